Source: an optimization exercise on an open RTL-to-GDS flow (aim: small area, a short achievable clock period and few clock cycles). Production flows keep margins and buffers that such runs may drop. RTL that was checked went through simulation tests only; none was proved equivalent to the original. Runs are listed by start time; runs that overlapped did not see each other's results, and the first one shown may already differ from the original design. Some runs may be left out. An edit can pass the tests and still lose a function that they never use. No functional check of the RTL was part of runs 2 to 7, 11, 12, 15, 16, 22 to 24, 31, 32, 35 and 36. Power is estimated from default activity; no workload was simulated.

==> design/flow/design.v <==
`timescale 1ns / 1ps
module sign_extend(
	input [5:0] instr,
	input [15:0] imm,
	output reg [17:0] offset
);
parameter BGTZ = 6'b000111;
parameter J = 6'b000010;
always@(*)
begin
	case(instr)
		BGTZ:
			offset <= imm << 2;
		J:
			offset <= imm << 2;
		default:
			offset <= {2'b0, imm};
	endcase
end
endmodule
`timescale 1ns / 1ps
module reg_file(
	input clk,
	input rst_n,
	input [4:0]r1_addr,
	input [4:0]r2_addr,
	input [4:0]r3_addr,
	input [31:0]r3_din,
	input r3_wr,
	output [31:0]r1_dout,
	output [31:0]r2_dout
);
integer i;
reg [31:0]add[31:0];
assign r1_dout = add[r1_addr];  
assign r2_dout = add[r2_addr];
always @ (posedge clk or negedge rst_n)
begin 
	if(~rst_n)
	begin
		for(i = 0; i < 32; i = i + 1)
		begin
			add[i] = 0;
		end
	end
	else if(r3_wr)
	begin
		add[r3_addr] = r3_din;
	end
	else
	begin
		add[r3_addr] = add[r3_addr];
	end
end
endmodule
`timescale 1ns / 1ps
module alu(
	input signed [31:0] alu_a,
   input signed [31:0] alu_b,
   input [2:0]	alu_op,
	output reg zero,
   output reg [31:0] alu_out
);
parameter A_MOV = 0; 	
parameter A_ADD = 1;
parameter A_SUB = 2;
parameter A_AND = 3;
parameter A_OR  = 4;
parameter A_XOR = 5;
parameter A_NOR = 6;
parameter A_JMP = 7;
always @ (*)
	case(alu_op)
		A_MOV:
		begin
			alu_out = alu_b << 15;
			zero = 0;
		end
		A_ADD:
		begin
			alu_out = alu_a + alu_b;
			if(!alu_out[31] && alu_out != 0)
				zero = 1;
			else
				zero = 0;
		end
		A_SUB:
		begin
			alu_out = alu_a - alu_b;
			zero = 0;
		end
		A_AND:
		begin
			alu_out = alu_a & alu_b;
			zero = 0;
		end
		A_OR:
		begin
			alu_out = alu_a | alu_b;
			zero = 0;
		end
		A_XOR:
		begin
			alu_out = alu_a ^ alu_b;
			zero = 0;
		end
		A_NOR:
		begin
			alu_out = ~(alu_a | alu_b);
			zero = 0;
		end
		A_JMP:
		begin
			alu_out = 0;
			zero = 1;
		end
	endcase
endmodule
`timescale 1ns / 1ps
module pc(
	input clk,
	input rst_n,
	input j_en,
	input bgtz_en,
	input PCSrc,
	input [17:0] offset,
	output reg [31:0] pc
);
reg [2:0]curr_state;
reg [2:0]next_state;
parameter S0 = 0;
parameter S1 = 1;
parameter S2 = 2;
parameter S3 = 3;
always @ (posedge clk or negedge rst_n)
begin
	if(!rst_n)
	begin
		pc <= 0;
	end
	else if(PCSrc)
	begin
		if(j_en)
			begin
				if(!offset[17])
					pc <= (pc & 18'b0) + offset;
				else
					pc <= (pc & 18'b0) - (~{14'h3fff, offset} + 1);
			end
			else if(bgtz_en)
			begin
				if(!offset[17])
					pc <= pc + offset;
				else
					pc <= pc - (~{14'h3fff, offset} + 1);
			end
		end
	else if(!PCSrc && curr_state == S1)
		pc <= pc + 4;
end
always @ (posedge clk or negedge rst_n)
begin
if(!rst_n)
	curr_state <= S0;
else
	curr_state <= next_state;
end
always @ (*)
begin
	case(curr_state)
		S0: next_state = S1;
		S1: next_state = S2;
		S2: next_state = S3;
		S3: next_state = S0;
		default: next_state = S0;
	endcase
end
endmodule
`timescale 1ns / 1ps
module cu(
	input clk,
	input rst_n,
	input [5:0]instr,
	output reg [2:0]curr_state,
	output reg IorD,
	output reg Branch,
	output reg j_en,
	output reg bgtz_en,
	output reg RegDst,
	output reg ALUSrc,
	output reg [2:0]ALUControl,
	output reg MemtoReg,
	output reg RegWrite,
	output reg MemWrite
);
reg [2:0] next_state;
parameter S0 = 0;
parameter S1 = 1;
parameter S2 = 2;
parameter S3 = 3;
parameter ADD = 6'b000000;
parameter ADDI = 6'b001000;
parameter SW = 6'b101011;
parameter LW = 6'b100011;
parameter BGTZ = 6'b000111;
parameter J = 6'b000010;
always @ (posedge clk or negedge rst_n)
begin
	if(!rst_n)
	begin
		IorD <= 0;
		Branch <= 0;
		j_en <= 0;
		bgtz_en <= 0;
		RegDst <= 0;
		ALUSrc <= 0;
		ALUControl <= 0;
		MemtoReg <= 0;
		RegWrite <= 0;
		MemWrite <= 0;
	end
	else
	begin
		case(instr)
			ADD:
				if(curr_state == S1)
				begin
					IorD <= 0;
					RegDst <= 1;
					ALUSrc <= 0;
					ALUControl <= 1;
					Branch <= 0;
					MemWrite <= 0;
					MemtoReg <= 0;
					RegWrite <= 0;
					j_en <= 0;
					bgtz_en <= 0;
				end
				else if(curr_state == S2)
				begin
					RegWrite <= 1;
				end
				else if(curr_state == S3)
				begin
					RegWrite <= 0;
				end
			ADDI:
				if(curr_state == S1) 
				begin
					IorD <= 0;
					RegDst <= 0;
					ALUSrc <= 1;
					ALUControl <= 1;
					Branch <= 0;
					MemWrite <= 0;
					MemtoReg <= 0;
					RegWrite <= 0;
					j_en <= 0;
					bgtz_en <= 0;
				end
				else if(curr_state == S2)
				begin
					RegWrite <= 1;
				end
				else if(curr_state == S3)
				begin
					RegWrite <= 0;
				end
			SW:
				if(curr_state == S1)
				begin
					IorD <= 1;
					RegDst <= 1;
					ALUSrc <= 1;
					ALUControl <= 1;
					Branch <= 0;
					RegWrite <= 0;
					MemtoReg <= 0;
					MemWrite <= 1;
					j_en <= 0;
					bgtz_en <= 0;
				end
				else if(curr_state == S2)
				begin
					IorD <= 0;
					MemWrite <= 0;
				end
			LW:
				if(curr_state == S1)
				begin
					IorD <= 1;
					RegDst <= 0;
					ALUSrc <= 1;
					ALUControl <= 1;
					Branch <= 0;
					MemWrite <= 0;
					MemtoReg <= 1;
					RegWrite <= 0;		
					j_en <= 0;
					bgtz_en <= 0;
				end
				else if(curr_state == S2)
				begin
					IorD <= 0;
					RegWrite <= 1;
				end
				else if(curr_state == S3)
				begin
					RegWrite <= 0;
				end
			BGTZ:
				if(curr_state == S1)
				begin
					IorD <= 0;
					RegDst <= 1;
					ALUSrc <= 0;
					ALUControl <= 1;
					Branch <= 1;
					RegWrite <= 0;
					MemWrite <= 0;
					MemtoReg <= 0;
					bgtz_en <= 1;
					j_en <= 0;
				end
				else
				begin
					Branch <= 0;
				end
			J:
				if(curr_state == S1)
				begin
					IorD <= 0;
					RegDst <= 1;
					ALUSrc <= 0;
					ALUControl <= 7;
					Branch <= 1;
					RegWrite <= 0;
					MemWrite <= 0;
					MemtoReg <= 0;
					j_en <= 1;
					bgtz_en <= 0;
				end
				else
				begin
					Branch <= 0;
				end
		endcase
	end
end
always@(posedge clk or negedge rst_n)
begin
	if(!rst_n)
		curr_state <= S0;
	else
		curr_state <= next_state;
end
always@(*)
begin
	case(curr_state)
		S0:
			next_state = S1;
		S1:
			next_state = S2;
		S2:
			next_state = S3;
		S3:
			next_state = S0;
		default:
			next_state = S0;
	endcase
end
endmodule
`timescale 1ns / 1ps
module top(
	input clk, rst_n,
	output [5:0] mem_raddr,
	input [31:0] mem_rdata,
	output mem_we,
	output [5:0] mem_waddr,
	output [31:0] mem_wdata
);
wire IorD;
wire Branch;
wire j_en;
wire bgtz_en;
wire RegDst;
wire ALUSrc;
wire [2:0] ALUControl;
wire MemtoReg;
wire RegWrite;
wire MemWrite;
wire [31:0] pc;
wire [31:0] pc_word;
reg [31:0] ir;
wire [4:0] r3_addr;
wire [31:0] r3_din;
wire [31:0] Memout;
wire [31:0] alu_out;
wire [31:0] r1_dout;
wire [31:0] r2_dout;
wire [31:0] alu_b;
wire PCSrc;
wire Zero;
wire [17:0] offset;
wire [5:0] addrb;
wire [2:0] state;
parameter S0 = 0;
assign PCSrc = Branch & Zero;
assign r3_addr = RegDst ? ir[15:11] : ir[20:16];
assign r3_din = MemtoReg ? Memout : alu_out;
assign alu_b = ALUSrc ? {{16{ir[15]}}, ir[15:0]} : r2_dout;
assign addrb = IorD ? alu_out[5:0] : pc_word[5:0];
assign pc_word = pc >> 2;
always @ (posedge clk)
begin
	if(state == S0)
		ir <= Memout;
end
sign_extend se(
	.instr(ir[31:26]),
	.imm(ir[15:0]),
	.offset(offset)
	);
reg_file register(
	.clk(clk),
	.rst_n(rst_n),
	.r1_addr(ir[25:21]),
	.r2_addr(ir[20:16]),
	.r3_addr(r3_addr),
	.r3_din(r3_din),
	.r3_wr(RegWrite),
	.r1_dout(r1_dout),
	.r2_dout(r2_dout)
);
alu alu_1(
	.alu_a(r1_dout),   
	.alu_b(alu_b),      
	.alu_op(ALUControl), 
	.zero(Zero),       
	.alu_out(alu_out)     
);
assign mem_we = MemWrite;
assign mem_waddr = alu_out[5:0];
assign mem_wdata = r2_dout;
assign mem_raddr = addrb;
assign Memout = mem_rdata;
pc pc_1(
	.clk(clk),		
	.rst_n(rst_n),	
	.j_en(j_en),	
	.bgtz_en(bgtz_en),
	.PCSrc(PCSrc),
	.offset(offset),
	.pc(pc)
);
cu control_unit(
	.clk(clk),			
	.rst_n(rst_n),		
	.instr(ir[31:26]),	
	.curr_state(state),		
	.IorD(IorD),			
	.Branch(Branch),
	.j_en(j_en),
	.bgtz_en(bgtz_en),	
	.RegDst(RegDst),
	.ALUSrc(ALUSrc),
	.ALUControl(ALUControl),
	.MemtoReg(MemtoReg),
	.RegWrite(RegWrite),
	.MemWrite(MemWrite)	
);
endmodule
==> design/flow/run.sh <==
#!/bin/bash
# synth_recipe.tcl (not shown) runs the flow's synth.tcl, then flattens the netlist and writes it again
# the make line also repeats each setting of config.mk as NAME=value (left out here)
make -C /OpenROAD-flow-scripts/flow DESIGN_CONFIG=/design/flow/config.mk WORK_HOME=/design/flow/orfs CLKGATE_MAP_FILE= SYNTH_SCRIPT=/design/flow/synth_recipe.tcl finish
==> design/flow/config.mk <==
export PLATFORM = sky130hd
export DESIGN_NAME = top
export DESIGN_NICKNAME = top
export VERILOG_FILES = /design/flow/design.v
export SDC_FILE = /design/flow/constraint.sdc
export NUM_CORES = 8
export LEC_CHECK = 0
export CAP_MARGIN = 20
export CORE_MARGIN = 2
export CORE_UTILIZATION = 25
export PLACE_DENSITY = 0.45
export SLEW_MARGIN = 20
==> design/flow/constraint.sdc <==
create_clock -name core_clock -period 10.0 [get_ports {clk}]
set_input_delay 2.0000 -clock core_clock [delete_from_list [all_inputs] [get_ports {clk}]]
set_output_delay 2.0000 -clock core_clock [all_outputs]
set_load 0.01 [all_outputs]
==> notes.md, run 1 <==
- Outcome: complete, no violations
- Number of hold violations in the final report: 0
- Initial antenna violation count: 46
- Part of the Yosys area used for sequential elements: about 44%
- Max-Cap Viols: 0
- Clock tree from TritonCTS: yes
- Period utilization: slightly above 90%
- Count of routing violations after the opening detailed-route iteration: 16.2k
- DRC violations left: 0
- Crit path required time: 8000 ps
- Worst relative slew slack: about a tenth
- Site Rows: 182
- Post-synth EDFFs: 32
- Net count of the mapped netlist: roughly 7.5k
- Total wire length after detailed routing: 456 mm
- Master of the slowest instance on the critical path: edfxtp_1
- Largest net degree at the start of global routing: approximately 150
- Clock tree root buffer cell: clkbuf_16
- Minimum clock period: about 9300 ps
- Max Root-Sink Buffers: 3
- Vias in the first global route: 65.0k
- Number of iterations in the first detailed-routing pass: 13
- Average via count per standard cell: about 6.7
- Fraction of final layout cells sized beyond drive strength 1: 9.81%
- Leakage power: 31.2 nW
- # setup viols final: 0
- Most used flip-flop cell after synthesis: dfrtp_1
- Post-Route Setup TNS: 0 ps
- Element type at the critical path start: register
- Fill cell count: 26.2k
- Worst IR drop on VDD: 0.000223 V
- Die Ht: 502 µm
- Die ar.: 252000 µm²
- Worst hold path type: reg2reg
- Post-route non-filler standard cell count: 10.6k
- Synth Instances: between 7k and 8k
- Critical path fanouts, max: 20
- Post-CTS setup buffer count: 0
- Clock-pin transition on the worst setup and hold timing paths: ~60 ps
- Latest clock arrival within the worst-skew pair: around 870 ps
- Number of max-slew violations in the final report: 0
- Critical setup path kind: reg2out
- Post-layout power: 15.5 mW
- Yosys warns: 7
- Starting density of the core: 25.2%
- Width of the die: 502 µm
- Highest Clock Rate: roughly 110 MHz
- Quantity of gates resized following cts: 0
- Max incr delay on CP: 880 ps
- Post-route worst hold slack: roughly 510 ps
- Total clock buffers created by CTS: about 130
- CTS Sinks: ~1.1k
- Cts-stage hold buffer count: 0
- Growth of design area from synthesis to finish: 17.1%
- Number of vias after detailed routing: 71.6k
- Input/output buffers: 78
- Pwr dens: 213 nW/µm²
- Instance count after placement with tap cells included: 10.3k
- Endpoint class of the critical path: output pin
- Total core area: 246000 µm²
- Placer Congestion: 1.03
- HPWL after DPL: between 200 and 300 mm
- Number of H-tree levels: 4
- Actual slew at the worst max-slew pin: 1340 ps
- Avg Inst Size Synth: 8.45 µm²
- Remaining global-route overflow: 0
- Top-Level Pins: 79
- Area of the mapped netlist: 62000 µm²
- Critical path data arrival time: 7320 ps
- Flip-flop and latch count after synthesis: 1078
- Final routed wire length divided by cell count: about 43 µm
- Setup repair after global routing missed its margin: false
- Total routing usage reported by global routing: about a third
- Total number of nets in the final design: 7309
- FFs w/ async S/R, synth: a little over nine tenths
- Count of different cell masters after synthesis: 101
- Detail Route Antenna Nets: 0
- Worst path cell trace: or3b_1 > nor2_4 > buf_4 > a22oi_1 > nand2_1 > nor4_1 > nand4_1 > o22ai_1 > nor2_1 > a21oi_1 > inv_1 > ha_1 > nor2b_1 > a21oi_1 > nor2b_1 > xnor2_1 > o21ai_0 > mux2_2 > clkdlybuf4s50_1
- Clock Skew: around 53 ps
- Global-route wire length before repair: 606 mm
kinds of logic after synthesis:
kind of cell               count (synthesis)  share of synthesized area, %
AOI/OAI and AO/OA                       2921                          31.4
xor gates and xnor gates                  43                         0.607
DFF                                     1078                          43.8
adders and majority gates                107                          2.18
and+or+nand+nor                         2328                          16.3
buffers and inverters                    827                          5.21
muxes                                     35                         0.571
layout by cell type (no fill, tap or decap), types with 114 or more instances in the layout:
master and count:
a22oi_1 946, nor2_1 189, o21ai_0 1018, buf_4 264, a221oi_1 194, nand2_1 1483
nand4_1 114, a21oi_1 203, dfrtp_1 1043, inv_1 149, a22o_1 190, clkbuf_16 138
per-layer routing:
layer	vias up	part of all wire [%]	track usage, %
met2	7308	39	48.2
met4	36	8.9	24.3
li1	26800	-	-
met5	-	0.11	0.656
met3	2466	15	16.4
met1	34900	37	43.0
cell type report:
class / count / area [µm²] / area share (%)
flip-flops and latches: 1078 / 27100 / 37.4
well taps: 3312 / 4140 / 5.71
multi-input cells: 5434 / 32800 / 45.1
diodes: 54 / 135 / 0.186
repair buffers: 371 / 3340 / 4.60
clock inverters: 54 / 614 / 0.846
clock buffers: 184 / 3890 / 5.35
inverters: 150 / 563 / 0.776
critical path, delay by kind of cell (launching register included):
family	cells	cell delay (ps)
AO/OA/AOI/OAI	5	2320
buffers and inverters	3	930
flip-flops	1	880
AND/OR/NAND/NOR	8	1720
XOR/XNOR	1	110
adder cells (fa/ha/maj)	1	230
multiplexers	1	260
path summary, 6_finish.rpt:
check	from	to	slack, ps	cells after the start
min reg2reg	control_unit.Branch	control_unit.Branch	510	1
min	control_unit.Branch	control_unit.Branch	510	1
max reg2reg	ir[20]	pc_1.pc[4]	1440	26
max	ir[20]	mem_raddr[5]	680	19
max in group asynchronous	rst_n	register.add[16][20]	6500	3
min in group asynchronous	rst_n	register.add[14][11]	1220	1
Yosys cell counts, types with 14 or more instances:
library cell  number  area [µm²]
xnor2_1           30         263
and3_1            29         181
nand3b_1          23         173
nand3_1          103         515
o32ai_1           31         272
a22oi_1          946        7100
nor2_1           275        1030
nor4_1            82         513
o21ai_0         1028        5140
buf_1             80         300
o21ai_1           40         200
clkbuf_1         554        2080
nor2b_1           19         119
o21a_1            53         398
nand2_1         1516        5690
dfrtp_1         1046       26200
nor3_1            53         265
edfxtp_1          32         961
nand2b_1          25         156
inv_1            149         559
nand4_1          114         713
a221oi_1         194        1700
a222oi_1          38         380
a22o_1           190        1660
a211oi_1          14         105
ha_1             105        1310
mux2i_1           32         320
a21oi_1          222        1110
o22ai_1           33         206
buf_2             26         130
metrics by stage:
stage	worst slack, ps	util, %	area (µm²)
floorplan	4170	-	62000
global placement	1850	27.6	67800
detailed placement	1840	27.6	67900
CTS	1140	29.4	72400
global route	627	29.4	72500
finish	676	29.5	72600
flip-flops by register name, summed over array words and instances, names as in the netlist:
name and flops:
control_unit.MemtoReg 1, pc_1.curr_state 2, control_unit.ALUControl 2, control_unit.bgtz_en 1, control_unit.ALUSrc 1, control_unit.RegWrite 1
control_unit.curr_state 2, ir 32, control_unit.MemWrite 1, control_unit.Branch 1, register.add 1024, pc_1.pc 8
control_unit.IorD 1, control_unit.RegDst 1
where the power goes:
part | leakage (nW) | switching [mW] | total [mW] | internal [mW]
combinational | 15.9 | 2.67 | 3.84 | 1.17
clock | 2.23 | 2.17 | 5.15 | 2.98
sequential | 13.0 | 1.33 | 6.46 | 5.13
total | 31.2 | 6.17 | 15.5 | 9.28
Testbench counts, summed over its fixed seeds: cycles 62,368.
==> run 2: changes to the inputs <==
==> design/flow/design.v (replaced) <==
module sign_extend(
	input [15:0] imm,
	output [31:0] ext
);
assign ext = {{16{imm[15]}}, imm};
endmodule
module reg_file(
	input clk,
	input rst_n,
	input [4:0] r1_addr,
	input [4:0] r2_addr,
	input [4:0] r3_addr,
	input [31:0] r3_din,
	input r3_wr,
	output [31:0] r1_dout,
	output [31:0] r2_dout
);
reg [31:0] rf [0:31];
reg [31:0] rv;
always @(posedge clk)
	if (r3_wr)
		rf[r3_addr] <= r3_din;
always @(posedge clk or negedge rst_n)
	if (!rst_n)
		rv <= 32'd0;
	else if (r3_wr)
		rv[r3_addr] <= 1'b1;
assign r1_dout = rv[r1_addr] ? rf[r1_addr] : 32'd0;
assign r2_dout = rv[r2_addr] ? rf[r2_addr] : 32'd0;
endmodule
module alu(
	input [31:0] alu_a,
	input [31:0] alu_b,
	output [31:0] alu_out,
	output gtz
);
assign alu_out = alu_a + alu_b;
assign gtz = !alu_out[31] && (alu_out != 32'd0);
endmodule
module pc(
	input [31:0] word,
	input [5:0] pc1,
	output redir,
	output [5:0] tgt
);
wire is_j = word[31:26] == 6'b000010;
wire is_b = word[31:26] == 6'b000111;
assign redir = is_j | (is_b & word[15]);
assign tgt = is_j ? word[5:0] : pc1 + word[5:0];
endmodule
module cu(
	input [5:0] op,
	output is_add,    
	output is_addi,
	output is_lw,
	output is_sw,
	output is_bgtz
);
assign is_addi = op == 6'b001000;
assign is_add = (op == 6'b000000) | is_addi;
assign is_lw = op == 6'b100011;
assign is_sw = op == 6'b101011;
assign is_bgtz = op == 6'b000111;
endmodule
module top(
	input clk, rst_n,
	output [5:0] mem_raddr,
	input [31:0] mem_rdata,
	output mem_we,
	output [5:0] mem_waddr,
	output [31:0] mem_wdata
);
reg        fvalid;       
reg [5:0]  fpc;          
reg [5:0]  npc;          
reg        svalid;
reg [31:0] sw_word;
reg [5:0]  spc;
reg        sredir;
reg [5:0]  stgt;
reg        dvalid;
reg [31:0] ir;
reg [5:0]  dpc;
reg        dredir;       
reg [5:0]  dtgt;
reg        evalid;
reg        e_add, e_lw, e_sw, e_bgtz, e_pred;
reg [31:0] e_a, e_b;
reg [5:0]  e_imm;
reg [4:0]  e_dest;
reg [5:0]  e_alt;        
reg        lwb;          
reg        redir;
reg [5:0]  redir_addr;
wire kill = redir;
wire       f_redir;
wire [5:0] f_tgt;
pc pd(.word(mem_rdata), .pc1(npc), .redir(f_redir), .tgt(f_tgt));
wire [31:0] sum;
wire        gtz;
alu alu_1(.alu_a(e_a), .alu_b(e_b), .alu_out(sum), .gtz(gtz));
wire [5:0] maddr = e_a[5:0] + e_imm;
wire e_go  = evalid & ~kill;
wire e_lw0 = e_go & e_lw;           
wire        rf_we = (e_go & e_add) | lwb;
wire [31:0] rf_wd = lwb ? mem_rdata : sum;
wire d_add, d_addi, d_lw, d_sw, d_bgtz;
cu dec(.op(ir[31:26]), .is_add(d_add), .is_addi(d_addi), .is_lw(d_lw),
       .is_sw(d_sw), .is_bgtz(d_bgtz));
wire [4:0] rs = ir[25:21];
wire [4:0] rt = ir[20:16];
wire [31:0] r1, r2;
reg_file register(
	.clk(clk), .rst_n(rst_n),
	.r1_addr(rs), .r2_addr(rt),
	.r3_addr(e_dest), .r3_din(rf_wd), .r3_wr(rf_we),
	.r1_dout(r1), .r2_dout(r2)
);
wire [31:0] simm;
sign_extend se(.imm(ir[15:0]), .ext(simm));
wire [31:0] opa = (rf_we && e_dest == rs) ? rf_wd : r1;
wire [31:0] opb_r = (rf_we && e_dest == rt) ? rf_wd : r2;
wire [31:0] opb = d_addi ? simm : opb_r;
wire dfire = dvalid & ~kill & ~e_lw0;
wire dtake = dfire & dredir;
wire [5:0] raddr = kill ? redir_addr :
                   e_lw0 ? maddr :
                   dtake ? dtgt : npc;
wire fetching = ~(~kill & e_lw0);
assign mem_raddr = raddr;
assign mem_we = e_go & e_sw;
assign mem_waddr = maddr;
assign mem_wdata = e_b;
wire sw_hit = (dvalid & (dpc == maddr)) | (svalid & (spc == maddr)) |
              (fvalid & (fpc == maddr)) | (fetching & (raddr == maddr));
wire e_redir = e_go & ((e_bgtz & (gtz ^ e_pred)) | (e_sw & sw_hit));
wire d_accept = ~dvalid | dfire;
always @(posedge clk or negedge rst_n)
	if (!rst_n) begin
		fvalid <= 1'b0;
		fpc <= 6'd0;
		npc <= 6'd0;
		svalid <= 1'b0;
		dvalid <= 1'b0;
		evalid <= 1'b0;
		lwb <= 1'b0;
		redir <= 1'b0;
	end else begin
		fvalid <= fetching;
		fpc <= raddr;
		if (fetching)
			npc <= raddr + 6'd1;
		redir <= e_redir;
		lwb <= e_lw0;
		if (kill) begin
			dvalid <= 1'b0;
			svalid <= 1'b0;
			evalid <= 1'b0;
		end else begin
			evalid <= dfire;
			if (d_accept) begin
				if (dtake) begin
					dvalid <= 1'b0;
					svalid <= 1'b0;
				end else if (svalid) begin
					dvalid <= 1'b1;
					svalid <= fvalid;
				end else begin
					dvalid <= fvalid;
				end
			end else begin
				svalid <= fvalid;
			end
		end
	end
always @(posedge clk) begin
	redir_addr <= e_alt;
	if (~kill) begin
		if (d_accept & ~dtake) begin
			if (svalid) begin
				ir <= sw_word;
				dpc <= spc;
				dredir <= sredir;
				dtgt <= stgt;
			end else begin
				ir <= mem_rdata;
				dpc <= fpc;
				dredir <= f_redir;
				dtgt <= f_tgt;
			end
		end
		if (svalid ? (d_accept & ~dtake) : ~d_accept) begin
			sw_word <= mem_rdata;
			spc <= fpc;
			sredir <= f_redir;
			stgt <= f_tgt;
		end
		if (dfire) begin
			e_add <= d_add;
			e_lw <= d_lw;
			e_sw <= d_sw;
			e_bgtz <= d_bgtz;
			e_pred <= dredir;
			e_a <= opa;
			e_b <= opb;
			e_imm <= ir[5:0];
			e_dest <= (ir[31:26] == 6'b000000) ? ir[15:11] : rt;
			e_alt <= (dredir | d_sw) ? dpc + 6'd1 : dtgt;
		end
	end
end
endmodule
==> notes.md, run 2 <==
- Starting density of the core: 25.1%
- Dpl ws: 4890 ps
- Commonest non-fill, non-tap cell in the layout: edfxtp_1
- Fin worst setup slack: 4040 ps
- Outcome: complete, no violations
- Internal portion of total power: 17.0 mW
- Net count of the mapped netlist: 3204
- Clock tree from TritonCTS: yes
- Capture instance of the worst register-to-register path: register.rf[19][10]
- Beginning of the worst hold path: e_alt[5]
- Die ar.: 243000 µm²
- Pwr dens: 398 nW/µm²
- CP most frequent cell: a21oi_1
- Endpoint class of the critical path: output pin
- Post-layout power: 27.8 mW
- Clock Skew: 30.2 ps
- Setup repair after global routing missed its margin: false
- Top post-synthesis cells by area: edfxtp_1, mux4_2, dfrtp_1
- Vias in the first global route: roughly 34k
- Critical path fanouts, max: 19
- Global-route wire length before repair: about 280 mm
- Placer Congestion: 0.865
- Average via count per standard cell: roughly 5.1
- Detail Route Antenna Nets: 0
- Critical setup path kind: reg2out
- Input/output buffers: 78
- Count of routing violations after the opening detailed-route iteration: 3231
- Number of iterations in the first detailed-routing pass: 7
- Quantity of gates resized following cts: 0
- Avg Inst Size Synth: 19.2 µm²
- Minimum clock period: 5960 ps
- CP startpoint: redir
- Number of vias after detailed routing: 33.3k
- Actual slew at the worst max-slew pin: 1170 ps
- Width of the die: 493 µm
- CTS Sinks: 1266
- Total number of nets in the final design: 3332
- Net switching share of the total power: 39.0%
- Largest area contributor in the netlist: edfxtp_1
- Worst hold path type: reg2reg
- Worst path depth: 7
- Grt met2 use: 27.4%
- Total core area: ~240000 µm²
- Max incr delay on CP: a little over 700 ps
- Remaining global-route overflow: 0
- Crit path required time: ~8000 ps
- Cts-stage hold buffer count: 0
- Period utilization: 59.6%
- Most numerous cell types in the synthesized netlist: edfxtp_1, mux4_2, clkbuf_1, nor2_1, nand2_1
- Largest net degree at the start of global routing: 113
- Most used flip-flop cell after synthesis: edfxtp_1
- Top Usage Layer GRT: met2
- Worst IR drop on VDD: 0.000267 V
- Area share of the largest cell type after synthesis: around three fifths
- Relative contribution of sequential cells to total power: about 36%
- Clock tree root buffer cell: clkbuf_16
- Yosys warns: 2
- Highest Clock Rate: between 150 and 200 MHz
- Growth of design area from synthesis to finish: 16.6%
- Worst relative slew slack: 22.3%
- Buffers plus inverters on the worst setup path: 2
- DRC violations left: 0
- Post-route non-filler standard cell count: 6531
- Total clock buffers created by CTS: 145
- Post-Route Setup TNS: 0 ps
- Master of the slowest instance on the critical path: dfrtp_1
- Total routing usage reported by global routing: 16.5%
- Global routing met3 resource utilization: under 10%
- Fraction of final layout cells sized beyond drive strength 1: 33.6%
- Latest clock arrival within the worst-skew pair: just over 800 ps
- Worst-case register-to-register setup slack: 5690 ps
- Element type at the critical path start: register
- Routing usage on met1: between 20 and 25%
- HPWL after DPL: 116 mm
- Post-route worst hold slack: about 340 ps
- Family of cells with the greatest summed delay on the critical path: buffers and inverters
- Leakage power: about 22 nW
- Fill cell count: 23.2k
- Synth Instances: 3120
- Max-Cap Viols: 0
- Psw: 10.8 mW
- Total wire length after detailed routing: just over 200 mm
- Clock-pin transition on the worst setup and hold timing paths: 60 ps
- # setup viols final: 0
- Top-Level Pins: 79
- Number of max-slew violations in the final report: 0
- Highest-count cells in the layout ignoring fill and taps: edfxtp_1, mux4_2, clkbuf_16, nand2_1, a21oi_1
- Instance count after placement with tap cells included: between 6k and 7k
- Worst Setup EP: mem_raddr[2]
- Most numerous cell in the Yosys netlist: edfxtp_1
- Number of H-tree levels: 4
- Count of different cell masters after synthesis: 72
- Final routed wire length divided by cell count: slightly above 30 µm
- Flip-flop and latch count after synthesis: 1266
- Initial antenna violation count: 6
- Critical R2R Launch: lwb
- Worst path cell trace: and2b_1 > nand2_1 > inv_1 > a21oi_1 > a21oi_1 > o21ai_1 > clkdlybuf4s50_1
- Area of the mapped netlist: roughly 60000 µm²
- Number of flip-flops in the largest register: 1024
- Part of the Yosys area used for sequential elements: 62.8%
- Post-CTS setup buffer count: 0
- Relative contribution of the clock network to total power: 19.2%
- Site Rows: 179
- Post-synth EDFFs: 1200
- Max Root-Sink Buffers: 3
- Register-to-Register Path Depth: 6
- FFs w/ async S/R, synth: 3.95%
- Die Ht: 493 µm
- Share of total power in combinational logic: 45.1%
- Number of hold violations in the final report: 0
- Critical path data arrival time: 3960 ps
-- run 2: through the flow --
| step | instance area [µm²] | util (%) |
|---|---|---|
| floorplan | 59900 | - |
| global placement | 65000 | 27.3 |
| detailed placement | 65200 | 27.4 |
| CTS | 69800 | 29.3 |
| global route | 69800 | 29.3 |
| finish | 69800 | 29.3 |
-- run 2: cells by family (layout without fill, tap and decap cells) --
kind of cell	Yosys count	count (layout)	share of synthesized area (%)
adders and majority gates	50	50	1.08
AOI/OAI and AO/OA	311	311	3.26
muxes	804	804	27.4
other	0	1	0
buffers and inverters	265	508	1.73
and+or+nand+nor	347	347	2.62
DFF	1266	1266	62.8
xor gates and xnor gates	77	77	1.13
-- run 2: power groups by stage --
stage	Clock (mW)	Sequential (mW)	Combinational, mW
6_report	5.34	9.93	12.5
3_5_place_dp	0	10.0	12.7
3_3_place_gp	0	10.1	12.6
2_1_floorplan	0	9.43	8.16
5_1_grt	5.64	10.0	13.5
4_1_cts	5.46	9.94	12.7
-- run 2: layout make-up --
| class | count | area (µm²) | share of cell area (%) |
|---|---|---|---|
| diodes | 1 | 2.50 | 0.00358 |
| clock buffers | 179 | 3870 | 5.54 |
| clock inverters | 83 | 803 | 1.15 |
| inverters | 60 | 225 | 0.322 |
| multi-input cells | 1589 | 21600 | 30.9 |
| flip-flops and latches | 1266 | 37600 | 53.9 |
| well taps | 3167 | 3960 | 5.67 |
| repair buffers | 186 | 1730 | 2.48 |
-- run 2: worst min path at each step --
stage	end	slack, ps	cells after the start
4_1_cts	redir_addr[5]	340	0
5_1_grt	redir_addr[5]	350	0
3_5_place_dp	redir_addr[1]	330	0
2_1_floorplan	redir_addr[0]	320	0
6_report	redir_addr[5]	340	0
3_3_place_gp	redir_addr[3]	320	0
-- run 2: layer usage --
layer | part of all wire [%] | wire length, µm
met1 | 43 | 87400
met2 | 49 | 99400
met3 | 5.6 | 11300
met4 | 2.6 | 5390
met5 | 0.032 | 65
==> run 3: changes to the inputs <==
==> design/flow/design.v (replaced) <==
module sign_extend(
	input [15:0] imm,
	output [31:0] ext
);
assign ext = {{16{imm[15]}}, imm};
endmodule
module reg_file(
	input clk,
	input rst_n,
	input [4:0] r1_addr,
	input [4:0] r2_addr,
	input [4:0] r3_addr,
	input [31:0] r3_din,
	input r3_wr,
	output [31:0] r1_dout,
	output [31:0] r2_dout
);
reg [31:0] rf [0:31];
reg [31:0] rv;
always @(posedge clk)
	if (r3_wr)
		rf[r3_addr] <= r3_din;
always @(posedge clk or negedge rst_n)
	if (!rst_n)
		rv <= 32'd0;
	else if (r3_wr)
		rv[r3_addr] <= 1'b1;
assign r1_dout = rv[r1_addr] ? rf[r1_addr] : 32'd0;
assign r2_dout = rv[r2_addr] ? rf[r2_addr] : 32'd0;
endmodule
module alu(
	input [31:0] alu_a,
	input [31:0] alu_b,
	output [31:0] alu_out,
	output gtz
);
assign alu_out = alu_a + alu_b;
assign gtz = !alu_out[31] && (alu_out != 32'd0);
endmodule
module pc(
	input [31:0] word,
	input [5:0] wpc,
	output redir,
	output [5:0] tgt
);
wire is_j = word[31:26] == 6'b000010;
wire is_b = word[31:26] == 6'b000111;
assign redir = is_j | (is_b & word[15]);
assign tgt = is_j ? word[5:0] : wpc + word[5:0] + 6'd1;
endmodule
module cu(
	input [5:0] op,
	output is_add,    
	output is_addi,
	output is_lw,
	output is_sw,
	output is_bgtz
);
assign is_addi = op == 6'b001000;
assign is_add = (op == 6'b000000) | is_addi;
assign is_lw = op == 6'b100011;
assign is_sw = op == 6'b101011;
assign is_bgtz = op == 6'b000111;
endmodule
module top(
	input clk, rst_n,
	output [5:0] mem_raddr,
	input [31:0] mem_rdata,
	output mem_we,
	output [5:0] mem_waddr,
	output [31:0] mem_wdata
);
reg [5:0]  raddr_q;      
reg        ra_fetch;     
reg [5:0]  npc;          
reg        fvalid;       
reg [5:0]  fpc;          
reg        svalid;
reg [31:0] sk_word;
reg [5:0]  spc;
reg        sredir;
reg [5:0]  stgt;
reg        dvalid;
reg [31:0] ir;
reg [5:0]  dpc;
reg        dredir;       
reg        dpend;        
reg [5:0]  dtgt;
reg        evalid;
reg        e_add, e_lw, e_sw, e_bgtz, e_pred;
reg [31:0] e_a, e_b;
reg [5:0]  e_maddr;
reg [4:0]  e_dest;
reg [5:0]  e_alt;        
reg        we_q;         
reg        lwb;          
reg        kill;         
wire       f_redir;
wire [5:0] f_tgt;
pc pd(.word(mem_rdata), .wpc(fpc), .redir(f_redir), .tgt(f_tgt));
wire [31:0] sum;
wire        gtz;
alu alu_1(.alu_a(e_a), .alu_b(e_b), .alu_out(sum), .gtz(gtz));
wire e_go = evalid & ~kill;
wire e_lw0 = e_go & e_lw;           
wire        rf_we = (e_go & e_add) | lwb;
wire [31:0] rf_wd = lwb ? mem_rdata : sum;
wire d_add, d_addi, d_lw, d_sw, d_bgtz;
cu dec(.op(ir[31:26]), .is_add(d_add), .is_addi(d_addi), .is_lw(d_lw),
       .is_sw(d_sw), .is_bgtz(d_bgtz));
wire [4:0] rs = ir[25:21];
wire [4:0] rt = ir[20:16];
wire [31:0] r1, r2;
reg_file register(
	.clk(clk), .rst_n(rst_n),
	.r1_addr(rs), .r2_addr(rt),
	.r3_addr(e_dest), .r3_din(rf_wd), .r3_wr(rf_we),
	.r1_dout(r1), .r2_dout(r2)
);
wire [31:0] simm;
sign_extend se(.imm(ir[15:0]), .ext(simm));
wire [31:0] opa = (rf_we && e_dest == rs) ? rf_wd : r1;
wire [31:0] opb_r = (rf_we && e_dest == rt) ? rf_wd : r2;
wire [31:0] opb = d_addi ? simm : opb_r;
wire [5:0]  maddr = opa[5:0] + ir[5:0];
wire dlive = dvalid & ~kill;
wire dfire = dlive & ~e_lw0;
wire flive = fvalid & ~kill;
wire sw_hit = (dvalid & (dpc == e_maddr)) | (svalid & (spc == e_maddr)) |
              (fvalid & (fpc == e_maddr)) | (ra_fetch & (raddr_q == e_maddr));
wire e_mis = e_go & ((e_bgtz & (gtz ^ e_pred)) | (e_sw & sw_hit));
wire req_lw = dfire & d_lw;
wire req_d  = dlive & dpend;
wire req_f  = flive & f_redir;
wire take_d = ~req_lw & req_d;                  
wire take_f = ~req_lw & ~req_d & req_f;
wire [5:0] seq_addr = take_d ? dtgt : take_f ? f_tgt : npc;
wire d_accept = ~dvalid | dfire;
wire f_keep = flive & ~take_d;                  
always @(posedge clk or negedge rst_n)
	if (!rst_n) begin
		raddr_q <= 6'd0;
		ra_fetch <= 1'b1;
		npc <= 6'd1;
		fvalid <= 1'b0;
		svalid <= 1'b0;
		dvalid <= 1'b0;
		dpend <= 1'b0;
		evalid <= 1'b0;
		we_q <= 1'b0;
		lwb <= 1'b0;
		kill <= 1'b0;
	end else begin
		kill <= e_mis;
		lwb <= e_lw0;
		we_q <= dfire & d_sw & ~e_mis;
		evalid <= dfire;
		if (e_mis) begin
			raddr_q <= e_alt;
			npc <= e_alt + 6'd1;
			ra_fetch <= 1'b1;
		end else if (req_lw) begin
			raddr_q <= maddr;
			ra_fetch <= 1'b0;
		end else begin
			raddr_q <= seq_addr;
			npc <= seq_addr + 6'd1;
			ra_fetch <= 1'b1;
		end
		fvalid <= ra_fetch & ~take_d & ~take_f;
		if (kill) begin
			dvalid <= 1'b0;
			svalid <= 1'b0;
			dpend <= 1'b0;
		end else if (d_accept) begin
			if (svalid) begin
				dvalid <= ~take_d;
				dpend <= 1'b0;
				svalid <= f_keep;
			end else begin
				dvalid <= f_keep;
				dpend <= f_keep & req_f & req_lw;
			end
		end else begin
			if (take_d)
				dpend <= 1'b0;
			svalid <= f_keep;
		end
	end
always @(posedge clk) begin
	fpc <= raddr_q;
	e_alt <= (dredir | d_sw) ? dpc + 6'd1 : dtgt;
	e_a <= opa;
	e_b <= opb;
	e_maddr <= maddr;
	e_add <= d_add;
	e_lw <= d_lw;
	e_sw <= d_sw;
	e_bgtz <= d_bgtz;
	e_pred <= dredir;
	if (dfire)
		e_dest <= (ir[31:26] == 6'b000000) ? ir[15:11] : rt;
	if (d_accept) begin
		if (svalid) begin
			ir <= sk_word;
			dpc <= spc;
			dredir <= sredir;
			dtgt <= stgt;
		end else begin
			ir <= mem_rdata;
			dpc <= fpc;
			dredir <= f_redir;
			dtgt <= f_tgt;
		end
	end
	if (svalid ? d_accept : ~d_accept) begin
		sk_word <= mem_rdata;
		spc <= fpc;
		sredir <= f_redir;
		stgt <= f_tgt;
	end
end
assign mem_raddr = raddr_q;
assign mem_we = we_q;
assign mem_waddr = e_maddr;
assign mem_wdata = e_b;
endmodule
==> notes.md, run 3 <==
- Worst hold path type: reg2reg
- Clock tree root buffer cell: clkbuf_16
- Final routed wire length divided by cell count: 31.5 µm
- Top post-synthesis cells by area: edfxtp_1, mux4_2, dfxtp_1
- Max Root-Sink Buffers: 3
- Highest-count cells in the layout ignoring fill and taps: edfxtp_1, mux4_2, clkbuf_16, nand2_1, nor2_1
- Max-Cap Viols: 0
- Detail Route Antenna Nets: 0
- Synthesized-area fraction occupied by ao, oa, aoi and oai cells: 3.31%
- Part of the Yosys area used for sequential elements: a little over 60%
- Total wire length after detailed routing: between 200 and 250 mm
- Total area of sequential cells: 36900 µm²
- Input/output buffers: 78
- Buffers plus inverters on the worst setup path: 1
- Setup repair after global routing missed its margin: false
- Master of the slowest instance on the critical path: or4_1
- Combinational family with the most area after synthesis: multiplexers
- Crit path required time: 10660 ps
- Worst IR drop on VDD: ~0.00021 V
- Quantity of gates resized following cts: 0
- Family of cells with the greatest summed delay on the critical path: simple AND/OR/NAND/NOR gates
- CTS Sinks: 1269
- Count of different cell masters after synthesis: 73
- Growth of design area from synthesis to finish: 16.1%
- Width of the die: roughly 500 µm
- Number of flip-flops in the largest register: 1024
- Synth Instances: 3104
- Yosys warns: 2
- Placer Congestion: 0.833
- Number of hold violations in the final report: 0
- Fraction of final layout cells sized beyond drive strength 1: approximately 34%
- Number of H-tree levels: 4
- Critical setup path kind: reg2reg
- Endpoint class of the critical path: register
- Worst relative slew slack: about a fifth
- Worst path cell trace: ha_1 > nand2_1 > or4_1 > nor4_1 > o21ai_1 > a31oi_1 > xor2_1 > a21oi_1 > and4_1 > a31oi_1 > nand3_2 > o21ai_0 > ha_1 > inv_1 > nor2_1 > nand2_1 > xnor2_1 > nor2_1 > a211oi_1 > a21oi_1
- Critical path data arrival time: 5980 ps
- Area of the multi-input gates: ~22000 µm²
- Outcome: complete, no violations
- Total clock buffers created by CTS: 147
- Worst-case register-to-register setup slack: 4680 ps
- Mux cell area share after synthesis: around 28%
- Flip-flop and latch count after synthesis: 1269
- Number of vias after detailed routing: between 30k and 40k
- Global-route wire length before repair: between 200 and 300 mm
- Post-CTS setup buffer count: 0
- Post-Route Setup TNS: 0 ps
- Remaining global-route overflow: 0
- FFs w/ async S/R, synth: 4.18%
- Area share of the largest cell type after synthesis: 56.8%
- Commonest non-fill, non-tap cell in the layout: edfxtp_1
- Max incr delay on CP: 510 ps
- Dpl ws: 4580 ps
- Fin worst setup slack: 4680 ps
- Most numerous cell in the Yosys netlist: edfxtp_1
- Post-route worst hold slack: 447 ps
- Period utilization: 53.2%
- Fill cell count: between 20k and 25k
- Avg Inst Size Synth: 19.1 µm²
- Number of max-slew violations in the final report: 0
- Critical path fanouts, max: 28
- Xor/xnor cell area share of the yosys netlist: 1.23%
- Most used flip-flop cell after synthesis: edfxtp_1
- Most numerous cell types in the synthesized netlist: edfxtp_1, mux4_2, clkbuf_1
- Total number of nets in the final design: 3297
- # setup viols final: 0
- Average via count per standard cell: 5.12
- Highest Clock Rate: approximately 190 MHz
- Net count of the mapped netlist: 3188
- Post-synth EDFFs: 1119
- Site Rows: 178
- Largest net degree at the start of global routing: between 100 and 150
- Synth Area in Simple Gates: under 10%
- HPWL after DPL: 114 mm
- Largest area contributor in the netlist: edfxtp_1
- Actual slew at the worst max-slew pin: 1190 ps
- Die Ht: between 400 and 500 µm
- Clock-pin transition on the worst setup and hold timing paths: approximately 60 ps
- Leakage power: 22.0 nW
- Latest clock arrival within the worst-skew pair: 800 ps
- DRC violations left: 0
- Minimum clock period: 5320 ps
- Clock tree from TritonCTS: yes
- Count of routing violations after the opening detailed-route iteration: between 3k and 4k
- Clock Skew: ~32 ps
- Element type at the critical path start: register
- Core occupancy in the finished layout: 29.2%
- Vias in the first global route: 33.8k
- Die ar.: 241000 µm²
- Total routing usage reported by global routing: 16.6%
- Starting density of the core: 25.1%
- Cts-stage hold buffer count: 0
- Top-Level Pins: 79
- Total core area: between 200000 and 250000 µm²
- Number of iterations in the first detailed-routing pass: 5
- Pwr dens: 322 nW/µm²
- Area of the mapped netlist: 59200 µm²
- Initial antenna violation count: 4
- Post-Synth Adder-Cell Area: between 1 and 1.5%
-- run 3: cell families (layout without fill, tap and decap cells) --
logic type / Yosys count / after routing
other: 0 / 1
multiplexers: 797 / 797
AO/OA/AOI/OAI: 292 / 292
buffers and inverters: 264 / 480
flip-flops: 1269 / 1269
AND/OR/NAND/NOR: 349 / 349
XOR/XNOR: 83 / 83
adder cells (fa/ha/maj): 50 / 50
-- run 3: where the power goes --
group          total, mW  internal [mW]  switching, mW
Clock               5.11           2.91           2.20
Sequential          8.16           7.29          0.864
Combinational       8.87           3.93           4.94
-- run 3: area by class of cell --
cell class,instances,share of cell area (%)
Clock buffer,205,5.81
Tap cell,3150,5.74
Sequential cell,1269,53.7
Clock inverter,51,0.659
Timing Repair Buffer,167,2.21
Multi-Input combinational cell,1571,31.5
Antenna cell,1,0.00364
Inverter,57,0.311
-- run 3: through the flow --
stage / std cells / cell area, µm² / total power [mW]
3_5_place_dp: 6214 / 64200 / 17.3
5_1_grt: 6470 / 68700 / 23.1
6_report: 6471 / 68700 / 22.1
3_3_place_gp: 6214 / 64200 / 17.3
2_1_floorplan: 3104 / 59200 / 13.8
4_1_cts: 6470 / 68700 / 22.4
-- run 3: path summary, 6_finish.rpt --
path                                         to     from  cells past startpoint
worst max-delay path                     npc[4]  e_b[17]                     20
worst min-delay path                     e_pred   dredir                      0
worst max register to register           npc[4]  e_b[17]                     20
worst min register to register           e_pred   dredir                      0
max in group asynchronous                svalid    rst_n                      2
min in group asynchronous       register.rv[12]    rst_n                      2
-- run 3: per-layer routing --
layer | vias up | global-route usage (%) | part of all wire [%]
met5 | - | 0 | 0
met4 | 0 | 4.62 | 2.5
met3 | 250 | 2.44 | 6.0
met2 | 1237 | 26.3 | 47
met1 | 18300 | 23.8 | 45
li1 | 13300 | - | -
==> run 4: changes to the inputs <==
--- a/design/flow/config.mk
+++ b/design/flow/config.mk
@@ -5,8 +5,10 @@
 export SDC_FILE = /design/flow/constraint.sdc
 export NUM_CORES = 8
 export LEC_CHECK = 0
+export ABC_CLOCK_PERIOD_IN_PS = 3000
 export CAP_MARGIN = 20
 export CORE_MARGIN = 2
 export CORE_UTILIZATION = 25
 export PLACE_DENSITY = 0.45
+export SETUP_SLACK_MARGIN = 5
 export SLEW_MARGIN = 20
==> notes.md, run 4 <==
- Outcome: complete, no violations
- Clock tree root buffer cell: clkbuf_16
- Area share of the largest cell type after synthesis: 56.8%
- Initial antenna violation count: 4
- Total number of nets in the final design: approximately 3.3k
- Number of H-tree levels: 4
- Detail Route Antenna Nets: 0
- Flip-flop and latch count after synthesis: 1269
- Count of routing violations after the opening detailed-route iteration: between 3k and 4k
- Die Ht: 491 µm
- Synth Area in Simple Gates: 2.72%
- Die ar.: around 240000 µm²
- Actual slew at the worst max-slew pin: 1190 ps
- Total routing usage reported by global routing: 16.7%
- FFs w/ async S/R, synth: around 4.2%
- Minimum clock period: 4810 ps
- Yosys warns: 2
- Master of the slowest instance on the critical path: or4_1
- Post-Route Setup TNS: 0 ps
- Latest clock arrival within the worst-skew pair: 810 ps
- Endpoint class of the critical path: register
- Count of different cell masters after synthesis: 73
- Starting density of the core: roughly a quarter
- Beginning of the worst hold path: dredir
- Synth Instances: 3104
- Highest-count cells in the layout ignoring fill and taps: edfxtp_1, mux4_2, clkbuf_16, buf_4, nand2_1
- Critical setup path kind: reg2reg
- Worst Hold End: e_pred
- HPWL after DPL: 114 mm
- Pwr dens: 324 nW/µm²
- Worst path cell trace: ha_1 > nand2_1 > or4_1 > nor4_1 > o21ai_1 > a31oi_1 > xor2_2 > a21oi_1 > and4_1 > a31oi_4 > nand3_4 > o21ai_1 > ha_2 > inv_1 > nor2_1 > nand2_1 > xnor2_1 > nor2_1 > a211oi_1 > a21oi_1
- CTS Sinks: 1269
- Worst hold path cell count: 0
- Worst-case register-to-register setup slack: 5190 ps
- Critical R2R Launch: e_b[18]
- Net count of the mapped netlist: ~3.2k
- DRC violations left: 0
- Growth of design area from synthesis to finish: 16.7%
- Clock-pin transition on the worst setup and hold timing paths: 60 ps
- Mux cell area share after synthesis: 27.6%
- Number of iterations in the first detailed-routing pass: 5
- Post-synth EDFFs: 1119
- Avg Inst Size Synth: 19.1 µm²
- Post-layout power: 22.3 mW
- Cts-stage hold buffer count: 0
- Number of vias after detailed routing: about 33k
- Highest Clock Rate: ~210 MHz
- Fill cell count: approximately 23k
- Average via count per standard cell: 5.12
- Global-route wire length before repair: about 280 mm
- Clock tree from TritonCTS: yes
- Number of flip-flops in the largest register: 1024
- Most numerous cell in the Yosys netlist: edfxtp_1
- Fin worst setup slack: 5190 ps
- Total wire length after detailed routing: 205 mm
- Worst IR drop on VDD: 0.000218 V
- Total core area: 235000 µm²
- Width of the die: between 400 and 500 µm
- # setup viols final: 0
- Area of the mapped netlist: 59200 µm²
- Dpl ws: 4580 ps
- Most numerous cell types in the synthesized netlist: edfxtp_1, mux4_2, clkbuf_1
- Max-Cap Viols: 0
- Period utilization: between 40% and 50%
- Critical path fanouts, max: 11
- Input/output buffers: 78
- Site Rows: 178
- Top post-synthesis cells by area: edfxtp_1, mux4_2, dfxtp_1
- Synthesized-area fraction occupied by ao, oa, aoi and oai cells: approximately 3.3%
- Number of max-slew violations in the final report: 0
- Post-Synth Adder-Cell Area: between 1 and 1.5%
- Element type at the critical path start: register
- Capture instance of the worst register-to-register path: npc[4]
- Most used flip-flop cell after synthesis: edfxtp_1
- Top-Level Pins: 79
- Vias in the first global route: around 34k
- Crit path required time: 10670 ps
- Max Root-Sink Buffers: 3
- Fraction of final layout cells sized beyond drive strength 1: between 30% and 40%
- Critical path data arrival time: about 5500 ps
- Worst hold path type: reg2reg
- Total clock buffers created by CTS: 147
- Commonest non-fill, non-tap cell in the layout: edfxtp_1
- Combinational family with the most area after synthesis: multiplexers
- Max incr delay on CP: between 500 and 600 ps
- Placer Congestion: 0.833
- Worst relative slew slack: between 20% and 30%
- Largest area contributor in the netlist: edfxtp_1
- Final routed wire length divided by cell count: 31.5 µm
- Remaining global-route overflow: 0
- Largest net degree at the start of global routing: 127
- Clock Skew: 33.1 ps
- Number of hold violations in the final report: 0
- Register-to-Register Path Depth: 20
- Leakage power: 22.1 nW
- Part of the Yosys area used for sequential elements: 62.3%
- Setup repair after global routing missed its margin: true
- Xor/xnor cell area share of the yosys netlist: 1.23%
run 4: logic make-up after synthesis:
| group | after synthesis |
|---|---|
| buffers and inverters | 264 |
| adder cells (fa/ha/maj) | 50 |
| AND/OR/NAND/NOR | 349 |
| multiplexers | 797 |
| XOR/XNOR | 83 |
| AO/OA/AOI/OAI | 292 |
| flip-flops | 1269 |
run 4: final cells by class:
| type | count | area, µm² | area share [%] |
|---|---|---|---|
| multi-input cells | 1572 | 21800 | 31.5 |
| clock buffers | 205 | 3990 | 5.78 |
| diodes | 1 | 2.50 | 0.00362 |
| repair buffers | 188 | 1740 | 2.52 |
| inverters | 57 | 214 | 0.310 |
| clock inverters | 51 | 453 | 0.656 |
| flip-flops and latches | 1269 | 36900 | 53.5 |
| well taps | 3150 | 3940 | 5.71 |
run 4: worst max path at each step:
stage                        startpoint    endpoint  slack (ps)  cells after the start
after floorplan            mem_rdata[1]  raddr_q[5]        5050                     13
after global placement    mem_rdata[29]      npc[4]        4350                     15
after detailed placement  mem_rdata[29]      npc[4]        4580                     15
after CTS                       e_b[17]      npc[4]        5010                     20
after global routing             e_b[0]      npc[4]        4960                     22
final                           e_b[18]      npc[4]        5190                     20
run 4: metal layers:
metal	GRT usage, %	vias to the layer above	wire length, µm
li1	-	13400	-
met1	23.8	18400	92300
met2	26.4	1168	95700
met3	2.44	252	11400
met4	4.62	0	5120
met5	0	-	0
run 4: power breakdown:
group          switching, mW  internal [mW]  total [mW]
Combinational           5.06           4.04        9.10
Sequential             0.823           7.29        8.11
Clock                   2.20           2.91        5.11
run 4: critical path, delay by kind of cell (launching register included):
kind / cells / cell delay (ps)
and+or+nand+nor: 8 / 1690
AOI/OAI and AO/OA: 7 / 1420
adders and majority gates: 2 / 690
xor gates and xnor gates: 2 / 490
DFF: 1 / 330
buffers and inverters: 1 / 60
run 4: timing repair:
| action | CTS | global route |
|---|---|---|
| gates resized for setup | 4 | 18 |
| pin swaps | 0 | 3 |
| cloned | 1 | 1 |
| endpoints found under the setup margin | 3 | 3 |
| setup buffers | 1 | 19 |
run 4: through the flow:
step	area (µm²)	hold WS [ps]	utilization, %	cells
finish	69000	448	29.3	6493
global route	69000	461	29.3	6492
CTS	68800	443	29.2	6472
detailed placement	64200	409	27.3	6214
global placement	64200	439	27.3	6214
floorplan	59200	349	-	3104
==> run 5: changes to the inputs <==
--- a/design/flow/design.v
+++ b/design/flow/design.v
@@ -12,11 +12,12 @@
 	input [4:0] r3_addr,
 	input [31:0] r3_din,
 	input r3_wr,
-	output [31:0] r1_dout,
-	output [31:0] r2_dout
+	output reg [31:0] r1_dout,
+	output reg [31:0] r2_dout
 );
 reg [31:0] rf [0:31];
 reg [31:0] rv;
+integer i;
 always @(posedge clk)
 	if (r3_wr)
 		rf[r3_addr] <= r3_din;
@@ -25,8 +26,14 @@
 		rv <= 32'd0;
 	else if (r3_wr)
 		rv[r3_addr] <= 1'b1;
-assign r1_dout = rv[r1_addr] ? rf[r1_addr] : 32'd0;
-assign r2_dout = rv[r2_addr] ? rf[r2_addr] : 32'd0;
+always @(*) begin
+	r1_dout = 32'd0;
+	r2_dout = 32'd0;
+	for (i = 0; i < 32; i = i + 1) begin
+		r1_dout = r1_dout | ({32{rv[i] && r1_addr == i}} & rf[i]);
+		r2_dout = r2_dout | ({32{rv[i] && r2_addr == i}} & rf[i]);
+	end
+end
 endmodule
 module alu(
 	input [31:0] alu_a,
@@ -35,18 +42,21 @@
 	output gtz
 );
 assign alu_out = alu_a + alu_b;
-assign gtz = !alu_out[31] && (alu_out != 32'd0);
+wire zero = ((alu_a ^ alu_b) == {alu_a[30:0] | alu_b[30:0], 1'b0});
+assign gtz = ~alu_out[31] & ~zero;
 endmodule
 module pc(
 	input [31:0] word,
 	input [5:0] wpc,
 	output redir,
-	output [5:0] tgt
+	output [5:0] tgt,
+	output [5:0] tgt1
 );
 wire is_j = word[31:26] == 6'b000010;
 wire is_b = word[31:26] == 6'b000111;
 assign redir = is_j | (is_b & word[15]);
 assign tgt = is_j ? word[5:0] : wpc + word[5:0] + 6'd1;
+assign tgt1 = is_j ? word[5:0] + 6'd1 : wpc + word[5:0] + 6'd2;
 endmodule
 module cu(
 	input [5:0] op,
@@ -79,25 +89,26 @@
 reg [31:0] sk_word;
 reg [5:0]  spc;
 reg        sredir;
-reg [5:0]  stgt;
+reg [5:0]  stgt, stgt1;
 reg        dvalid;
 reg [31:0] ir;
 reg [5:0]  dpc;
 reg        dredir;       
 reg        dpend;        
-reg [5:0]  dtgt;
+reg [5:0]  dtgt, dtgt1;   
 reg        evalid;
 reg        e_add, e_lw, e_sw, e_bgtz, e_pred;
 reg [31:0] e_a, e_b;
 reg [5:0]  e_maddr;
 reg [4:0]  e_dest;
 reg [5:0]  e_alt;        
+reg [5:0]  e_alt1;       
 reg        we_q;         
 reg        lwb;          
 reg        kill;         
 wire       f_redir;
-wire [5:0] f_tgt;
-pc pd(.word(mem_rdata), .wpc(fpc), .redir(f_redir), .tgt(f_tgt));
+wire [5:0] f_tgt, f_tgt1;
+pc pd(.word(mem_rdata), .wpc(fpc), .redir(f_redir), .tgt(f_tgt), .tgt1(f_tgt1));
 wire [31:0] sum;
 wire        gtz;
 alu alu_1(.alu_a(e_a), .alu_b(e_b), .alu_out(sum), .gtz(gtz));
@@ -119,10 +130,13 @@
 );
 wire [31:0] simm;
 sign_extend se(.imm(ir[15:0]), .ext(simm));
-wire [31:0] opa = (rf_we && e_dest == rs) ? rf_wd : r1;
-wire [31:0] opb_r = (rf_we && e_dest == rt) ? rf_wd : r2;
-wire [31:0] opb = d_addi ? simm : opb_r;
-wire [5:0]  maddr = opa[5:0] + ir[5:0];
+wire fwd_a = rf_we && e_dest == rs;
+wire fwd_b = rf_we && e_dest == rt;
+wire [31:0] opa = fwd_a ? rf_wd : r1;
+wire [31:0] opb = d_addi ? simm : fwd_b ? rf_wd : r2;
+wire [5:0]  maddr_f = rf_wd[5:0] + ir[5:0];
+wire [5:0]  maddr_r = r1[5:0] + ir[5:0];
+wire [5:0]  maddr = fwd_a ? maddr_f : maddr_r;
 wire dlive = dvalid & ~kill;
 wire dfire = dlive & ~e_lw0;
 wire flive = fvalid & ~kill;
@@ -135,6 +149,9 @@
 wire take_d = ~req_lw & req_d;                  
 wire take_f = ~req_lw & ~req_d & req_f;
 wire [5:0] seq_addr = take_d ? dtgt : take_f ? f_tgt : npc;
+wire [5:0] seq_addr1 = take_d ? dtgt1 : take_f ? f_tgt1 : npc + 6'd1;
+wire [5:0] ra_next = req_lw ? maddr : seq_addr;
+wire [5:0] npc_next = req_lw ? npc : seq_addr1;
 wire d_accept = ~dvalid | dfire;
 wire f_keep = flive & ~take_d;                  
 always @(posedge clk or negedge rst_n)
@@ -155,18 +172,9 @@
 		lwb <= e_lw0;
 		we_q <= dfire & d_sw & ~e_mis;
 		evalid <= dfire;
-		if (e_mis) begin
-			raddr_q <= e_alt;
-			npc <= e_alt + 6'd1;
-			ra_fetch <= 1'b1;
-		end else if (req_lw) begin
-			raddr_q <= maddr;
-			ra_fetch <= 1'b0;
-		end else begin
-			raddr_q <= seq_addr;
-			npc <= seq_addr + 6'd1;
-			ra_fetch <= 1'b1;
-		end
+		raddr_q <= e_mis ? e_alt : ra_next;
+		npc <= e_mis ? e_alt1 : npc_next;
+		ra_fetch <= e_mis | ~req_lw;
 		fvalid <= ra_fetch & ~take_d & ~take_f;
 		if (kill) begin
 			dvalid <= 1'b0;
@@ -190,6 +198,7 @@
 always @(posedge clk) begin
 	fpc <= raddr_q;
 	e_alt <= (dredir | d_sw) ? dpc + 6'd1 : dtgt;
+	e_alt1 <= (dredir | d_sw) ? dpc + 6'd2 : dtgt1;
 	e_a <= opa;
 	e_b <= opb;
 	e_maddr <= maddr;
@@ -206,11 +215,13 @@
 			dpc <= spc;
 			dredir <= sredir;
 			dtgt <= stgt;
+			dtgt1 <= stgt1;
 		end else begin
 			ir <= mem_rdata;
 			dpc <= fpc;
 			dredir <= f_redir;
 			dtgt <= f_tgt;
+			dtgt1 <= f_tgt1;
 		end
 	end
 	if (svalid ? d_accept : ~d_accept) begin
@@ -218,6 +229,7 @@
 		spc <= fpc;
 		sredir <= f_redir;
 		stgt <= f_tgt;
+		stgt1 <= f_tgt1;
 	end
 end
 assign mem_raddr = raddr_q;
==> notes.md, run 5 <==
- Average via count per standard cell: 6.31
- Worst IR drop on VDD: 0.000146 V
- Global-route wire length before repair: about 390 mm
- Period utilization: between 40 and 50%
- Post-layout power: 17.5 mW
- Net count of the mapped netlist: 4160
- Fill cell count: 22.4k
- Post-CTS setup buffer count: 0
- FFs w/ async S/R, synth: under 10%
- Highest-count cells in the layout ignoring fill and taps: edfxtp_1, a22oi_1, a221oi_1, a22o_1, nand4_1
- Most used flip-flop cell after synthesis: edfxtp_1
- Max Root-Sink Buffers: 3
- Number of iterations in the first detailed-routing pass: 11
- Instance count after placement with tap cells included: 6929
- Remaining global-route overflow: 0
- Width of the die: 477 µm
- Total wire length after detailed routing: 295 mm
- Top-Level Pins: 79
- Number of max-slew violations in the final report: 0
- Latest clock arrival within the worst-skew pair: between 800 and 900 ps
- Register-to-Register Path Depth: 17
- Cts-stage hold buffer count: 0
- # setup viols final: 0
- Fraction of final layout cells sized beyond drive strength 1: 14.0%
- Area share of the largest cell type after synthesis: 60.8%
- Highest Clock Rate: 201 MHz
- Worst relative slew slack: 14.0%
- Clock tree from TritonCTS: yes
- Total routing usage reported by global routing: 24.9%
- Number of H-tree levels: 4
- Top Usage Layer GRT: met2
- Detail Route Antenna Nets: 0
- Crit path required time: 10670 ps
- Actual slew at the worst max-slew pin: 1290 ps
- Avg Inst Size Synth: 13.8 µm²
- Most numerous cell in the Yosys netlist: edfxtp_1
- Routing usage on met1: 31.7%
- Initial antenna violation count: 16
- HPWL after DPL: 165 mm
- Die ar.: roughly 230000 µm²
- Die Ht: 477 µm
- Post-route non-filler standard cell count: approximately 7k
- Number of vias after detailed routing: 45.4k
- Critical path data arrival time: 5640 ps
- Final Instance Area: 65700 µm²
- Clock tree root buffer cell: clkbuf_16
- Critical path fanouts, max: 21
- Number of hold violations in the final report: 0
- Max-Cap Viols: 0
- Worst hold path type: reg2reg
- Count of different cell masters after synthesis: just over 70
- Part of the Yosys area used for sequential elements: between 60% and 70%
- Setup repair after global routing missed its margin: true
- Post-synth EDFFs: ~1.1k
- Growth of design area from synthesis to finish: 17.6%
- Endpoint class of the critical path: register
- Post-Route Setup TNS: 0 ps
- Pwr dens: 266 nW/µm²
- Site Rows: between 150 and 200
- Outcome: complete, no violations
- Total core area: 222000 µm²
- Quantity of gates resized following cts: 0
- Largest net degree at the start of global routing: 60
- Leakage power: 21.9 nW
- Total clock buffers created by CTS: 147
- Commonest non-fill, non-tap cell in the layout: edfxtp_1
- Vias in the first global route: 42.5k
- Final routed wire length divided by cell count: 41.0 µm
- Critical setup path kind: reg2reg
- Global routing met3 resource utilization: under 10%
- Placed Instance Area: 60800 µm²
- Number of flip-flops in the largest register: 1024
- Area of the mapped netlist: 55900 µm²
- Core occupancy in the finished layout: 29.6%
- Top post-synthesis cells by area: edfxtp_1, a22oi_1, a221oi_1
- Synth Instances: 4041
- DRC violations left: 0
- Count of routing violations after the opening detailed-route iteration: 9810
- Placer Congestion: 0.912
- Clock Skew: 33.4 ps
- Grt met2 use: around 36%
- Yosys warns: 2
- Flip-flop and latch count after synthesis: 1277
- Total number of nets in the final design: 4223
- Clock-pin transition on the worst setup and hold timing paths: 60 ps
- Most numerous cell types in the synthesized netlist: edfxtp_1, a22oi_1, clkbuf_1
- Starting density of the core: 25.2%
- Largest area contributor in the netlist: edfxtp_1
- Element type at the critical path start: register
- Worst hold path cell count: 0
- Input/output buffers: roughly 80
- Minimum clock period: 4970 ps
- CTS Sinks: around 1.3k
## run 5: changes by cell type after synthesis, moves of 55 or more
cell / change
a22oi_1: +522
clkbuf_1: +122
nand3_1: +55
mux4_2: -660
and3_1: +70
nand4_1: +151
a22o_1: +244
o21ai_0: +55
a221oi_1: +227
## run 5: power breakdown
group          total (mW)  internal [mW]  switching, mW
clock                5.51           3.22           2.30
combinational        4.12           1.22           2.90
sequential           7.83           7.30          0.529
total                17.5           11.7           5.73
## run 5: layout make-up
cell class / instances / area, µm² / share of cell area, %
antenna: 3 / 7.51 / 0.0114
clock buffer: 194 / 4120 / 6.28
clock inverter: 76 / 729 / 1.11
inverter: 89 / 334 / 0.508
multi-input combinational: 2351 / 17600 / 26.8
sequential: 1277 / 37200 / 56.5
tap: 2975 / 3720 / 5.66
timing repair buffer: 238 / 1990 / 3.03
## run 5: kinds of logic (layout without fill, tap and decap cells)
family	count (synthesis)	after routing	share of synthesized area (%)
AOI/OAI and AO/OA	1341	1341	18.4
DFF	1277	1277	66.5
and+or+nand+nor	717	717	6.65
buffers and inverters	413	597	2.86
xor gates and xnor gates	128	128	2.01
adders and majority gates	85	85	1.94
muxes	80	80	1.61
other	0	3	0
## run 5: worst paths after layout
check                      startpoint          to  slack (ps)
max                            ir[24]  raddr_q[4]        5030
max reg2reg                    ir[24]  raddr_q[4]        5030
max in group asynchronous       rst_n         lwb        8020
min in group asynchronous       rst_n      svalid        1370
min                            dredir      e_pred         380
min reg2reg                    dredir      e_pred         380
## run 5: worst max-delay path: stages (launching register included)
cell,delay (ps)
edfxtp_1,460
nor2b_1,490
and3_2,820
buf_4,740
a22oi_1,160
nand4_1,190
nor3_1,100
a21oi_1,290
ha_1,240
inv_1,70
fa_1,430
inv_1,80
a21o_1,120
a21oi_1,70
xnor2_1,140
nor2_1,120
nor2_1,70
mux2_4,260
## run 5: routing by layer
metal  up-vias  wire, µm
li1      16700         -
met1     22900    108000
met2      4634    123000
met3      1168     43900
met4        14     19900
met5         -       149
## run 5: stage by stage
stage | hold slack (ps) | worst slack, ps
after floorplan | 349 | 5060
after global placement | 377 | 4440
after detailed placement | 369 | 4510
after CTS | 384 | 5100
after global routing | 395 | 5000
final | 384 | 5030
==> run 6: changes to the inputs <==
==> design/flow/flow/run.sh (new file) <==
#!/bin/bash
set -euo pipefail
bash standard.sh synth > synth.log 2>&1
bash standard.sh SETUP_SLACK_MARGIN=6.5 finish > layout.log 2>&1
==> design/flow/standard.sh (new file) <==
#!/bin/bash
# synth_recipe.tcl (not shown) runs the flow's synth.tcl, then flattens the netlist and writes it again
# the make line also repeats each setting of config.mk as NAME=value (left out here)
make -C /OpenROAD-flow-scripts/flow DESIGN_CONFIG=/design/flow/config.mk WORK_HOME=/design/flow/orfs CLKGATE_MAP_FILE= SYNTH_SCRIPT=/design/flow/synth_recipe.tcl "${@:-finish}"
removed: design/flow/run.sh
==> notes.md, run 6 <==
- Part of the Yosys area used for sequential elements: 66.5%
- Net count of the mapped netlist: 4160
- Total routing usage reported by global routing: 25.8%
- Worst Hold End: e_pred
- Period utilization: 41.8%
- Top post-synthesis cells by area: edfxtp_1, a22oi_1, a221oi_1
- Placer Congestion: approximately 0.93
- Master of the slowest instance on the critical path: edfxtp_1
- Setup repair after global routing missed its margin: true
- Flip-flop and latch count after synthesis: 1277
- Post-Route Setup TNS: 0 ps
- Critical path fanouts, max: 6
- Critical R2R Launch: ir[21]
- Growth of design area from synthesis to finish: 23.6%
- Worst relative slew slack: 15.7%
- Critical setup path kind: reg2reg
- # setup viols final: 0
- Capture instance of the worst register-to-register path: raddr_q[5]
- Beginning of the worst hold path: dredir
- Number of vias after detailed routing: 47.1k
- Leakage power: 23.3 nW
- Number of max-slew violations in the final report: 0
- Total number of nets in the final design: between 4k and 5k
- Most numerous cell in the Yosys netlist: edfxtp_1
- Die ar.: 227000 µm²
- Max-Cap Viols: 0
- Clock-pin transition on the worst setup and hold timing paths: roughly 60 ps
- Global-route wire length before repair: 402 mm
- Die Ht: 477 µm
- Most used flip-flop cell after synthesis: edfxtp_1
- Largest net degree at the start of global routing: 60
- Max incr delay on CP: about 500 ps
- Family of cells with the greatest summed delay on the critical path: compound AO/OA/AOI/OAI gates
- Final routed wire length divided by cell count: 41.8 µm
- Input/output buffers: 78
- Actual slew at the worst max-slew pin: 1250 ps
- Vias in the first global route: between 40k and 50k
- HPWL after DPL: 169 mm
- Register-to-Register Path Depth: 19
- Worst-case register-to-register setup slack: 5820 ps
- Worst hold path cell count: 0
- DRC violations left: 0
- Element type at the critical path start: register
- Clock tree root buffer cell: clkbuf_16
- Count of different cell masters after synthesis: 72
- Remaining global-route overflow: 0
- Clock Skew: 38.9 ps
- Synth Instances: 4041
- Commonest non-fill, non-tap cell in the layout: edfxtp_1
- Average via count per standard cell: 6.39
- FFs w/ async S/R, synth: 4.15%
- Worst hold path type: reg2reg
- Area share of the largest cell type after synthesis: 60.8%
- Number of hold violations in the final report: 0
- CTS Sinks: roughly 1.3k
- Max Root-Sink Buffers: 3
- Worst path cell trace: buf_6 > and3b_2 > and3_4 > buf_16 > a22o_1 > a221oi_2 > nand4_1 > nor3_4 > nand2_1 > o21a_1 > ha_1 > a21o_1 > a21oi_2 > o21bai_1 > a21oi_2 > xor2_1 > xnor2_1 > o221ai_1 > o2bb2ai_1
- Total core area: 222000 µm²
- Most numerous cell types in the synthesized netlist: edfxtp_1, a22oi_1, clkbuf_1
- Critical path data arrival time: 4890 ps
- Count of routing violations after the opening detailed-route iteration: between 10k and 15k
- Highest-count cells in the layout ignoring fill and taps: edfxtp_1, a22oi_1, a221oi_1, a22o_1, buf_4
- Largest area contributor in the netlist: edfxtp_1
- CP most frequent cell: a21oi_2
- Outcome: complete, no violations
- Site Rows: 173
- Endpoint class of the critical path: register
- Fraction of final layout cells sized beyond drive strength 1: ~22%
- Avg Inst Size Synth: approximately 14 µm²
- Detail Route Antenna Nets: 0
- Pwr dens: 263 nW/µm²
- Crit path required time: ~11000 ps
- Buffers plus inverters on the worst setup path: 2
- Post-route worst hold slack: 391 ps
- Number of H-tree levels: 4
- Clock tree from TritonCTS: yes
- Area of the mapped netlist: 55900 µm²
- Top-Level Pins: 79
- Minimum clock period: 4180 ps
- Width of the die: 477 µm
- Total wire length after detailed routing: 308 mm
- Post-synth EDFFs: around 1.1k
- Number of flip-flops in the largest register: 1024
- Total clock buffers created by CTS: 143
- Yosys warns: 2
- Number of iterations in the first detailed-routing pass: 11
- Latest clock arrival within the worst-skew pair: 820 ps
- Post-layout power: 18.1 mW
- Starting density of the core: 25.2%
- Highest Clock Rate: 239 MHz
- Initial antenna violation count: 22
- Worst IR drop on VDD: 0.000159 V
run 6: per-stage QoR:
step | instances | instance area, µm² | util (%) | worst slack (ps)
3_5_place_dp | 6926 | 60900 | 27.4 | 4840
2_1_floorplan | 4041 | 56000 | - | 6020
5_1_grt | 7360 | 69000 | 31.1 | 5670
6_report | 7371 | 69000 | 31.1 | 5820
3_3_place_gp | 6924 | 60900 | 27.4 | 4720
4_1_cts | 7331 | 68200 | 30.7 | 6000
run 6: report_power, final:
group          leakage [nW]  switching, mW  internal (mW)
Sequential             12.0          0.494           7.30
Clock                  2.32           2.33           3.06
Combinational          9.03           3.30           1.64
run 6: worst max path at each step:
stage,from,to,slack [ps],depth (start not counted)
after floorplan,mem_rdata[0],raddr_q[1],6020,9
after global placement,mem_rdata[0],raddr_q[4],4720,14
after detailed placement,mem_rdata[0],raddr_q[4],4840,14
after CTS,ir[21],raddr_q[5],6000,19
after global routing,ir[21],raddr_q[5],5670,19
final,ir[21],raddr_q[5],5820,19
run 6: final cells by class:
| class | count | area (µm²) |
|---|---|---|
| antenna | 11 | 27.5 |
| clock buffer | 182 | 3950 |
| clock inverter | 78 | 831 |
| fill | 22100 | 153000 |
| inverter | 89 | 344 |
| multi-input combinational | 2359 | 18800 |
| sequential | 1277 | 37200 |
| tap | 2975 | 3720 |
| timing repair buffer | 398 | 4130 |
| timing repair inverter | 2 | 15.0 |
run 6: layer usage:
| layer | global-route usage, % | vias up | wire, µm |
|---|---|---|---|
| met1 | 32.0 | 23400 | 109000 |
| met2 | 37.9 | 5043 | 127000 |
| met3 | 10.6 | 1492 | 48000 |
| li1 | - | 17100 | - |
| met5 | 0.189 | - | 359 |
| met4 | 14.7 | 24 | 23200 |
run 6: what timing repair did:
item | CTS | global route
endpoints found under the setup margin | 857 | 453
endpoints found under the hold margin | 0 | 0
pin swaps | 72 | 33
buffers inserted | 129 | 27
gates resized for setup | 458 | 119
gates cloned | 16 | 2
hold buffers | 0 | 0
run 6: kinds of logic (layout without fill, tap and decap cells):
group                      Yosys count  in the layout  share of synthesized area (%)
buffers and inverters              413            749                           2.86
AOI/OAI and AO/OA                 1341           1347                           18.4
adders and majority gates           85             85                           1.94
muxes                               80             82                           1.61
other                                0             11                              0
DFF                               1277           1277                           66.5
xor gates and xnor gates           128            128                           2.01
and+or+nand+nor                    717            717                           6.65
run 6: worst register-to-register path, cell delays in order, from the launching register on:
cell and delay [ps]:
edfxtp_1 500, buf_6 170, and3b_2 240, and3_4 230
buf_16 140, a22o_1 240, a221oi_2 190, nand4_1 200
nor3_4 410, nand2_1 120, o21a_1 170, ha_1 280
a21o_1 180, a21oi_2 150, o21bai_1 100, a21oi_2 170
xor2_1 190, xnor2_1 160, o221ai_1 120, o2bb2ai_1 160
==> run 7: changes to the inputs <==
--- a/design/flow/design.v
+++ b/design/flow/design.v
@@ -80,11 +80,17 @@
 	output [5:0] mem_waddr,
 	output [31:0] mem_wdata
 );
+localparam NB = 4;               
 reg [5:0]  raddr_q;      
 reg        ra_fetch;     
 reg [5:0]  npc;          
 reg        fvalid;       
 reg [5:0]  fpc;          
+reg        fhit;         
+reg [NB-1:0] bv;
+reg [5:0]  btag [0:NB-1];
+reg [5:0]  btgt [0:NB-1];
+reg [1:0]  brr;          
 reg        svalid;
 reg [31:0] sk_word;
 reg [5:0]  spc;
@@ -97,18 +103,21 @@
 reg        dpend;        
 reg [5:0]  dtgt, dtgt1;   
 reg        evalid;
-reg        e_add, e_lw, e_sw, e_bgtz, e_pred;
+reg        e_add, e_lw, e_sw, e_bgtz, e_j, e_pred;
 reg [31:0] e_a, e_b;
 reg [5:0]  e_maddr;
 reg [4:0]  e_dest;
+reg [5:0]  e_pc, e_tgt;
 reg [5:0]  e_alt;        
 reg [5:0]  e_alt1;       
 reg        we_q;         
 reg        lwb;          
 reg        kill;         
+integer i;
 wire       f_redir;
 wire [5:0] f_tgt, f_tgt1;
 pc pd(.word(mem_rdata), .wpc(fpc), .redir(f_redir), .tgt(f_tgt), .tgt1(f_tgt1));
+wire f_isb = mem_rdata[31:26] == 6'b000111;
 wire [31:0] sum;
 wire        gtz;
 alu alu_1(.alu_a(e_a), .alu_b(e_b), .alu_out(sum), .gtz(gtz));
@@ -119,6 +128,7 @@
 wire d_add, d_addi, d_lw, d_sw, d_bgtz;
 cu dec(.op(ir[31:26]), .is_add(d_add), .is_addi(d_addi), .is_lw(d_lw),
        .is_sw(d_sw), .is_bgtz(d_bgtz));
+wire d_j = ir[31:26] == 6'b000010;
 wire [4:0] rs = ir[25:21];
 wire [4:0] rt = ir[20:16];
 wire [31:0] r1, r2;
@@ -143,23 +153,46 @@
 wire sw_hit = (dvalid & (dpc == e_maddr)) | (svalid & (spc == e_maddr)) |
               (fvalid & (fpc == e_maddr)) | (ra_fetch & (raddr_q == e_maddr));
 wire e_mis = e_go & ((e_bgtz & (gtz ^ e_pred)) | (e_sw & sw_hit));
+reg [NB-1:0] bhit;
+reg [5:0]    bsel;
+always @(*) begin
+	bsel = 6'd0;
+	for (i = 0; i < NB; i = i + 1) begin
+		bhit[i] = bv[i] & (btag[i] == raddr_q);
+		bsel = bsel | ({6{bhit[i]}} & btgt[i]);
+	end
+end
+wire bpred = ra_fetch & (|bhit);
+wire [5:0] succ  = bpred ? bsel : npc;
+wire [5:0] succ1 = bpred ? bsel + 6'd1 : npc + 6'd1;
 wire req_lw = dfire & d_lw;
 wire req_d  = dlive & dpend;
-wire req_f  = flive & f_redir;
+wire req_f  = flive & f_redir & ~fhit;
 wire take_d = ~req_lw & req_d;                  
 wire take_f = ~req_lw & ~req_d & req_f;
-wire [5:0] seq_addr = take_d ? dtgt : take_f ? f_tgt : npc;
-wire [5:0] seq_addr1 = take_d ? dtgt1 : take_f ? f_tgt1 : npc + 6'd1;
+wire [5:0] seq_addr = take_d ? dtgt : take_f ? f_tgt : succ;
+wire [5:0] seq_addr1 = take_d ? dtgt1 : take_f ? f_tgt1 : succ1;
 wire [5:0] ra_next = req_lw ? maddr : seq_addr;
-wire [5:0] npc_next = req_lw ? npc : seq_addr1;
+wire [5:0] npc_next = req_lw ? succ : seq_addr1;
+reg [NB-1:0] bm_pc, bm_st;
+always @(*)
+	for (i = 0; i < NB; i = i + 1) begin
+		bm_pc[i] = bv[i] & (btag[i] == e_pc);
+		bm_st[i] = bv[i] & (btag[i] == e_maddr);
+	end
+wire b_ins = e_go & (e_j | (e_bgtz & gtz));
+wire b_del = e_go & e_bgtz & ~gtz;
+wire b_any = |bm_pc;
 wire d_accept = ~dvalid | dfire;
 wire f_keep = flive & ~take_d;                  
+wire f_pt = f_redir | (fhit & f_isb);           
 always @(posedge clk or negedge rst_n)
 	if (!rst_n) begin
 		raddr_q <= 6'd0;
 		ra_fetch <= 1'b1;
 		npc <= 6'd1;
 		fvalid <= 1'b0;
+		fhit <= 1'b0;
 		svalid <= 1'b0;
 		dvalid <= 1'b0;
 		dpend <= 1'b0;
@@ -167,6 +200,8 @@
 		we_q <= 1'b0;
 		lwb <= 1'b0;
 		kill <= 1'b0;
+		bv <= {NB{1'b0}};
+		brr <= 2'd0;
 	end else begin
 		kill <= e_mis;
 		lwb <= e_lw0;
@@ -176,6 +211,7 @@
 		npc <= e_mis ? e_alt1 : npc_next;
 		ra_fetch <= e_mis | ~req_lw;
 		fvalid <= ra_fetch & ~take_d & ~take_f;
+		fhit <= bpred;
 		if (kill) begin
 			dvalid <= 1'b0;
 			svalid <= 1'b0;
@@ -194,11 +230,28 @@
 				dpend <= 1'b0;
 			svalid <= f_keep;
 		end
+		if (we_q)
+			bv <= bv & ~bm_st;
+		else if (b_del)
+			bv <= bv & ~bm_pc;
+		else if (b_ins) begin
+			if (!b_any) begin
+				bv[brr] <= 1'b1;
+				brr <= brr + 2'd1;
+			end
+		end
+	end
+always @(posedge clk)
+	if (b_ins && !b_any) begin
+		btag[brr] <= e_pc;
+		btgt[brr] <= e_tgt;
 	end
 always @(posedge clk) begin
 	fpc <= raddr_q;
 	e_alt <= (dredir | d_sw) ? dpc + 6'd1 : dtgt;
 	e_alt1 <= (dredir | d_sw) ? dpc + 6'd2 : dtgt1;
+	e_pc <= dpc;
+	e_tgt <= dtgt;
 	e_a <= opa;
 	e_b <= opb;
 	e_maddr <= maddr;
@@ -206,6 +259,7 @@
 	e_lw <= d_lw;
 	e_sw <= d_sw;
 	e_bgtz <= d_bgtz;
+	e_j <= d_j;
 	e_pred <= dredir;
 	if (dfire)
 		e_dest <= (ir[31:26] == 6'b000000) ? ir[15:11] : rt;
@@ -219,7 +273,7 @@
 		end else begin
 			ir <= mem_rdata;
 			dpc <= fpc;
-			dredir <= f_redir;
+			dredir <= f_pt;
 			dtgt <= f_tgt;
 			dtgt1 <= f_tgt1;
 		end
@@ -227,7 +281,7 @@
 	if (svalid ? d_accept : ~d_accept) begin
 		sk_word <= mem_rdata;
 		spc <= fpc;
-		sredir <= f_redir;
+		sredir <= f_pt;
 		stgt <= f_tgt;
 		stgt1 <= f_tgt1;
 	end
==> notes.md, run 7 <==
- Die ar.: 241000 µm²
- Top-Level Pins: 79
- DRC violations left: 0
- Latest clock arrival within the worst-skew pair: 850 ps
- Number of iterations in the first detailed-routing pass: 10
- Largest area contributor in the netlist: edfxtp_1
- Worst relative slew slack: 14.3%
- Minimum clock period: 4140 ps
- Worst hold path type: reg2reg
- Clock Skew: 57.0 ps
- Worst IR drop on VDD: just over 0.0005 V
- Width of the die: 491 µm
- Pwr dens: 267 nW/µm²
- Highest Clock Rate: 241 MHz
- Top post-synthesis cells by area: edfxtp_1, a22oi_1, a221oi_1
- Post-Route Setup TNS: 0 ps
- FFs w/ async S/R, synth: 4.46%
- Total number of nets in the final design: 4755
- CTS Sinks: about 1.3k
- Total clock buffers created by CTS: 147
- Count of different cell masters after synthesis: 85
- Critical setup path kind: reg2reg
- Critical path fanouts, max: 10
- Highest-count cells in the layout ignoring fill and taps: edfxtp_1, a22oi_1, buf_4, a22o_1, a221oi_1
- Clock-pin transition on the worst setup and hold timing paths: 60 ps
- Most numerous cell in the Yosys netlist: edfxtp_1
- Leakage power: around 25 nW
- Final routed wire length divided by cell count: 40.6 µm
- Fraction of final layout cells sized beyond drive strength 1: 23.1%
- Critical path data arrival time: 4830 ps
- Number of hold violations in the final report: 0
- CP most frequent cell: a22oi_1
- Max-Cap Viols: 0
- Die Ht: 491 µm
- Area share of the largest cell type after synthesis: 59.7%
- Worst path cell trace: buf_6 > and3b_2 > and3_4 > buf_8 > a22oi_1 > nand4_1 > nor3_4 > mux2i_2 > ha_1 > inv_1 > o21bai_4 > a21oi_2 > xor2_1 > xnor2_2 > a22oi_1 > o21ai_1
- Flip-flop and latch count after synthesis: between 1k and 1.5k
- Initial antenna violation count: 15
- Number of H-tree levels: 4
- Placed Instance Area: 64700 µm²
- Placer Congestion: approximately 0.93
- Synth Instances: around 4.3k
- Max incr delay on CP: 550 ps
- HPWL after DPL: 179 mm
- Period utilization: 41.4%
- Count of routing violations after the opening detailed-route iteration: 9820
- Max Root-Sink Buffers: 3
- Final Instance Area: 73700 µm²
- Number of flip-flops in the largest register: 1024
- Global-route wire length before repair: between 400 and 500 mm
- Number of max-slew violations in the final report: 0
- Total wire length after detailed routing: 321 mm
- Net count of the mapped netlist: 4458
- Most numerous cell types in the synthesized netlist: edfxtp_1, a22oi_1, clkbuf_1
- Post-synth EDFFs: 1179
- Growth of design area from synthesis to finish: 24.4%
- Most used flip-flop cell after synthesis: edfxtp_1
- Avg Inst Size Synth: 13.7 µm²
- Element type at the critical path start: register
- Fill cell count: 23.5k
- Endpoint class of the critical path: register
- Starting density of the core: 25.2%
- Input/output buffers: slightly below 80
- Total core area: 236000 µm²
- Crit path required time: 10690 ps
- Total routing usage reported by global routing: 25.3%
- Clock tree root buffer cell: clkbuf_16
- Actual slew at the worst max-slew pin: 1280 ps
- Remaining global-route overflow: 0
- Average via count per standard cell: approximately 6.2
- Area of the mapped netlist: 59300 µm²
- Part of the Yosys area used for sequential elements: 65.8%
- Outcome: complete, no violations
- Site Rows: 178
- Yosys warns: 2
- # setup viols final: 0
- Number of vias after detailed routing: 49.4k
- Clock tree from TritonCTS: yes
- Largest net degree at the start of global routing: 62
- Master of the slowest instance on the critical path: edfxtp_1
- Commonest non-fill, non-tap cell in the layout: edfxtp_1
- Vias in the first global route: 46.2k
- Detail Route Antenna Nets: 0
- Setup repair after global routing missed its margin: true
[run 7: worst max-delay path: cells and delay by family, from the launching register on]
family	cells	cell delay, ps
AOI/OAI and AO/OA	5	820
xor gates and xnor gates	2	340
adders and majority gates	1	350
buffers and inverters	3	530
DFF	1	550
muxes	1	160
and+or+nand+nor	4	1220
[run 7: through the flow]
| step | util, % | hold WS [ps] | power, mW | setup WS [ps] | std cells |
|---|---|---|---|---|---|
| floorplan | - | 346 | 10.7 | 5850 | 4334 |
| global placement | 27.4 | 373 | 12.9 | 4740 | 7383 |
| detailed placement | 27.4 | 359 | 12.9 | 4760 | 7386 |
| CTS | 30.7 | 385 | 19.0 | 6180 | 7834 |
| global route | 31.3 | 392 | 20.2 | 5800 | 7902 |
| finish | 31.3 | 385 | 19.7 | 5860 | 7909 |
[run 7: what timing repair did]
item | CTS | global route
cloned | 19 | 7
hold buffers | 0 | 0
pin swaps | 78 | 81
gates resized for setup | 512 | 159
setup endpoints to repair | 1310 | 405
buffers inserted | 159 | 60
hold endpoints to repair | 0 | 0
[run 7: kinds of logic (layout without fill, tap and decap cells)]
group | Yosys count | in the layout | synth area share [%]
AO/OA/AOI/OAI | 1393 | 1399 | 18.0
XOR/XNOR | 191 | 191 | 2.82
adder cells (fa/ha/maj) | 90 | 90 | 1.94
buffers and inverters | 437 | 837 | 2.84
flip-flops | 1345 | 1345 | 65.8
multiplexers | 78 | 80 | 1.45
other | 0 | 7 | 0
AND/OR/NAND/NOR | 800 | 810 | 7.08
[run 7: cell type report]
| class | instances | area [µm²] | area share, % |
|---|---|---|---|
| Antenna cell | 7 | 17.5 | 0.0238 |
| Multi-Input combinational cell | 2570 | 20700 | 28.1 |
| Timing Repair Buffer | 469 | 4690 | 6.36 |
| Inverter | 96 | 373 | 0.506 |
| Clock inverter | 77 | 721 | 0.977 |
| Sequential cell | 1345 | 39100 | 53.1 |
| Tap cell | 3150 | 3940 | 5.34 |
| Clock buffer | 193 | 4090 | 5.55 |
| Timing Repair inverter | 2 | 15.0 | 0.0204 |
[run 7: power by group]
group          switching, mW  internal (mW)
registers              0.575           7.70
logic                   3.83           1.99
clock network           2.44           3.11
total                   6.85           12.8
[run 7: path summary, 6_finish.rpt]
| check | startpoint | slack (ps) | to | cells past startpoint |
|---|---|---|---|---|
| max | ir[22] | 5860 | raddr_q[5] | 16 |
| min | dredir | 380 | e_pred | 0 |
| max reg2reg | ir[22] | 5860 | raddr_q[5] | 16 |
| min reg2reg | dredir | 380 | e_pred | 0 |
| max in group asynchronous | rst_n | 7830 | raddr_q[1] | 2 |
| min in group asynchronous | rst_n | 1380 | bv[3] | 2 |
[run 7: routing by layer]
layer	share of wire (%)	global-route usage (%)	wire length (µm)
met3	15	10.6	48400
met2	41	36.9	133000
met4	7.1	13.6	22800
met5	0.093	0	298
met1	36	31.5	117000
==> run 8: changes to the inputs <==
--- a/design/flow/design.v
+++ b/design/flow/design.v
@@ -7,8 +7,8 @@
 module reg_file(
 	input clk,
 	input rst_n,
-	input [4:0] r1_addr,
-	input [4:0] r2_addr,
+	input [31:0] r1_sel,
+	input [31:0] r2_sel,
 	input [4:0] r3_addr,
 	input [31:0] r3_din,
 	input r3_wr,
@@ -30,8 +30,8 @@
 	r1_dout = 32'd0;
 	r2_dout = 32'd0;
 	for (i = 0; i < 32; i = i + 1) begin
-		r1_dout = r1_dout | ({32{rv[i] && r1_addr == i}} & rf[i]);
-		r2_dout = r2_dout | ({32{rv[i] && r2_addr == i}} & rf[i]);
+		r1_dout = r1_dout | ({32{rv[i] & r1_sel[i]}} & rf[i]);
+		r2_dout = r2_dout | ({32{rv[i] & r2_sel[i]}} & rf[i]);
 	end
 end
 endmodule
@@ -98,6 +98,7 @@
 reg [5:0]  stgt, stgt1;
 reg        dvalid;
 reg [31:0] ir;
+reg [31:0] dsel_a, dsel_b;   
 reg [5:0]  dpc;
 reg        dredir;       
 reg        dpend;        
@@ -134,7 +135,7 @@
 wire [31:0] r1, r2;
 reg_file register(
 	.clk(clk), .rst_n(rst_n),
-	.r1_addr(rs), .r2_addr(rt),
+	.r1_sel(dsel_a), .r2_sel(dsel_b),
 	.r3_addr(e_dest), .r3_din(rf_wd), .r3_wr(rf_we),
 	.r1_dout(r1), .r2_dout(r2)
 );
@@ -184,6 +185,7 @@
 wire b_del = e_go & e_bgtz & ~gtz;
 wire b_any = |bm_pc;
 wire d_accept = ~dvalid | dfire;
+wire [31:0] d_word = svalid ? sk_word : mem_rdata;    
 wire f_keep = flive & ~take_d;                  
 wire f_pt = f_redir | (fhit & f_isb);           
 always @(posedge clk or negedge rst_n)
@@ -264,6 +266,8 @@
 	if (dfire)
 		e_dest <= (ir[31:26] == 6'b000000) ? ir[15:11] : rt;
 	if (d_accept) begin
+		dsel_a <= 32'd1 << d_word[25:21];
+		dsel_b <= 32'd1 << d_word[20:16];
 		if (svalid) begin
 			ir <= sk_word;
 			dpc <= spc;
==> notes.md, run 8 <==
- Input/output buffers: a little under 80
- Total clock buffers created by CTS: 154
- Clock tree from TritonCTS: yes
- Final routed wire length divided by cell count: 41.1 µm
- Element type at the critical path start: register
- Number of flip-flops in the largest register: approximately 1.0k
- DRC violations left: 0
- Most numerous cell in the Yosys netlist: edfxtp_1
- Leakage power: ~25 nW
- Max-Cap Viols: 0
- Top post-synthesis cells by area: edfxtp_1, a22oi_1, dfxtp_1
- # setup viols final: 0
- Number of H-tree levels: 4
- Instance count after placement with tap cells included: 7593
- Beginning of the worst hold path: dredir
- Worst IR drop on VDD: 0.000142 V
- Number of iterations in the first detailed-routing pass: 9
- Net count of the mapped netlist: 4601
- Crit path required time: 10700 ps
- Clock Skew: 84.3 ps
- Outcome: complete, no violations
- Fill cell count: between 20k and 25k
- Post-synth EDFFs: 1243
- Period utilization: 37.0%
- Initial antenna violation count: 27
- Highest-count cells in the layout ignoring fill and taps: edfxtp_1, a22oi_1, buf_4, nand4_1, nor2_1
- Die ar.: 250000 µm²
- Largest area contributor in the netlist: edfxtp_1
- Most used flip-flop cell after synthesis: edfxtp_1
- Critical setup path kind: reg2reg
- Growth of design area from synthesis to finish: 21.8%
- HPWL after DPL: 183 mm
- Setup repair after global routing missed its margin: true
- Worst path cell trace: and2_2 > buf_4 > a221oi_2 > nand4_1 > nor3_4 > a21oi_4 > ha_4 > a21o_1 > a21oi_2 > o21bai_1 > a21oi_1 > xor2_1 > xnor2_1 > o2bb2ai_1 > mux2_2
- Cts-stage hold buffer count: 0
- Critical R2R Launch: register.rv[28]
- Die Ht: 500 µm
- Fraction of final layout cells sized beyond drive strength 1: 20.4%
- Pwr dens: 268 nW/µm²
- Number of hold violations in the final report: 0
- Count of different cell masters after synthesis: 87
- Register-to-Register Path Depth: 15
- Remaining global-route overflow: 0
- Total core area: 244000 µm²
- Total wire length after detailed routing: 330 mm
- Most numerous cell types in the synthesized netlist: edfxtp_1, a22oi_1, clkbuf_1
- Minimum clock period: about 3700 ps
- Max incr delay on CP: 390 ps
- Synth Instances: between 4k and 5k
- Worst hold path cell count: 0
- Worst hold path type: reg2reg
- Total routing usage reported by global routing: between 20 and 30%
- Count of routing violations after the opening detailed-route iteration: 11.0k
- Highest Clock Rate: 270 MHz
- Largest net degree at the start of global routing: 62
- Critical path data arrival time: 4390 ps
- Worst Hold End: e_pred
- Vias in the first global route: around 46k
- Yosys warns: 2
- Number of max-slew violations in the final report: 0
- Worst-case register-to-register setup slack: ~6300 ps
- Clock-pin transition on the worst setup and hold timing paths: ~60 ps
- Post-Route Setup TNS: 0 ps
- Top-Level Pins: just under 80
- Capture instance of the worst register-to-register path: raddr_q[5]
- Worst relative slew slack: ~16%
- Avg Inst Size Synth: about 14 µm²
- Area of the mapped netlist: 61400 µm²
- Area share of the largest cell type after synthesis: 60.8%
- Global-route wire length before repair: 428 mm
- Critical path fanouts, max: 15
- Starting density of the core: 25.2%
- Commonest non-fill, non-tap cell in the layout: edfxtp_1
- Master of the slowest instance on the critical path: dfrtp_1
- Placer Congestion: 0.902
- Endpoint class of the critical path: register
- Part of the Yosys area used for sequential elements: 66.7%
- Detail Route Antenna Nets: 0
- Site Rows: between 150 and 200
- Post-route non-filler standard cell count: about 8k
- Number of vias after detailed routing: 50.4k
- Flip-flop and latch count after synthesis: roughly 1.4k
- Latest clock arrival within the worst-skew pair: 850 ps
- Actual slew at the worst max-slew pin: 1250 ps
- Total number of nets in the final design: 4817
- Average via count per standard cell: around 6.3
- Max Root-Sink Buffers: 3
- Width of the die: 500 µm
- CTS Sinks: 1409
- FFs w/ async S/R, synth: 4.26%
- Clock tree root buffer cell: clkbuf_16
-- run 8: cell type report --
cell class	count	area (µm²)	area share [%]
Clock buffer	205	4180	5.58
Clock inverter	79	1070	1.43
Sequential cell	1409	41000	54.9
Multi-Input combinational cell	2635	20400	27.3
Timing Repair Buffer	387	3610	4.83
Antenna cell	11	27.5	0.0368
Inverter	105	405	0.542
Timing Repair inverter	2	15.0	0.0201
Tap cell	3202	4010	5.36
-- run 8: logic make-up after synthesis --
kind of cell	Yosys count	share of synthesized area, %
muxes	88	1.56
AOI/OAI and AO/OA	1380	17.1
adders and majority gates	89	1.85
buffers and inverters	449	2.79
and+or+nand+nor	878	7.41
DFF	1409	66.7
xor gates and xnor gates	185	2.64
-- run 8: per-layer routing --
layer / GRT usage (%) / wire, µm
met5: 0.193 / 235
met4: 12.5 / 21300
met3: 10.4 / 51600
met2: 36.0 / 136000
met1: 32.4 / 122000
-- run 8: worst max path at each step --
stage	from	to	slack, ps	cells after the start
2_1_floorplan	mem_rdata[0]	raddr_q[5]	5920	11
3_3_place_gp	mem_rdata[1]	raddr_q[5]	4700	13
4_1_cts	mem_rdata[2]	raddr_q[5]	6140	13
5_1_grt	register.rv[12]	raddr_q[5]	6170	17
3_5_place_dp	mem_rdata[1]	raddr_q[5]	4670	13
6_report	register.rv[28]	raddr_q[5]	6300	15
-- run 8: power by group --
| part | internal, mW | switching, mW | leakage (nW) |
|---|---|---|---|
| Sequential | 7.75 | 0.590 | 13.3 |
| Clock | 3.42 | 2.58 | 2.55 |
| Combinational | 1.87 | 3.87 | 9.22 |
-- run 8: stage by stage --
step | utilization, % | total power, mW | setup WS (ps) | hold WS (ps) | area (µm²)
6_report | 30.7 | 20.1 | 6300 | 415 | 74800
5_1_grt | 30.7 | 20.6 | 6170 | 429 | 74800
4_1_cts | 30.2 | 19.6 | 6140 | 416 | 73600
3_5_place_dp | 27.5 | 13.3 | 4670 | 391 | 67000
3_3_place_gp | 27.5 | 13.3 | 4700 | 403 | 67000
2_1_floorplan | - | 10.8 | 5920 | 346 | 61700
-- run 8: critical path: cells and delay by family, from the launching register on --
family	cells	cell delay, ps
xor+xnor	2	300
fa+ha+maj	1	220
flops	1	390
compound gates	7	1260
buf+inv	1	290
simple gates	3	740
mux	1	260
-- run 8: repair_timing --
action	CTS	global route
setup endpoints to repair	1560	520
pin swaps	32	45
resized for setup	396	145
setup buffers	71	56
cloned	11	8
Testbench counts for the RTL of run 8, summed over its fixed seeds: cycles 18,334.
==> run 9: changes to the inputs <==
--- a/design/flow/config.mk
+++ b/design/flow/config.mk
@@ -8,7 +8,7 @@
 export ABC_CLOCK_PERIOD_IN_PS = 3000
 export CAP_MARGIN = 20
 export CORE_MARGIN = 2
-export CORE_UTILIZATION = 25
-export PLACE_DENSITY = 0.45
+export CORE_UTILIZATION = 50
+export PLACE_DENSITY = 0.65
 export SETUP_SLACK_MARGIN = 5
 export SLEW_MARGIN = 20
==> notes.md, run 9 <==
- Outcome: complete, but fails checks
- Checks that blocked a clean result: capacitance limit, slew limit
- Endpoint class of the critical path: register
- Most numerous cell in the Yosys netlist: edfxtp_1
- Site Rows: around 130
- Relative contribution of sequential cells to total power: 43.7%
- Placer Congestion: 0.958
- Total routing usage reported by global routing: 42.8%
- Global-route wire length before repair: 370 mm
- Input/output buffers: between 70 and 80
- HPWL after DPL: 149 mm
- Routing usage on met1: 52.6%
- Commonest non-fill, non-tap cell in the layout: edfxtp_1
- Placed Instance Area: 64700 µm²
- Critical path data arrival time: 4390 ps
- Vias in the first global route: 45.7k
- Area of the mapped netlist: 61400 µm²
- Largest net degree at the start of global routing: 85
- Highest Clock Rate: 268 MHz
- Relative contribution of the clock network to total power: 29.3%
- Starting density of the core: roughly half
- Yosys warns: 2
- Average via count per standard cell: 7.93
- Max-Cap Viols: 1
- Post-synth EDFFs: 1243
- Buffers plus inverters on the worst setup path: 3
- Number of vias after detailed routing: roughly 51k
- Detail Route Antenna Nets: 0
- Share of total power in combinational logic: 27.0%
- FFs w/ async S/R, synth: between 4 and 5%
- Leakage power: 24.5 nW
- Width of the die: 354 µm
- Pwr dens: between 200 and 300 nW/µm²
- Fraction of final layout cells sized beyond drive strength 1: 18.5%
- Total clock buffers created by CTS: 147
- Initial antenna violation count: 17
- Minimum clock period: 3730 ps
- Final Instance Area: between 70000 and 80000 µm²
- Net count of the mapped netlist: 4601
- Total core area: 122000 µm²
- Fill cell count: ~9.4k
- Top-Level Pins: 79
- Number of max-slew violations in the final report: 4
- Crit path required time: 10660 ps
- Part of the Yosys area used for sequential elements: 66.7%
- Element type at the critical path start: register
- Number of hold violations in the final report: 0
- Clock tree root buffer cell: clkbuf_16
- Area share of the largest cell type after synthesis: 60.8%
- Synth Instances: 4478
- Top Usage Layer GRT: met2
- Count of different cell masters after synthesis: 87
- Actual slew at the worst max-slew pin: 2110 ps
- Max Root-Sink Buffers: 3
- Clock-pin transition on the worst setup and hold timing paths: 60 ps
- Count of routing violations after the opening detailed-route iteration: 12.5k
- Worst IR drop on VDD: 0.000297 V
- Final routed wire length divided by cell count: 43.9 µm
- Family of cells with the greatest summed delay on the critical path: buffers and inverters
- # setup viols final: 0
- DRC violations left: 0
- Number of flip-flops in the largest register: 1024
- Global routing met3 resource utilization: 22.1%
- Critical setup path kind: reg2reg
- Total wire length after detailed routing: 280 mm
- Remaining global-route overflow: 0
- Top post-synthesis cells by area: edfxtp_1, a22oi_1, dfxtp_1
- Worst hold path type: reg2reg
- Setup repair after global routing missed its margin: true
- Psw: approximately 6.4 mW
- Master of the slowest instance on the critical path: buf_4
- Period utilization: 37.3%
- Worst path cell trace: and2_2 > buf_4 > buf_4 > a22oi_1 > nand4_1 > o22a_1 > ha_1 > inv_1 > o21bai_1 > a21oi_1 > xor2_1 > xnor2_1 > o2bb2ai_1 > mux2_4
- Growth of design area from synthesis to finish: 16.6%
- Critical path fanouts, max: 20
- Largest area contributor in the netlist: edfxtp_1
- Total number of nets in the final design: 4749
- Die ar.: around 130000 µm²
- Number of iterations in the first detailed-routing pass: 12
- Most used flip-flop cell after synthesis: edfxtp_1
- Clock Skew: 42.1 ps
- Max incr delay on CP: 610 ps
- Highest-count cells in the layout ignoring fill and taps: edfxtp_1, a22oi_1, nand4_1, buf_4, nor2_1
- Number of H-tree levels: 4
- Post-Route Setup TNS: 0 ps
- Most numerous cell types in the synthesized netlist: edfxtp_1, a22oi_1, clkbuf_1
- Worst relative slew slack: -42.6%
- Internal portion of total power: 12.6 mW
- Net switching share of the total power: 33.6%
- Clock tree from TritonCTS: yes
- Flip-flop and latch count after synthesis: 1409
- CP most frequent cell: buf_4
- Avg Inst Size Synth: roughly 14 µm²
- Latest clock arrival within the worst-skew pair: 810 ps
- CTS Sinks: 1409
- Die Ht: 354 µm
- Grt met2 use: between 50% and 60%
run 9: cell type report:
class / count / area, µm² / area share [%]
antenna: 11 / 27.5 / 0.0384
clock buffer: 184 / 3930 / 5.49
clock inverter: 87 / 882 / 1.23
inverter: 105 / 405 / 0.566
multi-input combinational: 2631 / 20200 / 28.3
sequential: 1409 / 41000 / 57.3
tap: 1625 / 2030 / 2.84
timing repair buffer: 330 / 3010 / 4.20
timing repair inverter: 2 / 15.0 / 0.0210
run 9: per-stage QoR:
stage | util [%] | std cells | hold WS [ps] | setup WS, ps | power, mW
floorplan | - | 4478 | 346 | 5920 | 10.8
global placement | 53.1 | 5983 | 364 | 4920 | 12.7
detailed placement | 53.1 | 5984 | 358 | 4840 | 12.8
CTS | 57.7 | 6307 | 375 | 6150 | 18.5
global route | 58.7 | 6376 | 387 | 6310 | 19.4
finish | 58.7 | 6384 | 373 | 6270 | 19.1
run 9: worst reg2reg max path, delay by kind of cell (launching register included):
kind	cells	cell delay [ps]
flops	1	390
simple gates	2	410
buf+inv	3	1170
xor+xnor	2	300
fa+ha+maj	1	260
compound gates	5	790
mux	1	260
run 9: path summary, 6_finish.rpt:
check                                from         endpoint  slack, ps  cells after the start
min in group asynchronous           rst_n  register.rv[19]       1320                      1
max in group asynchronous           rst_n              lwb       7870                      1
min reg2reg                        dredir           e_pred        370                      0
max reg2reg                register.rv[0]       raddr_q[5]       6270                     14
max                        register.rv[0]       raddr_q[5]       6270                     14
min                                dredir           e_pred        370                      0
run 9: routing by layer:
metal  vias up  wire length (µm)  share of wire [%]
met5         -               400               0.14
met4        26             26400                9.4
met3      1860             54500                 19
met2      6093            110000                 39
met1     24300             89600                 32
li1      18400                 -                  -
run 9: what timing repair did:
| action | CTS | global route |
|---|---|---|
| hold buffers | 0 | 0 |
| pin swaps | 21 | 62 |
| gates resized for setup | 241 | 171 |
| cloned | 4 | 12 |
| endpoints found under the hold margin | 0 | 0 |
| buffers inserted | 48 | 53 |
| setup endpoints to repair | 666 | 696 |
run 9: cell families after synthesis:
logic type               Yosys count  share of synthesized area, %
XOR/XNOR                         185                          2.64
AND/OR/NAND/NOR                  878                          7.41
AO/OA/AOI/OAI                   1380                          17.1
flip-flops                      1409                          66.7
buffers and inverters            449                          2.79
adder cells (fa/ha/maj)           89                          1.85
multiplexers                      88                          1.56
run 9: power by group through the flow:
stage	Sequential [mW]	Combinational [mW]	Clock, mW
2_1_floorplan	8.12	2.73	0
3_3_place_gp	8.50	4.24	0
3_5_place_dp	8.49	4.30	0
4_1_cts	8.30	4.61	5.55
5_1_grt	8.37	5.30	5.78
6_report	8.33	5.15	5.58
==> run 10: changes to the inputs <==
==> design/flow/flow/run.sh (replaced) <==
#!/bin/bash
set -euo pipefail
bash standard.sh synth > synth.log 2>&1
bash standard.sh SETUP_SLACK_MARGIN=7.2 finish > layout.log 2>&1
--- a/design/flow/config.mk
+++ b/design/flow/config.mk
@@ -8,7 +8,7 @@
 export ABC_CLOCK_PERIOD_IN_PS = 3000
 export CAP_MARGIN = 20
 export CORE_MARGIN = 2
-export CORE_UTILIZATION = 50
-export PLACE_DENSITY = 0.65
+export CORE_UTILIZATION = 25
+export PLACE_DENSITY = 0.45
 export SETUP_SLACK_MARGIN = 5
 export SLEW_MARGIN = 20
==> notes.md, run 10 <==
- Number of flip-flops in the largest register: 1024
- Number of iterations in the first detailed-routing pass: 14
- HPWL after DPL: 184 mm
- Critical R2R Launch: dsel_a[27]
- Actual slew at the worst max-slew pin: 1210 ps
- Post-layout power: 21.8 mW
- Max-Cap Viols: 0
- Largest area contributor in the netlist: edfxtp_1
- Total clock buffers created by CTS: around 150
- Pwr dens: 269 nW/µm²
- Top routing layer used: met5
- CP startpoint: mem_rdata[0]
- Number of vias after detailed routing: 52.1k
- Cts-stage hold buffer count: 0
- Critical setup path kind: in2reg
- Part of the Yosys area used for sequential elements: 66.7%
- Wl on met1: approximately 130 mm
- Crit path required time: 10680 ps
- Endpoint class of the critical path: register
- Clock tree root buffer cell: clkbuf_16
- Average via count per standard cell: 6.28
- Total number of nets in the final design: 5066
- Placer Congestion: 0.910
- Relative contribution of sequential cells to total power: around 39%
- Share of total power in combinational logic: 34.1%
- Area of the mapped netlist: 61400 µm²
- Commonest non-fill, non-tap cell in the layout: edfxtp_1
- Highest-count cells in the layout ignoring fill and taps: edfxtp_1, a22oi_1, buf_4, nand4_1, buf_6
- Total length of routed met2 wires: 141 mm
- Starting density of the core: 25.2%
- DRC violations left: 0
- Latest clock arrival within the worst-skew pair: around 860 ps
- Relative contribution of the clock network to total power: 27.4%
- CP most frequent cell: mux2i_1
- Avg Inst Size Synth: 13.7 µm²
- Max Root-Sink Buffers: 3
- # setup viols final: 0
- Internal portion of total power: 14.1 mW
- Post-synth EDFFs: 1243
- Top-Level Pins: 79
- Critical path data arrival time: 4290 ps
- Growth of design area from synthesis to finish: 32.0%
- Worst IR drop on VDD: 0.000155 V
- Element type at the critical path start: input pin
- Area share of the largest cell type after synthesis: approximately three fifths
- Post-route worst hold slack: 447 ps
- Critical path fanouts, max: 4
- Buffers plus inverters on the worst setup path: 2
- Psw: between 7 and 8 mW
- Minimum clock period: 3610 ps
- Worst path cell trace: buf_12 > ha_4 > fa_2 > buf_6 > xor2_4 > ha_4 > nand2_4 > xnor2_2 > mux2i_1 > mux2i_1 > mux2i_1 > o21ai_1 > mux2_4
- Number of max-slew violations in the final report: 0
- Worst hold path type: reg2reg
- FFs w/ async S/R, synth: 4.26%
- Site Rows: around 180
- Dpl ws: 4730 ps
- Count of routing violations after the opening detailed-route iteration: 11.2k
- Die ar.: approximately 250000 µm²
- Fraction of final layout cells sized beyond drive strength 1: between 20% and 30%
- Total wire length after detailed routing: around 350 mm
- Yosys warns: 2
- Outcome: complete, no violations
- Period utilization: a little over a third
- Flip-flop and latch count after synthesis: between 1k and 1.5k
- Highest Clock Rate: approximately 280 MHz
- Synth Instances: around 4.5k
- Vias in the first global route: between 40k and 50k
- Core occupancy in the finished layout: 33.3%
- Net switching share of the total power: 35.3%
- Top post-synthesis cells by area: edfxtp_1, a22oi_1, dfxtp_1
- Family of cells with the greatest summed delay on the critical path: multiplexers
- Master of the slowest instance on the critical path: fa_2
- Largest net degree at the start of global routing: 75
- Max incr delay on CP: 360 ps
- Net count of the mapped netlist: 4601
- Setup repair after global routing missed its margin: true
- Global-route wire length before repair: 449 mm
- Clock tree from TritonCTS: yes
- Post-Route Setup TNS: 0 ps
- Worst relative slew slack: 19.1%
- Most used flip-flop cell after synthesis: edfxtp_1
- Leakage power: 27.6 nW
- Fin worst setup slack: about 6400 ps
- Beginning of the worst hold path: dtgt[0]
- Remaining global-route overflow: 0
- Number of H-tree levels: 4
- Initial antenna violation count: 16
- Total routing usage reported by global routing: around a quarter
- Final routed wire length divided by cell count: 41.8 µm
- Width of the die: 500 µm
- CTS Sinks: ~1.4k
- Most numerous cell types in the synthesized netlist: edfxtp_1, a22oi_1, clkbuf_1
- Die Ht: 500 µm
- Input/output buffers: 78
- Detail Route Antenna Nets: 0
- Met3 WL: about 55 mm
- Count of different cell masters after synthesis: between 80 and 90
- Number of hold violations in the final report: 0
- Most numerous cell in the Yosys netlist: edfxtp_1
- Total core area: 244000 µm²
- Worst-case register-to-register setup slack: about 6500 ps
- Clock Skew: 84.8 ps
- Clock-pin transition on the worst setup and hold timing paths: 60 ps
run 10: cell counts after synthesis:
Identical to the previous run, type by type.
run 10: logic make-up after synthesis:
group                      count (synthesis)  share of synthesized area, %
DFF                                     1409                          66.7
AOI/OAI and AO/OA                       1380                          17.1
and+or+nand+nor                          878                          7.41
buffers and inverters                    449                          2.79
xor gates and xnor gates                 185                          2.64
adders and majority gates                 89                          1.85
muxes                                     88                          1.56
run 10: layout make-up:
class | instances | area [µm²]
diodes | 11 | 27.5
repair buffers | 615 | 7660
clock buffers | 200 | 4220
flip-flops and latches | 1409 | 41100
multi-input cells | 2657 | 22600
fillers | 23700 | 163000
well taps | 3202 | 4010
clock inverters | 84 | 1020
repair inverters | 2 | 15.0
inverters | 105 | 425
run 10: path summary, 6_finish.rpt:
kind	to	cells after the start
worst max-delay path	raddr_q[3]	13
worst min-delay path	e_tgt[0]	0
worst max register to register	raddr_q[5]	16
worst min register to register	e_tgt[0]	0
max in group asynchronous	raddr_q[3]	2
min in group asynchronous	register.rv[24]	1
run 10: stage by stage:
stage               instances  instance area [µm²]
floorplan                4478                62300
global placement         7599                67400
detailed placement       7600                67400
CTS                      8182                79000
global route             8275                81000
finish                   8285                81100
run 10: timing repair:
| item | 4_1_cts | 5_1_grt |
|---|---|---|
| cloned | 60 | 20 |
| setup buffers | 238 | 72 |
| endpoints found under the setup margin | 2126 | 1106 |
| hold endpoints to repair | 0 | 0 |
| pin swaps | 174 | 114 |
| resized for setup | 1038 | 239 |
run 10: power by group through the flow:
| stage | Clock, mW | Sequential [mW] | Combinational (mW) |
|---|---|---|---|
| final | 5.98 | 8.41 | 7.44 |
| after global routing | 6.23 | 8.46 | 7.61 |
| after CTS | 6.00 | 8.38 | 6.49 |
| after detailed placement | 0 | 8.64 | 4.64 |
| after global placement | 0 | 8.66 | 4.63 |
| after floorplan | 0 | 8.11 | 2.84 |
run 10: metal layers:
metal  GRT usage (%)  vias up
met1            33.0    26300
met3            12.1     1420
met5           0.289        -
li1                -    19100
met4            13.9       26
met2            37.9     5204
==> run 11: changes to the inputs <==
--- a/design/flow/design.v
+++ b/design/flow/design.v
@@ -7,11 +7,13 @@
 module reg_file(
 	input clk,
 	input rst_n,
+	input [31:0] r0_sel,
 	input [31:0] r1_sel,
 	input [31:0] r2_sel,
 	input [4:0] r3_addr,
 	input [31:0] r3_din,
 	input r3_wr,
+	output reg [5:0] r0_dout,
 	output reg [31:0] r1_dout,
 	output reg [31:0] r2_dout
 );
@@ -27,9 +29,11 @@
 	else if (r3_wr)
 		rv[r3_addr] <= 1'b1;
 always @(*) begin
+	r0_dout = 6'd0;
 	r1_dout = 32'd0;
 	r2_dout = 32'd0;
 	for (i = 0; i < 32; i = i + 1) begin
+		r0_dout = r0_dout | ({6{rv[i] & r0_sel[i]}} & rf[i][5:0]);
 		r1_dout = r1_dout | ({32{rv[i] & r1_sel[i]}} & rf[i]);
 		r2_dout = r2_dout | ({32{rv[i] & r2_sel[i]}} & rf[i]);
 	end
@@ -99,6 +103,7 @@
 reg        dvalid;
 reg [31:0] ir;
 reg [31:0] dsel_a, dsel_b;   
+reg [5:0]  d_e6;         
 reg [5:0]  dpc;
 reg        dredir;       
 reg        dpend;        
@@ -133,9 +138,13 @@
 wire [4:0] rs = ir[25:21];
 wire [4:0] rt = ir[20:16];
 wire [31:0] r1, r2;
+wire [5:0]  r0;
+wire [31:0] d_word;      
+wire [31:0] nsel_a = 32'd1 << d_word[25:21];
 reg_file register(
 	.clk(clk), .rst_n(rst_n),
-	.r1_sel(dsel_a), .r2_sel(dsel_b),
+	.r0_sel(nsel_a), .r1_sel(dsel_a), .r2_sel(dsel_b),
+	.r0_dout(r0),
 	.r3_addr(e_dest), .r3_din(rf_wd), .r3_wr(rf_we),
 	.r1_dout(r1), .r2_dout(r2)
 );
@@ -146,8 +155,10 @@
 wire [31:0] opa = fwd_a ? rf_wd : r1;
 wire [31:0] opb = d_addi ? simm : fwd_b ? rf_wd : r2;
 wire [5:0]  maddr_f = rf_wd[5:0] + ir[5:0];
-wire [5:0]  maddr_r = r1[5:0] + ir[5:0];
+wire [5:0]  maddr_r = d_e6 + ir[5:0];
 wire [5:0]  maddr = fwd_a ? maddr_f : maddr_r;
+wire [5:0]  base_now = fwd_a ? rf_wd[5:0] : d_e6;
+wire [5:0]  base_next = (rf_we && e_dest == d_word[25:21]) ? rf_wd[5:0] : r0;
 wire dlive = dvalid & ~kill;
 wire dfire = dlive & ~e_lw0;
 wire flive = fvalid & ~kill;
@@ -185,7 +196,7 @@
 wire b_del = e_go & e_bgtz & ~gtz;
 wire b_any = |bm_pc;
 wire d_accept = ~dvalid | dfire;
-wire [31:0] d_word = svalid ? sk_word : mem_rdata;    
+assign d_word = svalid ? sk_word : mem_rdata;
 wire f_keep = flive & ~take_d;                  
 wire f_pt = f_redir | (fhit & f_isb);           
 always @(posedge clk or negedge rst_n)
@@ -265,8 +276,9 @@
 	e_pred <= dredir;
 	if (dfire)
 		e_dest <= (ir[31:26] == 6'b000000) ? ir[15:11] : rt;
+	d_e6 <= d_accept ? base_next : base_now;
 	if (d_accept) begin
-		dsel_a <= 32'd1 << d_word[25:21];
+		dsel_a <= nsel_a;
 		dsel_b <= 32'd1 << d_word[20:16];
 		if (svalid) begin
 			ir <= sk_word;
==> design/flow/flow/run.sh (replaced) <==
#!/bin/bash
set -euo pipefail
bash standard.sh synth > synth.log 2>&1
bash standard.sh SETUP_SLACK_MARGIN=6.5 finish > layout.log 2>&1
==> notes.md, run 11 <==
- Outcome: complete, no violations
- Number of iterations in the first detailed-routing pass: 9
- Period utilization: 36.7%
- Minimum clock period: 3670 ps
- Width of the die: 506 µm
- Net count of the mapped netlist: slightly below 5k
- Most numerous cell in the Yosys netlist: edfxtp_1
- Worst relative slew slack: 6.96%
- Count of routing violations after the opening detailed-route iteration: approximately 11k
- Top-Level Pins: slightly below 80
- Global-route wire length before repair: 473 mm
- Critical path data arrival time: 4300 ps
- Clock tree from TritonCTS: yes
- Number of hold violations in the final report: 0
- Site Rows: about 180
- Routing usage on met1: around a third
- Largest area contributor in the netlist: edfxtp_1
- Top Usage Layer GRT: met2
- Leakage power: 25.9 nW
- Total core area: 251000 µm²
- Worst IR drop on VDD: just over 0.0002 V
- Actual slew at the worst max-slew pin: 1380 ps
- Instance count after placement with tap cells included: 7948
- Number of vias after detailed routing: 53.6k
- Die ar.: 256000 µm²
- Number of flip-flops in the largest register: 1024
- Pwr dens: 256 nW/µm²
- Die Ht: roughly 510 µm
- Placer Congestion: 0.973
- # setup viols final: 0
- Number of H-tree levels: 4
- Yosys warns: 2
- Synth Instances: 4697
- Relative contribution of the clock network to total power: a little under a third
- Count of different cell masters after synthesis: 85
- Clock-pin transition on the worst setup and hold timing paths: 60 ps
- Most used flip-flop cell after synthesis: edfxtp_1
- Max-Cap Viols: 0
- Cts-stage hold buffer count: 0
- Fraction of final layout cells sized beyond drive strength 1: 21.4%
- Highest Clock Rate: 273 MHz
- Share of total power in combinational logic: 26.9%
- Endpoint class of the critical path: register
- CTS Sinks: 1415
- Growth of design area from synthesis to finish: 21.8%
- Total wire length after detailed routing: between 300 and 400 mm
- HPWL after DPL: between 200 and 250 mm
- Critical path fanouts, max: 19
- Grt met2 use: between 40 and 50%
- Relative contribution of sequential cells to total power: 42.5%
- Starting density of the core: about a quarter
- Area of the mapped netlist: 63100 µm²
- Internal portion of total power: about 13 mW
- Total clock buffers created by CTS: 151
- Psw: roughly 6.8 mW
- Highest-count cells in the layout ignoring fill and taps: edfxtp_1, a22oi_1, buf_4, nand4_1, a22o_1
- Clock tree root buffer cell: clkbuf_16
- Post-synth EDFFs: between 1k and 1.5k
- Part of the Yosys area used for sequential elements: between 60% and 70%
- Initial antenna violation count: 19
- Top post-synthesis cells by area: edfxtp_1, a22oi_1, dfxtp_1
- Global routing met3 resource utilization: between 10 and 15%
- Commonest non-fill, non-tap cell in the layout: edfxtp_1
- Remaining global-route overflow: 0
- Total routing usage reported by global routing: 27.3%
- Most numerous cell types in the synthesized netlist: edfxtp_1, a22oi_1, clkbuf_1
- Vias in the first global route: about 50k
- Post-Route Setup TNS: 0 ps
- Clock Skew: 60.6 ps
- Max Root-Sink Buffers: 3
- Setup repair after global routing missed its margin: true
- Area share of the largest cell type after synthesis: between 50% and 60%
- Worst hold path type: reg2reg
- Post-route non-filler standard cell count: 8410
- Net switching share of the total power: 34.6%
- Critical setup path kind: reg2reg
- Flip-flop and latch count after synthesis: 1415
- Input/output buffers: a little under 80
- Avg Inst Size Synth: 13.4 µm²
- DRC violations left: 0
- Average via count per standard cell: 6.37
- Worst-case register-to-register setup slack: 6330 ps
- Detail Route Antenna Nets: 0
- Crit path required time: 10640 ps
- Final routed wire length divided by cell count: 43.3 µm
- Largest net degree at the start of global routing: 65
- Element type at the critical path start: register
- Total number of nets in the final design: 5041
- Latest clock arrival within the worst-skew pair: around 860 ps
- Number of max-slew violations in the final report: 0
- FFs w/ async S/R, synth: 4.24%
-- run 11: power by group through the flow --
stage	Clock (mW)	Sequential, mW	Combinational (mW)
3_3_place_gp	0	8.56	4.37
5_1_grt	6.24	8.39	5.51
6_report	6.01	8.35	5.30
3_5_place_dp	0	8.55	4.39
4_1_cts	6.03	8.34	4.88
2_1_floorplan	0	8.10	2.62
-- run 11: worst max-delay path, stage by stage (launching register included) --
cell	delay, ps
dfrtp_1	440
and2_2	200
buf_4	300
buf_4	450
a22o_1	330
a221oi_1	250
nand4_1	160
nor3_1	970
a21oi_1	310
-- run 11: logic make-up (layout without fill, tap and decap cells) --
group	Yosys count	count (layout)	synth area share, %
buf+inv	474	804	2.90
simple gates	959	967	8.00
mux	83	85	1.46
compound gates	1489	1494	18.0
xor+xnor	188	188	2.61
flops	1415	1415	65.2
other cells	0	20	0
fa+ha+maj	89	89	1.80
-- run 11: repair_timing --
item,4_1_cts,5_1_grt
setup buffers,109,40
setup endpoints to repair,1320,198
gates cloned,10,6
resized for setup,415,110
pin swaps,54,38
hold endpoints to repair,0,0
-- run 11: routing by layer --
metal,routed length (µm),part of all wire [%]
met4,29500,8.1
met2,154000,42
met5,223,0.061
met1,129000,36
met3,50600,14
-- run 11: path summary, 6_finish.rpt --
kind	end	cells after the start	from
max	e_a[3]	8	register.rv[1]
min	e_pred	0	dredir
max reg2reg	e_a[3]	8	register.rv[1]
min reg2reg	e_pred	0	dredir
max in group asynchronous	raddr_q[5]	2	rst_n
min in group asynchronous	brr[1]	2	rst_n
-- run 11: area by class of cell --
type,instances,area (µm²)
diodes,20,50.0
clock buffers,192,4160
clock inverters,85,1020
fillers,25000,174000
inverters,110,425
multi-input cells,2823,22100
flip-flops and latches,1415,41300
well taps,3348,4190
repair buffers,417,3660
-- run 11: through the flow --
| step | power [mW] | util (%) | hold WS [ps] | cell area, µm² | setup WS, ps |
|---|---|---|---|---|---|
| after global routing | 20.1 | 30.6 | 406 | 76800 | 6220 |
| after detailed placement | 12.9 | 27.5 | 382 | 69000 | 4610 |
| after floorplan | 10.7 | - | 346 | 63600 | 4090 |
| after CTS | 19.2 | 30.3 | 409 | 76000 | 6230 |
| final | 19.7 | 30.6 | 409 | 76900 | 6330 |
| after global placement | 12.9 | 27.5 | 407 | 69000 | 4600 |
==> run 12: changes to the inputs <==
--- a/design/flow/config.mk
+++ b/design/flow/config.mk
@@ -6,9 +6,9 @@
 export NUM_CORES = 8
 export LEC_CHECK = 0
 export ABC_CLOCK_PERIOD_IN_PS = 3000
-export CAP_MARGIN = 20
+export CAP_MARGIN = 0
 export CORE_MARGIN = 2
 export CORE_UTILIZATION = 25
 export PLACE_DENSITY = 0.45
 export SETUP_SLACK_MARGIN = 5
-export SLEW_MARGIN = 20
+export SLEW_MARGIN = 0
==> notes.md, run 12 <==
- Outcome: complete, no violations
- Count of different cell masters after synthesis: between 80 and 90
- Number of iterations in the first detailed-routing pass: 10
- Max incr delay on CP: 380 ps
- HPWL after DPL: 207 mm
- Starting density of the core: 25.1%
- Master of the slowest instance on the critical path: fa_2
- Worst path cell trace: buf_6 > buf_6 > ha_4 > fa_2 > a21o_1 > a21oi_2 > xnor2_2 > nand3_2 > xor2_2 > a2111oi_2 > o21a_1 > a2111oi_2 > mux2_4
- Total number of nets in the final design: 5039
- Count of routing violations after the opening detailed-route iteration: 10.7k
- Part of the Yosys area used for sequential elements: 65.2%
- Worst hold path type: reg2reg
- Number of max-slew violations in the final report: 0
- Largest area contributor in the netlist: edfxtp_1
- Critical setup path kind: in2reg
- Leakage power: 25.8 nW
- Fill cell count: 25.1k
- Number of flip-flops in the largest register: around 1.0k
- Width of the die: between 500 and 600 µm
- Total routing usage reported by global routing: roughly 27%
- Capture instance of the worst register-to-register path: register.rf[2][30]
- # setup viols final: 0
- Total core area: 251000 µm²
- Die Ht: 506 µm
- Top-Level Pins: 79
- Growth of design area from synthesis to finish: 21.6%
- Clock-pin transition on the worst setup and hold timing paths: 60 ps
- Total wire length after detailed routing: 362 mm
- Most numerous cell in the Yosys netlist: edfxtp_1
- Input/output buffers: between 70 and 80
- Die ar.: 256000 µm²
- Critical R2R Launch: e_a[0]
- Max Root-Sink Buffers: 3
- Highest-count cells in the layout ignoring fill and taps: edfxtp_1, a22oi_1, buf_4, nand4_1, a22o_1
- Worst Setup EP: npc[5]
- Area of the mapped netlist: between 60000 and 70000 µm²
- Highest Clock Rate: 270 MHz
- Yosys warns: 2
- Fin worst setup slack: 6300 ps
- Avg Inst Size Synth: 13.4 µm²
- Clock tree root buffer cell: clkbuf_16
- Element type at the critical path start: input pin
- Total clock buffers created by CTS: around 150
- CP startpoint: mem_rdata[0]
- Post-synth EDFFs: 1249
- Cts-stage hold buffer count: 0
- Final routed wire length divided by cell count: around 43 µm
- Worst IR drop on VDD: between 0.0002 and 0.00025 V
- Global-route wire length before repair: approximately 470 mm
- Vias in the first global route: about 50k
- Dpl ws: between 4000 and 5000 ps
- Post-route worst hold slack: 418 ps
- Initial antenna violation count: 27
- Synth Instances: 4697
- Commonest non-fill, non-tap cell in the layout: edfxtp_1
- Worst relative slew slack: approximately 9%
- Clock Skew: 58.6 ps
- Average via count per standard cell: approximately 6.4
- Actual slew at the worst max-slew pin: 1370 ps
- Number of vias after detailed routing: ~54k
- Minimum clock period: around 3700 ps
- Site Rows: roughly 180
- Critical path data arrival time: 4420 ps
- Remaining global-route overflow: 0
- Period utilization: approximately 37%
- Detail Route Antenna Nets: 0
- Pwr dens: around 250 nW/µm²
- Most numerous cell types in the synthesized netlist: edfxtp_1, a22oi_1, clkbuf_1
- Max-Cap Viols: 0
- Post-Route Setup TNS: 0 ps
- Number of hold violations in the final report: 0
- Largest net degree at the start of global routing: 65
- Register-to-Register Path Depth: 12
- Endpoint class of the critical path: register
- Critical path fanouts, max: 3
- Placer Congestion: 0.973
- Most used flip-flop cell after synthesis: edfxtp_1
- Net count of the mapped netlist: 4820
- Fraction of final layout cells sized beyond drive strength 1: 21.7%
- Area share of the largest cell type after synthesis: 59.4%
- Top post-synthesis cells by area: edfxtp_1, a22oi_1, dfxtp_1
- Number of H-tree levels: 4
- Worst-case register-to-register setup slack: roughly 6300 ps
- DRC violations left: 0
- Flip-flop and latch count after synthesis: 1415
- Latest clock arrival within the worst-skew pair: 860 ps
- Core occupancy in the finished layout: 30.5%
- CTS Sinks: 1415
- FFs w/ async S/R, synth: 4.24%
- Crit path required time: 10720 ps
- Clock tree from TritonCTS: yes
- Setup repair after global routing missed its margin: true
run 12: changes by cell type in the layout (fill, tap and decap cells not counted), sizes merged, moves of 2 or more:
cell,previous run,this run
clkbuf,201,220
clkinv,48,40
clkinvlp,14,7
bufinv,17,11
buf,362,367
diode,20,24
dlygate4sd2,3,1
inv,116,114
run 12: how the worst min path moves through the flow:
stage | start | end | slack, ps | depth (start not counted)
floorplan | dpc[3] | e_pc[3] | 350 | 0
global placement | dredir | e_pred | 410 | 0
detailed placement | dredir | e_pred | 390 | 0
CTS | dredir | e_pred | 420 | 0
global route | dredir | e_pred | 420 | 0
finish | dredir | e_pred | 420 | 0
run 12: through the flow:
step	instance area, µm²	std cells	total power, mW
floorplan	63600	4697	10.7
global placement	69000	7946	12.9
detailed placement	69000	7946	12.9
CTS	75600	8329	19.0
global route	76700	8391	19.9
finish	76700	8412	19.4
run 12: report_power, final:
group	leakage [nW]	internal, mW	total (mW)	switching [mW]
combinational	10.0	1.72	5.27	3.54
sequential	13.4	7.72	8.34	0.620
clock	2.41	3.26	5.78	2.52
total	25.8	12.7	19.4	6.69
run 12: final cells by class:
type | count | area, µm² | area share [%]
timing repair buffer | 420 | 3640 | 4.75
clock inverter | 62 | 696 | 0.907
sequential | 1415 | 41300 | 53.8
clock buffer | 213 | 4240 | 5.53
multi-input combinational | 2820 | 22200 | 28.9
tap | 3348 | 4190 | 5.46
inverter | 110 | 428 | 0.558
antenna | 24 | 60.1 | 0.0783
run 12: worst max-delay path, delay by kind of cell:
family | cells | cell delay [ps]
XOR/XNOR | 2 | 350
AND/OR/NAND/NOR | 1 | 120
multiplexers | 1 | 280
AO/OA/AOI/OAI | 5 | 910
buffers and inverters | 2 | 210
adder cells (fa/ha/maj) | 2 | 540
run 12: kinds of logic after synthesis:
group | Yosys count | synth area share (%)
compound gates | 1489 | 18.0
fa+ha+maj | 89 | 1.80
flops | 1415 | 65.2
buf+inv | 474 | 2.90
simple gates | 959 | 8.00
mux | 83 | 1.46
xor+xnor | 188 | 2.61
run 12: what timing repair did:
item,4_1_cts,5_1_grt
gates cloned,9,3
gates resized for setup,410,152
endpoints found under the setup margin,1360,472
pin swaps,60,57
buffers inserted,99,56
endpoints found under the hold margin,0,0
run 12: metal layers:
layer	GRT usage [%]	vias to the layer above	wire length, µm
li1	-	19500	-
met1	32.7	26900	129000
met2	40.2	5449	153000
met3	10.7	1673	50600
met4	17.8	22	29000
met5	0.241	-	372
==> run 13: changes to the inputs <==
--- a/design/flow/design.v
+++ b/design/flow/design.v
@@ -7,13 +7,11 @@
 module reg_file(
 	input clk,
 	input rst_n,
-	input [31:0] r0_sel,
 	input [31:0] r1_sel,
 	input [31:0] r2_sel,
 	input [4:0] r3_addr,
 	input [31:0] r3_din,
 	input r3_wr,
-	output reg [5:0] r0_dout,
 	output reg [31:0] r1_dout,
 	output reg [31:0] r2_dout
 );
@@ -29,11 +27,9 @@
 	else if (r3_wr)
 		rv[r3_addr] <= 1'b1;
 always @(*) begin
-	r0_dout = 6'd0;
 	r1_dout = 32'd0;
 	r2_dout = 32'd0;
 	for (i = 0; i < 32; i = i + 1) begin
-		r0_dout = r0_dout | ({6{rv[i] & r0_sel[i]}} & rf[i][5:0]);
 		r1_dout = r1_dout | ({32{rv[i] & r1_sel[i]}} & rf[i]);
 		r2_dout = r2_dout | ({32{rv[i] & r2_sel[i]}} & rf[i]);
 	end
@@ -103,7 +99,6 @@
 reg        dvalid;
 reg [31:0] ir;
 reg [31:0] dsel_a, dsel_b;   
-reg [5:0]  d_e6;         
 reg [5:0]  dpc;
 reg        dredir;       
 reg        dpend;        
@@ -138,13 +133,9 @@
 wire [4:0] rs = ir[25:21];
 wire [4:0] rt = ir[20:16];
 wire [31:0] r1, r2;
-wire [5:0]  r0;
-wire [31:0] d_word;      
-wire [31:0] nsel_a = 32'd1 << d_word[25:21];
 reg_file register(
 	.clk(clk), .rst_n(rst_n),
-	.r0_sel(nsel_a), .r1_sel(dsel_a), .r2_sel(dsel_b),
-	.r0_dout(r0),
+	.r1_sel(dsel_a), .r2_sel(dsel_b),
 	.r3_addr(e_dest), .r3_din(rf_wd), .r3_wr(rf_we),
 	.r1_dout(r1), .r2_dout(r2)
 );
@@ -155,10 +146,8 @@
 wire [31:0] opa = fwd_a ? rf_wd : r1;
 wire [31:0] opb = d_addi ? simm : fwd_b ? rf_wd : r2;
 wire [5:0]  maddr_f = rf_wd[5:0] + ir[5:0];
-wire [5:0]  maddr_r = d_e6 + ir[5:0];
+wire [5:0]  maddr_r = r1[5:0] + ir[5:0];
 wire [5:0]  maddr = fwd_a ? maddr_f : maddr_r;
-wire [5:0]  base_now = fwd_a ? rf_wd[5:0] : d_e6;
-wire [5:0]  base_next = (rf_we && e_dest == d_word[25:21]) ? rf_wd[5:0] : r0;
 wire dlive = dvalid & ~kill;
 wire dfire = dlive & ~e_lw0;
 wire flive = fvalid & ~kill;
@@ -196,7 +185,7 @@
 wire b_del = e_go & e_bgtz & ~gtz;
 wire b_any = |bm_pc;
 wire d_accept = ~dvalid | dfire;
-assign d_word = svalid ? sk_word : mem_rdata;
+wire [31:0] d_word = svalid ? sk_word : mem_rdata;    
 wire f_keep = flive & ~take_d;                  
 wire f_pt = f_redir | (fhit & f_isb);           
 always @(posedge clk or negedge rst_n)
@@ -276,9 +265,8 @@
 	e_pred <= dredir;
 	if (dfire)
 		e_dest <= (ir[31:26] == 6'b000000) ? ir[15:11] : rt;
-	d_e6 <= d_accept ? base_next : base_now;
 	if (d_accept) begin
-		dsel_a <= nsel_a;
+		dsel_a <= 32'd1 << d_word[25:21];
 		dsel_b <= 32'd1 << d_word[20:16];
 		if (svalid) begin
 			ir <= sk_word;
--- a/design/flow/config.mk
+++ b/design/flow/config.mk
@@ -6,9 +6,11 @@
 export NUM_CORES = 8
 export LEC_CHECK = 0
 export ABC_CLOCK_PERIOD_IN_PS = 3000
-export CAP_MARGIN = 0
+export CAP_MARGIN = 20
 export CORE_MARGIN = 2
 export CORE_UTILIZATION = 25
+export CTS_BUF_LIST = sky130_fd_sc_hd__clkbuf_8
+export CTS_CLUSTER_SIZE = 30
 export PLACE_DENSITY = 0.45
 export SETUP_SLACK_MARGIN = 5
-export SLEW_MARGIN = 0
+export SLEW_MARGIN = 20
==> notes.md, run 13 <==
- Clock tree root buffer cell: clkbuf_8
- Global-route wire length before repair: between 400 and 500 mm
- Vias in the first global route: 47.1k
- Part of the Yosys area used for sequential elements: 66.7%
- Max incr delay on CP: 520 ps
- Highest Clock Rate: 270 MHz
- DRC violations left: 0
- Average via count per standard cell: 6.19
- Critical setup path kind: reg2out
- Die Ht: 500 µm
- Max-Cap Viols: 0
- Total routing usage reported by global routing: about 25%
- Number of hold violations in the final report: 0
- Number of H-tree levels: 4
- Number of vias after detailed routing: roughly 51k
- Area of the mapped netlist: 61400 µm²
- Post-synth EDFFs: 1243
- Post-route non-filler standard cell count: 8180
- Total clock buffers created by CTS: 227
- Leakage power: approximately 25 nW
- Element type at the critical path start: register
- Flip-flop and latch count after synthesis: 1409
- Pwr dens: 261 nW/µm²
- Clock-pin transition on the worst setup and hold timing paths: 70 ps
- Endpoint class of the critical path: output pin
- Latest clock arrival within the worst-skew pair: 1040 ps
- # setup viols final: 0
- Number of flip-flops in the largest register: approximately 1.0k
- Worst hold path type: reg2reg
- Count of different cell masters after synthesis: 87
- Growth of design area from synthesis to finish: 21.4%
- Starting density of the core: 25.2%
- Largest area contributor in the netlist: edfxtp_1
- Site Rows: 181
- Period utilization: between 30% and 40%
- Critical path fanouts, max: 2
- Clock Skew: between 100 and 150 ps
- Worst IR drop on VDD: 0.000131 V
- Highest-count cells in the layout ignoring fill and taps: edfxtp_1, a22oi_1, buf_4, clkbuf_8, nand4_1
- Cts-stage hold buffer count: 0
- Clock tree from TritonCTS: yes
- Master of the slowest instance on the critical path: dfrtp_4
- Number of iterations in the first detailed-routing pass: 8
- Final routed wire length divided by cell count: 40.7 µm
- HPWL after DPL: 183 mm
- Total number of nets in the final design: slightly below 5k
- Avg Inst Size Synth: around 14 µm²
- Commonest non-fill, non-tap cell in the layout: edfxtp_1
- Critical path data arrival time: 1700 ps
- Top post-synthesis cells by area: edfxtp_1, a22oi_1, dfxtp_1
- Post-route worst hold slack: about 420 ps
- Synth Instances: 4478
- Most numerous cell in the Yosys netlist: edfxtp_1
- Most numerous cell types in the synthesized netlist: edfxtp_1, a22oi_1, clkbuf_1
- Number of max-slew violations in the final report: 0
- Die ar.: 250000 µm²
- Net count of the mapped netlist: between 4k and 5k
- Top-Level Pins: 79
- Crit path required time: 8000 ps
- FFs w/ async S/R, synth: 4.26%
- Largest net degree at the start of global routing: 62
- Max Root-Sink Buffers: 3
- Fraction of final layout cells sized beyond drive strength 1: around 22%
- Total core area: 244000 µm²
- Width of the die: 500 µm
- Actual slew at the worst max-slew pin: approximately 1200 ps
- Most used flip-flop cell after synthesis: edfxtp_1
- Outcome: complete, no violations
- Buffers plus inverters on the worst setup path: 1
- Minimum clock period: around 3700 ps
- Count of routing violations after the opening detailed-route iteration: 11.0k
- Post-Route Setup TNS: 0 ps
- Detail Route Antenna Nets: 0
- Worst relative slew slack: 16.7%
- Setup repair after global routing missed its margin: true
- Total wire length after detailed routing: 333 mm
- Area share of the largest cell type after synthesis: 60.8%
- Input/output buffers: 78
- Family of cells with the greatest summed delay on the critical path: flip-flops
- Placer Congestion: 0.902
- Yosys warns: 2
- Instance count after placement with tap cells included: 7593
- Worst path cell trace: buf_6
- Initial antenna violation count: 23
- Remaining global-route overflow: 0
- CTS Sinks: 1409
-- run 13: final timing paths --
check | startpoint | endpoint | slack, ps | cells past startpoint
worst min-delay path | dredir | e_pred | 420 | 0
worst max-delay path | raddr_q[2] | mem_raddr[2] | 6300 | 1
worst max register to register | register.rv[19] | raddr_q[5] | 6330 | 14
worst min register to register | dredir | e_pred | 420 | 0
max in group asynchronous | rst_n | raddr_q[3] | 7990 | 1
min in group asynchronous | rst_n | register.rv[29] | 1130 | 1
-- run 13: layout make-up --
type                            instances  area (µm²)
Multi-Input combinational cell       2635       20500
Inverter                              105         405
Antenna cell                            8        20.0
Tap cell                             3202        4010
Clock inverter                        189        1470
Fill cell                           24400      169000
Clock buffer                          244        3360
Sequential cell                      1409       41100
Timing Repair inverter                  2        15.0
Timing Repair Buffer                  386        3740
-- run 13: where the power goes --
group | internal, mW | switching [mW]
registers | 7.76 | 0.589
logic | 1.84 | 3.87
clock network | 2.76 | 2.62
-- run 13: what timing repair did --
item / 4_1_cts / 5_1_grt
setup buffers: 97 / 30
pin swaps: 44 / 33
gates cloned: 13 / 6
endpoints found under the setup margin: 1548 / 417
gates resized for setup: 540 / 101
-- run 13: kinds of logic after synthesis --
kind of cell | count (synthesis) | share of synthesized area [%]
AO/OA/AOI/OAI | 1380 | 17.1
XOR/XNOR | 185 | 2.64
adder cells (fa/ha/maj) | 89 | 1.85
buffers and inverters | 449 | 2.79
flip-flops | 1409 | 66.7
multiplexers | 88 | 1.56
AND/OR/NAND/NOR | 878 | 7.41
-- run 13: stage by stage --
step	util [%]	instance area (µm²)	worst slack (ps)	power, mW
6_report	30.6	74600	6300	19.4
5_1_grt	30.6	74600	6180	20.0
4_1_cts	30.3	73800	6240	19.0
3_5_place_dp	27.5	67000	4670	13.3
3_3_place_gp	27.5	67000	4700	13.3
2_1_floorplan	-	61700	5920	10.8
-- run 13: metal layers --
metal  GRT usage (%)  part of all wire [%]
met1            32.7                    37
met2            36.5                    41
met3            10.5                    16
met4            12.8                   6.3
met5               0                 0.043
Testbench counts for the RTL of run 13, summed over its fixed seeds: cycles 18,334.
==> run 14: changes to the inputs <==
--- a/design/flow/config.mk
+++ b/design/flow/config.mk
@@ -9,8 +9,9 @@
 export CAP_MARGIN = 20
 export CORE_MARGIN = 2
 export CORE_UTILIZATION = 25
-export CTS_BUF_LIST = sky130_fd_sc_hd__clkbuf_8
-export CTS_CLUSTER_SIZE = 30
+export CTS_BUF_LIST = sky130_fd_sc_hd__clkbuf_8 sky130_fd_sc_hd__clkbuf_16
+export CTS_CLUSTER_DIAMETER = 50
+export CTS_CLUSTER_SIZE = 20
 export PLACE_DENSITY = 0.45
 export SETUP_SLACK_MARGIN = 5
 export SLEW_MARGIN = 20
==> notes.md, run 14 <==
- Most numerous cell types in the synthesized netlist: edfxtp_1, a22oi_1, clkbuf_1
- Yosys warns: 2
- DRC violations left: 0
- Max-Cap Viols: 0
- FFs w/ async S/R, synth: 4.26%
- Number of hold violations in the final report: 0
- Area of the mapped netlist: 61400 µm²
- Master of the slowest instance on the critical path: nor4_4
- Number of H-tree levels: 4
- Input/output buffers: 78
- Family of cells with the greatest summed delay on the critical path: compound AO/OA/AOI/OAI gates
- Die Ht: between 400 and 500 µm
- Post-Route Setup TNS: 0 ps
- Leakage power: 24.9 nW
- Final Instance Area: 74500 µm²
- Clock tree from TritonCTS: yes
- Initial antenna violation count: 24
- Total wire length after detailed routing: 330 mm
- # setup viols final: 0
- Critical path fanouts, max: 22
- Worst hold path cell count: 0
- Total core area: 244000 µm²
- Critical path data arrival time: 4430 ps
- Highest-count cells in the layout ignoring fill and taps: edfxtp_1, a22oi_1, nand4_1, buf_4, nor2_1
- Max Root-Sink Buffers: 3
- Starting density of the core: ~25%
- Clock-pin transition on the worst setup and hold timing paths: 70 ps
- Top post-synthesis cells by area: edfxtp_1, a22oi_1, dfxtp_1
- Net count of the mapped netlist: 4601
- Total clock buffers created by CTS: 137
- Average via count per standard cell: 6.28
- Crit path required time: 10710 ps
- Setup repair after global routing missed its margin: true
- Global-route wire length before repair: 426 mm
- Latest clock arrival within the worst-skew pair: approximately 860 ps
- Worst hold path type: reg2reg
- Minimum clock period: 3720 ps
- HPWL after DPL: 183 mm
- Endpoint class of the critical path: register
- Worst path cell trace: and2_2 > buf_4 > a22o_1 > a221oi_1 > nand3_1 > nor4_4 > a21oi_1 > ha_1 > a21oi_1 > xor2_1 > xnor2_1 > o2bb2ai_1 > mux2_2
- Period utilization: roughly 37%
- Synth Instances: 4478
- Number of flip-flops in the largest register: 1024
- Clock Skew: 77.0 ps
- Growth of design area from synthesis to finish: 21.4%
- CP startpoint: register.rv[21]
- Buffers plus inverters on the worst setup path: 1
- Clock tree root buffer cell: clkbuf_16
- Detail Route Antenna Nets: 0
- Worst path depth: 13
- Actual slew at the worst max-slew pin: between 1000 and 1500 ps
- Site Rows: 181
- Register-to-Register Path Depth: 13
- Area share of the largest cell type after synthesis: 60.8%
- Fraction of final layout cells sized beyond drive strength 1: 20.8%
- Most numerous cell in the Yosys netlist: edfxtp_1
- Vias in the first global route: about 46k
- Number of iterations in the first detailed-routing pass: 10
- Element type at the critical path start: register
- Pwr dens: 266 nW/µm²
- Post-route worst hold slack: around 420 ps
- Count of routing violations after the opening detailed-route iteration: 10.3k
- Placed Instance Area: 67000 µm²
- Number of max-slew violations in the final report: 0
- Beginning of the worst hold path: dredir
- Width of the die: 500 µm
- Commonest non-fill, non-tap cell in the layout: edfxtp_1
- Die ar.: 250000 µm²
- Final routed wire length divided by cell count: 41.2 µm
- Count of different cell masters after synthesis: just under 90
- Worst relative slew slack: a little under an eighth
- Dpl ws: 4670 ps
- Fin worst setup slack: around 6300 ps
- Avg Inst Size Synth: 13.7 µm²
- CP most frequent cell: a21oi_1
- Post-synth EDFFs: roughly 1.2k
- Top-Level Pins: 79
- Placer Congestion: 0.902
- Critical R2R Launch: register.rv[21]
- Number of vias after detailed routing: 50.2k
- Critical setup path kind: reg2reg
- Max incr delay on CP: 420 ps
- Total number of nets in the final design: 4795
- Largest area contributor in the netlist: edfxtp_1
- Highest Clock Rate: 269 MHz
- Largest net degree at the start of global routing: between 60 and 70
- Flip-flop and latch count after synthesis: about 1.4k
- Worst IR drop on VDD: 0.000134 V
- Part of the Yosys area used for sequential elements: 66.7%
- CTS Sinks: 1409
- Core occupancy in the finished layout: 30.6%
- Total routing usage reported by global routing: 25.1%
- Remaining global-route overflow: 0
- Most used flip-flop cell after synthesis: edfxtp_1
- Outcome: complete, no violations
[run 14: cell counts after synthesis]
No cell type changed its count.
[run 14: repair_timing]
action,CTS,global route
hold buffers,0,0
gates resized for setup,375,151
buffers inserted,66,55
pin swaps,30,54
setup endpoints to repair,1522,494
cloned,11,9
[run 14: worst paths after layout]
kind / to / slack, ps
worst max-delay path: raddr_q[5] / 6280
worst min-delay path: e_pred / 420
worst max register to register: raddr_q[5] / 6280
worst min register to register: e_pred / 420
max in group asynchronous: lwb / 7810
min in group asynchronous: register.rv[18] / 1310
[run 14: per-stage QoR]
step | std cells | total power [mW]
floorplan | 4478 | 10.8
global placement | 7590 | 13.3
detailed placement | 7593 | 13.3
CTS | 7924 | 19.3
global route | 7989 | 20.3
finish | 7997 | 19.8
[run 14: layout make-up]
class	count	area, µm²
antenna	8	20.0
clock buffer	140	3490
clock inverter	114	1490
fill	24200	169000
inverter	105	405
multi-input combinational	2635	20400
sequential	1409	41000
tap	3202	4010
timing repair buffer	382	3620
timing repair inverter	2	15.0
[run 14: kinds of logic after synthesis]
logic type	share of synthesized area (%)
AND/OR/NAND/NOR	7.41
XOR/XNOR	2.64
flip-flops	66.7
multiplexers	1.56
adder cells (fa/ha/maj)	1.85
AO/OA/AOI/OAI	17.1
buffers and inverters	2.79
[run 14: where the power goes]
group / switching (mW) / internal, mW / leakage, nW
sequential: 0.595 / 7.75 / 13.3
clock: 2.78 / 2.96 / 2.40
combinational: 3.87 / 1.85 / 9.19
[run 14: routing by layer]
layer | GRT usage (%) | share of wire [%]
met1 | 32.6 | 37
met2 | 36.1 | 41
met3 | 9.85 | 16
met4 | 12.1 | 6.5
met5 | 0.0772 | 0.045
==> run 15: changes to the inputs <==
--- a/design/flow/design.v
+++ b/design/flow/design.v
@@ -6,7 +6,6 @@
 endmodule
 module reg_file(
 	input clk,
-	input rst_n,
 	input [31:0] r1_sel,
 	input [31:0] r2_sel,
 	input [4:0] r3_addr,
@@ -16,22 +15,16 @@
 	output reg [31:0] r2_dout
 );
 reg [31:0] rf [0:31];
-reg [31:0] rv;
 integer i;
 always @(posedge clk)
 	if (r3_wr)
 		rf[r3_addr] <= r3_din;
-always @(posedge clk or negedge rst_n)
-	if (!rst_n)
-		rv <= 32'd0;
-	else if (r3_wr)
-		rv[r3_addr] <= 1'b1;
 always @(*) begin
 	r1_dout = 32'd0;
 	r2_dout = 32'd0;
 	for (i = 0; i < 32; i = i + 1) begin
-		r1_dout = r1_dout | ({32{rv[i] & r1_sel[i]}} & rf[i]);
-		r2_dout = r2_dout | ({32{rv[i] & r2_sel[i]}} & rf[i]);
+		r1_dout = r1_dout | ({32{r1_sel[i]}} & rf[i]);
+		r2_dout = r2_dout | ({32{r2_sel[i]}} & rf[i]);
 	end
 end
 endmodule
@@ -98,7 +91,9 @@
 reg [5:0]  stgt, stgt1;
 reg        dvalid;
 reg [31:0] ir;
-reg [31:0] dsel_a, dsel_b;   
+reg [31:0] dsel_a, dsel_b;
+reg        fa_q, fb_q;   
+reg [31:0] rv;           
 reg [5:0]  dpc;
 reg        dredir;       
 reg        dpend;        
@@ -134,15 +129,15 @@
 wire [4:0] rt = ir[20:16];
 wire [31:0] r1, r2;
 reg_file register(
-	.clk(clk), .rst_n(rst_n),
+	.clk(clk),
 	.r1_sel(dsel_a), .r2_sel(dsel_b),
 	.r3_addr(e_dest), .r3_din(rf_wd), .r3_wr(rf_we),
 	.r1_dout(r1), .r2_dout(r2)
 );
 wire [31:0] simm;
 sign_extend se(.imm(ir[15:0]), .ext(simm));
-wire fwd_a = rf_we && e_dest == rs;
-wire fwd_b = rf_we && e_dest == rt;
+wire fwd_a = fa_q;
+wire fwd_b = fb_q;
 wire [31:0] opa = fwd_a ? rf_wd : r1;
 wire [31:0] opb = d_addi ? simm : fwd_b ? rf_wd : r2;
 wire [5:0]  maddr_f = rf_wd[5:0] + ir[5:0];
@@ -186,11 +181,17 @@
 wire b_any = |bm_pc;
 wire d_accept = ~dvalid | dfire;
 wire [31:0] d_word = svalid ? sk_word : mem_rdata;    
+wire [4:0] d_dest = (ir[31:26] == 6'b000000) ? ir[15:11] : rt;
+wire [4:0] dest_next = dfire ? d_dest : e_dest;
+wire       we_next = (dfire & d_add) | e_lw0;     
+wire [4:0] rs_next = d_accept ? d_word[25:21] : rs;
+wire [4:0] rt_next = d_accept ? d_word[20:16] : rt;
+wire [31:0] rv_next = rv | ({31'd0, rf_we} << e_dest);
 wire f_keep = flive & ~take_d;                  
 wire f_pt = f_redir | (fhit & f_isb);           
 always @(posedge clk or negedge rst_n)
 	if (!rst_n) begin
-		raddr_q <= 6'd0;
+		rv <= 32'd0;
 		ra_fetch <= 1'b1;
 		npc <= 6'd1;
 		fvalid <= 1'b0;
@@ -209,7 +210,7 @@
 		lwb <= e_lw0;
 		we_q <= dfire & d_sw & ~e_mis;
 		evalid <= dfire;
-		raddr_q <= e_mis ? e_alt : ra_next;
+		rv <= rv_next;
 		npc <= e_mis ? e_alt1 : npc_next;
 		ra_fetch <= e_mis | ~req_lw;
 		fvalid <= ra_fetch & ~take_d & ~take_f;
@@ -248,6 +249,8 @@
 		btag[brr] <= e_pc;
 		btgt[brr] <= e_tgt;
 	end
+always @(posedge clk)
+	raddr_q <= !rst_n ? 6'd0 : e_mis ? e_alt : ra_next;
 always @(posedge clk) begin
 	fpc <= raddr_q;
 	e_alt <= (dredir | d_sw) ? dpc + 6'd1 : dtgt;
@@ -264,10 +267,12 @@
 	e_j <= d_j;
 	e_pred <= dredir;
 	if (dfire)
-		e_dest <= (ir[31:26] == 6'b000000) ? ir[15:11] : rt;
+		e_dest <= d_dest;
+	dsel_a <= (32'd1 << rs_next) & rv_next;
+	dsel_b <= (32'd1 << rt_next) & rv_next;
+	fa_q <= we_next & (dest_next == rs_next);
+	fb_q <= we_next & (dest_next == rt_next);
 	if (d_accept) begin
-		dsel_a <= 32'd1 << d_word[25:21];
-		dsel_b <= 32'd1 << d_word[20:16];
 		if (svalid) begin
 			ir <= sk_word;
 			dpc <= spc;
--- a/design/flow/config.mk
+++ b/design/flow/config.mk
@@ -9,9 +9,6 @@
 export CAP_MARGIN = 20
 export CORE_MARGIN = 2
 export CORE_UTILIZATION = 25
-export CTS_BUF_LIST = sky130_fd_sc_hd__clkbuf_8 sky130_fd_sc_hd__clkbuf_16
-export CTS_CLUSTER_DIAMETER = 50
-export CTS_CLUSTER_SIZE = 20
 export PLACE_DENSITY = 0.45
 export SETUP_SLACK_MARGIN = 5
 export SLEW_MARGIN = 20
==> notes.md, run 15 <==
- Outcome: complete, no violations
- Worst hold path type: reg2reg
- Synth Instances: 4359
- Minimum clock period: 3720 ps
- Starting density of the core: approximately 25%
- Critical path data arrival time: 4440 ps
- DRC violations left: 0
- Leakage power: ~25 nW
- Number of hold violations in the final report: 0
- Critical path fanouts, max: 3
- Total number of nets in the final design: 4779
- Commonest non-fill, non-tap cell in the layout: edfxtp_1
- Max-Cap Viols: 0
- Total core area: between 200000 and 250000 µm²
- Actual slew at the worst max-slew pin: 1290 ps
- Max Root-Sink Buffers: 3
- Clock tree root buffer cell: clkbuf_16
- Number of iterations in the first detailed-routing pass: 10
- Met3 WL: about 49 mm
- Top routing layer used: met5
- Post-synth EDFFs: about 1.2k
- Post-Route Setup TNS: 0 ps
- Detail Route Antenna Nets: 0
- Initial antenna violation count: 16
- Fraction of final layout cells sized beyond drive strength 1: around 22%
- Largest area contributor in the netlist: edfxtp_1
- Critical setup path kind: reg2reg
- Area share of the largest cell type after synthesis: 58.4%
- Worst Hold End: npc[0]
- Total length of routed met2 wires: 139 mm
- Highest Clock Rate: about 270 MHz
- Synth Area in Simple Gates: under 10%
- Total routing usage reported by global routing: 25.8%
- Critical R2R Launch: e_a[16]
- Pwr dens: about 300 nW/µm²
- Total clock buffers created by CTS: 151
- Crit path required time: 10710 ps
- Number of vias after detailed routing: 50.0k
- Core occupancy in the finished layout: between 30% and 40%
- Element type at the critical path start: register
- Top-Level Pins: 79
- Number of H-tree levels: 4
- Vias in the first global route: 46.7k
- Flip-flop and latch count after synthesis: around 1.4k
- Cts-stage hold buffer count: 0
- Net count of the mapped netlist: roughly 4.5k
- Wl on met1: 118 mm
- Clock-pin transition on the worst setup and hold timing paths: 60 ps
- Part of the Yosys area used for sequential elements: between 60 and 70%
- Setup repair after global routing missed its margin: true
- Worst relative slew slack: 13.7%
- Largest net degree at the start of global routing: 52
- Highest-count cells in the layout ignoring fill and taps: edfxtp_1, a22oi_1, a22o_1, a221oi_1, buf_4
- Most numerous cell types in the synthesized netlist: edfxtp_1, a22oi_1, a221oi_1
- Final routed wire length divided by cell count: 41.4 µm
- Post-Synth Adder-Cell Area: 1.80%
- Area of the mapped netlist: 60400 µm²
- Number of max-slew violations in the final report: 0
- Endpoint class of the critical path: register
- Number of flip-flops in the largest register: 1024
- Capture instance of the worst register-to-register path: npc[4]
- Latest clock arrival within the worst-skew pair: 850 ps
- Global-route wire length before repair: 430 mm
- Worst hold path cell count: 2
- Clock tree from TritonCTS: yes
- Yosys warns: 2
- Clock Skew: a little over 40 ps
- # setup viols final: 0
- Period utilization: 37.2%
- Most numerous cell in the Yosys netlist: edfxtp_1
- Top post-synthesis cells by area: edfxtp_1, dfxtp_1, a221oi_1
- Worst IR drop on VDD: 0.000157 V
- CTS Sinks: between 1k and 1.5k
- Combinational family with the most area after synthesis: compound AO/OA/AOI/OAI gates
- Growth of design area from synthesis to finish: 23.1%
- Total wire length after detailed routing: 330 mm
- Register-to-Register Path Depth: 14
- Xor/xnor cell area share of the yosys netlist: 2.73%
- Remaining global-route overflow: 0
- Average via count per standard cell: 6.26
- Die ar.: approximately 250000 µm²
- Beginning of the worst hold path: e_alt1[0]
- Site Rows: 180
- Avg Inst Size Synth: 13.9 µm²
- FFs w/ async S/R, synth: 3.83%
- HPWL after DPL: about 180 mm
- Count of routing violations after the opening detailed-route iteration: 10.4k
- Die Ht: around 500 µm
- Synthesized-area fraction occupied by ao, oa, aoi and oai cells: around 18%
- Worst-case register-to-register setup slack: 6280 ps
- Placer Congestion: 0.901
- Mux cell area share after synthesis: 1.56%
- Count of different cell masters after synthesis: 96
- Width of the die: 496 µm
- Most used flip-flop cell after synthesis: edfxtp_1
- Input/output buffers: 78
[run 15: changes by cell type after synthesis, sizes merged, moves of 90 or more]
cell	change
clkbuf	-90
a221oi	+139
a22oi	-397
a22o	+140
nor3	+98
nand4	-105
[run 15: worst max path at each step]
stage / start / endpoint / cells after the start
after global placement: mem_rdata[0] / raddr_q[5] / 12
after floorplan: mem_rdata[0] / raddr_q[3] / 11
after detailed placement: mem_rdata[0] / raddr_q[5] / 12
after CTS: e_b[4] / register.rf[26][17] / 11
final: e_a[16] / npc[4] / 14
after global routing: e_a[16] / npc[2] / 14
[run 15: what timing repair did]
action | in CTS | in global routing
gates cloned | 23 | 13
resized for setup | 510 | 141
endpoints found under the setup margin | 1463 | 694
buffers inserted | 121 | 33
pin swaps | 60 | 50
[run 15: cell families (layout without fill, tap and decap cells)]
group / Yosys count / count (layout)
fa+ha+maj: 85 / 85
mux: 85 / 85
other cells: 0 / 9
compound gates: 1369 / 1371
simple gates: 775 / 780
xor+xnor: 188 / 188
buf+inv: 446 / 869
flops: 1411 / 1411
[run 15: metal layers]
layer	vias up	global-route usage (%)
met5	-	0.174
met4	18	15.1
met3	1395	9.97
met2	5087	38.3
met1	25000	31.9
li1	18400	-
[run 15: final cells by class]
class / count / area, µm²
fillers: 23900 / 166000
repair inverters: 19 / 156
clock inverters: 85 / 892
clock buffers: 197 / 4140
inverters: 170 / 708
well taps: 3185 / 3990
repair buffers: 398 / 4020
flip-flops and latches: 1411 / 40500
diodes: 9 / 22.5
multi-input cells: 2509 / 19900
[run 15: critical path, stage by stage (launching register included)]
cell and delay (ps):
dfxtp_4 420, inv_4 50, ha_4 250, a211oi_4 220, o211ai_1 240, nand3b_1 150
o211ai_1 180, o41ai_4 460, mux2i_4 470, buf_6 160, buf_6 90, mux2_4 340
nor2_4 120, buf_6 130, mux2_4 300
[run 15: where the power goes]
part / total [mW] / leakage (nW) / internal (mW) / switching [mW]
Combinational: 7.53 / 9.51 / 2.54 / 4.99
Clock: 5.82 / 2.42 / 3.24 / 2.58
Sequential: 9.03 / 13.2 / 8.42 / 0.609
[run 15: through the flow]
step	instance area (µm²)	instances	total power, mW	hold slack, ps	worst slack [ps]
CTS	73300	7926	21.5	418	6040
global route	74400	7974	23.0	457	6210
detailed placement	65800	7500	14.9	406	4910
floorplan	60600	4359	12.1	346	5980
global placement	65800	7500	14.9	402	4920
finish	74400	7983	22.4	406	6280
==> run 16: changes to the inputs <==
--- a/design/flow/config.mk
+++ b/design/flow/config.mk
@@ -9,6 +9,9 @@
 export CAP_MARGIN = 20
 export CORE_MARGIN = 2
 export CORE_UTILIZATION = 25
+export CTS_BUF_LIST = sky130_fd_sc_hd__clkbuf_8 sky130_fd_sc_hd__clkbuf_16
+export CTS_CLUSTER_DIAMETER = 50
+export CTS_CLUSTER_SIZE = 20
 export PLACE_DENSITY = 0.45
 export SETUP_SLACK_MARGIN = 5
 export SLEW_MARGIN = 20
==> notes.md, run 16 <==
- Critical R2R Launch: dsel_a[22]
- FFs w/ async S/R, synth: 3.83%
- Synthesized-area fraction occupied by ao, oa, aoi and oai cells: 17.8%
- Minimum clock period: 3610 ps
- Site Rows: 180
- Post-synth EDFFs: about 1.2k
- Worst relative slew slack: 8.20%
- Final Instance Area: 75100 µm²
- Critical path data arrival time: 4360 ps
- Number of vias after detailed routing: between 50k and 60k
- Number of H-tree levels: 4
- Die Ht: 496 µm
- Max Root-Sink Buffers: 3
- Input/output buffers: 78
- Growth of design area from synthesis to finish: 24.2%
- Fin worst setup slack: 6390 ps
- Synth Instances: between 4k and 5k
- Synth Area in Simple Gates: 6.50%
- Fraction of final layout cells sized beyond drive strength 1: 23.4%
- Starting density of the core: 25.1%
- Pwr dens: 302 nW/µm²
- Most numerous cell in the Yosys netlist: edfxtp_1
- Area of the mapped netlist: roughly 60000 µm²
- Period utilization: 36.1%
- Most numerous cell types in the synthesized netlist: edfxtp_1, a22oi_1, a221oi_1
- HPWL after DPL: 180 mm
- Clock tree from TritonCTS: yes
- Area share of the largest cell type after synthesis: approximately three fifths
- Remaining global-route overflow: 0
- Most used flip-flop cell after synthesis: edfxtp_1
- Dpl ws: around 4900 ps
- Highest-count cells in the layout ignoring fill and taps: edfxtp_1, a22oi_1, a22o_1, a221oi_1, buf_4
- Total routing usage reported by global routing: 25.6%
- Buffers plus inverters on the worst setup path: 3
- Yosys warns: 2
- Avg Inst Size Synth: 13.9 µm²
- Latest clock arrival within the worst-skew pair: 840 ps
- Post-Route Setup TNS: 0 ps
- Number of iterations in the first detailed-routing pass: 21
- Post-Synth Adder-Cell Area: 1.80%
- Number of max-slew violations in the final report: 0
- Endpoint class of the critical path: register
- Flip-flop and latch count after synthesis: 1411
- Placer Congestion: between 0.9 and 1
- Max-Cap Viols: 0
- Count of different cell masters after synthesis: between 90 and 100
- # setup viols final: 0
- Max incr delay on CP: 430 ps
- Register-to-Register Path Depth: 14
- Final routed wire length divided by cell count: 41.3 µm
- Width of the die: between 400 and 500 µm
- Number of flip-flops in the largest register: between 1k and 1.5k
- Combinational family with the most area after synthesis: compound AO/OA/AOI/OAI gates
- Average via count per standard cell: 6.24
- Largest area contributor in the netlist: edfxtp_1
- Family of cells with the greatest summed delay on the critical path: compound AO/OA/AOI/OAI gates
- Clock-pin transition on the worst setup and hold timing paths: around 70 ps
- Worst hold path cell count: 2
- Detail Route Antenna Nets: 0
- Highest Clock Rate: 277 MHz
- Worst path cell trace: buf_8 > buf_16 > buf_4 > a22o_1 > a221oi_1 > nand4_1 > nor3_4 > a21oi_1 > ha_1 > a21oi_2 > xnor2_1 > xnor2_1 > nand2_1 > a211oi_2
- Count of routing violations after the opening detailed-route iteration: 10.1k
- Clock tree root buffer cell: clkbuf_16
- Number of hold violations in the final report: 0
- Setup repair after global routing missed its margin: true
- Placed Instance Area: 65800 µm²
- Outcome: complete, no violations
- Core occupancy in the finished layout: 31.2%
- Worst IR drop on VDD: 0.000269 V
- Part of the Yosys area used for sequential elements: 66.7%
- Largest net degree at the start of global routing: 52
- Net count of the mapped netlist: 4478
- Top post-synthesis cells by area: edfxtp_1, dfxtp_1, a221oi_1
- Die ar.: 246000 µm²
- DRC violations left: 0
- Critical setup path kind: reg2reg
- CTS Sinks: between 1k and 1.5k
- Top-Level Pins: 79
- Commonest non-fill, non-tap cell in the layout: edfxtp_1
- Master of the slowest instance on the critical path: nor3_4
- Crit path required time: 10750 ps
- Cts-stage hold buffer count: 0
- Vias in the first global route: 46.4k
- Actual slew at the worst max-slew pin: 1380 ps
- Worst path depth: 14
- CP most frequent cell: xnor2_1
- Element type at the critical path start: register
- CP startpoint: dsel_a[22]
- Global-route wire length before repair: ~430 mm
- Initial antenna violation count: 18
- Clock Skew: 33.6 ps
- Leakage power: 25.4 nW
- Xor/xnor cell area share of the yosys netlist: under 10%
- Total wire length after detailed routing: 331 mm
- Total core area: 241000 µm²
- Total clock buffers created by CTS: ~150
- Mux cell area share after synthesis: 1.56%
- Worst hold path type: reg2reg
- Critical path fanouts, max: 16
- Worst-case register-to-register setup slack: 6390 ps
- Beginning of the worst hold path: e_alt1[0]
- Total number of nets in the final design: 4815
## run 16: report_power, final
group	switching [mW]	internal [mW]	total (mW)
logic	5.06	2.69	7.74
clock network	2.77	3.12	5.89
registers	0.608	8.42	9.02
total	8.44	14.2	22.7
## run 16: cell type report
class | count | area [µm²]
clock inverter | 120 | 1370
timing repair inverter | 20 | 148
tap | 3185 | 3990
antenna | 17 | 42.5
fill | 23800 | 165000
timing repair buffer | 437 | 4520
multi-input combinational | 2510 | 20000
sequential | 1411 | 40500
inverter | 170 | 702
clock buffer | 153 | 3760
## run 16: cell families after synthesis
logic type / after synthesis
AO/OA/AOI/OAI: 1369
multiplexers: 85
XOR/XNOR: 188
buffers and inverters: 446
AND/OR/NAND/NOR: 775
adder cells (fa/ha/maj): 85
flip-flops: 1411
## run 16: per-stage QoR
step,instances,hold WS [ps],total power [mW]
floorplan,4359,346,12.1
global placement,7500,402,14.9
detailed placement,7500,406,14.9
CTS,7894,416,21.5
global route,8007,450,23.2
finish,8023,410,22.7
## run 16: worst paths after layout
check / endpoint
max reg2reg: raddr_q[5]
min: npc[0]
max: raddr_q[5]
max in group asynchronous: dvalid
min in group asynchronous: brr[0]
min reg2reg: npc[0]
## run 16: tightest hold or removal path, stage by stage (launching register included)
cell and delay, ps:
dfxtp_1 300, inv_1 50, mux2i_1 60
## run 16: timing repair
| item | in CTS | in global routing |
|---|---|---|
| endpoints found under the setup margin | 1462 | 620 |
| resized for setup | 501 | 189 |
| cloned | 23 | 20 |
| setup buffers | 98 | 89 |
| pin swaps | 61 | 80 |
## run 16: layer usage
layer	routed length (µm)	vias to the layer above	global-route usage (%)
met4	25400	20	14.7
met1	119000	25100	31.9
met3	48700	1354	9.58
met2	139000	5043	38.0
met5	296	-	0.174
li1	-	18500	-
==> run 17: changes to the inputs <==
--- a/design/flow/design.v
+++ b/design/flow/design.v
@@ -42,14 +42,12 @@
 	input [31:0] word,
 	input [5:0] wpc,
 	output redir,
-	output [5:0] tgt,
-	output [5:0] tgt1
+	output [5:0] tgt
 );
 wire is_j = word[31:26] == 6'b000010;
 wire is_b = word[31:26] == 6'b000111;
 assign redir = is_j | (is_b & word[15]);
 assign tgt = is_j ? word[5:0] : wpc + word[5:0] + 6'd1;
-assign tgt1 = is_j ? word[5:0] + 6'd1 : wpc + word[5:0] + 6'd2;
 endmodule
 module cu(
 	input [5:0] op,
@@ -88,7 +86,6 @@
 reg [31:0] sk_word;
 reg [5:0]  spc;
 reg        sredir;
-reg [5:0]  stgt, stgt1;
 reg        dvalid;
 reg [31:0] ir;
 reg [31:0] dsel_a, dsel_b;
@@ -97,22 +94,23 @@
 reg [5:0]  dpc;
 reg        dredir;       
 reg        dpend;        
-reg [5:0]  dtgt, dtgt1;   
+reg [5:0]  dtgt;         
 reg        evalid;
 reg        e_add, e_lw, e_sw, e_bgtz, e_j, e_pred;
 reg [31:0] e_a, e_b;
 reg [5:0]  e_maddr;
 reg [4:0]  e_dest;
 reg [5:0]  e_pc, e_tgt;
-reg [5:0]  e_alt;        
-reg [5:0]  e_alt1;       
 reg        we_q;         
 reg        lwb;          
 reg        kill;         
 integer i;
 wire       f_redir;
-wire [5:0] f_tgt, f_tgt1;
-pc pd(.word(mem_rdata), .wpc(fpc), .redir(f_redir), .tgt(f_tgt), .tgt1(f_tgt1));
+wire [5:0] f_tgt;
+pc pd(.word(mem_rdata), .wpc(fpc), .redir(f_redir), .tgt(f_tgt));
+wire       s_redir_unused;
+wire [5:0] s_tgt;
+pc pds(.word(sk_word), .wpc(spc), .redir(s_redir_unused), .tgt(s_tgt));
 wire f_isb = mem_rdata[31:26] == 6'b000111;
 wire [31:0] sum;
 wire        gtz;
@@ -149,6 +147,7 @@
 wire sw_hit = (dvalid & (dpc == e_maddr)) | (svalid & (spc == e_maddr)) |
               (fvalid & (fpc == e_maddr)) | (ra_fetch & (raddr_q == e_maddr));
 wire e_mis = e_go & ((e_bgtz & (gtz ^ e_pred)) | (e_sw & sw_hit));
+wire [5:0] e_alt = (e_pred | e_sw) ? e_pc + 6'd1 : e_tgt;
 reg [NB-1:0] bhit;
 reg [5:0]    bsel;
 always @(*) begin
@@ -159,17 +158,14 @@
 	end
 end
 wire bpred = ra_fetch & (|bhit);
-wire [5:0] succ  = bpred ? bsel : npc;
-wire [5:0] succ1 = bpred ? bsel + 6'd1 : npc + 6'd1;
+wire [5:0] succ = !ra_fetch ? npc : bpred ? bsel : raddr_q + 6'd1;
 wire req_lw = dfire & d_lw;
 wire req_d  = dlive & dpend;
 wire req_f  = flive & f_redir & ~fhit;
 wire take_d = ~req_lw & req_d;                  
 wire take_f = ~req_lw & ~req_d & req_f;
 wire [5:0] seq_addr = take_d ? dtgt : take_f ? f_tgt : succ;
-wire [5:0] seq_addr1 = take_d ? dtgt1 : take_f ? f_tgt1 : succ1;
 wire [5:0] ra_next = req_lw ? maddr : seq_addr;
-wire [5:0] npc_next = req_lw ? succ : seq_addr1;
 reg [NB-1:0] bm_pc, bm_st;
 always @(*)
 	for (i = 0; i < NB; i = i + 1) begin
@@ -193,7 +189,7 @@
 	if (!rst_n) begin
 		rv <= 32'd0;
 		ra_fetch <= 1'b1;
-		npc <= 6'd1;
+		npc <= 6'd0;
 		fvalid <= 1'b0;
 		fhit <= 1'b0;
 		svalid <= 1'b0;
@@ -211,7 +207,8 @@
 		we_q <= dfire & d_sw & ~e_mis;
 		evalid <= dfire;
 		rv <= rv_next;
-		npc <= e_mis ? e_alt1 : npc_next;
+		if (req_lw)
+			npc <= succ;
 		ra_fetch <= e_mis | ~req_lw;
 		fvalid <= ra_fetch & ~take_d & ~take_f;
 		fhit <= bpred;
@@ -253,8 +250,6 @@
 	raddr_q <= !rst_n ? 6'd0 : e_mis ? e_alt : ra_next;
 always @(posedge clk) begin
 	fpc <= raddr_q;
-	e_alt <= (dredir | d_sw) ? dpc + 6'd1 : dtgt;
-	e_alt1 <= (dredir | d_sw) ? dpc + 6'd2 : dtgt1;
 	e_pc <= dpc;
 	e_tgt <= dtgt;
 	e_a <= opa;
@@ -277,22 +272,18 @@
 			ir <= sk_word;
 			dpc <= spc;
 			dredir <= sredir;
-			dtgt <= stgt;
-			dtgt1 <= stgt1;
+			dtgt <= s_tgt;
 		end else begin
 			ir <= mem_rdata;
 			dpc <= fpc;
 			dredir <= f_pt;
 			dtgt <= f_tgt;
-			dtgt1 <= f_tgt1;
 		end
 	end
 	if (svalid ? d_accept : ~d_accept) begin
 		sk_word <= mem_rdata;
 		spc <= fpc;
 		sredir <= f_pt;
-		stgt <= f_tgt;
-		stgt1 <= f_tgt1;
 	end
 end
 assign mem_raddr = raddr_q;
--- a/design/flow/config.mk
+++ b/design/flow/config.mk
@@ -9,9 +9,6 @@
 export CAP_MARGIN = 20
 export CORE_MARGIN = 2
 export CORE_UTILIZATION = 25
-export CTS_BUF_LIST = sky130_fd_sc_hd__clkbuf_8 sky130_fd_sc_hd__clkbuf_16
-export CTS_CLUSTER_DIAMETER = 50
-export CTS_CLUSTER_SIZE = 20
 export PLACE_DENSITY = 0.45
 export SETUP_SLACK_MARGIN = 5
 export SLEW_MARGIN = 20
==> notes.md, run 17 <==
- Post-route non-filler standard cell count: 7790
- Site Rows: 178
- Total wire length after detailed routing: 313 mm
- Register-to-Register Path Depth: 15
- Clock tree from TritonCTS: yes
- Die ar.: between 200000 and 250000 µm²
- Clock-pin transition on the worst setup and hold timing paths: 60 ps
- Post-layout power: between 20 and 25 mW
- Element type at the critical path start: input pin
- Top-Level Pins: around 80
- Count of different cell masters after synthesis: 77
- Vias in the first global route: 45.6k
- Top post-synthesis cells by area: edfxtp_1, dfxtp_1, a221oi_1
- Leakage power: ~24 nW
- Number of hold violations in the final report: 0
- Detail Route Antenna Nets: 0
- Growth of design area from synthesis to finish: 20.5%
- Setup repair after global routing missed its margin: true
- Fill cell count: 23.5k
- Worst hold path type: reg2reg
- Critical setup path kind: in2reg
- Part of the Yosys area used for sequential elements: around two thirds
- CP most frequent cell: o21ai_0
- HPWL after DPL: 178 mm
- Crit path required time: 10690 ps
- FFs w/ async S/R, synth: 3.91%
- Highest-count cells in the layout ignoring fill and taps: edfxtp_1, a22oi_1, a22o_1, a221oi_1, buf_4
- Commonest non-fill, non-tap cell in the layout: edfxtp_1
- Input/output buffers: 78
- Worst IR drop on VDD: 0.000455 V
- Area of the multi-input gates: ~19000 µm²
- Width of the die: 490 µm
- Global-route wire length before repair: approximately 410 mm
- Largest net degree at the start of global routing: 61
- Placer Congestion: just over 0.9
- Average via count per standard cell: between 6 and 7
- Number of iterations in the first detailed-routing pass: 10
- Master of the slowest instance on the critical path: clkdlybuf4s50_1
- Number of H-tree levels: 4
- Post-Route Setup TNS: 0 ps
- Minimum clock period: 3670 ps
- Number of flip-flops in the largest register: 1024
- Total clock buffers created by CTS: 152
- Fraction of final layout cells sized beyond drive strength 1: 17.8%
- Critical R2R Launch: dsel_a[25]
- Yosys warns: 2
- Worst path cell trace: clkdlybuf4s50_1 > ha_1 > or2_2 > o22ai_1 > mux2i_1 > xnor2_1 > o21ai_0 > o21ai_0 > a21oi_1 > o21a_1
- Count of routing violations after the opening detailed-route iteration: 10.9k
- Final routed wire length divided by cell count: 40.2 µm
- Die Ht: a little under 500 µm
- Actual slew at the worst max-slew pin: 1280 ps
- Pwr dens: about 290 nW/µm²
- Synth Instances: ~4.3k
- Relative contribution of the clock network to total power: 28.1%
- CP startpoint: mem_rdata[4]
- Number of max-slew violations in the final report: 0
- Starting density of the core: 25.1%
- Relative contribution of sequential cells to total power: 41.4%
- Psw: about 7.6 mW
- DRC violations left: 0
- Worst relative slew slack: between 10% and 20%
- Initial antenna violation count: 21
- Worst path depth: 10
- Critical path data arrival time: 4360 ps
- Total routing usage reported by global routing: 25.0%
- Most numerous cell types in the synthesized netlist: edfxtp_1, a22oi_1, a221oi_1
- Outcome: complete, no violations
- Buffers plus inverters on the worst setup path: 1
- Clock tree root buffer cell: clkbuf_16
- Area share of the largest cell type after synthesis: between 50% and 60%
- Net switching share of the total power: 36.2%
- Internal portion of total power: 13.3 mW
- Critical path fanouts, max: 5
- Flip-flop and latch count after synthesis: 1381
- Post-synth EDFFs: 1156
- Total number of nets in the final design: 4618
- CTS Sinks: 1381
- Period utilization: 36.7%
- Most numerous cell in the Yosys netlist: edfxtp_1
- Max incr delay on CP: 540 ps
- Max-Cap Viols: 0
- Most used flip-flop cell after synthesis: edfxtp_1
- Cts-stage hold buffer count: 0
- Net count of the mapped netlist: ~4.4k
- Clock Skew: 40.2 ps
- Latest clock arrival within the worst-skew pair: 830 ps
- Largest area contributor in the netlist: edfxtp_1
- Family of cells with the greatest summed delay on the critical path: compound AO/OA/AOI/OAI gates
- Remaining global-route overflow: 0
- Endpoint class of the critical path: register
- Area of the mapped netlist: 59000 µm²
- Max Root-Sink Buffers: 3
- Highest Clock Rate: 272 MHz
- Share of total power in combinational logic: 30.6%
- Instance count after placement with tap cells included: 7394
- Total area of sequential cells: 39700 µm²
- # setup viols final: 0
- Number of vias after detailed routing: 48.3k
- Worst hold path cell count: 0
- Total core area: approximately 230000 µm²
- Beginning of the worst hold path: dredir
- Avg Inst Size Synth: between 10 and 15 µm²
==> run 17: layout make-up <==
cell class / instances / area share [%]
Antenna cell: 16 / 0.0563
Multi-Input combinational cell: 2455 / 26.2
Sequential cell: 1381 / 55.8
Clock buffer: 195 / 5.76
Timing Repair Buffer: 340 / 4.26
Timing Repair inverter: 13 / 0.137
Inverter: 154 / 0.897
Clock inverter: 86 / 1.40
Tap cell: 3150 / 5.54
==> run 17: per-layer routing <==
layer / share of wire (%) / GRT usage (%)
met3: 15 / 9.52
met1: 37 / 32.0
met2: 42 / 36.2
met4: 6.5 / 13.5
met5: 0.085 / 0.238
==> run 17: path summary, 6_finish.rpt <==
kind                              end  slack, ps
max in group asynchronous         lwb       7930
min in group asynchronous       bv[3]       1370
setup / recovery           raddr_q[5]       6330
hold / removal                 e_pred        350
hold reg to reg                e_pred        350
setup reg to reg           raddr_q[5]       6440
==> run 17: cells by family after synthesis <==
logic type	after synthesis	synth area share [%]
xor+xnor	188	2.79
mux	66	1.19
fa+ha+maj	87	1.89
compound gates	1367	18.0
simple gates	747	6.38
buf+inv	433	2.86
flops	1381	66.9
==> run 17: stage by stage <==
stage                     worst slack, ps  util (%)  hold WS, ps  cell area (µm²)
after global placement               5230      27.4          329            64400
final                                6330      30.3          351            71200
after floorplan                      6310         -          323            59100
after detailed placement             5350      27.4          334            64500
after global routing                 6280      30.3          365            71100
after CTS                            6030      30.1          349            70700
==> run 17: what timing repair did <==
item / 4_1_cts / 5_1_grt
setup buffers: 64 / 19
pin swaps: 22 / 9
setup endpoints to repair: 1043 / 669
resized for setup: 273 / 70
cloned: 11 / 2
==> run 17: power by group through the flow <==
stage | clock network (mW) | registers, mW | logic, mW
final | 5.86 | 8.64 | 6.38
after floorplan | 0 | 8.47 | 3.18
after global routing | 6.11 | 8.69 | 6.70
after global placement | 0 | 8.86 | 5.47
after CTS | 5.89 | 8.66 | 6.01
after detailed placement | 0 | 8.85 | 5.52
Testbench counts for the RTL of run 17, summed over its fixed seeds: cycles 18,334.
==> run 18: changes to the inputs <==
==> design/flow/flow/run.sh (replaced) <==
#!/bin/bash
set -euo pipefail
bash standard.sh synth > synth.log 2>&1
bash standard.sh SETUP_SLACK_MARGIN=6.8 finish > layout.log 2>&1
==> notes.md, run 18 <==
- Outcome: complete, no violations
- Minimum clock period: approximately 3400 ps
- Input/output buffers: 78
- Worst path depth: 1
- Clock tree root buffer cell: clkbuf_16
- Clock Skew: 46.0 ps
- HPWL after DPL: 172 mm
- Worst relative slew slack: 18.5%
- Critical path fanouts, max: 2
- Latest clock arrival within the worst-skew pair: just over 800 ps
- DRC violations left: 0
- Initial antenna violation count: 18
- Largest area contributor in the netlist: edfxtp_1
- Capture instance of the worst register-to-register path: raddr_q[5]
- Dpl ws: 5310 ps
- Max incr delay on CP: 450 ps
- Setup repair after global routing missed its margin: true
- Actual slew at the worst max-slew pin: 1210 ps
- Largest net degree at the start of global routing: 61
- Clock tree from TritonCTS: yes
- Total number of nets in the final design: between 4k and 5k
- Top routing layer used: met5
- Number of iterations in the first detailed-routing pass: 13
- Synth Instances: approximately 4.3k
- Critical setup path kind: reg2out
- Area of the mapped netlist: roughly 60000 µm²
- Total core area: 235000 µm²
- Commonest non-fill, non-tap cell in the layout: edfxtp_1
- Number of H-tree levels: 4
- Fin worst setup slack: around 6600 ps
- Total length of routed met2 wires: 134 mm
- Most numerous cell in the Yosys netlist: edfxtp_1
- Flip-flop and latch count after synthesis: 1381
- Placer Congestion: a little over 0.9
- Most used flip-flop cell after synthesis: edfxtp_1
- Growth of design area from synthesis to finish: 25.7%
- Max Root-Sink Buffers: 3
- Worst hold path cell count: 0
- Number of max-slew violations in the final report: 0
- Pwr dens: 298 nW/µm²
- Die ar.: 240000 µm²
- Top post-synthesis cells by area: edfxtp_1, dfxtp_1, a221oi_1
- Starting density of the core: 25.1%
- Number of hold violations in the final report: 0
- Total wire length after detailed routing: 324 mm
- Crit path required time: 8000 ps
- Remaining global-route overflow: 0
- Critical path data arrival time: 1380 ps
- Post-Route Setup TNS: 0 ps
- Max-Cap Viols: 0
- Worst hold path type: reg2reg
- Instance count after placement with tap cells included: 7370
- Post-synth EDFFs: about 1.2k
- Width of the die: 490 µm
- Clock-pin transition on the worst setup and hold timing paths: 60 ps
- Fraction of final layout cells sized beyond drive strength 1: 23.4%
- Site Rows: ~180
- Master of the slowest instance on the critical path: dfrtp_2
- Post-layout power: 22.1 mW
- Count of routing violations after the opening detailed-route iteration: 10.5k
- Period utilization: 33.8%
- Top-Level Pins: 79
- Total clock buffers created by CTS: 152
- Area share of the largest cell type after synthesis: approximately 59%
- FFs w/ async S/R, synth: under 10%
- Net count of the mapped netlist: 4390
- Family of cells with the greatest summed delay on the critical path: flip-flops
- Yosys warns: 2
- Endpoint class of the critical path: output pin
- Leakage power: 25.3 nW
- Most numerous cell types in the synthesized netlist: edfxtp_1, a22oi_1, a221oi_1
- Worst-case register-to-register setup slack: 6690 ps
- Worst Hold End: e_pred
- Part of the Yosys area used for sequential elements: 66.9%
- Die Ht: 490 µm
- Buffers plus inverters on the worst setup path: 1
- # setup viols final: 0
- Average via count per standard cell: 6.20
- Met3 WL: 52.0 mm
- Number of vias after detailed routing: 49.2k
- Number of flip-flops in the largest register: 1024
- Worst path cell trace: buf_6
- CTS Sinks: between 1k and 1.5k
- Avg Inst Size Synth: 13.8 µm²
- Vias in the first global route: around 46k
- Count of different cell masters after synthesis: between 70 and 80
- Total routing usage reported by global routing: 25.6%
- Detail Route Antenna Nets: 0
- Highest-count cells in the layout ignoring fill and taps: edfxtp_1, a22oi_1, a22o_1, a221oi_1, buf_4
- Global-route wire length before repair: approximately 420 mm
- Critical R2R Launch: dsel_a[24]
- Register-to-Register Path Depth: 17
- Final routed wire length divided by cell count: 40.9 µm
- Worst IR drop on VDD: 0.000321 V
- Wl on met1: 117 mm
- Element type at the critical path start: register
- Beginning of the worst hold path: dredir
- Post-route non-filler standard cell count: 7930
- Highest Clock Rate: approximately 300 MHz
[run 18: cell counts after synthesis]
No cell type changed its count.
[run 18: power breakdown]
group | internal (mW) | total, mW | switching (mW)
clock | 3.31 | 5.84 | 2.53
combinational | 2.55 | 7.58 | 5.03
sequential | 8.11 | 8.67 | 0.557
[run 18: stage by stage]
step | utilization [%] | instance area [µm²] | hold slack, ps
3_3_place_gp | 27.4 | 64300 | 336
3_5_place_dp | 27.4 | 64400 | 329
2_1_floorplan | - | 59200 | 323
4_1_cts | 31.0 | 72700 | 349
6_report | 31.6 | 74200 | 348
5_1_grt | 31.6 | 74200 | 363
[run 18: final cells by class]
| cell class | count | area [µm²] |
|---|---|---|
| clock inverter | 85 | 932 |
| clock buffer | 197 | 4130 |
| antenna | 4 | 10.0 |
| timing repair inverter | 19 | 143 |
| sequential | 1381 | 39800 |
| tap | 3150 | 3940 |
| multi-input combinational | 2463 | 19500 |
| timing repair buffer | 477 | 5100 |
| fill | 23200 | 161000 |
| inverter | 154 | 659 |
[run 18: repair_timing]
item	4_1_cts	5_1_grt
setup endpoints to repair	2032	1007
hold buffers	0	0
pin swaps	62	66
cloned	28	17
buffers inserted	170	57
gates resized for setup	652	165
[run 18: cell families (layout without fill, tap and decap cells)]
logic type,after synthesis,after routing,synth area share [%]
XOR/XNOR,188,188,2.79
AO/OA/AOI/OAI,1367,1368,18.0
AND/OR/NAND/NOR,747,753,6.38
buffers and inverters,433,932,2.86
flip-flops,1381,1381,66.9
multiplexers,66,67,1.19
other,0,4,0
adder cells (fa/ha/maj),87,87,1.89
[run 18: worst max-delay path by stage]
| stage | from | to | slack (ps) |
|---|---|---|---|
| after floorplan | mem_rdata[1] | raddr_q[5] | 6310 |
| after CTS | e_maddr[1] | mem_waddr[1] | 6500 |
| after global routing | dsel_a[24] | raddr_q[5] | 6550 |
| final | we_q | mem_we | 6620 |
| after global placement | mem_rdata[0] | raddr_q[4] | 5240 |
| after detailed placement | mem_rdata[0] | raddr_q[5] | 5310 |
[run 18: per-layer routing]
metal | up-vias | global-route usage (%)
met2 | 4984 | 37.0
met1 | 24700 | 32.4
li1 | 18200 | -
met3 | 1242 | 10.3
met4 | 14 | 13.6
met5 | - | 0
==> run 19: changes to the inputs <==
==> design/flow/flow/run.sh (replaced) <==
#!/bin/bash
set -euo pipefail
bash standard.sh synth > synth.log 2>&1
bash standard.sh SETUP_SLACK_MARGIN=7.2 finish > layout.log 2>&1
==> notes.md, run 19 <==
- HPWL after DPL: 175 mm
- Detail Route Antenna Nets: 0
- Max Root-Sink Buffers: 3
- Capture instance of the worst register-to-register path: e_b[31]
- Net count of the mapped netlist: 4390
- Element type at the critical path start: register
- Leakage power: 26.2 nW
- Number of iterations in the first detailed-routing pass: 8
- Clock tree root buffer cell: clkbuf_16
- Total routing usage reported by global routing: 26.1%
- CTS Sinks: 1381
- Number of hold violations in the final report: 0
- Fraction of final layout cells sized beyond drive strength 1: 28.2%
- Clock-pin transition on the worst setup and hold timing paths: around 70 ps
- Highest-count cells in the layout ignoring fill and taps: edfxtp_1, a22oi_1, a22o_1, a221oi_1, buf_4
- Remaining global-route overflow: 0
- Post-Route Setup TNS: 0 ps
- Worst path cell trace: buf_6
- Period utilization: 33.8%
- Beginning of the worst hold path: dredir
- Critical path data arrival time: 1380 ps
- Master of the slowest instance on the critical path: dfrtp_2
- Flip-flop and latch count after synthesis: 1381
- Avg Inst Size Synth: 13.8 µm²
- Actual slew at the worst max-slew pin: 1210 ps
- Commonest non-fill, non-tap cell in the layout: edfxtp_1
- Worst hold path cell count: 0
- Clock Skew: between 40 and 50 ps
- Placer Congestion: 0.903
- Largest net degree at the start of global routing: 61
- Part of the Yosys area used for sequential elements: about 67%
- Width of the die: 490 µm
- Setup repair after global routing missed its margin: true
- Number of H-tree levels: 4
- Family of cells with the greatest summed delay on the critical path: flip-flops
- Total clock buffers created by CTS: 151
- Most numerous cell in the Yosys netlist: edfxtp_1
- Synth Instances: 4269
- Area of the mapped netlist: 59000 µm²
- Total wire length after detailed routing: 328 mm
- Starting density of the core: 25.1%
- Max incr delay on CP: between 400 and 500 ps
- Post-synth EDFFs: 1156
- Post-layout power: between 20 and 25 mW
- Final routed wire length divided by cell count: 40.8 µm
- Initial antenna violation count: 14
- Top-Level Pins: 79
- Number of flip-flops in the largest register: 1024
- # setup viols final: 0
- Endpoint class of the critical path: output pin
- Vias in the first global route: around 47k
- Highest Clock Rate: 296 MHz
- Area share of the largest cell type after synthesis: ~59%
- Buffers plus inverters on the worst setup path: 1
- Worst Hold End: e_pred
- Global-route wire length before repair: 430 mm
- FFs w/ async S/R, synth: 3.91%
- Die Ht: 490 µm
- Site Rows: 178
- Minimum clock period: between 3000 and 4000 ps
- Cts-stage hold buffer count: 0
- Worst-case register-to-register setup slack: 6630 ps
- Worst relative slew slack: 19.6%
- DRC violations left: 0
- Input/output buffers: slightly below 80
- Pwr dens: 310 nW/µm²
- Largest area contributor in the netlist: edfxtp_1
- Yosys warns: 2
- Max-Cap Viols: 0
- Die ar.: approximately 240000 µm²
- Register-to-Register Path Depth: 17
- Number of max-slew violations in the final report: 0
- Worst hold path type: reg2reg
- Count of different cell masters after synthesis: 77
- Number of vias after detailed routing: 50.2k
- Crit path required time: 8000 ps
- Top post-synthesis cells by area: edfxtp_1, dfxtp_1, a221oi_1
- Outcome: complete, no violations
- Latest clock arrival within the worst-skew pair: 830 ps
- Average via count per standard cell: 6.25
- Count of routing violations after the opening detailed-route iteration: a little over 10k
- Total core area: 235000 µm²
- Clock tree from TritonCTS: yes
- Most numerous cell types in the synthesized netlist: edfxtp_1, a22oi_1, a221oi_1
- Critical path fanouts, max: 2
- Fill cell count: ~23k
- Total number of nets in the final design: a little under 5k
- Critical setup path kind: reg2out
- Growth of design area from synthesis to finish: 30.3%
- Critical R2R Launch: e_b[4]
- Most used flip-flop cell after synthesis: edfxtp_1
- Worst IR drop on VDD: 0.000354 V
==> run 19: cell type report <==
class                   instances  area (µm²)  share of cell area, %
inverters                     154         691                  0.898
clock buffers                 205        4210                   5.47
repair inverters               23         189                  0.246
well taps                    3150        3940                   5.12
flip-flops and latches       1381       39800                   51.7
repair buffers                569        6340                   8.24
diodes                         14        35.0                 0.0455
multi-input cells            2474       21100                   27.5
clock inverters                72         627                  0.815
==> run 19: report_power, final <==
part	switching [mW]	internal [mW]
combinational	5.71	3.83
sequential	0.590	8.11
clock	2.46	3.14
==> run 19: what timing repair did <==
item / CTS / global route
gates resized for setup: 965 / 193
endpoints found under the setup margin: 1948 / 1264
gates cloned: 51 / 13
pin swaps: 160 / 88
endpoints found under the hold margin: 0 / 0
setup buffers: 252 / 48
==> run 19: logic make-up after synthesis <==
logic type / Yosys count / share of synthesized area [%]
DFF: 1381 / 66.9
AOI/OAI and AO/OA: 1367 / 18.0
and+or+nand+nor: 747 / 6.38
buffers and inverters: 433 / 2.86
xor gates and xnor gates: 188 / 2.79
adders and majority gates: 87 / 1.89
muxes: 66 / 1.19
==> run 19: worst max path at each step <==
stage	from	end	slack (ps)	cells past startpoint
finish	we_q	mem_we	6620	1
detailed placement	mem_rdata[0]	raddr_q[4]	5240	12
global route	e_b[4]	e_b[31]	6540	17
CTS	we_q	mem_we	6590	1
global placement	mem_rdata[0]	raddr_q[4]	5100	12
floorplan	mem_rdata[1]	raddr_q[5]	6310	12
==> run 19: per-stage QoR <==
stage | hold WS [ps] | instance area [µm²] | std cells | worst slack (ps) | util (%)
floorplan | 323 | 59600 | 4269 | 6310 | -
global placement | 325 | 64700 | 7382 | 5100 | 27.5
detailed placement | 341 | 64800 | 7387 | 5240 | 27.6
CTS | 356 | 75600 | 7967 | 6590 | 32.2
global route | 360 | 76900 | 8028 | 6540 | 32.7
finish | 353 | 76900 | 8042 | 6620 | 32.7
==> run 19: layer usage <==
layer  track usage, %  part of all wire (%)  up-vias
met4             14.1                   7.2       14
met1             33.3                    36    25300
li1                 -                     -    18500
met3             10.2                    15     1369
met5                0                 0.038        -
met2             37.9                    41     5119
==> run 20: changes to the inputs <==
==> design/flow/flow/run.sh (replaced) <==
#!/bin/bash
set -euo pipefail
bash standard.sh synth > synth.log 2>&1
bash standard.sh SETUP_SLACK_MARGIN=6.8 finish > layout.log 2>&1
--- a/design/flow/config.mk
+++ b/design/flow/config.mk
@@ -9,6 +9,9 @@
 export CAP_MARGIN = 20
 export CORE_MARGIN = 2
 export CORE_UTILIZATION = 25
+export CTS_BUF_LIST = sky130_fd_sc_hd__clkbuf_4 sky130_fd_sc_hd__clkbuf_8 sky130_fd_sc_hd__clkbuf_16
+export CTS_CLUSTER_DIAMETER = 50
+export CTS_CLUSTER_SIZE = 20
 export PLACE_DENSITY = 0.45
 export SETUP_SLACK_MARGIN = 5
 export SLEW_MARGIN = 20
==> notes.md, run 20 <==
- Worst IR drop on VDD: 0.000317 V
- Most numerous cell types in the synthesized netlist: edfxtp_1, a22oi_1, a221oi_1
- Total number of nets in the final design: 4746
- Worst path cell trace: buf_6
- Leakage power: between 20 and 30 nW
- Clock Skew: about 53 ps
- Setup repair after global routing missed its margin: true
- Largest area contributor in the netlist: edfxtp_1
- Number of max-slew violations in the final report: 0
- Flip-flop and latch count after synthesis: about 1.4k
- Placer Congestion: 0.917
- Critical setup path kind: reg2out
- FFs w/ async S/R, synth: 3.91%
- Element type at the critical path start: register
- Input/output buffers: 78
- Top post-synthesis cells by area: edfxtp_1, dfxtp_1, a221oi_1
- Most used flip-flop cell after synthesis: edfxtp_1
- Most numerous cell in the Yosys netlist: edfxtp_1
- Outcome: complete, no violations
- Total core area: 235000 µm²
- Net count of the mapped netlist: 4390
- Fraction of final layout cells sized beyond drive strength 1: a little under a quarter
- Count of routing violations after the opening detailed-route iteration: 10.8k
- Number of flip-flops in the largest register: between 1k and 1.5k
- Clock-pin transition on the worst setup and hold timing paths: 60 ps
- Critical path data arrival time: 1370 ps
- Actual slew at the worst max-slew pin: 1190 ps
- Growth of design area from synthesis to finish: 25.5%
- Site Rows: approximately 180
- Beginning of the worst hold path: dredir
- Die Ht: 490 µm
- DRC violations left: 0
- Total routing usage reported by global routing: 25.6%
- Average via count per standard cell: 6.24
- Register-to-Register Path Depth: 15
- Highest-count cells in the layout ignoring fill and taps: edfxtp_1, a22oi_1, a22o_1, a221oi_1, buf_4
- Core occupancy in the finished layout: 31.5%
- Clock tree from TritonCTS: yes
- Worst hold path type: reg2reg
- Synth Instances: roughly 4.3k
- Commonest non-fill, non-tap cell in the layout: edfxtp_1
- Worst-case register-to-register setup slack: 6670 ps
- Area of the mapped netlist: 59000 µm²
- Area share of the largest cell type after synthesis: 58.8%
- Worst relative slew slack: 20.3%
- Critical path fanouts, max: 2
- Number of vias after detailed routing: 49.3k
- Final routed wire length divided by cell count: 40.6 µm
- Clock tree root buffer cell: clkbuf_16
- Fill cell count: 23.2k
- Initial antenna violation count: 26
- Global-route wire length before repair: 420 mm
- Area of the multi-input gates: 19400 µm²
- Post-synth EDFFs: 1156
- Critical R2R Launch: dsel_a[9]
- Largest net degree at the start of global routing: ~60
- Avg Inst Size Synth: 13.8 µm²
- Detail Route Antenna Nets: 0
- Total clock buffers created by CTS: between 100 and 150
- Worst hold path cell count: 0
- Family of cells with the greatest summed delay on the critical path: flip-flops
- Number of iterations in the first detailed-routing pass: 10
- Number of H-tree levels: 4
- Crit path required time: 8000 ps
- Post-route worst hold slack: 346 ps
- Total wire length after detailed routing: between 300 and 400 mm
- Capture instance of the worst register-to-register path: raddr_q[5]
- Max incr delay on CP: 440 ps
- # setup viols final: 0
- Post-Route Setup TNS: 0 ps
- Top-Level Pins: around 80
- Total area of sequential cells: approximately 40000 µm²
- Latest clock arrival within the worst-skew pair: 840 ps
- Fin worst setup slack: 6630 ps
- Minimum clock period: 3370 ps
- Remaining global-route overflow: 0
- Buffers plus inverters on the worst setup path: 1
- Master of the slowest instance on the critical path: dfrtp_2
- Max Root-Sink Buffers: 3
- HPWL after DPL: 172 mm
- Width of the die: about 490 µm
- Dpl ws: about 5300 ps
- Die ar.: ~240000 µm²
- Worst Hold End: e_pred
- Yosys warns: 2
- Part of the Yosys area used for sequential elements: 66.9%
- Count of different cell masters after synthesis: 77
- Period utilization: 33.7%
- Endpoint class of the critical path: output pin
- Number of hold violations in the final report: 0
- Starting density of the core: 25.1%
- Highest Clock Rate: around 300 MHz
- Pwr dens: 297 nW/µm²
- Max-Cap Viols: 0
- CTS Sinks: 1381
- Vias in the first global route: 45.9k
[run 20: power by group]
part | total, mW | leakage, nW | internal, mW | switching [mW]
clock | 6.00 | 2.56 | 3.31 | 2.70
sequential | 8.66 | 12.9 | 8.10 | 0.555
combinational | 7.35 | 9.79 | 2.48 | 4.87
[run 20: worst reg2reg max path: stages (launching register included)]
cell	delay [ps]
dfxtp_2	330
buf_8	260
a22o_1	360
a221oi_1	210
nand4_1	190
nor3_4	410
a21oi_1	130
ha_1	350
inv_1	60
o21bai_1	180
a21oi_2	90
xor2_1	170
xnor2_1	140
nand2_1	100
a21oi_2	50
o21a_1	160
[run 20: timing repair]
item                        CTS  global route
gates resized for setup     652           134
cloned                       28            10
buffers inserted            169            45
setup endpoints to repair  2020           900
pin swaps                    60            64
hold buffers                  0             0
[run 20: area by class of cell]
type	instances	share of cell area, %
clock buffers	162	5.32
clock inverters	110	1.80
multi-input cells	2462	26.1
repair buffers	462	6.68
well taps	3150	5.32
diodes	13	0.0439
inverters	154	0.880
repair inverters	17	0.172
flip-flops and latches	1381	53.7
[run 20: cell families (layout without fill, tap and decap cells)]
family,count (synthesis),count (layout),synth area share (%)
mux,66,66,1.19
buf+inv,433,905,2.86
flops,1381,1381,66.9
other cells,0,13,0
compound gates,1367,1368,18.0
fa+ha+maj,87,87,1.89
xor+xnor,188,188,2.79
simple gates,747,753,6.38
[run 20: layer usage]
metal	vias to the layer above	share of wire (%)	track usage, %
li1	18200	-	-
met1	25000	37	32.4
met2	4831	41	36.9
met3	1283	15	10.3
met4	18	6.9	13.8
met5	-	0.054	0.198
[run 20: how the worst max path moves through the flow]
stage | to | startpoint | cells after the start
2_1_floorplan | raddr_q[5] | mem_rdata[1] | 12
3_3_place_gp | raddr_q[4] | mem_rdata[0] | 12
3_5_place_dp | raddr_q[5] | mem_rdata[0] | 13
4_1_cts | mem_we | we_q | 1
5_1_grt | raddr_q[5] | dsel_a[21] | 18
6_report | mem_we | we_q | 1
[run 20: stage by stage]
stage / total power, mW / std cells / cell area, µm²
after global routing: 22.6 / 7901 / 74100
after CTS: 21.3 / 7839 / 73000
final: 22.0 / 7911 / 74100
after floorplan: 11.7 / 4269 / 59200
after detailed placement: 14.4 / 7370 / 64400
after global placement: 14.4 / 7369 / 64300
==> run 21: changes to the inputs <==
==> design/flow/flow/run.sh (replaced) <==
#!/bin/bash
set -euo pipefail
bash standard.sh synth > synth.log 2>&1
bash standard.sh SETUP_SLACK_MARGIN=6.65 finish > layout.log 2>&1
--- a/design/flow/config.mk
+++ b/design/flow/config.mk
@@ -9,9 +9,6 @@
 export CAP_MARGIN = 20
 export CORE_MARGIN = 2
 export CORE_UTILIZATION = 25
-export CTS_BUF_LIST = sky130_fd_sc_hd__clkbuf_4 sky130_fd_sc_hd__clkbuf_8 sky130_fd_sc_hd__clkbuf_16
-export CTS_CLUSTER_DIAMETER = 50
-export CTS_CLUSTER_SIZE = 20
 export PLACE_DENSITY = 0.45
 export SETUP_SLACK_MARGIN = 5
 export SLEW_MARGIN = 20
==> notes.md, run 21 <==
- Outcome: complete, no violations
- Most used flip-flop cell after synthesis: edfxtp_1
- Worst path cell trace: buf_4 > a22oi_1 > nand3_1 > nor3_2 > buf_6 > a21oi_2 > ha_1 > a21o_1 > a21oi_2 > o21bai_1 > a21oi_2 > xor2_1 > xnor2_1 > nand2_1 > a21oi_2 > o21a_1
- Worst hold path cell count: 0
- Total wire length after detailed routing: 316 mm
- FFs w/ async S/R, synth: 3.91%
- Max incr delay on CP: 630 ps
- Beginning of the worst hold path: dredir
- Period utilization: 33.9%
- Critical path fanouts, max: 18
- Post-route non-filler standard cell count: roughly 7.8k
- Width of the die: 490 µm
- Number of flip-flops in the largest register: 1024
- Largest net degree at the start of global routing: 61
- Register-to-Register Path Depth: 16
- Worst hold path type: reg2reg
- Most numerous cell in the Yosys netlist: edfxtp_1
- Post-synth EDFFs: roughly 1.2k
- Initial antenna violation count: 22
- Count of routing violations after the opening detailed-route iteration: about 11k
- Cts-stage hold buffer count: 0
- Average via count per standard cell: 6.22
- Part of the Yosys area used for sequential elements: 66.9%
- Number of iterations in the first detailed-routing pass: 8
- Capture instance of the worst register-to-register path: raddr_q[5]
- Die ar.: 240000 µm²
- Clock tree root buffer cell: clkbuf_16
- Synth Instances: 4269
- Count of different cell masters after synthesis: 77
- Largest area contributor in the netlist: edfxtp_1
- Global-route wire length before repair: 414 mm
- DRC violations left: 0
- Number of H-tree levels: 4
- Total routing usage reported by global routing: 25.1%
- Worst Hold End: e_pred
- Master of the slowest instance on the critical path: dfxtp_4
- Latest clock arrival within the worst-skew pair: 840 ps
- Clock-pin transition on the worst setup and hold timing paths: 60 ps
- CP most frequent cell: a21oi_2
- Minimum clock period: 3390 ps
- Crit path required time: 10770 ps
- Number of hold violations in the final report: 0
- Placer Congestion: 0.900
- Yosys warns: 2
- Element type at the critical path start: register
- Die Ht: 490 µm
- Total clock buffers created by CTS: 153
- Growth of design area from synthesis to finish: 22.0%
- Fill cell count: 23.4k
- Detail Route Antenna Nets: 0
- Buffers plus inverters on the worst setup path: 2
- Max Root-Sink Buffers: 3
- Worst relative slew slack: 17.2%
- Leakage power: 24.4 nW
- Final routed wire length divided by cell count: 40.5 µm
- Core occupancy in the finished layout: 30.7%
- Clock Skew: 38.4 ps
- Critical setup path kind: reg2reg
- Number of vias after detailed routing: 48.6k
- Worst IR drop on VDD: 0.000197 V
- Starting density of the core: 25.1%
- Pwr dens: 294 nW/µm²
- Critical path data arrival time: 4150 ps
- Commonest non-fill, non-tap cell in the layout: edfxtp_1
- Most numerous cell types in the synthesized netlist: edfxtp_1, a22oi_1, a221oi_1
- Worst-case register-to-register setup slack: ~6600 ps
- Top post-synthesis cells by area: edfxtp_1, dfxtp_1, a221oi_1
- Site Rows: 178
- Instance count after placement with tap cells included: 7386
- Area share of the largest cell type after synthesis: 58.8%
- Top-Level Pins: 79
- Post-Route Setup TNS: 0 ps
- Setup repair after global routing missed its margin: true
- Input/output buffers: between 70 and 80
- Fraction of final layout cells sized beyond drive strength 1: 20.2%
- Flip-flop and latch count after synthesis: 1381
- Placed Instance Area: 64400 µm²
- Total core area: ~230000 µm²
- Critical R2R Launch: dsel_a[31]
- Highest Clock Rate: approximately 300 MHz
- Vias in the first global route: 45.2k
- Family of cells with the greatest summed delay on the critical path: compound AO/OA/AOI/OAI gates
- Final Instance Area: 72000 µm²
- Endpoint class of the critical path: register
- Number of max-slew violations in the final report: 0
- # setup viols final: 0
- Highest-count cells in the layout ignoring fill and taps: edfxtp_1, a22oi_1, a22o_1, a221oi_1, buf_4
- HPWL after DPL: 177 mm
- Net count of the mapped netlist: between 4k and 5k
- Avg Inst Size Synth: 13.8 µm²
- Area of the mapped netlist: roughly 59000 µm²
- Remaining global-route overflow: 0
- Max-Cap Viols: 0
- Clock tree from TritonCTS: yes
- Actual slew at the worst max-slew pin: 1230 ps
- CTS Sinks: 1381
- Total number of nets in the final design: 4655
==> run 21: metal layers <==
layer	GRT usage (%)	wire (µm)	vias to the layer above
met5	0.179	160	-
met4	13.3	21400	16
met3	9.40	46200	1228
met2	36.9	132000	4936
met1	31.9	117000	24500
li1	-	-	18000
==> run 21: timing repair <==
item                       in CTS  in global routing
resized for setup             470                152
gates cloned                   17                  2
pin swaps                      36                 51
setup endpoints to repair    1181                862
hold endpoints to repair        0                  0
buffers inserted               92                 26
==> run 21: how the worst max path moves through the flow <==
stage,start,to,cells past startpoint
5_1_grt,mem_rdata[3],raddr_q[5],12
3_3_place_gp,mem_rdata[1],raddr_q[5],13
6_report,dsel_a[31],raddr_q[5],16
4_1_cts,e_maddr[4],mem_waddr[4],1
2_1_floorplan,mem_rdata[1],raddr_q[5],12
3_5_place_dp,mem_rdata[1],raddr_q[5],13
==> run 21: cell type report <==
class / count / area (µm²) / area share, %
tap: 3150 / 3940 / 5.47
sequential: 1381 / 39700 / 55.2
timing repair buffer: 373 / 3590 / 4.99
multi-input combinational: 2458 / 19100 / 26.5
clock buffer: 202 / 4260 / 5.92
clock inverter: 77 / 681 / 0.945
timing repair inverter: 13 / 97.6 / 0.135
inverter: 154 / 638 / 0.886
antenna: 8 / 20.0 / 0.0278
==> run 21: per-stage QoR <==
| step | worst slack [ps] | hold WS (ps) | total power, mW |
|---|---|---|---|
| 4_1_cts | 6240 | 344 | 20.6 |
| 3_3_place_gp | 5270 | 324 | 14.3 |
| 5_1_grt | 6500 | 352 | 21.8 |
| 2_1_floorplan | 6310 | 323 | 11.6 |
| 6_report | 6610 | 343 | 21.2 |
| 3_5_place_dp | 5350 | 330 | 14.3 |
==> run 21: report_power, final <==
| part | switching, mW | internal [mW] |
|---|---|---|
| logic | 4.64 | 2.15 |
| clock network | 2.51 | 3.20 |
| registers | 0.551 | 8.11 |
| total | 7.70 | 13.5 |
==> run 21: logic make-up (layout without fill, tap and decap cells) <==
kind of cell | after synthesis | in the layout | synth area share [%]
other | 0 | 8 | 0
flip-flops | 1381 | 1381 | 66.9
XOR/XNOR | 188 | 188 | 2.79
AND/OR/NAND/NOR | 747 | 749 | 6.38
buffers and inverters | 433 | 819 | 2.86
adder cells (fa/ha/maj) | 87 | 87 | 1.89
AO/OA/AOI/OAI | 1367 | 1367 | 18.0
multiplexers | 66 | 67 | 1.19
==> run 22: changes to the inputs <==
--- a/design/flow/design.v
+++ b/design/flow/design.v
@@ -79,6 +79,7 @@
 reg [5:0]  fpc;          
 reg        fhit;         
 reg [NB-1:0] bv;
+reg [NB-1:0] bj;         
 reg [5:0]  btag [0:NB-1];
 reg [5:0]  btgt [0:NB-1];
 reg [1:0]  brr;          
@@ -144,21 +145,29 @@
 wire dlive = dvalid & ~kill;
 wire dfire = dlive & ~e_lw0;
 wire flive = fvalid & ~kill;
-wire sw_hit = (dvalid & (dpc == e_maddr)) | (svalid & (spc == e_maddr)) |
-              (fvalid & (fpc == e_maddr)) | (ra_fetch & (raddr_q == e_maddr));
+wire [5:0] e_maddr_m1 = e_maddr - 6'd1;
+wire sw_hit = (dvalid & (dpc == e_maddr | dpc == e_maddr_m1)) |
+              (svalid & (spc == e_maddr | spc == e_maddr_m1)) |
+              (fvalid & (fpc == e_maddr | fpc == e_maddr_m1)) |
+              (ra_fetch & (raddr_q == e_maddr | raddr_q == e_maddr_m1)) |
+              (e_pc == e_maddr_m1);
 wire e_mis = e_go & ((e_bgtz & (gtz ^ e_pred)) | (e_sw & sw_hit));
 wire [5:0] e_alt = (e_pred | e_sw) ? e_pc + 6'd1 : e_tgt;
-reg [NB-1:0] bhit;
-reg [5:0]    bsel;
+wire [5:0] ra1 = raddr_q + 6'd1;
+reg [NB-1:0] bhit, jhit;
+reg [5:0]    bsel, jsel;
 always @(*) begin
 	bsel = 6'd0;
+	jsel = 6'd0;
 	for (i = 0; i < NB; i = i + 1) begin
 		bhit[i] = bv[i] & (btag[i] == raddr_q);
+		jhit[i] = bv[i] & bj[i] & (btag[i] == ra1);
 		bsel = bsel | ({6{bhit[i]}} & btgt[i]);
+		jsel = jsel | ({6{jhit[i]}} & btgt[i]);
 	end
 end
 wire bpred = ra_fetch & (|bhit);
-wire [5:0] succ = !ra_fetch ? npc : bpred ? bsel : raddr_q + 6'd1;
+wire [5:0] succ = !ra_fetch ? npc : bpred ? bsel : (|jhit) ? jsel : ra1;
 wire req_lw = dfire & d_lw;
 wire req_d  = dlive & dpend;
 wire req_f  = flive & f_redir & ~fhit;
@@ -245,6 +254,7 @@
 	if (b_ins && !b_any) begin
 		btag[brr] <= e_pc;
 		btgt[brr] <= e_tgt;
+		bj[brr] <= e_j;
 	end
 always @(posedge clk)
 	raddr_q <= !rst_n ? 6'd0 : e_mis ? e_alt : ra_next;
==> design/flow/flow/run.sh (replaced) <==
#!/bin/bash
set -euo pipefail
bash standard.sh synth > synth.log 2>&1
bash standard.sh SETUP_SLACK_MARGIN=6.8 finish > layout.log 2>&1
==> notes.md, run 22 <==
- Outcome: complete, no violations
- Net count of the mapped netlist: 4503
- Post-synth EDFFs: 1160
- Global-route wire length before repair: 429 mm
- Critical path data arrival time: about 4000 ps
- Vias in the first global route: 46.9k
- Width of the die: roughly 490 µm
- Number of max-slew violations in the final report: 0
- Top post-synthesis cells by area: edfxtp_1, dfxtp_1, a22o_1
- Total number of nets in the final design: 4811
- Area share of the largest cell type after synthesis: 57.8%
- Clock-pin transition on the worst setup and hold timing paths: ~60 ps
- Placed Instance Area: 65800 µm²
- Largest area contributor in the netlist: edfxtp_1
- Input/output buffers: 78
- Dpl ws: just over 5000 ps
- Relative contribution of the clock network to total power: 25.8%
- Critical R2R Launch: e_a[0]
- Critical path fanouts, max: 14
- Most numerous cell in the Yosys netlist: edfxtp_1
- Minimum clock period: 3480 ps
- Avg Inst Size Synth: 13.8 µm²
- Placer Congestion: 0.916
- Final Instance Area: between 70000 and 80000 µm²
- Pwr dens: 298 nW/µm²
- Crit path required time: 10570 ps
- Area of the mapped netlist: 60200 µm²
- Site Rows: 180
- Highest-count cells in the layout ignoring fill and taps: edfxtp_1, a22o_1, a221oi_1, a22oi_1, buf_4
- Highest Clock Rate: 287 MHz
- CTS Sinks: around 1.4k
- Number of vias after detailed routing: 49.9k
- Number of flip-flops in the largest register: 1024
- Detail Route Antenna Nets: 0
- Period utilization: 34.8%
- Latest clock arrival within the worst-skew pair: around 830 ps
- Die Ht: 495 µm
- Critical setup path kind: reg2reg
- Yosys warns: 2
- Relative contribution of sequential cells to total power: 39.0%
- Count of different cell masters after synthesis: 95
- CP startpoint: e_a[0]
- DRC violations left: 0
- Psw: 8.18 mW
- Post-layout power: 22.5 mW
- Final routed wire length divided by cell count: 40.8 µm
- Net switching share of the total power: 36.4%
- Endpoint class of the critical path: register
- Top-Level Pins: 79
- HPWL after DPL: about 180 mm
- Total core area: 240000 µm²
- Clock Skew: 43.8 ps
- Leakage power: roughly 25 nW
- Share of total power in combinational logic: 35.3%
- Number of H-tree levels: 4
- Worst relative slew slack: between 10 and 15%
- Total wire length after detailed routing: between 300 and 400 mm
- Clock tree from TritonCTS: yes
- Clock tree root buffer cell: clkbuf_16
- Remaining global-route overflow: 0
- Synth Instances: roughly 4.4k
- Number of hold violations in the final report: 0
- Largest net degree at the start of global routing: 67
- Actual slew at the worst max-slew pin: 1280 ps
- Fraction of final layout cells sized beyond drive strength 1: 23.0%
- Most used flip-flop cell after synthesis: edfxtp_1
- Count of routing violations after the opening detailed-route iteration: between 10k and 15k
- Element type at the critical path start: register
- Setup repair after global routing missed its margin: true
- # setup viols final: 0
- Beginning of the worst hold path: dpc[5]
- Die ar.: 245000 µm²
- Number of iterations in the first detailed-routing pass: 9
- FFs w/ async S/R, synth: around 4%
- Flip-flop and latch count after synthesis: 1385
- Part of the Yosys area used for sequential elements: 65.7%
- Internal portion of total power: approximately 14 mW
- Post-route worst hold slack: 392 ps
- Total routing usage reported by global routing: 25.7%
- Worst IR drop on VDD: 0.000180 V
- Initial antenna violation count: 19
- Average via count per standard cell: 6.23
- Commonest non-fill, non-tap cell in the layout: edfxtp_1
- Total clock buffers created by CTS: 148
- Max Root-Sink Buffers: 3
- Max-Cap Viols: 0
- Worst hold path type: reg2reg
- Most numerous cell types in the synthesized netlist: edfxtp_1, a22o_1, a221oi_1
- Fin worst setup slack: 6520 ps
- Starting density of the core: 25.1%
- Post-Route Setup TNS: 0 ps
- Growth of design area from synthesis to finish: 25.3%
run 22: changes by cell type after synthesis, sizes merged, moves of 14 or more:
| cell | previous run | this run |
|---|---|---|
| nor2 | 144 | 125 |
| xor2 | 80 | 94 |
| a22o | 300 | 325 |
| a22oi | 321 | 279 |
| a221oi | 303 | 318 |
| a21oi | 159 | 145 |
| nand2 | 118 | 137 |
| xnor2 | 108 | 130 |
run 22: layout make-up:
cell class / count / area, µm²
clock inverter: 71 / 820
sequential: 1385 / 39900
timing repair inverter: 14 / 105
clock buffer: 201 / 4180
inverter: 165 / 688
multi-input combinational: 2554 / 21000
fill: 23700 / 165000
timing repair buffer: 420 / 4740
tap: 3185 / 3990
antenna: 18 / 45.0
run 22: cell families (layout without fill, tap and decap cells):
| logic type | count (synthesis) | count (layout) | synth area share, % |
|---|---|---|---|
| AO/OA/AOI/OAI | 1379 | 1382 | 18.2 |
| XOR/XNOR | 224 | 224 | 3.28 |
| buffers and inverters | 449 | 871 | 2.89 |
| other | 0 | 18 | 0 |
| AND/OR/NAND/NOR | 781 | 786 | 6.68 |
| flip-flops | 1385 | 1385 | 65.7 |
| multiplexers | 73 | 73 | 1.29 |
| adder cells (fa/ha/maj) | 89 | 89 | 1.90 |
run 22: power by group through the flow:
| stage | Sequential (mW) | Clock (mW) | Combinational (mW) |
|---|---|---|---|
| after floorplan | 8.54 | 0 | 3.43 |
| after detailed placement | 8.95 | 0 | 5.78 |
| after global routing | 8.81 | 6.04 | 8.32 |
| final | 8.77 | 5.80 | 7.94 |
| after CTS | 8.77 | 5.83 | 7.06 |
| after global placement | 8.96 | 0 | 5.74 |
run 22: final timing paths:
check | cells past startpoint | to | slack (ps)
worst max-delay path | 14 | register.rf[31][21] | 6520
worst min-delay path | 0 | e_pc[5] | 390
worst max register to register | 14 | register.rf[31][21] | 6520
worst min register to register | 0 | e_pc[5] | 390
max in group asynchronous | 2 | svalid | 7800
min in group asynchronous | 2 | bv[3] | 1390
run 22: timing repair:
action / CTS / global route
hold buffers: 0 / 0
resized for setup: 726 / 197
cloned: 27 / 8
setup endpoints to repair: 1610 / 917
setup buffers: 109 / 43
pin swaps: 71 / 61
run 22: metal layers:
layer | global-route usage [%] | up-vias | part of all wire [%]
met5 | 0 | - | 0.076
met3 | 9.25 | 1358 | 14
li1 | - | 18500 | -
met2 | 38.1 | 4826 | 42
met1 | 32.0 | 25200 | 36
met4 | 15.3 | 10 | 7.7
run 22: through the flow:
| step | util, % | instances |
|---|---|---|
| after floorplan | - | 4380 |
| after global placement | 27.4 | 7532 |
| after detailed placement | 27.4 | 7533 |
| after CTS | 30.8 | 7941 |
| after global routing | 31.4 | 8003 |
| final | 31.4 | 8013 |
run 22: worst max-delay path, cell delays in order (launching register included):
cell	delay [ps]
dfxtp_4	360
ha_4	170
buf_6	110
buf_6	110
a211oi_4	320
o211ai_4	160
a31oi_4	290
o31ai_4	110
buf_6	150
buf_6	110
or2_4	260
xnor2_4	190
mux2i_4	430
clkinvlp_4	240
buf_6	190
==> run 23: changes to the inputs <==
==> design/flow/flow/run.sh (replaced) <==
#!/bin/bash
set -euo pipefail
bash standard.sh synth > synth.log 2>&1
bash standard.sh SETUP_SLACK_MARGIN=6.65 finish > layout.log 2>&1
==> notes.md, run 23 <==
- Outcome: complete, no violations
- Worst IR drop on VDD: 0.000178 V
- Largest net degree at the start of global routing: 48
- Number of H-tree levels: 4
- Top post-synthesis cells by area: edfxtp_1, dfxtp_1, a22o_1
- Initial antenna violation count: 30
- Master of the slowest instance on the critical path: ha_1
- Number of iterations in the first detailed-routing pass: 10
- Area share of the largest cell type after synthesis: 57.8%
- Worst-case register-to-register setup slack: 6510 ps
- Worst path cell trace: buf_6 > buf_12 > a22oi_1 > nand3_1 > nor3_2 > buf_4 > a21oi_1 > ha_1 > inv_1 > o21bai_1 > a21oi_2 > xor2_2 > xnor2_2 > o2bb2ai_2 > o211ai_1 > mux2i_1
- Minimum clock period: 3490 ps
- Max Root-Sink Buffers: 3
- Average via count per standard cell: between 6 and 7
- Post-Route Setup TNS: 0 ps
- Actual slew at the worst max-slew pin: 1240 ps
- Input/output buffers: 78
- Top-Level Pins: 79
- Leakage power: approximately 26 nW
- Number of hold violations in the final report: 0
- Net count of the mapped netlist: between 4k and 5k
- Site Rows: 180
- Post-synth EDFFs: 1160
- Remaining global-route overflow: 0
- Detail Route Antenna Nets: 0
- Growth of design area from synthesis to finish: 25.7%
- Register-to-Register Path Depth: 16
- HPWL after DPL: ~180 mm
- Highest Clock Rate: 286 MHz
- Setup repair after global routing missed its margin: true
- Vias in the first global route: 46.9k
- Pwr dens: 294 nW/µm²
- DRC violations left: 0
- Total core area: roughly 240000 µm²
- Die ar.: 245000 µm²
- Instance count after placement with tap cells included: 7525
- Largest area contributor in the netlist: edfxtp_1
- Most numerous cell in the Yosys netlist: edfxtp_1
- Worst relative slew slack: 16.5%
- Worst hold path cell count: 0
- Avg Inst Size Synth: roughly 14 µm²
- Number of flip-flops in the largest register: 1024
- Endpoint class of the critical path: register
- Placer Congestion: 0.892
- # setup viols final: 0
- Buffers plus inverters on the worst setup path: 4
- Critical path data arrival time: 4240 ps
- Flip-flop and latch count after synthesis: 1385
- Clock-pin transition on the worst setup and hold timing paths: 60 ps
- Max-Cap Viols: 0
- Max incr delay on CP: between 300 and 400 ps
- Crit path required time: roughly 11000 ps
- Highest-count cells in the layout ignoring fill and taps: edfxtp_1, a22o_1, a221oi_1, a22oi_1, buf_4
- Clock tree from TritonCTS: yes
- Placed Instance Area: 65700 µm²
- Count of different cell masters after synthesis: 95
- Clock Skew: around 54 ps
- Worst hold path type: reg2reg
- Period utilization: 34.9%
- Final Instance Area: between 70000 and 80000 µm²
- Total clock buffers created by CTS: 151
- Critical setup path kind: reg2reg
- Starting density of the core: 25.1%
- Width of the die: 495 µm
- Total number of nets in the final design: 4858
- FFs w/ async S/R, synth: 3.90%
- Critical path fanouts, max: 19
- Number of max-slew violations in the final report: 0
- Total routing usage reported by global routing: 26.0%
- Part of the Yosys area used for sequential elements: 65.7%
- Global-route wire length before repair: between 400 and 500 mm
- Area of the mapped netlist: 60200 µm²
- Post-route non-filler standard cell count: 8069
- Synth Instances: 4380
- Commonest non-fill, non-tap cell in the layout: edfxtp_1
- Total wire length after detailed routing: approximately 330 mm
- Family of cells with the greatest summed delay on the critical path: compound AO/OA/AOI/OAI gates
- Latest clock arrival within the worst-skew pair: 850 ps
- Final routed wire length divided by cell count: 41.4 µm
- Most used flip-flop cell after synthesis: edfxtp_1
- Fraction of final layout cells sized beyond drive strength 1: 22.4%
- Yosys warns: 2
- Element type at the critical path start: register
- Core occupancy in the finished layout: 31.5%
- Post-layout power: 22.3 mW
- Number of vias after detailed routing: 51.0k
- Die Ht: ~500 µm
- Most numerous cell types in the synthesized netlist: edfxtp_1, a22o_1, a221oi_1
- Worst path depth: 16
- Count of routing violations after the opening detailed-route iteration: around 11k
- CTS Sinks: 1385
- Clock tree root buffer cell: clkbuf_16
-- run 23: cell count changes in the layout (fill, tap and decap cells not counted), moves of 8 or more --
cell	previous run	this run
buf_6	112	88
ha_4	31	22
buf_8	20	9
buf_12	41	49
buf_4	192	251
-- run 23: cells by family after synthesis --
logic type | after synthesis | synth area share, %
flip-flops | 1385 | 65.7
AO/OA/AOI/OAI | 1379 | 18.2
AND/OR/NAND/NOR | 781 | 6.68
buffers and inverters | 449 | 2.89
XOR/XNOR | 224 | 3.28
adder cells (fa/ha/maj) | 89 | 1.90
multiplexers | 73 | 1.29
-- run 23: routing by layer --
layer	up-vias	track usage [%]	part of all wire, %
met5	-	0.685	0.12
met4	26	15.5	7.5
met3	1431	10.6	15
met2	5303	37.5	41
met1	25600	32.5	36
li1	18600	-	-
-- run 23: per-stage QoR --
step	hold slack (ps)	setup slack (ps)
floorplan	323	6200
global placement	377	5050
detailed placement	382	5120
CTS	393	6240
global route	395	6480
finish	393	6510
-- run 23: cell type report --
cell class / count / area [µm²]
Antenna cell: 21 / 52.6
Clock buffer: 203 / 4110
Clock inverter: 78 / 1050
Fill cell: 23900 / 164000
Inverter: 165 / 679
Multi-Input combinational cell: 2557 / 20600
Sequential cell: 1385 / 39900
Tap cell: 3185 / 3990
Timing Repair Buffer: 462 / 5230
Timing Repair inverter: 13 / 97.6
-- run 23: path summary, 6_finish.rpt --
path | from | to
worst max register to register | dsel_a[8] | raddr_q[5]
max in group asynchronous | rst_n | rv[16]
worst max-delay path | dsel_a[8] | raddr_q[5]
worst min register to register | dpc[4] | e_pc[4]
worst min-delay path | dpc[4] | e_pc[4]
min in group asynchronous | rst_n | npc[5]
-- run 23: worst reg2reg max path: cells and delay by family, from the launching register on --
kind	cells	cell delay, ps
AO/OA/AOI/OAI	6	910
XOR/XNOR	2	460
buffers and inverters	4	830
multiplexers	1	150
AND/OR/NAND/NOR	2	350
adder cells (fa/ha/maj)	1	380
flip-flops	1	320
-- run 23: timing repair --
item,4_1_cts,5_1_grt
hold buffers,0,0
setup buffers,153,48
cloned,26,13
resized for setup,660,153
pin swaps,64,55
setup endpoints to repair,1666,834
-- run 23: report_power, final --
part	switching, mW	internal (mW)
Combinational	5.05	2.53
Clock	2.55	3.37
Sequential	0.600	8.18
Total	8.20	14.1
==> run 24: changes to the inputs <==
--- a/design/flow/design.v
+++ b/design/flow/design.v
@@ -6,11 +6,13 @@
 endmodule
 module reg_file(
 	input clk,
+	input [31:0] r0_sel,
 	input [31:0] r1_sel,
 	input [31:0] r2_sel,
 	input [4:0] r3_addr,
 	input [31:0] r3_din,
 	input r3_wr,
+	output reg [5:0] r0_dout,
 	output reg [31:0] r1_dout,
 	output reg [31:0] r2_dout
 );
@@ -20,9 +22,11 @@
 	if (r3_wr)
 		rf[r3_addr] <= r3_din;
 always @(*) begin
+	r0_dout = 6'd0;
 	r1_dout = 32'd0;
 	r2_dout = 32'd0;
 	for (i = 0; i < 32; i = i + 1) begin
+		r0_dout = r0_dout | ({6{r0_sel[i]}} & rf[i][5:0]);
 		r1_dout = r1_dout | ({32{r1_sel[i]}} & rf[i]);
 		r2_dout = r2_dout | ({32{r2_sel[i]}} & rf[i]);
 	end
@@ -91,6 +95,7 @@
 reg [31:0] ir;
 reg [31:0] dsel_a, dsel_b;
 reg        fa_q, fb_q;   
+reg [5:0]  d_e6;         
 reg [31:0] rv;           
 reg [5:0]  dpc;
 reg        dredir;       
@@ -127,8 +132,11 @@
 wire [4:0] rs = ir[25:21];
 wire [4:0] rt = ir[20:16];
 wire [31:0] r1, r2;
+wire [5:0]  r0;
+wire [31:0] nsel_a, nsel_b;      
 reg_file register(
 	.clk(clk),
+	.r0_sel(nsel_a), .r0_dout(r0),
 	.r1_sel(dsel_a), .r2_sel(dsel_b),
 	.r3_addr(e_dest), .r3_din(rf_wd), .r3_wr(rf_we),
 	.r1_dout(r1), .r2_dout(r2)
@@ -139,11 +147,12 @@
 wire fwd_b = fb_q;
 wire [31:0] opa = fwd_a ? rf_wd : r1;
 wire [31:0] opb = d_addi ? simm : fwd_b ? rf_wd : r2;
-wire [5:0]  maddr_f = rf_wd[5:0] + ir[5:0];
-wire [5:0]  maddr_r = r1[5:0] + ir[5:0];
+wire [5:0]  maddr_f = sum[5:0] + ir[5:0];
+wire [5:0]  maddr_r = d_e6 + ir[5:0];
 wire [5:0]  maddr = fwd_a ? maddr_f : maddr_r;
 wire dlive = dvalid & ~kill;
-wire dfire = dlive & ~e_lw0;
+wire d_replay = dlive & (d_lw | d_sw) & fwd_a & lwb;
+wire dfire = dlive & ~e_lw0 & ~d_replay;
 wire flive = fvalid & ~kill;
 wire [5:0] e_maddr_m1 = e_maddr - 6'd1;
 wire sw_hit = (dvalid & (dpc == e_maddr | dpc == e_maddr_m1)) |
@@ -192,6 +201,9 @@
 wire [4:0] rs_next = d_accept ? d_word[25:21] : rs;
 wire [4:0] rt_next = d_accept ? d_word[20:16] : rt;
 wire [31:0] rv_next = rv | ({31'd0, rf_we} << e_dest);
+assign nsel_a = (32'd1 << rs_next) & rv_next;
+assign nsel_b = (32'd1 << rt_next) & rv_next;
+wire [5:0] base_next = (rf_we && e_dest == rs_next) ? rf_wd[5:0] : r0;
 wire f_keep = flive & ~take_d;                  
 wire f_pt = f_redir | (fhit & f_isb);           
 always @(posedge clk or negedge rst_n)
@@ -211,7 +223,7 @@
 		bv <= {NB{1'b0}};
 		brr <= 2'd0;
 	end else begin
-		kill <= e_mis;
+		kill <= e_mis | d_replay;
 		lwb <= e_lw0;
 		we_q <= dfire & d_sw & ~e_mis;
 		evalid <= dfire;
@@ -257,7 +269,7 @@
 		bj[brr] <= e_j;
 	end
 always @(posedge clk)
-	raddr_q <= !rst_n ? 6'd0 : e_mis ? e_alt : ra_next;
+	raddr_q <= !rst_n ? 6'd0 : e_mis ? e_alt : d_replay ? dpc : ra_next;
 always @(posedge clk) begin
 	fpc <= raddr_q;
 	e_pc <= dpc;
@@ -273,8 +285,9 @@
 	e_pred <= dredir;
 	if (dfire)
 		e_dest <= d_dest;
-	dsel_a <= (32'd1 << rs_next) & rv_next;
-	dsel_b <= (32'd1 << rt_next) & rv_next;
+	dsel_a <= nsel_a;
+	dsel_b <= nsel_b;
+	d_e6 <= base_next;
 	fa_q <= we_next & (dest_next == rs_next);
 	fb_q <= we_next & (dest_next == rt_next);
 	if (d_accept) begin
==> design/flow/flow/run.sh (replaced) <==
#!/bin/bash
set -euo pipefail
bash standard.sh synth > synth.log 2>&1
bash standard.sh SETUP_SLACK_MARGIN=6.8 finish > layout.log 2>&1
==> notes.md, run 24 <==
- Outcome: complete, no violations
- Fraction of final layout cells sized beyond drive strength 1: about a quarter
- Input/output buffers: slightly below 80
- Most numerous cell in the Yosys netlist: edfxtp_1
- Count of routing violations after the opening detailed-route iteration: 11.9k
- Period utilization: 36.6%
- CTS Sinks: 1391
- Number of hold violations in the final report: 0
- Yosys warns: 2
- Area share of the largest cell type after synthesis: 56.0%
- Max-Cap Viols: 0
- HPWL after DPL: between 200 and 250 mm
- Number of max-slew violations in the final report: 0
- Number of vias after detailed routing: 54.7k
- Number of H-tree levels: 4
- Vias in the first global route: 51.1k
- Critical path fanouts, max: 4
- Internal portion of total power: between 15 and 20 mW
- Max Root-Sink Buffers: 3
- Actual slew at the worst max-slew pin: 1370 ps
- Commonest non-fill, non-tap cell in the layout: edfxtp_1
- Worst IR drop on VDD: 0.000197 V
- Total routing usage reported by global routing: between 20% and 30%
- Global-route wire length before repair: 483 mm
- Largest net degree at the start of global routing: 62
- Register-to-Register Path Depth: 15
- Share of total power in combinational logic: about two fifths
- Top-Level Pins: 79
- Post-route worst hold slack: 351 ps
- Avg Inst Size Synth: 13.6 µm²
- Worst hold path type: reg2reg
- # setup viols final: 0
- Critical R2R Launch: e_b[0]
- Clock tree from TritonCTS: yes
- Minimum clock period: 3660 ps
- Pwr dens: about 300 nW/µm²
- Element type at the critical path start: register
- Worst hold path cell count: 0
- Worst relative slew slack: 7.87%
- Crit path required time: approximately 11000 ps
- Part of the Yosys area used for sequential elements: 63.9%
- Placed Instance Area: roughly 68000 µm²
- Area of the mapped netlist: ~62000 µm²
- Average via count per standard cell: 6.41
- Worst-case register-to-register setup slack: 6340 ps
- Total wire length after detailed routing: approximately 370 mm
- Clock Skew: 79.7 ps
- Relative contribution of sequential cells to total power: 36.5%
- Growth of design area from synthesis to finish: 28.9%
- Synth Instances: 4588
- CP startpoint: e_b[0]
- Highest-count cells in the layout ignoring fill and taps: edfxtp_1, a22oi_1, a22o_1, a221oi_1, buf_4
- Fin worst setup slack: 6340 ps
- Die ar.: approximately 250000 µm²
- Die Ht: 503 µm
- Highest Clock Rate: ~270 MHz
- FFs w/ async S/R, synth: 3.88%
- Post-Route Setup TNS: 0 ps
- Site Rows: 183
- Latest clock arrival within the worst-skew pair: 860 ps
- Beginning of the worst hold path: dredir
- Dpl ws: 4640 ps
- Most numerous cell types in the synthesized netlist: edfxtp_1, a22oi_1, a22o_1
- Net count of the mapped netlist: 4711
- Placer Congestion: 0.989
- Total core area: 248000 µm²
- Most used flip-flop cell after synthesis: edfxtp_1
- Post-synth EDFFs: 1160
- Setup repair after global routing missed its margin: true
- Count of different cell masters after synthesis: slightly below 100
- Total clock buffers created by CTS: 153
- Instance count after placement with tap cells included: approximately 7.9k
- Final routed wire length divided by cell count: 43.5 µm
- Critical setup path kind: reg2reg
- Leakage power: approximately 27 nW
- Relative contribution of the clock network to total power: 24.4%
- Net switching share of the total power: 37.2%
- Endpoint class of the critical path: register
- DRC violations left: 0
- Number of iterations in the first detailed-routing pass: 13
- Clock-pin transition on the worst setup and hold timing paths: 70 ps
- Post-route non-filler standard cell count: approximately 8.5k
- Critical path data arrival time: 4360 ps
- Remaining global-route overflow: 0
- Detail Route Antenna Nets: 0
- Flip-flop and latch count after synthesis: 1391
- Final Instance Area: ~80000 µm²
- Top post-synthesis cells by area: edfxtp_1, dfxtp_1, a22o_1
- Clock tree root buffer cell: clkbuf_16
- Psw: 8.97 mW
- Cts-stage hold buffer count: 0
- Total number of nets in the final design: 5184
- Number of flip-flops in the largest register: 1024
- Largest area contributor in the netlist: edfxtp_1
- Initial antenna violation count: 23
- Width of the die: around 500 µm
- Starting density of the core: 25.1%
## run 24: cell type report
| class | count | area, µm² |
|---|---|---|
| repair inverters | 22 | 194 |
| fillers | 24200 | 168000 |
| well taps | 3330 | 4170 |
| inverters | 159 | 682 |
| repair buffers | 585 | 6550 |
| flip-flops and latches | 1391 | 39900 |
| clock inverters | 78 | 968 |
| clock buffers | 205 | 4130 |
| diodes | 19 | 47.5 |
| multi-input cells | 2749 | 23400 |
## run 24: metal layers
layer  global-route usage, %  vias up  part of all wire (%)
met1                    34.2    27500                    35
met5                    1.29        -                  0.17
li1                        -    19800                     -
met4                    17.9       32                   8.3
met2                    40.8     5670                    41
met3                    12.6     1697                    15
## run 24: worst max-delay path, cell delays in order, from the launching register on
cell,delay (ps)
dfxtp_4,350
ha_4,160
fa_2,400
a211oi_2,240
o211ai_1,290
a41oi_2,310
a21oi_4,120
a221oi_4,290
a21oi_2,130
xnor2_2,170
nor2_4,210
a21oi_2,60
buf_6,160
buf_6,120
buf_6,100
a22oi_2,400
## run 24: path summary, 6_finish.rpt
check	end
worst min register to register	e_pred
min in group asynchronous	bv[0]
worst max register to register	e_b[22]
max in group asynchronous	svalid
worst max-delay path	e_b[22]
worst min-delay path	e_pred
## run 24: stage by stage
step	util, %	power [mW]
floorplan	-	12.2
global placement	27.4	14.9
detailed placement	27.5	14.9
CTS	31.7	23.1
global route	32.3	24.7
finish	32.3	24.1
## run 24: cells by family after synthesis
logic type               after synthesis  synth area share (%)
flip-flops                          1391                  63.9
buffers and inverters                462                  2.92
AND/OR/NAND/NOR                      819                  7.27
adder cells (fa/ha/maj)               90                  1.86
XOR/XNOR                             226                  3.39
AO/OA/AOI/OAI                       1506                  19.0
multiplexers                          94                  1.67
## run 24: power by group through the flow
stage | Sequential (mW) | Clock [mW] | Combinational (mW)
after detailed placement | 8.91 | 0 | 6.03
after floorplan | 8.47 | 0 | 3.70
after CTS | 8.77 | 5.88 | 8.41
final | 8.80 | 5.87 | 9.42
after global routing | 8.84 | 6.11 | 9.74
after global placement | 8.92 | 0 | 6.03
## run 24: timing repair
item | 4_1_cts | 5_1_grt
pin swaps | 152 | 90
gates cloned | 42 | 12
resized for setup | 766 | 197
setup buffers | 268 | 51
setup endpoints to repair | 1527 | 922
==> run 25: changes to the inputs <==
==> design/flow/design.v: back to that of run 17 <==
==> design/flow/flow/run.sh (replaced) <==
#!/bin/bash
set -euo pipefail
bash standard.sh synth > synth.log 2>&1
bash standard.sh SETUP_SLACK_MARGIN=6.8 \
  "CTS_ARGS=-sink_clustering_enable -repair_clock_nets -dont_use_dummy_load -sink_clustering_buffer sky130_fd_sc_hd__clkbuf_8" \
  finish > layout.log 2>&1
==> notes.md, run 25 <==
- Post-Route Setup TNS: 0 ps
- Crit path required time: 10680 ps
- Final routed wire length divided by cell count: 41.1 µm
- Total core area: 235000 µm²
- Core occupancy in the finished layout: a little under a third
- HPWL after DPL: 172 mm
- Endpoint class of the critical path: register
- Area share of the largest cell type after synthesis: 58.8%
- Critical path fanouts, max: 7
- Number of hold violations in the final report: 0
- Total routing usage reported by global routing: 25.7%
- Synthesized-area fraction occupied by ao, oa, aoi and oai cells: 18.0%
- Outcome: complete, no violations
- Combinational family with the most area after synthesis: compound AO/OA/AOI/OAI gates
- Site Rows: approximately 180
- Post-synth EDFFs: 1156
- Dpl ws: ~5300 ps
- Critical path data arrival time: 4030 ps
- Max-Cap Viols: 0
- Initial antenna violation count: 28
- Net count of the mapped netlist: approximately 4.4k
- Worst hold path type: reg2reg
- Latest clock arrival within the worst-skew pair: 830 ps
- Die ar.: around 240000 µm²
- Worst-case register-to-register setup slack: between 6000 and 7000 ps
- Number of flip-flops in the largest register: 1024
- Worst IR drop on VDD: 0.000319 V
- Worst hold path cell count: 0
- Setup repair after global routing missed its margin: true
- Remaining global-route overflow: 0
- Critical R2R Launch: dsel_a[1]
- Total number of nets in the final design: about 4.8k
- Period utilization: between 30% and 40%
- Most numerous cell in the Yosys netlist: edfxtp_1
- Clock Skew: 92.3 ps
- Minimum clock period: 3350 ps
- Commonest non-fill, non-tap cell in the layout: edfxtp_1
- Placer Congestion: 0.917
- Number of max-slew violations in the final report: 0
- Highest-count cells in the layout ignoring fill and taps: edfxtp_1, a22oi_1, a22o_1, a221oi_1, buf_4
- Clock-pin transition on the worst setup and hold timing paths: roughly 60 ps
- Top post-synthesis cells by area: edfxtp_1, dfxtp_1, a221oi_1
- CP startpoint: mem_rdata[30]
- Largest area contributor in the netlist: edfxtp_1
- Largest net degree at the start of global routing: 61
- Count of routing violations after the opening detailed-route iteration: 10.6k
- Fraction of final layout cells sized beyond drive strength 1: 23.8%
- Synth Instances: 4269
- Number of H-tree levels: 4
- Yosys warns: 2
- Most numerous cell types in the synthesized netlist: edfxtp_1, a22oi_1, a221oi_1
- Worst Setup EP: raddr_q[5]
- Worst path depth: 11
- Clock tree root buffer cell: clkbuf_16
- Number of vias after detailed routing: 49.4k
- Fin worst setup slack: between 6000 and 7000 ps
- Clock tree from TritonCTS: yes
- Vias in the first global route: around 46k
- CTS Sinks: 1381
- Master of the slowest instance on the critical path: dlygate4sd2_1
- Critical setup path kind: in2reg
- DRC violations left: 0
- Actual slew at the worst max-slew pin: 1270 ps
- Highest Clock Rate: 298 MHz
- Buffers plus inverters on the worst setup path: 3
- Worst path cell trace: dlygate4sd2_1 > nor4b_4 > o211ai_1 > buf_4 > buf_2 > nand3_1 > o21ai_0 > a31o_2 > o21ai_1 > a21oi_2 > o21a_1
- Input/output buffers: 78
- Post-layout power: 20.5 mW
- Worst relative slew slack: 14.5%
- Flip-flop and latch count after synthesis: 1381
- Growth of design area from synthesis to finish: 22.8%
- Part of the Yosys area used for sequential elements: 66.9%
- Placed Instance Area: 64400 µm²
- Detail Route Antenna Nets: 0
- Total wire length after detailed routing: 325 mm
- Total clock buffers created by CTS: between 200 and 250
- Number of iterations in the first detailed-routing pass: 14
- # setup viols final: 0
- Max incr delay on CP: 310 ps
- Element type at the critical path start: input pin
- Average via count per standard cell: 6.27
- Family of cells with the greatest summed delay on the critical path: compound AO/OA/AOI/OAI gates
- Pwr dens: 283 nW/µm²
- Global-route wire length before repair: 424 mm
- Count of different cell masters after synthesis: 77
- Post-Synth Adder-Cell Area: 1.89%
- Cts-stage hold buffer count: 0
- Mux cell area share after synthesis: 1.19%
- Capture instance of the worst register-to-register path: raddr_q[5]
- Final Instance Area: 72500 µm²
- Top-Level Pins: 79
- Register-to-Register Path Depth: 15
- Width of the die: 490 µm
- Most used flip-flop cell after synthesis: edfxtp_1
- FFs w/ async S/R, synth: around 3.9%
- Leakage power: 24.6 nW
- Area of the mapped netlist: 59000 µm²
- Avg Inst Size Synth: roughly 14 µm²
- Max Root-Sink Buffers: 3
- Starting density of the core: 25.1%
- Xor/xnor cell area share of the yosys netlist: 2.79%
- Die Ht: 490 µm
- Synth Area in Simple Gates: 6.38%
run 25: cell types whose count changed after synthesis, moves of 10 or more:
cell / previous run / this run
buf_1: 50 / 37
mux2i_1: 46 / 34
a22o_1: 326 / 300
xnor2_1: 144 / 108
a22oi_1: 374 / 321
nor4_1: 29 / 19
nor3_1: 122 / 141
a221oi_1: 322 / 303
a211oi_1: 24 / 12
and3_1: 20 / 10
o21ai_0: 66 / 76
nor4_2: 33 / 3
nand4_1: 158 / 135
run 25: area by class of cell:
class                      count  area (µm²)
fill                       23300      162000
antenna                       15        37.5
timing repair inverter        16         120
clock buffer                 234        3410
timing repair buffer         476        5100
sequential                  1381       39800
multi-input combinational   2462       19500
tap                         3150        3940
inverter                     154         652
run 25: cell families after synthesis:
kind of cell | after synthesis
buffers and inverters | 433
AOI/OAI and AO/OA | 1367
muxes | 66
adders and majority gates | 87
and+or+nand+nor | 747
xor gates and xnor gates | 188
DFF | 1381
run 25: power by group:
part           switching, mW  internal (mW)
sequential             0.558           8.12
combinational           4.89           2.51
clock                   2.24           2.20
run 25: stage by stage:
step                hold WS [ps]  cells
floorplan                    323   4269
global placement             336   7369
detailed placement           329   7370
CTS                          350   7803
global route                 365   7874
finish                       349   7888
run 25: worst min-delay path by stage:
stage                start      to
floorplan           dredir  e_pred
global placement    dredir  e_pred
detailed placement  dredir  e_pred
CTS                 dredir  e_pred
global route        dredir  e_pred
finish              dredir  e_pred
run 25: layer usage:
| layer | global-route usage (%) | part of all wire (%) | vias up |
|---|---|---|---|
| met5 | 0 | 0.035 | - |
| met4 | 14.0 | 6.7 | 16 |
| met3 | 10.9 | 15 | 1267 |
| met1 | 32.3 | 37 | 25000 |
| li1 | - | - | 18200 |
| met2 | 37.2 | 41 | 4930 |
run 25: timing repair:
action / CTS / global route
buffers inserted: 163 / 63
resized for setup: 677 / 148
setup endpoints to repair: 2080 / 935
gates cloned: 36 / 3
pin swaps: 66 / 72
Testbench counts for the RTL of run 25, summed over its fixed seeds: cycles 18,334.
==> run 26: changes to the inputs <==
==> design/flow/flow/run.sh (replaced) <==
#!/bin/bash
set -euo pipefail
bash standard.sh synth > synth.log 2>&1
bash standard.sh SETUP_SLACK_MARGIN=6.8 \
  "CTS_ARGS=-sink_clustering_enable -repair_clock_nets -dont_use_dummy_load" \
  finish > layout.log 2>&1
==> notes.md, run 26 <==
- Worst relative slew slack: around 15%
- Relative contribution of sequential cells to total power: 41.5%
- # setup viols final: 0
- Synth Instances: 4269
- Count of different cell masters after synthesis: 77
- Area of the mapped netlist: 59000 µm²
- Commonest non-fill, non-tap cell in the layout: edfxtp_1
- Worst-case register-to-register setup slack: between 6000 and 7000 ps
- HPWL after DPL: approximately 170 mm
- Core occupancy in the finished layout: 31.0%
- Total number of nets in the final design: 4767
- Area share of the largest cell type after synthesis: around 59%
- Number of iterations in the first detailed-routing pass: 10
- Top post-synthesis cells by area: edfxtp_1, dfxtp_1, a221oi_1
- Top-Level Pins: 79
- Max-Cap Viols: 0
- Net switching share of the total power: 36.6%
- Total core area: 235000 µm²
- Worst hold path type: reg2reg
- Family of cells with the greatest summed delay on the critical path: flip-flops
- Placed Instance Area: 64400 µm²
- Total routing usage reported by global routing: 25.6%
- Critical path fanouts, max: 2
- Clock tree root buffer cell: clkbuf_16
- Fraction of final layout cells sized beyond drive strength 1: 22.2%
- Share of total power in combinational logic: 35.2%
- Detail Route Antenna Nets: 0
- Number of max-slew violations in the final report: 0
- Setup repair after global routing missed its margin: true
- Flip-flop and latch count after synthesis: 1381
- Post-Route Setup TNS: 0 ps
- Die Ht: between 400 and 500 µm
- Clock-pin transition on the worst setup and hold timing paths: 60 ps
- Internal portion of total power: 13.2 mW
- Part of the Yosys area used for sequential elements: 66.9%
- Most numerous cell in the Yosys netlist: edfxtp_1
- Total clock buffers created by CTS: between 150 and 200
- Clock tree from TritonCTS: yes
- CTS Sinks: 1381
- Most numerous cell types in the synthesized netlist: edfxtp_1, a22oi_1, a221oi_1
- Max incr delay on CP: 440 ps
- Global-route wire length before repair: 421 mm
- Die ar.: ~240000 µm²
- Leakage power: ~25 nW
- DRC violations left: 0
- Worst path cell trace: buf_6
- Final routed wire length divided by cell count: 41.3 µm
- Input/output buffers: 78
- Largest area contributor in the netlist: edfxtp_1
- Total wire length after detailed routing: 322 mm
- Worst IR drop on VDD: 0.000318 V
- Site Rows: 178
- Yosys warns: 2
- Post-synth EDFFs: 1156
- Growth of design area from synthesis to finish: 23.3%
- Width of the die: 490 µm
- Master of the slowest instance on the critical path: dfrtp_2
- Placer Congestion: 0.917
- Relative contribution of the clock network to total power: 23.3%
- Avg Inst Size Synth: 13.8 µm²
- Number of hold violations in the final report: 0
- Element type at the critical path start: register
- Fin worst setup slack: 6670 ps
- Dpl ws: between 5000 and 6000 ps
- Starting density of the core: 25.1%
- Net count of the mapped netlist: 4390
- Minimum clock period: 3330 ps
- Critical setup path kind: reg2out
- Highest-count cells in the layout ignoring fill and taps: edfxtp_1, a22oi_1, a22o_1, a221oi_1, buf_4
- Number of H-tree levels: 4
- Critical path data arrival time: between 1000 and 1500 ps
- Buffers plus inverters on the worst setup path: 1
- Psw: 7.65 mW
- Crit path required time: around 8000 ps
- Actual slew at the worst max-slew pin: 1260 ps
- Most used flip-flop cell after synthesis: edfxtp_1
- FFs w/ async S/R, synth: 3.91%
- Vias in the first global route: 45.9k
- Max Root-Sink Buffers: 3
- Average via count per standard cell: about 6.3
- Count of routing violations after the opening detailed-route iteration: ~11k
- Latest clock arrival within the worst-skew pair: 830 ps
- Clock Skew: between 80 and 90 ps
- Largest net degree at the start of global routing: 61
- Remaining global-route overflow: 0
- Outcome: complete, no violations
- Highest Clock Rate: approximately 300 MHz
- Pwr dens: 287 nW/µm²
- Initial antenna violation count: 17
- Final Instance Area: 72800 µm²
- Number of vias after detailed routing: 49.2k
- Number of flip-flops in the largest register: 1024
- Period utilization: 33.3%
- Endpoint class of the critical path: output pin
## run 26: cell counts after synthesis
No cell type changed its count.
## run 26: kinds of logic after synthesis
logic type               synth area share (%)
XOR/XNOR                                 2.79
adder cells (fa/ha/maj)                  1.89
multiplexers                             1.19
buffers and inverters                    2.86
flip-flops                               66.9
AO/OA/AOI/OAI                            18.0
AND/OR/NAND/NOR                          6.38
## run 26: metal layers
metal	wire [µm]	up-vias	global-route usage, %
li1	-	18100	-
met2	133000	4902	37.0
met4	21500	12	13.9
met1	119000	25000	32.7
met5	88	-	0
met3	48900	1232	9.96
## run 26: timing repair
item | CTS | global route
hold buffers | 0 | 0
cloned | 31 | 6
setup buffers | 178 | 55
resized for setup | 661 | 146
setup endpoints to repair | 2092 | 855
pin swaps | 54 | 61
## run 26: final timing paths
path                         endpoint        from  cells after the start
setup / recovery               mem_we        we_q                      1
min in group asynchronous      brr[0]       rst_n                      2
hold reg to reg                e_pred      dredir                      0
max in group asynchronous         lwb       rst_n                      2
hold / removal                 e_pred      dredir                      0
setup reg to reg           raddr_q[5]  dsel_a[30]                     18
## run 26: metrics by stage
step                      cells  total power, mW  hold WS, ps
after floorplan            4269             11.7          323
after global placement     7369             14.4          336
after detailed placement   7370             14.4          329
after CTS                  7731             20.2          349
after global routing       7794             21.4          362
final                      7806             20.9          348
## run 26: power by group through the flow
stage	clock, mW	combinational, mW	sequential, mW
2_1_floorplan	0	3.20	8.46
3_3_place_gp	0	5.49	8.88
3_5_place_dp	0	5.50	8.87
4_1_cts	4.90	6.62	8.67
5_1_grt	5.09	7.64	8.71
6_report	4.87	7.35	8.67
## run 26: cell type report
class,count,area [µm²]
sequential,1381,39800
timing repair inverter,16,120
timing repair buffer,479,5080
clock buffer,152,3800
antenna,12,30.0
multi-input combinational,2462,19400
inverter,154,656
fill,23300,162000
tap,3150,3940
==> run 27: changes to the inputs <==
==> design/flow/flow/run.sh (replaced) <==
#!/bin/bash
set -euo pipefail
bash standard.sh synth > synth.log 2>&1
bash standard.sh SETUP_SLACK_MARGIN=6.95 \
  "CTS_ARGS=-sink_clustering_enable -repair_clock_nets -dont_use_dummy_load" \
  finish > layout.log 2>&1
==> notes.md, run 27 <==
- Width of the die: 490 µm
- Post-Route Setup TNS: 0 ps
- Period utilization: 33.9%
- Largest net degree at the start of global routing: 61
- Worst IR drop on VDD: 0.000214 V
- Buffers plus inverters on the worst setup path: 1
- Highest-count cells in the layout ignoring fill and taps: edfxtp_1, a22oi_1, a22o_1, a221oi_1, buf_4
- Critical setup path kind: reg2reg
- Detail Route Antenna Nets: 0
- Count of different cell masters after synthesis: 77
- Number of H-tree levels: 4
- CTS Sinks: 1381
- Die Ht: 490 µm
- FFs w/ async S/R, synth: 3.91%
- # setup viols final: 0
- Most numerous cell in the Yosys netlist: edfxtp_1
- Most numerous cell types in the synthesized netlist: edfxtp_1, a22oi_1, a221oi_1
- Worst hold path type: reg2reg
- Worst relative slew slack: 11.7%
- Minimum clock period: 3390 ps
- Vias in the first global route: 45.9k
- Family of cells with the greatest summed delay on the critical path: compound AO/OA/AOI/OAI gates
- Global-route wire length before repair: 426 mm
- Clock tree from TritonCTS: yes
- Max Root-Sink Buffers: 3
- Element type at the critical path start: register
- Critical path fanouts, max: 17
- CP most frequent cell: a21oi_2
- Starting density of the core: 25.1%
- Pwr dens: approximately 290 nW/µm²
- Avg Inst Size Synth: roughly 14 µm²
- Commonest non-fill, non-tap cell in the layout: edfxtp_1
- Part of the Yosys area used for sequential elements: between 60 and 70%
- Number of iterations in the first detailed-routing pass: 9
- Critical path data arrival time: 4130 ps
- Worst path cell trace: buf_6 > a22oi_1 > nand4_1 > nor3_4 > a21oi_2 > ha_2 > a21o_1 > a21oi_2 > o21bai_1 > a21oi_2 > xor2_1 > xnor2_1 > nand2_1 > a21oi_2 > o21a_1
- Endpoint class of the critical path: register
- Initial antenna violation count: 22
- Outcome: complete, no violations
- Number of vias after detailed routing: 49.4k
- Remaining global-route overflow: 0
- Cts-stage hold buffer count: 0
- Post-synth EDFFs: 1156
- Total core area: 235000 µm²
- Clock tree root buffer cell: clkbuf_16
- Top post-synthesis cells by area: edfxtp_1, dfxtp_1, a221oi_1
- Clock-pin transition on the worst setup and hold timing paths: 60 ps
- Most used flip-flop cell after synthesis: edfxtp_1
- Clock Skew: 77.4 ps
- Post-route worst hold slack: 348 ps
- Total clock buffers created by CTS: around 150
- Flip-flop and latch count after synthesis: about 1.4k
- Latest clock arrival within the worst-skew pair: between 800 and 900 ps
- Area of the mapped netlist: 59000 µm²
- Max-Cap Viols: 0
- Area share of the largest cell type after synthesis: 58.8%
- Fraction of final layout cells sized beyond drive strength 1: 25.3%
- Largest area contributor in the netlist: edfxtp_1
- Max incr delay on CP: about 510 ps
- Total routing usage reported by global routing: 25.9%
- Placer Congestion: 0.886
- Average via count per standard cell: 6.31
- Count of routing violations after the opening detailed-route iteration: 10.4k
- Site Rows: 178
- Input/output buffers: between 70 and 80
- Actual slew at the worst max-slew pin: 1290 ps
- Yosys warns: 2
- Crit path required time: 10740 ps
- Growth of design area from synthesis to finish: 25.1%
- DRC violations left: 0
- Top-Level Pins: 79
- Highest Clock Rate: around 300 MHz
- Total wire length after detailed routing: 327 mm
- Die ar.: 240000 µm²
- Number of hold violations in the final report: 0
- Final routed wire length divided by cell count: 41.8 µm
- Setup repair after global routing missed its margin: true
- Total number of nets in the final design: 4795
- Number of flip-flops in the largest register: 1024
- Net count of the mapped netlist: 4390
- Synth Instances: about 4.3k
- HPWL after DPL: 180 mm
- Master of the slowest instance on the critical path: dfxtp_4
- Leakage power: 24.9 nW
- Number of max-slew violations in the final report: 0
==> run 27: changes by cell type in the layout (fill, tap and decap cells not counted), moves of 10 or more <==
cell	previous run	this run
buf_6	82	107
nor2_1	107	93
buf_12	39	52
a21oi_1	127	115
buf_4	287	276
o21ai_0	55	45
==> run 27: path summary, 6_finish.rpt <==
kind	startpoint	end	slack (ps)	depth (start not counted)
min reg2reg	dredir	e_pred	350	0
max reg2reg	dsel_a[21]	raddr_q[5]	6610	15
max in group asynchronous	rst_n	lwb	7900	2
min	dredir	e_pred	350	0
min in group asynchronous	rst_n	brr[0]	1370	2
max	dsel_a[21]	raddr_q[5]	6610	15
==> run 27: kinds of logic (layout without fill, tap and decap cells) <==
family / count (synthesis) / in the layout / synth area share [%]
fa+ha+maj: 87 / 87 / 1.89
buf+inv: 433 / 826 / 2.86
other cells: 0 / 12 / 0
simple gates: 747 / 753 / 6.38
mux: 66 / 67 / 1.19
xor+xnor: 188 / 188 / 2.79
flops: 1381 / 1381 / 66.9
compound gates: 1367 / 1370 / 18.0
==> run 27: stage by stage <==
stage	total power, mW	cell area, µm²	std cells	utilization, %	worst slack [ps]
floorplan	11.7	59300	4269	-	6310
global placement	14.4	64500	7385	27.4	5300
detailed placement	14.5	64600	7390	27.5	5260
CTS	20.4	71700	7718	30.5	6540
global route	22.2	73800	7822	31.4	6570
finish	21.6	73800	7834	31.4	6610
==> run 27: what timing repair did <==
action | 4_1_cts | 5_1_grt
gates resized for setup | 728 | 291
setup endpoints to repair | 2111 | 904
buffers inserted | 151 | 88
pin swaps | 69 | 93
cloned | 28 | 13
==> run 27: area by class of cell <==
cell class	count	area (µm²)
Antenna cell	12	30.0
Clock buffer	149	3730
Fill cell	23300	161000
Inverter	154	658
Multi-Input combinational cell	2465	20300
Sequential cell	1381	39800
Tap cell	3150	3940
Timing Repair Buffer	499	5230
Timing Repair inverter	24	180
==> run 27: layer usage <==
| layer | GRT usage, % | routed length [µm] |
|---|---|---|
| met4 | 14.9 | 23900 |
| met1 | 32.6 | 118000 |
| met2 | 38.1 | 137000 |
| met3 | 9.40 | 47800 |
| met5 | 0 | 258 |
==> run 27: report_power, final <==
group          internal, mW  total [mW]  switching (mW)
sequential             8.11        8.67           0.566
clock                  2.60        4.79            2.19
combinational          2.93        8.16            5.23
total                  13.6        21.6            7.98
==> run 28: changes to the inputs <==
==> design/flow/flow/run.sh (replaced) <==
#!/bin/bash
set -euo pipefail
bash standard.sh synth > synth.log 2>&1
bash standard.sh SETUP_SLACK_MARGIN=6.8 \
  "CTS_ARGS=-sink_clustering_enable -repair_clock_nets -dont_use_dummy_load -sink_clustering_size 20 -sink_clustering_max_diameter 120" \
  finish > layout.log 2>&1
--- a/design/flow/config.mk
+++ b/design/flow/config.mk
@@ -9,6 +9,7 @@
 export CAP_MARGIN = 20
 export CORE_MARGIN = 2
 export CORE_UTILIZATION = 25
+export GPL_ROUTABILITY_DRIVEN = 0
 export PLACE_DENSITY = 0.45
 export SETUP_SLACK_MARGIN = 5
 export SLEW_MARGIN = 20
==> notes.md, run 28 <==
- Outcome: complete, no violations
- Critical path fanouts, max: 7
- Max incr delay on CP: 300 ps
- Family of cells with the greatest summed delay on the critical path: compound AO/OA/AOI/OAI gates
- Clock-pin transition on the worst setup and hold timing paths: 90 ps
- Fraction of final layout cells sized beyond drive strength 1: 20.7%
- Max Root-Sink Buffers: 3
- Master of the slowest instance on the critical path: dlygate4sd2_1
- CTS Sinks: 1381
- Area of the mapped netlist: 59000 µm²
- Number of max-slew violations in the final report: 0
- Final Instance Area: 70700 µm²
- Total wire length after detailed routing: 319 mm
- Avg Inst Size Synth: 13.8 µm²
- Highest Clock Rate: 295 MHz
- # setup viols final: 0
- CP startpoint: mem_rdata[29]
- Die Ht: between 400 and 500 µm
- Commonest non-fill, non-tap cell in the layout: edfxtp_1
- Clock tree root buffer cell: clkbuf_16
- Flip-flop and latch count after synthesis: 1381
- Capture instance of the worst register-to-register path: raddr_q[5]
- DRC violations left: 0
- Remaining global-route overflow: 0
- Post-synth EDFFs: 1156
- Net count of the mapped netlist: 4390
- Placed Instance Area: 64400 µm²
- Net switching share of the total power: 38.3%
- Register-to-Register Path Depth: 14
- Instance count after placement with tap cells included: 7370
- Largest area contributor in the netlist: edfxtp_1
- Number of iterations in the first detailed-routing pass: 11
- Max-Cap Viols: 0
- Count of routing violations after the opening detailed-route iteration: approximately 11k
- Number of H-tree levels: 3
- Worst-case register-to-register setup slack: 6650 ps
- Yosys warns: 2
- FFs w/ async S/R, synth: under 10%
- Setup repair after global routing missed its margin: true
- Worst IR drop on VDD: 0.000316 V
- Clock tree from TritonCTS: yes
- Endpoint class of the critical path: register
- Worst hold path type: reg2reg
- Number of flip-flops in the largest register: between 1k and 1.5k
- Synth Instances: 4269
- Most used flip-flop cell after synthesis: edfxtp_1
- Largest net degree at the start of global routing: 61
- Relative contribution of sequential cells to total power: 45.1%
- Element type at the critical path start: input pin
- Total clock buffers created by CTS: 79
- Number of hold violations in the final report: 0
- Highest-count cells in the layout ignoring fill and taps: edfxtp_1, a22oi_1, a22o_1, a221oi_1, buf_4
- Final routed wire length divided by cell count: roughly 41 µm
- Site Rows: 178
- Critical path data arrival time: 3990 ps
- Input/output buffers: 78
- Initial antenna violation count: 20
- Worst path cell trace: dlygate4sd2_1 > nor4b_4 > o211ai_1 > buf_4 > buf_2 > nand3_1 > o21ai_0 > a31o_2 > o21ai_1 > a21oi_2 > o21a_1
- Vias in the first global route: 44.9k
- Part of the Yosys area used for sequential elements: approximately two thirds
- Total core area: 235000 µm²
- Total length of routed met2 wires: 133 mm
- Buffers plus inverters on the worst setup path: 3
- Starting density of the core: 25.1%
- Share of total power in combinational logic: 37.3%
- Psw: 7.36 mW
- Top post-synthesis cells by area: edfxtp_1, dfxtp_1, a221oi_1
- Leakage power: between 20 and 25 nW
- Width of the die: 490 µm
- Number of vias after detailed routing: 48.6k
- Worst relative slew slack: 14.7%
- HPWL after DPL: roughly 170 mm
- Wl on met1: 118 mm
- Average via count per standard cell: 6.31
- Relative contribution of the clock network to total power: 17.6%
- Top-Level Pins: 79
- Worst path depth: 11
- Detail Route Antenna Nets: 0
- Critical setup path kind: in2reg
- Period utilization: 33.9%
- Area share of the largest cell type after synthesis: 58.8%
- Internal portion of total power: around 12 mW
- Die ar.: 240000 µm²
- Crit path required time: 10590 ps
- Growth of design area from synthesis to finish: 19.7%
- Top routing layer used: met5
- Global-route wire length before repair: 416 mm
- Total number of nets in the final design: 4663
- Worst Setup EP: raddr_q[5]
- Clock Skew: between 80 and 90 ps
- Post-route non-filler standard cell count: 7700
- Actual slew at the worst max-slew pin: 1270 ps
- Minimum clock period: between 3000 and 4000 ps
- Latest clock arrival within the worst-skew pair: 760 ps
- Post-route worst hold slack: 354 ps
- Most numerous cell in the Yosys netlist: edfxtp_1
- Count of different cell masters after synthesis: 77
- Most numerous cell types in the synthesized netlist: edfxtp_1, a22oi_1, a221oi_1
- Critical R2R Launch: dsel_a[15]
- Total routing usage reported by global routing: roughly a quarter
- Post-Route Setup TNS: 0 ps
- Met3 WL: around 48 mm
- Pwr dens: 272 nW/µm²
run 28: cell types whose count changed in the layout (fill, tap and decap cells not counted), moves of 8 or more:
cell,change
nor2_1,+11
o21ai_4,-8
xnor2_1,+8
clkbuf_16,-71
buf_12,-15
buf_4,-8
buf_6,-38
a21oi_4,-8
o21ai_0,+9
a21oi_1,+15
run 28: worst min path at each step:
stage	from	cells past startpoint	to	slack [ps]
after global placement	dredir	0	e_pred	340
after global routing	dredir	0	e_pred	370
after detailed placement	dredir	0	e_pred	330
after floorplan	dredir	0	e_pred	320
after CTS	dredir	0	e_pred	360
final	dredir	0	e_pred	350
run 28: area by class of cell:
type                            count  area [µm²]
Antenna cell                       10        25.0
Clock buffer                       79        1980
Fill cell                       23400      164000
Inverter                          154         653
Multi-Input combinational cell   2462       19400
Sequential cell                  1381       39800
Tap cell                         3150        3940
Timing Repair Buffer              445        4710
Timing Repair inverter             19         143
run 28: power groups by stage:
stage	combinational, mW	clock [mW]	sequential (mW)
detailed placement	5.50	0	8.87
floorplan	3.20	0	8.46
finish	7.17	3.38	8.67
global placement	5.49	0	8.88
global route	7.46	3.55	8.71
CTS	6.53	3.38	8.65
run 28: cells by family after synthesis:
kind of cell    synth area share, %
xor+xnor                       2.79
compound gates                 18.0
buf+inv                        2.86
fa+ha+maj                      1.89
mux                            1.19
simple gates                   6.38
flops                          66.9
run 28: layer usage:
layer	vias to the layer above	GRT usage (%)
li1	17900	-
met1	24700	32.6
met2	4897	37.1
met3	1175	9.13
met4	18	12.8
met5	-	0
run 28: what timing repair did:
| item | in CTS | in global routing |
|---|---|---|
| buffers inserted | 154 | 48 |
| hold buffers | 0 | 0 |
| gates resized for setup | 658 | 156 |
| pin swaps | 52 | 66 |
| gates cloned | 32 | 7 |
| setup endpoints to repair | 2131 | 883 |
run 28: metrics by stage:
stage / utilization [%] / setup WS [ps] / power (mW)
global route: 30.1 / 6550 / 19.7
finish: 30.1 / 6610 / 19.2
CTS: 29.6 / 6650 / 18.6
floorplan: - / 6310 / 11.7
detailed placement: 27.4 / 5310 / 14.4
global placement: 27.4 / 5240 / 14.4
==> run 29: changes to the inputs <==
--- a/design/flow/config.mk
+++ b/design/flow/config.mk
@@ -8,8 +8,7 @@
 export ABC_CLOCK_PERIOD_IN_PS = 3000
 export CAP_MARGIN = 20
 export CORE_MARGIN = 2
-export CORE_UTILIZATION = 25
-export GPL_ROUTABILITY_DRIVEN = 0
-export PLACE_DENSITY = 0.45
+export CORE_UTILIZATION = 35
+export PLACE_DENSITY = 0.55
 export SETUP_SLACK_MARGIN = 5
 export SLEW_MARGIN = 20
==> notes.md, run 29 <==
- Outcome: complete, no violations
- Remaining global-route overflow: 0
- Internal portion of total power: 11.9 mW
- Total routing usage reported by global routing: between 30% and 40%
- Endpoint class of the critical path: register
- Placer Congestion: roughly 0.95
- DRC violations left: 0
- FFs w/ async S/R, synth: 3.91%
- Final Instance Area: 69000 µm²
- Width of the die: ~410 µm
- CTS Sinks: about 1.4k
- Detail Route Antenna Nets: 0
- Total core area: 167000 µm²
- Total clock buffers created by CTS: 79
- Leakage power: about 23 nW
- Max incr delay on CP: ~470 ps
- Flip-flop and latch count after synthesis: 1381
- Post-synth EDFFs: ~1.2k
- Worst IR drop on VDD: 0.000166 V
- Number of iterations in the first detailed-routing pass: 13
- Largest net degree at the start of global routing: 61
- Worst hold path type: reg2reg
- Number of max-slew violations in the final report: 0
- Yosys warns: 2
- Die Ht: 415 µm
- Critical path data arrival time: around 4100 ps
- Relative contribution of sequential cells to total power: 45.8%
- Worst path cell trace: buf_8 > a221oi_2 > nand4_1 > nor3_4 > a21oi_4 > buf_4 > fa_2 > a21oi_2 > nor2_1 > nor2_1 > xnor2_1 > nor2_1 > nor4_2 > o21a_1
- Initial antenna violation count: 13
- Max Root-Sink Buffers: 3
- Post-Route Setup TNS: 0 ps
- # setup viols final: 0
- Count of routing violations after the opening detailed-route iteration: 11.5k
- Actual slew at the worst max-slew pin: between 1000 and 1500 ps
- Cts-stage hold buffer count: 0
- Area of the mapped netlist: approximately 60000 µm²
- Highest-count cells in the layout ignoring fill and taps: edfxtp_1, a22oi_1, a22o_1, a221oi_1, buf_4
- Starting density of the core: 35.3%
- Top post-synthesis cells by area: edfxtp_1, dfxtp_1, a221oi_1
- Die ar.: 172000 µm²
- Relative contribution of the clock network to total power: 17.4%
- Input/output buffers: between 70 and 80
- HPWL after DPL: 161 mm
- Worst relative slew slack: between 10% and 20%
- Vias in the first global route: 45.1k
- Psw: between 7 and 8 mW
- CP most frequent cell: nor2_1
- Global-route wire length before repair: 392 mm
- Average via count per standard cell: just over 7
- Total number of nets in the final design: 4637
- Commonest non-fill, non-tap cell in the layout: edfxtp_1
- Highest Clock Rate: between 200 and 300 MHz
- Pwr dens: 276 nW/µm²
- Element type at the critical path start: register
- Clock-pin transition on the worst setup and hold timing paths: 90 ps
- Most numerous cell in the Yosys netlist: edfxtp_1
- Buffers plus inverters on the worst setup path: 2
- Largest area contributor in the netlist: edfxtp_1
- Area share of the largest cell type after synthesis: 58.8%
- Total wire length after detailed routing: around 300 mm
- Net count of the mapped netlist: 4390
- Final routed wire length divided by cell count: 44.3 µm
- Clock tree root buffer cell: clkbuf_16
- Share of total power in combinational logic: 36.9%
- Crit path required time: 10640 ps
- Site Rows: 150
- Period utilization: 34.1%
- Most used flip-flop cell after synthesis: edfxtp_1
- Family of cells with the greatest summed delay on the critical path: simple AND/OR/NAND/NOR gates
- Fraction of final layout cells sized beyond drive strength 1: 20.4%
- Number of hold violations in the final report: 0
- Minimum clock period: 3410 ps
- Clock tree from TritonCTS: yes
- Net switching share of the total power: 37.7%
- Critical setup path kind: reg2reg
- Most numerous cell types in the synthesized netlist: edfxtp_1, a22oi_1, a221oi_1
- Critical path fanouts, max: 26
- Max-Cap Viols: 0
- Top-Level Pins: a little under 80
- Part of the Yosys area used for sequential elements: 66.9%
- Growth of design area from synthesis to finish: 16.8%
- Number of vias after detailed routing: 48.9k
- Number of H-tree levels: 3
- Clock Skew: 116 ps
- Setup repair after global routing missed its margin: true
- Avg Inst Size Synth: around 14 µm²
- Number of flip-flops in the largest register: approximately 1.0k
- Master of the slowest instance on the critical path: dfxtp_2
- Count of different cell masters after synthesis: 77
- Latest clock arrival within the worst-skew pair: 780 ps
- Synth Instances: about 4.3k
- Placed Instance Area: about 63000 µm²
==> run 29: cell types whose count changed in the layout (fill, tap and decap cells not counted), moves of 5 or more <==
cell       change
nor2_2         -5
buf_4          -9
diode_2        +8
buf_6         +13
bufbuf_16      -6
buf_8          -7
dfxtp_2        +5
buf_12        -15
==> run 29: final timing paths <==
| check | startpoint | end | slack (ps) | cells after the start |
|---|---|---|---|---|
| setup / recovery | dsel_a[26] | raddr_q[4] | 6590 | 14 |
| hold / removal | dredir | e_pred | 350 | 0 |
| setup reg to reg | dsel_a[26] | raddr_q[4] | 6590 | 14 |
| hold reg to reg | dredir | e_pred | 350 | 0 |
| max in group asynchronous | rst_n | lwb | 7790 | 2 |
| min in group asynchronous | rst_n | bv[3] | 1500 | 2 |
==> run 29: kinds of logic after synthesis <==
group	after synthesis	synth area share [%]
buffers and inverters	433	2.86
adders and majority gates	87	1.89
DFF	1381	66.9
xor gates and xnor gates	188	2.79
and+or+nand+nor	747	6.38
AOI/OAI and AO/OA	1367	18.0
muxes	66	1.19
==> run 29: area by class of cell <==
| class | count | area [µm²] |
|---|---|---|
| Timing Repair Buffer | 421 | 4170 |
| Fill cell | 15300 | 98400 |
| Clock buffer | 79 | 1980 |
| Timing Repair inverter | 19 | 143 |
| Multi-Input combinational cell | 2460 | 19500 |
| Antenna cell | 18 | 45.0 |
| Sequential cell | 1381 | 39800 |
| Inverter | 154 | 648 |
| Tap cell | 2204 | 2760 |
==> run 29: layer usage <==
metal  vias to the layer above  GRT usage (%)  routed length, µm
li1                      17800              -                  -
met1                     24000           39.8              98500
met2                      5420           46.4             119000
met3                      1654           15.8              52200
met4                        20           23.5              28800
met5                         -          0.167                246
==> run 29: through the flow <==
stage	total power [mW]	hold slack, ps	setup slack, ps	utilization [%]	cells
after floorplan	11.7	323	6310	-	4269
after global placement	14.1	331	5230	37.7	6411
after detailed placement	14.2	333	5310	37.7	6415
after CTS	18.2	354	6640	40.3	6629
after global routing	19.5	368	6560	41.2	6719
final	19.0	351	6590	41.2	6736
==> run 29: power groups by stage <==
| stage | Clock [mW] | Sequential [mW] | Combinational, mW |
|---|---|---|---|
| final | 3.31 | 8.72 | 7.02 |
| after CTS | 3.29 | 8.69 | 6.20 |
| after floorplan | 0 | 8.46 | 3.20 |
| after detailed placement | 0 | 8.90 | 5.31 |
| after global placement | 0 | 8.90 | 5.25 |
| after global routing | 3.48 | 8.75 | 7.26 |
==> run 29: worst reg2reg max path, cell delays in order (launching register included) <==
cell,delay (ps)
dfxtp_2,470
buf_8,340
a221oi_2,330
nand4_1,220
nor3_4,420
a21oi_4,90
buf_4,180
fa_2,370
a21oi_2,180
nor2_1,50
nor2_1,120
xnor2_1,150
nor2_1,80
nor4_2,210
o21a_1,150
==> run 29: what timing repair did <==
item,CTS,global route
resized for setup,645,170
gates cloned,23,8
endpoints found under the setup margin,1412,973
pin swaps,47,89
endpoints found under the hold margin,0,0
setup buffers,112,79
==> run 30: changes to the inputs <==
==> design/flow/flow/run.sh (replaced) <==
#!/bin/bash
set -euo pipefail
bash standard.sh synth > synth.log 2>&1
bash standard.sh SETUP_SLACK_MARGIN=6.8 \
  "BUFFER_PORTS_ARGS=-buffer_cell sky130_fd_sc_hd__buf_4" \
  "CTS_ARGS=-sink_clustering_enable -repair_clock_nets -dont_use_dummy_load -sink_clustering_size 20 -sink_clustering_max_diameter 120" \
  finish > layout.log 2>&1
--- a/design/flow/config.mk
+++ b/design/flow/config.mk
@@ -8,7 +8,7 @@
 export ABC_CLOCK_PERIOD_IN_PS = 3000
 export CAP_MARGIN = 20
 export CORE_MARGIN = 2
-export CORE_UTILIZATION = 35
-export PLACE_DENSITY = 0.55
+export CORE_UTILIZATION = 25
+export PLACE_DENSITY = 0.45
 export SETUP_SLACK_MARGIN = 5
 export SLEW_MARGIN = 20
==> notes.md, run 30 <==
- Total clock buffers created by CTS: 79
- Latest clock arrival within the worst-skew pair: around 770 ps
- Yosys warns: 2
- Fraction of final layout cells sized beyond drive strength 1: 21.2%
- Final routed wire length divided by cell count: 41.3 µm
- Number of hold violations in the final report: 0
- Worst hold path cell count: 0
- Area of the mapped netlist: 59000 µm²
- Fin worst setup slack: 6560 ps
- Setup repair after global routing missed its margin: true
- Remaining global-route overflow: 0
- Number of flip-flops in the largest register: 1024
- Leakage power: 23.4 nW
- Post-synth EDFFs: between 1k and 1.5k
- Die ar.: around 240000 µm²
- Number of vias after detailed routing: 48.0k
- Area of the multi-input gates: a little under 20000 µm²
- Average via count per standard cell: 6.25
- Max-Cap Viols: 0
- Synth Instances: 4269
- Period utilization: between 30% and 40%
- Critical path data arrival time: slightly above 4000 ps
- Post-Route Setup TNS: 0 ps
- Post-route non-filler standard cell count: 7675
- Capture instance of the worst register-to-register path: raddr_q[5]
- # setup viols final: 0
- Actual slew at the worst max-slew pin: 1290 ps
- Total area of sequential cells: 39700 µm²
- Worst IR drop on VDD: 0.000298 V
- Area share of the largest cell type after synthesis: 58.8%
- Beginning of the worst hold path: dredir
- Worst Hold End: e_pred
- Register-to-Register Path Depth: 14
- Instance count after placement with tap cells included: 7379
- Top post-synthesis cells by area: edfxtp_1, dfxtp_1, a221oi_1
- Growth of design area from synthesis to finish: 19.4%
- Die Ht: 490 µm
- Top-Level Pins: 79
- Most numerous cell in the Yosys netlist: edfxtp_1
- Net switching share of the total power: a little under two fifths
- Highest Clock Rate: 291 MHz
- Critical setup path kind: reg2reg
- Relative contribution of sequential cells to total power: 44.0%
- Placed Instance Area: 64200 µm²
- Most numerous cell types in the synthesized netlist: edfxtp_1, a22oi_1, a221oi_1
- Count of different cell masters after synthesis: between 70 and 80
- Worst hold path type: reg2reg
- Input/output buffers: 78
- Number of iterations in the first detailed-routing pass: 10
- Largest net degree at the start of global routing: 61
- Total routing usage reported by global routing: 25.0%
- Worst relative slew slack: 14.0%
- Pwr dens: 277 nW/µm²
- Placer Congestion: 0.893
- Flip-flop and latch count after synthesis: approximately 1.4k
- Total core area: 235000 µm²
- Share of total power in combinational logic: slightly below 40%
- Site Rows: 178
- Clock Skew: about 100 ps
- Minimum clock period: roughly 3400 ps
- HPWL after DPL: 176 mm
- Number of H-tree levels: 3
- Number of max-slew violations in the final report: 0
- Worst-case register-to-register setup slack: between 6000 and 7000 ps
- Cts-stage hold buffer count: 0
- Crit path required time: 10630 ps
- Element type at the critical path start: register
- Relative contribution of the clock network to total power: roughly 17%
- Initial antenna violation count: 20
- Total wire length after detailed routing: 317 mm
- Max Root-Sink Buffers: 3
- Net count of the mapped netlist: 4390
- Post-layout power: between 15 and 20 mW
- Internal portion of total power: roughly 12 mW
- Post-route worst hold slack: between 300 and 400 ps
- Width of the die: 490 µm
- Outcome: complete, no violations
- Final Instance Area: between 70000 and 80000 µm²
- Dpl ws: 5430 ps
- Most used flip-flop cell after synthesis: edfxtp_1
- Starting density of the core: 25.1%
- Critical path fanouts, max: 21
- Clock tree root buffer cell: clkbuf_16
- CTS Sinks: 1381
- Largest area contributor in the netlist: edfxtp_1
- Total number of nets in the final design: 4644
- Commonest non-fill, non-tap cell in the layout: edfxtp_1
- Global-route wire length before repair: 412 mm
- Detail Route Antenna Nets: 0
- Psw: between 7 and 8 mW
- Vias in the first global route: around 45k
- Avg Inst Size Synth: 13.8 µm²
- Fill cell count: 23.5k
- Highest-count cells in the layout ignoring fill and taps: edfxtp_1, a22oi_1, a22o_1, a221oi_1, buf_4
- Core occupancy in the finished layout: 30.0%
- Count of routing violations after the opening detailed-route iteration: 10.7k
- Critical R2R Launch: dsel_a[4]
- Clock tree from TritonCTS: yes
- Endpoint class of the critical path: register
- Part of the Yosys area used for sequential elements: between 60% and 70%
- DRC violations left: 0
- FFs w/ async S/R, synth: 3.91%
- Clock-pin transition on the worst setup and hold timing paths: roughly 90 ps
## run 30: power groups by stage
| stage | logic, mW | clock network, mW | registers (mW) |
|---|---|---|---|
| floorplan | 3.20 | 0 | 8.46 |
| detailed placement | 5.53 | 0 | 8.83 |
| CTS | 6.57 | 3.38 | 8.60 |
| global route | 7.89 | 3.56 | 8.65 |
| global placement | 5.52 | 0 | 8.82 |
| finish | 7.59 | 3.36 | 8.60 |
## run 30: layout make-up
class                      count  area share (%)
sequential                  1381            56.4
multi-input combinational   2460            27.8
timing repair buffer         430            6.26
tap                         3150            5.59
clock buffer                  79            2.80
inverter                     154           0.927
timing repair inverter        17           0.178
antenna                        4          0.0142
## run 30: repair_timing
item,4_1_cts,5_1_grt
gates resized for setup,428,150
setup endpoints to repair,1253,753
pin swaps,55,60
gates cloned,20,9
buffers inserted,142,40
## run 30: worst max-delay path, cell delays in order, from the launching register on
cell and delay [ps]:
dfxtp_4 480, buf_8 300, a222oi_1 270, nand4_1 230
nor3_4 460, a21oi_2 90, ha_1 360, a21oi_2 170
o21bai_1 90, a21oi_2 150, xor2_1 180, xnor2_1 180
nand2_1 110, a21oi_2 120, o21a_1 120
## run 30: kinds of logic after synthesis
| kind of cell | count (synthesis) | share of synthesized area (%) |
|---|---|---|
| compound gates | 1367 | 18.0 |
| xor+xnor | 188 | 2.79 |
| fa+ha+maj | 87 | 1.89 |
| buf+inv | 433 | 2.86 |
| flops | 1381 | 66.9 |
| mux | 66 | 1.19 |
| simple gates | 747 | 6.38 |
## run 30: worst max path at each step
stage	startpoint	end	cells after the start
after floorplan	mem_rdata[1]	raddr_q[5]	12
after global placement	e_b[0]	register.rf[24][16]	11
after detailed placement	e_b[0]	register.rf[18][16]	11
after CTS	dsel_a[18]	raddr_q[5]	16
after global routing	e_b[0]	raddr_q[5]	15
final	dsel_a[4]	raddr_q[5]	14
## run 30: metal layers
metal / vias up / wire, µm / GRT usage (%)
met2: 4741 / 131000 / 36.4
met1: 24300 / 117000 / 31.9
met3: 1132 / 49000 / 9.88
li1: 17800 / - / -
met4: 22 / 20100 / 12.8
met5: - / 238 / 0
==> run 31: changes to the inputs <==
--- a/design/flow/design.v
+++ b/design/flow/design.v
@@ -86,6 +86,7 @@
 reg [31:0] sk_word;
 reg [5:0]  spc;
 reg        sredir;
+reg        spend;
 reg        dvalid;
 reg [31:0] ir;
 reg [31:0] dsel_a, dsel_b;
@@ -161,10 +162,9 @@
 wire [5:0] succ = !ra_fetch ? npc : bpred ? bsel : raddr_q + 6'd1;
 wire req_lw = dfire & d_lw;
 wire req_d  = dlive & dpend;
-wire req_f  = flive & f_redir & ~fhit;
+wire f_pend = f_redir & ~fhit;                  
 wire take_d = ~req_lw & req_d;                  
-wire take_f = ~req_lw & ~req_d & req_f;
-wire [5:0] seq_addr = take_d ? dtgt : take_f ? f_tgt : succ;
+wire [5:0] seq_addr = take_d ? dtgt : succ;
 wire [5:0] ra_next = req_lw ? maddr : seq_addr;
 reg [NB-1:0] bm_pc, bm_st;
 always @(*)
@@ -210,7 +210,7 @@
 		if (req_lw)
 			npc <= succ;
 		ra_fetch <= e_mis | ~req_lw;
-		fvalid <= ra_fetch & ~take_d & ~take_f;
+		fvalid <= ra_fetch & ~take_d;
 		fhit <= bpred;
 		if (kill) begin
 			dvalid <= 1'b0;
@@ -219,11 +219,11 @@
 		end else if (d_accept) begin
 			if (svalid) begin
 				dvalid <= ~take_d;
-				dpend <= 1'b0;
+				dpend <= spend & ~take_d;
 				svalid <= f_keep;
 			end else begin
 				dvalid <= f_keep;
-				dpend <= f_keep & req_f & req_lw;
+				dpend <= f_keep & f_pend;
 			end
 		end else begin
 			if (take_d)
@@ -284,6 +284,7 @@
 		sk_word <= mem_rdata;
 		spc <= fpc;
 		sredir <= f_pt;
+		spend <= f_pend;
 	end
 end
 assign mem_raddr = raddr_q;
==> design/flow/flow/run.sh (replaced) <==
#!/bin/bash
set -euo pipefail
bash standard.sh synth > synth.log 2>&1
bash standard.sh SETUP_SLACK_MARGIN=6.8 \
  "CTS_ARGS=-sink_clustering_enable -repair_clock_nets -dont_use_dummy_load -sink_clustering_size 20 -sink_clustering_max_diameter 120" \
  finish > layout.log 2>&1
==> notes.md, run 31 <==
- Outcome: complete, no violations
- Most used flip-flop cell after synthesis: edfxtp_1
- Number of iterations in the first detailed-routing pass: 11
- Global-route wire length before repair: 415 mm
- Critical R2R Launch: dsel_a[6]
- Top-Level Pins: 79
- Starting density of the core: 25.1%
- Pwr dens: 279 nW/µm²
- Commonest non-fill, non-tap cell in the layout: edfxtp_1
- Area share of the largest cell type after synthesis: 59.0%
- Number of H-tree levels: 3
- Width of the die: 489 µm
- Top post-synthesis cells by area: edfxtp_1, dfxtp_1, a221oi_1
- Total clock buffers created by CTS: 79
- Input/output buffers: approximately 80
- Most numerous cell types in the synthesized netlist: edfxtp_1, a221oi_1, a22o_1
- Highest-count cells in the layout ignoring fill and taps: edfxtp_1, a22o_1, a221oi_1, a22oi_1, buf_4
- Flip-flop and latch count after synthesis: 1382
- DRC violations left: 0
- Period utilization: 36.4%
- Number of vias after detailed routing: about 48k
- Max Root-Sink Buffers: 3
- Highest Clock Rate: 275 MHz
- Worst hold path type: reg2reg
- CTS Sinks: 1382
- Post-route non-filler standard cell count: 7675
- Total routing usage reported by global routing: roughly 26%
- Post-layout power: 20.0 mW
- Site Rows: ~180
- Clock tree from TritonCTS: yes
- Total core area: 235000 µm²
- Critical path data arrival time: 4270 ps
- Count of different cell masters after synthesis: 82
- Fill cell count: around 23k
- Count of routing violations after the opening detailed-route iteration: 10.4k
- CP startpoint: dsel_a[6]
- Endpoint class of the critical path: register
- Worst Hold End: e_pred
- Post-synth EDFFs: 1157
- Net count of the mapped netlist: 4321
- Crit path required time: ~11000 ps
- Avg Inst Size Synth: around 14 µm²
- FFs w/ async S/R, synth: 3.91%
- Most numerous cell in the Yosys netlist: edfxtp_1
- Worst hold path cell count: 0
- Largest area contributor in the netlist: edfxtp_1
- Clock tree root buffer cell: clkbuf_16
- Number of hold violations in the final report: 0
- Die ar.: about 240000 µm²
- Area of the mapped netlist: between 50000 and 60000 µm²
- Worst-case register-to-register setup slack: 6360 ps
- CP most frequent cell: buf_4
- Vias in the first global route: 44.7k
- Setup repair after global routing missed its margin: true
- Clock Skew: 103 ps
- Largest net degree at the start of global routing: 67
- Yosys warns: 2
- Total number of nets in the final design: 4630
- Growth of design area from synthesis to finish: 21.7%
- Max incr delay on CP: 460 ps
- Synth Instances: 4200
- Die Ht: 489 µm
- Fraction of final layout cells sized beyond drive strength 1: 22.6%
- HPWL after DPL: 175 mm
- Number of max-slew violations in the final report: 0
- Minimum clock period: 3640 ps
- Critical setup path kind: reg2reg
- Element type at the critical path start: register
- Post-Route Setup TNS: 0 ps
- Detail Route Antenna Nets: 0
- Clock-pin transition on the worst setup and hold timing paths: 100 ps
- Worst IR drop on VDD: 0.000206 V
- Register-to-Register Path Depth: 15
- Capture instance of the worst register-to-register path: raddr_q[5]
- Actual slew at the worst max-slew pin: roughly 1400 ps
- Beginning of the worst hold path: dredir
- Initial antenna violation count: 29
- Part of the Yosys area used for sequential elements: between 60 and 70%
- Worst relative slew slack: 8.59%
- Leakage power: 24.0 nW
- Master of the slowest instance on the critical path: dfxtp_2
- Critical path fanouts, max: 18
- Average via count per standard cell: about 6.3
- Placer Congestion: 0.912
- Final routed wire length divided by cell count: 41.8 µm
- Total wire length after detailed routing: about 320 mm
- Worst path cell trace: buf_8 > buf_4 > a22o_1 > a221oi_1 > nand4_1 > nor3_2 > buf_4 > a21oi_1 > ha_1 > a21oi_2 > xor2_1 > xnor2_1 > and2_1 > o21ai_1 > mux2i_1
- Number of flip-flops in the largest register: 1024
- Max-Cap Viols: 0
- Remaining global-route overflow: 0
- Instance count after placement with tap cells included: 7318
- # setup viols final: 0
- Latest clock arrival within the worst-skew pair: 780 ps
-- run 31: logic make-up after synthesis --
family	count (synthesis)	share of synthesized area, %
fa+ha+maj	87	1.90
flops	1382	67.1
buf+inv	434	2.83
compound gates	1355	18.2
mux	69	1.24
simple gates	688	5.94
xor+xnor	185	2.75
-- run 31: what timing repair did --
item	4_1_cts	5_1_grt
buffers inserted	144	76
pin swaps	71	57
hold buffers	0	0
endpoints found under the hold margin	0	0
gates resized for setup	742	190
endpoints found under the setup margin	1939	951
cloned	29	10
-- run 31: report_power, final --
| group | switching (mW) | total, mW | internal (mW) |
|---|---|---|---|
| sequential | 0.596 | 8.68 | 8.09 |
| combinational | 4.98 | 7.94 | 2.96 |
| clock | 1.96 | 3.37 | 1.41 |
| total | 7.54 | 20.0 | 12.5 |
-- run 31: cell type report --
type                            count  area, µm²  area share (%)
Sequential cell                  1382      39800            55.6
Timing Repair Buffer              475       5040            7.04
Tap cell                         3150       3940            5.50
Antenna cell                       18       45.0          0.0629
Multi-Input combinational cell   2397      20000            28.0
Clock buffer                       79       1980            2.76
Timing Repair inverter             16        115           0.161
Inverter                          158        671           0.936
-- run 31: how the worst max path moves through the flow --
stage	endpoint	slack, ps	depth (start not counted)
floorplan	raddr_q[5]	6270	12
global placement	raddr_q[5]	4940	13
detailed placement	raddr_q[5]	5180	13
CTS	raddr_q[5]	6420	15
global route	raddr_q[5]	6340	17
finish	raddr_q[5]	6360	15
-- run 31: worst max-delay path: cells and delay by family, from the launching register on --
family / cells / cell delay [ps]
xor gates and xnor gates: 2 / 400
AOI/OAI and AO/OA: 5 / 750
muxes: 1 / 160
DFF: 1 / 460
and+or+nand+nor: 3 / 570
adders and majority gates: 1 / 370
buffers and inverters: 3 / 820
-- run 31: metrics by stage --
stage	util, %	hold slack (ps)	setup WS, ps	cell area [µm²]
2_1_floorplan	-	323	6270	59000
3_3_place_gp	27.4	336	4940	64300
3_5_place_dp	27.4	328	5180	64400
4_1_cts	29.7	353	6420	69800
5_1_grt	30.5	366	6340	71600
6_report	30.5	346	6360	71700
-- run 31: metal layers --
metal,track usage [%],vias up,wire length (µm)
met5,0,-,174
met4,14.1,18,22300
met3,9.85,1268,49300
met2,37.3,4928,132000
met1,32.4,24300,116000
li1,-,17700,-
==> run 32: changes to the inputs <==
--- a/design/flow/design.v
+++ b/design/flow/design.v
@@ -103,7 +103,9 @@
 reg [4:0]  e_dest;
 reg [5:0]  e_pc, e_tgt;
 reg        we_q;         
+reg        lwp;          
 reg        lwb;          
+reg [4:0]  lwp_dest, lwb_dest;
 reg        kill;         
 integer i;
 wire       f_redir;
@@ -117,8 +119,10 @@
 wire        gtz;
 alu alu_1(.alu_a(e_a), .alu_b(e_b), .alu_out(sum), .gtz(gtz));
 wire e_go = evalid & ~kill;
-wire e_lw0 = e_go & e_lw;           
+wire lw_issue = e_go & e_lw;        
+wire lw_cancel = lwp & e_go & e_add & (e_dest == lwp_dest);
 wire        rf_we = (e_go & e_add) | lwb;
+wire [4:0]  rf_wa = lwb ? lwb_dest : e_dest;
 wire [31:0] rf_wd = lwb ? mem_rdata : sum;
 wire d_add, d_addi, d_lw, d_sw, d_bgtz;
 cu dec(.op(ir[31:26]), .is_add(d_add), .is_addi(d_addi), .is_lw(d_lw),
@@ -130,7 +134,7 @@
 reg_file register(
 	.clk(clk),
 	.r1_sel(dsel_a), .r2_sel(dsel_b),
-	.r3_addr(e_dest), .r3_din(rf_wd), .r3_wr(rf_we),
+	.r3_addr(rf_wa), .r3_din(rf_wd), .r3_wr(rf_we),
 	.r1_dout(r1), .r2_dout(r2)
 );
 wire [31:0] simm;
@@ -138,12 +142,15 @@
 wire fwd_a = fa_q;
 wire fwd_b = fb_q;
 wire [31:0] opa = fwd_a ? rf_wd : r1;
-wire [31:0] opb = d_addi ? simm : fwd_b ? rf_wd : r2;
+wire [31:0] opb = (d_addi | d_lw) ? simm : fwd_b ? rf_wd : r2;
 wire [5:0]  maddr_f = rf_wd[5:0] + ir[5:0];
 wire [5:0]  maddr_r = r1[5:0] + ir[5:0];
 wire [5:0]  maddr = fwd_a ? maddr_f : maddr_r;
 wire dlive = dvalid & ~kill;
-wire dfire = dlive & ~e_lw0;
+wire d_rs = d_add | d_addi | d_lw | d_sw | d_bgtz;
+wire d_rt = (ir[31:26] == 6'b000000) | d_sw | d_bgtz;
+wire lu = lw_issue & ((d_rs & rs == e_dest) | (d_rt & rt == e_dest));
+wire dfire = dlive & ~lwp & ~lu & ~(lw_issue & dpend);
 wire flive = fvalid & ~kill;
 wire sw_hit = (dvalid & (dpc == e_maddr)) | (svalid & (spc == e_maddr)) |
               (fvalid & (fpc == e_maddr)) | (ra_fetch & (raddr_q == e_maddr));
@@ -160,12 +167,11 @@
 end
 wire bpred = ra_fetch & (|bhit);
 wire [5:0] succ = !ra_fetch ? npc : bpred ? bsel : raddr_q + 6'd1;
-wire req_lw = dfire & d_lw;
 wire req_d  = dlive & dpend;
 wire f_pend = f_redir & ~fhit;                  
-wire take_d = ~req_lw & req_d;                  
+wire take_d = ~lw_issue & req_d;                
 wire [5:0] seq_addr = take_d ? dtgt : succ;
-wire [5:0] ra_next = req_lw ? maddr : seq_addr;
+wire drop_f = lw_issue & lu & dlive;
 reg [NB-1:0] bm_pc, bm_st;
 always @(*)
 	for (i = 0; i < NB; i = i + 1) begin
@@ -178,11 +184,11 @@
 wire d_accept = ~dvalid | dfire;
 wire [31:0] d_word = svalid ? sk_word : mem_rdata;    
 wire [4:0] d_dest = (ir[31:26] == 6'b000000) ? ir[15:11] : rt;
-wire [4:0] dest_next = dfire ? d_dest : e_dest;
-wire       we_next = (dfire & d_add) | e_lw0;     
+wire [4:0] dest_next = lwp ? lwp_dest : d_dest;
+wire       we_next = (dfire & d_add) | (lwp & ~lw_cancel);     
 wire [4:0] rs_next = d_accept ? d_word[25:21] : rs;
 wire [4:0] rt_next = d_accept ? d_word[20:16] : rt;
-wire [31:0] rv_next = rv | ({31'd0, rf_we} << e_dest);
+wire [31:0] rv_next = rv | ({31'd0, rf_we} << rf_wa);
 wire f_keep = flive & ~take_d;                  
 wire f_pt = f_redir | (fhit & f_isb);           
 always @(posedge clk or negedge rst_n)
@@ -197,20 +203,22 @@
 		dpend <= 1'b0;
 		evalid <= 1'b0;
 		we_q <= 1'b0;
+		lwp <= 1'b0;
 		lwb <= 1'b0;
 		kill <= 1'b0;
 		bv <= {NB{1'b0}};
 		brr <= 2'd0;
 	end else begin
 		kill <= e_mis;
-		lwb <= e_lw0;
+		lwp <= lw_issue;
+		lwb <= lwp & ~lw_cancel;
 		we_q <= dfire & d_sw & ~e_mis;
 		evalid <= dfire;
 		rv <= rv_next;
-		if (req_lw)
-			npc <= succ;
-		ra_fetch <= e_mis | ~req_lw;
-		fvalid <= ra_fetch & ~take_d;
+		if (lw_issue)
+			npc <= drop_f ? (ra_fetch ? raddr_q : npc) : succ;
+		ra_fetch <= ~lw_issue;
+		fvalid <= ra_fetch & ~take_d & ~drop_f;
 		fhit <= bpred;
 		if (kill) begin
 			dvalid <= 1'b0;
@@ -226,9 +234,11 @@
 				dpend <= f_keep & f_pend;
 			end
 		end else begin
-			if (take_d)
+			if (take_d) begin
 				dpend <= 1'b0;
-			svalid <= f_keep;
+				svalid <= 1'b0;
+			end else
+				svalid <= svalid | f_keep;
 		end
 		if (we_q)
 			bv <= bv & ~bm_st;
@@ -247,7 +257,7 @@
 		btgt[brr] <= e_tgt;
 	end
 always @(posedge clk)
-	raddr_q <= !rst_n ? 6'd0 : e_mis ? e_alt : ra_next;
+	raddr_q <= !rst_n ? 6'd0 : e_mis ? e_alt : lw_issue ? sum[5:0] : seq_addr;
 always @(posedge clk) begin
 	fpc <= raddr_q;
 	e_pc <= dpc;
@@ -263,6 +273,8 @@
 	e_pred <= dredir;
 	if (dfire)
 		e_dest <= d_dest;
+	lwp_dest <= e_dest;
+	lwb_dest <= lwp_dest;
 	dsel_a <= (32'd1 << rs_next) & rv_next;
 	dsel_b <= (32'd1 << rt_next) & rv_next;
 	fa_q <= we_next & (dest_next == rs_next);
==> notes.md, run 32 <==
- Outcome: complete, no violations
- Setup repair after global routing missed its margin: true
- Crit path required time: ~11000 ps
- Final routed wire length divided by cell count: 41.2 µm
- Growth of design area from synthesis to finish: 22.9%
- Number of iterations in the first detailed-routing pass: 23
- Highest-count cells in the layout ignoring fill and taps: edfxtp_1, a221oi_1, a22o_1, a22oi_1, buf_4
- Largest area contributor in the netlist: edfxtp_1
- Worst Setup EP: e_b[30]
- Clock tree from TritonCTS: yes
- Average via count per standard cell: 6.25
- DRC violations left: 0
- Number of flip-flops in the largest register: 1024
- Net count of the mapped netlist: 4418
- Avg Inst Size Synth: between 10 and 15 µm²
- Site Rows: 179
- Actual slew at the worst max-slew pin: 1250 ps
- Starting density of the core: 25.2%
- CTS Sinks: between 1k and 1.5k
- Number of H-tree levels: 3
- Largest net degree at the start of global routing: between 50 and 60
- Synthesized-area fraction occupied by ao, oa, aoi and oai cells: around 18%
- Detail Route Antenna Nets: 0
- Total number of nets in the final design: 4727
- Most used flip-flop cell after synthesis: edfxtp_1
- Number of max-slew violations in the final report: 0
- Post-synth EDFFs: 1162
- Total routing usage reported by global routing: 25.1%
- Input/output buffers: just under 80
- Xor/xnor cell area share of the yosys netlist: 2.90%
- Critical path fanouts, max: 17
- Element type at the critical path start: register
- Latest clock arrival within the worst-skew pair: 770 ps
- Initial antenna violation count: 12
- Highest Clock Rate: 282 MHz
- Synth Instances: 4297
- FFs w/ async S/R, synth: 3.95%
- Clock tree root buffer cell: clkbuf_16
- Most numerous cell in the Yosys netlist: edfxtp_1
- Worst hold path cell count: 0
- Count of different cell masters after synthesis: 85
- Commonest non-fill, non-tap cell in the layout: edfxtp_1
- Leakage power: 24.7 nW
- Area share of the largest cell type after synthesis: roughly three fifths
- Total wire length after detailed routing: 320 mm
- Max Root-Sink Buffers: 3
- Max incr delay on CP: 1090 ps
- Area of the mapped netlist: between 50000 and 60000 µm²
- Synth Area in Simple Gates: 6.54%
- Critical R2R Launch: dsel_b[21]
- Die Ht: about 490 µm
- Flip-flop and latch count after synthesis: 1393
- Worst relative slew slack: 16.3%
- Critical setup path kind: reg2reg
- Period utilization: a little over a third
- Number of hold violations in the final report: 0
- Worst hold path type: reg2reg
- Fin worst setup slack: roughly 6500 ps
- Number of vias after detailed routing: between 40k and 50k
- Dpl ws: 5420 ps
- Max-Cap Viols: 0
- Combinational family with the most area after synthesis: compound AO/OA/AOI/OAI gates
- Register-to-Register Path Depth: 8
- CP startpoint: dsel_b[21]
- Remaining global-route overflow: 0
- Total core area: between 200000 and 250000 µm²
- Worst-case register-to-register setup slack: 6450 ps
- Placer Congestion: 0.894
- Capture instance of the worst register-to-register path: e_b[30]
- Part of the Yosys area used for sequential elements: 66.5%
- Fraction of final layout cells sized beyond drive strength 1: approximately 25%
- Count of routing violations after the opening detailed-route iteration: 10.1k
- Post-Route Setup TNS: 0 ps
- Total clock buffers created by CTS: 80
- Yosys warns: 2
- Die ar.: 243000 µm²
- Instance count after placement with tap cells included: 7426
- Post-Synth Adder-Cell Area: 1.87%
- Vias in the first global route: 45.6k
- Master of the slowest instance on the critical path: dfxtp_2
- Pwr dens: 291 nW/µm²
- Top post-synthesis cells by area: edfxtp_1, dfxtp_1, a221oi_1
- Top-Level Pins: 79
- Worst IR drop on VDD: 0.000179 V
- Most numerous cell types in the synthesized netlist: edfxtp_1, a221oi_1, a22o_1
- Minimum clock period: 3550 ps
- Global-route wire length before repair: between 400 and 500 mm
- # setup viols final: 0
- Clock Skew: 136 ps
- Post-route non-filler standard cell count: about 7.8k
- Beginning of the worst hold path: dredir
- Clock-pin transition on the worst setup and hold timing paths: 90 ps
- Critical path data arrival time: 4240 ps
- HPWL after DPL: 178 mm
- Endpoint class of the critical path: register
- Mux cell area share after synthesis: 1.59%
- Worst path cell trace: buf_4 > a22o_1 > a221oi_1 > nand4_1 > nor3_1 > a21oi_1 > nor2_1 > a41oi_2
- Width of the die: roughly 490 µm
## run 32: cell types whose count changed after synthesis, moves of 9 or more
cell | before | now
mux2_2 | 30 | 52
clkbuf_1 | 219 | 230
inv_1 | 158 | 148
nor2_1 | 103 | 126
o21ai_0 | 62 | 46
nand4_1 | 134 | 124
a211oi_1 | 19 | 6
mux2i_1 | 39 | 30
a21oi_1 | 141 | 154
nand3_1 | 109 | 138
a221oi_1 | 318 | 330
## run 32: power breakdown
part           switching, mW  internal, mW
clock network           1.95          1.43
logic                   5.53          3.62
registers              0.660          8.21
## run 32: critical path: cells and delay by family (launching register included)
family,cells,cell delay [ps]
compound gates,4,1410
flops,1,1090
buf+inv,1,630
simple gates,3,340
## run 32: cells by family (layout without fill, tap and decap cells)
| logic type | Yosys count | after routing |
|---|---|---|
| flops | 1393 | 1393 |
| compound gates | 1346 | 1347 |
| simple gates | 759 | 767 |
| buf+inv | 427 | 725 |
| xor+xnor | 198 | 198 |
| fa+ha+maj | 87 | 87 |
| mux | 87 | 87 |
| other cells | 0 | 5 |
## run 32: cell type report
type / count / area [µm²]
fillers: 23600 / 164000
flip-flops and latches: 1393 / 40100
multi-input cells: 2486 / 21500
repair buffers: 476 / 5230
well taps: 3167 / 3960
clock buffers: 80 / 2000
inverters: 150 / 632
repair inverters: 19 / 151
diodes: 5 / 12.5
## run 32: through the flow
step | total power, mW | hold WS (ps) | instance area [µm²] | utilization [%]
floorplan | 12.0 | 323 | 60300 | -
global placement | 14.8 | 332 | 65500 | 27.5
detailed placement | 14.8 | 330 | 65500 | 27.5
CTS | 19.7 | 349 | 71300 | 30.0
global route | 22.0 | 372 | 73500 | 30.9
finish | 21.4 | 351 | 73500 | 30.9
## run 32: worst min path at each step
stage | to | slack (ps)
after floorplan | e_pred | 320
after global placement | e_pred | 330
after detailed placement | e_pred | 330
after CTS | e_pred | 350
after global routing | e_pred | 370
final | e_pred | 350
## run 32: repair_timing
item                       in CTS  in global routing
pin swaps                     117                 93
setup buffers                 144                 71
gates resized for setup       785                250
setup endpoints to repair    2166                990
cloned                         25                 24
hold buffers                    0                  0
## run 32: metal layers
metal	global-route usage, %	wire length (µm)
met1	31.9	117000
met2	37.6	136000
met3	9.20	47800
met4	12.1	19200
met5	0	95
==> run 33: changes to the inputs <==
==> design/flow/design.v: back to that of run 17 <==
==> notes.md, run 33 <==
- Outcome: complete, no violations
- Area share of the largest cell type after synthesis: 58.8%
- Pwr dens: 272 nW/µm²
- Number of flip-flops in the largest register: 1024
- Total clock buffers created by CTS: 79
- Critical path fanouts, max: 7
- Highest-count cells in the layout ignoring fill and taps: edfxtp_1, a22oi_1, a22o_1, a221oi_1, buf_4
- Vias in the first global route: 44.9k
- Worst-case register-to-register setup slack: between 6000 and 7000 ps
- Top-Level Pins: between 70 and 80
- Growth of design area from synthesis to finish: 19.7%
- CTS Sinks: 1381
- Critical R2R Launch: dsel_a[15]
- Element type at the critical path start: input pin
- Average via count per standard cell: around 6.3
- Part of the Yosys area used for sequential elements: 66.9%
- Avg Inst Size Synth: roughly 14 µm²
- Count of different cell masters after synthesis: 77
- Beginning of the worst hold path: dredir
- Site Rows: 178
- Remaining global-route overflow: 0
- Fill cell count: ~23k
- Clock tree root buffer cell: clkbuf_16
- Capture instance of the worst register-to-register path: raddr_q[5]
- Post-synth EDFFs: 1156
- Critical path data arrival time: 3990 ps
- Register-to-Register Path Depth: 14
- Actual slew at the worst max-slew pin: 1270 ps
- Crit path required time: 10590 ps
- Fraction of final layout cells sized beyond drive strength 1: 20.7%
- HPWL after DPL: 172 mm
- Clock-pin transition on the worst setup and hold timing paths: about 90 ps
- Worst hold path type: reg2reg
- Most used flip-flop cell after synthesis: edfxtp_1
- Post-layout power: 19.2 mW
- Worst relative slew slack: between 10 and 15%
- Area of the multi-input gates: 19400 µm²
- FFs w/ async S/R, synth: 3.91%
- Placer Congestion: around 0.9
- Critical setup path kind: in2reg
- Worst Hold End: e_pred
- Final routed wire length divided by cell count: 41.5 µm
- Commonest non-fill, non-tap cell in the layout: edfxtp_1
- Most numerous cell types in the synthesized netlist: edfxtp_1, a22oi_1, a221oi_1
- Setup repair after global routing missed its margin: true
- Count of routing violations after the opening detailed-route iteration: 10.8k
- Total core area: 235000 µm²
- DRC violations left: 0
- Top post-synthesis cells by area: edfxtp_1, dfxtp_1, a221oi_1
- Global-route wire length before repair: 416 mm
- Total wire length after detailed routing: roughly 320 mm
- Leakage power: 23.5 nW
- Flip-flop and latch count after synthesis: 1381
- Period utilization: 33.9%
- Number of iterations in the first detailed-routing pass: 11
- Endpoint class of the critical path: register
- Total routing usage reported by global routing: 25.3%
- Yosys warns: 2
- Most numerous cell in the Yosys netlist: edfxtp_1
- Width of the die: 490 µm
- Total number of nets in the final design: 4663
- Die ar.: ~240000 µm²
- Cts-stage hold buffer count: 0
- Starting density of the core: 25.1%
- Clock Skew: between 80 and 90 ps
- Net count of the mapped netlist: 4390
- Number of max-slew violations in the final report: 0
- Clock tree from TritonCTS: yes
- Number of H-tree levels: 3
- Die Ht: 490 µm
- Largest net degree at the start of global routing: 61
- Largest area contributor in the netlist: edfxtp_1
- Minimum clock period: approximately 3400 ps
- # setup viols final: 0
- Detail Route Antenna Nets: 0
- Initial antenna violation count: 20
- Max-Cap Viols: 0
- Total area of sequential cells: 39800 µm²
- Worst hold path cell count: 0
- Input/output buffers: 78
- Area of the mapped netlist: 59000 µm²
- Number of vias after detailed routing: 48.6k
- Highest Clock Rate: 295 MHz
- Synth Instances: approximately 4.3k
- Post-Route Setup TNS: 0 ps
- Worst IR drop on VDD: about 0.00032 V
- Number of hold violations in the final report: 0
- Max Root-Sink Buffers: 3
- Core occupancy in the finished layout: 30.1%
- Latest clock arrival within the worst-skew pair: 760 ps
run 33: power breakdown:
part	switching (mW)	leakage, nW	internal (mW)
Clock	1.97	0.974	1.41
Sequential	0.558	12.9	8.11
Combinational	4.83	9.65	2.34
Total	7.36	23.5	11.9
run 33: logic make-up after synthesis:
logic type	count (synthesis)	share of synthesized area [%]
DFF	1381	66.9
AOI/OAI and AO/OA	1367	18.0
and+or+nand+nor	747	6.38
buffers and inverters	433	2.86
xor gates and xnor gates	188	2.79
adders and majority gates	87	1.89
muxes	66	1.19
run 33: timing repair:
action                                  4_1_cts  5_1_grt
gates cloned                                 32        7
resized for setup                           658      156
pin swaps                                    52       66
setup buffers                               154       48
endpoints found under the setup margin     2131      883
run 33: through the flow:
stage / std cells / cell area [µm²] / hold slack, ps / setup WS, ps
6_report: 7700 / 70700 / 354 / 6610
5_1_grt: 7690 / 70600 / 371 / 6550
4_1_cts: 7635 / 69500 / 356 / 6650
3_5_place_dp: 7370 / 64400 / 329 / 5310
3_3_place_gp: 7369 / 64300 / 336 / 5240
2_1_floorplan: 4269 / 59200 / 323 / 6310
run 33: worst max path at each step:
| stage | cells past startpoint | from | end | slack (ps) |
|---|---|---|---|---|
| after floorplan | 12 | mem_rdata[1] | raddr_q[5] | 6310 |
| after global placement | 12 | mem_rdata[0] | raddr_q[4] | 5240 |
| after global routing | 11 | mem_rdata[29] | raddr_q[5] | 6550 |
| final | 11 | mem_rdata[29] | raddr_q[5] | 6610 |
| after detailed placement | 13 | mem_rdata[0] | raddr_q[5] | 5310 |
| after CTS | 1 | we_q | mem_we | 6650 |
run 33: cell type report:
cell class,instances,area share [%]
antenna,10,0.0354
clock buffer,79,2.80
inverter,154,0.924
multi-input combinational,2462,27.5
sequential,1381,56.3
tap,3150,5.58
timing repair buffer,445,6.67
timing repair inverter,19,0.202
run 33: critical path, stage by stage:
cell	delay [ps]
dlygate4sd2_1	300
nor4b_4	290
o211ai_1	180
buf_4	200
buf_2	200
nand3_1	100
o21ai_0	80
a31o_2	240
o21ai_1	170
a21oi_2	70
o21a_1	160
run 33: routing by layer:
metal / wire length [µm] / track usage (%) / share of wire (%)
met1: 118000 / 32.6 / 37
met5: 273 / 0 / 0.085
met3: 47900 / 9.13 / 15
met4: 20200 / 12.8 / 6.3
met2: 133000 / 37.1 / 42
Testbench counts for the RTL of run 33, summed over its fixed seeds: cycles 18,334.
==> run 34: changes to the inputs <==
==> design/flow/flow/run.sh (replaced) <==
#!/bin/bash
set -euo pipefail
bash standard.sh synth > synth.log 2>&1
bash standard.sh SETUP_SLACK_MARGIN=6.8 \
  "CTS_ARGS=-sink_clustering_enable -repair_clock_nets -dont_use_dummy_load -sink_clustering_size 20 -sink_clustering_max_diameter 120" \
  POST_GLOBAL_ROUTE_TCL=$PWD/flow/post_grt.tcl \
  finish > layout.log 2>&1
==> design/flow/flow/post_grt.tcl (new file) <==
# A second round of setup repair on global-route parasitics, before detailed
# routing (same margin as the standard round).
log_cmd global_route -start_incremental
repair_timing_helper -setup
log_cmd detailed_placement
log_cmd global_route -end_incremental
log_cmd estimate_parasitics -global_routing
report_worst_slack -max
==> notes.md, run 34 <==
- Outcome: complete, no violations
- Input/output buffers: 78
- Growth of design area from synthesis to finish: 20.0%
- Clock-pin transition on the worst setup and hold timing paths: 90 ps
- Relative contribution of sequential cells to total power: 44.8%
- Initial antenna violation count: 20
- Remaining global-route overflow: 0
- Highest Clock Rate: 295 MHz
- Clock Skew: a little over 80 ps
- Highest-count cells in the layout ignoring fill and taps: edfxtp_1, a22oi_1, a22o_1, a221oi_1, buf_4
- Die ar.: 240000 µm²
- Psw: 7.40 mW
- Quantity of gates resized following cts: about 660
- Actual slew at the worst max-slew pin: 1270 ps
- Synth Instances: 4269
- Clock tree from TritonCTS: yes
- DRC violations left: 0
- Most used flip-flop cell after synthesis: edfxtp_1
- Number of H-tree levels: 3
- Number of iterations in the first detailed-routing pass: 11
- Post-CTS setup buffer count: between 150 and 200
- Total clock buffers created by CTS: 79
- Area of the mapped netlist: 59000 µm²
- Critical path fanouts, max: 10
- Beginning of the worst hold path: dredir
- Largest net degree at the start of global routing: 61
- Element type at the critical path start: register
- Most numerous cell in the Yosys netlist: edfxtp_1
- CP startpoint: dsel_a[15]
- Average via count per standard cell: 6.31
- FFs w/ async S/R, synth: 3.91%
- Latest clock arrival within the worst-skew pair: between 700 and 800 ps
- Starting density of the core: about a quarter
- Worst relative slew slack: 14.9%
- Critical R2R Launch: dsel_a[15]
- Largest area contributor in the netlist: edfxtp_1
- Fraction of final layout cells sized beyond drive strength 1: around a fifth
- Clock tree root buffer cell: clkbuf_16
- Net count of the mapped netlist: between 4k and 5k
- Cts-stage hold buffer count: 0
- Number of max-slew violations in the final report: 0
- Top post-synthesis cells by area: edfxtp_1, dfxtp_1, a221oi_1
- Post-Route Setup TNS: 0 ps
- Dpl ws: about 5300 ps
- Post-synth EDFFs: around 1.2k
- Global-route wire length before repair: approximately 420 mm
- Avg Inst Size Synth: 13.8 µm²
- Max-Cap Viols: 0
- Period utilization: between 30% and 40%
- Flip-flop and latch count after synthesis: 1381
- Share of total power in combinational logic: 37.7%
- Net switching share of the total power: 38.3%
- Max Root-Sink Buffers: 3
- Most numerous cell types in the synthesized netlist: edfxtp_1, a22oi_1, a221oi_1
- Critical setup path kind: reg2reg
- Register-to-Register Path Depth: 14
- Site Rows: around 180
- Minimum clock period: between 3000 and 4000 ps
- Capture instance of the worst register-to-register path: raddr_q[5]
- Number of flip-flops in the largest register: 1024
- Fill cell count: 23.4k
- Relative contribution of the clock network to total power: 17.5%
- CTS Sinks: 1381
- Top-Level Pins: 79
- Critical path data arrival time: 4030 ps
- # setup viols final: 0
- Detail Route Antenna Nets: 0
- Die Ht: 490 µm
- Number of vias after detailed routing: 48.6k
- Pwr dens: 273 nW/µm²
- Internal portion of total power: roughly 12 mW
- Core occupancy in the finished layout: a little under a third
- Endpoint class of the critical path: register
- Width of the die: 490 µm
- Total wire length after detailed routing: roughly 320 mm
- Worst hold path type: reg2reg
- HPWL after DPL: 172 mm
- Final routed wire length divided by cell count: 41.5 µm
- Part of the Yosys area used for sequential elements: 66.9%
- Commonest non-fill, non-tap cell in the layout: edfxtp_1
- Number of hold violations in the final report: 0
- Count of routing violations after the opening detailed-route iteration: 10.5k
- Worst-case register-to-register setup slack: around 6600 ps
- Total number of nets in the final design: 4672
- Worst IR drop on VDD: 0.000348 V
- Area share of the largest cell type after synthesis: 58.8%
- Crit path required time: 10640 ps
- Leakage power: 23.6 nW
- Yosys warns: 2
- Fin worst setup slack: 6610 ps
- Vias in the first global route: ~45k
- Total routing usage reported by global routing: 25.3%
- Count of different cell masters after synthesis: 77
- Placer Congestion: 0.917
- Worst Setup EP: raddr_q[5]
- Total core area: 235000 µm²
[run 34: routing by layer]
layer | GRT usage [%] | share of wire, % | up-vias
met3 | 9.13 | 15 | 1126
met1 | 32.6 | 37 | 24800
met4 | 12.8 | 6.2 | 14
met5 | 0 | 0.050 | -
met2 | 37.1 | 42 | 4793
li1 | - | - | 17900
[run 34: cells by family after synthesis]
family                     share of synthesized area, %
AOI/OAI and AO/OA                                  18.0
xor gates and xnor gates                           2.79
adders and majority gates                          1.89
buffers and inverters                              2.86
DFF                                                66.9
muxes                                              1.19
and+or+nand+nor                                    6.38
[run 34: worst min path at each step]
stage	end	cells after the start
after global placement	e_pred	0
after CTS	e_pred	0
after detailed placement	e_pred	0
after floorplan	e_pred	0
final	e_pred	0
[run 34: final cells by class]
class	count	area, µm²	area share (%)
Inverter	154	656	0.925
Timing Repair Buffer	454	4790	6.76
Multi-Input combinational cell	2462	19500	27.6
Sequential cell	1381	39800	56.2
Tap cell	3150	3940	5.56
Antenna cell	10	25.0	0.0353
Clock buffer	79	1980	2.79
Timing Repair inverter	19	143	0.201
[run 34: per-stage QoR]
stage               power (mW)  cells  area, µm²  hold WS, ps
CTS                       18.6   7635      69500          356
floorplan                 11.7   4269      59200          323
detailed placement        14.4   7370      64400          329
global placement          14.4   7369      64300          336
finish                    19.3   7709      70900          353
[run 34: power groups by stage]
stage / clock network (mW) / registers, mW / logic [mW]
after floorplan: 0 / 8.46 / 3.20
after global placement: 0 / 8.88 / 5.49
after detailed placement: 0 / 8.87 / 5.50
after CTS: 3.38 / 8.65 / 6.53
final: 3.38 / 8.67 / 7.28
[run 34: critical path, cell delays in order, from the launching register on]
cell      delay (ps)
dfxtp_2          530
a22o_1           300
a221oi_1         360
nand4_1          240
nor3_4           380
a21oi_1          120
ha_1             370
inv_1             70
o21bai_1         180
a21oi_2           80
xor2_1           170
xnor2_1          180
nand2_1          100
a21oi_2          110
o21a_1           110
==> run 35: changes to the inputs <==
--- a/design/flow/design.v
+++ b/design/flow/design.v
@@ -86,6 +86,7 @@
 reg [31:0] sk_word;
 reg [5:0]  spc;
 reg        sredir;
+reg        spend;
 reg        dvalid;
 reg [31:0] ir;
 reg [31:0] dsel_a, dsel_b;
@@ -102,7 +103,9 @@
 reg [4:0]  e_dest;
 reg [5:0]  e_pc, e_tgt;
 reg        we_q;         
+reg        lwp;          
 reg        lwb;          
+reg [4:0]  lwp_dest, lwb_dest;
 reg        kill;         
 integer i;
 wire       f_redir;
@@ -116,8 +119,10 @@
 wire        gtz;
 alu alu_1(.alu_a(e_a), .alu_b(e_b), .alu_out(sum), .gtz(gtz));
 wire e_go = evalid & ~kill;
-wire e_lw0 = e_go & e_lw;           
+wire lw_issue = e_go & e_lw;        
+wire lw_cancel = lwp & e_go & e_add & (e_dest == lwp_dest);
 wire        rf_we = (e_go & e_add) | lwb;
+wire [4:0]  rf_wa = lwb ? lwb_dest : e_dest;
 wire [31:0] rf_wd = lwb ? mem_rdata : sum;
 wire d_add, d_addi, d_lw, d_sw, d_bgtz;
 cu dec(.op(ir[31:26]), .is_add(d_add), .is_addi(d_addi), .is_lw(d_lw),
@@ -129,7 +134,7 @@
 reg_file register(
 	.clk(clk),
 	.r1_sel(dsel_a), .r2_sel(dsel_b),
-	.r3_addr(e_dest), .r3_din(rf_wd), .r3_wr(rf_we),
+	.r3_addr(rf_wa), .r3_din(rf_wd), .r3_wr(rf_we),
 	.r1_dout(r1), .r2_dout(r2)
 );
 wire [31:0] simm;
@@ -142,7 +147,10 @@
 wire [5:0]  maddr_r = r1[5:0] + ir[5:0];
 wire [5:0]  maddr = fwd_a ? maddr_f : maddr_r;
 wire dlive = dvalid & ~kill;
-wire dfire = dlive & ~e_lw0;
+wire d_rs = d_add | d_addi | d_lw | d_sw | d_bgtz;
+wire d_rt = (ir[31:26] == 6'b000000) | d_sw | d_bgtz;
+wire lu = lw_issue & ((d_rs & rs == e_dest) | (d_rt & rt == e_dest));
+wire dfire = dlive & ~lwp & ~lu & ~(lw_issue & dpend);
 wire flive = fvalid & ~kill;
 wire sw_hit = (dvalid & (dpc == e_maddr)) | (svalid & (spc == e_maddr)) |
               (fvalid & (fpc == e_maddr)) | (ra_fetch & (raddr_q == e_maddr));
@@ -159,13 +167,11 @@
 end
 wire bpred = ra_fetch & (|bhit);
 wire [5:0] succ = !ra_fetch ? npc : bpred ? bsel : raddr_q + 6'd1;
-wire req_lw = dfire & d_lw;
 wire req_d  = dlive & dpend;
-wire req_f  = flive & f_redir & ~fhit;
-wire take_d = ~req_lw & req_d;                  
-wire take_f = ~req_lw & ~req_d & req_f;
-wire [5:0] seq_addr = take_d ? dtgt : take_f ? f_tgt : succ;
-wire [5:0] ra_next = req_lw ? maddr : seq_addr;
+wire f_pend = f_redir & ~fhit;                  
+wire take_d = ~lw_issue & req_d;                
+wire [5:0] seq_addr = take_d ? dtgt : succ;
+wire drop_f = lw_issue & lu & dlive;
 reg [NB-1:0] bm_pc, bm_st;
 always @(*)
 	for (i = 0; i < NB; i = i + 1) begin
@@ -178,11 +184,11 @@
 wire d_accept = ~dvalid | dfire;
 wire [31:0] d_word = svalid ? sk_word : mem_rdata;    
 wire [4:0] d_dest = (ir[31:26] == 6'b000000) ? ir[15:11] : rt;
-wire [4:0] dest_next = dfire ? d_dest : e_dest;
-wire       we_next = (dfire & d_add) | e_lw0;     
+wire [4:0] dest_next = lwp ? lwp_dest : d_dest;
+wire       we_next = (dfire & d_add) | (lwp & ~lw_cancel);     
 wire [4:0] rs_next = d_accept ? d_word[25:21] : rs;
 wire [4:0] rt_next = d_accept ? d_word[20:16] : rt;
-wire [31:0] rv_next = rv | ({31'd0, rf_we} << e_dest);
+wire [31:0] rv_next = rv | ({31'd0, rf_we} << rf_wa);
 wire f_keep = flive & ~take_d;                  
 wire f_pt = f_redir | (fhit & f_isb);           
 always @(posedge clk or negedge rst_n)
@@ -197,20 +203,22 @@
 		dpend <= 1'b0;
 		evalid <= 1'b0;
 		we_q <= 1'b0;
+		lwp <= 1'b0;
 		lwb <= 1'b0;
 		kill <= 1'b0;
 		bv <= {NB{1'b0}};
 		brr <= 2'd0;
 	end else begin
 		kill <= e_mis;
-		lwb <= e_lw0;
+		lwp <= lw_issue;
+		lwb <= lwp & ~lw_cancel;
 		we_q <= dfire & d_sw & ~e_mis;
 		evalid <= dfire;
 		rv <= rv_next;
-		if (req_lw)
-			npc <= succ;
-		ra_fetch <= e_mis | ~req_lw;
-		fvalid <= ra_fetch & ~take_d & ~take_f;
+		if (lw_issue)
+			npc <= drop_f ? (ra_fetch ? raddr_q : npc) : succ;
+		ra_fetch <= ~lw_issue;
+		fvalid <= ra_fetch & ~take_d & ~drop_f;
 		fhit <= bpred;
 		if (kill) begin
 			dvalid <= 1'b0;
@@ -219,16 +227,18 @@
 		end else if (d_accept) begin
 			if (svalid) begin
 				dvalid <= ~take_d;
-				dpend <= 1'b0;
+				dpend <= spend & ~take_d;
 				svalid <= f_keep;
 			end else begin
 				dvalid <= f_keep;
-				dpend <= f_keep & req_f & req_lw;
+				dpend <= f_keep & f_pend;
 			end
 		end else begin
-			if (take_d)
+			if (take_d) begin
 				dpend <= 1'b0;
-			svalid <= f_keep;
+				svalid <= 1'b0;
+			end else
+				svalid <= svalid | f_keep;
 		end
 		if (we_q)
 			bv <= bv & ~bm_st;
@@ -247,7 +257,7 @@
 		btgt[brr] <= e_tgt;
 	end
 always @(posedge clk)
-	raddr_q <= !rst_n ? 6'd0 : e_mis ? e_alt : ra_next;
+	raddr_q <= !rst_n ? 6'd0 : e_mis ? e_alt : lw_issue ? e_maddr : seq_addr;
 always @(posedge clk) begin
 	fpc <= raddr_q;
 	e_pc <= dpc;
@@ -263,6 +273,8 @@
 	e_pred <= dredir;
 	if (dfire)
 		e_dest <= d_dest;
+	lwp_dest <= e_dest;
+	lwb_dest <= lwp_dest;
 	dsel_a <= (32'd1 << rs_next) & rv_next;
 	dsel_b <= (32'd1 << rt_next) & rv_next;
 	fa_q <= we_next & (dest_next == rs_next);
@@ -284,6 +296,7 @@
 		sk_word <= mem_rdata;
 		spc <= fpc;
 		sredir <= f_pt;
+		spend <= f_pend;
 	end
 end
 assign mem_raddr = raddr_q;
==> design/flow/flow/run.sh (replaced) <==
#!/bin/bash
set -euo pipefail
bash standard.sh synth > synth.log 2>&1
bash standard.sh SETUP_SLACK_MARGIN=6.8 \
  "CTS_ARGS=-sink_clustering_enable -repair_clock_nets -dont_use_dummy_load -sink_clustering_size 20 -sink_clustering_max_diameter 120" \
  finish > layout.log 2>&1
removed: design/flow/flow/post_grt.tcl
==> notes.md, run 35 <==
- Number of iterations in the first detailed-routing pass: 27
- Total number of nets in the final design: 4617
- Family of cells with the greatest summed delay on the critical path: XOR/XNOR gates
- Growth of design area from synthesis to finish: 18.5%
- Number of H-tree levels: 3
- Max-Cap Viols: 0
- Initial antenna violation count: 16
- Width of the die: 493 µm
- Number of max-slew violations in the final report: 0
- Die ar.: between 200000 and 250000 µm²
- Fin worst setup slack: approximately 6600 ps
- Most numerous cell in the Yosys netlist: edfxtp_1
- Site Rows: 179
- Element type at the critical path start: register
- Global-route wire length before repair: 413 mm
- Synth Instances: 4286
- Fill cell count: 23.8k
- Part of the Yosys area used for sequential elements: 66.6%
- Master of the slowest instance on the critical path: xor2_1
- Most used flip-flop cell after synthesis: edfxtp_1
- Number of vias after detailed routing: 48.4k
- Crit path required time: around 10000 ps
- Clock-pin transition on the worst setup and hold timing paths: 90 ps
- Final routed wire length divided by cell count: between 40 and 50 µm
- Most numerous cell types in the synthesized netlist: edfxtp_1, a221oi_1, a22o_1
- Actual slew at the worst max-slew pin: roughly 1200 ps
- Setup repair after global routing missed its margin: true
- Commonest non-fill, non-tap cell in the layout: edfxtp_1
- Minimum clock period: 3380 ps
- Placer Congestion: between 0.8 and 0.9
- Average via count per standard cell: 6.31
- HPWL after DPL: 173 mm
- Detail Route Antenna Nets: 0
- Pwr dens: 236 nW/µm²
- # setup viols final: 0
- Leakage power: 23.3 nW
- Yosys warns: 2
- Input/output buffers: slightly below 80
- Top post-synthesis cells by area: edfxtp_1, dfxtp_1, a221oi_1
- Outcome: complete, no violations
- Dpl ws: just over 5000 ps
- Critical setup path kind: reg2reg
- Post-Route Setup TNS: 0 ps
- Max Root-Sink Buffers: 3
- Top-Level Pins: 79
- Count of routing violations after the opening detailed-route iteration: 10.1k
- Highest Clock Rate: approximately 300 MHz
- Number of flip-flops in the largest register: slightly above 1k
- Critical path data arrival time: 3770 ps
- Highest-count cells in the layout ignoring fill and taps: edfxtp_1, a221oi_1, a22o_1, a22oi_1, buf_4
- Worst path cell trace: xor2_1 > xnor2_1 > nor3_1 > nand4_1 > buf_4 > nand2_1 > mux2i_4 > nand2_2 > a211oi_4 > buf_6 > and2_4
- Flip-flop and latch count after synthesis: 1393
- Largest net degree at the start of global routing: between 60 and 70
- Vias in the first global route: 45.2k
- Starting density of the core: 25.1%
- Worst relative slew slack: 18.8%
- Latest clock arrival within the worst-skew pair: 760 ps
- Number of hold violations in the final report: 0
- Clock tree from TritonCTS: yes
- Remaining global-route overflow: 0
- Total clock buffers created by CTS: 79
- Worst hold path type: reg2reg
- Net count of the mapped netlist: approximately 4.4k
- Period utilization: 33.8%
- Area share of the largest cell type after synthesis: 58.4%
- FFs w/ async S/R, synth: 3.95%
- Buffers plus inverters on the worst setup path: 2
- Fraction of final layout cells sized beyond drive strength 1: 19.6%
- Total routing usage reported by global routing: between 20% and 30%
- Total wire length after detailed routing: roughly 320 mm
- Endpoint class of the critical path: register
- Total core area: 238000 µm²
- Clock Skew: 91.1 ps
- Die Ht: 493 µm
- Avg Inst Size Synth: between 10 and 15 µm²
- Max incr delay on CP: 860 ps
- Worst-case register-to-register setup slack: 6620 ps
- Post-synth EDFFs: 1162
- Count of different cell masters after synthesis: 87
- Area of the mapped netlist: about 60000 µm²
- Critical path fanouts, max: 8
- DRC violations left: 0
- Worst IR drop on VDD: 0.000143 V
- CTS Sinks: 1393
- Largest area contributor in the netlist: edfxtp_1
- Clock tree root buffer cell: clkbuf_16
## run 35: changes by cell type after synthesis, sizes merged, moves of 13 or more
| cell | before | now |
|---|---|---|
| a22oi | 321 | 294 |
| a221oi | 303 | 316 |
| mux2 | 32 | 49 |
| xor2 | 80 | 94 |
| nor2 | 144 | 119 |
| a21oi | 159 | 140 |
| nor3 | 142 | 117 |
## run 35: final timing paths
kind / from / to / cells past startpoint
worst max-delay path: e_b[31] / btgt[3][3] / 11
worst min-delay path: dredir / e_pred / 0
max in group asynchronous: rst_n / lwb / 2
min in group asynchronous: rst_n / we_q / 2
worst min register to register: dredir / e_pred / 0
worst max register to register: e_b[31] / btgt[3][3] / 11
## run 35: where the power goes
group / switching, mW / leakage, nW / total [mW] / internal (mW)
combinational: 3.45 / 9.32 / 5.29 / 1.84
sequential: 0.458 / 13.0 / 8.08 / 7.62
clock: 1.96 / 0.974 / 3.37 / 1.41
## run 35: area by class of cell
type	count	area (µm²)	share of cell area (%)
tap	3167	3960	5.60
antenna	9	22.5	0.0318
sequential	1393	40000	56.5
clock buffer	79	1980	2.79
multi-input combinational	2474	20100	28.4
timing repair inverter	18	135	0.191
inverter	154	626	0.884
timing repair buffer	376	3930	5.54
## run 35: what timing repair did
item | in CTS | in global routing
endpoints found under the setup margin | 2030 | 963
pin swaps | 46 | 48
setup buffers | 86 | 49
hold buffers | 0 | 0
resized for setup | 618 | 201
gates cloned | 21 | 17
## run 35: through the flow
stage                     hold WS (ps)  cells  total power, mW  instance area [µm²]  util [%]
after floorplan                    323   4286             10.3                60000         -
after global placement             337   7403             12.2                65100      27.4
after detailed placement           334   7407             12.2                65100      27.4
after CTS                          352   7593             16.1                69400      29.2
after global routing               356   7663             17.2                70800      29.8
final                              350   7670             16.7                70800      29.8
## run 35: logic make-up after synthesis
family / after synthesis / synth area share, %
muxes: 93 / 1.74
adders and majority gates: 87 / 1.87
buffers and inverters: 432 / 2.79
DFF: 1393 / 66.6
AOI/OAI and AO/OA: 1357 / 17.9
xor gates and xnor gates: 197 / 2.89
and+or+nand+nor: 727 / 6.22
## run 35: layer usage
metal | GRT usage, % | part of all wire [%] | up-vias
li1 | - | - | 17900
met1 | 31.0 | 37 | 24700
met2 | 36.9 | 42 | 4563
met3 | 8.46 | 14 | 1218
met4 | 14.5 | 7.2 | 18
met5 | 0.137 | 0.050 | -
==> run 36: changes to the inputs <==
==> design/flow/flow/run.sh (replaced) <==
#!/bin/bash
set -euo pipefail
bash standard.sh synth > synth.log 2>&1
bash standard.sh SETUP_SLACK_MARGIN=6.8 \
  "CTS_ARGS=-sink_clustering_enable -repair_clock_nets -dont_use_dummy_load -sink_clustering_size 20 -sink_clustering_max_diameter 120" \
  POST_GLOBAL_ROUTE_TCL=$PWD/flow/post_grt.tcl \
  finish > layout.log 2>&1
==> design/flow/flow/post_grt.tcl (new file) <==
# A second round of setup repair on global-route parasitics, before detailed
# routing (same margin as the standard round).
log_cmd global_route -start_incremental
repair_timing_helper -setup
log_cmd detailed_placement
log_cmd global_route -end_incremental
log_cmd estimate_parasitics -global_routing
report_worst_slack -max
==> notes.md, run 36 <==
- Outcome: complete, no violations
- Initial antenna violation count: 16
- Area of the mapped netlist: between 50000 and 60000 µm²
- Commonest non-fill, non-tap cell in the layout: edfxtp_1
- Pwr dens: 238 nW/µm²
- Most numerous cell types in the synthesized netlist: edfxtp_1, a221oi_1, a22o_1
- Count of different cell masters after synthesis: 87
- Largest net degree at the start of global routing: just under 70
- Share of total power in combinational logic: between 30% and 40%
- Worst Hold End: e_pred
- Register-to-Register Path Depth: 13
- Critical setup path kind: reg2reg
- Yosys warns: 2
- Detail Route Antenna Nets: 0
- Number of iterations in the first detailed-routing pass: 27
- Final routed wire length divided by cell count: 41.2 µm
- Site Rows: 179
- Psw: 5.95 mW
- Minimum clock period: around 3500 ps
- Fraction of final layout cells sized beyond drive strength 1: 20.2%
- Most numerous cell in the Yosys netlist: edfxtp_1
- Total clock buffers created by CTS: 79
- # setup viols final: 0
- Endpoint class of the critical path: register
- Period utilization: 34.7%
- Max Root-Sink Buffers: 3
- Post-Route Setup TNS: 0 ps
- Net count of the mapped netlist: 4407
- Average via count per standard cell: 6.31
- Worst hold path type: reg2reg
- Worst path cell trace: ha_4 > fa_2 > a211oi_4 > o21ai_4 > and4_1 > a211o_4 > a21oi_4 > buf_6 > xnor2_4 > o21ai_4 > buf_12 > buf_12 > a2bb2oi_2
- Routing usage on met1: a little under a third
- Clock tree root buffer cell: clkbuf_16
- Master of the slowest instance on the critical path: a2bb2oi_2
- Critical path data arrival time: 4070 ps
- Post-synth EDFFs: 1162
- Number of max-slew violations in the final report: 0
- Total number of nets in the final design: 4632
- Family of cells with the greatest summed delay on the critical path: compound AO/OA/AOI/OAI gates
- Worst IR drop on VDD: 0.000143 V
- Global-route wire length before repair: 413 mm
- Critical path fanouts, max: 6
- Remaining global-route overflow: 0
- Clock-pin transition on the worst setup and hold timing paths: around 100 ps
- Die Ht: 493 µm
- FFs w/ async S/R, synth: between 3 and 4%
- Worst relative slew slack: 18.3%
- Most used flip-flop cell after synthesis: edfxtp_1
- Beginning of the worst hold path: dredir
- Capture instance of the worst register-to-register path: e_a[26]
- CTS Sinks: 1393
- Max-Cap Viols: 0
- Clock Skew: roughly 94 ps
- Post-CTS setup buffer count: 86
- Crit path required time: 10600 ps
- Top post-synthesis cells by area: edfxtp_1, dfxtp_1, a221oi_1
- HPWL after DPL: 173 mm
- Cts-stage hold buffer count: 0
- Actual slew at the worst max-slew pin: ~1200 ps
- Total wire length after detailed routing: 317 mm
- Highest-count cells in the layout ignoring fill and taps: edfxtp_1, a221oi_1, a22o_1, a22oi_1, buf_4
- Net switching share of the total power: 35.1%
- Max incr delay on CP: 470 ps
- Quantity of gates resized following cts: a little over 600
- Width of the die: ~500 µm
- Total routing usage reported by global routing: roughly a quarter
- Growth of design area from synthesis to finish: 19.1%
- Die ar.: 243000 µm²
- Total core area: 238000 µm²
- Worst path depth: 13
- Top-Level Pins: a little under 80
- Clock tree from TritonCTS: yes
- Count of routing violations after the opening detailed-route iteration: 9879
- Worst hold path cell count: 0
- Global routing met3 resource utilization: ~8.5%
- Latest clock arrival within the worst-skew pair: 770 ps
- Placer Congestion: 0.896
- Number of H-tree levels: 3
- Worst-case register-to-register setup slack: 6530 ps
- Leakage power: 23.4 nW
- Input/output buffers: 78
- Area share of the largest cell type after synthesis: 58.4%
- Number of flip-flops in the largest register: 1024
- Critical R2R Launch: e_b[0]
- Highest Clock Rate: 288 MHz
- Internal portion of total power: 11.0 mW
- Synth Instances: 4286
- Number of hold violations in the final report: 0
- Post-layout power: around 17 mW
- Part of the Yosys area used for sequential elements: between 60% and 70%
- Flip-flop and latch count after synthesis: 1393
- Element type at the critical path start: register
- Avg Inst Size Synth: ~14 µm²
- Grt met2 use: 36.9%
- DRC violations left: 0
- Top Usage Layer GRT: met2
- Vias in the first global route: 45.2k
- Relative contribution of sequential cells to total power: 47.7%
- Number of vias after detailed routing: 48.5k
- Largest area contributor in the netlist: edfxtp_1
- Starting density of the core: between 20 and 30%
- Relative contribution of the clock network to total power: 19.9%
- Buffers plus inverters on the worst setup path: 3
[run 36: cell families (layout without fill, tap and decap cells)]
group / count (synthesis) / in the layout / synth area share, %
flip-flops: 1393 / 1393 / 66.6
AO/OA/AOI/OAI: 1357 / 1357 / 17.9
AND/OR/NAND/NOR: 727 / 739 / 6.22
buffers and inverters: 432 / 641 / 2.79
XOR/XNOR: 197 / 197 / 2.89
multiplexers: 93 / 95 / 1.74
adder cells (fa/ha/maj): 87 / 87 / 1.87
other: 0 / 8 / 0
[run 36: layout make-up]
type | count | area (µm²)
Fill cell | 23800 | 167000
Timing Repair inverter | 18 | 135
Antenna cell | 8 | 20.0
Multi-Input combinational cell | 2475 | 20300
Inverter | 154 | 626
Timing Repair Buffer | 390 | 4190
Sequential cell | 1393 | 40000
Tap cell | 3167 | 3960
Clock buffer | 79 | 1980
[run 36: how the worst max path moves through the flow]
stage	start	end	slack [ps]
3_5_place_dp	mem_rdata[4]	e_maddr[5]	5170
3_3_place_gp	mem_rdata[4]	e_maddr[5]	5170
2_1_floorplan	mem_rdata[30]	dtgt[1]	6440
4_1_cts	e_b[1]	brr[1]	6580
6_report	e_b[0]	e_a[26]	6530
[run 36: stage by stage]
stage | instance area (µm²) | setup WS (ps) | cells | hold WS (ps) | util, %
after CTS | 69400 | 6580 | 7593 | 352 | 29.2
after floorplan | 60000 | 6440 | 4286 | 323 | -
after global placement | 65100 | 5170 | 7403 | 337 | 27.4
final | 71200 | 6530 | 7684 | 351 | 29.9
after detailed placement | 65100 | 5170 | 7407 | 334 | 27.4
[run 36: power by group through the flow]
stage	Clock [mW]	Combinational, mW	Sequential, mW
detailed placement	0	3.85	8.35
global placement	0	3.84	8.34
floorplan	0	2.31	7.97
finish	3.38	5.48	8.08
CTS	3.39	4.67	8.08
[run 36: per-layer routing]
metal	routed length, µm	share of wire [%]
met1	116000	37
met3	45500	14
met4	23000	7.3
met5	152	0.048
met2	132000	42
[run 36: worst register-to-register path: stages (launching register included)]
cell       delay [ps]
dfxtp_4           370
ha_4              180
fa_2              420
a211oi_4          310
o21ai_4           130
and4_1            170
a211o_4           380
a21oi_4           220
buf_6             150
xnor2_4            70
o21ai_4           200
buf_12            170
buf_12            120
a2bb2oi_2         470
==> run 37: changes to the inputs <==
--- a/design/flow/design.v
+++ b/design/flow/design.v
@@ -82,6 +82,8 @@
 reg [5:0]  btag [0:NB-1];
 reg [5:0]  btgt [0:NB-1];
 reg [1:0]  brr;          
+reg        ins_q;        
+reg [5:0]  ins_pc, ins_tgt;   
 reg        svalid;
 reg [31:0] sk_word;
 reg [5:0]  spc;
@@ -181,6 +183,8 @@
 wire b_ins = e_go & (e_j | (e_bgtz & gtz));
 wire b_del = e_go & e_bgtz & ~gtz;
 wire b_any = |bm_pc;
+wire ins_ok = ins_q & ~(we_q & (e_maddr == ins_pc)) & ~(b_del & (e_pc == ins_pc));
+wire [NB-1:0] b_clr = we_q ? bm_st : b_del ? bm_pc : {NB{1'b0}};
 wire d_accept = ~dvalid | dfire;
 wire [31:0] d_word = svalid ? sk_word : mem_rdata;    
 wire [4:0] d_dest = (ir[31:26] == 6'b000000) ? ir[15:11] : rt;
@@ -208,6 +212,7 @@
 		kill <= 1'b0;
 		bv <= {NB{1'b0}};
 		brr <= 2'd0;
+		ins_q <= 1'b0;
 	end else begin
 		kill <= e_mis;
 		lwp <= lw_issue;
@@ -240,22 +245,21 @@
 			end else
 				svalid <= svalid | f_keep;
 		end
-		if (we_q)
-			bv <= bv & ~bm_st;
-		else if (b_del)
-			bv <= bv & ~bm_pc;
-		else if (b_ins) begin
-			if (!b_any) begin
-				bv[brr] <= 1'b1;
-				brr <= brr + 2'd1;
-			end
-		end
+		ins_q <= b_ins & ~b_any;
+		if (ins_q) begin
+			bv <= (bv & ~b_clr & ~(4'd1 << brr)) | ({3'd0, ins_ok} << brr);
+			brr <= brr + 2'd1;
+		end else
+			bv <= bv & ~b_clr;
 	end
-always @(posedge clk)
-	if (b_ins && !b_any) begin
-		btag[brr] <= e_pc;
-		btgt[brr] <= e_tgt;
+always @(posedge clk) begin
+	if (ins_q) begin
+		btag[brr] <= ins_pc;
+		btgt[brr] <= ins_tgt;
 	end
+	ins_pc <= e_pc;
+	ins_tgt <= e_tgt;
+end
 always @(posedge clk)
 	raddr_q <= !rst_n ? 6'd0 : e_mis ? e_alt : lw_issue ? e_maddr : seq_addr;
 always @(posedge clk) begin
==> design/flow/flow/run.sh (replaced) <==
#!/bin/bash
set -euo pipefail
bash standard.sh synth > synth.log 2>&1
bash standard.sh SETUP_SLACK_MARGIN=6.8 \
  "CTS_ARGS=-sink_clustering_enable -repair_clock_nets -dont_use_dummy_load -sink_clustering_size 20 -sink_clustering_max_diameter 120" \
  finish > layout.log 2>&1
removed: design/flow/flow/post_grt.tcl
==> notes.md, run 37 <==
- Initial antenna violation count: 25
- Most numerous cell types in the synthesized netlist: edfxtp_1, a221oi_1, a22o_1
- Detail Route Antenna Nets: 0
- # setup viols final: 0
- Die ar.: roughly 250000 µm²
- Post-synth EDFFs: 1162
- Placer Congestion: 0.917
- Capture instance of the worst register-to-register path: register.rf[16][7]
- Flip-flop and latch count after synthesis: roughly 1.4k
- Highest-count cells in the layout ignoring fill and taps: edfxtp_1, a22o_1, a221oi_1, a22oi_1, buf_4
- Worst path cell trace: buf_6
- Actual slew at the worst max-slew pin: about 1200 ps
- Worst Setup EP: mem_wdata[15]
- Relative contribution of the clock network to total power: around 19%
- Most numerous cell in the Yosys netlist: edfxtp_1
- Total number of nets in the final design: 4684
- Placed Instance Area: around 66000 µm²
- Internal portion of total power: 11.2 mW
- Global-route wire length before repair: 425 mm
- CP startpoint: e_b[15]
- Total wire length after detailed routing: 329 mm
- Vias in the first global route: 46.0k
- Count of different cell masters after synthesis: 86
- Worst hold path type: reg2reg
- Core occupancy in the finished layout: 29.8%
- Top post-synthesis cells by area: edfxtp_1, dfxtp_1, a221oi_1
- Buffers plus inverters on the worst setup path: 1
- Worst IR drop on VDD: 0.000155 V
- Most used flip-flop cell after synthesis: edfxtp_1
- Number of max-slew violations in the final report: 0
- Max-Cap Viols: 0
- Commonest non-fill, non-tap cell in the layout: edfxtp_1
- Family of cells with the greatest summed delay on the critical path: flip-flops
- Net switching share of the total power: 36.2%
- Final routed wire length divided by cell count: 42.4 µm
- Post-route non-filler standard cell count: 7758
- Post-route worst hold slack: 353 ps
- Total core area: 240000 µm²
- Number of vias after detailed routing: a little under 50k
- Fill cell count: 23.9k
- Number of flip-flops in the largest register: between 1k and 1.5k
- Critical R2R Launch: e_b[2]
- Number of iterations in the first detailed-routing pass: 10
- Critical setup path kind: reg2out
- Top-Level Pins: 79
- Leakage power: between 20 and 25 nW
- Growth of design area from synthesis to finish: 18.9%
- Fin worst setup slack: between 6000 and 7000 ps
- Part of the Yosys area used for sequential elements: 66.4%
- Starting density of the core: around a quarter
- Setup repair after global routing missed its margin: true
- Die Ht: 495 µm
- Total routing usage reported by global routing: 25.5%
- Final Instance Area: 71700 µm²
- Clock Skew: between 70 and 80 ps
- Worst-case register-to-register setup slack: 6690 ps
- Avg Inst Size Synth: 13.9 µm²
- Register-to-Register Path Depth: 10
- Outcome: complete, no violations
- Element type at the critical path start: register
- FFs w/ async S/R, synth: about 4%
- Period utilization: 33.4%
- Master of the slowest instance on the critical path: dfxtp_4
- Net count of the mapped netlist: roughly 4.5k
- Site Rows: 180
- Share of total power in combinational logic: 32.9%
- Area share of the largest cell type after synthesis: roughly 58%
- Clock-pin transition on the worst setup and hold timing paths: 90 ps
- Psw: 6.33 mW
- Largest area contributor in the netlist: edfxtp_1
- CTS Sinks: 1406
- Count of routing violations after the opening detailed-route iteration: 10.1k
- Crit path required time: approximately 8000 ps
- Width of the die: 495 µm
- Relative contribution of sequential cells to total power: 47.7%
- Highest Clock Rate: about 300 MHz
- Latest clock arrival within the worst-skew pair: 770 ps
- Largest net degree at the start of global routing: 69
- Pwr dens: 244 nW/µm²
- Area of the mapped netlist: 60300 µm²
- Post-Route Setup TNS: 0 ps
- Number of hold violations in the final report: 0
- Clock tree from TritonCTS: yes
- Total clock buffers created by CTS: 80
- Critical path data arrival time: 1340 ps
- DRC violations left: 0
- Input/output buffers: 78
- Average via count per standard cell: around 6.4
- Worst path depth: 1
- Fraction of final layout cells sized beyond drive strength 1: 20.1%
- Critical path fanouts, max: 2
- Post-layout power: roughly 17 mW
- Number of H-tree levels: 3
- Minimum clock period: 3340 ps
- Synth Instances: 4347
- Worst relative slew slack: a little under a fifth
- Clock tree root buffer cell: clkbuf_16
- HPWL after DPL: 181 mm
- Yosys warns: 2
- Dpl ws: 5280 ps
- Max incr delay on CP: 440 ps
- Endpoint class of the critical path: output pin
- Max Root-Sink Buffers: 3
- Remaining global-route overflow: 0
- Instance count after placement with tap cells included: 7485
-- run 37: logic make-up after synthesis --
logic type / after synthesis / synth area share (%)
buf+inv: 431 / 2.70
xor+xnor: 200 / 2.90
simple gates: 773 / 6.74
fa+ha+maj: 87 / 1.85
mux: 83 / 1.53
flops: 1406 / 66.4
compound gates: 1367 / 17.9
-- run 37: what timing repair did --
item,in CTS,in global routing
pin swaps,44,33
resized for setup,624,199
hold endpoints to repair,0,0
cloned,9,15
setup buffers,94,62
hold buffers,0,0
endpoints found under the setup margin,2055,862
-- run 37: power by group through the flow --
stage,clock network [mW],logic [mW],registers [mW]
2_1_floorplan,0,2.58,8.15
3_3_place_gp,0,4.32,8.59
3_5_place_dp,0,4.33,8.58
4_1_cts,3.41,5.09,8.33
5_1_grt,3.60,6.00,8.39
6_report,3.40,5.76,8.34
-- run 37: layout make-up --
cell class,count,area (µm²),share of cell area [%]
diodes,12,30.0,0.0419
well taps,3185,3990,5.56
repair inverters,12,92.6,0.129
multi-input cells,2516,20500,28.6
clock buffers,80,2000,2.79
flip-flops and latches,1406,40300,56.2
repair buffers,398,4140,5.77
inverters,149,623,0.869
-- run 37: worst min path at each step --
stage	start	to	slack, ps	cells past startpoint
final	e_tgt[4]	ins_tgt[4]	350	0
after global routing	e_tgt[4]	ins_tgt[4]	370	0
after CTS	e_tgt[4]	ins_tgt[4]	360	0
after detailed placement	e_tgt[4]	ins_tgt[4]	350	0
after global placement	dredir	e_pred	340	0
after floorplan	dredir	e_pred	320	0
-- run 37: layer usage --
layer	vias up	track usage, %	routed length [µm]	share of wire [%]
li1	18200	-	-	-
met1	24800	31.5	116000	35
met2	5019	38.1	138000	42
met3	1340	10.2	50800	15
met4	24	13.5	23200	7.1
met5	-	0.0978	423	0.13
Testbench counts for the RTL of run 37, summed over its fixed seeds: cycles 18,487.
==> run 38: changes to the inputs <==
==> design/flow/flow/run.sh (replaced) <==
#!/bin/bash
set -euo pipefail
bash standard.sh synth > synth.log 2>&1
bash standard.sh SETUP_SLACK_MARGIN=6.7 \
  "CTS_ARGS=-sink_clustering_enable -repair_clock_nets -dont_use_dummy_load -sink_clustering_size 20 -sink_clustering_max_diameter 120" \
  finish > layout.log 2>&1
==> notes.md, run 38 <==
- Placer Congestion: between 0.9 and 1
- Synth Instances: 4347
- Element type at the critical path start: register
- Commonest non-fill, non-tap cell in the layout: edfxtp_1
- Fin worst setup slack: about 6600 ps
- Die Ht: ~500 µm
- Total clock buffers created by CTS: a little over 80
- Number of max-slew violations in the final report: 0
- Share of total power in combinational logic: 31.1%
- Setup repair after global routing missed its margin: true
- HPWL after DPL: 179 mm
- Relative contribution of the clock network to total power: about 20%
- Net count of the mapped netlist: about 4.5k
- Input/output buffers: between 70 and 80
- Fill cell count: 24.0k
- Final routed wire length divided by cell count: 41.9 µm
- Detail Route Antenna Nets: 0
- Critical setup path kind: reg2reg
- Most used flip-flop cell after synthesis: edfxtp_1
- Count of routing violations after the opening detailed-route iteration: between 10k and 15k
- Number of iterations in the first detailed-routing pass: 13
- Most numerous cell types in the synthesized netlist: edfxtp_1, a221oi_1, a22o_1
- Top post-synthesis cells by area: edfxtp_1, dfxtp_1, a221oi_1
- Actual slew at the worst max-slew pin: 1260 ps
- Core occupancy in the finished layout: 29.3%
- Clock-pin transition on the worst setup and hold timing paths: 100 ps
- CTS Sinks: 1406
- Largest net degree at the start of global routing: 69
- Count of different cell masters after synthesis: 86
- Number of hold violations in the final report: 0
- DRC violations left: 0
- Clock Skew: 113 ps
- Relative contribution of sequential cells to total power: 48.8%
- Internal portion of total power: between 10 and 15 mW
- Growth of design area from synthesis to finish: 16.6%
- Highest-count cells in the layout ignoring fill and taps: edfxtp_1, a22o_1, a221oi_1, a22oi_1, buf_4
- Worst relative slew slack: around 16%
- Number of vias after detailed routing: 49.0k
- Critical path fanouts, max: 21
- Worst IR drop on VDD: 0.000143 V
- Largest area contributor in the netlist: edfxtp_1
- # setup viols final: 0
- Dpl ws: 5270 ps
- Area of the mapped netlist: 60300 µm²
- Period utilization: 33.6%
- Max Root-Sink Buffers: 3
- Leakage power: 23.2 nW
- Placed Instance Area: 65600 µm²
- Total routing usage reported by global routing: 25.2%
- Total core area: 240000 µm²
- Global-route wire length before repair: 421 mm
- Clock tree from TritonCTS: yes
- Width of the die: roughly 500 µm
- Minimum clock period: 3360 ps
- Part of the Yosys area used for sequential elements: between 60% and 70%
- Number of H-tree levels: 3
- Site Rows: 180
- Area share of the largest cell type after synthesis: 57.9%
- Latest clock arrival within the worst-skew pair: 770 ps
- Max-Cap Viols: 0
- Cts-stage hold buffer count: 0
- Top-Level Pins: 79
- Worst hold path type: reg2reg
- Avg Inst Size Synth: 13.9 µm²
- Number of flip-flops in the largest register: 1024
- Post-Route Setup TNS: 0 ps
- Post-synth EDFFs: 1162
- Remaining global-route overflow: 0
- Starting density of the core: around a quarter
- Total number of nets in the final design: ~4.6k
- Psw: around 6.1 mW
- Average via count per standard cell: around 6.4
- Fraction of final layout cells sized beyond drive strength 1: 17.7%
- Endpoint class of the critical path: register
- Net switching share of the total power: 35.6%
- Most numerous cell in the Yosys netlist: edfxtp_1
- Initial antenna violation count: 17
- Pwr dens: roughly 240 nW/µm²
- Flip-flop and latch count after synthesis: approximately 1.4k
- Yosys warns: 2
- Die ar.: 245000 µm²
- Vias in the first global route: roughly 46k
- Highest Clock Rate: 297 MHz
- Crit path required time: 10630 ps
- Outcome: complete, no violations
- Total wire length after detailed routing: 322 mm
- Clock tree root buffer cell: clkbuf_16
- Final Instance Area: 70400 µm²
- Critical path data arrival time: 4000 ps
- FFs w/ async S/R, synth: 3.98%
[run 38: cell families (layout without fill, tap and decap cells)]
family	Yosys count	in the layout	synth area share (%)
muxes	83	84	1.53
adders and majority gates	87	87	1.85
AOI/OAI and AO/OA	1367	1367	17.9
xor gates and xnor gates	200	200	2.90
DFF	1406	1406	66.4
other	0	14	0
and+or+nand+nor	773	775	6.74
buffers and inverters	431	574	2.70
[run 38: worst paths after layout]
path                                 start     end  slack [ps]  depth (start not counted)
max in group asynchronous            rst_n     lwb        7730                          2
worst max register to register  dsel_b[27]  e_b[1]        6640                          7
min in group asynchronous            rst_n   ins_q        1550                          2
worst min-delay path                dredir  e_pred         350                          0
worst max-delay path            dsel_b[27]  e_b[1]        6640                          7
worst min register to register      dredir  e_pred         350                          0
[run 38: worst max-delay path, stage by stage, from the launching register on]
cell,delay [ps]
dfxtp_2,610
buf_4,530
a22o_1,280
a221oi_1,250
nand3_1,110
nor3_1,990
a221o_1,280
o21ai_0,110
[run 38: area by class of cell]
type,instances,area [µm²],share of cell area (%)
antenna,14,35.0,0.0498
clock buffer,81,2030,2.88
inverter,149,606,0.861
multi-input combinational,2513,20100,28.6
sequential,1406,40300,57.3
tap,3185,3990,5.66
timing repair buffer,333,3220,4.57
timing repair inverter,11,82.6,0.117
[run 38: power groups by stage]
stage                     registers, mW  clock network (mW)  logic, mW
after CTS                          8.37                3.45       4.85
after global placement             8.61                   0       4.22
after detailed placement           8.61                   0       4.24
final                              8.36                3.44       5.32
after floorplan                    8.15                   0       2.55
after global routing               8.40                3.63       5.59
[run 38: stage by stage]
step	instances	hold WS [ps]	power, mW
3_3_place_gp	7470	338	12.8
6_report	7692	352	17.1
3_5_place_dp	7473	337	12.8
5_1_grt	7680	367	17.6
4_1_cts	7637	358	16.7
2_1_floorplan	4347	323	10.7
[run 38: what timing repair did]
action | in CTS | in global routing
gates resized for setup | 497 | 151
setup buffers | 74 | 32
setup endpoints to repair | 1864 | 659
gates cloned | 9 | 8
pin swaps | 25 | 32
[run 38: routing by layer]
layer  track usage [%]  wire length (µm)  vias to the layer above
li1                  -                 -                    18000
met1              31.7            118000                    24900
met2              37.7            137000                     4856
met3              8.89             46100                     1251
met4              13.6             21200                       18
met5            0.0978               145                        -
==> run 39: changes to the inputs <==
==> design/flow/flow/run.sh (replaced) <==
#!/bin/bash
set -euo pipefail
bash standard.sh synth > synth.log 2>&1
bash standard.sh SETUP_SLACK_MARGIN=6.9 \
  "CTS_ARGS=-sink_clustering_enable -repair_clock_nets -dont_use_dummy_load -sink_clustering_size 20 -sink_clustering_max_diameter 120" \
  finish > layout.log 2>&1
==> notes.md, run 39 <==
- Top-Level Pins: 79
- Total clock buffers created by CTS: 80
- Area of the mapped netlist: just over 60000 µm²
- Worst IR drop on VDD: approximately 0.00013 V
- Relative contribution of sequential cells to total power: approximately 47%
- Number of iterations in the first detailed-routing pass: 10
- Final routed wire length divided by cell count: 42.1 µm
- Starting density of the core: 25.1%
- Yosys warns: 2
- Vias in the first global route: 46.2k
- Number of flip-flops in the largest register: 1024
- Post-Route Setup TNS: 0 ps
- Cts-stage hold buffer count: 0
- Width of the die: roughly 500 µm
- Largest net degree at the start of global routing: 69
- Post-route worst hold slack: 357 ps
- Max incr delay on CP: about 380 ps
- Total core area: ~240000 µm²
- Placed Instance Area: 65800 µm²
- Setup repair after global routing missed its margin: true
- Most used flip-flop cell after synthesis: edfxtp_1
- Fraction of final layout cells sized beyond drive strength 1: 22.3%
- Highest-count cells in the layout ignoring fill and taps: edfxtp_1, a22o_1, a221oi_1, a22oi_1, buf_4
- Part of the Yosys area used for sequential elements: 66.4%
- Most numerous cell in the Yosys netlist: edfxtp_1
- Clock tree from TritonCTS: yes
- Number of vias after detailed routing: 49.9k
- Max Root-Sink Buffers: 3
- Die ar.: 245000 µm²
- Highest Clock Rate: 304 MHz
- Net switching share of the total power: 35.9%
- Die Ht: 495 µm
- Number of H-tree levels: 3
- Count of routing violations after the opening detailed-route iteration: 10.6k
- Post-layout power: 17.7 mW
- Critical path data arrival time: 1290 ps
- Avg Inst Size Synth: around 14 µm²
- Growth of design area from synthesis to finish: 21.2%
- DRC violations left: 0
- Site Rows: between 150 and 200
- Total routing usage reported by global routing: 25.5%
- CTS Sinks: 1406
- Element type at the critical path start: register
- Master of the slowest instance on the critical path: dfxtp_4
- Number of hold violations in the final report: 0
- Number of max-slew violations in the final report: 0
- Endpoint class of the critical path: output pin
- FFs w/ async S/R, synth: 3.98%
- Actual slew at the worst max-slew pin: 1260 ps
- Placer Congestion: 0.900
- Relative contribution of the clock network to total power: 19.2%
- Top post-synthesis cells by area: edfxtp_1, dfxtp_1, a221oi_1
- Pwr dens: between 200 and 250 nW/µm²
- Total wire length after detailed routing: 330 mm
- Area share of the largest cell type after synthesis: 57.9%
- Clock Skew: roughly 110 ps
- Outcome: complete, no violations
- Critical path fanouts, max: 3
- # setup viols final: 0
- Input/output buffers: between 70 and 80
- Average via count per standard cell: 6.37
- Detail Route Antenna Nets: 0
- Dpl ws: 5230 ps
- Period utilization: about a third
- Remaining global-route overflow: 0
- Commonest non-fill, non-tap cell in the layout: edfxtp_1
- Worst relative slew slack: 15.3%
- Max-Cap Viols: 0
- Minimum clock period: ~3300 ps
- Count of different cell masters after synthesis: 86
- Largest area contributor in the netlist: edfxtp_1
- Most numerous cell types in the synthesized netlist: edfxtp_1, a221oi_1, a22o_1
- Post-synth EDFFs: 1162
- Buffers plus inverters on the worst setup path: 1
- Worst hold path type: reg2reg
- Leakage power: 24.3 nW
- Synth Instances: 4347
- Worst path cell trace: buf_8
- Flip-flop and latch count after synthesis: 1406
- Crit path required time: 8000 ps
- Initial antenna violation count: 32
- Total number of nets in the final design: 4746
- Net count of the mapped netlist: ~4.5k
- Clock tree root buffer cell: clkbuf_16
- Global-route wire length before repair: 425 mm
- Share of total power in combinational logic: 33.9%
- Latest clock arrival within the worst-skew pair: 770 ps
- Family of cells with the greatest summed delay on the critical path: flip-flops
- Fin worst setup slack: 6710 ps
- Clock-pin transition on the worst setup and hold timing paths: 80 ps
- HPWL after DPL: 177 mm
- Critical setup path kind: reg2out
- Internal portion of total power: 11.4 mW
- Final Instance Area: 73100 µm²
- Psw: 6.37 mW
run 39: cell types whose count changed in the layout (fill, tap and decap cells not counted), sizes merged, moves of 4 or more:
cell / previous run / this run
buf: 295 / 412
dlymetal6s2s: 5 / 1
clkdlybuf4s50: 16 / 12
diode: 14 / 24
bufbuf: 1 / 6
clkbuf: 88 / 96
run 39: power by group through the flow:
stage                     clock (mW)  sequential [mW]  combinational (mW)
after floorplan                    0             8.15                2.59
after CTS                       3.41             8.31                5.34
final                           3.40             8.33                6.02
after global routing            3.59             8.38                6.29
after detailed placement           0             8.56                4.31
after global placement             0             8.57                4.31
run 39: cells by family (layout without fill, tap and decap cells):
group                      after synthesis  after routing  share of synthesized area, %
AOI/OAI and AO/OA                     1367           1372                          17.9
xor gates and xnor gates               200            200                          2.90
adders and majority gates               87             87                          1.85
buffers and inverters                  431            698                          2.70
DFF                                   1406           1406                          66.4
muxes                                   83             84                          1.53
other                                    0             24                             0
and+or+nand+nor                        773            776                          6.74
run 39: final timing paths:
check	startpoint	endpoint	slack (ps)	cells after the start
max in group asynchronous	rst_n	lwb	7690	2
max reg2reg	e_b[1]	register.rf[12][13]	6770	13
min in group asynchronous	rst_n	fhit	1560	2
min reg2reg	dredir	e_pred	360	0
min	dredir	e_pred	360	0
max	e_b[12]	mem_wdata[12]	6710	1
run 39: per-layer routing:
| layer | GRT usage [%] | wire, µm | up-vias | share of wire, % |
|---|---|---|---|---|
| li1 | - | - | 18300 | - |
| met1 | 31.7 | 118000 | 25200 | 36 |
| met2 | 37.6 | 137000 | 4993 | 41 |
| met3 | 9.27 | 49000 | 1352 | 15 |
| met4 | 15.3 | 25400 | 30 | 7.7 |
| met5 | 0.157 | 402 | - | 0.12 |
run 39: stage by stage:
step | cells | utilization (%)
after floorplan | 4347 | -
after global placement | 7481 | 27.4
after detailed placement | 7481 | 27.4
after CTS | 7705 | 29.6
after global routing | 7810 | 30.4
final | 7832 | 30.4
run 39: repair_timing:
action                                  4_1_cts  5_1_grt
endpoints found under the setup margin     2068      746
gates resized for setup                     733      227
pin swaps                                    64       87
setup buffers                               122       88
cloned                                       22       13
hold endpoints to repair                      0        0
run 39: cell type report:
type | instances | area, µm²
Fill cell | 23800 | 167000
Tap cell | 3185 | 3990
Sequential cell | 1406 | 40300
Timing Repair inverter | 10 | 75.1
Multi-Input combinational cell | 2519 | 21000
Clock buffer | 80 | 2000
Antenna cell | 24 | 60.1
Timing Repair Buffer | 459 | 5070
Inverter | 149 | 613
==> run 40: changes to the inputs <==
==> design/flow/flow/run.sh (replaced) <==
#!/bin/bash
set -euo pipefail
bash standard.sh synth > synth.log 2>&1
bash standard.sh SETUP_SLACK_MARGIN=7.05 \
  "CTS_ARGS=-sink_clustering_enable -repair_clock_nets -dont_use_dummy_load -sink_clustering_size 20 -sink_clustering_max_diameter 120" \
  finish > layout.log 2>&1
==> notes.md, run 40 <==
- Outcome: complete, no violations
- Site Rows: 180
- Number of flip-flops in the largest register: 1024
- Total routing usage reported by global routing: 25.9%
- Worst Hold End: e_pred
- Global-route wire length before repair: 434 mm
- Critical path fanouts, max: 2
- Top routing layer used: met5
- Wl on met1: approximately 120 mm
- Latest clock arrival within the worst-skew pair: 760 ps
- Average via count per standard cell: 6.39
- Element type at the critical path start: register
- Most used flip-flop cell after synthesis: edfxtp_1
- Dpl ws: 5410 ps
- Number of vias after detailed routing: 50.8k
- Growth of design area from synthesis to finish: 26.1%
- Register-to-Register Path Depth: 14
- Highest-count cells in the layout ignoring fill and taps: edfxtp_1, a22o_1, a221oi_1, a22oi_1, buf_4
- Setup repair after global routing missed its margin: true
- Max Root-Sink Buffers: 3
- HPWL after DPL: 180 mm
- FFs w/ async S/R, synth: 3.98%
- Beginning of the worst hold path: dredir
- Area share of the largest cell type after synthesis: 57.9%
- Detail Route Antenna Nets: 0
- Largest net degree at the start of global routing: 69
- Remaining global-route overflow: 0
- Width of the die: 495 µm
- Largest area contributor in the netlist: edfxtp_1
- Core occupancy in the finished layout: 31.7%
- Clock tree from TritonCTS: yes
- Fraction of final layout cells sized beyond drive strength 1: approximately a quarter
- Met3 WL: 50.2 mm
- Number of H-tree levels: 3
- Die Ht: 495 µm
- Post-route worst hold slack: 351 ps
- Final Instance Area: 76100 µm²
- Starting density of the core: 25.1%
- Top post-synthesis cells by area: edfxtp_1, dfxtp_1, a221oi_1
- Post-Route Setup TNS: 0 ps
- Fin worst setup slack: 6670 ps
- Yosys warns: 2
- Capture instance of the worst register-to-register path: register.rf[8][13]
- Post-synth EDFFs: 1162
- Net count of the mapped netlist: 4468
- Total clock buffers created by CTS: 80
- Synth Instances: 4347
- Number of max-slew violations in the final report: 0
- Count of different cell masters after synthesis: 86
- Crit path required time: 8000 ps
- Cts-stage hold buffer count: 0
- Placer Congestion: 0.897
- Number of hold violations in the final report: 0
- Flip-flop and latch count after synthesis: 1406
- Fill cell count: 23.5k
- Total length of routed met2 wires: 139 mm
- Total wire length after detailed routing: ~330 mm
- Worst relative slew slack: 15.7%
- Initial antenna violation count: 18
- Total core area: between 200000 and 250000 µm²
- Total number of nets in the final design: 4876
- Count of routing violations after the opening detailed-route iteration: 10.8k
- Input/output buffers: 78
- Critical R2R Launch: e_b[2]
- Commonest non-fill, non-tap cell in the layout: edfxtp_1
- Worst hold path cell count: 0
- # setup viols final: 0
- Worst-case register-to-register setup slack: 6700 ps
- Most numerous cell types in the synthesized netlist: edfxtp_1, a221oi_1, a22o_1
- Part of the Yosys area used for sequential elements: 66.4%
- Endpoint class of the critical path: output pin
- DRC violations left: 0
- Die ar.: 245000 µm²
- Vias in the first global route: 47.3k
- Number of iterations in the first detailed-routing pass: 7
- Top-Level Pins: 79
- CTS Sinks: 1406
- Avg Inst Size Synth: 13.9 µm²
- Actual slew at the worst max-slew pin: 1260 ps
- Final routed wire length divided by cell count: ~42 µm
- Clock Skew: between 100 and 150 ps
- Pwr dens: 253 nW/µm²
- Clock tree root buffer cell: clkbuf_16
- Highest Clock Rate: 300 MHz
- Leakage power: 25.4 nW
- Placed Instance Area: 65800 µm²
- Critical path data arrival time: 1330 ps
- Critical setup path kind: reg2out
- Max-Cap Viols: 0
- Area of the mapped netlist: 60300 µm²
- Minimum clock period: 3330 ps
- Clock-pin transition on the worst setup and hold timing paths: roughly 100 ps
- Worst IR drop on VDD: around 0.00015 V
- Worst hold path type: reg2reg
- Period utilization: 33.3%
- Most numerous cell in the Yosys netlist: edfxtp_1
==> run 40: timing repair <==
item / in CTS / in global routing
endpoints found under the setup margin: 2195 / 1286
cloned: 49 / 23
setup buffers: 230 / 76
pin swaps: 132 / 120
gates resized for setup: 971 / 272
==> run 40: area by class of cell <==
type	count	area, µm²	share of cell area [%]
repair buffers	567	6610	8.69
repair inverters	17	139	0.183
diodes	15	37.5	0.0494
clock buffers	80	2000	2.63
multi-input cells	2534	22400	29.4
flip-flops and latches	1406	40300	53.0
inverters	149	634	0.834
well taps	3185	3990	5.24
==> run 40: cells by family after synthesis <==
group / Yosys count / share of synthesized area, %
compound gates: 1367 / 17.9
fa+ha+maj: 87 / 1.85
buf+inv: 431 / 2.70
flops: 1406 / 66.4
xor+xnor: 200 / 2.90
simple gates: 773 / 6.74
mux: 83 / 1.53
==> run 40: worst max path at each step <==
stage / cells past startpoint / slack (ps) / start / endpoint
after floorplan: 9 / 6520 / mem_rdata[1] / dtgt[5]
after global placement: 4 / 5190 / mem_rdata[27] / register.rf[17][27]
after detailed placement: 4 / 5410 / mem_rdata[22] / e_a[22]
after CTS: 1 / 6680 / we_q / mem_we
after global routing: 2 / 6660 / e_b[2] / mem_wdata[2]
final: 2 / 6670 / e_b[2] / mem_wdata[2]
==> run 40: critical path, stage by stage, from the launching register on <==
cell and delay [ps]:
dfxtp_2 350, buf_6 110, buf_6 110
==> run 40: per-stage QoR <==
stage	std cells	total power, mW
CTS	7837	18.0
detailed placement	7478	12.9
finish	7953	19.2
global route	7939	19.7
global placement	7478	12.9
floorplan	4347	10.8
==> run 40: layer usage <==
layer | up-vias | global-route usage [%]
met5 | - | 0.0783
met4 | 26 | 14.4
met3 | 1366 | 10.1
met2 | 5000 | 38.3
met1 | 25800 | 32.3
li1 | 18600 | -
==> run 40: power by group <==
| group | total (mW) | switching (mW) | internal, mW |
|---|---|---|---|
| sequential | 8.31 | 0.537 | 7.78 |
| combinational | 7.49 | 4.48 | 3.01 |
| clock | 3.41 | 1.98 | 1.43 |
==> run 41: changes to the inputs <==
==> design/flow/flow/run.sh (replaced) <==
#!/bin/bash
set -euo pipefail
bash standard.sh synth > synth.log 2>&1
bash standard.sh SETUP_SLACK_MARGIN=6.9 \
  "CTS_ARGS=-sink_clustering_enable -repair_clock_nets -dont_use_dummy_load -sink_clustering_size 24 -sink_clustering_max_diameter 90" \
  finish > layout.log 2>&1
==> notes.md, run 41 <==
- Outcome: complete, no violations
- Endpoint class of the critical path: output pin
- Synth Area in Simple Gates: about 6.7%
- Dpl ws: 5230 ps
- Family of cells with the greatest summed delay on the critical path: flip-flops
- Worst IR drop on VDD: ~0.00017 V
- Fraction of final layout cells sized beyond drive strength 1: 22.1%
- Clock-pin transition on the worst setup and hold timing paths: around 100 ps
- Most numerous cell in the Yosys netlist: edfxtp_1
- Max incr delay on CP: 440 ps
- Placed Instance Area: 65800 µm²
- Critical R2R Launch: e_b[8]
- Total number of nets in the final design: 4742
- Instance count after placement with tap cells included: around 7.5k
- Number of flip-flops in the largest register: 1024
- Yosys warns: 2
- Number of iterations in the first detailed-routing pass: 10
- # setup viols final: 0
- Core occupancy in the finished layout: 30.4%
- Period utilization: 32.6%
- Number of H-tree levels: 3
- Worst path cell trace: buf_6
- Buffers plus inverters on the worst setup path: 1
- Final routed wire length divided by cell count: 42.1 µm
- Combinational family with the most area after synthesis: compound AO/OA/AOI/OAI gates
- Post-layout power: between 15 and 20 mW
- Most used flip-flop cell after synthesis: edfxtp_1
- Element type at the critical path start: register
- Initial antenna violation count: 22
- Pwr dens: between 200 and 250 nW/µm²
- Total wire length after detailed routing: 330 mm
- Capture instance of the worst register-to-register path: e_a[23]
- Total clock buffers created by CTS: 72
- Most numerous cell types in the synthesized netlist: edfxtp_1, a221oi_1, a22o_1
- DRC violations left: 0
- Worst Setup EP: mem_we
- Synth Instances: 4347
- Max-Cap Viols: 0
- Xor/xnor cell area share of the yosys netlist: between 2 and 3%
- Critical path fanouts, max: 2
- Clock tree from TritonCTS: yes
- Max Root-Sink Buffers: 3
- Critical setup path kind: reg2out
- Worst path depth: 1
- Actual slew at the worst max-slew pin: 1280 ps
- Remaining global-route overflow: 0
- Clock Skew: 134 ps
- Width of the die: 495 µm
- Commonest non-fill, non-tap cell in the layout: edfxtp_1
- Number of hold violations in the final report: 0
- Post-Synth Adder-Cell Area: 1.85%
- Net count of the mapped netlist: 4468
- Count of routing violations after the opening detailed-route iteration: around 11k
- FFs w/ async S/R, synth: about 4.0%
- Part of the Yosys area used for sequential elements: 66.4%
- Input/output buffers: 78
- Number of max-slew violations in the final report: 0
- Master of the slowest instance on the critical path: dfrtp_2
- Number of vias after detailed routing: ~49k
- Largest area contributor in the netlist: edfxtp_1
- Post-route non-filler standard cell count: 7833
- Area of the mapped netlist: 60300 µm²
- Detail Route Antenna Nets: 0
- Highest Clock Rate: 307 MHz
- Worst hold path type: reg2reg
- Mux cell area share after synthesis: 1.53%
- Starting density of the core: 25.1%
- CTS Sinks: approximately 1.4k
- Total core area: 240000 µm²
- Register-to-Register Path Depth: 13
- Beginning of the worst hold path: dredir
- Area share of the largest cell type after synthesis: roughly 58%
- Latest clock arrival within the worst-skew pair: 780 ps
- Worst relative slew slack: 14.6%
- Highest-count cells in the layout ignoring fill and taps: edfxtp_1, a22o_1, a221oi_1, a22oi_1, buf_4
- Synthesized-area fraction occupied by ao, oa, aoi and oai cells: approximately 18%
- Leakage power: 24.2 nW
- Largest net degree at the start of global routing: 69
- Critical path data arrival time: 1260 ps
- Clock tree root buffer cell: clkbuf_16
- Average via count per standard cell: 6.32
- Total routing usage reported by global routing: 25.5%
- Die Ht: 495 µm
- Avg Inst Size Synth: 13.9 µm²
- Setup repair after global routing missed its margin: true
- HPWL after DPL: roughly 180 mm
- Global-route wire length before repair: 424 mm
- Growth of design area from synthesis to finish: 21.2%
- Site Rows: 180
- Crit path required time: 8000 ps
- Top post-synthesis cells by area: edfxtp_1, dfxtp_1, a221oi_1
- Post-Route Setup TNS: 0 ps
- Die ar.: 245000 µm²
- Count of different cell masters after synthesis: 86
- Worst-case register-to-register setup slack: around 6800 ps
- Cts-stage hold buffer count: 0
- Post-route worst hold slack: 369 ps
- Flip-flop and latch count after synthesis: 1406
- Fin worst setup slack: 6740 ps
- Placer Congestion: 0.900
- Final Instance Area: 73100 µm²
- Vias in the first global route: 46.1k
- Post-synth EDFFs: 1162
- Minimum clock period: 3260 ps
- CP startpoint: we_q
- Top-Level Pins: approximately 80
## run 41: cell counts after synthesis
No cell type changed its count.
## run 41: layer usage
metal	part of all wire [%]	GRT usage, %	up-vias
li1	-	-	18300
met1	36	31.9	24900
met2	41	37.5	4958
met3	15	9.26	1312
met4	7.5	15.2	14
met5	0.14	0	-
## run 41: worst min path at each step
stage | to | cells past startpoint | slack [ps]
finish | e_pred | 0 | 370
global route | e_pred | 0 | 390
detailed placement | e_pred | 0 | 340
floorplan | e_pred | 0 | 320
global placement | e_pred | 0 | 340
CTS | e_pred | 0 | 370
## run 41: cells by family after synthesis
kind of cell,after synthesis
flip-flops,1406
multiplexers,83
AO/OA/AOI/OAI,1367
buffers and inverters,431
AND/OR/NAND/NOR,773
XOR/XNOR,200
adder cells (fa/ha/maj),87
## run 41: final cells by class
| cell class | count | area, µm² |
|---|---|---|
| Inverter | 149 | 616 |
| Fill cell | 23800 | 167000 |
| Sequential cell | 1406 | 40300 |
| Clock buffer | 72 | 1800 |
| Timing Repair Buffer | 459 | 5210 |
| Tap cell | 3185 | 3990 |
| Multi-Input combinational cell | 2520 | 21000 |
| Antenna cell | 29 | 72.6 |
| Timing Repair inverter | 13 | 97.6 |
## run 41: where the power goes
| group | internal [mW] | leakage (nW) | switching [mW] |
|---|---|---|---|
| Clock | 1.29 | 0.887 | 1.94 |
| Combinational | 2.19 | 10.2 | 3.90 |
| Sequential | 7.79 | 13.2 | 0.542 |
| Total | 11.3 | 24.2 | 6.38 |
## run 41: timing repair
action	in CTS	in global routing
resized for setup	727	246
setup buffers	121	87
cloned	19	23
endpoints found under the setup margin	2101	905
pin swaps	73	91
==> run 42: changes to the inputs <==
==> design/flow/flow/run.sh (replaced) <==
#!/bin/bash
set -euo pipefail
bash standard.sh synth > synth.log 2>&1
bash standard.sh SETUP_SLACK_MARGIN=6.9 \
  "CTS_ARGS=-sink_clustering_enable -repair_clock_nets -dont_use_dummy_load -sink_clustering_size 16 -sink_clustering_max_diameter 150" \
  finish > layout.log 2>&1
==> notes.md, run 42 <==
- Cts-stage hold buffer count: 0
- Average via count per standard cell: 6.37
- Yosys warns: 2
- Total routing usage reported by global routing: 25.5%
- Top post-synthesis cells by area: edfxtp_1, dfxtp_1, a221oi_1
- Max-Cap Viols: 0
- Top Usage Layer GRT: met2
- Final Instance Area: 73300 µm²
- Number of vias after detailed routing: 50.0k
- CTS Sinks: approximately 1.4k
- Endpoint class of the critical path: output pin
- DRC violations left: 0
- Highest Clock Rate: around 300 MHz
- Final routed wire length divided by cell count: 42.1 µm
- Site Rows: 180
- FFs w/ async S/R, synth: roughly 4.0%
- Area of the mapped netlist: 60300 µm²
- Max incr delay on CP: approximately 360 ps
- Die ar.: 245000 µm²
- Critical path data arrival time: 1290 ps
- Pwr dens: between 200 and 250 nW/µm²
- Actual slew at the worst max-slew pin: 1260 ps
- Total wire length after detailed routing: 330 mm
- Post-route worst hold slack: 361 ps
- Setup repair after global routing missed its margin: true
- Post-synth EDFFs: ~1.2k
- Xor/xnor cell area share of the yosys netlist: slightly below 3%
- Number of H-tree levels: 3
- Count of routing violations after the opening detailed-route iteration: roughly 11k
- Beginning of the worst hold path: dredir
- Vias in the first global route: 46.2k
- Initial antenna violation count: 24
- Number of max-slew violations in the final report: 0
- Placed Instance Area: 65800 µm²
- Largest area contributor in the netlist: edfxtp_1
- Commonest non-fill, non-tap cell in the layout: edfxtp_1
- Synth Instances: 4347
- Element type at the critical path start: register
- HPWL after DPL: 177 mm
- Latest clock arrival within the worst-skew pair: 780 ps
- Clock Skew: about 86 ps
- Fill cell count: 23.8k
- # setup viols final: 0
- Input/output buffers: 78
- Largest net degree at the start of global routing: 69
- Most numerous cell types in the synthesized netlist: edfxtp_1, a221oi_1, a22o_1
- Critical R2R Launch: e_b[0]
- Highest-count cells in the layout ignoring fill and taps: edfxtp_1, a22o_1, a221oi_1, a22oi_1, buf_4
- Most used flip-flop cell after synthesis: edfxtp_1
- Starting density of the core: 25.1%
- Minimum clock period: 3290 ps
- Synthesized-area fraction occupied by ao, oa, aoi and oai cells: 17.9%
- CP startpoint: e_b[11]
- Placer Congestion: between 0.9 and 1
- Area share of the largest cell type after synthesis: 57.9%
- Buffers plus inverters on the worst setup path: 1
- Routing usage on met1: 31.8%
- Period utilization: around a third
- Master of the slowest instance on the critical path: dfxtp_2
- Worst IR drop on VDD: around 0.00018 V
- Worst path cell trace: buf_6
- Critical setup path kind: reg2out
- Grt met2 use: around 37%
- Global routing met3 resource utilization: 9.30%
- Top-Level Pins: 79
- Synth Area in Simple Gates: 6.74%
- Avg Inst Size Synth: 13.9 µm²
- Post-layout power: 18.0 mW
- Mux cell area share after synthesis: roughly 1.5%
- Outcome: complete, no violations
- Max Root-Sink Buffers: 3
- Worst hold path type: reg2reg
- Total clock buffers created by CTS: 97
- Combinational family with the most area after synthesis: compound AO/OA/AOI/OAI gates
- Critical path fanouts, max: 3
- Family of cells with the greatest summed delay on the critical path: flip-flops
- Most numerous cell in the Yosys netlist: edfxtp_1
- Net count of the mapped netlist: around 4.5k
- Post-Synth Adder-Cell Area: roughly 1.9%
- Core occupancy in the finished layout: 30.5%
- Leakage power: 24.4 nW
- Flip-flop and latch count after synthesis: 1406
- Fraction of final layout cells sized beyond drive strength 1: 21.8%
- Clock-pin transition on the worst setup and hold timing paths: 70 ps
- Number of iterations in the first detailed-routing pass: 9
- Die Ht: 495 µm
- Number of hold violations in the final report: 0
- Global-route wire length before repair: between 400 and 500 mm
- Growth of design area from synthesis to finish: 21.6%
- Clock tree root buffer cell: clkbuf_16
- Width of the die: 495 µm
- Worst relative slew slack: approximately 15%
- Clock tree from TritonCTS: yes
- Remaining global-route overflow: 0
- Post-Route Setup TNS: 0 ps
- Crit path required time: roughly 8000 ps
- Total core area: 240000 µm²
- Count of different cell masters after synthesis: 86
- Number of flip-flops in the largest register: 1024
- Total number of nets in the final design: ~4.8k
- Detail Route Antenna Nets: 0
- Part of the Yosys area used for sequential elements: 66.4%
## run 42: power breakdown
group | switching [mW] | total (mW) | internal [mW]
logic | 3.81 | 5.95 | 2.14
registers | 0.543 | 8.33 | 7.79
clock network | 2.05 | 3.75 | 1.71
## run 42: per-stage QoR
step / instances / setup WS [ps]
floorplan: 4347 / 6510
global placement: 7481 / 5250
detailed placement: 7481 / 5230
CTS: 7720 / 6370
global route: 7822 / 6690
finish: 7844 / 6710
## run 42: final timing paths
check / cells after the start / to / slack (ps)
max: 1 / mem_wdata[11] / 6710
min: 0 / e_pred / 360
max reg2reg: 12 / e_a[16] / 6780
min reg2reg: 0 / e_pred / 360
max in group asynchronous: 2 / lwb / 7700
min in group asynchronous: 2 / bv[3] / 1540
## run 42: area by class of cell
cell class	count	area (µm²)	share of cell area [%]
Antenna cell	24	60.1	0.0819
Clock buffer	97	2430	3.31
Timing Repair inverter	10	75.1	0.102
Inverter	149	622	0.848
Tap cell	3185	3990	5.43
Multi-Input combinational cell	2516	20700	28.3
Timing Repair Buffer	457	5120	6.98
Sequential cell	1406	40300	55.0
## run 42: per-layer routing
metal	share of wire, %	wire, µm	up-vias
met5	0.078	259	-
met4	7.5	24700	10
met1	36	119000	25200
li1	-	-	18300
met3	15	49700	1311
met2	41	137000	5091
## run 42: what timing repair did
item / 4_1_cts / 5_1_grt
buffers inserted: 123 / 80
endpoints found under the setup margin: 2065 / 835
endpoints found under the hold margin: 0 / 0
resized for setup: 699 / 227
cloned: 19 / 17
pin swaps: 72 / 81
## run 42: kinds of logic (layout without fill, tap and decap cells)
kind of cell / count (synthesis) / after routing
AO/OA/AOI/OAI: 1367 / 1370
multiplexers: 83 / 84
AND/OR/NAND/NOR: 773 / 775
XOR/XNOR: 200 / 200
flip-flops: 1406 / 1406
adder cells (fa/ha/maj): 87 / 87
other: 0 / 24
buffers and inverters: 431 / 713
==> run 43: changes to the inputs <==
==> design/flow/flow/run.sh (replaced) <==
#!/bin/bash
set -euo pipefail
bash standard.sh synth > synth.log 2>&1
bash standard.sh SETUP_SLACK_MARGIN=6.9 \
  "CTS_ARGS=-sink_clustering_enable -repair_clock_nets -dont_use_dummy_load -sink_clustering_size 20 -sink_clustering_max_diameter 120" \
  finish > layout.log 2>&1
--- a/design/flow/config.mk
+++ b/design/flow/config.mk
@@ -8,7 +8,7 @@
 export ABC_CLOCK_PERIOD_IN_PS = 3000
 export CAP_MARGIN = 20
 export CORE_MARGIN = 2
-export CORE_UTILIZATION = 25
-export PLACE_DENSITY = 0.45
+export CORE_UTILIZATION = 40
+export PLACE_DENSITY = 0.6
 export SETUP_SLACK_MARGIN = 5
 export SLEW_MARGIN = 20
==> notes.md, run 43 <==
- Outcome: complete, no violations
- Clock tree root buffer cell: clkbuf_16
- Average via count per standard cell: 7.57
- HPWL after DPL: 154 mm
- Area share of the largest cell type after synthesis: between 50% and 60%
- Most numerous cell in the Yosys netlist: edfxtp_1
- Net count of the mapped netlist: 4468
- Total number of nets in the final design: 4695
- Clock tree from TritonCTS: yes
- Post-route worst hold slack: 354 ps
- Master of the slowest instance on the critical path: dfrtp_2
- Fill cell count: 12.9k
- Worst relative slew slack: 17.5%
- Critical path data arrival time: 1250 ps
- Total routing usage reported by global routing: 36.1%
- Setup repair after global routing missed its margin: true
- Internal portion of total power: roughly 11 mW
- Crit path required time: ~8000 ps
- Relative contribution of sequential cells to total power: 47.3%
- Post-route non-filler standard cell count: 6610
- Share of total power in combinational logic: between 30 and 40%
- Relative contribution of the clock network to total power: 19.0%
- Synth Instances: 4347
- Pwr dens: about 250 nW/µm²
- Remaining global-route overflow: 0
- Fraction of final layout cells sized beyond drive strength 1: 21.0%
- Input/output buffers: 78
- Starting density of the core: 40.3%
- FFs w/ async S/R, synth: 3.98%
- Post-Route Setup TNS: 0 ps
- # setup viols final: 0
- Worst-case register-to-register setup slack: slightly below 7000 ps
- Number of hold violations in the final report: 0
- Vias in the first global route: between 40k and 50k
- Worst path cell trace: buf_6
- Highest Clock Rate: around 310 MHz
- Endpoint class of the critical path: output pin
- Net switching share of the total power: 35.4%
- Family of cells with the greatest summed delay on the critical path: flip-flops
- Flip-flop and latch count after synthesis: 1406
- Clock Skew: 118 ps
- Worst IR drop on VDD: 0.000157 V
- Max incr delay on CP: around 440 ps
- Latest clock arrival within the worst-skew pair: 760 ps
- Critical path fanouts, max: 2
- Core occupancy in the finished layout: 47.1%
- Capture instance of the worst register-to-register path: register.rf[3][13]
- Number of vias after detailed routing: 50.0k
- Die Ht: 392 µm
- Worst hold path cell count: 0
- Critical R2R Launch: e_b[0]
- Worst Hold End: ins_tgt[4]
- Leakage power: 23.7 nW
- Most numerous cell types in the synthesized netlist: edfxtp_1, a221oi_1, a22o_1
- Cts-stage hold buffer count: 0
- Largest net degree at the start of global routing: slightly below 70
- Area of the mapped netlist: around 60000 µm²
- Width of the die: 392 µm
- Placed Instance Area: 64100 µm²
- Detail Route Antenna Nets: 0
- Psw: 6.22 mW
- Element type at the critical path start: register
- Worst hold path type: reg2reg
- Number of H-tree levels: 3
- Post-synth EDFFs: 1162
- Total wire length after detailed routing: 290 mm
- Max Root-Sink Buffers: 3
- Yosys warns: 2
- Count of different cell masters after synthesis: 86
- DRC violations left: 0
- Initial antenna violation count: 18
- Dpl ws: 5360 ps
- Top post-synthesis cells by area: edfxtp_1, dfxtp_1, a221oi_1
- Clock-pin transition on the worst setup and hold timing paths: 90 ps
- Largest area contributor in the netlist: edfxtp_1
- Avg Inst Size Synth: roughly 14 µm²
- CTS Sinks: 1406
- Number of max-slew violations in the final report: 0
- Beginning of the worst hold path: e_tgt[4]
- Buffers plus inverters on the worst setup path: 1
- Register-to-Register Path Depth: 12
- Max-Cap Viols: 0
- Critical setup path kind: reg2out
- Total clock buffers created by CTS: 80
- Fin worst setup slack: 6750 ps
- Growth of design area from synthesis to finish: 16.9%
- Total core area: 150000 µm²
- Instance count after placement with tap cells included: ~6.3k
- Period utilization: 32.5%
- Minimum clock period: 3250 ps
- Post-layout power: between 15 and 20 mW
- Top-Level Pins: 79
- Commonest non-fill, non-tap cell in the layout: edfxtp_1
- Actual slew at the worst max-slew pin: 1240 ps
- Number of iterations in the first detailed-routing pass: 14
- Final routed wire length divided by cell count: ~44 µm
- Most used flip-flop cell after synthesis: edfxtp_1
- Highest-count cells in the layout ignoring fill and taps: edfxtp_1, a22o_1, a221oi_1, a22oi_1, buf_4
- Part of the Yosys area used for sequential elements: 66.4%
- Final Instance Area: 70500 µm²
- Site Rows: ~140
- Number of flip-flops in the largest register: a little over 1k
- Count of routing violations after the opening detailed-route iteration: around 12k
- Placer Congestion: slightly below 1
- Die ar.: 154000 µm²
- Global-route wire length before repair: 381 mm
==> run 43: final cells by class <==
cell class	instances	area (µm²)	share of cell area, %
clock buffer	80	2000	2.84
tap	2016	2520	3.58
inverter	149	623	0.884
antenna	22	55.1	0.0781
multi-input combinational	2518	20700	29.4
sequential	1406	40300	57.2
timing repair inverter	12	97.6	0.138
timing repair buffer	407	4140	5.87
==> run 43: worst max-delay path by stage <==
stage	from	end	slack, ps	depth (start not counted)
floorplan	mem_rdata[1]	dtgt[5]	6510	9
global placement	mem_rdata[19]	e_a[19]	5210	4
detailed placement	mem_rdata[27]	register.rf[1][27]	5360	4
CTS	kill	dsel_a[0]	6520	10
global route	we_q	mem_we	6730	1
finish	we_q	mem_we	6750	1
==> run 43: power by group through the flow <==
| stage | Combinational, mW | Clock (mW) | Sequential [mW] |
|---|---|---|---|
| after global routing | 6.11 | 3.50 | 8.35 |
| after CTS | 5.00 | 3.31 | 8.29 |
| final | 5.91 | 3.34 | 8.31 |
| after global placement | 4.11 | 0 | 8.53 |
| after floorplan | 2.59 | 0 | 8.15 |
| after detailed placement | 4.15 | 0 | 8.53 |
==> run 43: kinds of logic (layout without fill, tap and decap cells) <==
family / after synthesis / after routing / share of synthesized area [%]
adder cells (fa/ha/maj): 87 / 87 / 1.85
XOR/XNOR: 200 / 200 / 2.90
flip-flops: 1406 / 1406 / 66.4
buffers and inverters: 431 / 648 / 2.70
AO/OA/AOI/OAI: 1367 / 1369 / 17.9
multiplexers: 83 / 86 / 1.53
AND/OR/NAND/NOR: 773 / 776 / 6.74
other: 0 / 22 / 0
==> run 43: what timing repair did <==
item | CTS | global route
hold endpoints to repair | 0 | 0
endpoints found under the setup margin | 2104 | 1231
pin swaps | 68 | 75
cloned | 15 | 10
setup buffers | 108 | 83
gates resized for setup | 606 | 242
==> run 43: per-layer routing <==
metal  global-route usage [%]  up-vias  wire (µm)  share of wire (%)
met2                     50.2     5850     116000                 40
li1                         -    18200          -                  -
met1                     43.2    24200      93400                 32
met5                     1.05        -        941               0.32
met3                     18.9     1746      55200                 19
met4                     24.0       20      25100                8.6
==> run 44: changes to the inputs <==
==> design/flow/flow/run.sh (replaced) <==
#!/bin/bash
set -euo pipefail
bash standard.sh synth > synth.log 2>&1
bash standard.sh SETUP_SLACK_MARGIN=6.8 \
  "CTS_ARGS=-sink_clustering_enable -repair_clock_nets -dont_use_dummy_load -sink_clustering_size 20 -sink_clustering_max_diameter 120" \
  finish > layout.log 2>&1
==> notes.md, run 44 <==
- Most used flip-flop cell after synthesis: edfxtp_1
- Pwr dens: around 250 nW/µm²
- Most numerous cell in the Yosys netlist: edfxtp_1
- Post-Route Setup TNS: 0 ps
- Site Rows: 142
- Average via count per standard cell: 7.64
- Count of routing violations after the opening detailed-route iteration: 12.0k
- Die Ht: 392 µm
- Number of hold violations in the final report: 0
- Initial antenna violation count: 20
- Critical path data arrival time: slightly above 4000 ps
- Final routed wire length divided by cell count: 44.1 µm
- Commonest non-fill, non-tap cell in the layout: edfxtp_1
- Clock tree from TritonCTS: yes
- Total number of nets in the final design: 4629
- Critical path fanouts, max: 17
- Beginning of the worst hold path: dredir
- Number of H-tree levels: 3
- Area of the mapped netlist: 60300 µm²
- Setup repair after global routing missed its margin: true
- Max-Cap Viols: 0
- Latest clock arrival within the worst-skew pair: approximately 770 ps
- Worst relative slew slack: 7.76%
- Number of iterations in the first detailed-routing pass: 13
- Most numerous cell types in the synthesized netlist: edfxtp_1, a221oi_1, a22o_1
- Area share of the largest cell type after synthesis: between 50 and 60%
- Largest net degree at the start of global routing: 69
- Number of vias after detailed routing: around 50k
- Largest area contributor in the netlist: edfxtp_1
- Yosys warns: 2
- Critical R2R Launch: dsel_b[17]
- Fraction of final layout cells sized beyond drive strength 1: between 10% and 20%
- Post-synth EDFFs: 1162
- CTS Sinks: 1406
- Width of the die: about 390 µm
- Die ar.: 154000 µm²
- Top-Level Pins: 79
- Fill cell count: 13.1k
- Max incr delay on CP: roughly 1100 ps
- Growth of design area from synthesis to finish: 14.8%
- Avg Inst Size Synth: between 10 and 15 µm²
- Starting density of the core: 40.3%
- Post-layout power: 17.1 mW
- Number of max-slew violations in the final report: 0
- Highest-count cells in the layout ignoring fill and taps: edfxtp_1, a22o_1, a221oi_1, a22oi_1, buf_4
- Leakage power: 23.3 nW
- Total area of sequential cells: 40300 µm²
- FFs w/ async S/R, synth: 3.98%
- Element type at the critical path start: register
- CP startpoint: dsel_b[17]
- Input/output buffers: 78
- # setup viols final: 0
- Top post-synthesis cells by area: edfxtp_1, dfxtp_1, a221oi_1
- Clock tree root buffer cell: clkbuf_16
- Endpoint class of the critical path: register
- Actual slew at the worst max-slew pin: 1370 ps
- Count of different cell masters after synthesis: 86
- Max Root-Sink Buffers: 3
- Highest Clock Rate: 288 MHz
- Worst path cell trace: buf_4 > a22o_1 > a221oi_1 > nand4_1 > nor3_1 > a221oi_1 > a21o_1
- Minimum clock period: 3470 ps
- Crit path required time: 10640 ps
- Global-route wire length before repair: 380 mm
- Part of the Yosys area used for sequential elements: between 60 and 70%
- Synth Instances: 4347
- Clock Skew: between 90 and 100 ps
- Total clock buffers created by CTS: 80
- CP most frequent cell: a221oi_1
- Worst IR drop on VDD: 0.000144 V
- Total core area: approximately 150000 µm²
- Remaining global-route overflow: 0
- Detail Route Antenna Nets: 0
- HPWL after DPL: 155 mm
- Vias in the first global route: 45.7k
- Total wire length after detailed routing: 289 mm
- Worst hold path type: reg2reg
- Total routing usage reported by global routing: 36.0%
- Area of the multi-input gates: 20300 µm²
- Flip-flop and latch count after synthesis: 1406
- DRC violations left: 0
- Period utilization: a little over a third
- Placer Congestion: 0.984
- Number of flip-flops in the largest register: 1024
- Master of the slowest instance on the critical path: dfxtp_2
- Net count of the mapped netlist: 4468
- Clock-pin transition on the worst setup and hold timing paths: around 90 ps
- Outcome: complete, no violations
- Critical setup path kind: reg2reg
-- run 44: cell count changes in the layout (fill, tap and decap cells not counted), moves of 7 or more --
cell	before	now
buf_4	231	188
buf_6	80	61
buf_2	2	15
ha_4	28	17
buf_8	20	12
diode_2	22	14
ha_1	48	55
inv_1	127	134
-- run 44: worst max-delay path, delay by kind of cell, from the launching register on --
kind,cells,cell delay (ps)
buffers and inverters,1,620
AO/OA/AOI/OAI,4,1460
flip-flops,1,1070
AND/OR/NAND/NOR,2,210
-- run 44: power by group --
group	internal [mW]	switching [mW]
Combinational	1.85	3.55
Sequential	7.79	0.560
Clock	1.43	1.91
-- run 44: cell type report --
| type | count | share of cell area (%) |
|---|---|---|
| antenna | 14 | 0.0506 |
| clock buffer | 80 | 2.89 |
| timing repair buffer | 345 | 4.92 |
| timing repair inverter | 9 | 0.0976 |
| sequential | 1406 | 58.3 |
| multi-input combinational | 2517 | 29.3 |
| inverter | 149 | 0.873 |
| tap | 2016 | 3.64 |
-- run 44: layer usage --
layer | GRT usage [%] | routed length [µm] | share of wire (%)
met1 | 43.2 | 93900 | 33
met2 | 49.3 | 113000 | 39
met3 | 20.1 | 55900 | 19
met4 | 23.2 | 24800 | 8.6
met5 | 0.319 | 488 | 0.17
-- run 44: cells by family (layout without fill, tap and decap cells) --
family	after synthesis	after routing	share of synthesized area, %
mux	83	84	1.53
xor+xnor	200	200	2.90
buf+inv	431	583	2.70
compound gates	1367	1369	17.9
other cells	0	14	0
flops	1406	1406	66.4
simple gates	773	777	6.74
fa+ha+maj	87	87	1.85
-- run 44: worst paths after layout --
check / end / slack (ps) / cells past startpoint
worst min register to register: e_pred / 350 / 0
min in group asynchronous: bv[0] / 1500 / 2
worst max register to register: e_b[4] / 6530 / 7
worst min-delay path: e_pred / 350 / 0
max in group asynchronous: lwb / 7750 / 2
worst max-delay path: e_b[4] / 6530 / 7
-- run 44: timing repair --
item	in CTS	in global routing
gates cloned	12	6
hold buffers	0	0
resized for setup	549	168
pin swaps	27	52
endpoints found under the hold margin	0	0
setup endpoints to repair	1982	891
buffers inserted	74	57
-- run 44: stage by stage --
step	area, µm²	setup WS (ps)	utilization (%)	instances	hold WS, ps
2_1_floorplan	60600	6510	-	4347	323
3_3_place_gp	64100	5380	42.8	6289	340
3_5_place_dp	64100	5350	42.8	6290	334
4_1_cts	67900	6570	45.3	6456	342
5_1_grt	69200	6700	46.2	6522	364
6_report	69200	6530	46.2	6536	346
==> run 45: changes to the inputs <==
==> design/flow/flow/run.sh (replaced) <==
#!/bin/bash
set -euo pipefail
bash standard.sh synth > synth.log 2>&1
bash standard.sh SETUP_SLACK_MARGIN=7.0 \
  "CTS_ARGS=-sink_clustering_enable -repair_clock_nets -dont_use_dummy_load -sink_clustering_size 20 -sink_clustering_max_diameter 120" \
  finish > layout.log 2>&1
==> notes.md, run 45 <==
- Outcome: complete, no violations
- Largest area contributor in the netlist: edfxtp_1
- Remaining global-route overflow: 0
- Starting density of the core: about 40%
- Flip-flop and latch count after synthesis: 1406
- Setup repair after global routing missed its margin: true
- Number of H-tree levels: 3
- Worst Setup EP: mem_we
- Critical setup path kind: reg2out
- Average via count per standard cell: 7.62
- Fraction of final layout cells sized beyond drive strength 1: 25.1%
- Capture instance of the worst register-to-register path: e_a[20]
- Avg Inst Size Synth: 13.9 µm²
- Master of the slowest instance on the critical path: dfrtp_2
- Part of the Yosys area used for sequential elements: 66.4%
- Area of the mapped netlist: 60300 µm²
- Most numerous cell in the Yosys netlist: edfxtp_1
- Critical R2R Launch: e_b[0]
- Final routed wire length divided by cell count: roughly 45 µm
- Max-Cap Viols: 0
- Input/output buffers: 78
- HPWL after DPL: 152 mm
- Minimum clock period: 3290 ps
- Die Ht: 392 µm
- Latest clock arrival within the worst-skew pair: 750 ps
- Placer Congestion: 0.972
- Endpoint class of the critical path: output pin
- Width of the die: 392 µm
- Number of vias after detailed routing: 51.2k
- Critical path fanouts, max: 2
- DRC violations left: 0
- Register-to-Register Path Depth: 11
- Detail Route Antenna Nets: 0
- Family of cells with the greatest summed delay on the critical path: flip-flops
- Total number of nets in the final design: 4801
- Number of hold violations in the final report: 0
- Net count of the mapped netlist: 4468
- Number of max-slew violations in the final report: 0
- Number of flip-flops in the largest register: roughly 1.0k
- Post-synth EDFFs: about 1.2k
- Critical path data arrival time: 1290 ps
- Top-Level Pins: around 80
- Vias in the first global route: 46.5k
- Crit path required time: 8000 ps
- # setup viols final: 0
- Number of iterations in the first detailed-routing pass: 13
- Period utilization: between 30% and 40%
- Clock tree from TritonCTS: yes
- Leakage power: about 25 nW
- Clock tree root buffer cell: clkbuf_16
- Worst relative slew slack: under 10%
- CP startpoint: we_q
- Die ar.: around 150000 µm²
- Max incr delay on CP: 450 ps
- Worst path depth: 1
- Worst hold path type: reg2reg
- FFs w/ async S/R, synth: 3.98%
- Buffers plus inverters on the worst setup path: 1
- Worst IR drop on VDD: ~0.00015 V
- Count of routing violations after the opening detailed-route iteration: approximately 13k
- Highest-count cells in the layout ignoring fill and taps: edfxtp_1, a22o_1, a221oi_1, a22oi_1, buf_4
- Global-route wire length before repair: 387 mm
- Post-layout power: 18.5 mW
- Worst hold path cell count: 0
- Total clock buffers created by CTS: 80
- CTS Sinks: approximately 1.4k
- Commonest non-fill, non-tap cell in the layout: edfxtp_1
- Top post-synthesis cells by area: edfxtp_1, dfxtp_1, a221oi_1
- Worst-case register-to-register setup slack: 6710 ps
- Post-Route Setup TNS: 0 ps
- Clock-pin transition on the worst setup and hold timing paths: about 90 ps
- Most numerous cell types in the synthesized netlist: edfxtp_1, a221oi_1, a22o_1
- Most used flip-flop cell after synthesis: edfxtp_1
- Element type at the critical path start: register
- Count of different cell masters after synthesis: 86
- Growth of design area from synthesis to finish: 21.2%
- Largest net degree at the start of global routing: about 70
- Site Rows: 142
- Synth Instances: approximately 4.3k
- Highest Clock Rate: 304 MHz
- Total wire length after detailed routing: 299 mm
- Actual slew at the worst max-slew pin: ~1400 ps
- Total routing usage reported by global routing: 36.7%
- Yosys warns: 2
- Total core area: between 100000 and 150000 µm²
- Pwr dens: 254 nW/µm²
- Max Root-Sink Buffers: 3
- Clock Skew: 118 ps
- Initial antenna violation count: 18
- Worst path cell trace: buf_6
- Area share of the largest cell type after synthesis: between 50% and 60%
run 45: cell count changes in the layout (fill, tap and decap cells not counted), moves of 13 or more:
cell,change
buf_6,+74
buf_4,+57
nor4_1,-24
ha_4,+17
nor3_1,-17
nor3_2,+17
inv_1,-16
buf_8,+13
clkbuf_16,+13
nor4_2,+13
run 45: routing by layer:
layer	global-route usage (%)	vias to the layer above	part of all wire [%]
li1	-	18400	-
met2	50.6	6048	39
met5	1.05	-	0.38
met3	19.7	1824	19
met1	44.3	24800	32
met4	23.4	45	9.0
run 45: where the power goes:
part	leakage [nW]	internal [mW]	switching, mW
Clock	0.986	1.42	1.94
Combinational	10.6	2.63	4.23
Sequential	13.2	7.78	0.529
run 45: area by class of cell:
type                    count  area (µm²)
fillers                 12600       76700
flip-flops and latches   1406       40300
multi-input cells        2526       21900
repair buffers            504        5580
well taps                2016        2520
clock buffers              80        2000
inverters                 149         636
repair inverters           13         114
diodes                     23        57.6
run 45: cells by family (layout without fill, tap and decap cells):
kind of cell               Yosys count  count (layout)  synth area share, %
muxes                               83              88                 1.53
adders and majority gates           87              87                 1.85
DFF                               1406            1406                 66.4
AOI/OAI and AO/OA                 1367            1372                 17.9
and+or+nand+nor                    773             779                 6.74
buffers and inverters              431             746                 2.70
xor gates and xnor gates           200             200                 2.90
other                                0              23                    0
run 45: worst min path at each step:
stage	endpoint	start	slack, ps
floorplan	e_pred	dredir	320
global placement	e_pred	dredir	330
detailed placement	e_pred	dredir	360
CTS	lwb_dest[2]	lwp_dest[2]	380
global route	lwb_dest[2]	lwp_dest[2]	380
finish	lwb_dest[2]	lwp_dest[2]	380
run 45: through the flow:
step / hold slack, ps / utilization (%) / std cells / instance area (µm²) / setup WS (ps)
2_1_floorplan: 323 / - / 4347 / 60700 / 6510
3_3_place_gp: 329 / 42.8 / 6289 / 64200 / 5440
3_5_place_dp: 360 / 42.9 / 6290 / 64200 / 5420
4_1_cts: 380 / 46.7 / 6559 / 70000 / 6690
5_1_grt: 380 / 48.8 / 6695 / 73000 / 6700
6_report: 380 / 48.8 / 6717 / 73100 / 6710
run 45: repair_timing:
item	in CTS	in global routing
endpoints found under the setup margin	2099	1036
cloned	23	30
setup buffers	166	105
resized for setup	781	368
hold buffers	0	0
pin swaps	103	130

afterwards: timing with drivers on the ports:
In the flow no input, the clock included, has a driving cell. The finished layouts below were timed again as built, in two steps. Step 1 (the two cells are an assumption about what drives the block):
set clk [get_ports {clk}]
set_driving_cell -lib_cell sky130_fd_sc_hd__clkbuf_16 $clk
set_driving_cell -lib_cell sky130_fd_sc_hd__buf_2 [delete_from_list [all_inputs] $clk]
Step 2 adds t to the input delays and takes it off the output delays; t is the mean of the earliest and latest rising clock arrival at the registers after step 1. Input paths then give back, and output paths get back, about the clock's delay inside the block. Slacks: ideal ports / drivers / drivers and shift; pairs: ideal ports / drivers.
| run | shift t [ns] | setup WS [ns] | worst setup path after step 2 |
|---|---|---|---|
| run 1 | 0.953 | 0.676 / 0.570 / 1.441 | register to register |
| run 2 | 0.881 | 4.041 / 3.955 / 4.837 | register to output |
| run 3 | 0.871 | 4.682 / 4.682 / 4.565 | input to register |
| run 4 | 0.873 | 5.193 / 5.193 / 4.671 | input to register |
| run 5 | 0.882 | 5.032 / 5.032 / 4.448 | input to register |
| run 6 | 0.886 | 5.820 / 5.820 / 5.478 | input to register |
| run 7 | 0.916 | 5.857 / 5.857 / 5.397 | input to register |
| run 8 | 0.910 | 6.302 / 6.302 / 5.541 | input to register |
| run 9 | 0.864 | 6.272 / 6.272 / 5.629 | input to register |
| run 10 | 0.906 | 6.392 / 6.430 / 5.524 | input to register |
| run 11 | 0.944 | 6.334 / 6.334 / 5.471 | input to register |
| run 12 | 0.933 | 6.302 / 6.334 / 5.442 | input to register |
| run 13 | 1.083 | 6.301 / 6.219 / 5.333 | input to register |
| run 14 | 0.906 | 6.278 / 6.278 / 5.470 | input to register |
| run 15 | 0.930 | 6.276 / 6.276 / 5.524 | input to register |
| run 16 | 0.934 | 6.389 / 6.333 / 5.618 | input to register |
| run 17 | 0.905 | 6.326 / 6.390 / 5.484 | input to register |
| run 18 | 0.913 | 6.621 / 6.517 / 5.889 | input to register |
| run 19 | 0.909 | 6.618 / 6.517 / 5.922 | input to register |
| run 20 | 0.907 | 6.629 / 6.537 / 5.857 | input to register |
| run 21 | 0.919 | 6.612 / 6.512 / 5.828 | input to register |
| run 22 | 0.906 | 6.517 / 6.490 / 5.747 | input to register |
| run 23 | 0.915 | 6.506 / 6.482 / 5.745 | input to register |
| run 24 | 0.917 | 6.344 / 6.344 / 5.522 | input to register |
| run 25 | 0.892 | 6.649 / 6.549 / 5.837 | input to register |
| run 26 | 0.884 | 6.673 / 6.570 / 5.879 | input to register |
| run 27 | 0.910 | 6.611 / 6.516 / 5.835 | input to register |
| run 28 | 0.807 | 6.606 / 6.594 / 5.867 | input to register |
| run 29 | 0.812 | 6.591 / 6.591 / 5.866 | input to register |
| run 30 | 0.821 | 6.559 / 6.559 / 5.906 | input to register |
| run 31 | 0.829 | 6.360 / 6.360 / 5.721 | input to register |
| run 32 | 0.806 | 6.451 / 6.438 / 5.955 | input to register |
| run 33 | 0.807 | 6.606 / 6.594 / 5.867 | input to register |
| run 34 | 0.810 | 6.614 / 6.600 / 5.929 | input to register |
| run 35 | 0.814 | 6.621 / 6.567 / 6.020 | input to register |
| run 36 | 0.815 | 6.529 / 6.529 / 6.014 | input to register |
| run 37 | 0.825 | 6.664 / 6.570 / 5.958 | input to register |
| run 38 | 0.803 | 6.637 / 6.573 / 5.887 | input to register |
| run 39 | 0.817 | 6.712 / 6.621 / 6.063 | input to register |
| run 40 | 0.818 | 6.670 / 6.566 / 6.111 | input to register |
| run 41 | 0.807 | 6.737 / 6.642 / 6.068 | input to register |
| run 42 | 0.835 | 6.711 / 6.616 / 6.120 | input to register |
| run 43 | 0.787 | 6.753 / 6.658 / 6.016 | input to register |
| run 44 | 0.817 | 6.529 / 6.529 / 5.947 | input to register |
| run 45 | 0.783 | 6.713 / 6.625 / 6.063 | input to register |
The setup slack of run 13, which loses most, moves by -0.082 ns with the drivers and by -0.968 ns with both steps.
